Source: an optimization exercise on an open RTL-to-GDS flow (aim: small area). Production flows keep margins and buffers that such runs may drop.
RTL that was checked went through simulation tests only; none was proved equivalent to the original.
Order is by start time. A run may have started before the one above it ended, and the first run may already hold edits.
Not every run is shown, and edits may drop behaviour that the tests do not exercise.
For run 3, only the layout was checked, not whether the RTL still works.
The clock cells of runs 10 to 12 come from the design's own scripts or RTL, not from TritonCTS.
The clock input has no modelled driver; a real chip could not lean on it and would need a root buffer or a full tree.
Power is estimated from default activity; no workload was simulated.

`constraint.sdc`:
```
create_clock -name core_clock -period 20.0 [get_ports {clk}]
set_input_delay 4.0000 -clock core_clock [delete_from_list [all_inputs] [get_ports {clk}]]
set_output_delay 4.0000 -clock core_clock [all_outputs]
set_load 0.01 [all_outputs]
```
`config.mk`:
```
export PLATFORM = sky130hd
export DESIGN_NAME = kof_top
export DESIGN_NICKNAME = kof_top
export VERILOG_FILES = /design/flow/design.v
export SDC_FILE = /design/flow/constraint.sdc
export NUM_CORES = 4
export LEC_CHECK = 0
export CAP_MARGIN = 20
export CORE_MARGIN = 2
export CORE_UTILIZATION = 40
export SLEW_MARGIN = 20
export SYNTH_MEMORY_MAX_BITS = 131072
```
`run.sh`:
```
#!/bin/bash
# synth_recipe.tcl (not shown) runs the flow's synth.tcl, then flattens the netlist and writes it again
# the make line also repeats each setting of config.mk as NAME=value (left out here)
make -C /OpenROAD-flow-scripts/flow DESIGN_CONFIG=/design/flow/config.mk WORK_HOME=/design/flow/orfs CLKGATE_MAP_FILE= SYNTH_SCRIPT=/design/flow/synth_recipe.tcl finish
```
`design.v`:
```
module INV(input I, output O);
	assign O = ~I;
endmodule
module AND2(input I0, I1, output O);
	assign O = I0 & I1;
endmodule
module AND3(input I0, I1, I2, output O);
	assign O = I0 & I1 & I2;
endmodule
module AND4(input I0, I1, I2, I3, output O);
	assign O = I0 & I1 & I2 & I3;
endmodule
module OR2(input I0, I1, output O);
	assign O = I0 | I1;
endmodule
module OR3(input I0, I1, I2, output O);
	assign O = I0 | I1 | I2;
endmodule
module OR4(input I0, I1, I2, I3, output O);
	assign O = I0 | I1 | I2 | I3;
endmodule
`timescale 1ns / 1ps
module Mux441(input wire[1:0] sel, 
input wire[3:0] num1, 
input wire[3:0] num2, 
input wire[3:0] num3, 
input wire[3:0] num4, 
output reg[3:0] num);
	always @(*) begin
		case(sel) 
			2'b00: num <= num1;
			2'b01: num <= num2;
			2'b10: num <= num3;
			2'b11: num <= num4;
		endcase
	end
endmodule
`timescale 1ns / 1ps
module clkdiv(input clk, input rst, output reg[31:0] clkdiv);
	always @(posedge clk) begin 
		if (rst) clkdiv <= 0;
		else clkdiv <= clkdiv + 1;
	end
endmodule
`timescale 1ns / 1ps
module MY_MC14495_MUSER_disp_num(D0, 
                                 D1, 
                                 D2, 
                                 D3, 
                                 LE, 
                                 point, 
                                 a, 
                                 b, 
                                 c, 
                                 d, 
                                 e, 
                                 f, 
                                 g, 
                                 p);
    input D0;
    input D1;
    input D2;
    input D3;
    input LE;
    input point;
   output a;
   output b;
   output c;
   output d;
   output e;
   output f;
   output g;
   output p;
   wire XLXN_129;
   wire XLXN_130;
   wire XLXN_131;
   wire XLXN_132;
   wire XLXN_133;
   wire XLXN_134;
   wire XLXN_135;
   wire XLXN_136;
   wire XLXN_137;
   wire XLXN_138;
   wire XLXN_139;
   wire XLXN_140;
   wire XLXN_141;
   wire XLXN_142;
   wire XLXN_143;
   wire XLXN_144;
   wire XLXN_145;
   wire XLXN_146;
   wire XLXN_148;
   wire XLXN_149;
   wire XLXN_152;
   wire XLXN_156;
   wire XLXN_158;
   wire XLXN_166;
   wire XLXN_171;
   wire XLXN_178;
   wire XLXN_179;
   wire XLXN_180;
   wire XLXN_184;
   wire XLXN_185;
   wire XLXN_186;
   wire XLXN_187;
   INV  XLXI_97 (.I(D0), 
                .O(XLXN_171));
   INV  XLXI_98 (.I(D1), 
                .O(XLXN_166));
   INV  XLXI_99 (.I(D2), 
                .O(XLXN_158));
   INV  XLXI_100 (.I(D3), 
                 .O(XLXN_156));
   AND4  XLXI_228 (.I0(XLXN_171), 
                  .I1(XLXN_166), 
                  .I2(D2), 
                  .I3(D3), 
                  .O(XLXN_129));
   AND4  XLXI_229 (.I0(D0), 
                  .I1(D1), 
                  .I2(D2), 
                  .I3(XLXN_156), 
                  .O(XLXN_130));
   AND3  XLXI_233 (.I0(XLXN_166), 
                  .I1(XLXN_158), 
                  .I2(XLXN_156), 
                  .O(XLXN_131));
   AND3  XLXI_234 (.I0(D0), 
                  .I1(D1), 
                  .I2(XLXN_156), 
                  .O(XLXN_132));
   AND3  XLXI_235 (.I0(D1), 
                  .I1(XLXN_158), 
                  .I2(XLXN_156), 
                  .O(XLXN_133));
   AND3  XLXI_236 (.I0(D0), 
                  .I1(XLXN_158), 
                  .I2(XLXN_156), 
                  .O(XLXN_134));
   AND3  XLXI_237 (.I0(D0), 
                  .I1(XLXN_166), 
                  .I2(XLXN_158), 
                  .O(XLXN_136));
   AND3  XLXI_238 (.I0(XLXN_166), 
                  .I1(D2), 
                  .I2(XLXN_156), 
                  .O(XLXN_137));
   AND2  XLXI_239 (.I0(D0), 
                  .I1(XLXN_156), 
                  .O(XLXN_138));
   AND4  XLXI_240 (.I0(XLXN_171), 
                  .I1(D1), 
                  .I2(XLXN_158), 
                  .I3(D3), 
                  .O(XLXN_139));
   AND3  XLXI_241 (.I0(D0), 
                  .I1(D1), 
                  .I2(D2), 
                  .O(XLXN_140));
   AND3  XLXI_242 (.I0(D1), 
                  .I1(D2), 
                  .I2(D3), 
                  .O(XLXN_143));
   AND4  XLXI_243 (.I0(XLXN_171), 
                  .I1(D1), 
                  .I2(XLXN_158), 
                  .I3(XLXN_156), 
                  .O(XLXN_144));
   AND3  XLXI_244 (.I0(D0), 
                  .I1(D1), 
                  .I2(D3), 
                  .O(XLXN_146));
   AND3  XLXI_245 (.I0(XLXN_171), 
                  .I1(D2), 
                  .I2(D3), 
                  .O(XLXN_145));
   AND3  XLXI_246 (.I0(XLXN_171), 
                  .I1(D1), 
                  .I2(D2), 
                  .O(XLXN_148));
   AND4  XLXI_247 (.I0(D0), 
                  .I1(XLXN_166), 
                  .I2(D2), 
                  .I3(XLXN_156), 
                  .O(XLXN_149));
   AND4  XLXI_248 (.I0(D0), 
                  .I1(D1), 
                  .I2(XLXN_158), 
                  .I3(D3), 
                  .O(XLXN_152));
   AND4  XLXI_249 (.I0(D0), 
                  .I1(XLXN_166), 
                  .I2(D2), 
                  .I3(D3), 
                  .O(XLXN_135));
   AND4  XLXI_250 (.I0(XLXN_171), 
                  .I1(XLXN_166), 
                  .I2(D2), 
                  .I3(XLXN_156), 
                  .O(XLXN_141));
   AND4  XLXI_271 (.I0(D0), 
                  .I1(XLXN_158), 
                  .I2(XLXN_166), 
                  .I3(XLXN_156), 
                  .O(XLXN_142));
   OR3  XLXI_272 (.I0(XLXN_129), 
                 .I1(XLXN_130), 
                 .I2(XLXN_131), 
                 .O(XLXN_187));
   OR4  XLXI_273 (.I0(XLXN_132), 
                 .I1(XLXN_133), 
                 .I2(XLXN_134), 
                 .I3(XLXN_135), 
                 .O(XLXN_186));
   OR3  XLXI_274 (.I0(XLXN_136), 
                 .I1(XLXN_137), 
                 .I2(XLXN_138), 
                 .O(XLXN_185));
   OR4  XLXI_275 (.I0(XLXN_139), 
                 .I1(XLXN_140), 
                 .I2(XLXN_141), 
                 .I3(XLXN_142), 
                 .O(XLXN_184));
   OR3  XLXI_276 (.I0(XLXN_143), 
                 .I1(XLXN_144), 
                 .I2(XLXN_145), 
                 .O(XLXN_180));
   OR4  XLXI_277 (.I0(XLXN_146), 
                 .I1(XLXN_145), 
                 .I2(XLXN_148), 
                 .I3(XLXN_149), 
                 .O(XLXN_179));
   OR4  XLXI_278 (.I0(XLXN_152), 
                 .I1(XLXN_135), 
                 .I2(XLXN_141), 
                 .I3(XLXN_142), 
                 .O(XLXN_178));
   OR2  XLXI_290 (.I0(LE), 
                 .I1(XLXN_187), 
                 .O(g));
   OR2  XLXI_291 (.I0(LE), 
                 .I1(XLXN_186), 
                 .O(f));
   OR2  XLXI_292 (.I0(LE), 
                 .I1(XLXN_185), 
                 .O(e));
   OR2  XLXI_293 (.I0(LE), 
                 .I1(XLXN_184), 
                 .O(d));
   OR2  XLXI_294 (.I0(LE), 
                 .I1(XLXN_180), 
                 .O(c));
   OR2  XLXI_295 (.I0(LE), 
                 .I1(XLXN_179), 
                 .O(b));
   OR2  XLXI_296 (.I0(LE), 
                 .I1(XLXN_178), 
                 .O(a));
   INV  XLXI_297 (.I(point), 
                 .O(p));
endmodule
`timescale 1ns / 1ps
module Mux4to1_MUSER_disp_num(I0, 
                              I1, 
                              I2, 
                              I3, 
                              s, 
                              o);
    input I0;
    input I1;
    input I2;
    input I3;
    input [1:0] s;
   output o;
   wire XLXN_17;
   wire XLXN_20;
   wire XLXN_26;
   wire XLXN_27;
   wire XLXN_28;
   wire XLXN_29;
   wire XLXN_30;
   wire XLXN_31;
   wire XLXN_32;
   wire XLXN_33;
   AND2  XLXI_1 (.I0(XLXN_20), 
                .I1(XLXN_17), 
                .O(XLXN_26));
   AND2  XLXI_2 (.I0(s[0]), 
                .I1(XLXN_17), 
                .O(XLXN_27));
   AND2  XLXI_3 (.I0(s[1]), 
                .I1(XLXN_20), 
                .O(XLXN_28));
   AND2  XLXI_4 (.I0(s[1]), 
                .I1(s[0]), 
                .O(XLXN_29));
   AND2  XLXI_5 (.I0(I0), 
                .I1(XLXN_26), 
                .O(XLXN_30));
   AND2  XLXI_6 (.I0(I1), 
                .I1(XLXN_27), 
                .O(XLXN_31));
   AND2  XLXI_7 (.I0(I2), 
                .I1(XLXN_28), 
                .O(XLXN_32));
   AND2  XLXI_8 (.I0(I3), 
                .I1(XLXN_29), 
                .O(XLXN_33));
   INV  XLXI_9 (.I(s[1]), 
               .O(XLXN_17));
   INV  XLXI_10 (.I(s[0]), 
                .O(XLXN_20));
   OR4  XLXI_11 (.I0(XLXN_33), 
                .I1(XLXN_32), 
                .I2(XLXN_31), 
                .I3(XLXN_30), 
                .O(o));
endmodule
`timescale 1ns / 1ps
module Dispsync_MUSER_disp_num(Hexs, 
                               LES, 
                               point, 
                               Scan, 
                               AN, 
                               Hex, 
                               LE, 
                               p);
    input [15:0] Hexs;
    input [3:0] LES;
    input [3:0] point;
    input [1:0] Scan;
   output [3:0] AN;
   output [3:0] Hex;
   output LE;
   output p;
   wire [3:0] XLXN_21;
   wire [3:0] XLXN_22;
   wire [3:0] XLXN_23;
   wire [3:0] XLXN_24;
   assign XLXN_21 = 4'hE;
   assign XLXN_22 = 4'hD;
   assign XLXN_23 = 4'hB;
   assign XLXN_24 = 4'h7;
   Mux441  XLXI_3 (.num1(Hexs[3:0]), 
                  .num2(Hexs[7:4]), 
                  .num3(Hexs[11:8]), 
                  .num4(Hexs[15:12]), 
                  .sel(Scan[1:0]), 
                  .num(Hex[3:0]));
   Mux441  XLXI_4 (.num1(XLXN_21[3:0]), 
                  .num2(XLXN_22[3:0]), 
                  .num3(XLXN_23[3:0]), 
                  .num4(XLXN_24[3:0]), 
                  .sel(Scan[1:0]), 
                  .num(AN[3:0]));
   Mux4to1_MUSER_disp_num  XLXI_5 (.I0(point[0]), 
                                  .I1(point[1]), 
                                  .I2(point[2]), 
                                  .I3(point[3]), 
                                  .s(Scan[1:0]), 
                                  .o(p));
   Mux4to1_MUSER_disp_num  XLXI_6 (.I0(LES[0]), 
                                  .I1(LES[1]), 
                                  .I2(LES[2]), 
                                  .I3(LES[3]), 
                                  .s(Scan[1:0]), 
                                  .o(LE));
endmodule
`timescale 1ns / 1ps
module disp_num(clk, 
                hex_num, 
                Les, 
                Points, 
                rst, 
                AN, 
                SEGMENT);
    input clk;
    input [15:0] hex_num;
    input [3:0] Les;
    input [3:0] Points;
    input rst;
   output [3:0] AN;
   output [7:0] SEGMENT;
   wire [31:0] clkd;
   wire [3:0] h;
   wire XLXN_13;
   wire XLXN_14;
   clkdiv  XLXI_1 (.clk(clk), 
                  .rst(rst), 
                  .clkdiv(clkd[31:0]));
   Dispsync_MUSER_disp_num  XLXI_2 (.Hexs(hex_num[15:0]), 
                                   .LES(Les[3:0]), 
                                   .point(Points[3:0]), 
                                   .Scan(clkd[18:17]), 
                                   .AN(AN[3:0]), 
                                   .Hex(h[3:0]), 
                                   .LE(XLXN_14), 
                                   .p(XLXN_13));
   MY_MC14495_MUSER_disp_num  XLXI_3 (.D0(h[0]), 
                                     .D1(h[1]), 
                                     .D2(h[2]), 
                                     .D3(h[3]), 
                                     .LE(XLXN_14), 
                                     .point(XLXN_13), 
                                     .a(SEGMENT[0]), 
                                     .b(SEGMENT[1]), 
                                     .c(SEGMENT[2]), 
                                     .d(SEGMENT[3]), 
                                     .e(SEGMENT[4]), 
                                     .f(SEGMENT[5]), 
                                     .g(SEGMENT[6]), 
                                     .p(SEGMENT[7]));
endmodule
`timescale 1ns / 1ps
module vga_sync(input wire clk, reset,output wire hsync ,vsync, video_on, p_tick,
	output wire [9:0] pixel_x, pixel_y);
	localparam HD = 640;  
	localparam HF = 48 ;  
	localparam HB = 16 ;  
	localparam HR = 96 ;  
	localparam VD = 480;  
	localparam VF = 10;  
	localparam VB = 33;  
	localparam VR = 2;  
	reg mod2_reg;
	wire mod2_next ;
	reg [9:0] h_count_reg, h_count_next;
	reg [9:0] v_count_reg , v_count_next;
	reg v_sync_reg, h_sync_reg;
	wire v_sync_next, h_sync_next;
	wire h_end,v_end,pixel_tick;
	always @(posedge clk)
		if (reset)
			begin
				mod2_reg <= 1'b0;
				v_count_reg <= 0;
				h_count_reg <= 0 ;
				v_sync_reg <= 1'b0;
				h_sync_reg <= 1'b0;
			end
		else
			begin
				mod2_reg <= mod2_next ;
				v_count_reg <= v_count_next;
				h_count_reg <= h_count_next;
				v_sync_reg <= v_sync_next ;
				h_sync_reg <= h_sync_next ;
			end
	assign mod2_next = ~mod2_reg;
	assign pixel_tick = mod2_reg;
	assign h_end = (h_count_reg==(HD+HF+HB+HR-1)) ;
	assign v_end = (v_count_reg==(VD+VF+VB+VR-1)) ;
	always @*
		if (pixel_tick)  
			if (h_end)
				h_count_next = 0 ;
			else
				h_count_next = h_count_reg + 1;
		else
			h_count_next = h_count_reg;
	always @*
		if (pixel_tick & h_end)
			if (v_end)
				v_count_next = 0;
			else
				v_count_next = v_count_reg + 1;
		else
			v_count_next = v_count_reg;
	assign h_sync_next = (h_count_reg>=(HD+HB) &&
								h_count_reg<=(HD+HB+HR-1));
	assign v_sync_next = (v_count_reg>=(VD+VB) &&
								v_count_reg<=(VD+VB+VR-1));
   assign video_on = (h_count_reg<HD) && (v_count_reg<VD);
	assign hsync = h_sync_reg;
	assign vsync = v_sync_reg;
	assign pixel_x = h_count_reg;
	assign pixel_y = v_count_reg;
	assign p_tick = pixel_tick;
endmodule
`timescale 1ns / 1ps
module PS2_Keyboard(
input clk,
input rst,
input ps2_clk,
input ps2_data,
output [9:0] data_out,
output ready
    );
    reg ps2_clk_sign0, ps2_clk_sign1, ps2_clk_sign2, ps2_clk_sign3;
    wire negedge_ps2_clk;
    always @(posedge clk) begin
        if(rst) begin
            ps2_clk_sign0 <= 1'b0;
            ps2_clk_sign1 <= 1'b0;
            ps2_clk_sign2 <= 1'b0; 
            ps2_clk_sign3 <= 1'b0;
        end
        else begin
            ps2_clk_sign0 <= ps2_clk;
            ps2_clk_sign1 <= ps2_clk_sign0;
            ps2_clk_sign2 <= ps2_clk_sign1; 
            ps2_clk_sign3 <= ps2_clk_sign2;  
        end
    end
    assign negedge_ps2_clk = !ps2_clk_sign0 & !ps2_clk_sign1 & ps2_clk_sign2 & ps2_clk_sign3;
    reg [3:0] cnt;
    always @(posedge clk) begin
        if(rst)
            cnt <= 4'd0;
        else if(cnt == 4'd11)
            cnt <= 4'd0;
        else if(negedge_ps2_clk)
            cnt <= cnt + 1'b1;
    end
    reg negedge_ps2_clk_shift;
    always @ (posedge clk) begin
        negedge_ps2_clk_shift <= negedge_ps2_clk;
    end
    reg [7:0] data_in;
    always @(posedge clk) begin
        if(rst)
            data_in <= 8'd0;
        else if(negedge_ps2_clk_shift) begin
            case(cnt)
                4'd2 : data_in[0] <= ps2_data;
                4'd3 : data_in[1] <= ps2_data;
                4'd4 : data_in[2] <= ps2_data;
                4'd5 : data_in[3] <= ps2_data;
                4'd6 : data_in[4] <= ps2_data;
                4'd7 : data_in[5] <= ps2_data;
                4'd8 : data_in[6] <= ps2_data;
                4'd9 : data_in[7] <= ps2_data;
                default : data_in <= data_in;
            endcase 
        end else
            data_in <= data_in;
    end
    reg key_break, key_done, key_expand;
    reg [9:0] data;
    always @(posedge clk) begin
        if(rst) begin
            key_break <= 1'b0;
            data <= 10'd0;
            key_done <= 1'b0;
            key_expand <= 1'b0;
        end else if(cnt == 4'd11) begin
            if(data_in == 8'hE0)
                key_expand <= 1'b1;
            else if(data_in == 8'hF0)
                key_break <= 1'b1;
            else begin
                data <= {key_expand, key_break, data_in};
                key_done <= 1'b1;
                key_expand <= 1'b0;
                key_break <= 1'b0;
            end  
        end else begin
            data <= data;
            key_done <= 1'b0;
            key_expand <= key_expand;
            key_break <= key_break;
        end
    end
    assign data_out = data;
    assign ready = key_done;
endmodule
`timescale 1ns / 1ps
module Scan_Code_ASCII(
    input clk,
    input rst,
    input [9:0] data,
    output [7:0] data_out
    );
    reg [7:0] data_ascii;
    parameter Scan_Space = 8'h29;
    parameter Scan_Enter = 8'h5A;
    parameter Scan_Back = 8'h66;
    parameter Scan_Esc = 8'h76;
    parameter Scan_0 = 8'h45;
    parameter Scan_1 = 8'h16;
    parameter Scan_2 = 8'h1E;
    parameter Scan_3 = 8'h26;
    parameter Scan_4 = 8'h25;
    parameter Scan_5 = 8'h2E;
    parameter Scan_6 = 8'h36;
    parameter Scan_7 = 8'h3D;
    parameter Scan_8 = 8'h3E;
    parameter Scan_9 = 8'h46;
    parameter Scan_A = 8'h1C;
    parameter Scan_B = 8'h32;
    parameter Scan_C = 8'h21;
    parameter Scan_D = 8'h23;
    parameter Scan_E = 8'h24;
    parameter Scan_F = 8'h2B;
    parameter Scan_G = 8'h34;
    parameter Scan_H = 8'h33;
    parameter Scan_I = 8'h43;
    parameter Scan_J = 8'h3B;
    parameter Scan_K = 8'h42;
    parameter Scan_L = 8'h4B;
    parameter Scan_M = 8'h3A;
    parameter Scan_N = 8'h31;
    parameter Scan_O = 8'h44;
    parameter Scan_P = 8'h4D;
    parameter Scan_Q = 8'h15;
    parameter Scan_R = 8'h2D;
    parameter Scan_S = 8'h1B;
    parameter Scan_T = 8'h2C;
    parameter Scan_U = 8'h3C;
    parameter Scan_V = 8'h2A;
    parameter Scan_W = 8'h1D;
    parameter Scan_X = 8'h22;
    parameter Scan_Y = 8'h35;
    parameter Scan_Z = 8'h1A;
    parameter Scan_Right = 8'h74;
    parameter Scan_Left = 8'h6B;
    parameter Scan_Up = 8'h75;
    parameter Scan_Down = 8'h72;
    always @ (posedge clk) begin
        if(rst) data_ascii <= 8'h00;
        else if(!data[9] & !data[8]) begin
            case (data[7:0])
                Scan_Space : data_ascii <= 8'h20;
                Scan_Enter : data_ascii <= 8'h0D;
                Scan_Back : data_ascii <= 8'h08;
                Scan_Esc : data_ascii <= 8'h1B;
                Scan_0 : data_ascii <= 8'h30;
                Scan_1 : data_ascii <= 8'h31;
                Scan_2 : data_ascii <= 8'h32;
                Scan_3 : data_ascii <= 8'h33;
                Scan_4 : data_ascii <= 8'h34;
                Scan_5 : data_ascii <= 8'h35;
                Scan_6 : data_ascii <= 8'h36;
                Scan_7 : data_ascii <= 8'h37;
                Scan_8 : data_ascii <= 8'h38;
                Scan_9 : data_ascii <= 8'h39;
                Scan_A : data_ascii <= 8'h61;
                Scan_B : data_ascii <= 8'h62;
                Scan_C : data_ascii <= 8'h63;
                Scan_D : data_ascii <= 8'h64;
                Scan_E : data_ascii <= 8'h65;
                Scan_F : data_ascii <= 8'h66;
                Scan_G : data_ascii <= 8'h67;
                Scan_H : data_ascii <= 8'h68;
                Scan_I : data_ascii <= 8'h69;
                Scan_J : data_ascii <= 8'h6A;
                Scan_K : data_ascii <= 8'h6B;
                Scan_L : data_ascii <= 8'h6C;
                Scan_M : data_ascii <= 8'h6D;
                Scan_N : data_ascii <= 8'h6E;
                Scan_O : data_ascii <= 8'h6F;
                Scan_P : data_ascii <= 8'h70;
                Scan_Q : data_ascii <= 8'h71;
                Scan_R : data_ascii <= 8'h72;
                Scan_S : data_ascii <= 8'h73;
                Scan_T : data_ascii <= 8'h74;
                Scan_U : data_ascii <= 8'h75;
                Scan_V : data_ascii <= 8'h76;
                Scan_W : data_ascii <= 8'h77;
                Scan_X : data_ascii <= 8'h78;
                Scan_Y : data_ascii <= 8'h79;
                Scan_Z : data_ascii <= 8'h7A;
                default : data_ascii <= 8'h00;
            endcase
        end else if(data[9] & !data[8]) begin
            case (data[7:0])
                Scan_Right : data_ascii <= 8'h1C;
                Scan_Left : data_ascii <= 8'h1D;
                Scan_Up : data_ascii <= 8'h1E;
                Scan_Down : data_ascii <= 8'h1F;
                default : data_ascii <= 8'h00;
            endcase
        end else data_ascii <= data_ascii;
    end
    assign data_out = data_ascii;
endmodule
`timescale 1ns / 1ps
module PS2_Read(
    input clk,
    input rst,
    input ps2_clk,
    input ps2_data,
    output reg [7:0] ascii,
    output key_break,
    output ready
    );
    wire ready_keyboard;
    wire [9:0] data;
    wire [7:0] data_ascii;
    assign key_break = data[8];
    PS2_Keyboard    PS2_1(.clk(clk), .rst(rst), .ps2_clk(ps2_clk), .ps2_data(ps2_data), .data_out(data), .ready(ready_keyboard));
    Scan_Code_ASCII PS2_2(.clk(clk), .rst(rst), .data(data), .data_out(data_ascii));
    reg [4:0] ready_shift;
    always @(posedge clk) begin
        if(rst) ready_shift <= 0;
        else ready_shift <= {ready_shift[3:0], ready_keyboard};
    end
    assign ready = ready_shift[4];
    always @(posedge clk) begin
        if(rst) begin
            ascii <= 8'h00;
        end else if (ready_shift[2] & ~ready_shift[3]) begin
            ascii <= data_ascii;
        end
    end
endmodule
`timescale 1ns / 1ps
module Blood_Counter(input wire clk, reset, keep, fresh, input wire[15:0] blood_dec,
	output wire[15:0] blood, output wire over);
	localparam blood_init=16'b00001111_00001111;
	reg [15:0] blood_reg,blood_next;
	reg over_reg,over_next;
	always @(posedge clk)
		if (reset)
			begin
				blood_reg<=blood_init;
				over_reg<=0;
			end
		else
			begin
				if (fresh) begin
					blood_reg<=blood_next;
					over_reg<=over_next;
				end
			end
	always @(*)
	begin
		over_next=over_reg;
		blood_next=blood_reg;
		if (~keep) begin 
		if (blood_next[15:8]<=blood_dec[15:8]) 
			begin
				over_next=1;
				blood_next[15:8]=0;
			end
		else 
			blood_next[15:8]=blood_reg[15:8]-blood_dec[15:8];
		if (blood_next[7:0]<=blood_dec[7:0]) 
			begin
				over_next=1;
				blood_next[7:0]=0;
			end
		else 
			blood_next[7:0]=blood_reg[7:0]-blood_dec[7:0];
		end
	end
	assign blood=blood_reg;
	assign over=over_reg;
endmodule
`timescale 1ns / 1ps
module Timer(input wire clk, reset, keep, output wire [6:0] remain_t,
	output wire timeout);
	localparam limit_time=7'd60;
	localparam freq=400000;
	reg[6:0] times;
	reg[31:0] clk_1s;
	reg timeout_reg;
	always @(posedge clk)
	begin
		if (reset)
			begin
				times<=limit_time;
				clk_1s<=0;
				timeout_reg<=0;
			end
		else 
			if (~keep) begin 
			if (times==0) 
				timeout_reg<=1;
			else 
				begin
					if (clk_1s==freq-1) 
						begin
							times<=times-1;
							clk_1s<=0;
						end
					else
						clk_1s<=clk_1s+1;
				end
			end
	end
	assign remain_t=times;
	assign timeout=timeout_reg;
endmodule
`timescale 1ns / 1ps
module BCD_cvt(input wire clk, input wire [15:0] data_in, output reg [15:0] bcd);
	reg [15:0] data;
	always @(posedge clk)
		data<=data_in;
	always@(*) 
	begin
		bcd=0;
		if (data[15:8]>=90) 
					begin
						bcd[15:12]=9;
						bcd[11:8]=data[15:8]-90;
					end
		else if (data[15:8]>=80) 
					begin
						bcd[15:12]=8;
						bcd[11:8]=data[15:8]-80;
					end
		else if (data[15:8]>=70) 
					begin
						bcd[15:12]=7;
						bcd[11:8]=data[15:8]-70;
					end
		else if (data[15:8]>=60) 
					begin
						bcd[15:12]=6;
						bcd[11:8]=data[15:8]-60;
					end
		else if (data[15:8]>=50) 
					begin
						bcd[15:12]=5;
						bcd[11:8]=data[15:8]-50;
					end
		else if (data[15:8]>=40) 
					begin
						bcd[15:12]=4;
						bcd[11:8]=data[15:8]-40;
					end
		else if (data[15:8]>=30) 
					begin
						bcd[15:12]=3;
						bcd[11:8]=data[15:8]-30;
					end
		else if (data[15:8]>=20) 
					begin
						bcd[15:12]=2;
						bcd[11:8]=data[15:8]-20;
					end
		else if (data[15:8]>=10) 
					begin
						bcd[15:12]=1;
						bcd[11:8]=data[15:8]-10;
					end
		else bcd[11:8]=data[11:8];
		if (data[7:0]>=90) 
					begin
						bcd[7:4]=9;
						bcd[3:0]=data[7:0]-90;
					end
		else if (data[7:0]>=80) 
					begin
						bcd[7:4]=8;
						bcd[3:0]=data[7:0]-80;
					end
		else if (data[7:0]>=70) 
					begin
						bcd[7:4]=7;
						bcd[3:0]=data[7:0]-70;
					end
		else if (data[7:0]>=60) 
					begin
						bcd[7:4]=6;
						bcd[3:0]=data[7:0]-60;
					end
		else if (data[7:0]>=50) 
					begin
						bcd[7:4]=5;
						bcd[3:0]=data[7:0]-50;
					end
		else if (data[7:0]>=40) 
					begin
						bcd[7:4]=4;
						bcd[3:0]=data[7:0]-40;
					end
		else if (data[7:0]>=30) 
					begin
						bcd[7:4]=3;
						bcd[3:0]=data[7:0]-30;
					end
		else if (data[7:0]>=20) 
					begin
						bcd[7:4]=2;
						bcd[3:0]=data[7:0]-20;
					end
		else if (data[7:0]>=10) 
					begin
						bcd[7:4]=1;
						bcd[3:0]=data[7:0]-10;
					end
		else bcd[3:0]=data[3:0];
	end
endmodule
`timescale 1ns / 1ps
module BCD_cvt_t(input wire clk, input wire [6:0] data_in, output reg [7:0] bcd);
	reg [6:0] data;
	always @(posedge clk)
		data<=data_in;
	always@(*) 
	begin
		bcd=0;
		if (data>=90)
			begin
				bcd[7:4]=9;
				bcd[3:0]=data-7'd90;
			end
		else if (data>=80)
			begin
				bcd[7:4]=8;
				bcd[3:0]=data-7'd80;
			end	
		else if (data>=70)
			begin
				bcd[7:4]=7;
				bcd[3:0]=data-7'd70;
			end	
		else if (data>=60)
			begin
				bcd[7:4]=6;
				bcd[3:0]=data-7'd60;
			end	
		else if (data>=50)
			begin
				bcd[7:4]=5;
				bcd[3:0]=data-7'd50;
			end	
		else if (data>=40)
			begin
				bcd[7:4]=4;
				bcd[3:0]=data-7'd40;
			end	
		else if (data>=30)
			begin
				bcd[7:4]=3;
				bcd[3:0]=data-7'd30;
			end	
		else if (data>=20)
			begin
				bcd[7:4]=2;
				bcd[3:0]=data-7'd20;
			end	
		else if (data>=10)
			begin
				bcd[7:4]=1;
				bcd[3:0]=data-7'd10;
			end	
		else 	bcd[3:0]=data[3:0];
	end
endmodule
`timescale 1ns / 1ps
module p1_rom_red(input wire clk, input wire[9:0] addr, output reg[15:0] bitmap);
	reg [9:0] addr_reg;
	always @(posedge clk)
		addr_reg<=addr;
	always @(*)
	begin
		case (addr_reg)
10'o0000:bitmap<=16'b1111110000111111;
10'o0100:bitmap<=16'b1111100000011111;
10'o0200:bitmap<=16'b1111110000111111;
10'o0300:bitmap<=16'b1111110000011111;
10'o0400:bitmap<=16'b1111101110011111;
10'o0500:bitmap<=16'b1111101111011111;
10'o0600:bitmap<=16'b1111110111011111;
10'o0700:bitmap<=16'b1111100001111111;
10'o1000:bitmap<=16'b1111111111111111;
10'o1100:bitmap<=16'b1111111111111111;
10'o1200:bitmap<=16'b1111111111111111;
10'o1300:bitmap<=16'b1111111111111111;
10'o1400:bitmap<=16'b1111111111111111;
10'o1500:bitmap<=16'b1111111111111111;
10'o1600:bitmap<=16'b1111111111111111;
10'o1700:bitmap<=16'b1111111111111111;
10'o0001:bitmap<=16'b1111110000111111;
10'o0101:bitmap<=16'b1111100000011111;
10'o0201:bitmap<=16'b1111110000111111;
10'o0301:bitmap<=16'b1111110000011111;
10'o0401:bitmap<=16'b1111101110011111;
10'o0501:bitmap<=16'b1111101111011111;
10'o0601:bitmap<=16'b1111110111011111;
10'o0701:bitmap<=16'b1111100001111111;
10'o1001:bitmap<=16'b1111111111111111;
10'o1101:bitmap<=16'b1111111111111111;
10'o1201:bitmap<=16'b1111111111111111;
10'o1301:bitmap<=16'b1111111111111111;
10'o1401:bitmap<=16'b1111111111111111;
10'o1501:bitmap<=16'b1111111111111111;
10'o1601:bitmap<=16'b1111111111111111;
10'o1701:bitmap<=16'b1111111111111111;
10'o0002:bitmap<=16'b1111110000111111;
10'o0102:bitmap<=16'b1111100000011111;
10'o0202:bitmap<=16'b1111110000111111;
10'o0302:bitmap<=16'b1111110000011111;
10'o0402:bitmap<=16'b1111101110011111;
10'o0502:bitmap<=16'b1111101111011111;
10'o0602:bitmap<=16'b1111110111011111;
10'o0702:bitmap<=16'b1111100001111111;
10'o1002:bitmap<=16'b1111111111111111;
10'o1102:bitmap<=16'b1111111111111111;
10'o1202:bitmap<=16'b1111111111111111;
10'o1302:bitmap<=16'b1111111111111111;
10'o1402:bitmap<=16'b1111111111111111;
10'o1502:bitmap<=16'b1111111111111111;
10'o1602:bitmap<=16'b1111111111111111;
10'o1702:bitmap<=16'b1111111111111111;
10'o0003:bitmap<=16'b1111110000111111;
10'o0103:bitmap<=16'b1111100000011111;
10'o0203:bitmap<=16'b1111110000111111;
10'o0303:bitmap<=16'b1111110000011111;
10'o0403:bitmap<=16'b1111101110011111;
10'o0503:bitmap<=16'b1111101111011111;
10'o0603:bitmap<=16'b1111110111011111;
10'o0703:bitmap<=16'b1111100001111111;
10'o1003:bitmap<=16'b1111111111111111;
10'o1103:bitmap<=16'b1111111111111111;
10'o1203:bitmap<=16'b1111111111111111;
10'o1303:bitmap<=16'b1111111111111111;
10'o1403:bitmap<=16'b1111111111111111;
10'o1503:bitmap<=16'b1111111111111111;
10'o1603:bitmap<=16'b1111111111111111;
10'o1703:bitmap<=16'b1111111111111111;
10'o0010:bitmap<=16'b1111110000111111;
10'o0110:bitmap<=16'b1111100000011111;
10'o0210:bitmap<=16'b1111110000111111;
10'o0310:bitmap<=16'b1111110000011111;
10'o0410:bitmap<=16'b1111101110011111;
10'o0510:bitmap<=16'b1111101111010111;
10'o0610:bitmap<=16'b1111111111111111;
10'o0710:bitmap<=16'b1111100111111111;
10'o1010:bitmap<=16'b1111111111111111;
10'o1110:bitmap<=16'b1111111111111111;
10'o1210:bitmap<=16'b1111111111111111;
10'o1310:bitmap<=16'b1111111111111111;
10'o1410:bitmap<=16'b1111111111111111;
10'o1510:bitmap<=16'b1111111111111111;
10'o1610:bitmap<=16'b1111111111111111;
10'o1710:bitmap<=16'b1111111111111111;
10'o0011:bitmap<=16'b1111110000111111;
10'o0111:bitmap<=16'b1111100000011111;
10'o0211:bitmap<=16'b1111110000111111;
10'o0311:bitmap<=16'b1111110000011111;
10'o0411:bitmap<=16'b1111100111011111;
10'o0511:bitmap<=16'b1111111100011111;
10'o0611:bitmap<=16'b1111110000011111;
10'o0711:bitmap<=16'b1111110000011111;
10'o1011:bitmap<=16'b1111111111111111;
10'o1111:bitmap<=16'b1111111111111111;
10'o1211:bitmap<=16'b1111111111111111;
10'o1311:bitmap<=16'b1111111111111111;
10'o1411:bitmap<=16'b1111111111111111;
10'o1511:bitmap<=16'b1111111111111111;
10'o1611:bitmap<=16'b1111111111111111;
10'o1711:bitmap<=16'b1111111111111111;
10'o0012:bitmap<=16'b1111110000111111;
10'o0112:bitmap<=16'b1111100000011111;
10'o0212:bitmap<=16'b1111110000111111;
10'o0312:bitmap<=16'b1111110000011111;
10'o0412:bitmap<=16'b1111100111011111;
10'o0512:bitmap<=16'b1111111100011111;
10'o0612:bitmap<=16'b1111110000011111;
10'o0712:bitmap<=16'b1111110000011111;
10'o1012:bitmap<=16'b1111111111111111;
10'o1112:bitmap<=16'b1111111111111111;
10'o1212:bitmap<=16'b1111111111111111;
10'o1312:bitmap<=16'b1111111111111111;
10'o1412:bitmap<=16'b1111111111111111;
10'o1512:bitmap<=16'b1111111111111111;
10'o1612:bitmap<=16'b1111111111111111;
10'o1712:bitmap<=16'b1111111111111111;
10'o0013:bitmap<=16'b1111110000111111;
10'o0113:bitmap<=16'b1111100000011111;
10'o0213:bitmap<=16'b1111110000111111;
10'o0313:bitmap<=16'b1111110000011111;
10'o0413:bitmap<=16'b1111101110011111;
10'o0513:bitmap<=16'b1111101111010111;
10'o0613:bitmap<=16'b1111111111111111;
10'o0713:bitmap<=16'b1111100111111111;
10'o1013:bitmap<=16'b1111111111111111;
10'o1113:bitmap<=16'b1111111111111111;
10'o1213:bitmap<=16'b1111111111111111;
10'o1313:bitmap<=16'b1111111111111111;
10'o1413:bitmap<=16'b1111111111111111;
10'o1513:bitmap<=16'b1111111111111111;
10'o1613:bitmap<=16'b1111111111111111;
10'o1713:bitmap<=16'b1111111111111111;
10'o0020:bitmap<=16'b1111110000111111;
10'o0120:bitmap<=16'b1111100000011111;
10'o0220:bitmap<=16'b1111110000111111;
10'o0320:bitmap<=16'b1111110000011111;
10'o0420:bitmap<=16'b1111101110011111;
10'o0520:bitmap<=16'b1111101111010111;
10'o0620:bitmap<=16'b1111111111111111;
10'o0720:bitmap<=16'b1111100111111111;
10'o1020:bitmap<=16'b1111111111111111;
10'o1120:bitmap<=16'b1111111111111111;
10'o1220:bitmap<=16'b1111111111111111;
10'o1320:bitmap<=16'b1111111111111111;
10'o1420:bitmap<=16'b1111111111111111;
10'o1520:bitmap<=16'b1111111111111111;
10'o1620:bitmap<=16'b1111111111111111;
10'o1720:bitmap<=16'b1111111111111111;
10'o0021:bitmap<=16'b1111110000111111;
10'o0121:bitmap<=16'b1111100000011111;
10'o0221:bitmap<=16'b1111110000111111;
10'o0321:bitmap<=16'b1111110000011111;
10'o0421:bitmap<=16'b1111100111011111;
10'o0521:bitmap<=16'b1111111100011111;
10'o0621:bitmap<=16'b1111110000011111;
10'o0721:bitmap<=16'b1111110000011111;
10'o1021:bitmap<=16'b1111111111111111;
10'o1121:bitmap<=16'b1111111111111111;
10'o1221:bitmap<=16'b1111111111111111;
10'o1321:bitmap<=16'b1111111111111111;
10'o1421:bitmap<=16'b1111111111111111;
10'o1521:bitmap<=16'b1111111111111111;
10'o1621:bitmap<=16'b1111111111111111;
10'o1721:bitmap<=16'b1111111111111111;
10'o0022:bitmap<=16'b1111110000111111;
10'o0122:bitmap<=16'b1111100000011111;
10'o0222:bitmap<=16'b1111110000111111;
10'o0322:bitmap<=16'b1111110000011111;
10'o0422:bitmap<=16'b1111100111011111;
10'o0522:bitmap<=16'b1111111100011111;
10'o0622:bitmap<=16'b1111110000011111;
10'o0722:bitmap<=16'b1111110000011111;
10'o1022:bitmap<=16'b1111111111111111;
10'o1122:bitmap<=16'b1111111111111111;
10'o1222:bitmap<=16'b1111111111111111;
10'o1322:bitmap<=16'b1111111111111111;
10'o1422:bitmap<=16'b1111111111111111;
10'o1522:bitmap<=16'b1111111111111111;
10'o1622:bitmap<=16'b1111111111111111;
10'o1722:bitmap<=16'b1111111111111111;
10'o0023:bitmap<=16'b1111110000111111;
10'o0123:bitmap<=16'b1111100000011111;
10'o0223:bitmap<=16'b1111110000111111;
10'o0323:bitmap<=16'b1111110000011111;
10'o0423:bitmap<=16'b1111101110011111;
10'o0523:bitmap<=16'b1111101111010111;
10'o0623:bitmap<=16'b1111111111111111;
10'o0723:bitmap<=16'b1111100111111111;
10'o1023:bitmap<=16'b1111111111111111;
10'o1123:bitmap<=16'b1111111111111111;
10'o1223:bitmap<=16'b1111111111111111;
10'o1323:bitmap<=16'b1111111111111111;
10'o1423:bitmap<=16'b1111111111111111;
10'o1523:bitmap<=16'b1111111111111111;
10'o1623:bitmap<=16'b1111111111111111;
10'o1723:bitmap<=16'b1111111111111111;
10'o0030:bitmap<=16'b1111000011111111;
10'o0130:bitmap<=16'b1110000001111111;
10'o0230:bitmap<=16'b1111000011111111;
10'o0330:bitmap<=16'b1111100000111111;
10'o0430:bitmap<=16'b1111101110011111;
10'o0530:bitmap<=16'b1111101111011111;
10'o0630:bitmap<=16'b1111111111111111;
10'o0730:bitmap<=16'b1111100111111111;
10'o1030:bitmap<=16'b1111111111111111;
10'o1130:bitmap<=16'b1111111111111111;
10'o1230:bitmap<=16'b1111111111111111;
10'o1330:bitmap<=16'b1111111111111111;
10'o1430:bitmap<=16'b1111111111111111;
10'o1530:bitmap<=16'b1111111111111111;
10'o1630:bitmap<=16'b1111111111111111;
10'o1730:bitmap<=16'b1111111111111111;
10'o0031:bitmap<=16'b1111000011111111;
10'o0131:bitmap<=16'b1110000001111111;
10'o0231:bitmap<=16'b1111000011111111;
10'o0331:bitmap<=16'b1111100000111111;
10'o0431:bitmap<=16'b1111101110011111;
10'o0531:bitmap<=16'b1111101111011111;
10'o0631:bitmap<=16'b1111111111111111;
10'o0731:bitmap<=16'b1111100111111111;
10'o1031:bitmap<=16'b1111111111111111;
10'o1131:bitmap<=16'b1111111111111111;
10'o1231:bitmap<=16'b1111111111111111;
10'o1331:bitmap<=16'b1111111111111111;
10'o1431:bitmap<=16'b1111111111111111;
10'o1531:bitmap<=16'b1111111111111111;
10'o1631:bitmap<=16'b1111111111111111;
10'o1731:bitmap<=16'b1111111111111111;
10'o0032:bitmap<=16'b1111111110000111;
10'o0132:bitmap<=16'b1111111100000011;
10'o0232:bitmap<=16'b1111111110000111;
10'o0332:bitmap<=16'b1111111000001111;
10'o0432:bitmap<=16'b1111101111111111;
10'o0532:bitmap<=16'b1111100000111111;
10'o0632:bitmap<=16'b1111110000111111;
10'o0732:bitmap<=16'b1111100000111111;
10'o1032:bitmap<=16'b1111111111111111;
10'o1132:bitmap<=16'b1111111111111111;
10'o1232:bitmap<=16'b1111111111111111;
10'o1332:bitmap<=16'b1111111111111111;
10'o1432:bitmap<=16'b1111111111111111;
10'o1532:bitmap<=16'b1111111111111111;
10'o1632:bitmap<=16'b1111111111111111;
10'o1732:bitmap<=16'b1111111111111111;
10'o0033:bitmap<=16'b1111111110000111;
10'o0133:bitmap<=16'b1111111100000011;
10'o0233:bitmap<=16'b1111111110000111;
10'o0333:bitmap<=16'b1111111000001111;
10'o0433:bitmap<=16'b1111101111111111;
10'o0533:bitmap<=16'b1111100000111111;
10'o0633:bitmap<=16'b1111110000111111;
10'o0733:bitmap<=16'b1111100000111111;
10'o1033:bitmap<=16'b1111111111111111;
10'o1133:bitmap<=16'b1111111111111111;
10'o1233:bitmap<=16'b1111111111111111;
10'o1333:bitmap<=16'b1111111111111111;
10'o1433:bitmap<=16'b1111111111111111;
10'o1533:bitmap<=16'b1111111111111111;
10'o1633:bitmap<=16'b1111111111111111;
10'o1733:bitmap<=16'b1111111111111111;
10'o0040:bitmap<=16'b1111110000111111;
10'o0140:bitmap<=16'b1111100000011111;
10'o0240:bitmap<=16'b1111110000111111;
10'o0340:bitmap<=16'b1111110000011111;
10'o0440:bitmap<=16'b1111101110011111;
10'o0540:bitmap<=16'b1111101111011111;
10'o0640:bitmap<=16'b1111110111011111;
10'o0740:bitmap<=16'b1111100001111111;
10'o1040:bitmap<=16'b1111111111111111;
10'o1140:bitmap<=16'b1111111111111111;
10'o1240:bitmap<=16'b1111111111111111;
10'o1340:bitmap<=16'b1111111111111111;
10'o1440:bitmap<=16'b1111111111111111;
10'o1540:bitmap<=16'b1111111111111111;
10'o1640:bitmap<=16'b1111111111111111;
10'o1740:bitmap<=16'b1111111111111111;
10'o0041:bitmap<=16'b1111110000111111;
10'o0141:bitmap<=16'b1111100000011111;
10'o0241:bitmap<=16'b1111110000111111;
10'o0341:bitmap<=16'b1111110000011111;
10'o0441:bitmap<=16'b1111100111011111;
10'o0541:bitmap<=16'b1111111100011111;
10'o0641:bitmap<=16'b1111110000011111;
10'o0741:bitmap<=16'b1111110000011111;
10'o1041:bitmap<=16'b1111111111111111;
10'o1141:bitmap<=16'b1111111111111111;
10'o1241:bitmap<=16'b1111111111111111;
10'o1341:bitmap<=16'b1111111111111111;
10'o1441:bitmap<=16'b1111111111111111;
10'o1541:bitmap<=16'b1111111111111111;
10'o1641:bitmap<=16'b1111111111111111;
10'o1741:bitmap<=16'b1111111111111111;
10'o0042:bitmap<=16'b1111110000111111;
10'o0142:bitmap<=16'b1111100000011111;
10'o0242:bitmap<=16'b1111110000111111;
10'o0342:bitmap<=16'b1111110000011111;
10'o0442:bitmap<=16'b1111100111011111;
10'o0542:bitmap<=16'b1111111100011111;
10'o0642:bitmap<=16'b1111110000011111;
10'o0742:bitmap<=16'b1111110000011111;
10'o1042:bitmap<=16'b1111111111111111;
10'o1142:bitmap<=16'b1111111111111111;
10'o1242:bitmap<=16'b1111111111111111;
10'o1342:bitmap<=16'b1111111111111111;
10'o1442:bitmap<=16'b1111111111111111;
10'o1542:bitmap<=16'b1111111111111111;
10'o1642:bitmap<=16'b1111111111111111;
10'o1742:bitmap<=16'b1111111111111111;
10'o0043:bitmap<=16'b1111000011111111;
10'o0143:bitmap<=16'b1110000001111111;
10'o0243:bitmap<=16'b1111000011111111;
10'o0343:bitmap<=16'b1111100000111111;
10'o0443:bitmap<=16'b1111100111011111;
10'o0543:bitmap<=16'b1111111100011111;
10'o0643:bitmap<=16'b1111110000011111;
10'o0743:bitmap<=16'b1111110000011111;
10'o1043:bitmap<=16'b1111111111111111;
10'o1143:bitmap<=16'b1111111111111111;
10'o1243:bitmap<=16'b1111111111111111;
10'o1343:bitmap<=16'b1111111111111111;
10'o1443:bitmap<=16'b1111111111111111;
10'o1543:bitmap<=16'b1111111111111111;
10'o1643:bitmap<=16'b1111111111111111;
10'o1743:bitmap<=16'b1111111111111111;
			default: bitmap<=16'b1111111111111111;
		endcase
	end
endmodule
`timescale 1ns / 1ps
module p1_rom_green(input wire clk, input wire[9:0] addr, output reg[15:0] bitmap);
reg [9:0] addr_reg;
	always @(posedge clk)
		addr_reg<=addr;
	always @(*)
	begin
		case (addr_reg)
10'o0000:bitmap<=16'b1111110000111111;
10'o0100:bitmap<=16'b1111100000011111;
10'o0200:bitmap<=16'b1111110000111111;
10'o0300:bitmap<=16'b1111000000011111;
10'o0400:bitmap<=16'b1100000000011100;
10'o0500:bitmap<=16'b0001100000010001;
10'o0600:bitmap<=16'b1000110000000111;
10'o0700:bitmap<=16'b1111100000011111;
10'o1000:bitmap<=16'b1111100000111111;
10'o1100:bitmap<=16'b1111000000011111;
10'o1200:bitmap<=16'b1111000000001111;
10'o1300:bitmap<=16'b1110000110000111;
10'o1400:bitmap<=16'b1110001111000011;
10'o1500:bitmap<=16'b1100011111100011;
10'o1600:bitmap<=16'b0000111111100001;
10'o1700:bitmap<=16'b0000111111110000;
10'o0001:bitmap<=16'b1111110000111111;
10'o0101:bitmap<=16'b1111100000011111;
10'o0201:bitmap<=16'b1111110000111111;
10'o0301:bitmap<=16'b1111000000011111;
10'o0401:bitmap<=16'b1100000000011100;
10'o0501:bitmap<=16'b0001100000010001;
10'o0601:bitmap<=16'b1000110000000111;
10'o0701:bitmap<=16'b1111100000011111;
10'o1001:bitmap<=16'b1111100000111111;
10'o1101:bitmap<=16'b1111000000011111;
10'o1201:bitmap<=16'b1111000000001111;
10'o1301:bitmap<=16'b1110000110000111;
10'o1401:bitmap<=16'b1110001111000011;
10'o1501:bitmap<=16'b1100011111100011;
10'o1601:bitmap<=16'b0000111111100001;
10'o1701:bitmap<=16'b0000111111110000;
10'o0002:bitmap<=16'b1111110000111111;
10'o0102:bitmap<=16'b1111100000011111;
10'o0202:bitmap<=16'b1111110000111111;
10'o0302:bitmap<=16'b1111000000011111;
10'o0402:bitmap<=16'b1100000000011100;
10'o0502:bitmap<=16'b0001100000010001;
10'o0602:bitmap<=16'b1000110000000111;
10'o0702:bitmap<=16'b1111100000011111;
10'o1002:bitmap<=16'b1111100000111111;
10'o1102:bitmap<=16'b1111000000011111;
10'o1202:bitmap<=16'b1111000000001111;
10'o1302:bitmap<=16'b1110000110000111;
10'o1402:bitmap<=16'b1110001111000011;
10'o1502:bitmap<=16'b1100011111100011;
10'o1602:bitmap<=16'b0000111111100001;
10'o1702:bitmap<=16'b0000111111110000;
10'o0003:bitmap<=16'b1111110000111111;
10'o0103:bitmap<=16'b1111100000011111;
10'o0203:bitmap<=16'b1111110000111111;
10'o0303:bitmap<=16'b1111000000011111;
10'o0403:bitmap<=16'b1100000000011100;
10'o0503:bitmap<=16'b0001100000010001;
10'o0603:bitmap<=16'b1000110000000111;
10'o0703:bitmap<=16'b1111100000011111;
10'o1003:bitmap<=16'b1111100000111111;
10'o1103:bitmap<=16'b1111000000011111;
10'o1203:bitmap<=16'b1111000000001111;
10'o1303:bitmap<=16'b1110000110000111;
10'o1403:bitmap<=16'b1110001111000011;
10'o1503:bitmap<=16'b1100011111100011;
10'o1603:bitmap<=16'b0000111111100001;
10'o1703:bitmap<=16'b0000111111110000;
10'o0010:bitmap<=16'b1111110000111111;
10'o0110:bitmap<=16'b1111100000011111;
10'o0210:bitmap<=16'b1111110000111111;
10'o0310:bitmap<=16'b1111110000011111;
10'o0410:bitmap<=16'b1111100000011111;
10'o0510:bitmap<=16'b1111100000011111;
10'o0610:bitmap<=16'b1111110000111111;
10'o0710:bitmap<=16'b1111100000000111;
10'o1010:bitmap<=16'b1111100000111111;
10'o1110:bitmap<=16'b1111100000001111;
10'o1210:bitmap<=16'b1111000010000111;
10'o1310:bitmap<=16'b1110000111000111;
10'o1410:bitmap<=16'b1110001111100011;
10'o1510:bitmap<=16'b1100011111000111;
10'o1610:bitmap<=16'b0000111110000111;
10'o1710:bitmap<=16'b0000111100001111;
10'o0011:bitmap<=16'b1111110000111111;
10'o0111:bitmap<=16'b1111100000011111;
10'o0211:bitmap<=16'b1111110000111111;
10'o0311:bitmap<=16'b1111110000011111;
10'o0411:bitmap<=16'b1111100000011100;
10'o0511:bitmap<=16'b1111000000011001;
10'o0611:bitmap<=16'b1100000000000111;
10'o0711:bitmap<=16'b1111000000011111;
10'o1011:bitmap<=16'b1111100000111111;
10'o1111:bitmap<=16'b1111100000111111;
10'o1211:bitmap<=16'b1111100000111111;
10'o1311:bitmap<=16'b1111100000111111;
10'o1411:bitmap<=16'b1111100000111111;
10'o1511:bitmap<=16'b1111100000111111;
10'o1611:bitmap<=16'b1111100000111111;
10'o1711:bitmap<=16'b1111100000111111;
10'o0012:bitmap<=16'b1111110000111111;
10'o0112:bitmap<=16'b1111100000011111;
10'o0212:bitmap<=16'b1111110000111111;
10'o0312:bitmap<=16'b1111110000011111;
10'o0412:bitmap<=16'b1111100000011100;
10'o0512:bitmap<=16'b1111000000011001;
10'o0612:bitmap<=16'b1100000000000111;
10'o0712:bitmap<=16'b1111000000011111;
10'o1012:bitmap<=16'b1111100000111111;
10'o1112:bitmap<=16'b1111100000111111;
10'o1212:bitmap<=16'b1111100000111111;
10'o1312:bitmap<=16'b1111100000111111;
10'o1412:bitmap<=16'b1111100000111111;
10'o1512:bitmap<=16'b1111100000111111;
10'o1612:bitmap<=16'b1111100000111111;
10'o1712:bitmap<=16'b1111100000111111;
10'o0013:bitmap<=16'b1111110000111111;
10'o0113:bitmap<=16'b1111100000011111;
10'o0213:bitmap<=16'b1111110000111111;
10'o0313:bitmap<=16'b1111110000011111;
10'o0413:bitmap<=16'b1111100000011111;
10'o0513:bitmap<=16'b1111100000011111;
10'o0613:bitmap<=16'b1111110000111111;
10'o0713:bitmap<=16'b1111100000000111;
10'o1013:bitmap<=16'b1111100000111111;
10'o1113:bitmap<=16'b1111100000001111;
10'o1213:bitmap<=16'b1111000010000111;
10'o1313:bitmap<=16'b1110000111000111;
10'o1413:bitmap<=16'b1110001111100011;
10'o1513:bitmap<=16'b1100011111000111;
10'o1613:bitmap<=16'b0000111110000111;
10'o1713:bitmap<=16'b0000111100001111;
10'o0020:bitmap<=16'b111111000011111;
10'o0120:bitmap<=16'b1111100000011111;
10'o0220:bitmap<=16'b1111110000111111;
10'o0320:bitmap<=16'b1111110000011111;
10'o0420:bitmap<=16'b1111100000011111;
10'o0520:bitmap<=16'b1111100000011111;
10'o0620:bitmap<=16'b1111110000111111;
10'o0720:bitmap<=16'b1111100000000111;
10'o1020:bitmap<=16'b1111100000111111;
10'o1120:bitmap<=16'b1111100000001111;
10'o1220:bitmap<=16'b1111000010000111;
10'o1320:bitmap<=16'b1110000111000111;
10'o1420:bitmap<=16'b1110001111100011;
10'o1520:bitmap<=16'b1100011111000111;
10'o1620:bitmap<=16'b0000111110000111;
10'o1720:bitmap<=16'b0000111100001111;
10'o0021:bitmap<=16'b1111110000111111;
10'o0121:bitmap<=16'b1111100000011111;
10'o0221:bitmap<=16'b1111110000111111;
10'o0321:bitmap<=16'b1111110000011111;
10'o0421:bitmap<=16'b1111100000011100;
10'o0521:bitmap<=16'b1111000000011001;
10'o0621:bitmap<=16'b1100000000000111;
10'o0721:bitmap<=16'b1111000000011111;
10'o1021:bitmap<=16'b1111100000111111;
10'o1121:bitmap<=16'b1111100000111111;
10'o1221:bitmap<=16'b1111100000111111;
10'o1321:bitmap<=16'b1111100000111111;
10'o1421:bitmap<=16'b1111100000111111;
10'o1521:bitmap<=16'b1111100000111111;
10'o1621:bitmap<=16'b1111100000111111;
10'o1721:bitmap<=16'b1111100000111111;
10'o0022:bitmap<=16'b1111110000111111;
10'o0122:bitmap<=16'b1111100000011111;
10'o0222:bitmap<=16'b1111110000111111;
10'o0322:bitmap<=16'b1111110000011111;
10'o0422:bitmap<=16'b1111100000011100;
10'o0522:bitmap<=16'b1111000000011001;
10'o0622:bitmap<=16'b1100000000000111;
10'o0722:bitmap<=16'b1111000000011111;
10'o1022:bitmap<=16'b1111100000111111;
10'o1122:bitmap<=16'b1111100000111111;
10'o1222:bitmap<=16'b1111100000111111;
10'o1322:bitmap<=16'b1111100000111111;
10'o1422:bitmap<=16'b1111100000111111;
10'o1522:bitmap<=16'b1111100000111111;
10'o1622:bitmap<=16'b1111100000111111;
10'o1722:bitmap<=16'b1111100000111111;
10'o0023:bitmap<=16'b1111110000111111;
10'o0123:bitmap<=16'b1111100000011111;
10'o0223:bitmap<=16'b1111110000111111;
10'o0323:bitmap<=16'b1111110000011111;
10'o0423:bitmap<=16'b1111100000011111;
10'o0523:bitmap<=16'b1111100000011111;
10'o0623:bitmap<=16'b1111110000111111;
10'o0723:bitmap<=16'b1111100000000111;
10'o1023:bitmap<=16'b1111100000111111;
10'o1123:bitmap<=16'b1111100000001111;
10'o1223:bitmap<=16'b1111000010000111;
10'o1323:bitmap<=16'b1110000111000111;
10'o1423:bitmap<=16'b1110001111100011;
10'o1523:bitmap<=16'b1100011111000111;
10'o1623:bitmap<=16'b0000111110000111;
10'o1723:bitmap<=16'b0000111100001111;
10'o0030:bitmap<=16'b1111000011111111;
10'o0130:bitmap<=16'b1110000001111111;
10'o0230:bitmap<=16'b1111000011111111;
10'o0330:bitmap<=16'b1111100000111111;
10'o0430:bitmap<=16'b1111100000011111;
10'o0530:bitmap<=16'b1111100000011111;
10'o0630:bitmap<=16'b1111110000111111;
10'o0730:bitmap<=16'b1111100000000111;
10'o1030:bitmap<=16'b1111100000111111;
10'o1130:bitmap<=16'b1111100000001111;
10'o1230:bitmap<=16'b1111000010000111;
10'o1330:bitmap<=16'b1110000111000111;
10'o1430:bitmap<=16'b1110001111100011;
10'o1530:bitmap<=16'b1100011111000111;
10'o1630:bitmap<=16'b0000111110000111;
10'o1730:bitmap<=16'b0000111100001111;
10'o0031:bitmap<=16'b1111000011111111;
10'o0131:bitmap<=16'b1110000001111111;
10'o0231:bitmap<=16'b1111000011111111;
10'o0331:bitmap<=16'b1111100000111111;
10'o0431:bitmap<=16'b1111100000011111;
10'o0531:bitmap<=16'b1111100000011111;
10'o0631:bitmap<=16'b1111110000111111;
10'o0731:bitmap<=16'b1111100000000111;
10'o1031:bitmap<=16'b1111100000111111;
10'o1131:bitmap<=16'b1111100000001111;
10'o1231:bitmap<=16'b1111000010000111;
10'o1331:bitmap<=16'b1110000111000111;
10'o1431:bitmap<=16'b1110001111100011;
10'o1531:bitmap<=16'b1100011111000111;
10'o1631:bitmap<=16'b0000111110000111;
10'o1731:bitmap<=16'b0000111100001111;
10'o0032:bitmap<=16'b1111111110000111;
10'o0132:bitmap<=16'b1111111100000011;
10'o0232:bitmap<=16'b1111111110000111;
10'o0332:bitmap<=16'b1111111000001111;
10'o0432:bitmap<=16'b1111100000000000;
10'o0532:bitmap<=16'b1111100000111111;
10'o0632:bitmap<=16'b1111110000111111;
10'o0732:bitmap<=16'b1111100000111111;
10'o1032:bitmap<=16'b1111100000111111;
10'o1132:bitmap<=16'b1111100000001111;
10'o1232:bitmap<=16'b1111000010000111;
10'o1332:bitmap<=16'b1110000111000111;
10'o1432:bitmap<=16'b1110001111100011;
10'o1532:bitmap<=16'b1100011111000111;
10'o1632:bitmap<=16'b0000111110000111;
10'o1732:bitmap<=16'b0000111100001111;
10'o0033:bitmap<=16'b1111111110000111;
10'o0133:bitmap<=16'b1111111100000011;
10'o0233:bitmap<=16'b1111111110000111;
10'o0333:bitmap<=16'b1111111000001111;
10'o0433:bitmap<=16'b1111100000000000;
10'o0533:bitmap<=16'b1111100000111111;
10'o0633:bitmap<=16'b1111110000111111;
10'o0733:bitmap<=16'b1111100000111111;
10'o1033:bitmap<=16'b1111100000111111;
10'o1133:bitmap<=16'b1111100000001111;
10'o1233:bitmap<=16'b1111000010000111;
10'o1333:bitmap<=16'b1110000111000111;
10'o1433:bitmap<=16'b1110001111100011;
10'o1533:bitmap<=16'b1100011111000111;
10'o1633:bitmap<=16'b0000111110000111;
10'o1733:bitmap<=16'b0000111100001111;
10'o0040:bitmap<=16'b1111110000111111;
10'o0140:bitmap<=16'b1111100000011111;
10'o0240:bitmap<=16'b1111110000111111;
10'o0340:bitmap<=16'b1111000000011111;
10'o0440:bitmap<=16'b1100000000011100;
10'o0540:bitmap<=16'b0001100000010001;
10'o0640:bitmap<=16'b1000110000000111;
10'o0740:bitmap<=16'b1111100000011111;
10'o1040:bitmap<=16'b1111100000111111;
10'o1140:bitmap<=16'b1111100000001111;
10'o1240:bitmap<=16'b1111000010000111;
10'o1340:bitmap<=16'b1110000111000111;
10'o1440:bitmap<=16'b1110001111100011;
10'o1540:bitmap<=16'b1100011111000111;
10'o1640:bitmap<=16'b0000111110000111;
10'o1740:bitmap<=16'b0000111100001111;
10'o0041:bitmap<=16'b1111110000111111;
10'o0141:bitmap<=16'b1111100000011111;
10'o0241:bitmap<=16'b1111110000111111;
10'o0341:bitmap<=16'b1111110000011111;
10'o0441:bitmap<=16'b1111100000011100;
10'o0541:bitmap<=16'b1111000000011001;
10'o0641:bitmap<=16'b1100000000000111;
10'o0741:bitmap<=16'b1111000000011111;
10'o1041:bitmap<=16'b1111100000111111;
10'o1141:bitmap<=16'b1111100000111111;
10'o1241:bitmap<=16'b1111100000111111;
10'o1341:bitmap<=16'b0000000000111111;
10'o1441:bitmap<=16'b1111100011111111;
10'o1541:bitmap<=16'b1111100011111111;
10'o1641:bitmap<=16'b1111100011111111;
10'o1741:bitmap<=16'b1111100011111111;
10'o0042:bitmap<=16'b1111000011111111;
10'o0142:bitmap<=16'b1110000001111111;
10'o0242:bitmap<=16'b1111000011111111;
10'o0342:bitmap<=16'b1111100000111111;
10'o0442:bitmap<=16'b1111100000011100;
10'o0542:bitmap<=16'b1111000000011001;
10'o0642:bitmap<=16'b1100000000000111;
10'o0742:bitmap<=16'b1111000000011111;
10'o1042:bitmap<=16'b1111100000111111;
10'o1142:bitmap<=16'b1111100010001111;
10'o1242:bitmap<=16'b1111100011000111;
10'o1342:bitmap<=16'b1111100011100011;
10'o1442:bitmap<=16'b1111100011110001;
10'o1542:bitmap<=16'b1111100011111000;
10'o1642:bitmap<=16'b1111100011111100;
10'o1742:bitmap<=16'b1111100011111110;
10'o0043:bitmap<=16'b1111110000111111;
10'o0143:bitmap<=16'b1111100000011111;
10'o0243:bitmap<=16'b1111110000111111;
10'o0343:bitmap<=16'b1111110000011111;
10'o0443:bitmap<=16'b1111100000011100;
10'o0543:bitmap<=16'b1111000000011001;
10'o0643:bitmap<=16'b1100000000000111;
10'o0743:bitmap<=16'b1111000000011111;
10'o1043:bitmap<=16'b1111100000111111;
10'o1143:bitmap<=16'b1111100000111111;
10'o1243:bitmap<=16'b1111100000111111;
10'o1343:bitmap<=16'b0000000000111111;
10'o1443:bitmap<=16'b1111100011111111;
10'o1543:bitmap<=16'b1111100011111111;
10'o1643:bitmap<=16'b1111100011111111;
10'o1743:bitmap<=16'b1111100011111111;
			default: bitmap<=16'b1111111111111111;
		endcase
	end
endmodule
`timescale 1ns / 1ps
module p1_rom_blue(input wire clk, input wire[9:0] addr, output reg[15:0] bitmap);
reg [9:0] addr_reg;
	always @(posedge clk)
		addr_reg<=addr;
	always @(*)
	begin
		case (addr_reg)
10'o0000:bitmap<=16'b1111110000111111;
10'o0100:bitmap<=16'b1111100000011111;
10'o0200:bitmap<=16'b1111110000111111;
10'o0300:bitmap<=16'b1111000000011111;
10'o0400:bitmap<=16'b1100000000011100;
10'o0500:bitmap<=16'b0001100000010001;
10'o0600:bitmap<=16'b1000110000000111;
10'o0700:bitmap<=16'b1111100000011111;
10'o1000:bitmap<=16'b1111100000111111;
10'o1100:bitmap<=16'b1111000000011111;
10'o1200:bitmap<=16'b1111000000001111;
10'o1300:bitmap<=16'b1110000110000111;
10'o1400:bitmap<=16'b1110001111000011;
10'o1500:bitmap<=16'b1100011111100011;
10'o1600:bitmap<=16'b0000111111100001;
10'o1700:bitmap<=16'b0000111111110000;
10'o0001:bitmap<=16'b1111110000111111;
10'o0101:bitmap<=16'b1111100000011111;
10'o0201:bitmap<=16'b1111110000111111;
10'o0301:bitmap<=16'b1111000000011111;
10'o0401:bitmap<=16'b1100000000011100;
10'o0501:bitmap<=16'b0001100000010001;
10'o0601:bitmap<=16'b1000110000000111;
10'o0701:bitmap<=16'b1111100000011111;
10'o1001:bitmap<=16'b1111100000111111;
10'o1101:bitmap<=16'b1111000000011111;
10'o1201:bitmap<=16'b1111000000001111;
10'o1301:bitmap<=16'b1110000110000111;
10'o1401:bitmap<=16'b1110001111000011;
10'o1501:bitmap<=16'b1100011111100011;
10'o1601:bitmap<=16'b0000111111100001;
10'o1701:bitmap<=16'b0000111111110000;
10'o0002:bitmap<=16'b1111110000111111;
10'o0102:bitmap<=16'b1111100000011111;
10'o0202:bitmap<=16'b1111110000111111;
10'o0302:bitmap<=16'b1111000000011111;
10'o0402:bitmap<=16'b1100000000011100;
10'o0502:bitmap<=16'b0001100000010001;
10'o0602:bitmap<=16'b1000110000000111;
10'o0702:bitmap<=16'b1111100000011111;
10'o1002:bitmap<=16'b1111100000111111;
10'o1102:bitmap<=16'b1111000000011111;
10'o1202:bitmap<=16'b1111000000001111;
10'o1302:bitmap<=16'b1110000110000111;
10'o1402:bitmap<=16'b1110001111000011;
10'o1502:bitmap<=16'b1100011111100011;
10'o1602:bitmap<=16'b0000111111100001;
10'o1702:bitmap<=16'b0000111111110000;
10'o0003:bitmap<=16'b1111110000111111;
10'o0103:bitmap<=16'b1111100000011111;
10'o0203:bitmap<=16'b1111110000111111;
10'o0303:bitmap<=16'b1111000000011111;
10'o0403:bitmap<=16'b1100000000011100;
10'o0503:bitmap<=16'b0001100000010001;
10'o0603:bitmap<=16'b1000110000000111;
10'o0703:bitmap<=16'b1111100000011111;
10'o1003:bitmap<=16'b1111100000111111;
10'o1103:bitmap<=16'b1111000000011111;
10'o1203:bitmap<=16'b1111000000001111;
10'o1303:bitmap<=16'b1110000110000111;
10'o1403:bitmap<=16'b1110001111000011;
10'o1503:bitmap<=16'b1100011111100011;
10'o1603:bitmap<=16'b0000111111100001;
10'o1703:bitmap<=16'b0000111111110000;
10'o0010:bitmap<=16'b1111110000111111;
10'o0110:bitmap<=16'b1111100000011111;
10'o0210:bitmap<=16'b1111110000111111;
10'o0310:bitmap<=16'b1111110000011111;
10'o0410:bitmap<=16'b1111100000011111;
10'o0510:bitmap<=16'b1111100000011111;
10'o0610:bitmap<=16'b1111110000111111;
10'o0710:bitmap<=16'b1111100000000111;
10'o1010:bitmap<=16'b1111100000111111;
10'o1110:bitmap<=16'b1111100000001111;
10'o1210:bitmap<=16'b1111000010000111;
10'o1310:bitmap<=16'b1110000111000111;
10'o1410:bitmap<=16'b1110001111100011;
10'o1510:bitmap<=16'b1100011111000111;
10'o1610:bitmap<=16'b0000111110000111;
10'o1710:bitmap<=16'b0000111100001111;
10'o0011:bitmap<=16'b1111110000111111;
10'o0111:bitmap<=16'b1111100000011111;
10'o0211:bitmap<=16'b1111110000111111;
10'o0311:bitmap<=16'b1111110000011111;
10'o0411:bitmap<=16'b1111100000011100;
10'o0511:bitmap<=16'b1111000000011001;
10'o0611:bitmap<=16'b1100000000000111;
10'o0711:bitmap<=16'b1111000000011111;
10'o1011:bitmap<=16'b1111100000111111;
10'o1111:bitmap<=16'b1111100000111111;
10'o1211:bitmap<=16'b1111100000111111;
10'o1311:bitmap<=16'b1111100000111111;
10'o1411:bitmap<=16'b1111100000111111;
10'o1511:bitmap<=16'b1111100000111111;
10'o1611:bitmap<=16'b1111100000111111;
10'o1711:bitmap<=16'b1111100000111111;
10'o0012:bitmap<=16'b1111110000111111;
10'o0112:bitmap<=16'b1111100000011111;
10'o0212:bitmap<=16'b1111110000111111;
10'o0312:bitmap<=16'b1111110000011111;
10'o0412:bitmap<=16'b1111100000011100;
10'o0512:bitmap<=16'b1111000000011001;
10'o0612:bitmap<=16'b1100000000000111;
10'o0712:bitmap<=16'b1111000000011111;
10'o1012:bitmap<=16'b1111100000111111;
10'o1112:bitmap<=16'b1111100000111111;
10'o1212:bitmap<=16'b1111100000111111;
10'o1312:bitmap<=16'b1111100000111111;
10'o1412:bitmap<=16'b1111100000111111;
10'o1512:bitmap<=16'b1111100000111111;
10'o1612:bitmap<=16'b1111100000111111;
10'o1712:bitmap<=16'b1111100000111111;
10'o0013:bitmap<=16'b1111110000111111;
10'o0113:bitmap<=16'b1111100000011111;
10'o0213:bitmap<=16'b1111110000111111;
10'o0313:bitmap<=16'b1111110000011111;
10'o0413:bitmap<=16'b1111100000011111;
10'o0513:bitmap<=16'b1111100000011111;
10'o0613:bitmap<=16'b1111110000111111;
10'o0713:bitmap<=16'b1111100000000111;
10'o1013:bitmap<=16'b1111100000111111;
10'o1113:bitmap<=16'b1111100000001111;
10'o1213:bitmap<=16'b1111000010000111;
10'o1313:bitmap<=16'b1110000111000111;
10'o1413:bitmap<=16'b1110001111100011;
10'o1513:bitmap<=16'b1100011111000111;
10'o1613:bitmap<=16'b0000111110000111;
10'o1713:bitmap<=16'b0000111100001111;
10'o0020:bitmap<=16'b111111000011111;
10'o0120:bitmap<=16'b1111100000011111;
10'o0220:bitmap<=16'b1111110000111111;
10'o0320:bitmap<=16'b1111110000011111;
10'o0420:bitmap<=16'b1111100000011111;
10'o0520:bitmap<=16'b1111100000011111;
10'o0620:bitmap<=16'b1111110000111111;
10'o0720:bitmap<=16'b1111100000000111;
10'o1020:bitmap<=16'b1111100000111111;
10'o1120:bitmap<=16'b1111100000001111;
10'o1220:bitmap<=16'b1111000010000111;
10'o1320:bitmap<=16'b1110000111000111;
10'o1420:bitmap<=16'b1110001111100011;
10'o1520:bitmap<=16'b1100011111000111;
10'o1620:bitmap<=16'b0000111110000111;
10'o1720:bitmap<=16'b0000111100001111;
10'o0021:bitmap<=16'b1111110000111111;
10'o0121:bitmap<=16'b1111100000011111;
10'o0221:bitmap<=16'b1111110000111111;
10'o0321:bitmap<=16'b1111110000011111;
10'o0421:bitmap<=16'b1111100000011100;
10'o0521:bitmap<=16'b1111000000011001;
10'o0621:bitmap<=16'b1100000000000111;
10'o0721:bitmap<=16'b1111000000011111;
10'o1021:bitmap<=16'b1111100000111111;
10'o1121:bitmap<=16'b1111100000111111;
10'o1221:bitmap<=16'b1111100000111111;
10'o1321:bitmap<=16'b1111100000111111;
10'o1421:bitmap<=16'b1111100000111111;
10'o1521:bitmap<=16'b1111100000111111;
10'o1621:bitmap<=16'b1111100000111111;
10'o1721:bitmap<=16'b1111100000111111;
10'o0022:bitmap<=16'b1111110000111111;
10'o0122:bitmap<=16'b1111100000011111;
10'o0222:bitmap<=16'b1111110000111111;
10'o0322:bitmap<=16'b1111110000011111;
10'o0422:bitmap<=16'b1111100000011100;
10'o0522:bitmap<=16'b1111000000011001;
10'o0622:bitmap<=16'b1100000000000111;
10'o0722:bitmap<=16'b1111000000011111;
10'o1022:bitmap<=16'b1111100000111111;
10'o1122:bitmap<=16'b1111100000111111;
10'o1222:bitmap<=16'b1111100000111111;
10'o1322:bitmap<=16'b1111100000111111;
10'o1422:bitmap<=16'b1111100000111111;
10'o1522:bitmap<=16'b1111100000111111;
10'o1622:bitmap<=16'b1111100000111111;
10'o1722:bitmap<=16'b1111100000111111;
10'o0023:bitmap<=16'b1111110000111111;
10'o0123:bitmap<=16'b1111100000011111;
10'o0223:bitmap<=16'b1111110000111111;
10'o0323:bitmap<=16'b1111110000011111;
10'o0423:bitmap<=16'b1111100000011111;
10'o0523:bitmap<=16'b1111100000011111;
10'o0623:bitmap<=16'b1111110000111111;
10'o0723:bitmap<=16'b1111100000000111;
10'o1023:bitmap<=16'b1111100000111111;
10'o1123:bitmap<=16'b1111100000001111;
10'o1223:bitmap<=16'b1111000010000111;
10'o1323:bitmap<=16'b1110000111000111;
10'o1423:bitmap<=16'b1110001111100011;
10'o1523:bitmap<=16'b1100011111000111;
10'o1623:bitmap<=16'b0000111110000111;
10'o1723:bitmap<=16'b0000111100001111;
10'o0030:bitmap<=16'b1111000011111111;
10'o0130:bitmap<=16'b1110000001111111;
10'o0230:bitmap<=16'b1111000011111111;
10'o0330:bitmap<=16'b1111100000111111;
10'o0430:bitmap<=16'b1111100000011111;
10'o0530:bitmap<=16'b1111100000011111;
10'o0630:bitmap<=16'b1111110000111111;
10'o0730:bitmap<=16'b1111100000000111;
10'o1030:bitmap<=16'b1111100000111111;
10'o1130:bitmap<=16'b1111100000001111;
10'o1230:bitmap<=16'b1111000010000111;
10'o1330:bitmap<=16'b1110000111000111;
10'o1430:bitmap<=16'b1110001111100011;
10'o1530:bitmap<=16'b1100011111000111;
10'o1630:bitmap<=16'b0000111110000111;
10'o1730:bitmap<=16'b0000111100001111;
10'o0031:bitmap<=16'b1111000011111111;
10'o0131:bitmap<=16'b1110000001111111;
10'o0231:bitmap<=16'b1111000011111111;
10'o0331:bitmap<=16'b1111100000111111;
10'o0431:bitmap<=16'b1111100000011111;
10'o0531:bitmap<=16'b1111100000011111;
10'o0631:bitmap<=16'b1111110000111111;
10'o0731:bitmap<=16'b1111100000000111;
10'o1031:bitmap<=16'b1111100000111111;
10'o1131:bitmap<=16'b1111100000001111;
10'o1231:bitmap<=16'b1111000010000111;
10'o1331:bitmap<=16'b1110000111000111;
10'o1431:bitmap<=16'b1110001111100011;
10'o1531:bitmap<=16'b1100011111000111;
10'o1631:bitmap<=16'b0000111110000111;
10'o1731:bitmap<=16'b0000111100001111;
10'o0032:bitmap<=16'b1111111110000111;
10'o0132:bitmap<=16'b1111111100000011;
10'o0232:bitmap<=16'b1111111110000111;
10'o0332:bitmap<=16'b1111111000001111;
10'o0432:bitmap<=16'b1111100000000000;
10'o0532:bitmap<=16'b1111100000111111;
10'o0632:bitmap<=16'b1111110000111111;
10'o0732:bitmap<=16'b1111100000111111;
10'o1032:bitmap<=16'b1111100000111111;
10'o1132:bitmap<=16'b1111100000001111;
10'o1232:bitmap<=16'b1111000010000111;
10'o1332:bitmap<=16'b1110000111000111;
10'o1432:bitmap<=16'b1110001111100011;
10'o1532:bitmap<=16'b1100011111000111;
10'o1632:bitmap<=16'b0000111110000111;
10'o1732:bitmap<=16'b0000111100001111;
10'o0033:bitmap<=16'b1111111110000111;
10'o0133:bitmap<=16'b1111111100000011;
10'o0233:bitmap<=16'b1111111110000111;
10'o0333:bitmap<=16'b1111111000001111;
10'o0433:bitmap<=16'b1111100000000000;
10'o0533:bitmap<=16'b1111100000111111;
10'o0633:bitmap<=16'b1111110000111111;
10'o0733:bitmap<=16'b1111100000111111;
10'o1033:bitmap<=16'b1111100000111111;
10'o1133:bitmap<=16'b1111100000001111;
10'o1233:bitmap<=16'b1111000010000111;
10'o1333:bitmap<=16'b1110000111000111;
10'o1433:bitmap<=16'b1110001111100011;
10'o1533:bitmap<=16'b1100011111000111;
10'o1633:bitmap<=16'b0000111110000111;
10'o1733:bitmap<=16'b0000111100001111;
10'o0040:bitmap<=16'b1111110000111111;
10'o0140:bitmap<=16'b1111100000011111;
10'o0240:bitmap<=16'b1111110000111111;
10'o0340:bitmap<=16'b1111000000011111;
10'o0440:bitmap<=16'b1100000000011100;
10'o0540:bitmap<=16'b0001100000010001;
10'o0640:bitmap<=16'b1000110000000111;
10'o0740:bitmap<=16'b1111100000011111;
10'o1040:bitmap<=16'b1111100000111111;
10'o1140:bitmap<=16'b1111100000001111;
10'o1240:bitmap<=16'b1111000010000111;
10'o1340:bitmap<=16'b1110000111000111;
10'o1440:bitmap<=16'b1110001111100011;
10'o1540:bitmap<=16'b1100011111000111;
10'o1640:bitmap<=16'b0000111110000111;
10'o1740:bitmap<=16'b0000111100001111;
10'o0041:bitmap<=16'b1111110000111111;
10'o0141:bitmap<=16'b1111100000011111;
10'o0241:bitmap<=16'b1111110000111111;
10'o0341:bitmap<=16'b1111110000011111;
10'o0441:bitmap<=16'b1111100000011100;
10'o0541:bitmap<=16'b1111000000011001;
10'o0641:bitmap<=16'b1100000000000111;
10'o0741:bitmap<=16'b1111000000011111;
10'o1041:bitmap<=16'b1111100000111111;
10'o1141:bitmap<=16'b1111100000111111;
10'o1241:bitmap<=16'b1111100000111111;
10'o1341:bitmap<=16'b0000000000111111;
10'o1441:bitmap<=16'b1111100011111111;
10'o1541:bitmap<=16'b1111100011111111;
10'o1641:bitmap<=16'b1111100011111111;
10'o1741:bitmap<=16'b1111100011111111;
10'o0042:bitmap<=16'b1111000011111111;
10'o0142:bitmap<=16'b1110000001111111;
10'o0242:bitmap<=16'b1111000011111111;
10'o0342:bitmap<=16'b1111100000111111;
10'o0442:bitmap<=16'b1111100000011100;
10'o0542:bitmap<=16'b1111000000011001;
10'o0642:bitmap<=16'b1100000000000111;
10'o0742:bitmap<=16'b1111000000011111;
10'o1042:bitmap<=16'b1111100000111111;
10'o1142:bitmap<=16'b1111100010001111;
10'o1242:bitmap<=16'b1111100011000111;
10'o1342:bitmap<=16'b1111100011100011;
10'o1442:bitmap<=16'b1111100011110001;
10'o1542:bitmap<=16'b1111100011111000;
10'o1642:bitmap<=16'b1111100011111100;
10'o1742:bitmap<=16'b1111100011111110;
10'o0043:bitmap<=16'b1111110000111111;
10'o0143:bitmap<=16'b1111100000011111;
10'o0243:bitmap<=16'b1111110000111111;
10'o0343:bitmap<=16'b1111110000011111;
10'o0443:bitmap<=16'b1111100000011100;
10'o0543:bitmap<=16'b1111000000011001;
10'o0643:bitmap<=16'b1100000000000111;
10'o0743:bitmap<=16'b1111000000011111;
10'o1043:bitmap<=16'b1111100000111111;
10'o1143:bitmap<=16'b1111100000111111;
10'o1243:bitmap<=16'b1111100000111111;
10'o1343:bitmap<=16'b0000000000111111;
10'o1443:bitmap<=16'b1111100011111111;
10'o1543:bitmap<=16'b1111100011111111;
10'o1643:bitmap<=16'b1111100011111111;
10'o1743:bitmap<=16'b1111100011111111;
			default: bitmap<=16'b1111111111111111;
		endcase
	end
endmodule
`timescale 1ns / 1ps
module p2_rom_red(input wire clk, input wire[9:0] addr, output reg[15:0] bitmap);
reg [9:0] addr_reg;
	always @(posedge clk)
		addr_reg<=addr;
	always @(*)
	begin
		case (addr_reg)
10'o0000:bitmap<=16'b1111110000111111;
10'o0100:bitmap<=16'b1111100000011111;
10'o0200:bitmap<=16'b1111110000111111;
10'o0300:bitmap<=16'b1111100000001111;
10'o0400:bitmap<=16'b0011100000000011;
10'o0500:bitmap<=16'b1000100000011000;
10'o0600:bitmap<=16'b1110000000110001;
10'o0700:bitmap<=16'b1111100000011111;
10'o1000:bitmap<=16'b1111110000011111;
10'o1100:bitmap<=16'b1111100000001111;
10'o1200:bitmap<=16'b1111000000001111;
10'o1300:bitmap<=16'b1110000110000111;
10'o1400:bitmap<=16'b1100001111000111;
10'o1500:bitmap<=16'b1100011111100011;
10'o1600:bitmap<=16'b1000011111110000;
10'o1700:bitmap<=16'b0000111111110000;
10'o0001:bitmap<=16'b1111110000111111;
10'o0101:bitmap<=16'b1111100000011111;
10'o0201:bitmap<=16'b1111110000111111;
10'o0301:bitmap<=16'b1111100000001111;
10'o0401:bitmap<=16'b0011100000000011;
10'o0501:bitmap<=16'b1000100000011000;
10'o0601:bitmap<=16'b1110000000110001;
10'o0701:bitmap<=16'b1111100000011111;
10'o1001:bitmap<=16'b1111110000011111;
10'o1101:bitmap<=16'b1111100000001111;
10'o1201:bitmap<=16'b1111000000001111;
10'o1301:bitmap<=16'b1110000110000111;
10'o1401:bitmap<=16'b1100001111000111;
10'o1501:bitmap<=16'b1100011111100011;
10'o1601:bitmap<=16'b1000011111110000;
10'o1701:bitmap<=16'b0000111111110000;
10'o0002:bitmap<=16'b1111110000111111;
10'o0102:bitmap<=16'b1111100000011111;
10'o0202:bitmap<=16'b1111110000111111;
10'o0302:bitmap<=16'b1111100000001111;
10'o0402:bitmap<=16'b0011100000000011;
10'o0502:bitmap<=16'b1000100000011000;
10'o0602:bitmap<=16'b1110000000110001;
10'o0702:bitmap<=16'b1111100000011111;
10'o1002:bitmap<=16'b1111110000011111;
10'o1102:bitmap<=16'b1111100000001111;
10'o1202:bitmap<=16'b1111000000001111;
10'o1302:bitmap<=16'b1110000110000111;
10'o1402:bitmap<=16'b1100001111000111;
10'o1502:bitmap<=16'b1100011111100011;
10'o1602:bitmap<=16'b1000011111110000;
10'o1702:bitmap<=16'b0000111111110000;
10'o0003:bitmap<=16'b1111110000111111;
10'o0103:bitmap<=16'b1111100000011111;
10'o0203:bitmap<=16'b1111110000111111;
10'o0303:bitmap<=16'b1111100000001111;
10'o0403:bitmap<=16'b0011100000000011;
10'o0503:bitmap<=16'b1000100000011000;
10'o0603:bitmap<=16'b1110000000110001;
10'o0703:bitmap<=16'b1111100000011111;
10'o1003:bitmap<=16'b1111110000011111;
10'o1103:bitmap<=16'b1111100000001111;
10'o1203:bitmap<=16'b1111000000001111;
10'o1303:bitmap<=16'b1110000110000111;
10'o1403:bitmap<=16'b1100001111000111;
10'o1503:bitmap<=16'b1100011111100011;
10'o1603:bitmap<=16'b1000011111110000;
10'o1703:bitmap<=16'b0000111111110000;
10'o0010:bitmap<=16'b111110000111111;
10'o0110:bitmap<=16'b1111100000011111;
10'o0210:bitmap<=16'b1111110000111111;
10'o0310:bitmap<=16'b1111100000111111;
10'o0410:bitmap<=16'b1111100000011111;
10'o0510:bitmap<=16'b1111100000011111;
10'o0610:bitmap<=16'b1111110000111111;
10'o0710:bitmap<=16'b1110000000011111;
10'o1010:bitmap<=16'b1111110000011111;
10'o1110:bitmap<=16'b1111000000011111;
10'o1210:bitmap<=16'b1110000100001111;
10'o1310:bitmap<=16'b1110001110000111;
10'o1410:bitmap<=16'b1100011111000111;
10'o1510:bitmap<=16'b1110001111100011;
10'o1610:bitmap<=16'b1110000111110000;
10'o1710:bitmap<=16'b1111000011110000;
10'o0011:bitmap<=16'b1111110000111111;
10'o0111:bitmap<=16'b1111100000011111;
10'o0211:bitmap<=16'b1111110000111111;
10'o0311:bitmap<=16'b1111100000111111;
10'o0411:bitmap<=16'b0011100000011111;
10'o0511:bitmap<=16'b1001100000001111;
10'o0611:bitmap<=16'b1110000000000011;
10'o0711:bitmap<=16'b1111100000001111;
10'o1011:bitmap<=16'b1111110000011111;
10'o1111:bitmap<=16'b1111110000011111;
10'o1211:bitmap<=16'b1111110000011111;
10'o1311:bitmap<=16'b1111110000011111;
10'o1411:bitmap<=16'b1111110000011111;
10'o1511:bitmap<=16'b1111110000011111;
10'o1611:bitmap<=16'b1111110000011111;
10'o1711:bitmap<=16'b1111110000011111;
10'o0012:bitmap<=16'b1111110000111111;
10'o0112:bitmap<=16'b1111100000011111;
10'o0212:bitmap<=16'b1111110000111111;
10'o0312:bitmap<=16'b1111100000111111;
10'o0412:bitmap<=16'b0011100000011111;
10'o0512:bitmap<=16'b1001100000001111;
10'o0612:bitmap<=16'b1110000000000011;
10'o0712:bitmap<=16'b1111100000001111;
10'o1012:bitmap<=16'b1111110000011111;
10'o1112:bitmap<=16'b1111110000011111;
10'o1212:bitmap<=16'b1111110000011111;
10'o1312:bitmap<=16'b1111110000011111;
10'o1412:bitmap<=16'b1111110000011111;
10'o1512:bitmap<=16'b1111110000011111;
10'o1612:bitmap<=16'b1111110000011111;
10'o1712:bitmap<=16'b1111110000011111;
10'o0013:bitmap<=16'b111110000111111;
10'o0113:bitmap<=16'b1111100000011111;
10'o0213:bitmap<=16'b1111110000111111;
10'o0313:bitmap<=16'b1111100000111111;
10'o0413:bitmap<=16'b1111100000011111;
10'o0513:bitmap<=16'b1111100000011111;
10'o0613:bitmap<=16'b1111110000111111;
10'o0713:bitmap<=16'b1110000000011111;
10'o1013:bitmap<=16'b1111110000011111;
10'o1113:bitmap<=16'b1111000000011111;
10'o1213:bitmap<=16'b1110000100001111;
10'o1313:bitmap<=16'b1110001110000111;
10'o1413:bitmap<=16'b1100011111000111;
10'o1513:bitmap<=16'b1110001111100011;
10'o1613:bitmap<=16'b1110000111110000;
10'o1713:bitmap<=16'b1111000011110000;
10'o0020:bitmap<=16'b111110000111111;
10'o0120:bitmap<=16'b1111100000011111;
10'o0220:bitmap<=16'b1111110000111111;
10'o0320:bitmap<=16'b1111100000111111;
10'o0420:bitmap<=16'b1111100000011111;
10'o0520:bitmap<=16'b1111100000011111;
10'o0620:bitmap<=16'b1111110000111111;
10'o0720:bitmap<=16'b1110000000011111;
10'o1020:bitmap<=16'b1111110000011111;
10'o1120:bitmap<=16'b1111000000011111;
10'o1220:bitmap<=16'b1110000100001111;
10'o1320:bitmap<=16'b1110001110000111;
10'o1420:bitmap<=16'b1100011111000111;
10'o1520:bitmap<=16'b1110001111100011;
10'o1620:bitmap<=16'b1110000111110000;
10'o1720:bitmap<=16'b1111000011110000;
10'o0021:bitmap<=16'b1111110000111111;
10'o0121:bitmap<=16'b1111100000011111;
10'o0221:bitmap<=16'b1111110000111111;
10'o0321:bitmap<=16'b1111100000111111;
10'o0421:bitmap<=16'b0011100000011111;
10'o0521:bitmap<=16'b1001100000001111;
10'o0621:bitmap<=16'b1110000000000011;
10'o0721:bitmap<=16'b1111100000001111;
10'o1021:bitmap<=16'b1111110000011111;
10'o1121:bitmap<=16'b1111110000011111;
10'o1221:bitmap<=16'b1111110000011111;
10'o1321:bitmap<=16'b1111110000011111;
10'o1421:bitmap<=16'b1111110000011111;
10'o1521:bitmap<=16'b1111110000011111;
10'o1621:bitmap<=16'b1111110000011111;
10'o1721:bitmap<=16'b1111110000011111;
10'o0022:bitmap<=16'b1111110000111111;
10'o0122:bitmap<=16'b1111100000011111;
10'o0222:bitmap<=16'b1111110000111111;
10'o0322:bitmap<=16'b1111100000111111;
10'o0422:bitmap<=16'b0011100000011111;
10'o0522:bitmap<=16'b1001100000001111;
10'o0622:bitmap<=16'b1110000000000011;
10'o0722:bitmap<=16'b1111100000001111;
10'o1022:bitmap<=16'b1111110000011111;
10'o1122:bitmap<=16'b1111110000011111;
10'o1222:bitmap<=16'b1111110000011111;
10'o1322:bitmap<=16'b1111110000011111;
10'o1422:bitmap<=16'b1111110000011111;
10'o1522:bitmap<=16'b1111110000011111;
10'o1622:bitmap<=16'b1111110000011111;
10'o1722:bitmap<=16'b1111110000011111;
10'o0023:bitmap<=16'b111110000111111;
10'o0123:bitmap<=16'b1111100000011111;
10'o0223:bitmap<=16'b1111110000111111;
10'o0323:bitmap<=16'b1111100000111111;
10'o0423:bitmap<=16'b1111100000011111;
10'o0523:bitmap<=16'b1111100000011111;
10'o0623:bitmap<=16'b1111110000111111;
10'o0723:bitmap<=16'b1110000000011111;
10'o1023:bitmap<=16'b1111110000011111;
10'o1123:bitmap<=16'b1111000000011111;
10'o1223:bitmap<=16'b1110000100001111;
10'o1323:bitmap<=16'b1110001110000111;
10'o1423:bitmap<=16'b1100011111000111;
10'o1523:bitmap<=16'b1110001111100011;
10'o1623:bitmap<=16'b1110000111110000;
10'o1723:bitmap<=16'b1111000011110000;
10'o0030:bitmap<=16'b1111111100001111;
10'o0130:bitmap<=16'b1111111000000111;
10'o0230:bitmap<=16'b1111111100001111;
10'o0330:bitmap<=16'b1111110000011111;
10'o0430:bitmap<=16'b1111100000011111;
10'o0530:bitmap<=16'b1111100000011111;
10'o0630:bitmap<=16'b111110000111111;
10'o0730:bitmap<=16'b110000000011111;
10'o1030:bitmap<=16'b1111110000011111;
10'o1130:bitmap<=16'b1111000000011111;
10'o1230:bitmap<=16'b1110000100001111;
10'o1330:bitmap<=16'b1110001110000111;
10'o1430:bitmap<=16'b1100011111000111;
10'o1530:bitmap<=16'b1110001111100011;
10'o1630:bitmap<=16'b1110000111110000;
10'o1730:bitmap<=16'b1111000011110000;
10'o0031:bitmap<=16'b1111111100001111;
10'o0131:bitmap<=16'b1111111000000111;
10'o0231:bitmap<=16'b1111111100001111;
10'o0331:bitmap<=16'b1111110000011111;
10'o0431:bitmap<=16'b1111100000011111;
10'o0531:bitmap<=16'b1111100000011111;
10'o0631:bitmap<=16'b111110000111111;
10'o0731:bitmap<=16'b110000000011111;
10'o1031:bitmap<=16'b1111110000011111;
10'o1131:bitmap<=16'b1111000000011111;
10'o1231:bitmap<=16'b1110000100001111;
10'o1331:bitmap<=16'b1110001110000111;
10'o1431:bitmap<=16'b1100011111000111;
10'o1531:bitmap<=16'b1110001111100011;
10'o1631:bitmap<=16'b1110000111110000;
10'o1731:bitmap<=16'b1111000011110000;
10'o0032:bitmap<=16'b1110000111111111;
10'o0132:bitmap<=16'b1100000011111111;
10'o0232:bitmap<=16'b1110000111111111;
10'o0332:bitmap<=16'b1111000001111111;
10'o0432:bitmap<=16'b0000000000011111;
10'o0532:bitmap<=16'b1111110000011111;
10'o0632:bitmap<=16'b1111110000111111;
10'o0732:bitmap<=16'b1111110000011111;
10'o1032:bitmap<=16'b1111110000011111;
10'o1132:bitmap<=16'b1111000000011111;
10'o1232:bitmap<=16'b1110000100001111;
10'o1332:bitmap<=16'b1110001110000111;
10'o1432:bitmap<=16'b1100011111000111;
10'o1532:bitmap<=16'b1110001111100011;
10'o1632:bitmap<=16'b1110000111110000;
10'o1732:bitmap<=16'b1111000011110000;
10'o0033:bitmap<=16'b1110000111111111;
10'o0133:bitmap<=16'b1100000011111111;
10'o0233:bitmap<=16'b1110000111111111;
10'o0333:bitmap<=16'b1111000001111111;
10'o0433:bitmap<=16'b0000000000011111;
10'o0533:bitmap<=16'b1111110000011111;
10'o0633:bitmap<=16'b1111110000111111;
10'o0733:bitmap<=16'b1111110000011111;
10'o1033:bitmap<=16'b1111110000011111;
10'o1133:bitmap<=16'b1111000000011111;
10'o1233:bitmap<=16'b1110000100001111;
10'o1333:bitmap<=16'b1110001110000111;
10'o1433:bitmap<=16'b1100011111000111;
10'o1533:bitmap<=16'b1110001111100011;
10'o1633:bitmap<=16'b1110000111110000;
10'o1733:bitmap<=16'b1111000011110000;
10'o0040:bitmap<=16'b1111111000011111;
10'o0140:bitmap<=16'b1111100000011111;
10'o0240:bitmap<=16'b1111110000111111;
10'o0340:bitmap<=16'b1111100000001111;
10'o0440:bitmap<=16'b0011100000000011;
10'o0540:bitmap<=16'b1000100000011000;
10'o0640:bitmap<=16'b1110000000110001;
10'o0740:bitmap<=16'b1111100000011111;
10'o1040:bitmap<=16'b1111110000011111;
10'o1140:bitmap<=16'b1111000000011111;
10'o1240:bitmap<=16'b1110000100001111;
10'o1340:bitmap<=16'b1110001110000111;
10'o1440:bitmap<=16'b1100011111000111;
10'o1540:bitmap<=16'b1110001111100011;
10'o1640:bitmap<=16'b1110000111110000;
10'o1740:bitmap<=16'b1111000011110000;
10'o0041:bitmap<=16'b1111110000111111;
10'o0141:bitmap<=16'b1111100000011111;
10'o0241:bitmap<=16'b1111110000111111;
10'o0341:bitmap<=16'b1111100000111111;
10'o0441:bitmap<=16'b0011100000011111;
10'o0541:bitmap<=16'b1001100000001111;
10'o0641:bitmap<=16'b1110000000000011;
10'o0741:bitmap<=16'b1111100000001111;
10'o1041:bitmap<=16'b1111110000011111;
10'o1141:bitmap<=16'b1111110000011111;
10'o1241:bitmap<=16'b1111110000011111;
10'o1341:bitmap<=16'b1111110000000000;
10'o1441:bitmap<=16'b1111111100011111;
10'o1541:bitmap<=16'b1111111100011111;
10'o1641:bitmap<=16'b1111111100011111;
10'o1741:bitmap<=16'b1111111100011111;
10'o0042:bitmap<=16'b1111111100001111;
10'o0142:bitmap<=16'b1111111000000111;
10'o0242:bitmap<=16'b1111111100001111;
10'o0342:bitmap<=16'b1111110000011111;
10'o0442:bitmap<=16'b0011100000011111;
10'o0542:bitmap<=16'b1001100000001111;
10'o0642:bitmap<=16'b1110000000000011;
10'o0742:bitmap<=16'b1111100000001111;
10'o1042:bitmap<=16'b1111110000011111;
10'o1142:bitmap<=16'b1111000100011111;
10'o1242:bitmap<=16'b1110001100011111;
10'o1342:bitmap<=16'b1100011100011111;
10'o1442:bitmap<=16'b1000111100011111;
10'o1542:bitmap<=16'b0001111100011111;
10'o1642:bitmap<=16'b0011111100011111;
10'o1742:bitmap<=16'b0111111100011111;
10'o0043:bitmap<=16'b1111110000111111;
10'o0143:bitmap<=16'b1111100000011111;
10'o0243:bitmap<=16'b1111110000111111;
10'o0343:bitmap<=16'b1111100000111111;
10'o0443:bitmap<=16'b0011100000011111;
10'o0543:bitmap<=16'b1001100000001111;
10'o0643:bitmap<=16'b1110000000000011;
10'o0743:bitmap<=16'b1111100000001111;
10'o1043:bitmap<=16'b1111110000011111;
10'o1143:bitmap<=16'b1111110000011111;
10'o1243:bitmap<=16'b1111110000011111;
10'o1343:bitmap<=16'b1111110000000000;
10'o1443:bitmap<=16'b1111111100011111;
10'o1543:bitmap<=16'b1111111100011111;
10'o1643:bitmap<=16'b1111111100011111;
10'o1743:bitmap<=16'b1111111100011111;
			default: bitmap<=16'b1111111111111111;
		endcase
	end
endmodule
`timescale 1ns / 1ps
module p2_rom_green(input wire clk, input wire[9:0] addr, output reg[15:0] bitmap);
reg [9:0] addr_reg;
	always @(posedge clk)
		addr_reg<=addr;
	always @(*)
	begin
		case (addr_reg)
10'o0000:bitmap<=16'b1111110000111111;
10'o0100:bitmap<=16'b1111100000011111;
10'o0200:bitmap<=16'b1111110000111111;
10'o0300:bitmap<=16'b1111100000001111;
10'o0400:bitmap<=16'b0011100000000011;
10'o0500:bitmap<=16'b1000100000011000;
10'o0600:bitmap<=16'b1110000000110001;
10'o0700:bitmap<=16'b1111100000011111;
10'o1000:bitmap<=16'b1111110000011111;
10'o1100:bitmap<=16'b1111100000001111;
10'o1200:bitmap<=16'b1111000000001111;
10'o1300:bitmap<=16'b1110000110000111;
10'o1400:bitmap<=16'b1100001111000111;
10'o1500:bitmap<=16'b1100011111100011;
10'o1600:bitmap<=16'b1000011111110000;
10'o1700:bitmap<=16'b0000111111110000;
10'o0001:bitmap<=16'b1111110000111111;
10'o0101:bitmap<=16'b1111100000011111;
10'o0201:bitmap<=16'b1111110000111111;
10'o0301:bitmap<=16'b1111100000001111;
10'o0401:bitmap<=16'b0011100000000011;
10'o0501:bitmap<=16'b1000100000011000;
10'o0601:bitmap<=16'b1110000000110001;
10'o0701:bitmap<=16'b1111100000011111;
10'o1001:bitmap<=16'b1111110000011111;
10'o1101:bitmap<=16'b1111100000001111;
10'o1201:bitmap<=16'b1111000000001111;
10'o1301:bitmap<=16'b1110000110000111;
10'o1401:bitmap<=16'b1100001111000111;
10'o1501:bitmap<=16'b1100011111100011;
10'o1601:bitmap<=16'b1000011111110000;
10'o1701:bitmap<=16'b0000111111110000;
10'o0002:bitmap<=16'b1111110000111111;
10'o0102:bitmap<=16'b1111100000011111;
10'o0202:bitmap<=16'b1111110000111111;
10'o0302:bitmap<=16'b1111100000001111;
10'o0402:bitmap<=16'b0011100000000011;
10'o0502:bitmap<=16'b1000100000011000;
10'o0602:bitmap<=16'b1110000000110001;
10'o0702:bitmap<=16'b1111100000011111;
10'o1002:bitmap<=16'b1111110000011111;
10'o1102:bitmap<=16'b1111100000001111;
10'o1202:bitmap<=16'b1111000000001111;
10'o1302:bitmap<=16'b1110000110000111;
10'o1402:bitmap<=16'b1100001111000111;
10'o1502:bitmap<=16'b1100011111100011;
10'o1602:bitmap<=16'b1000011111110000;
10'o1702:bitmap<=16'b0000111111110000;
10'o0003:bitmap<=16'b1111110000111111;
10'o0103:bitmap<=16'b1111100000011111;
10'o0203:bitmap<=16'b1111110000111111;
10'o0303:bitmap<=16'b1111100000001111;
10'o0403:bitmap<=16'b0011100000000011;
10'o0503:bitmap<=16'b1000100000011000;
10'o0603:bitmap<=16'b1110000000110001;
10'o0703:bitmap<=16'b1111100000011111;
10'o1003:bitmap<=16'b1111110000011111;
10'o1103:bitmap<=16'b1111100000001111;
10'o1203:bitmap<=16'b1111000000001111;
10'o1303:bitmap<=16'b1110000110000111;
10'o1403:bitmap<=16'b1100001111000111;
10'o1503:bitmap<=16'b1100011111100011;
10'o1603:bitmap<=16'b1000011111110000;
10'o1703:bitmap<=16'b0000111111110000;
10'o0010:bitmap<=16'b111110000111111;
10'o0110:bitmap<=16'b1111100000011111;
10'o0210:bitmap<=16'b1111110000111111;
10'o0310:bitmap<=16'b1111100000111111;
10'o0410:bitmap<=16'b1111100000011111;
10'o0510:bitmap<=16'b1111100000011111;
10'o0610:bitmap<=16'b1111110000111111;
10'o0710:bitmap<=16'b1110000000011111;
10'o1010:bitmap<=16'b1111110000011111;
10'o1110:bitmap<=16'b1111000000011111;
10'o1210:bitmap<=16'b1110000100001111;
10'o1310:bitmap<=16'b1110001110000111;
10'o1410:bitmap<=16'b1100011111000111;
10'o1510:bitmap<=16'b1110001111100011;
10'o1610:bitmap<=16'b1110000111110000;
10'o1710:bitmap<=16'b1111000011110000;
10'o0011:bitmap<=16'b1111110000111111;
10'o0111:bitmap<=16'b1111100000011111;
10'o0211:bitmap<=16'b1111110000111111;
10'o0311:bitmap<=16'b1111100000111111;
10'o0411:bitmap<=16'b0011100000011111;
10'o0511:bitmap<=16'b1001100000001111;
10'o0611:bitmap<=16'b1110000000000011;
10'o0711:bitmap<=16'b1111100000001111;
10'o1011:bitmap<=16'b1111110000011111;
10'o1111:bitmap<=16'b1111110000011111;
10'o1211:bitmap<=16'b1111110000011111;
10'o1311:bitmap<=16'b1111110000011111;
10'o1411:bitmap<=16'b1111110000011111;
10'o1511:bitmap<=16'b1111110000011111;
10'o1611:bitmap<=16'b1111110000011111;
10'o1711:bitmap<=16'b1111110000011111;
10'o0012:bitmap<=16'b1111110000111111;
10'o0112:bitmap<=16'b1111100000011111;
10'o0212:bitmap<=16'b1111110000111111;
10'o0312:bitmap<=16'b1111100000111111;
10'o0412:bitmap<=16'b0011100000011111;
10'o0512:bitmap<=16'b1001100000001111;
10'o0612:bitmap<=16'b1110000000000011;
10'o0712:bitmap<=16'b1111100000001111;
10'o1012:bitmap<=16'b1111110000011111;
10'o1112:bitmap<=16'b1111110000011111;
10'o1212:bitmap<=16'b1111110000011111;
10'o1312:bitmap<=16'b1111110000011111;
10'o1412:bitmap<=16'b1111110000011111;
10'o1512:bitmap<=16'b1111110000011111;
10'o1612:bitmap<=16'b1111110000011111;
10'o1712:bitmap<=16'b1111110000011111;
10'o0013:bitmap<=16'b111110000111111;
10'o0113:bitmap<=16'b1111100000011111;
10'o0213:bitmap<=16'b1111110000111111;
10'o0313:bitmap<=16'b1111100000111111;
10'o0413:bitmap<=16'b1111100000011111;
10'o0513:bitmap<=16'b1111100000011111;
10'o0613:bitmap<=16'b1111110000111111;
10'o0713:bitmap<=16'b1110000000011111;
10'o1013:bitmap<=16'b1111110000011111;
10'o1113:bitmap<=16'b1111000000011111;
10'o1213:bitmap<=16'b1110000100001111;
10'o1313:bitmap<=16'b1110001110000111;
10'o1413:bitmap<=16'b1100011111000111;
10'o1513:bitmap<=16'b1110001111100011;
10'o1613:bitmap<=16'b1110000111110000;
10'o1713:bitmap<=16'b1111000011110000;
10'o0020:bitmap<=16'b111110000111111;
10'o0120:bitmap<=16'b1111100000011111;
10'o0220:bitmap<=16'b1111110000111111;
10'o0320:bitmap<=16'b1111100000111111;
10'o0420:bitmap<=16'b1111100000011111;
10'o0520:bitmap<=16'b1111100000011111;
10'o0620:bitmap<=16'b1111110000111111;
10'o0720:bitmap<=16'b1110000000011111;
10'o1020:bitmap<=16'b1111110000011111;
10'o1120:bitmap<=16'b1111000000011111;
10'o1220:bitmap<=16'b1110000100001111;
10'o1320:bitmap<=16'b1110001110000111;
10'o1420:bitmap<=16'b1100011111000111;
10'o1520:bitmap<=16'b1110001111100011;
10'o1620:bitmap<=16'b1110000111110000;
10'o1720:bitmap<=16'b1111000011110000;
10'o0021:bitmap<=16'b1111110000111111;
10'o0121:bitmap<=16'b1111100000011111;
10'o0221:bitmap<=16'b1111110000111111;
10'o0321:bitmap<=16'b1111100000111111;
10'o0421:bitmap<=16'b0011100000011111;
10'o0521:bitmap<=16'b1001100000001111;
10'o0621:bitmap<=16'b1110000000000011;
10'o0721:bitmap<=16'b1111100000001111;
10'o1021:bitmap<=16'b1111110000011111;
10'o1121:bitmap<=16'b1111110000011111;
10'o1221:bitmap<=16'b1111110000011111;
10'o1321:bitmap<=16'b1111110000011111;
10'o1421:bitmap<=16'b1111110000011111;
10'o1521:bitmap<=16'b1111110000011111;
10'o1621:bitmap<=16'b1111110000011111;
10'o1721:bitmap<=16'b1111110000011111;
10'o0022:bitmap<=16'b1111110000111111;
10'o0122:bitmap<=16'b1111100000011111;
10'o0222:bitmap<=16'b1111110000111111;
10'o0322:bitmap<=16'b1111100000111111;
10'o0422:bitmap<=16'b0011100000011111;
10'o0522:bitmap<=16'b1001100000001111;
10'o0622:bitmap<=16'b1110000000000011;
10'o0722:bitmap<=16'b1111100000001111;
10'o1022:bitmap<=16'b1111110000011111;
10'o1122:bitmap<=16'b1111110000011111;
10'o1222:bitmap<=16'b1111110000011111;
10'o1322:bitmap<=16'b1111110000011111;
10'o1422:bitmap<=16'b1111110000011111;
10'o1522:bitmap<=16'b1111110000011111;
10'o1622:bitmap<=16'b1111110000011111;
10'o1722:bitmap<=16'b1111110000011111;
10'o0023:bitmap<=16'b111110000111111;
10'o0123:bitmap<=16'b1111100000011111;
10'o0223:bitmap<=16'b1111110000111111;
10'o0323:bitmap<=16'b1111100000111111;
10'o0423:bitmap<=16'b1111100000011111;
10'o0523:bitmap<=16'b1111100000011111;
10'o0623:bitmap<=16'b1111110000111111;
10'o0723:bitmap<=16'b1110000000011111;
10'o1023:bitmap<=16'b1111110000011111;
10'o1123:bitmap<=16'b1111000000011111;
10'o1223:bitmap<=16'b1110000100001111;
10'o1323:bitmap<=16'b1110001110000111;
10'o1423:bitmap<=16'b1100011111000111;
10'o1523:bitmap<=16'b1110001111100011;
10'o1623:bitmap<=16'b1110000111110000;
10'o1723:bitmap<=16'b1111000011110000;
10'o0030:bitmap<=16'b1111111100001111;
10'o0130:bitmap<=16'b1111111000000111;
10'o0230:bitmap<=16'b1111111100001111;
10'o0330:bitmap<=16'b1111110000011111;
10'o0430:bitmap<=16'b1111100000011111;
10'o0530:bitmap<=16'b1111100000011111;
10'o0630:bitmap<=16'b111110000111111;
10'o0730:bitmap<=16'b110000000011111;
10'o1030:bitmap<=16'b1111110000011111;
10'o1130:bitmap<=16'b1111000000011111;
10'o1230:bitmap<=16'b1110000100001111;
10'o1330:bitmap<=16'b1110001110000111;
10'o1430:bitmap<=16'b1100011111000111;
10'o1530:bitmap<=16'b1110001111100011;
10'o1630:bitmap<=16'b1110000111110000;
10'o1730:bitmap<=16'b1111000011110000;
10'o0031:bitmap<=16'b1111111100001111;
10'o0131:bitmap<=16'b1111111000000111;
10'o0231:bitmap<=16'b1111111100001111;
10'o0331:bitmap<=16'b1111110000011111;
10'o0431:bitmap<=16'b1111100000011111;
10'o0531:bitmap<=16'b1111100000011111;
10'o0631:bitmap<=16'b111110000111111;
10'o0731:bitmap<=16'b110000000011111;
10'o1031:bitmap<=16'b1111110000011111;
10'o1131:bitmap<=16'b1111000000011111;
10'o1231:bitmap<=16'b1110000100001111;
10'o1331:bitmap<=16'b1110001110000111;
10'o1431:bitmap<=16'b1100011111000111;
10'o1531:bitmap<=16'b1110001111100011;
10'o1631:bitmap<=16'b1110000111110000;
10'o1731:bitmap<=16'b1111000011110000;
10'o0032:bitmap<=16'b1110000111111111;
10'o0132:bitmap<=16'b1100000011111111;
10'o0232:bitmap<=16'b1110000111111111;
10'o0332:bitmap<=16'b1111000001111111;
10'o0432:bitmap<=16'b0000000000011111;
10'o0532:bitmap<=16'b1111110000011111;
10'o0632:bitmap<=16'b1111110000111111;
10'o0732:bitmap<=16'b1111110000011111;
10'o1032:bitmap<=16'b1111110000011111;
10'o1132:bitmap<=16'b1111000000011111;
10'o1232:bitmap<=16'b1110000100001111;
10'o1332:bitmap<=16'b1110001110000111;
10'o1432:bitmap<=16'b1100011111000111;
10'o1532:bitmap<=16'b1110001111100011;
10'o1632:bitmap<=16'b1110000111110000;
10'o1732:bitmap<=16'b1111000011110000;
10'o0033:bitmap<=16'b1110000111111111;
10'o0133:bitmap<=16'b1100000011111111;
10'o0233:bitmap<=16'b1110000111111111;
10'o0333:bitmap<=16'b1111000001111111;
10'o0433:bitmap<=16'b0000000000011111;
10'o0533:bitmap<=16'b1111110000011111;
10'o0633:bitmap<=16'b1111110000111111;
10'o0733:bitmap<=16'b1111110000011111;
10'o1033:bitmap<=16'b1111110000011111;
10'o1133:bitmap<=16'b1111000000011111;
10'o1233:bitmap<=16'b1110000100001111;
10'o1333:bitmap<=16'b1110001110000111;
10'o1433:bitmap<=16'b1100011111000111;
10'o1533:bitmap<=16'b1110001111100011;
10'o1633:bitmap<=16'b1110000111110000;
10'o1733:bitmap<=16'b1111000011110000;
10'o0040:bitmap<=16'b1111111000011111;
10'o0140:bitmap<=16'b1111100000011111;
10'o0240:bitmap<=16'b1111110000111111;
10'o0340:bitmap<=16'b1111100000001111;
10'o0440:bitmap<=16'b0011100000000011;
10'o0540:bitmap<=16'b1000100000011000;
10'o0640:bitmap<=16'b1110000000110001;
10'o0740:bitmap<=16'b1111100000011111;
10'o1040:bitmap<=16'b1111110000011111;
10'o1140:bitmap<=16'b1111000000011111;
10'o1240:bitmap<=16'b1110000100001111;
10'o1340:bitmap<=16'b1110001110000111;
10'o1440:bitmap<=16'b1100011111000111;
10'o1540:bitmap<=16'b1110001111100011;
10'o1640:bitmap<=16'b1110000111110000;
10'o1740:bitmap<=16'b1111000011110000;
10'o0041:bitmap<=16'b1111110000111111;
10'o0141:bitmap<=16'b1111100000011111;
10'o0241:bitmap<=16'b1111110000111111;
10'o0341:bitmap<=16'b1111100000111111;
10'o0441:bitmap<=16'b0011100000011111;
10'o0541:bitmap<=16'b1001100000001111;
10'o0641:bitmap<=16'b1110000000000011;
10'o0741:bitmap<=16'b1111100000001111;
10'o1041:bitmap<=16'b1111110000011111;
10'o1141:bitmap<=16'b1111110000011111;
10'o1241:bitmap<=16'b1111110000011111;
10'o1341:bitmap<=16'b1111110000000000;
10'o1441:bitmap<=16'b1111111100011111;
10'o1541:bitmap<=16'b1111111100011111;
10'o1641:bitmap<=16'b1111111100011111;
10'o1741:bitmap<=16'b1111111100011111;
10'o0042:bitmap<=16'b1111111100001111;
10'o0142:bitmap<=16'b1111111000000111;
10'o0242:bitmap<=16'b1111111100001111;
10'o0342:bitmap<=16'b1111110000011111;
10'o0442:bitmap<=16'b0011100000011111;
10'o0542:bitmap<=16'b1001100000001111;
10'o0642:bitmap<=16'b1110000000000011;
10'o0742:bitmap<=16'b1111100000001111;
10'o1042:bitmap<=16'b1111110000011111;
10'o1142:bitmap<=16'b1111000100011111;
10'o1242:bitmap<=16'b1110001100011111;
10'o1342:bitmap<=16'b1100011100011111;
10'o1442:bitmap<=16'b1000111100011111;
10'o1542:bitmap<=16'b0001111100011111;
10'o1642:bitmap<=16'b0011111100011111;
10'o1742:bitmap<=16'b0111111100011111;
10'o0043:bitmap<=16'b1111110000111111;
10'o0143:bitmap<=16'b1111100000011111;
10'o0243:bitmap<=16'b1111110000111111;
10'o0343:bitmap<=16'b1111100000111111;
10'o0443:bitmap<=16'b0011100000011111;
10'o0543:bitmap<=16'b1001100000001111;
10'o0643:bitmap<=16'b1110000000000011;
10'o0743:bitmap<=16'b1111100000001111;
10'o1043:bitmap<=16'b1111110000011111;
10'o1143:bitmap<=16'b1111110000011111;
10'o1243:bitmap<=16'b1111110000011111;
10'o1343:bitmap<=16'b1111110000000000;
10'o1443:bitmap<=16'b1111111100011111;
10'o1543:bitmap<=16'b1111111100011111;
10'o1643:bitmap<=16'b1111111100011111;
10'o1743:bitmap<=16'b1111111100011111;
			default: bitmap<=16'b1111111111111111;
		endcase
	end
endmodule
`timescale 1ns / 1ps
module p2_rom_blue(input wire clk, input wire[9:0] addr, output reg[15:0] bitmap);
reg [9:0] addr_reg;
	always @(posedge clk)
		addr_reg<=addr;
	always @(*)
	begin
		case (addr_reg)
10'o0000:bitmap<=16'b1111110000111111;
10'o0100:bitmap<=16'b1111100000011111;
10'o0200:bitmap<=16'b1111110000111111;
10'o0300:bitmap<=16'b1111100000111111;
10'o0400:bitmap<=16'b1111100111011111;
10'o0500:bitmap<=16'b1111101111011111;
10'o0600:bitmap<=16'b1111101110111111;
10'o0700:bitmap<=16'b1111111000011111;
10'o1000:bitmap<=16'b1111111111111111;
10'o1100:bitmap<=16'b1111111111111111;
10'o1200:bitmap<=16'b1111111111111111;
10'o1300:bitmap<=16'b1111111111111111;
10'o1400:bitmap<=16'b1111111111111111;
10'o1500:bitmap<=16'b1111111111111111;
10'o1600:bitmap<=16'b1111111111111111;
10'o1700:bitmap<=16'b1111111111111111;
10'o0001:bitmap<=16'b1111110000111111;
10'o0101:bitmap<=16'b1111100000011111;
10'o0201:bitmap<=16'b1111110000111111;
10'o0301:bitmap<=16'b1111100000111111;
10'o0401:bitmap<=16'b1111100111011111;
10'o0501:bitmap<=16'b1111101111011111;
10'o0601:bitmap<=16'b1111101110111111;
10'o0701:bitmap<=16'b1111111000011111;
10'o1001:bitmap<=16'b1111111111111111;
10'o1101:bitmap<=16'b1111111111111111;
10'o1201:bitmap<=16'b1111111111111111;
10'o1301:bitmap<=16'b1111111111111111;
10'o1401:bitmap<=16'b1111111111111111;
10'o1501:bitmap<=16'b1111111111111111;
10'o1601:bitmap<=16'b1111111111111111;
10'o1701:bitmap<=16'b1111111111111111;
10'o0002:bitmap<=16'b1111110000111111;
10'o0102:bitmap<=16'b1111100000011111;
10'o0202:bitmap<=16'b1111110000111111;
10'o0302:bitmap<=16'b1111100000111111;
10'o0402:bitmap<=16'b1111100111011111;
10'o0502:bitmap<=16'b1111101111011111;
10'o0602:bitmap<=16'b1111101110111111;
10'o0702:bitmap<=16'b1111111000011111;
10'o1002:bitmap<=16'b1111111111111111;
10'o1102:bitmap<=16'b1111111111111111;
10'o1202:bitmap<=16'b1111111111111111;
10'o1302:bitmap<=16'b1111111111111111;
10'o1402:bitmap<=16'b1111111111111111;
10'o1502:bitmap<=16'b1111111111111111;
10'o1602:bitmap<=16'b1111111111111111;
10'o1702:bitmap<=16'b1111111111111111;
10'o0003:bitmap<=16'b1111110000111111;
10'o0103:bitmap<=16'b1111100000011111;
10'o0203:bitmap<=16'b1111110000111111;
10'o0303:bitmap<=16'b1111100000111111;
10'o0403:bitmap<=16'b1111100111011111;
10'o0503:bitmap<=16'b1111101111011111;
10'o0603:bitmap<=16'b1111101110111111;
10'o0703:bitmap<=16'b1111111000011111;
10'o1003:bitmap<=16'b1111111111111111;
10'o1103:bitmap<=16'b1111111111111111;
10'o1203:bitmap<=16'b1111111111111111;
10'o1303:bitmap<=16'b1111111111111111;
10'o1403:bitmap<=16'b1111111111111111;
10'o1503:bitmap<=16'b1111111111111111;
10'o1603:bitmap<=16'b1111111111111111;
10'o1703:bitmap<=16'b1111111111111111;
10'o0010:bitmap<=16'b1111110000111111;
10'o0110:bitmap<=16'b1111100000011111;
10'o0210:bitmap<=16'b1111110000111111;
10'o0310:bitmap<=16'b1111100000111111;
10'o0410:bitmap<=16'b1111100111011111;
10'o0510:bitmap<=16'b1110101111011111;
10'o0610:bitmap<=16'b1111111111111111;
10'o0710:bitmap<=16'b1111111110011111;
10'o1010:bitmap<=16'b1111111111111111;
10'o1110:bitmap<=16'b1111111111111111;
10'o1210:bitmap<=16'b1111111111111111;
10'o1310:bitmap<=16'b1111111111111111;
10'o1410:bitmap<=16'b1111111111111111;
10'o1510:bitmap<=16'b1111111111111111;
10'o1610:bitmap<=16'b1111111111111111;
10'o1710:bitmap<=16'b1111111111111111;
10'o0011:bitmap<=16'b1111110000111111;
10'o0111:bitmap<=16'b1111100000011111;
10'o0211:bitmap<=16'b1111110000111111;
10'o0311:bitmap<=16'b1111100000111111;
10'o0411:bitmap<=16'b1111101110011111;
10'o0511:bitmap<=16'b1111100011111111;
10'o0611:bitmap<=16'b1111100000111111;
10'o0711:bitmap<=16'b1111100000111111;
10'o1011:bitmap<=16'b1111111111111111;
10'o1111:bitmap<=16'b1111111111111111;
10'o1211:bitmap<=16'b1111111111111111;
10'o1311:bitmap<=16'b1111111111111111;
10'o1411:bitmap<=16'b1111111111111111;
10'o1511:bitmap<=16'b1111111111111111;
10'o1611:bitmap<=16'b1111111111111111;
10'o1711:bitmap<=16'b1111111111111111;
10'o0012:bitmap<=16'b1111110000111111;
10'o0112:bitmap<=16'b1111100000011111;
10'o0212:bitmap<=16'b1111110000111111;
10'o0312:bitmap<=16'b1111100000111111;
10'o0412:bitmap<=16'b1111101110011111;
10'o0512:bitmap<=16'b1111100011111111;
10'o0612:bitmap<=16'b1111100000111111;
10'o0712:bitmap<=16'b1111100000111111;
10'o1012:bitmap<=16'b1111111111111111;
10'o1112:bitmap<=16'b1111111111111111;
10'o1212:bitmap<=16'b1111111111111111;
10'o1312:bitmap<=16'b1111111111111111;
10'o1412:bitmap<=16'b1111111111111111;
10'o1512:bitmap<=16'b1111111111111111;
10'o1612:bitmap<=16'b1111111111111111;
10'o1712:bitmap<=16'b1111111111111111;
10'o0013:bitmap<=16'b1111110000111111;
10'o0113:bitmap<=16'b1111100000011111;
10'o0213:bitmap<=16'b1111110000111111;
10'o0313:bitmap<=16'b1111100000111111;
10'o0413:bitmap<=16'b1111100111011111;
10'o0513:bitmap<=16'b1110101111011111;
10'o0613:bitmap<=16'b1111111111111111;
10'o0713:bitmap<=16'b1111111110011111;
10'o1013:bitmap<=16'b1111111111111111;
10'o1113:bitmap<=16'b1111111111111111;
10'o1213:bitmap<=16'b1111111111111111;
10'o1313:bitmap<=16'b1111111111111111;
10'o1413:bitmap<=16'b1111111111111111;
10'o1513:bitmap<=16'b1111111111111111;
10'o1613:bitmap<=16'b1111111111111111;
10'o1713:bitmap<=16'b1111111111111111;
10'o0020:bitmap<=16'b1111110000111111;
10'o0120:bitmap<=16'b1111100000011111;
10'o0220:bitmap<=16'b1111110000111111;
10'o0320:bitmap<=16'b1111100000111111;
10'o0420:bitmap<=16'b1111100111011111;
10'o0520:bitmap<=16'b1110101111011111;
10'o0620:bitmap<=16'b1111111111111111;
10'o0720:bitmap<=16'b1111111110011111;
10'o1020:bitmap<=16'b1111111111111111;
10'o1120:bitmap<=16'b1111111111111111;
10'o1220:bitmap<=16'b1111111111111111;
10'o1320:bitmap<=16'b1111111111111111;
10'o1420:bitmap<=16'b1111111111111111;
10'o1520:bitmap<=16'b1111111111111111;
10'o1620:bitmap<=16'b1111111111111111;
10'o1720:bitmap<=16'b1111111111111111;
10'o0021:bitmap<=16'b1111110000111111;
10'o0121:bitmap<=16'b1111100000011111;
10'o0221:bitmap<=16'b1111110000111111;
10'o0321:bitmap<=16'b1111100000111111;
10'o0421:bitmap<=16'b1111101110011111;
10'o0521:bitmap<=16'b1111100011111111;
10'o0621:bitmap<=16'b1111100000111111;
10'o0721:bitmap<=16'b1111100000111111;
10'o1021:bitmap<=16'b1111111111111111;
10'o1121:bitmap<=16'b1111111111111111;
10'o1221:bitmap<=16'b1111111111111111;
10'o1321:bitmap<=16'b1111111111111111;
10'o1421:bitmap<=16'b1111111111111111;
10'o1521:bitmap<=16'b1111111111111111;
10'o1621:bitmap<=16'b1111111111111111;
10'o1721:bitmap<=16'b1111111111111111;
10'o0022:bitmap<=16'b1111110000111111;
10'o0122:bitmap<=16'b1111100000011111;
10'o0222:bitmap<=16'b1111110000111111;
10'o0322:bitmap<=16'b1111100000111111;
10'o0422:bitmap<=16'b1111101110011111;
10'o0522:bitmap<=16'b1111100011111111;
10'o0622:bitmap<=16'b1111100000111111;
10'o0722:bitmap<=16'b1111100000111111;
10'o1022:bitmap<=16'b1111111111111111;
10'o1122:bitmap<=16'b1111111111111111;
10'o1222:bitmap<=16'b1111111111111111;
10'o1322:bitmap<=16'b1111111111111111;
10'o1422:bitmap<=16'b1111111111111111;
10'o1522:bitmap<=16'b1111111111111111;
10'o1622:bitmap<=16'b1111111111111111;
10'o1722:bitmap<=16'b1111111111111111;
10'o0023:bitmap<=16'b1111110000111111;
10'o0123:bitmap<=16'b1111100000011111;
10'o0223:bitmap<=16'b1111110000111111;
10'o0323:bitmap<=16'b1111100000111111;
10'o0423:bitmap<=16'b1111100111011111;
10'o0523:bitmap<=16'b1110101111011111;
10'o0623:bitmap<=16'b1111111111111111;
10'o0723:bitmap<=16'b1111111110011111;
10'o1023:bitmap<=16'b1111111111111111;
10'o1123:bitmap<=16'b1111111111111111;
10'o1223:bitmap<=16'b1111111111111111;
10'o1323:bitmap<=16'b1111111111111111;
10'o1423:bitmap<=16'b1111111111111111;
10'o1523:bitmap<=16'b1111111111111111;
10'o1623:bitmap<=16'b1111111111111111;
10'o1723:bitmap<=16'b1111111111111111;
10'o0030:bitmap<=16'b1111111100001111;
10'o0130:bitmap<=16'b1111111000000111;
10'o0230:bitmap<=16'b1111111100001111;
10'o0330:bitmap<=16'b1111110000011111;
10'o0430:bitmap<=16'b1111100111011111;
10'o0530:bitmap<=16'b1111101111011111;
10'o0630:bitmap<=16'b1111111111111111;
10'o0730:bitmap<=16'b1111111110011111;
10'o1030:bitmap<=16'b1111111111111111;
10'o1130:bitmap<=16'b1111111111111111;
10'o1230:bitmap<=16'b1111111111111111;
10'o1330:bitmap<=16'b1111111111111111;
10'o1430:bitmap<=16'b1111111111111111;
10'o1530:bitmap<=16'b1111111111111111;
10'o1630:bitmap<=16'b1111111111111111;
10'o1730:bitmap<=16'b1111111111111111;
10'o0031:bitmap<=16'b1111111100001111;
10'o0131:bitmap<=16'b1111111000000111;
10'o0231:bitmap<=16'b1111111100001111;
10'o0331:bitmap<=16'b1111110000011111;
10'o0431:bitmap<=16'b1111100111011111;
10'o0531:bitmap<=16'b1111101111011111;
10'o0631:bitmap<=16'b1111111111111111;
10'o0731:bitmap<=16'b1111111110011111;
10'o1031:bitmap<=16'b1111111111111111;
10'o1131:bitmap<=16'b1111111111111111;
10'o1231:bitmap<=16'b1111111111111111;
10'o1331:bitmap<=16'b1111111111111111;
10'o1431:bitmap<=16'b1111111111111111;
10'o1531:bitmap<=16'b1111111111111111;
10'o1631:bitmap<=16'b1111111111111111;
10'o1731:bitmap<=16'b1111111111111111;
10'o0032:bitmap<=16'b1110000111111111;
10'o0132:bitmap<=16'b1100000011111111;
10'o0232:bitmap<=16'b1110000111111111;
10'o0332:bitmap<=16'b1111000001111111;
10'o0432:bitmap<=16'b1111111111011111;
10'o0532:bitmap<=16'b1111110000011111;
10'o0632:bitmap<=16'b1111110000111111;
10'o0732:bitmap<=16'b1111110000011111;
10'o1032:bitmap<=16'b1111111111111111;
10'o1132:bitmap<=16'b1111111111111111;
10'o1232:bitmap<=16'b1111111111111111;
10'o1332:bitmap<=16'b1111111111111111;
10'o1432:bitmap<=16'b1111111111111111;
10'o1532:bitmap<=16'b1111111111111111;
10'o1632:bitmap<=16'b1111111111111111;
10'o1732:bitmap<=16'b1111111111111111;
10'o0033:bitmap<=16'b1110000111111111;
10'o0133:bitmap<=16'b1100000011111111;
10'o0233:bitmap<=16'b1110000111111111;
10'o0333:bitmap<=16'b1111000001111111;
10'o0433:bitmap<=16'b1111111111011111;
10'o0533:bitmap<=16'b1111110000011111;
10'o0633:bitmap<=16'b1111110000111111;
10'o0733:bitmap<=16'b1111110000011111;
10'o1033:bitmap<=16'b1111111111111111;
10'o1133:bitmap<=16'b1111111111111111;
10'o1233:bitmap<=16'b1111111111111111;
10'o1333:bitmap<=16'b1111111111111111;
10'o1433:bitmap<=16'b1111111111111111;
10'o1533:bitmap<=16'b1111111111111111;
10'o1633:bitmap<=16'b1111111111111111;
10'o1733:bitmap<=16'b1111111111111111;
10'o0040:bitmap<=16'b1111110000111111;
10'o0140:bitmap<=16'b1111100000011111;
10'o0240:bitmap<=16'b1111110000111111;
10'o0340:bitmap<=16'b1111100000111111;
10'o0440:bitmap<=16'b1111100111011111;
10'o0540:bitmap<=16'b1111101111011111;
10'o0640:bitmap<=16'b1111101110111111;
10'o0740:bitmap<=16'b1111111000011111;
10'o1040:bitmap<=16'b1111111111111111;
10'o1140:bitmap<=16'b1111111111111111;
10'o1240:bitmap<=16'b1111111111111111;
10'o1340:bitmap<=16'b1111111111111111;
10'o1440:bitmap<=16'b1111111111111111;
10'o1540:bitmap<=16'b1111111111111111;
10'o1640:bitmap<=16'b1111111111111111;
10'o1740:bitmap<=16'b1111111111111111;
10'o0041:bitmap<=16'b1111110000111111;
10'o0141:bitmap<=16'b1111100000011111;
10'o0241:bitmap<=16'b1111110000111111;
10'o0341:bitmap<=16'b1111100000111111;
10'o0441:bitmap<=16'b1111101110011111;
10'o0541:bitmap<=16'b1111100011111111;
10'o0641:bitmap<=16'b1111100000111111;
10'o0741:bitmap<=16'b1111100000111111;
10'o1041:bitmap<=16'b1111111111111111;
10'o1141:bitmap<=16'b1111111111111111;
10'o1241:bitmap<=16'b1111111111111111;
10'o1341:bitmap<=16'b1111111111111111;
10'o1441:bitmap<=16'b1111111111111111;
10'o1541:bitmap<=16'b1111111111111111;
10'o1641:bitmap<=16'b1111111111111111;
10'o1741:bitmap<=16'b1111111111111111;
10'o0042:bitmap<=16'b1111110000111111;
10'o0142:bitmap<=16'b1111100000011111;
10'o0242:bitmap<=16'b1111110000111111;
10'o0342:bitmap<=16'b1111100000111111;
10'o0442:bitmap<=16'b1111101110011111;
10'o0542:bitmap<=16'b1111100011111111;
10'o0642:bitmap<=16'b1111100000111111;
10'o0742:bitmap<=16'b1111100000111111;
10'o1042:bitmap<=16'b1111111111111111;
10'o1142:bitmap<=16'b1111111111111111;
10'o1242:bitmap<=16'b1111111111111111;
10'o1342:bitmap<=16'b1111111111111111;
10'o1442:bitmap<=16'b1111111111111111;
10'o1542:bitmap<=16'b1111111111111111;
10'o1642:bitmap<=16'b1111111111111111;
10'o1742:bitmap<=16'b1111111111111111;
10'o0043:bitmap<=16'b1111111100001111;
10'o0143:bitmap<=16'b1111111000000111;
10'o0243:bitmap<=16'b1111111100001111;
10'o0343:bitmap<=16'b1111110000011111;
10'o0443:bitmap<=16'b1111101110011111;
10'o0543:bitmap<=16'b1111100011111111;
10'o0643:bitmap<=16'b1111100000111111;
10'o0743:bitmap<=16'b1111100000111111;
10'o1043:bitmap<=16'b1111111111111111;
10'o1143:bitmap<=16'b1111111111111111;
10'o1243:bitmap<=16'b1111111111111111;
10'o1343:bitmap<=16'b1111111111111111;
10'o1443:bitmap<=16'b1111111111111111;
10'o1543:bitmap<=16'b1111111111111111;
10'o1643:bitmap<=16'b1111111111111111;
10'o1743:bitmap<=16'b1111111111111111;
			default: bitmap<=16'b1111111111111111;
		endcase
	end
endmodule
`timescale 1ns / 1ps
module graph(input wire clk, input wire rst, input wire p_tick, input wire keep, input wire[7:0] action, input wire[9:0] pixel_x, pixel_y, 
				input wire video_on, input wire graph_state,
				input wire[15:0] blood, output wire [3:0] hit, output wire fresh, 
				output reg [2:0] graph_rgb, output wire graph_on);
	localparam start_state=0;
	localparam run_state=1;
	localparam timeout_state=2;
	localparam gameover_state=3;
	localparam stay=3'b000;
	localparam forward=3'b001;
	localparam backward=3'b010;
	localparam punch=3'b011;
	localparam kick=3'b100;
	localparam action_frame=3'd3;
	localparam delay=2;
	localparam p1_bar_x=10'd10;
	localparam p1_bar_y=10'd10;
	localparam p2_bar_x=10'd330;
	localparam p2_bar_y=10'd10;
	localparam bar_lx=10'd200;
	localparam bar_ly=10'd50;
	localparam p1_init_x=10'd100;
	localparam p1_init_y=10'd380;
	localparam p2_init_x=10'd150;
	localparam p2_init_y=10'd380;
	localparam p1_lx=10'd64;
	localparam p1_ly=10'd64;
	localparam p2_lx=10'd64;
	localparam p2_ly=10'd64;
	localparam p1_speed=10'd4;
	localparam p2_speed=10'd4;
	localparam p_block=10'd32;
	localparam p_wall=10'd620;
	wire p1_bar_on,p2_bar_on;
	wire [2:0] p1_bar_rgb,p2_bar_rgb;
	reg[9:0] p1_x,p1_y,p2_x,p2_y;
	reg[9:0] p1_x_next,p1_y_next,p2_x_next,p2_y_next;
	wire[5:0] p1_bitrow,p2_bitrow;
	wire[5:0] p1_bitcol,p2_bitcol;
	wire[3:0] p1_bitcolh,p2_bitcolh;
	reg[5:0] p1_state,p2_state;  
	reg[5:0] p1_state_next,p2_state_next;
	wire[9:0] p1_addr,p2_addr;  
	wire[15:0] p1_bitmap_r,p1_bitmap_g,p1_bitmap_b;
	wire[15:0] p2_bitmap_r,p2_bitmap_g,p2_bitmap_b;
	wire p1_bit_r,p1_bit_g,p1_bit_b;
	wire p2_bit_r,p2_bit_g,p2_bit_b;
	wire[2:0] p1_rgb,p2_rgb;
	wire p1_on, p2_on;
	reg p1_anime,p2_anime;
	reg p1_anime_next,p2_anime_next;
	reg[4:0] hit_reg,hit_reg_next;
	reg[4:0] p1_delay,p2_delay;
	reg[4:0] p1_delay_next,p2_delay_next;
	wire frame;
	wire ground_on;
	assign ground_on=(pixel_y>=p1_init_y+p1_ly);
	assign p1_bar_on=(p1_bar_x<=pixel_x) && (p1_bar_x+bar_lx>=pixel_x) && (p1_bar_y<=pixel_y) && (p1_bar_y+bar_ly>=pixel_y);
	assign p1_bar_rgb=((p1_bar_x<=pixel_x) && ((p1_bar_x+blood[15:8]*2)>=pixel_x))?3'b100:3'b111;
	assign p2_bar_on=(p2_bar_x<=pixel_x) && (p2_bar_x+bar_lx>=pixel_x) && (p2_bar_y<=pixel_y) && (p2_bar_y+bar_ly>=pixel_y);
	assign p2_bar_rgb=((p2_bar_x+bar_lx-blood[7:0]*2<=pixel_x) && (p2_bar_x+bar_lx>=pixel_x))? 3'b100:3'b111;
	assign p1_on=(p1_x<=pixel_x) && (p1_x+p1_lx>=pixel_x) && (p1_y<=pixel_y) && (p1_y+p1_ly>=pixel_y);
	assign p1_bitcol=pixel_x-p1_x;
	assign p1_bitcolh=p1_bitcol[5:2];
	assign p1_bitrow=pixel_y-p1_y;
	assign p1_addr={p1_bitrow[5:2],p1_state};
	p1_rom_red p1_r(clk,p1_addr,p1_bitmap_r);
	p1_rom_green p1_g(clk,p1_addr,p1_bitmap_g);
	p1_rom_blue p1_b(clk,p1_addr,p1_bitmap_b);
	assign p1_bit_r=p1_bitmap_r[~p1_bitcolh];
	assign p1_bit_g=p1_bitmap_g[~p1_bitcolh];
	assign p1_bit_b=p1_bitmap_b[~p1_bitcolh];
	assign p1_rgb=p1_on?{p1_bit_r,p1_bit_g,p1_bit_b}:3'b000;
	assign p2_on=(p2_x<=pixel_x) && (p2_x+p2_lx>=pixel_x) && (p2_y<=pixel_y) && (p2_y+p2_ly>=pixel_y);
	assign p2_bitcol=pixel_x-p2_x;
	assign p2_bitcolh=p2_bitcol[5:2];
	assign p2_bitrow=pixel_y-p2_y;
	assign p2_addr={p2_bitrow[5:2],p2_state};
	p2_rom_red p2_r(clk,p2_addr,p2_bitmap_r);
	p2_rom_green p2_g(clk,p2_addr,p2_bitmap_g);
	p2_rom_blue p2_b(clk,p2_addr,p2_bitmap_b);
	assign p2_bit_r=p2_bitmap_r[~p2_bitcolh];
	assign p2_bit_g=p2_bitmap_g[~p2_bitcolh];
	assign p2_bit_b=p2_bitmap_b[~p2_bitcolh];
	assign p2_rgb=p2_on?{p2_bit_r,p2_bit_g,p2_bit_b}:3'b000;
	assign frame=(pixel_y==481) & (pixel_x==0) & ~p_tick;
	assign fresh=frame;
	always @(posedge clk)
		if (rst | (frame & (graph_state!=run_state)))
			begin
				p1_x<=p1_init_x;
				p1_y<=p1_init_y;
				p2_x<=p2_init_x;
				p2_y<=p2_init_y;
				p1_anime<=0;p2_anime<=0;
				p1_delay<=delay;p2_delay<=delay;
				p1_state<={stay,3'b000};p2_state<={stay,3'b000};
				hit_reg<=0;
			end
		else if (frame)
			begin
				p1_x<=p1_x_next;
				p1_y<=p1_init_y;
				p2_x<=p2_x_next;
				p2_y<=p2_init_y;
				p1_anime<=p1_anime_next;
				p2_anime<=p2_anime_next;
				p1_delay<=p1_delay_next;
				p2_delay<=p2_delay_next;
				p1_state<=p1_state_next;
				p2_state<=p2_state_next;
				hit_reg<=hit_reg_next;
			end
	always @(*)
		begin
			p1_x_next=p1_x;
			p2_x_next=p2_x;
			p1_anime_next=p1_anime;
			p1_state_next=p1_state;
			p1_delay_next=p1_delay;
			p2_anime_next=p2_anime;
			p2_state_next=p2_state;
			p2_delay_next=p2_delay;
			hit_reg_next=5'b0;
			if ((graph_state==run_state) & (~keep)) begin
			if ((p1_state_next[5:0]=={punch,3'b010}) && (p1_x_next+p1_lx>p2_x_next))
				hit_reg_next[1]=1;
			if ((p1_state_next[5:0]=={kick,3'b010}) && (p1_x_next+p1_lx>p2_x_next))
				hit_reg_next[0]=1;
			if ((p2_state_next[5:0]=={punch,3'b010}) && (p1_x_next+p1_lx>p2_x_next))
				hit_reg_next[3]=1;
			if ((p2_state_next[5:0]=={kick,3'b010}) && (p1_x_next+p1_lx>p2_x_next))
				hit_reg_next[2]=1;
			if (!p1_anime_next)
				begin
					if (action[7])
						begin
							p1_anime_next=1;
							p1_state_next={forward,3'b000};
						end
					else if (action[6])
						begin
							p1_anime_next=1;
							p1_state_next={backward,3'b000};
						end
					else if (action[5])
						begin
							p1_anime_next=1;
							p1_state_next={punch,3'b000};
						end
					else if (action[4])
						begin
							p1_anime_next=1;
							p1_state_next={kick,3'b000};
						end
				end
			else begin
				if (p1_state_next[2:0]<action_frame)
				begin
					p1_delay_next=p1_delay_next-1;
					if (p1_delay_next==0) 
					begin
						p1_state_next[2:0]=p1_state_next[2:0]+3'b1;
						p1_delay_next=delay;
					end
				end
				else 
					begin
						p1_anime_next=0;
						p1_delay_next=delay;
						p1_state_next={stay,3'b000};
					end	
			end	
			if (!p2_anime_next)
				begin
					if (action[3])
						begin
							p2_anime_next=1;
							p2_state_next={forward,3'b000};
						end
					else if (action[2])
						begin
							p2_anime_next=1;
							p2_state_next={backward,3'b000};
						end
					else if (action[1])
						begin
							p2_anime_next=1;
							p2_state_next={punch,3'b000};
						end
					else if (action[0])
						begin
							p2_anime_next=1;
							p2_state_next={kick,3'b000};
						end
				end
			else begin
				if (p2_state_next[2:0]<action_frame)
				begin
					p2_delay_next=p2_delay_next-1;
					if (p2_delay_next==0)
					begin
						p2_state_next[2:0]=p2_state_next[2:0]+3'b1;
						p2_delay_next=delay;
					end
				end
				else 
					begin
						p2_anime_next=0;
						p2_delay_next=delay;
						p2_state_next={stay,3'b000};
					end	
			end	
		if ((p1_state_next[5:3]==forward) && (p1_x_next+p1_speed+p_block<=p2_x_next))
			p1_x_next=p1_x_next+p1_speed;
		else if ((p1_state_next[5:3]==backward) && (p1_x_next>p_block))
			p1_x_next=p1_x_next-p1_speed;		
		if ((p2_state_next[5:3]==forward) && (p1_x_next+p1_speed+p_block<=p2_x_next))
			p2_x_next=p2_x_next-p2_speed;
		else if ((p2_state_next[5:3]==backward) && (p2_x_next+p2_lx<p_wall))
			p2_x_next=p2_x_next+p2_speed;	
		end
	end	
	assign hit=hit_reg;
	always @(*)
		if (!video_on)
			graph_rgb=3'b000;
		else
			if ((p1_on) && (p1_rgb!=3'b111))
				graph_rgb=p1_rgb;
			else if ((p2_on) && (p2_rgb!=3'b111))
				graph_rgb=p2_rgb;
			else if (p1_bar_on)
				graph_rgb=p1_bar_rgb;
			else if (p2_bar_on)
				graph_rgb=p2_bar_rgb;
			else if (ground_on)
				graph_rgb=3'b010;
			else graph_rgb=3'b111; 
	assign graph_on=p1_on|p2_on|p1_bar_on|p2_bar_on|ground_on;
endmodule
`timescale 1ns / 1ps
module Font_ROM(input wire clk, input wire[10:0] addr, output reg[7:0] data);
	reg [10:0] addr_reg;
	always @(posedge clk)
		addr_reg<=addr;
	always @(*)
		case (addr_reg)
			11'h000: data<=8'b0001_1000; 
			11'h001: data<=8'b0010_0100; 
			11'h002: data<=8'b0100_0010; 
			11'h003: data<=8'b0100_0010; 
			11'h004: data<=8'b0100_0010; 
			11'h005: data<=8'b0111_1110; 
			11'h006: data<=8'b0100_0010; 
			11'h007: data<=8'b0100_0010; 
			11'h010: data<=8'b0011_1100; 
			11'h011: data<=8'b0100_0010; 
			11'h012: data<=8'b0100_0010; 
			11'h013: data<=8'b0100_0010; 
			11'h014: data<=8'b0100_0010; 
			11'h015: data<=8'b0100_0010; 
			11'h016: data<=8'b0100_0010; 
			11'h017: data<=8'b0011_1100; 
			11'h020: data<=8'b0011_1100; 
			11'h021: data<=8'b0100_0010; 
			11'h022: data<=8'b0100_0010; 
			11'h023: data<=8'b0100_0000; 
			11'h024: data<=8'b0100_0110; 
			11'h025: data<=8'b0100_0010; 
			11'h026: data<=8'b0100_0010; 
			11'h027: data<=8'b0011_1100; 
			11'h030: data<=8'b0111_1110; 
			11'h031: data<=8'b0100_0000; 
			11'h032: data<=8'b0100_0000; 
			11'h033: data<=8'b0100_0000; 
			11'h034: data<=8'b0111_1110; 
			11'h035: data<=8'b0100_0000; 
			11'h036: data<=8'b0100_0000; 
			11'h037: data<=8'b0111_1110; 
			11'h040: data<=8'b0111_1100; 
			11'h041: data<=8'b0100_0010; 
			11'h042: data<=8'b0100_0010; 
			11'h043: data<=8'b0111_1100; 
			11'h044: data<=8'b0110_0000; 
			11'h045: data<=8'b0101_1000; 
			11'h046: data<=8'b0100_1100; 
			11'h047: data<=8'b0100_0010; 
			11'h050: data<=8'b1000_0001; 
			11'h051: data<=8'b1000_0001; 
			11'h052: data<=8'b1000_0001; 
			11'h053: data<=8'b1000_0001; 
			11'h054: data<=8'b1000_0001; 
			11'h055: data<=8'b0100_0010; 
			11'h056: data<=8'b0010_0100; 
			11'h057: data<=8'b0001_1000; 
			11'h060: data<=8'b1111_1111; 
			11'h061: data<=8'b0001_1000; 
			11'h062: data<=8'b0001_1000; 
			11'h063: data<=8'b0001_1000; 
			11'h064: data<=8'b0001_1000; 
			11'h065: data<=8'b0001_1000; 
			11'h066: data<=8'b0001_1000; 
			11'h067: data<=8'b0001_1000; 
			11'h070: data<=8'b0011_1100; 
			11'h071: data<=8'b0100_0010; 
			11'h072: data<=8'b0100_0010; 
			11'h073: data<=8'b0100_0000; 
			11'h074: data<=8'b0011_1100; 
			11'h075: data<=8'b0000_0010; 
			11'h076: data<=8'b0100_0010; 
			11'h077: data<=8'b0011_1100; 
			11'h080: data<=8'b1000_0010; 
			11'h081: data<=8'b1100_0110; 
			11'h082: data<=8'b1010_1010; 
			11'h083: data<=8'b1001_0010; 
			11'h084: data<=8'b1001_0010; 
			11'h085: data<=8'b1001_0010; 
			11'h086: data<=8'b1001_0010; 
			11'h087: data<=8'b1001_0010; 
			11'h090: data<=8'b0100_0010; 
			11'h091: data<=8'b0100_0010; 
			11'h092: data<=8'b0100_0010; 
			11'h093: data<=8'b0100_0010; 
			11'h094: data<=8'b0100_0010; 
			11'h095: data<=8'b0100_0010; 
			11'h096: data<=8'b0100_0010; 
			11'h097: data<=8'b0011_1100; 
			11'h0a0: data<=8'b1001_0010; 
			11'h0a1: data<=8'b1001_0010; 
			11'h0a2: data<=8'b1001_0010; 
			11'h0a3: data<=8'b1001_0010; 
			11'h0a4: data<=8'b1001_0010; 
			11'h0a5: data<=8'b1001_0010; 
			11'h0a6: data<=8'b0101_0100; 
			11'h0a7: data<=8'b0010_1000; 
			11'h0b0: data<=8'b0011_1100; 
			11'h0b1: data<=8'b0001_1000; 
			11'h0b2: data<=8'b0001_1000; 
			11'h0b3: data<=8'b0001_1000; 
			11'h0b4: data<=8'b0001_1000; 
			11'h0b5: data<=8'b0001_1000; 
			11'h0b6: data<=8'b0001_1000; 
			11'h0b7: data<=8'b0011_1100; 
			11'h0c0: data<=8'b0100_0010; 
			11'h0c1: data<=8'b0110_0010; 
			11'h0c2: data<=8'b0111_0010; 
			11'h0c3: data<=8'b0101_0010; 
			11'h0c4: data<=8'b0100_1010; 
			11'h0c5: data<=8'b0100_1110; 
			11'h0c6: data<=8'b0100_0110; 
			11'h0c7: data<=8'b0100_0010; 
			11'h0d0: data<=8'b0111_1100; 
			11'h0d1: data<=8'b0100_0010; 
			11'h0d2: data<=8'b0100_0010; 
			11'h0d3: data<=8'b0111_1100; 
			11'h0d4: data<=8'b0100_0000; 
			11'h0d5: data<=8'b0100_0000; 
			11'h0d6: data<=8'b0100_0000; 
			11'h0d7: data<=8'b0100_0000; 
			11'h0e0: data<=8'b0000_0000;
			11'h0e1: data<=8'b0000_0000;
			11'h0e2: data<=8'b0000_0000;
			11'h0e3: data<=8'b0000_0000;
			11'h0e4: data<=8'b0000_0000;
			11'h0e5: data<=8'b0000_0000;
			11'h0e6: data<=8'b0000_0000;
			11'h0e7: data<=8'b0000_0000;
			11'h100: data<=8'b0011_1100; 
			11'h101: data<=8'b0100_0010; 
			11'h102: data<=8'b0100_0010; 
			11'h103: data<=8'b0100_0010; 
			11'h104: data<=8'b0100_0010; 
			11'h105: data<=8'b0100_0010; 
			11'h106: data<=8'b0100_0010; 
			11'h107: data<=8'b0011_1100; 
			11'h110: data<=8'b0001_1000; 
			11'h111: data<=8'b0011_1000; 
			11'h112: data<=8'b0111_1000; 
			11'h113: data<=8'b0001_1000; 
			11'h114: data<=8'b0001_1000; 
			11'h115: data<=8'b0001_1000; 
			11'h116: data<=8'b0001_1000; 
			11'h117: data<=8'b0001_1000; 
			11'h120: data<=8'b0011_1100; 
			11'h121: data<=8'b0100_0010; 
			11'h122: data<=8'b0100_0010; 
			11'h123: data<=8'b0000_0010; 
			11'h124: data<=8'b0011_1100; 
			11'h125: data<=8'b0100_0000; 
			11'h126: data<=8'b0100_0000; 
			11'h127: data<=8'b0111_1110; 
			11'h130: data<=8'b0011_1100; 
			11'h131: data<=8'b0100_0010; 
			11'h132: data<=8'b0100_0010; 
			11'h133: data<=8'b0000_0010; 
			11'h134: data<=8'b0011_1100; 
			11'h135: data<=8'b0000_0010; 
			11'h136: data<=8'b0100_0010; 
			11'h137: data<=8'b0011_1100; 
			11'h140: data<=8'b0000_1100; 
			11'h141: data<=8'b0001_1100; 
			11'h142: data<=8'b0010_1100; 
			11'h143: data<=8'b0100_1100; 
			11'h144: data<=8'b0100_1100; 
			11'h145: data<=8'b0111_1111; 
			11'h146: data<=8'b0000_1100; 
			11'h147: data<=8'b0000_1100; 
			11'h150: data<=8'b0111_1110; 
			11'h151: data<=8'b0100_0000; 
			11'h152: data<=8'b0100_0000; 
			11'h153: data<=8'b0111_1100; 
			11'h154: data<=8'b0000_0010; 
			11'h155: data<=8'b0000_0010; 
			11'h156: data<=8'b0100_0010; 
			11'h157: data<=8'b0011_1100; 
			11'h160: data<=8'b0011_1100; 
			11'h161: data<=8'b0100_0000; 
			11'h162: data<=8'b0100_0000; 
			11'h163: data<=8'b0100_0000; 
			11'h164: data<=8'b0111_1100; 
			11'h165: data<=8'b0100_0010; 
			11'h166: data<=8'b0100_0010; 
			11'h167: data<=8'b0011_1100; 
			11'h170: data<=8'b0111_1111; 
			11'h171: data<=8'b0000_0011; 
			11'h172: data<=8'b0000_0110; 
			11'h173: data<=8'b0000_1000; 
			11'h174: data<=8'b0000_1000; 
			11'h175: data<=8'b0000_1000; 
			11'h176: data<=8'b0000_1000; 
			11'h177: data<=8'b0000_1000; 
			11'h180: data<=8'b0011_1100; 
			11'h181: data<=8'b0100_0010; 
			11'h182: data<=8'b0100_0010; 
			11'h183: data<=8'b0011_1100; 
			11'h184: data<=8'b0011_1100; 
			11'h185: data<=8'b0100_0010; 
			11'h186: data<=8'b0100_0010; 
			11'h187: data<=8'b0011_1100; 
			11'h190: data<=8'b0011_1100; 
			11'h191: data<=8'b0100_0010; 
			11'h192: data<=8'b0100_0010; 
			11'h193: data<=8'b0011_1110; 
			11'h194: data<=8'b0000_0010; 
			11'h195: data<=8'b0000_0010; 
			11'h196: data<=8'b0100_0010; 
			11'h197: data<=8'b0011_1100; 
			default: data<=8'b0000_0000;
		endcase
endmodule
`timescale 1ns / 1ps
module Font(input wire clk, input wire[9:0] pixel_x, pixel_y, input wire video_on, 
				input wire[7:0] time_BCD,  input wire[15:0] blood, input wire[1:0] graph_state, output reg [2:0] font_rgb, output wire [5:0] font_on);
	localparam start_state=0;
	localparam run_state=1;
	localparam timeout_state=2;
	localparam gameover_state=3;
	reg [3:0] font_row;
	reg [2:0] font_col;
	reg [7:0] font_addr;
	wire font_bit;
	wire [10:0] rom_addr;
	wire [7:0] rom_data;
	wire start_on;
	wire [3:0] start_row;
	wire [2:0] start_col;
	reg [6:0] start_addr;
	assign start_on=((pixel_y[9:5]==4) & (5<=pixel_x[9:5]) & (pixel_x[9:5]<=9));
	assign start_row={1'b0,pixel_y[4:2]};
	assign start_col=pixel_x[4:2];
	always @(*)
		case (pixel_x[9:5])
			5'd5:start_addr<=7'h07;
			5'd6:start_addr<=7'h06;
			5'd7:start_addr<=7'h00;
			5'd8:start_addr<=7'h04;
			default:start_addr<=7'h06;
		endcase
	wire gameover_on;
	wire [3:0] gameover_row;
	wire [2:0] gameover_col;
	reg [6:0] gameover_addr;
	assign gameover_on=((pixel_y[9:5]==4) & (4<=pixel_x[9:5]) & (pixel_x[9:5]<=12));
	assign gameover_row={1'b0,pixel_y[4:2]};
	assign gameover_col=pixel_x[4:2];
	always @(*)
		case (pixel_x[9:5])
			5'd4:gameover_addr<=7'h02;
			5'd5:gameover_addr<=7'h00;
			5'd6:gameover_addr<=7'h08;
			5'd7:gameover_addr<=7'h03;
			5'd8:gameover_addr<=7'h0e;
			5'd9:gameover_addr<=7'h01;
			5'd10:gameover_addr<=7'h05;
			5'd11:gameover_addr<=7'h03;
			default:gameover_addr<=7'h04;
		endcase
	wire p1win_on;
	wire [3:0] p1win_row;
	wire [2:0] p1win_col;
	reg [6:0] p1win_addr;
	assign p1win_on=((pixel_y[9:5]==6) & (5<=pixel_x[9:5]) & (pixel_x[9:5]<=10));
	assign p1win_row={1'b0,pixel_y[4:2]};
	assign p1win_col=pixel_x[4:2];
	always @(*)
		case (pixel_x[9:5])
			5'd5:p1win_addr<=7'h0d;
			5'd6:p1win_addr<=7'h11;
			5'd7:p1win_addr<=7'h0e;
			5'd8:p1win_addr<=7'h0a;
			5'd9:p1win_addr<=7'h0b;
			5'd10:p1win_addr<=7'h0c;
			default:p1win_addr<=7'h0c;
		endcase
	wire p2win_on;
	wire [3:0] p2win_row;
	wire [2:0] p2win_col;
	reg [6:0] p2win_addr;
	assign p2win_on=((pixel_y[9:5]==6) & (5<=pixel_x[9:5]) & (pixel_x[9:5]<=10));
	assign p2win_row={1'b0,pixel_y[4:2]};
	assign p2win_col=pixel_x[4:2];
	always @(*)
		case (pixel_x[9:5])
			5'd5:p2win_addr<=7'h0d;
			5'd6:p2win_addr<=7'h12;
			5'd7:p2win_addr<=7'h0e;
			5'd8:p2win_addr<=7'h0a;
			5'd9:p2win_addr<=7'h0b;
			5'd10:p2win_addr<=7'h0c;
			default:p2win_addr<=7'h0c;
		endcase
	wire timeout_on;
	wire [3:0] timeout_row;
	wire [2:0] timeout_col;
	reg [6:0] timeout_addr;
	assign timeout_on=((pixel_y[9:5]==4) & (4<=pixel_x[9:5]) & (pixel_x[9:5]<=10));
	assign timeout_row={1'b0,pixel_y[4:2]};
	assign timeout_col=pixel_x[4:2];
	always @(*)
		case (pixel_x[9:5])
			4'd4:timeout_addr<=7'h06;
			4'd5:timeout_addr<=7'h0b;
			4'd6:timeout_addr<=7'h08;
			4'd7:timeout_addr<=7'h03;
			4'd8:timeout_addr<=7'h01;
			4'd9:timeout_addr<=7'h09;
			default:timeout_addr<=7'h06;
		endcase
	wire time_on;
	wire [3:0] time_row;
	wire [2:0] time_col;
	reg [6:0] time_addr;
	assign time_on=((pixel_y[9:5]==1) & (7<=pixel_x[9:5]) & (pixel_x[9:5]<=8));
	assign time_row={1'b0,pixel_y[4:2]};
	assign time_col=pixel_x[4:2];
	always @(*)
		if (pixel_x[9:5]==7)
			time_addr={3'b001,time_BCD[7:4]};
		else
			time_addr={3'b001,time_BCD[3:0]};
	always @(*)
	begin
		font_rgb=3'b111;
		font_addr=8'd0;
		font_row=4'd0;
		font_col=3'd0;
		if ((start_on) & (graph_state==start_state))
			begin
				font_addr=start_addr;
				font_row=start_row;
				font_col=start_col;
				if (font_bit)
					font_rgb=3'b000;
			end
		else if ((gameover_on) & (graph_state==gameover_state))
			begin
				font_addr=gameover_addr;
				font_row=gameover_row;
				font_col=gameover_col;
				if (font_bit)
					font_rgb=3'b000;				
			end
		else if ((timeout_on) & (graph_state==timeout_state))
			begin
				font_addr=timeout_addr;
				font_row=timeout_row;
				font_col=timeout_col;
				if (font_bit)
					font_rgb=3'b000;
			end
		else if ((p1win_on) & ((graph_state==gameover_state) | (graph_state==timeout_state)))
			begin
				if (blood[7:0]==0) begin
				font_addr=p1win_addr;
				font_row=p1win_row;
				font_col=p1win_col;
				if (font_bit)
					font_rgb=3'b000;
				end	
			end
		else if ((p2win_on) & ((graph_state==gameover_state) | (graph_state==timeout_state)))
			begin
				if (blood[15:8]==0) begin
				font_addr=p2win_addr;
				font_row=p2win_row;
				font_col=p2win_col;
				if (font_bit)
					font_rgb=3'b000;
				end
			end
		else if (time_on)
			begin
				font_addr=time_addr;
				font_row=time_row;
				font_col=time_col;
				if (font_bit)
					font_rgb=3'b000;						
			end
	end
	assign rom_addr={font_addr,font_row};
	Font_ROM ftROM(clk,rom_addr,rom_data);
	assign font_bit=rom_data[~font_col];
	assign font_on={start_on,gameover_on,timeout_on,p1win_on,p2win_on,time_on};
endmodule
`timescale 1ns / 1ps
module kof_top(input wire clk, input wire rst, input wire [3:0] btn,input wire ps2d,ps2c,
			input wire [7:0]sw,output wire [3:0]an, output wire [7:0]segment,
			output wire hsync ,vsync, output wire [2:0] rgb);
	localparam start_state=2'b0;
	localparam run_state=2'd1;
	localparam timeout_state=2'd2;
	localparam gameover_state=2'd3;		
	wire video_on, p_tick;
	wire [9:0] pixel_x, pixel_y;
	wire [3:0] hit;
	wire reset,over,timeout;
	wire [6:0] remain_t;
	wire [7:0] time_BCD;
	wire [15:0] blood_dec;
	wire [15:0] blood;
	wire [15:0] blood_BCD;
	wire [1:0] graph_state;
	wire [2:0] graph_rgb;
	wire graph_on; 
	wire [2:0] font_rgb;
	wire [5:0] font_on;
	wire fresh;
	reg keep_reg,keep_next;
	wire reset_game;
	assign reset_game=sw[0];
	wire reset_scr;
	assign reset_scr=~sw[1];
	reg [7:0] action_reg,action_next;
	wire [7:0] ascii;
	wire keybreak,ready;
	PS2_Read ps2(clk, rst | ~reset_game, ps2c, ps2d, ascii, keybreak, ready); 
	always @(posedge clk)
		if (rst | ~reset_game)
			action_reg<=8'b0;
		else 
			action_reg<=action_next;
	always @(*)
	begin
		action_next=0;
		if ((~keybreak) && (ascii==8'h64))
			action_next[7]=1;
		if ((~keybreak) && (ascii==8'h61))
			action_next[6]=1;
		if ((~keybreak) && (ascii==8'h77))
			action_next[5]=1;
		if ((~keybreak) && (ascii==8'h73))
			action_next[4]=1;
		if ((~keybreak) && (ascii==8'h1d))
			action_next[3]=1;
		if ((~keybreak) && (ascii==8'h1c))
			action_next[2]=1;
		if ((~keybreak) && (ascii==8'h1e))
			action_next[1]=1;
		if ((~keybreak) && (ascii==8'h1f))
			action_next[0]=1;
	end
	vga_sync sync(clk, rst, hsync ,vsync, video_on, p_tick, pixel_x, pixel_y);
	Blood_Counter blood_c(clk, rst | reset, keep_reg, fresh, blood_dec, blood, over);
	Timer timer(clk, rst | reset, keep_reg, remain_t, timeout);
	BCD_cvt cvt(clk, blood, blood_BCD);
	BCD_cvt_t cvt_t(clk, remain_t, time_BCD);
	graph gph(clk, rst, p_tick, keep_reg, action_reg, pixel_x, pixel_y, video_on, graph_state, blood, hit, fresh, graph_rgb, graph_on);
	Font ft(clk, pixel_x, pixel_y, video_on, time_BCD, blood, graph_state, font_rgb, font_on);
	disp_num disp(clk, blood_BCD, 4'b0000,4'b0000, rst, an, segment);
	localparam hit_punch=8'd15;
	localparam hit_kick=8'd10;
	localparam hit_interval=8'd5;
	reg[15:0] blood_dec_reg,blood_dec_next;
	reg reset_reg,reset_next;
	reg[1:0] graph_state_reg,graph_state_next;
	reg [7:0] hit_valid_reg,hit_valid_next;
	always @(posedge clk)
		if (rst | ~reset_game)
			begin
				blood_dec_reg<=0;
				reset_reg<=1;
				keep_reg<=1;
				graph_state_reg<=start_state;
				hit_valid_reg<=0;
			end
		else 
			begin
				blood_dec_reg<=blood_dec_next;
				reset_reg<=reset_next;keep_reg<=keep_next;
				graph_state_reg<=graph_state_next;
				hit_valid_reg<=hit_valid_next;
			end
	always @(*)
	begin
		reset_next=reset_reg;
		graph_state_next=graph_state;
		keep_next=keep_reg;
		case (graph_state)
			start_state:
			if (reset_game)
				begin
					reset_next=0;
					keep_next=0;
					graph_state_next=run_state;
				end
			run_state:
			if (over)
				begin
					reset_next=0;
					keep_next=1;
					graph_state_next=gameover_state;
				end		
			else if (timeout)
				begin
					reset_next=0;
					keep_next=1;
					graph_state_next=timeout_state;
				end
			default:keep_next=1;
		endcase
	end
	always @(*)
		begin
		blood_dec_next=blood_dec_reg;
		hit_valid_next=hit_valid_reg;
		if (fresh & ~reset_reg)
		begin
			blood_dec_next=16'b0;
			if (hit_valid_next==hit_interval) begin
				if (hit[3]) blood_dec_next[15:8]=blood_dec_next[15:8]+hit_punch;
				if (hit[2]) blood_dec_next[15:8]=blood_dec_next[15:8]+hit_kick;
				if (hit[1]) blood_dec_next[7:0]=blood_dec_next[7:0]+hit_punch;
				if (hit[0]) blood_dec_next[7:0]=blood_dec_next[7:0]+hit_kick;
				hit_valid_next=0;
			end
			else hit_valid_next=hit_valid_next+1;
		end
		end
	assign blood_dec=blood_dec_reg;
	assign reset=reset_reg;	
	assign graph_state=graph_state_reg;
	reg [3:0] rgb_reg,rgb_next;
	always @(posedge clk)
		if (rst | ~reset_scr)
			rgb_reg<=0;
		else 
			if (p_tick)
				rgb_reg<=rgb_next;
	always @(*)
	begin
		if (~video_on)
			rgb_next=3'b000;
		else if ((font_on[5] & (graph_state==start_state)) | (font_on[4] & (graph_state==gameover_state))) 
			rgb_next=font_rgb;
		else if ((font_on[3] & (graph_state==timeout_state)) | font_on[0])
			rgb_next=font_rgb;
		else if (font_on[2] & ((graph_state==timeout_state) | (graph_state==gameover_state)))
			rgb_next=font_rgb;
		else if (font_on[1] & ((graph_state==timeout_state) | (graph_state==gameover_state)))
			rgb_next=font_rgb;
		else if (graph_on)
			rgb_next=graph_rgb;
		else rgb_next=3'b111;
	end
	assign rgb=rgb_reg;
endmodule
```
==> summary.txt, run 1 <==
Run status
  • Status: no timing/DRC/antenna violations

Critical path
  • Worst-path fanout max: 11
  • Crit path capture type: output pin
  • CP most frequent cell: o21ai_0
  • R2r setup slk: between 10 and 15 ns
  • Critical setup path kind: reg2out
  • Largest delay share family, worst path: compound AO/OA/AOI/OAI gates
  • Arrival time at the worst endpoint: between 4 and 5 ns
  • R2r endpoint: gph.p2_x[9]
  • CP Cell Sequence: inv_1, ha_1, a21oi_1, o21ai_0, a221oi_1, o21ai_0, xnor2_1, o211ai_1, nor2_1, a211o_1, clkdlybuf4s50_1
  • Critical path required time: about 16 ns
  • Buf/Inv on CP: 2
  • Critical register-to-register path startpoint: gph.p1_x[4]
  • Startpoint types: flop
  • Reg2reg path depth: 32
  • CP max stage delay: between 0.5 and 0.6 ns
  • Slowest cell on the critical path: o211ai_1

Die
  • Die X: 246 µm
  • Row Count: 88
  • Die extent in y: approximately 250 µm
  • Top Ports: 33
  • Initial Util: ~40%
  • Core Region: 57700 µm²
  • Die area: just over 60000 µm²

Route
  • WL final: around 68 mm
  • 1st-iter DRT viols: a little over 2000
  • Vias per inst: around 6.0
  • Routed Antenna Nets: 0
  • Avg WL per Cell: approximately 18 µm
  • Drt drc: 0
  • Drt first pass iters: 5
  • Via count: approximately 22000

Cells and area
  • Final std cells w/o fill: ~3700
  • Area grow syn2layout: 7.92%
  • Largest Register: timer.clk_1s
  • Max reg flops: 32
  • Fillers: approximately 5800
  • Regs by FF count: timer.clk_1s (32), disp.XLXI_1.clkdiv (19)
  • Share of layout cells above drive strength 1: roughly 5.5%
  • Design Area, Final: about 25000 µm²
  • Number of nets in the layout: between 3000 and 4000
  • Antenna cells: 0

Yosys
  • Post-Syn Area: 23400 µm²
  • Top FF cell, synth: dfxtp_1
  • Post-synth ARST share: 0%
  • EDFF count, synth: 0
  • Syn Nets: 3248
  • Top cells by count, synth: 350 x nor2_1, 320 x dfxtp_1, 291 x nand2_1
  • Yosys warns: 21
  • Most common cell in the netlist: nor2_1
  • Post-synthesis cell type count: between 90 and 100
  • Cells after Synth: 3047
  • Top post-synthesis cells by area: dfxtp_1 27%, ha_1 9.6%, nor2_1 5.6%
  • Synth area leader: dfxtp_1
  • Flops & latches, synth: 320
  • Post-Syn Area per Cell: about 7.7 µm²
  • Area share of the leading cell type in the synthesized netlist: 27.4%
  • Sequential fraction of the synthesis area: roughly 27%

CTS
  • Worst-skew pair later-pin latency: between 0.5 and 0.6 ns
  • Post-CTS Hold Buffers: 0
  • CTS Buf Count: 38
  • H-tree levels: 2
  • CTS sink count: 320
  • Max Root-Sink Buffers: 3
  • Clock root buffer: clkbuf_16
  • Post-cts resize count: 0
  • Post-CTS setup buffer count: 0
  • TritonCTS clock tree: built
  • Clock transition at path regs: 0.06 ns

Timing
  • Final hold violations: 0
  • Final period util: between 40% and 50%
  • Fmax: approximately 0.12 GHz
  • RSZ-0062 raised after global routing: no
  • Slew HR: between 20% and 30%
  • Final setup vio count: 0
  • Slew @ Worst Pin: roughly 1.1 ns
  • Setup Skew: about 0.021 ns
  • Period minus WS final: roughly 8.5 ns
  • Slew Viols, Final: 0
  • Setup TNS Final: 0 ns

Global routing
  • GRT overflow: 0
  • GRT Util Overall: between 20% and 30%
  • First-pass GRT wire length: about 110 mm
  • Vias in the first global route: 21000
  • Initial antenna violation count: 0
  • Largest net degree at the start of global routing: 69

Place
  • Inst Count DP: ~3700
  • Hpwl dp: 49.0 mm
  • Port buffer count: 21
  • GPL Wtd Cong: roughly 0.95
  • DP Area: approximately 24000 µm²

Hold path
  • HP Class: reg2reg
  • Hold EP: cvt_t.data[6]
  • Min-delay src: timer.times[6]
  • WHS Path Cells: 0

Job
  • Max-cap check violation count: 0
==> worst max path at each step <==
stage / slack, ns / startpoint / to / depth (start not counted)
2_1_floorplan: 13.04 / cvt.data[11] / segment[1] / 12
3_3_place_gp: 12.25 / cvt.data[10] / segment[1] / 11
3_5_place_dp: 12.20 / cvt.data[10] / segment[1] / 11
4_1_cts: 11.58 / cvt.data[10] / segment[1] / 11
5_1_grt: 11.28 / cvt.data[10] / segment[1] / 11
6_report: 11.51 / cvt.data[10] / segment[1] / 11
==> cell type report <==
cell class                      count  area, µm²  share of cell area, %
Inverter                          134        503                   1.99
Tap cell                          765        957                   3.80
Multi-Input combinational cell   2399      15700                   62.2
Clock inverter                     14        135                  0.536
Timing Repair Buffer               49        420                   1.67
Sequential cell                   320       6410                   25.4
Clock buffer                       54       1110                   4.41
==> stage by stage <==
| stage | hold slack (ns) | setup slack [ns] | utilization [%] |
|---|---|---|---|
| floorplan | 0.329 | 13.04 | - |
| CTS | 0.351 | 11.58 | 43.7 |
| global placement | 0.340 | 12.25 | 41.5 |
| global route | 0.359 | 11.28 | 43.7 |
| finish | 0.350 | 11.51 | 43.7 |
| detailed placement | 0.345 | 12.20 | 41.5 |
==> cells in the final DEF (no fill, tap or decap), types with 35 or more instances in the layout <==
cell type	n
nor2_1	349
dfxtp_1	318
nand2_1	291
a21oi_1	238
ha_1	179
o21ai_0	171
inv_1	129
nand3_1	112
nor3_1	88
xor2_1	81
xnor2_1	69
mux2i_1	60
a31oi_1	50
nand2b_1	40
nand4_1	39
clkbuf_16	38
o211ai_1	37
a22oi_1	35
==> cells by family after synthesis <==
| group | count (synthesis) | share of synthesized area (%) |
|---|---|---|
| simple gates | 1137 | 23.2 |
| compound gates | 837 | 23.2 |
| buf+inv | 328 | 5.62 |
| flops | 320 | 27.4 |
| fa+ha+maj | 185 | 10.1 |
| xor+xnor | 154 | 5.77 |
| mux | 85 | 4.64 |
| other cells | 1 | 0.0161 |
==> routing by layer <==
metal	track usage [%]	share of wire [%]	up-vias
met5	0	0	-
met4	6.47	2.1	0
met3	3.47	6.8	131
met2	35.9	46	826
met1	30.0	45	10700
li1	-	-	10800
Power of run 1 is not shown: the default activity estimate is doubtful for this run.
## Run 2: large edit since run 1, in outline
design.v: 3722 -> 5424 lines; modules unchanged: 0
  spr_p1: new, 2588 lines, shown in part
  spr_p2: new, 2332 lines, not shown
  font_rom: new, 199 lines
  kof_top: edited, 161 -> 304 lines
  removed: INV, AND2, AND3, AND4, OR2, OR3, OR4, Mux441, clkdiv, MY_MC14495_MUSER_disp_num, Mux4to1_MUSER_disp_num, Dispsync_MUSER_disp_num, disp_num, vga_sync, PS2_Keyboard, Scan_Code_ASCII, PS2_Read, Blood_Counter, Timer, BCD_cvt, BCD_cvt_t, p1_rom_red, p1_rom_green, p1_rom_blue, p2_rom_red, p2_rom_green, p2_rom_blue, graph, Font_ROM, Font
  code outside the modules changed too, not shown
==> module spr_p1 as of run 2, first 79 of 2588 lines <==
module spr_p1(input wire [2:0] a, input wire [1:0] f, input wire [3:0] row, input wire [3:0] col, output reg [1:0] q);
reg [3:0] id;
always @(*) begin
  case ({a,f})
    5'd0: id = 4'd0;
    5'd4: id = 4'd1;
    5'd5: id = 4'd2;
    5'd6: id = 4'd2;
    5'd7: id = 4'd1;
    5'd8: id = 4'd3;
    5'd9: id = 4'd2;
    5'd10: id = 4'd2;
    5'd11: id = 4'd1;
    5'd12: id = 4'd4;
    5'd13: id = 4'd4;
    5'd14: id = 4'd5;
    5'd15: id = 4'd5;
    5'd16: id = 4'd6;
    5'd17: id = 4'd7;
    5'd18: id = 4'd8;
    5'd19: id = 4'd9;
    default: id = 4'd0;
  endcase
  case ({id,row,col})
    12'd0: q = 2'd3;
    12'd1: q = 2'd3;
    12'd2: q = 2'd3;
    12'd3: q = 2'd3;
    12'd4: q = 2'd3;
    12'd5: q = 2'd3;
    12'd6: q = 2'd0;
    12'd7: q = 2'd0;
    12'd8: q = 2'd0;
    12'd9: q = 2'd0;
    12'd10: q = 2'd3;
    12'd11: q = 2'd3;
    12'd12: q = 2'd3;
    12'd13: q = 2'd3;
    12'd14: q = 2'd3;
    12'd15: q = 2'd3;
    12'd16: q = 2'd3;
    12'd17: q = 2'd3;
    12'd18: q = 2'd3;
    12'd19: q = 2'd3;
    12'd20: q = 2'd3;
    12'd21: q = 2'd0;
    12'd22: q = 2'd0;
    12'd23: q = 2'd0;
    12'd24: q = 2'd0;
    12'd25: q = 2'd0;
    12'd26: q = 2'd0;
    12'd27: q = 2'd3;
    12'd28: q = 2'd3;
    12'd29: q = 2'd3;
    12'd30: q = 2'd3;
    12'd31: q = 2'd3;
    12'd32: q = 2'd3;
    12'd33: q = 2'd3;
    12'd34: q = 2'd3;
    12'd35: q = 2'd3;
    12'd36: q = 2'd3;
    12'd37: q = 2'd3;
    12'd38: q = 2'd0;
    12'd39: q = 2'd0;
    12'd40: q = 2'd0;
    12'd41: q = 2'd0;
    12'd42: q = 2'd3;
    12'd43: q = 2'd3;
    12'd44: q = 2'd3;
    12'd45: q = 2'd3;
    12'd46: q = 2'd3;
    12'd47: q = 2'd3;
    12'd48: q = 2'd3;
    12'd49: q = 2'd3;
    12'd50: q = 2'd3;
    12'd51: q = 2'd3;
    12'd52: q = 2'd2;
    12'd53: q = 2'd2;
    12'd54: q = 2'd0;
==> module font_rom as of run 2 <==
module font_rom(input wire [4:0] ch, input wire [2:0] r, output reg [7:0] data);
always @(*) begin
  case ({ch,r})
    8'h00: data = 8'b00011000;
    8'h01: data = 8'b00100100;
    8'h02: data = 8'b01000010;
    8'h03: data = 8'b01000010;
    8'h04: data = 8'b01000010;
    8'h05: data = 8'b01111110;
    8'h06: data = 8'b01000010;
    8'h07: data = 8'b01000010;
    8'h08: data = 8'b00111100;
    8'h09: data = 8'b01000010;
    8'h0a: data = 8'b01000010;
    8'h0b: data = 8'b01000010;
    8'h0c: data = 8'b01000010;
    8'h0d: data = 8'b01000010;
    8'h0e: data = 8'b01000010;
    8'h0f: data = 8'b00111100;
    8'h10: data = 8'b00111100;
    8'h11: data = 8'b01000010;
    8'h12: data = 8'b01000010;
    8'h13: data = 8'b01000000;
    8'h14: data = 8'b01000110;
    8'h15: data = 8'b01000010;
    8'h16: data = 8'b01000010;
    8'h17: data = 8'b00111100;
    8'h18: data = 8'b01111110;
    8'h19: data = 8'b01000000;
    8'h1a: data = 8'b01000000;
    8'h1b: data = 8'b01000000;
    8'h1c: data = 8'b01111110;
    8'h1d: data = 8'b01000000;
    8'h1e: data = 8'b01000000;
    8'h1f: data = 8'b01111110;
    8'h20: data = 8'b01111100;
    8'h21: data = 8'b01000010;
    8'h22: data = 8'b01000010;
    8'h23: data = 8'b01111100;
    8'h24: data = 8'b01100000;
    8'h25: data = 8'b01011000;
    8'h26: data = 8'b01001100;
    8'h27: data = 8'b01000010;
    8'h28: data = 8'b10000001;
    8'h29: data = 8'b10000001;
    8'h2a: data = 8'b10000001;
    8'h2b: data = 8'b10000001;
    8'h2c: data = 8'b10000001;
    8'h2d: data = 8'b01000010;
    8'h2e: data = 8'b00100100;
    8'h2f: data = 8'b00011000;
    8'h30: data = 8'b11111111;
    8'h31: data = 8'b00011000;
    8'h32: data = 8'b00011000;
    8'h33: data = 8'b00011000;
    8'h34: data = 8'b00011000;
    8'h35: data = 8'b00011000;
    8'h36: data = 8'b00011000;
    8'h37: data = 8'b00011000;
    8'h38: data = 8'b00111100;
    8'h39: data = 8'b01000010;
    8'h3a: data = 8'b01000010;
    8'h3b: data = 8'b01000000;
    8'h3c: data = 8'b00111100;
    8'h3d: data = 8'b00000010;
    8'h3e: data = 8'b01000010;
    8'h3f: data = 8'b00111100;
    8'h40: data = 8'b10000010;
    8'h41: data = 8'b11000110;
    8'h42: data = 8'b10101010;
    8'h43: data = 8'b10010010;
    8'h44: data = 8'b10010010;
    8'h45: data = 8'b10010010;
    8'h46: data = 8'b10010010;
    8'h47: data = 8'b10010010;
    8'h48: data = 8'b01000010;
    8'h49: data = 8'b01000010;
    8'h4a: data = 8'b01000010;
    8'h4b: data = 8'b01000010;
    8'h4c: data = 8'b01000010;
    8'h4d: data = 8'b01000010;
    8'h4e: data = 8'b01000010;
    8'h4f: data = 8'b00111100;
    8'h50: data = 8'b10010010;
    8'h51: data = 8'b10010010;
    8'h52: data = 8'b10010010;
    8'h53: data = 8'b10010010;
    8'h54: data = 8'b10010010;
    8'h55: data = 8'b10010010;
    8'h56: data = 8'b01010100;
    8'h57: data = 8'b00101000;
    8'h58: data = 8'b00111100;
    8'h59: data = 8'b00011000;
    8'h5a: data = 8'b00011000;
    8'h5b: data = 8'b00011000;
    8'h5c: data = 8'b00011000;
    8'h5d: data = 8'b00011000;
    8'h5e: data = 8'b00011000;
    8'h5f: data = 8'b00111100;
    8'h60: data = 8'b01000010;
    8'h61: data = 8'b01100010;
    8'h62: data = 8'b01110010;
    8'h63: data = 8'b01010010;
    8'h64: data = 8'b01001010;
    8'h65: data = 8'b01001110;
    8'h66: data = 8'b01000110;
    8'h67: data = 8'b01000010;
    8'h68: data = 8'b01111100;
    8'h69: data = 8'b01000010;
    8'h6a: data = 8'b01000010;
    8'h6b: data = 8'b01111100;
    8'h6c: data = 8'b01000000;
    8'h6d: data = 8'b01000000;
    8'h6e: data = 8'b01000000;
    8'h6f: data = 8'b01000000;
    8'h80: data = 8'b00111100;
    8'h81: data = 8'b01000010;
    8'h82: data = 8'b01000010;
    8'h83: data = 8'b01000010;
    8'h84: data = 8'b01000010;
    8'h85: data = 8'b01000010;
    8'h86: data = 8'b01000010;
    8'h87: data = 8'b00111100;
    8'h88: data = 8'b00011000;
    8'h89: data = 8'b00111000;
    8'h8a: data = 8'b01111000;
    8'h8b: data = 8'b00011000;
    8'h8c: data = 8'b00011000;
    8'h8d: data = 8'b00011000;
    8'h8e: data = 8'b00011000;
    8'h8f: data = 8'b00011000;
    8'h90: data = 8'b00111100;
    8'h91: data = 8'b01000010;
    8'h92: data = 8'b01000010;
    8'h93: data = 8'b00000010;
    8'h94: data = 8'b00111100;
    8'h95: data = 8'b01000000;
    8'h96: data = 8'b01000000;
    8'h97: data = 8'b01111110;
    8'h98: data = 8'b00111100;
    8'h99: data = 8'b01000010;
    8'h9a: data = 8'b01000010;
    8'h9b: data = 8'b00000010;
    8'h9c: data = 8'b00111100;
    8'h9d: data = 8'b00000010;
    8'h9e: data = 8'b01000010;
    8'h9f: data = 8'b00111100;
    8'ha0: data = 8'b00001100;
    8'ha1: data = 8'b00011100;
    8'ha2: data = 8'b00101100;
    8'ha3: data = 8'b01001100;
    8'ha4: data = 8'b01001100;
    8'ha5: data = 8'b01111111;
    8'ha6: data = 8'b00001100;
    8'ha7: data = 8'b00001100;
    8'ha8: data = 8'b01111110;
    8'ha9: data = 8'b01000000;
    8'haa: data = 8'b01000000;
    8'hab: data = 8'b01111100;
    8'hac: data = 8'b00000010;
    8'had: data = 8'b00000010;
    8'hae: data = 8'b01000010;
    8'haf: data = 8'b00111100;
    8'hb0: data = 8'b00111100;
    8'hb1: data = 8'b01000000;
    8'hb2: data = 8'b01000000;
    8'hb3: data = 8'b01000000;
    8'hb4: data = 8'b01111100;
    8'hb5: data = 8'b01000010;
    8'hb6: data = 8'b01000010;
    8'hb7: data = 8'b00111100;
    8'hb8: data = 8'b01111111;
    8'hb9: data = 8'b00000011;
    8'hba: data = 8'b00000110;
    8'hbb: data = 8'b00001000;
    8'hbc: data = 8'b00001000;
    8'hbd: data = 8'b00001000;
    8'hbe: data = 8'b00001000;
    8'hbf: data = 8'b00001000;
    8'hc0: data = 8'b00111100;
    8'hc1: data = 8'b01000010;
    8'hc2: data = 8'b01000010;
    8'hc3: data = 8'b00111100;
    8'hc4: data = 8'b00111100;
    8'hc5: data = 8'b01000010;
    8'hc6: data = 8'b01000010;
    8'hc7: data = 8'b00111100;
    8'hc8: data = 8'b00111100;
    8'hc9: data = 8'b01000010;
    8'hca: data = 8'b01000010;
    8'hcb: data = 8'b00111110;
    8'hcc: data = 8'b00000010;
    8'hcd: data = 8'b00000010;
    8'hce: data = 8'b01000010;
    8'hcf: data = 8'b00111100;
    default: data = 8'b0;
  endcase
end
endmodule
==> module kof_top as of run 2 <==
module kof_top(input wire clk, input wire rst, input wire [3:0] btn, input wire ps2d, ps2c,
			input wire [7:0] sw, output wire [3:0] an, output wire [7:0] segment,
			output wire hsync, vsync, output wire [2:0] rgb);
	wire grst = rst | ~sw[0];           
	reg mod2;
	reg [9:0] hc, vc;
	reg hs, vs;
	wire h_end = (hc == 10'd799);
	wire v_end = (vc == 10'd524);
	always @(posedge clk)
		if (rst) begin
			mod2 <= 1'b0; hc <= 10'd0; vc <= 10'd0; hs <= 1'b0; vs <= 1'b0;
		end else begin
			mod2 <= ~mod2;
			if (mod2) hc <= h_end ? 10'd0 : hc + 10'd1;
			if (mod2 & h_end) vc <= v_end ? 10'd0 : vc + 10'd1;
			hs <= (hc >= 10'd656) && (hc <= 10'd751);
			vs <= (vc >= 10'd513) && (vc <= 10'd514);
		end
	assign hsync = hs;
	assign vsync = vs;
	wire video_on = (hc < 10'd640) && (vc < 10'd480);
	wire frame = (vc == 10'd481) && (hc == 10'd0) && ~mod2;
	reg [1:0] gs;
	reg over, timeout;
	wire gs_start = (gs == 2'd0);
	wire gs_run = (gs == 2'd1);
	always @(posedge clk)
		if (grst) gs <= 2'd0;
		else case (gs)
			2'd0: gs <= 2'd1;
			2'd1: if (over) gs <= 2'd3; else if (timeout) gs <= 2'd2;
			default: ;
		endcase
	wire greset = rst | gs_start;        
	reg [2:0] t1;
	reg [3:0] t0;
	reg [18:0] c1s;
	wire tzero = (t1 == 3'd0) && (t0 == 4'd0);
	always @(posedge clk)
		if (greset) begin
			t1 <= 3'd6; t0 <= 4'd0; c1s <= 19'd0; timeout <= 1'b0;
		end else if (gs_run) begin
			if (tzero) timeout <= 1'b1;
			else if (c1s == 19'd399999) begin
				c1s <= 19'd0;
				if (t0 == 4'd0) begin t0 <= 4'd9; t1 <= t1 - 3'd1; end
				else t0 <= t0 - 4'd1;
			end else c1s <= c1s + 19'd1;
		end
	reg [2:0] t1d;
	reg [3:0] t0d;
	always @(posedge clk) begin t1d <= t1; t0d <= t0; end
	reg [3:0] b1, b2;                   
	reg [3:0] bd;                       
	reg [2:0] hv;
	reg [3:0] hit;
	wire c1 = bd[3] | (bd[2] ? (b1 <= 4'd10) : (b1 == 4'd0));
	wire c2 = bd[1] | (bd[0] ? (b2 <= 4'd10) : (b2 == 4'd0));
	always @(posedge clk)
		if (greset) begin
			b1 <= 4'd15; b2 <= 4'd15; over <= 1'b0;
		end else if (frame & gs_run) begin
			if (c1) b1 <= 4'd0; else if (bd[2]) b1 <= b1 - 4'd10;
			if (c2) b2 <= 4'd0; else if (bd[0]) b2 <= b2 - 4'd10;
			if (c1 | c2) over <= 1'b1;
		end
	always @(posedge clk)
		if (grst) begin
			bd <= 4'd0; hv <= 3'd0;
		end else if (frame & ~gs_start) begin
			if (hv == 3'd5) begin bd <= hit; hv <= 3'd0; end
			else begin bd <= 4'd0; hv <= hv + 3'd1; end
		end
	reg [3:0] b1d, b2d;
	always @(posedge clk) begin b1d <= b1; b2d <= b2; end
	reg [18:0] cd;
	always @(posedge clk)
		if (rst) cd <= 19'd0;
		else cd <= cd + 19'd1;
	wire [1:0] sel = cd[18:17];
	assign an = ~(4'b0001 << sel);
	wire [3:0] dv = sel[1] ? b1d : b2d;
	wire tens = (dv >= 4'd10);
	wire [3:0] units = tens ? dv - 4'd10 : dv;
	wire [3:0] digit = sel[0] ? {3'b000, tens} : units;
	reg [6:0] seg;
	always @(*)
		case (digit)
			4'd0: seg = 7'b1000000;
			4'd1: seg = 7'b1111001;
			4'd2: seg = 7'b0100100;
			4'd3: seg = 7'b0110000;
			4'd4: seg = 7'b0011001;
			4'd5: seg = 7'b0010010;
			4'd6: seg = 7'b0000010;
			4'd7: seg = 7'b1111000;
			4'd8: seg = 7'b0000000;
			4'd9: seg = 7'b0010000;
			4'd10: seg = 7'b0001000;
			4'd11: seg = 7'b0000011;
			4'd12: seg = 7'b1000110;
			4'd13: seg = 7'b0100001;
			4'd14: seg = 7'b0000110;
			default: seg = 7'b0001110;
		endcase
	assign segment = {1'b1, seg};
	reg s0, s1, s2, s3;
	wire ne = ~s0 & ~s1 & s2 & s3;
	reg [3:0] cnt;
	reg nsh;
	reg [7:0] din;
	reg kbrk, kexp, kdone;
	reg kb;                              
	reg [3:0] kcode;                     
	reg [2:0] rs;
	reg [3:0] asc;
	reg [3:0] act;
	reg [3:0] cls;
	always @(*) begin
		cls = 4'd0;
		if (~kexp)
			case (din)
				8'h23: cls = 4'b1000;    
				8'h1C: cls = 4'b1001;    
				8'h1D: cls = 4'b1010;    
				8'h1B: cls = 4'b1011;    
				default: cls = 4'd0;
			endcase
		else
			case (din)
				8'h6B: cls = 4'b1100;    
				8'h74: cls = 4'b1101;    
				8'h75: cls = 4'b1110;    
				8'h72: cls = 4'b1111;    
				default: cls = 4'd0;
			endcase
	end
	always @(posedge clk) nsh <= ne;
	always @(posedge clk)
		if (grst) begin
			s0 <= 1'b0; s1 <= 1'b0; s2 <= 1'b0; s3 <= 1'b0;
			cnt <= 4'd0; din <= 8'd0;
			kbrk <= 1'b0; kexp <= 1'b0; kdone <= 1'b0;
			kb <= 1'b0; kcode <= 4'd0; rs <= 3'd0; asc <= 4'd0; act <= 4'd0;
		end else begin
			s0 <= ps2c; s1 <= s0; s2 <= s1; s3 <= s2;
			if (cnt == 4'd11) cnt <= 4'd0;
			else if (ne) cnt <= cnt + 4'd1;
			if (nsh)
				case (cnt)
					4'd2: din[0] <= ps2d;
					4'd3: din[1] <= ps2d;
					4'd4: din[2] <= ps2d;
					4'd5: din[3] <= ps2d;
					4'd6: din[4] <= ps2d;
					4'd7: din[5] <= ps2d;
					4'd8: din[6] <= ps2d;
					4'd9: din[7] <= ps2d;
					default: ;
				endcase
			kdone <= 1'b0;
			if (cnt == 4'd11) begin
				if (din == 8'hE0) kexp <= 1'b1;
				else if (din == 8'hF0) kbrk <= 1'b1;
				else begin
					kb <= kbrk;
					if (~kbrk) kcode <= cls;
					kdone <= 1'b1;
					kexp <= 1'b0;
					kbrk <= 1'b0;
				end
			end
			rs <= {rs[1:0], kdone};
			if (rs[2]) asc <= kcode;
			act <= (~kb & asc[3]) ? asc : 4'd0;
		end
	reg [7:0] x1, x2;
	reg [2:0] a1, a2;
	reg [1:0] f1, f2;
	reg dl1, dl2;
	reg [2:0] a1n, a2n;
	reg [1:0] f1n, f2n;
	reg dl1n, dl2n;
	reg [7:0] x1n, x2n;
	wire hitc = (x1 + 8'd16 > x2);
	wire [3:0] hitn = {(a2 == 3'd3) && (f2 == 2'd2) && hitc, (a2 == 3'd4) && (f2 == 2'd2) && hitc,
	                   (a1 == 3'd3) && (f1 == 2'd2) && hitc, (a1 == 3'd4) && (f1 == 2'd2) && hitc};
	always @(*) begin
		a1n = a1; f1n = f1; dl1n = dl1;
		a2n = a2; f2n = f2; dl2n = dl2;
		if (a1 == 3'd0) begin
			if (act[3] & ~act[2]) begin a1n = {1'b0, act[1:0]} + 3'd1; f1n = 2'd0; end
		end else if (f1 != 2'd3) begin
			if (dl1) begin f1n = f1 + 2'd1; dl1n = 1'b0; end
			else dl1n = 1'b1;
		end else begin
			a1n = 3'd0; f1n = 2'd0; dl1n = 1'b0;
		end
		if (a2 == 3'd0) begin
			if (act[3] & act[2]) begin a2n = {1'b0, act[1:0]} + 3'd1; f2n = 2'd0; end
		end else if (f2 != 2'd3) begin
			if (dl2) begin f2n = f2 + 2'd1; dl2n = 1'b0; end
			else dl2n = 1'b1;
		end else begin
			a2n = 3'd0; f2n = 2'd0; dl2n = 1'b0;
		end
		x1n = x1;
		if ((a1n == 3'd1) && (x1 + 8'd9 <= x2)) x1n = x1 + 8'd1;
		else if ((a1n == 3'd2) && (x1 > 8'd8)) x1n = x1 - 8'd1;
		x2n = x2;
		if ((a2n == 3'd1) && (x1n + 8'd9 <= x2)) x2n = x2 - 8'd1;
		else if ((a2n == 3'd2) && (x2 <= 8'd138)) x2n = x2 + 8'd1;
	end
	always @(posedge clk)
		if (rst | (frame & ~gs[0])) begin
			x1 <= 8'd25; x2 <= 8'd37;
			a1 <= 3'd0; f1 <= 2'd0; dl1 <= 1'b0;
			a2 <= 3'd0; f2 <= 2'd0; dl2 <= 1'b0;
			hit <= 4'd0;
		end else if (frame) begin
			if (gs_run) begin
				x1 <= x1n; x2 <= x2n;
				a1 <= a1n; f1 <= f1n; dl1 <= dl1n;
				a2 <= a2n; f2 <= f2n; dl2 <= dl2n;
				hit <= hitn;
			end else hit <= 4'd0;
		end
	wire [9:0] ry = vc - 10'd380;
	wire on_y = (vc >= 10'd380) && (vc <= 10'd444);
	wire [10:0] dx1 = {1'b0, hc} - {1'b0, x1, 2'b00};
	wire [10:0] dx2 = {1'b0, hc} - {1'b0, x2, 2'b10};
	wire p1_on = on_y && ~dx1[10] && ((dx1[9:6] == 4'd0) || (dx1[9:0] == 10'd64));
	wire p2_on = on_y && ~dx2[10] && ((dx2[9:6] == 4'd0) || (dx2[9:0] == 10'd64));
	wire [1:0] q1, q2;
	spr_p1 sp1(.a(a1), .f(f1), .row(ry[5:2]), .col(dx1[5:2]), .q(q1));
	spr_p2 sp2(.a(a2), .f(f2), .row(ry[5:2]), .col(dx2[5:2]), .q(q2));
	wire bar_y = (vc >= 10'd10) && (vc <= 10'd60);
	wire p1bar = bar_y && (hc >= 10'd10) && (hc <= 10'd210);
	wire p2bar = bar_y && (hc >= 10'd330) && (hc <= 10'd530);
	wire red1 = (hc <= 10'd10 + {5'd0, b1, 1'b0});
	wire red2 = (hc >= 10'd530 - {5'd0, b2, 1'b0});
	wire ground = (vc >= 10'd444);
	reg [2:0] grgb;
	always @(*)
		if (p1_on && (q1 != 2'b11)) grgb = {q1[1], q1[0], q1[0]};
		else if (p2_on && (q2 != 2'b11)) grgb = {q2[1], q2[1], q2[0]};
		else if (p1bar) grgb = red1 ? 3'b100 : 3'b111;
		else if (p2bar) grgb = red2 ? 3'b100 : 3'b111;
		else if (ground) grgb = 3'b010;
		else grgb = 3'b111;
	wire [4:0] X5 = hc[9:5];
	wire [4:0] Y5 = vc[9:5];
	wire br_start = gs_start && (Y5 == 5'd4) && (X5 >= 5'd5) && (X5 <= 5'd9);
	wire br_go = (gs == 2'd3) && (Y5 == 5'd4) && (X5 >= 5'd4) && (X5 <= 5'd12);
	wire br_to = (gs == 2'd2) && (Y5 == 5'd4) && (X5 >= 5'd4) && (X5 <= 5'd10);
	wire br_win = gs[1] && (Y5 == 5'd6) && (X5 >= 5'd5) && (X5 <= 5'd10);
	wire br_time = (Y5 == 5'd1) && (X5 >= 5'd7) && (X5 <= 5'd8);
	wire p1wins = (b2 == 4'd0);
	wire txt = br_start | br_go | br_to | br_win | br_time;
	wire txt_real = br_start | br_go | br_to | (br_win & p1wins) | br_time;
	reg [4:0] ch;
	always @(*) begin
		ch = 5'd0;
		if (br_start)
			case (X5)
				5'd5: ch = 5'h07; 5'd6: ch = 5'h06; 5'd7: ch = 5'h00; 5'd8: ch = 5'h04;
				default: ch = 5'h06;
			endcase
		else if (br_go)
			case (X5)
				5'd4: ch = 5'h02; 5'd5: ch = 5'h00; 5'd6: ch = 5'h08; 5'd7: ch = 5'h03;
				5'd8: ch = 5'h0e; 5'd9: ch = 5'h01; 5'd10: ch = 5'h05; 5'd11: ch = 5'h03;
				default: ch = 5'h04;
			endcase
		else if (br_to)
			case (X5)
				5'd4: ch = 5'h06; 5'd5: ch = 5'h0b; 5'd6: ch = 5'h08; 5'd7: ch = 5'h03;
				5'd8: ch = 5'h01; 5'd9: ch = 5'h09;
				default: ch = 5'h06;
			endcase
		else if (br_win) begin
			if (p1wins)
				case (X5)
					5'd5: ch = 5'h0d; 5'd6: ch = 5'h11; 5'd7: ch = 5'h0e; 5'd8: ch = 5'h0a;
					5'd9: ch = 5'h0b;
					default: ch = 5'h0c;
				endcase
		end else if (br_time)
			ch = (X5 == 5'd7) ? {2'b10, t1d} : {1'b1, t0d};
	end
	wire [2:0] frow = txt_real ? vc[4:2] : 3'd0;
	wire [7:0] fdata;
	font_rom from(.ch(ch), .r(frow), .data(fdata));
	reg fbit;
	always @(posedge clk) fbit <= fdata[~hc[4:2]];
	wire [2:0] frgb = (txt_real & fbit) ? 3'b000 : 3'b111;
	wire [2:0] rgb_next = ~video_on ? 3'b000 : txt ? frgb : grgb;
	reg [2:0] rgb_reg;
	always @(posedge clk)
		if (rst | sw[1]) rgb_reg <= 3'b000;
		else if (mod2) rgb_reg <= rgb_next;
	assign rgb = rgb_reg;
endmodule
==> summary.txt, run 2 <==
Yosys
  • Area share of the leading cell type in the synthesized netlist: 22.3% (was 27.4%)
  • Post-synthesis cell type count: 103 (was 95)
  • EDFF count, synth: 0 (unchanged)
  • Flops & latches, synth: 178 (was 320)
  • Post-synth ARST share: 0% (unchanged)
  • Top FF cell, synth: dfxtp_1 (unchanged)
  • Cells after Synth: 2152 (was 3047)
  • Synth area leader: dfxtp_1 (unchanged)
  • Top cells by count, synth: 252 x nor2_1, 198 x nand2_1, 178 x dfxtp_1 (was 350 x nor2_1, 320 x dfxtp_1, 291 x nand2_1)
  • Syn Nets: 2314 (was 3248)
  • Top post-synthesis cells by area: dfxtp_1 22%, ha_1 11%, nor2_1 5.9% (was dfxtp_1 27%, ha_1 9.6%, nor2_1 5.6%)
  • Post-Syn Area: 16000 µm² (was 23400 µm²)
  • Post-Syn Area per Cell: 7.42 µm² (was 7.67 µm²)
  • Most common cell in the netlist: nor2_1 (unchanged)
  • Yosys warns: 4 (was 21)
  • Sequential fraction of the synthesis area: 22.3% (was 27.4%)

CTS
  • Clock root buffer: clkbuf_16 (unchanged)
  • TritonCTS clock tree: built (unchanged)
  • Post-cts resize count: 0 (unchanged)
  • CTS sink count: 178 (was 320)
  • Max Root-Sink Buffers: 2 (was 3)
  • Post-CTS Hold Buffers: 0 (unchanged)
  • H-tree levels: 4 (was 2)
  • Post-CTS setup buffer count: 0 (unchanged)
  • Worst-skew pair later-pin latency: 0.45 ns (was 0.58 ns)
  • CTS Buf Count: 17 (was 38)
  • Clock transition at path regs: 0.07 ns (was 0.06 ns)

Critical path
  • Slowest cell on the critical path: nor4b_2 (was o211ai_1)
  • Startpoint types: flop (unchanged)
  • R2r setup slk: 12.22 ns (was 12.33 ns)
  • Crit path capture type: flop (was output pin)
  • Critical path required time: 20.31 ns (was 16.00 ns)
  • Arrival time at the worst endpoint: 8.09 ns (was 4.49 ns)
  • Worst-path fanout max: 8 (was 11)
  • Critical setup path kind: reg2reg (was reg2out)
  • Critical path origin: x1[0] (was cvt.data[10])
  • CP max stage delay: 0.73 ns (was 0.59 ns)
  • Critical register-to-register path startpoint: x1[0] (was gph.p1_x[4])
  • Reg2reg path depth: 35 (was 32)
  • CP most frequent cell: o21ai_0 (unchanged)
  • R2r endpoint: x2[7] (was gph.p2_x[9])
  • Crit path capture: x2[7] (was segment[1])

Pwr
  • Leak: approximately 6.3 nW
  • Int Pwr: roughly 550 µW
  • Clock share of power: between 40% and 50%
  • Max VDD drop: a little under 0.07 mV
  • Switching part of the total power: about 26%
  • Switching Power: ~190 µW
  • Gate power share: around 4%
  • Sequential group share of total power: 48.5%
  • Pwr Density: 43.2 nW/µm²

Place
  • Port buffer count: 21 (unchanged)
  • DP Area: 16500 µm² (was 24000 µm²)
  • Hpwl dp: 36.1 mm (was 49.0 mm)
  • GPL Wtd Cong: 0.961 (was 0.949)

Route
  • Drt first pass iters: 6 (was 5)
  • 1st-iter DRT viols: 1416 (was 2017)
  • Vias per inst: 6.15 (was 6.02)
  • Avg WL per Cell: 18.9 µm (was 18.2 µm)
  • WL final: 49.6 mm (was 68.1 mm)
  • Via count: 16100 (was 22500)
  • Routed Antenna Nets: 0 (unchanged)
  • Drt drc: 0 (unchanged)

Cells and area
  • Area grow syn2layout: 6.95% (was 7.92%)
  • Share of layout cells above drive strength 1: 5.30% (was 5.52%)
  • Regs by FF count: c1s (19), cd (19) (was timer.clk_1s (32), disp.XLXI_1.clkdiv (19))
  • Sequential cell area: 3560 µm² (was 6410 µm²)
  • Commonest non-fill, non-tap cell in the layout: nor2_1 (unchanged)
  • Most frequent cells in the layout: 252 x nor2_1, 198 x nand2_1, 177 x dfxtp_1 (was 349 x nor2_1, 318 x dfxtp_1, 291 x nand2_1)
  • Final Util: 43.2% (was 43.7%)
  • Antenna cells: 0 (unchanged)
  • Design Area, Final: 17100 µm² (was 25200 µm²)
  • Multi-input combinational cell area: 11500 µm² (was 15700 µm²)
  • Fillers: 4014 (was 5791)
  • Number of nets in the layout: 2243 (was 3143)

Timing
  • Final setup vio count: 0 (unchanged)
  • RSZ-0062 raised after global routing: no (unchanged)
  • Slew HR: 25.7% (was 26.8%)
  • Slew Viols, Final: 0 (unchanged)
  • Final hold violations: 0 (unchanged)
  • Final period util: 38.9% (was 42.4%)
  • Fmax: 0.129 GHz (was 0.118 GHz)
  • Setup Skew: 0.0172 ns (was 0.0209 ns)
  • Slew @ Worst Pin: 1.10 ns (about the same)
  • Period minus WS final: 7.78 ns (was 8.49 ns)
  • Setup TNS Final: 0 ns (unchanged)

Run status
  • Status: no timing/DRC/antenna violations (unchanged)

Die
  • Row Count: 73 (was 88)
  • Die area: 41600 µm² (was 60400 µm²)
  • Die X: 204 µm (was 246 µm)
  • Initial Util: 40.4% (was 40.5%)
  • Top Ports: 33 (unchanged)
  • Core Region: 39500 µm² (was 57700 µm²)
  • Die extent in y: 204 µm (was 246 µm)

Global routing
  • Initial antenna violation count: 1 (was 0)
  • Largest net degree at the start of global routing: 70 (was 69)
  • GRT overflow: 0 (unchanged)
  • Vias in the first global route: 15100 (was 21000)
  • GRT Util Overall: 23.7% (was 22.1%)
  • First-pass GRT wire length: 80.8 mm (was 110 mm)

Job
  • Max-cap check violation count: 0 (unchanged)

Hold path
  • HP Class: reg2reg (unchanged)
  • WHS Path Cells: 0 (unchanged)
-- run 2: cell types whose count changed after synthesis, moves of 52 or more --
| cell | before | now |
|---|---|---|
| a21oi_1 | 238 | 159 |
| o21ai_0 | 171 | 115 |
| clkbuf_1 | 147 | 95 |
| nand2_1 | 291 | 198 |
| dfxtp_1 | 320 | 178 |
| nor2_1 | 350 | 252 |
-- run 2: final cells by class --
class	count	share of cell area (%)
sequential	178	20.9
tap	525	3.84
inverter	87	1.91
multi-input combinational	1755	67.6
clock buffer	17	2.49
timing repair buffer	42	2.15
clock inverter	15	1.16
-- run 2: logic make-up (layout without fill, tap and decap cells) --
logic type | Yosys count | after routing | synth area share (%)
muxes | 45 | 45 | 2.87
AOI/OAI and AO/OA | 613 | 613 | 25.9
xor gates and xnor gates | 102 | 102 | 5.59
other | 1 | 1 | 0.0235
adders and majority gates | 146 | 146 | 11.6
buffers and inverters | 219 | 161 | 5.51
DFF | 178 | 178 | 22.3
and+or+nand+nor | 848 | 848 | 26.2
-- run 2: layer usage --
metal  track usage (%)  wire length [µm]  part of all wire (%)  up-vias
met3              3.75              3610                   7.3      109
met5                 0                 0                     0        -
met2              36.9             21700                    44      656
met4              7.95              1420                   2.9        0
li1                  -                 -                     -     7722
met1              33.2             22800                    46     7624
-- run 2: worst min path at each step --
stage | start | endpoint | slack [ns]
2_1_floorplan | t1[0] | t1d[0] | 0.33
3_3_place_gp | t1[0] | t1d[0] | 0.35
3_5_place_dp | t1[0] | t1d[0] | 0.35
4_1_cts | t1[0] | t1d[0] | 0.37
5_1_grt | t1[0] | t1d[0] | 0.37
6_report | t1[0] | t1d[0] | 0.36
-- run 2: critical path, delay by kind of cell (launching register included) --
| kind | cells | cell delay [ns] |
|---|---|---|
| AO/OA/AOI/OAI | 15 | 2.76 |
| XOR/XNOR | 4 | 0.63 |
| adder cells (fa/ha/maj) | 4 | 1.12 |
| buffers and inverters | 2 | 0.47 |
| flip-flops | 1 | 0.49 |
| multiplexers | 1 | 0.25 |
| AND/OR/NAND/NOR | 9 | 1.92 |
-- run 2: power by group through the flow --
| stage | sequential, mW | combinational, mW | clock [mW] |
|---|---|---|---|
| 6_report | 0.358 | 0.0288 | 0.351 |
| 5_1_grt | 0.358 | 0.0314 | 0.375 |
| 4_1_cts | 0.358 | 0.0283 | 0.360 |
| 3_5_place_dp | 0.366 | 0.0281 | 0 |
| 3_3_place_gp | 0.366 | 0.0279 | 0 |
| 2_1_floorplan | 0.365 | 0.0199 | 0 |
-- run 2: through the flow --
step                      worst slack [ns]  cells  hold slack [ns]  power, mW
after floorplan                      13.46   2152            0.331      0.385
after global placement               12.45   2587            0.354      0.394
after detailed placement             12.28   2587            0.346      0.394
after CTS                            12.26   2619            0.366      0.747
after global routing                 11.49   2619            0.372      0.765
final                                12.22   2619            0.362      0.738
==> inputs of run 3 (changes only) <==
--- a/design.v
+++ b/design.v
@@ -5131,3 +5131,3 @@
 		if (rst) begin
-			mod2 <= 1'b0; hc <= 10'd0; vc <= 10'd0; hs <= 1'b0; vs <= 1'b0;
+			mod2 <= 1'b0; hc <= 10'd0; vc <= 10'd0;
 		end else begin
@@ -5136,5 +5136,7 @@
 			if (mod2 & h_end) vc <= v_end ? 10'd0 : vc + 10'd1;
-			hs <= (hc >= 10'd656) && (hc <= 10'd751);
-			vs <= (vc >= 10'd513) && (vc <= 10'd514);
 		end
+	always @(posedge clk) begin
+		hs <= (hc >= 10'd656) && (hc <= 10'd751);
+		vs <= (vc >= 10'd513) && (vc <= 10'd514);
+	end
 	assign hsync = hs;
@@ -5162,9 +5164,11 @@
 			t1 <= 3'd6; t0 <= 4'd0; c1s <= 19'd0; timeout <= 1'b0;
-		end else if (gs_run) begin
-			if (tzero) timeout <= 1'b1;
-			else if (c1s == 19'd399999) begin
-				c1s <= 19'd0;
-				if (t0 == 4'd0) begin t0 <= 4'd9; t1 <= t1 - 3'd1; end
-				else t0 <= t0 - 4'd1;
-			end else c1s <= c1s + 19'd1;
+		end else begin
+			c1s <= (c1s == 19'd399999) ? 19'd0 : c1s + 19'd1;
+			if (gs_run) begin
+				if (tzero) timeout <= 1'b1;
+				else if (c1s == 19'd399999) begin
+					if (t0 == 4'd0) begin t0 <= 4'd9; t1 <= t1 - 3'd1; end
+					else t0 <= t0 - 4'd1;
+				end
+			end
 		end
@@ -5196,7 +5200,7 @@
 	always @(posedge clk) begin b1d <= b1; b2d <= b2; end
-	reg [18:0] cd;
+	reg [12:0] cd;
 	always @(posedge clk)
-		if (rst) cd <= 19'd0;
-		else cd <= cd + 19'd1;
-	wire [1:0] sel = cd[18:17];
+		if (rst) cd <= 13'd0;
+		else if (mod2 && (hc[4:0] == 5'd31)) cd <= cd + 13'd1;
+	wire [1:0] sel = cd[12:11];
 	assign an = ~(4'b0001 << sel);
@@ -5233,7 +5237,5 @@
 	reg kbrk, kexp, kdone;
-	reg kb;                              
-	reg [3:0] kcode;                     
-	reg [2:0] rs;
-	reg [3:0] asc;
-	reg [3:0] act;
+	reg [3:0] rs;
+	reg kb, ke;                          
+	reg [3:0] asc;                       
 	reg [3:0] cls;
@@ -5241,3 +5243,3 @@
 		cls = 4'd0;
-		if (~kexp)
+		if (~ke)
 			case (din)
@@ -5260,7 +5262,11 @@
 	always @(posedge clk)
+		if (nsh && (cnt >= 4'd2) && (cnt <= 4'd9)) din <= {ps2d, din[7:1]};
+	always @(posedge clk)
+		if (kdone) ke <= kexp;
+	always @(posedge clk)
 		if (grst) begin
 			s0 <= 1'b0; s1 <= 1'b0; s2 <= 1'b0; s3 <= 1'b0;
-			cnt <= 4'd0; din <= 8'd0;
+			cnt <= 4'd0;
 			kbrk <= 1'b0; kexp <= 1'b0; kdone <= 1'b0;
-			kb <= 1'b0; kcode <= 4'd0; rs <= 3'd0; asc <= 4'd0; act <= 4'd0;
+			kb <= 1'b0; rs <= 4'd0; asc <= 4'd0;
 		end else begin
@@ -5269,15 +5275,3 @@
 			else if (ne) cnt <= cnt + 4'd1;
-			if (nsh)
-				case (cnt)
-					4'd2: din[0] <= ps2d;
-					4'd3: din[1] <= ps2d;
-					4'd4: din[2] <= ps2d;
-					4'd5: din[3] <= ps2d;
-					4'd6: din[4] <= ps2d;
-					4'd7: din[5] <= ps2d;
-					4'd8: din[6] <= ps2d;
-					4'd9: din[7] <= ps2d;
-					default: ;
-				endcase
-			kdone <= 1'b0;
+			kdone <= (cnt == 4'd11) && (din != 8'hE0) && (din != 8'hF0);
 			if (cnt == 4'd11) begin
@@ -5285,14 +5279,12 @@
 				else if (din == 8'hF0) kbrk <= 1'b1;
-				else begin
-					kb <= kbrk;
-					if (~kbrk) kcode <= cls;
-					kdone <= 1'b1;
-					kexp <= 1'b0;
-					kbrk <= 1'b0;
-				end
 			end
-			rs <= {rs[1:0], kdone};
-			if (rs[2]) asc <= kcode;
-			act <= (~kb & asc[3]) ? asc : 4'd0;
+			if (kdone) begin
+				kb <= kbrk;
+				kbrk <= 1'b0;
+				kexp <= 1'b0;
+			end
+			rs <= {rs[2:0], kdone};
+			if (rs[3] & ~kb) asc <= cls;
 		end
+	wire [3:0] act = (~kb & asc[3]) ? asc : 4'd0;
 	reg [7:0] x1, x2;
==> flow/run.sh (new file) <==
#!/bin/bash
# Standard synthesis, then the combinational logic is re-mapped for area with a stronger ABC
# script (registers, their names and cell types are kept), then the standard layout flow.
set -euo pipefail
LIB=$FLOW_HOME/platforms/sky130hd/lib/sky130_fd_sc_hd__tt_025C_1v80.lib
RES=orfs/results/sky130hd/kof_top/base
bash standard.sh synth > synth.log 2>&1
cp $RES/1_2_yosys.v std_synth.v
python3 flow/mk_techmap.py $LIB > cells_comb.v
DU=$(sed -n '/DONT_USE_CELLS/,/^$/p' $FLOW_HOME/platforms/sky130hd/config.mk | grep -o "sky130_fd_sc_hd__[a-z0-9_]*" | sed 's/^/-dont_use /' | tr '\n' ' ')
cat > remap.ys <<EOS
read_liberty -lib $LIB
read_verilog std_synth.v
hierarchy -check -top kof_top
techmap -map cells_comb.v
techmap
opt -purge
abc -liberty $LIB $DU -script flow/deep.abc
splitnets
opt_clean -purge
hilomap -singleton -hicell sky130_fd_sc_hd__conb_1 HI -locell sky130_fd_sc_hd__conb_1 LO
insbuf -buf sky130_fd_sc_hd__buf_4 A X
opt_clean -purge
tee -o remap_stat.txt stat -liberty $LIB
write_verilog -noattr -nohex -nodec remap.v
EOS
yosys -s remap.ys > remap.log 2>&1
cp remap.v $RES/1_2_yosys.v
rm -f $RES/1_synth.odb $RES/1_synth.sdc
bash standard.sh finish > finish.log 2>&1
==> flow/deep.abc (new file) <==
strash
&get -n
&deepsyn -T 120
&put
dch -f
amap
==> flow/mk_techmap.py (new file) <==
# Generate a yosys techmap turning combinational sky130 cells into generic logic.
import re, sys
lib = open(sys.argv[1]).read()
out = []
# crude liberty parser: cell blocks
seen = set()
for m in re.finditer(r'\n\s*cell\s*\(\s*"?([\w]+)"?\s*\)\s*\{', lib):
    name = m.group(1)
    if name in seen:
        continue
    seen.add(name)
    # find block end by brace matching
    i = m.end(); depth = 1
    while depth:
        c = lib[i]
        if c == '{': depth += 1
        elif c == '}': depth -= 1
        i += 1
    body = lib[m.end():i]
    if re.search(r'\bff\s*\(|\blatch\s*\(|statetable', body):
        continue
    pins = []
    for pm in re.finditer(r'\n\s*pin\s*\(\s*"?(\w+)"?\s*\)\s*\{', body):
        j = pm.end(); d = 1
        while d:
            c = body[j]
            if c == '{': d += 1
            elif c == '}': d -= 1
            j += 1
        pb = body[pm.end():j]
        dirm = re.search(r'direction\s*:\s*"?(\w+)"?', pb)
        fm = re.search(r'function\s*:\s*"([^"]*)"', pb)
        pins.append((pm.group(1), dirm.group(1) if dirm else None, fm.group(1) if fm else None))
    outs = [p for p in pins if p[1] == 'output']
    ins = [p for p in pins if p[1] == 'input']
    if not outs or any(o[2] is None for o in outs):
        continue
    if re.search(r'three_state|tristate', body):
        continue
    ports = [p[0] for p in ins] + [o[0] for o in outs]
    s = f"module {name}(" + ", ".join(ports) + ");\n"
    for p in ins: s += f"  input {p[0]};\n"
    for o in outs:
        f = o[2].replace('!', '~')
        f = re.sub(r'\)\s*\(', ') & (', f)
        s += f"  output {o[0]};\n  assign {o[0]} = {f};\n"
    s += "endmodule\n"
    out.append(s)
print("\n".join(out))
==> standard.sh (new file) <==
#!/bin/bash
# synth_recipe.tcl (not shown) runs the flow's synth.tcl, then flattens the netlist and writes it again
# the make line also repeats each setting of config.mk as NAME=value (left out here)
make -C /OpenROAD-flow-scripts/flow DESIGN_CONFIG=/design/flow/config.mk WORK_HOME=/design/flow/orfs CLKGATE_MAP_FILE= SYNTH_SCRIPT=/design/flow/synth_recipe.tcl "${@:-finish}"
removed: run.sh
==> summary.txt, run 3 <==
Run status
  • Status: no timing/DRC/antenna violations (unchanged)

Timing
  • Hold Slack: 0.364 ns (was 0.362 ns)
  • Setup TNS Final: 0 ns (unchanged)
  • RSZ-0062 raised after global routing: no (unchanged)
  • Slew @ Worst Pin: 1.02 ns (was 1.10 ns)
  • Slew HR: 31.8% (was 25.7%)
  • Slew Viols, Final: 0 (unchanged)
  • Final period util: 35.4% (was 38.9%)
  • Final setup margin: 12.92 ns (was 12.22 ns)
  • Setup Skew: 0.00858 ns (was 0.0172 ns)
  • Final hold violations: 0 (unchanged)
  • Final setup vio count: 0 (unchanged)
  • Period minus WS final: 7.08 ns (was 7.78 ns)
  • Fmax: 0.141 GHz (was 0.129 GHz)

Cells and area
  • Most frequent cells in the layout: 361 x nor2_1, 201 x clkinv_1, 157 x dfxtp_1 (was 252 x nor2_1, 198 x nand2_1, 177 x dfxtp_1)
  • Area grow syn2layout: 12.3% (was 6.95%)
  • Commonest non-fill, non-tap cell in the layout: nor2_1 (unchanged)
  • Share of layout cells above drive strength 1: 2.68% (was 5.30%)
  • Number of nets in the layout: 1644 (was 2243)
  • Design Area, Final: 11800 µm² (was 17100 µm²)
  • Regs by FF count: c1s (19), cd (13) (was c1s (19), cd (19))
  • Final Util: 45.4% (was 43.2%)
  • Max reg flops: 19
  • Antenna cells: 0 (unchanged)
  • Largest Register: c1s
  • Final std cells w/o fill: 1975 (was 2619)

Critical path
  • Largest delay share family, worst path: buffers and inverters (was compound AO/OA/AOI/OAI gates)
  • Crit path capture type: output pin (was flop)
  • Startpoint types: flop (unchanged)
  • Worst-path fanout max: 7 (was 8)
  • CP Cell Sequence: clkinv_1, a32oi_1, clkinv_1, nor2_1, nand2_1, nand2_1, o31ai_1, and2_0, or2_0, clkdlybuf4s50_1
  • Buf/Inv on CP: 3 (was 2)
  • Arrival time at the worst endpoint: 3.08 ns (was 8.09 ns)
  • Critical setup path kind: reg2out (was reg2reg)
  • CP max stage delay: 0.49 ns (was 0.73 ns)
  • Slowest cell on the critical path: a32oi_1 (was nor4b_2)
  • Critical path required time: 16.00 ns (was 20.31 ns)

Die
  • Core Region: 25900 µm² (was 39500 µm²)
  • Row Count: 59 (was 73)
  • Die area: 27500 µm² (was 41600 µm²)
  • Die extent in y: 166 µm (was 204 µm)
  • Initial Util: 40.4% (about the same)
  • Die X: 166 µm (was 204 µm)
  • Top Ports: 33 (unchanged)

Route
  • Routed Antenna Nets: 0 (unchanged)
  • Drt first pass iters: 6 (unchanged)
  • Drt drc: 0 (unchanged)
  • Vias per inst: 6.05 (was 6.15)
  • WL final: 38.5 mm (was 49.6 mm)
  • Avg WL per Cell: 19.5 µm (was 18.9 µm)
  • Via count: 12000 (was 16100)
  • 1st-iter DRT viols: 1485 (was 1416)

Global routing
  • GRT overflow: 0 (unchanged)
  • Initial antenna violation count: 0 (was 1)
  • Largest net degree at the start of global routing: 29 (was 70)
  • GRT Util Overall: 27.2% (was 23.7%)
  • Vias in the first global route: 10800 (was 15100)
  • First-pass GRT wire length: 60.3 mm (was 80.8 mm)

Place
  • Inst Count DP: 1944 (was 2587)
  • Port buffer count: 21 (unchanged)
  • GPL Wtd Cong: 0.959 (was 0.961)
  • DP Area: 11200 µm² (was 16500 µm²)
  • Post-place setup slack: 12.97 ns (was 12.28 ns)
  • Hpwl dp: 29.7 mm (was 36.1 mm)

CTS
  • Post-cts resize count: 0 (unchanged)
  • Max Root-Sink Buffers: 2 (unchanged)
  • TritonCTS clock tree: built (unchanged)
  • Worst-skew pair later-pin latency: 0.43 ns (was 0.45 ns)
  • Post-CTS setup buffer count: 0 (unchanged)
  • Post-CTS Hold Buffers: 0 (unchanged)
  • Clock transition at path regs: 0.07 ns (about the same)
  • CTS sink count: 166 (was 178)
  • Clock root buffer: clkbuf_16 (unchanged)
  • H-tree levels: 4 (unchanged)
  • CTS Buf Count: 17 (unchanged)

Pwr
  • Sequential group share of total power: 50.1% (was 48.5%)
  • Clock share of power: 46.1% (was 47.6%)
  • Design Power: 675 µW (was 738 µW)
  • Switching part of the total power: 24.6% (was 25.8%)
  • Max VDD drop: 0.0510 mV (was 0.0689 mV)
  • Switching Power: 166 µW (was 190 µW)
  • Pwr Density: 57.4 nW/µm² (was 43.2 nW/µm²)
  • Gate power share: 3.8% (was 3.9%)
  • Int Pwr: 509 µW (was 548 µW)
  • Leak: 3.85 nW (was 6.33 nW)

Job
  • Max-cap check violation count: 0 (unchanged)

Yosys
  • Syn Nets: 1591 (was 2314)
  • Yosys warns: 4 (unchanged)
  • Post-Syn Area per Cell: 6.65 µm² (was 7.42 µm²)
  • Cells after Synth: 1575 (was 2152)
  • Post-Syn Area: 10500 µm² (was 16000 µm²)

Hold path
  • HP Class: reg2reg (unchanged)
-- run 3: final cells by class --
cell class	count	area, µm²
Clock buffer	19	443
Clock inverter	12	115
Fill cell	2708	14200
Inverter	201	754
Multi-Input combinational cell	1207	6300
Sequential cell	166	3410
Tap cell	335	419
Timing Repair Buffer	35	315
-- run 3: power by group through the flow --
stage / clock (mW) / combinational (mW) / sequential (mW)
after floorplan: 0 / 0.0155 / 0.344
after detailed placement: 0 / 0.0250 / 0.345
final: 0.311 / 0.0257 / 0.338
after global routing: 0.331 / 0.0283 / 0.338
after CTS: 0.317 / 0.0251 / 0.338
after global placement: 0 / 0.0250 / 0.345
-- run 3: metal layers --
layer	routed length, µm	vias up	GRT usage, %
li1	-	5804	-
met1	17200	5482	37.4
met2	16800	554	42.4
met3	2800	110	3.60
met4	1670	0	13.1
met5	0	-	0
-- run 3: path summary, 6_finish.rpt --
path / start / end / slack, ns / depth (start not counted)
max: cd[11] / segment[4] / 12.92 / 10
min: t1[2] / t1d[2] / 0.36 / 0
max reg2reg: x1[4] / x2[6] / 13.36 / 31
min reg2reg: t1[2] / t1d[2] / 0.36 / 0
==> inputs of run 4 (changes only) <==
--- a/design.v
+++ b/design.v
@@ -2588,2331 +2588,19 @@
 endmodule
-module spr_p2(input wire [2:0] a, input wire [1:0] f, input wire [3:0] row, input wire [3:0] col, output reg [1:0] q);
-reg [3:0] id;
+module spr_p2x(input wire [2:0] a, input wire [1:0] f, input wire [3:0] row, input wire [3:0] col, output reg [1:0] q);
 always @(*) begin
-  case ({a,f})
-    5'd0: id = 4'd0;
-    5'd4: id = 4'd1;
-    5'd5: id = 4'd2;
-    5'd6: id = 4'd2;
-    5'd7: id = 4'd1;
-    5'd8: id = 4'd1;
-    5'd9: id = 4'd2;
-    5'd10: id = 4'd2;
-    5'd11: id = 4'd1;
-    5'd12: id = 4'd3;
-    5'd13: id = 4'd3;
-    5'd14: id = 4'd4;
-    5'd15: id = 4'd4;
-    5'd16: id = 4'd5;
-    5'd17: id = 4'd6;
-    5'd18: id = 4'd7;
-    5'd19: id = 4'd8;
-    default: id = 4'd0;
-  endcase
-  case ({id,row,col})
-    12'd0: q = 2'd3;
-    12'd1: q = 2'd3;
-    12'd2: q = 2'd3;
-    12'd3: q = 2'd3;
-    12'd4: q = 2'd3;
-    12'd5: q = 2'd3;
-    12'd6: q = 2'd0;
-    12'd7: q = 2'd0;
-    12'd8: q = 2'd0;
-    12'd9: q = 2'd0;
-    12'd10: q = 2'd3;
-    12'd11: q = 2'd3;
-    12'd12: q = 2'd3;
-    12'd13: q = 2'd3;
-    12'd14: q = 2'd3;
-    12'd15: q = 2'd3;
-    12'd16: q = 2'd3;
-    12'd17: q = 2'd3;
-    12'd18: q = 2'd3;
-    12'd19: q = 2'd3;
-    12'd20: q = 2'd3;
-    12'd21: q = 2'd0;
-    12'd22: q = 2'd0;
-    12'd23: q = 2'd0;
-    12'd24: q = 2'd0;
-    12'd25: q = 2'd0;
-    12'd26: q = 2'd0;
-    12'd27: q = 2'd3;
-    12'd28: q = 2'd3;
-    12'd29: q = 2'd3;
-    12'd30: q = 2'd3;
-    12'd31: q = 2'd3;
-    12'd32: q = 2'd3;
-    12'd33: q = 2'd3;
-    12'd34: q = 2'd3;
-    12'd35: q = 2'd3;
-    12'd36: q = 2'd3;
-    12'd37: q = 2'd3;
-    12'd38: q = 2'd0;
-    12'd39: q = 2'd0;
-    12'd40: q = 2'd0;
-    12'd41: q = 2'd0;
-    12'd42: q = 2'd3;
-    12'd43: q = 2'd3;
-    12'd44: q = 2'd3;
-    12'd45: q = 2'd3;
-    12'd46: q = 2'd3;
-    12'd47: q = 2'd3;
-    12'd48: q = 2'd3;
-    12'd49: q = 2'd3;
-    12'd50: q = 2'd3;
-    12'd51: q = 2'd3;
-    12'd52: q = 2'd3;
-    12'd53: q = 2'd0;
-    12'd54: q = 2'd0;
-    12'd55: q = 2'd0;
-    12'd56: q = 2'd0;
-    12'd57: q = 2'd0;
-    12'd58: q = 2'd1;
-    12'd59: q = 2'd1;
-    12'd60: q = 2'd3;
-    12'd61: q = 2'd3;
-    12'd62: q = 2'd3;
-    12'd63: q = 2'd3;
-    12'd64: q = 2'd1;
-    12'd65: q = 2'd1;
-    12'd66: q = 2'd3;
-    12'd67: q = 2'd3;
-    12'd68: q = 2'd3;
-    12'd69: q = 2'd0;
-    12'd70: q = 2'd0;
-    12'd71: q = 2'd1;
-    12'd72: q = 2'd1;
-    12'd73: q = 2'd1;
-    12'd74: q = 2'd0;
-    12'd75: q = 2'd1;
-    12'd76: q = 2'd1;
-    12'd77: q = 2'd1;
-    12'd78: q = 2'd3;
-    12'd79: q = 2'd3;
-    12'd80: q = 2'd3;
-    12'd81: q = 2'd1;
-    12'd82: q = 2'd1;
-    12'd83: q = 2'd1;
-    12'd84: q = 2'd3;
-    12'd85: q = 2'd0;
-    12'd86: q = 2'd1;
-    12'd87: q = 2'd1;
-    12'd88: q = 2'd1;
-    12'd89: q = 2'd1;
-    12'd90: q = 2'd0;
-    12'd91: q = 2'd3;
-    12'd92: q = 2'd3;
-    12'd93: q = 2'd1;
-    12'd94: q = 2'd1;
-    12'd95: q = 2'd1;
-    12'd96: q = 2'd3;
-    12'd97: q = 2'd3;
-    12'd98: q = 2'd3;
-    12'd99: q = 2'd1;
-    12'd100: q = 2'd1;
-    12'd101: q = 2'd0;
-    12'd102: q = 2'd1;
-    12'd103: q = 2'd1;
-    12'd104: q = 2'd1;
-    12'd105: q = 2'd0;
-    12'd106: q = 2'd3;
-    12'd107: q = 2'd3;
-    12'd108: q = 2'd1;
-    12'd109: q = 2'd1;
-    12'd110: q = 2'd1;
-    12'd111: q = 2'd3;
-    12'd112: q = 2'd3;
-    12'd113: q = 2'd3;
-    12'd114: q = 2'd3;
-    12'd115: q = 2'd3;
-    12'd116: q = 2'd3;
-    12'd117: q = 2'd1;
-    12'd118: q = 2'd1;
-    12'd119: q = 2'd0;
-    12'd120: q = 2'd0;
-    12'd121: q = 2'd0;
-    12'd122: q = 2'd0;
-    12'd123: q = 2'd3;
-    12'd124: q = 2'd3;
-    12'd125: q = 2'd3;
-    12'd126: q = 2'd3;
-    12'd127: q = 2'd3;
-    12'd128: q = 2'd3;
-    12'd129: q = 2'd3;
-    12'd130: q = 2'd3;
-    12'd131: q = 2'd3;
-    12'd132: q = 2'd3;
-    12'd133: q = 2'd3;
-    12'd134: q = 2'd1;
-    12'd135: q = 2'd1;
-    12'd136: q = 2'd1;
-    12'd137: q = 2'd1;
-    12'd138: q = 2'd1;
-    12'd139: q = 2'd3;
-    12'd140: q = 2'd3;
-    12'd141: q = 2'd3;
-    12'd142: q = 2'd3;
-    12'd143: q = 2'd3;
-    12'd144: q = 2'd3;
-    12'd145: q = 2'd3;
-    12'd146: q = 2'd3;
-    12'd147: q = 2'd3;
-    12'd148: q = 2'd3;
-    12'd149: q = 2'd1;
-    12'd150: q = 2'd1;
-    12'd151: q = 2'd1;
-    12'd152: q = 2'd1;
-    12'd153: q = 2'd1;
-    12'd154: q = 2'd1;
-    12'd155: q = 2'd1;
-    12'd156: q = 2'd3;
-    12'd157: q = 2'd3;
-    12'd158: q = 2'd3;
-    12'd159: q = 2'd3;
-    12'd160: q = 2'd3;
-    12'd161: q = 2'd3;
-    12'd162: q = 2'd3;
-    12'd163: q = 2'd3;
-    12'd164: q = 2'd1;
-    12'd165: q = 2'd1;
-    12'd166: q = 2'd1;
-    12'd167: q = 2'd1;
-    12'd168: q = 2'd1;
-    12'd169: q = 2'd1;
-    12'd170: q = 2'd1;
-    12'd171: q = 2'd1;
-    12'd172: q = 2'd3;
-    12'd173: q = 2'd3;
-    12'd174: q = 2'd3;
-    12'd175: q = 2'd3;
-    12'd176: q = 2'd3;
-    12'd177: q = 2'd3;
-    12'd178: q = 2'd3;
-    12'd179: q = 2'd1;
-    12'd180: q = 2'd1;
-    12'd181: q = 2'd1;
-    12'd182: q = 2'd1;
-    12'd183: q = 2'd3;
-    12'd184: q = 2'd3;
-    12'd185: q = 2'd1;
-    12'd186: q = 2'd1;
-    12'd187: q = 2'd1;
-    12'd188: q = 2'd1;
-    12'd189: q = 2'd3;
-    12'd190: q = 2'd3;
-    12'd191: q = 2'd3;
-    12'd192: q = 2'd3;
-    12'd193: q = 2'd3;
-    12'd194: q = 2'd1;
-    12'd195: q = 2'd1;
-    12'd196: q = 2'd1;
-    12'd197: q = 2'd1;
-    12'd198: q = 2'd3;
-    12'd199: q = 2'd3;
-    12'd200: q = 2'd3;
-    12'd201: q = 2'd3;
-    12'd202: q = 2'd1;
-    12'd203: q = 2'd1;
-    12'd204: q = 2'd1;
-    12'd205: q = 2'd3;
-    12'd206: q = 2'd3;
-    12'd207: q = 2'd3;
-    12'd208: q = 2'd3;
-    12'd209: q = 2'd3;
-    12'd210: q = 2'd1;
-    12'd211: q = 2'd1;
-    12'd212: q = 2'd1;
-    12'd213: q = 2'd3;
-    12'd214: q = 2'd3;
-    12'd215: q = 2'd3;
-    12'd216: q = 2'd3;
-    12'd217: q = 2'd3;
-    12'd218: q = 2'd3;
-    12'd219: q = 2'd1;
-    12'd220: q = 2'd1;
-    12'd221: q = 2'd1;
-    12'd222: q = 2'd3;
-    12'd223: q = 2'd3;
-    12'd224: q = 2'd3;
-    12'd225: q = 2'd1;
-    12'd226: q = 2'd1;
-    12'd227: q = 2'd1;
-    12'd228: q = 2'd1;
-    12'd229: q = 2'd3;
-    12'd230: q = 2'd3;
-    12'd231: q = 2'd3;
-    12'd232: q = 2'd3;
-    12'd233: q = 2'd3;
-    12'd234: q = 2'd3;
-    12'd235: q = 2'd3;
-    12'd236: q = 2'd1;
-    12'd237: q = 2'd1;
-    12'd238: q = 2'd1;
-    12'd239: q = 2'd1;
-    12'd240: q = 2'd1;
-    12'd241: q = 2'd1;
-    12'd242: q = 2'd1;
-    12'd243: q = 2'd1;
-    12'd244: q = 2'd3;
-    12'd245: q = 2'd3;
-    12'd246: q = 2'd3;
-    12'd247: q = 2'd3;
-    12'd248: q = 2'd3;
-    12'd249: q = 2'd3;
-    12'd250: q = 2'd3;
-    12'd251: q = 2'd3;
-    12'd252: q = 2'd1;
-    12'd253: q = 2'd1;
-    12'd254: q = 2'd1;
-    12'd255: q = 2'd1;
-    12'd256: q = 2'd1;
-    12'd257: q = 2'd3;
-    12'd258: q = 2'd3;
-    12'd259: q = 2'd3;
-    12'd260: q = 2'd3;
-    12'd261: q = 2'd3;
-    12'd262: q = 2'd0;
-    12'd263: q = 2'd0;
-    12'd264: q = 2'd0;
-    12'd265: q = 2'd0;
-    12'd266: q = 2'd3;
-    12'd267: q = 2'd3;
-    12'd268: q = 2'd3;
-    12'd269: q = 2'd3;
-    12'd270: q = 2'd3;
-    12'd271: q = 2'd3;
-    12'd272: q = 2'd3;
-    12'd273: q = 2'd3;
-    12'd274: q = 2'd3;
-    12'd275: q = 2'd3;
-    12'd276: q = 2'd3;
-    12'd277: q = 2'd0;
-    12'd278: q = 2'd0;
-    12'd279: q = 2'd0;
-    12'd280: q = 2'd0;
-    12'd281: q = 2'd0;
-    12'd282: q = 2'd0;
-    12'd283: q = 2'd3;
-    12'd284: q = 2'd3;
-    12'd285: q = 2'd3;
-    12'd286: q = 2'd3;
-    12'd287: q = 2'd3;
-    12'd288: q = 2'd3;
-    12'd289: q = 2'd3;
-    12'd290: q = 2'd3;
-    12'd291: q = 2'd3;
-    12'd292: q = 2'd3;
-    12'd293: q = 2'd3;
-    12'd294: q = 2'd0;
-    12'd295: q = 2'd0;
-    12'd296: q = 2'd0;
-    12'd297: q = 2'd0;
-    12'd298: q = 2'd3;
-    12'd299: q = 2'd3;
-    12'd300: q = 2'd3;
-    12'd301: q = 2'd3;
-    12'd302: q = 2'd3;
-    12'd303: q = 2'd3;
-    12'd304: q = 2'd3;
-    12'd305: q = 2'd3;
-    12'd306: q = 2'd3;
-    12'd307: q = 2'd3;
-    12'd308: q = 2'd3;
-    12'd309: q = 2'd0;
-    12'd310: q = 2'd0;
-    12'd311: q = 2'd0;
-    12'd312: q = 2'd0;
-    12'd313: q = 2'd0;
-    12'd314: q = 2'd3;
-    12'd315: q = 2'd3;
-    12'd316: q = 2'd3;
-    12'd317: q = 2'd3;
-    12'd318: q = 2'd3;
-    12'd319: q = 2'd3;
-    12'd320: q = 2'd3;
-    12'd321: q = 2'd3;
-    12'd322: q = 2'd3;
-    12'd323: q = 2'd3;
-    12'd324: q = 2'd3;
-    12'd325: q = 2'd0;
-    12'd326: q = 2'd0;
-    12'd327: q = 2'd1;
-    12'd328: q = 2'd1;
-    12'd329: q = 2'd1;
-    12'd330: q = 2'd0;
-    12'd331: q = 2'd3;
-    12'd332: q = 2'd3;
-    12'd333: q = 2'd3;
-    12'd334: q = 2'd3;
-    12'd335: q = 2'd3;
-    12'd336: q = 2'd3;
-    12'd337: q = 2'd3;
-    12'd338: q = 2'd3;
-    12'd339: q = 2'd2;
-    12'd340: q = 2'd3;
-    12'd341: q = 2'd0;
-    12'd342: q = 2'd1;
-    12'd343: q = 2'd1;
-    12'd344: q = 2'd1;
-    12'd345: q = 2'd1;
-    12'd346: q = 2'd0;
-    12'd347: q = 2'd3;
-    12'd348: q = 2'd3;
-    12'd349: q = 2'd3;
-    12'd350: q = 2'd3;
-    12'd351: q = 2'd3;
-    12'd352: q = 2'd3;
-    12'd353: q = 2'd3;
-    12'd354: q = 2'd3;
-    12'd355: q = 2'd3;
-    12'd356: q = 2'd3;
-    12'd357: q = 2'd3;
-    12'd358: q = 2'd1;
-    12'd359: q = 2'd1;
-    12'd360: q = 2'd1;
-    12'd361: q = 2'd1;
-    12'd362: q = 2'd3;
-    12'd363: q = 2'd3;
-    12'd364: q = 2'd3;
-    12'd365: q = 2'd3;
-    12'd366: q = 2'd3;
-    12'd367: q = 2'd3;
-    12'd368: q = 2'd3;
-    12'd369: q = 2'd3;
-    12'd370: q = 2'd3;
-    12'd371: q = 2'd1;
-    12'd372: q = 2'd1;
-    12'd373: q = 2'd1;
-    12'd374: q = 2'd1;
-    12'd375: q = 2'd1;
-    12'd376: q = 2'd1;
-    12'd377: q = 2'd0;
-    12'd378: q = 2'd0;
-    12'd379: q = 2'd3;
-    12'd380: q = 2'd3;
-    12'd381: q = 2'd3;
-    12'd382: q = 2'd3;
-    12'd383: q = 2'd3;
-    12'd384: q = 2'd3;
-    12'd385: q = 2'd3;
-    12'd386: q = 2'd3;
-    12'd387: q = 2'd3;
-    12'd388: q = 2'd3;
-    12'd389: q = 2'd3;
-    12'd390: q = 2'd1;
-    12'd391: q = 2'd1;
-    12'd392: q = 2'd1;
-    12'd393: q = 2'd1;
-    12'd394: q = 2'd1;
-    12'd395: q = 2'd3;
-    12'd396: q = 2'd3;
-    12'd397: q = 2'd3;
-    12'd398: q = 2'd3;
-    12'd399: q = 2'd3;
-    12'd400: q = 2'd3;
-    12'd401: q = 2'd3;
-    12'd402: q = 2'd3;
-    12'd403: q = 2'd3;
-    12'd404: q = 2'd1;
-    12'd405: q = 2'd1;
-    12'd406: q = 2'd1;
-    12'd407: q = 2'd1;
-    12'd408: q = 2'd1;
-    12'd409: q = 2'd1;
-    12'd410: q = 2'd1;
-    12'd411: q = 2'd3;
-    12'd412: q = 2'd3;
-    12'd413: q = 2'd3;
-    12'd414: q = 2'd3;
-    12'd415: q = 2'd3;
-    12'd416: q = 2'd3;
-    12'd417: q = 2'd3;
-    12'd418: q = 2'd3;
-    12'd419: q = 2'd1;
-    12'd420: q = 2'd1;
-    12'd421: q = 2'd1;
-    12'd422: q = 2'd1;
-    12'd423: q = 2'd3;
-    12'd424: q = 2'd1;
-    12'd425: q = 2'd1;
-    12'd426: q = 2'd1;
-    12'd427: q = 2'd1;
-    12'd428: q = 2'd3;
-    12'd429: q = 2'd3;
-    12'd430: q = 2'd3;
-    12'd431: q = 2'd3;
-    12'd432: q = 2'd3;
-    12'd433: q = 2'd3;
-    12'd434: q = 2'd3;
-    12'd435: q = 2'd1;
-    12'd436: q = 2'd1;
-    12'd437: q = 2'd1;
-    12'd438: q = 2'd3;
-    12'd439: q = 2'd3;
-    12'd440: q = 2'd3;
-    12'd441: q = 2'd1;
-    12'd442: q = 2'd1;
-    12'd443: q = 2'd1;
-    12'd444: q = 2'd1;
-    12'd445: q = 2'd3;
-    12'd446: q = 2'd3;
-    12'd447: q = 2'd3;
-    12'd448: q = 2'd3;
-    12'd449: q = 2'd3;
-    12'd450: q = 2'd1;
-    12'd451: q = 2'd1;
-    12'd452: q = 2'd1;
-    12'd453: q = 2'd3;
-    12'd454: q = 2'd3;
-    12'd455: q = 2'd3;
-    12'd456: q = 2'd3;
-    12'd457: q = 2'd3;
-    12'd458: q = 2'd1;
-    12'd459: q = 2'd1;
-    12'd460: q = 2'd1;
-    12'd461: q = 2'd3;
-    12'd462: q = 2'd3;
-    12'd463: q = 2'd3;
-    12'd464: q = 2'd3;
-    12'd465: q = 2'd3;
-    12'd466: q = 2'd3;
-    12'd467: q = 2'd1;
-    12'd468: q = 2'd1;
-    12'd469: q = 2'd1;
-    12'd470: q = 2'd3;
-    12'd471: q = 2'd3;
-    12'd472: q = 2'd3;
-    12'd473: q = 2'd3;
-    12'd474: q = 2'd3;
-    12'd475: q = 2'd1;
-    12'd476: q = 2'd1;
-    12'd477: q = 2'd1;
-    12'd478: q = 2'd3;
-    12'd479: q = 2'd3;
-    12'd480: q = 2'd3;
-    12'd481: q = 2'd3;
-    12'd482: q = 2'd3;
-    12'd483: q = 2'd1;
-    12'd484: q = 2'd1;
-    12'd485: q = 2'd1;
-    12'd486: q = 2'd1;
-    12'd487: q = 2'd3;
-    12'd488: q = 2'd3;
-    12'd489: q = 2'd3;
-    12'd490: q = 2'd3;
-    12'd491: q = 2'd3;
-    12'd492: q = 2'd1;
-    12'd493: q = 2'd1;
-    12'd494: q = 2'd1;
-    12'd495: q = 2'd1;
-    12'd496: q = 2'd3;
-    12'd497: q = 2'd3;
-    12'd498: q = 2'd3;
-    12'd499: q = 2'd3;
-    12'd500: q = 2'd1;
-    12'd501: q = 2'd1;
-    12'd502: q = 2'd1;
-    12'd503: q = 2'd1;
-    12'd504: q = 2'd3;
-    12'd505: q = 2'd3;
-    12'd506: q = 2'd3;
-    12'd507: q = 2'd3;
-    12'd508: q = 2'd1;
-    12'd509: q = 2'd1;
-    12'd510: q = 2'd1;
-    12'd511: q = 2'd1;
-    12'd512: q = 2'd3;
-    12'd513: q = 2'd3;
-    12'd514: q = 2'd3;
-    12'd515: q = 2'd3;
-    12'd516: q = 2'd3;
-    12'd517: q = 2'd3;
-    12'd518: q = 2'd0;
-    12'd519: q = 2'd0;
-    12'd520: q = 2'd0;
-    12'd521: q = 2'd0;
-    12'd522: q = 2'd3;
-    12'd523: q = 2'd3;
-    12'd524: q = 2'd3;
-    12'd525: q = 2'd3;
-    12'd526: q = 2'd3;
-    12'd527: q = 2'd3;
-    12'd528: q = 2'd3;
-    12'd529: q = 2'd3;
-    12'd530: q = 2'd3;
-    12'd531: q = 2'd3;
-    12'd532: q = 2'd3;
-    12'd533: q = 2'd0;
-    12'd534: q = 2'd0;
-    12'd535: q = 2'd0;
-    12'd536: q = 2'd0;
-    12'd537: q = 2'd0;
-    12'd538: q = 2'd0;
-    12'd539: q = 2'd3;
-    12'd540: q = 2'd3;
-    12'd541: q = 2'd3;
-    12'd542: q = 2'd3;
-    12'd543: q = 2'd3;
-    12'd544: q = 2'd3;
-    12'd545: q = 2'd3;
-    12'd546: q = 2'd3;
-    12'd547: q = 2'd3;
-    12'd548: q = 2'd3;
-    12'd549: q = 2'd3;
-    12'd550: q = 2'd0;
-    12'd551: q = 2'd0;
-    12'd552: q = 2'd0;
-    12'd553: q = 2'd0;
-    12'd554: q = 2'd3;
-    12'd555: q = 2'd3;
-    12'd556: q = 2'd3;
-    12'd557: q = 2'd3;
-    12'd558: q = 2'd3;
-    12'd559: q = 2'd3;
-    12'd560: q = 2'd3;
-    12'd561: q = 2'd3;
-    12'd562: q = 2'd3;
-    12'd563: q = 2'd3;
-    12'd564: q = 2'd3;
-    12'd565: q = 2'd0;
-    12'd566: q = 2'd0;
-    12'd567: q = 2'd0;
-    12'd568: q = 2'd0;
-    12'd569: q = 2'd0;
-    12'd570: q = 2'd3;
-    12'd571: q = 2'd3;
-    12'd572: q = 2'd3;
-    12'd573: q = 2'd3;
-    12'd574: q = 2'd3;
-    12'd575: q = 2'd3;
-    12'd576: q = 2'd1;
-    12'd577: q = 2'd1;
-    12'd578: q = 2'd3;
-    12'd579: q = 2'd3;
-    12'd580: q = 2'd3;
-    12'd581: q = 2'd0;
-    12'd582: q = 2'd1;
-    12'd583: q = 2'd1;
-    12'd584: q = 2'd1;
-    12'd585: q = 2'd0;
-    12'd586: q = 2'd0;
-    12'd587: q = 2'd3;
-    12'd588: q = 2'd3;
-    12'd589: q = 2'd3;
-    12'd590: q = 2'd3;
-    12'd591: q = 2'd3;
-    12'd592: q = 2'd3;
-    12'd593: q = 2'd1;
-    12'd594: q = 2'd1;
-    12'd595: q = 2'd3;
-    12'd596: q = 2'd3;
-    12'd597: q = 2'd0;
-    12'd598: q = 2'd0;
-    12'd599: q = 2'd0;
-    12'd600: q = 2'd1;
-    12'd601: q = 2'd1;
-    12'd602: q = 2'd1;
-    12'd603: q = 2'd1;
-    12'd604: q = 2'd3;
-    12'd605: q = 2'd3;
-    12'd606: q = 2'd3;
-    12'd607: q = 2'd3;
-    12'd608: q = 2'd3;
-    12'd609: q = 2'd3;
-    12'd610: q = 2'd3;
-    12'd611: q = 2'd1;
-    12'd612: q = 2'd1;
-    12'd613: q = 2'd0;
-    12'd614: q = 2'd0;
-    12'd615: q = 2'd0;
-    12'd616: q = 2'd0;
-    12'd617: q = 2'd0;
-    12'd618: q = 2'd1;
-    12'd619: q = 2'd1;
-    12'd620: q = 2'd1;
-    12'd621: q = 2'd1;
-    12'd622: q = 2'd3;
-    12'd623: q = 2'd3;
-    12'd624: q = 2'd3;
-    12'd625: q = 2'd3;
-    12'd626: q = 2'd3;
-    12'd627: q = 2'd3;
-    12'd628: q = 2'd3;
-    12'd629: q = 2'd0;
-    12'd630: q = 2'd0;
-    12'd631: q = 2'd0;
-    12'd632: q = 2'd0;
-    12'd633: q = 2'd0;
-    12'd634: q = 2'd1;
-    12'd635: q = 2'd1;
-    12'd636: q = 2'd3;
-    12'd637: q = 2'd3;
-    12'd638: q = 2'd3;
-    12'd639: q = 2'd3;
-    12'd640: q = 2'd3;
-    12'd641: q = 2'd3;
-    12'd642: q = 2'd3;
-    12'd643: q = 2'd3;
-    12'd644: q = 2'd3;
-    12'd645: q = 2'd3;
-    12'd646: q = 2'd1;
-    12'd647: q = 2'd1;
-    12'd648: q = 2'd1;
-    12'd649: q = 2'd1;
-    12'd650: q = 2'd1;
-    12'd651: q = 2'd3;
-    12'd652: q = 2'd3;
-    12'd653: q = 2'd3;
-    12'd654: q = 2'd3;
-    12'd655: q = 2'd3;
-    12'd656: q = 2'd3;
-    12'd657: q = 2'd3;
-    12'd658: q = 2'd3;
-    12'd659: q = 2'd3;
-    12'd660: q = 2'd3;
-    12'd661: q = 2'd3;
-    12'd662: q = 2'd1;
-    12'd663: q = 2'd1;
-    12'd664: q = 2'd1;
-    12'd665: q = 2'd1;
-    12'd666: q = 2'd1;
-    12'd667: q = 2'd3;
-    12'd668: q = 2'd3;
-    12'd669: q = 2'd3;
-    12'd670: q = 2'd3;
-    12'd671: q = 2'd3;
-    12'd672: q = 2'd3;
-    12'd673: q = 2'd3;
-    12'd674: q = 2'd3;
-    12'd675: q = 2'd3;
-    12'd676: q = 2'd3;
-    12'd677: q = 2'd3;
-    12'd678: q = 2'd1;
-    12'd679: q = 2'd1;
-    12'd680: q = 2'd1;
-    12'd681: q = 2'd1;
-    12'd682: q = 2'd1;
-    12'd683: q = 2'd3;
-    12'd684: q = 2'd3;
-    12'd685: q = 2'd3;
-    12'd686: q = 2'd3;
-    12'd687: q = 2'd3;
-    12'd688: q = 2'd3;
-    12'd689: q = 2'd3;
-    12'd690: q = 2'd3;
-    12'd691: q = 2'd3;
-    12'd692: q = 2'd3;
-    12'd693: q = 2'd3;
-    12'd694: q = 2'd1;
-    12'd695: q = 2'd1;
-    12'd696: q = 2'd1;
-    12'd697: q = 2'd1;
-    12'd698: q = 2'd1;
-    12'd699: q = 2'd3;
-    12'd700: q = 2'd3;
-    12'd701: q = 2'd3;
-    12'd702: q = 2'd3;
-    12'd703: q = 2'd3;
-    12'd704: q = 2'd3;
-    12'd705: q = 2'd3;
-    12'd706: q = 2'd3;
-    12'd707: q = 2'd3;
-    12'd708: q = 2'd3;
-    12'd709: q = 2'd3;
-    12'd710: q = 2'd1;
-    12'd711: q = 2'd1;
-    12'd712: q = 2'd1;
-    12'd713: q = 2'd1;
-    12'd714: q = 2'd1;
-    12'd715: q = 2'd3;
-    12'd716: q = 2'd3;
-    12'd717: q = 2'd3;
-    12'd718: q = 2'd3;
-    12'd719: q = 2'd3;
-    12'd720: q = 2'd3;
-    12'd721: q = 2'd3;
-    12'd722: q = 2'd3;
-    12'd723: q = 2'd3;
-    12'd724: q = 2'd3;
-    12'd725: q = 2'd3;
-    12'd726: q = 2'd1;
-    12'd727: q = 2'd1;
-    12'd728: q = 2'd1;
-    12'd729: q = 2'd1;
-    12'd730: q = 2'd1;
-    12'd731: q = 2'd3;
-    12'd732: q = 2'd3;
-    12'd733: q = 2'd3;
-    12'd734: q = 2'd3;
-    12'd735: q = 2'd3;
-    12'd736: q = 2'd3;
-    12'd737: q = 2'd3;
-    12'd738: q = 2'd3;
-    12'd739: q = 2'd3;
-    12'd740: q = 2'd3;
-    12'd741: q = 2'd3;
-    12'd742: q = 2'd1;
-    12'd743: q = 2'd1;
-    12'd744: q = 2'd1;
-    12'd745: q = 2'd1;
-    12'd746: q = 2'd1;
-    12'd747: q = 2'd3;
-    12'd748: q = 2'd3;
-    12'd749: q = 2'd3;
-    12'd750: q = 2'd3;
-    12'd751: q = 2'd3;
-    12'd752: q = 2'd3;
-    12'd753: q = 2'd3;
-    12'd754: q = 2'd3;
-    12'd755: q = 2'd3;
-    12'd756: q = 2'd3;
-    12'd757: q = 2'd3;
-    12'd758: q = 2'd1;
-    12'd759: q = 2'd1;
-    12'd760: q = 2'd1;
-    12'd761: q = 2'd1;
-    12'd762: q = 2'd1;
-    12'd763: q = 2'd3;
-    12'd764: q = 2'd3;
-    12'd765: q = 2'd3;
-    12'd766: q = 2'd3;
-    12'd767: q = 2'd3;
-    12'd768: q = 2'd3;
-    12'd769: q = 2'd3;
-    12'd770: q = 2'd3;
-    12'd771: q = 2'd3;
-    12'd772: q = 2'd3;
-    12'd773: q = 2'd3;
-    12'd774: q = 2'd3;
-    12'd775: q = 2'd3;
-    12'd776: q = 2'd0;
-    12'd777: q = 2'd0;
-    12'd778: q = 2'd0;
-    12'd779: q = 2'd0;
-    12'd780: q = 2'd3;
-    12'd781: q = 2'd3;
-    12'd782: q = 2'd3;
-    12'd783: q = 2'd3;
-    12'd784: q = 2'd3;
-    12'd785: q = 2'd3;
-    12'd786: q = 2'd3;
-    12'd787: q = 2'd3;
-    12'd788: q = 2'd3;
-    12'd789: q = 2'd3;
-    12'd790: q = 2'd3;
-    12'd791: q = 2'd0;
-    12'd792: q = 2'd0;
-    12'd793: q = 2'd0;
-    12'd794: q = 2'd0;
-    12'd795: q = 2'd0;
-    12'd796: q = 2'd0;
-    12'd797: q = 2'd3;
-    12'd798: q = 2'd3;
-    12'd799: q = 2'd3;
-    12'd800: q = 2'd3;
-    12'd801: q = 2'd3;
-    12'd802: q = 2'd3;
-    12'd803: q = 2'd3;
-    12'd804: q = 2'd3;
-    12'd805: q = 2'd3;
-    12'd806: q = 2'd3;
-    12'd807: q = 2'd3;
-    12'd808: q = 2'd0;
-    12'd809: q = 2'd0;
-    12'd810: q = 2'd0;
-    12'd811: q = 2'd0;
-    12'd812: q = 2'd3;
-    12'd813: q = 2'd3;
-    12'd814: q = 2'd3;
-    12'd815: q = 2'd3;
-    12'd816: q = 2'd3;
-    12'd817: q = 2'd3;
-    12'd818: q = 2'd3;
-    12'd819: q = 2'd3;
-    12'd820: q = 2'd3;
-    12'd821: q = 2'd3;
-    12'd822: q = 2'd0;
-    12'd823: q = 2'd0;
-    12'd824: q = 2'd0;
-    12'd825: q = 2'd0;
-    12'd826: q = 2'd0;
-    12'd827: q = 2'd3;
-    12'd828: q = 2'd3;
-    12'd829: q = 2'd3;
-    12'd830: q = 2'd3;
-    12'd831: q = 2'd3;
-    12'd832: q = 2'd3;
-    12'd833: q = 2'd3;
-    12'd834: q = 2'd3;
-    12'd835: q = 2'd3;
-    12'd836: q = 2'd3;
-    12'd837: q = 2'd0;
-    12'd838: q = 2'd0;
-    12'd839: q = 2'd1;
-    12'd840: q = 2'd1;
-    12'd841: q = 2'd1;
-    12'd842: q = 2'd0;
-    12'd843: q = 2'd3;
-    12'd844: q = 2'd3;
-    12'd845: q = 2'd3;
-    12'd846: q = 2'd3;
-    12'd847: q = 2'd3;
-    12'd848: q = 2'd3;
-    12'd849: q = 2'd3;
-    12'd850: q = 2'd3;
-    12'd851: q = 2'd3;
-    12'd852: q = 2'd3;
-    12'd853: q = 2'd0;
-    12'd854: q = 2'd1;
-    12'd855: q = 2'd1;
-    12'd856: q = 2'd1;
-    12'd857: q = 2'd1;
-    12'd858: q = 2'd0;
-    12'd859: q = 2'd3;
-    12'd860: q = 2'd3;
-    12'd861: q = 2'd3;
-    12'd862: q = 2'd3;
-    12'd863: q = 2'd3;
-    12'd864: q = 2'd1;
-    12'd865: q = 2'd3;
-    12'd866: q = 2'd3;
-    12'd867: q = 2'd3;
-    12'd868: q = 2'd3;
-    12'd869: q = 2'd3;
-    12'd870: q = 2'd1;
-    12'd871: q = 2'd1;
-    12'd872: q = 2'd1;
-    12'd873: q = 2'd1;
-    12'd874: q = 2'd3;
-    12'd875: q = 2'd3;
-    12'd876: q = 2'd3;
-    12'd877: q = 2'd3;
-    12'd878: q = 2'd3;
-    12'd879: q = 2'd3;
-    12'd880: q = 2'd1;
-    12'd881: q = 2'd3;
-    12'd882: q = 2'd3;
-    12'd883: q = 2'd1;
-    12'd884: q = 2'd1;
-    12'd885: q = 2'd1;
-    12'd886: q = 2'd1;
-    12'd887: q = 2'd1;
-    12'd888: q = 2'd1;
-    12'd889: q = 2'd0;
-    12'd890: q = 2'd0;
-    12'd891: q = 2'd3;
-    12'd892: q = 2'd3;
-    12'd893: q = 2'd3;
-    12'd894: q = 2'd3;
-    12'd895: q = 2'd3;
-    12'd896: q = 2'd3;
-    12'd897: q = 2'd3;
-    12'd898: q = 2'd3;
-    12'd899: q = 2'd3;
-    12'd900: q = 2'd3;
-    12'd901: q = 2'd3;
-    12'd902: q = 2'd1;
-    12'd903: q = 2'd1;
-    12'd904: q = 2'd1;
-    12'd905: q = 2'd1;
-    12'd906: q = 2'd1;
-    12'd907: q = 2'd3;
-    12'd908: q = 2'd3;
-    12'd909: q = 2'd3;
-    12'd910: q = 2'd3;
-    12'd911: q = 2'd3;
-    12'd912: q = 2'd3;
-    12'd913: q = 2'd3;
-    12'd914: q = 2'd3;
-    12'd915: q = 2'd3;
-    12'd916: q = 2'd1;
-    12'd917: q = 2'd1;
-    12'd918: q = 2'd1;
-    12'd919: q = 2'd1;
-    12'd920: q = 2'd1;
-    12'd921: q = 2'd1;
-    12'd922: q = 2'd1;
-    12'd923: q = 2'd3;
-    12'd924: q = 2'd3;
-    12'd925: q = 2'd3;
-    12'd926: q = 2'd3;
-    12'd927: q = 2'd3;
-    12'd928: q = 2'd3;
-    12'd929: q = 2'd3;
-    12'd930: q = 2'd3;
-    12'd931: q = 2'd1;
-    12'd932: q = 2'd1;
-    12'd933: q = 2'd1;
-    12'd934: q = 2'd1;
-    12'd935: q = 2'd3;
-    12'd936: q = 2'd1;
-    12'd937: q = 2'd1;
-    12'd938: q = 2'd1;
-    12'd939: q = 2'd1;
-    12'd940: q = 2'd3;
-    12'd941: q = 2'd3;
-    12'd942: q = 2'd3;
-    12'd943: q = 2'd3;
-    12'd944: q = 2'd3;
-    12'd945: q = 2'd3;
-    12'd946: q = 2'd3;
-    12'd947: q = 2'd1;
-    12'd948: q = 2'd1;
-    12'd949: q = 2'd1;
-    12'd950: q = 2'd3;
-    12'd951: q = 2'd3;
-    12'd952: q = 2'd3;
-    12'd953: q = 2'd1;
-    12'd954: q = 2'd1;
-    12'd955: q = 2'd1;
-    12'd956: q = 2'd1;
-    12'd957: q = 2'd3;
-    12'd958: q = 2'd3;
-    12'd959: q = 2'd3;
-    12'd960: q = 2'd3;
-    12'd961: q = 2'd3;
-    12'd962: q = 2'd1;
-    12'd963: q = 2'd1;
-    12'd964: q = 2'd1;
-    12'd965: q = 2'd3;
-    12'd966: q = 2'd3;
-    12'd967: q = 2'd3;
-    12'd968: q = 2'd3;
-    12'd969: q = 2'd3;
-    12'd970: q = 2'd1;
-    12'd971: q = 2'd1;
-    12'd972: q = 2'd1;
-    12'd973: q = 2'd3;
-    12'd974: q = 2'd3;
-    12'd975: q = 2'd3;
-    12'd976: q = 2'd3;
-    12'd977: q = 2'd3;
-    12'd978: q = 2'd3;
-    12'd979: q = 2'd1;
-    12'd980: q = 2'd1;
-    12'd981: q = 2'd1;
-    12'd982: q = 2'd3;
-    12'd983: q = 2'd3;
-    12'd984: q = 2'd3;
-    12'd985: q = 2'd3;
-    12'd986: q = 2'd3;
-    12'd987: q = 2'd1;
-    12'd988: q = 2'd1;
-    12'd989: q = 2'd1;
-    12'd990: q = 2'd3;
-    12'd991: q = 2'd3;
-    12'd992: q = 2'd3;
-    12'd993: q = 2'd3;
-    12'd994: q = 2'd3;
-    12'd995: q = 2'd1;
-    12'd996: q = 2'd1;
-    12'd997: q = 2'd1;
-    12'd998: q = 2'd1;
-    12'd999: q = 2'd3;
-    12'd1000: q = 2'd3;
-    12'd1001: q = 2'd3;
-    12'd1002: q = 2'd3;
-    12'd1003: q = 2'd3;
-    12'd1004: q = 2'd1;
-    12'd1005: q = 2'd1;
-    12'd1006: q = 2'd1;
-    12'd1007: q = 2'd1;
-    12'd1008: q = 2'd3;
-    12'd1009: q = 2'd3;
-    12'd1010: q = 2'd3;
-    12'd1011: q = 2'd3;
-    12'd1012: q = 2'd1;
-    12'd1013: q = 2'd1;
-    12'd1014: q = 2'd1;
-    12'd1015: q = 2'd1;
-    12'd1016: q = 2'd3;
-    12'd1017: q = 2'd3;
-    12'd1018: q = 2'd3;
-    12'd1019: q = 2'd3;
-    12'd1020: q = 2'd1;
-    12'd1021: q = 2'd1;
-    12'd1022: q = 2'd1;
-    12'd1023: q = 2'd1;
-    12'd1024: q = 2'd3;
-    12'd1025: q = 2'd3;
-    12'd1026: q = 2'd3;
-    12'd1027: q = 2'd0;
-    12'd1028: q = 2'd0;
-    12'd1029: q = 2'd0;
-    12'd1030: q = 2'd0;
-    12'd1031: q = 2'd3;
-    12'd1032: q = 2'd3;
-    12'd1033: q = 2'd3;
-    12'd1034: q = 2'd3;
-    12'd1035: q = 2'd3;
-    12'd1036: q = 2'd3;
-    12'd1037: q = 2'd3;
-    12'd1038: q = 2'd3;
-    12'd1039: q = 2'd3;
-    12'd1040: q = 2'd3;
-    12'd1041: q = 2'd3;
-    12'd1042: q = 2'd0;
-    12'd1043: q = 2'd0;
-    12'd1044: q = 2'd0;
-    12'd1045: q = 2'd0;
-    12'd1046: q = 2'd0;
-    12'd1047: q = 2'd0;
-    12'd1048: q = 2'd3;
-    12'd1049: q = 2'd3;
-    12'd1050: q = 2'd3;
-    12'd1051: q = 2'd3;
-    12'd1052: q = 2'd3;
-    12'd1053: q = 2'd3;
-    12'd1054: q = 2'd3;
-    12'd1055: q = 2'd3;
-    12'd1056: q = 2'd3;
-    12'd1057: q = 2'd3;
-    12'd1058: q = 2'd3;
-    12'd1059: q = 2'd0;
-    12'd1060: q = 2'd0;
-    12'd1061: q = 2'd0;
-    12'd1062: q = 2'd0;
-    12'd1063: q = 2'd3;
-    12'd1064: q = 2'd3;
-    12'd1065: q = 2'd3;
-    12'd1066: q = 2'd3;
-    12'd1067: q = 2'd3;
-    12'd1068: q = 2'd3;
-    12'd1069: q = 2'd3;
-    12'd1070: q = 2'd3;
-    12'd1071: q = 2'd3;
-    12'd1072: q = 2'd3;
-    12'd1073: q = 2'd3;
-    12'd1074: q = 2'd3;
-    12'd1075: q = 2'd3;
-    12'd1076: q = 2'd0;
-    12'd1077: q = 2'd0;
-    12'd1078: q = 2'd0;
-    12'd1079: q = 2'd0;
-    12'd1080: q = 2'd0;
-    12'd1081: q = 2'd3;
-    12'd1082: q = 2'd3;
-    12'd1083: q = 2'd3;
-    12'd1084: q = 2'd3;
-    12'd1085: q = 2'd3;
-    12'd1086: q = 2'd3;
-    12'd1087: q = 2'd3;
-    12'd1088: q = 2'd1;
-    12'd1089: q = 2'd1;
-    12'd1090: q = 2'd1;
-    12'd1091: q = 2'd1;
-    12'd1092: q = 2'd1;
-    12'd1093: q = 2'd1;
-    12'd1094: q = 2'd1;
-    12'd1095: q = 2'd1;
-    12'd1096: q = 2'd1;
-    12'd1097: q = 2'd1;
-    12'd1098: q = 2'd0;
-    12'd1099: q = 2'd3;
-    12'd1100: q = 2'd3;
-    12'd1101: q = 2'd3;
-    12'd1102: q = 2'd3;
-    12'd1103: q = 2'd3;
-    12'd1104: q = 2'd3;
-    12'd1105: q = 2'd3;
-    12'd1106: q = 2'd3;
-    12'd1107: q = 2'd3;
-    12'd1108: q = 2'd3;
-    12'd1109: q = 2'd3;
-    12'd1110: q = 2'd0;
-    12'd1111: q = 2'd0;
-    12'd1112: q = 2'd0;
-    12'd1113: q = 2'd0;
-    12'd1114: q = 2'd0;
-    12'd1115: q = 2'd3;
-    12'd1116: q = 2'd3;
-    12'd1117: q = 2'd3;
-    12'd1118: q = 2'd3;
-    12'd1119: q = 2'd3;
-    12'd1120: q = 2'd3;
-    12'd1121: q = 2'd3;
-    12'd1122: q = 2'd3;
-    12'd1123: q = 2'd3;
-    12'd1124: q = 2'd3;
-    12'd1125: q = 2'd3;
-    12'd1126: q = 2'd0;
-    12'd1127: q = 2'd0;
-    12'd1128: q = 2'd0;
-    12'd1129: q = 2'd0;
-    12'd1130: q = 2'd3;
-    12'd1131: q = 2'd3;
-    12'd1132: q = 2'd3;
-    12'd1133: q = 2'd3;
-    12'd1134: q = 2'd3;
-    12'd1135: q = 2'd3;
-    12'd1136: q = 2'd3;
-    12'd1137: q = 2'd3;
-    12'd1138: q = 2'd3;
-    12'd1139: q = 2'd3;
-    12'd1140: q = 2'd3;
-    12'd1141: q = 2'd3;
-    12'd1142: q = 2'd0;
-    12'd1143: q = 2'd0;
-    12'd1144: q = 2'd0;
-    12'd1145: q = 2'd0;
-    12'd1146: q = 2'd0;
-    12'd1147: q = 2'd3;
-    12'd1148: q = 2'd3;
-    12'd1149: q = 2'd3;
-    12'd1150: q = 2'd3;
-    12'd1151: q = 2'd3;
-    12'd1152: q = 2'd3;
-    12'd1153: q = 2'd3;
-    12'd1154: q = 2'd3;
-    12'd1155: q = 2'd3;
-    12'd1156: q = 2'd3;
-    12'd1157: q = 2'd3;
-    12'd1158: q = 2'd1;
-    12'd1159: q = 2'd1;
-    12'd1160: q = 2'd1;
-    12'd1161: q = 2'd1;
-    12'd1162: q = 2'd1;
-    12'd1163: q = 2'd3;
-    12'd1164: q = 2'd3;
-    12'd1165: q = 2'd3;
-    12'd1166: q = 2'd3;
-    12'd1167: q = 2'd3;
-    12'd1168: q = 2'd3;
-    12'd1169: q = 2'd3;
-    12'd1170: q = 2'd3;
-    12'd1171: q = 2'd3;
-    12'd1172: q = 2'd1;
-    12'd1173: q = 2'd1;
-    12'd1174: q = 2'd1;
-    12'd1175: q = 2'd1;
-    12'd1176: q = 2'd1;
-    12'd1177: q = 2'd1;
-    12'd1178: q = 2'd1;
-    12'd1179: q = 2'd3;
-    12'd1180: q = 2'd3;
-    12'd1181: q = 2'd3;
-    12'd1182: q = 2'd3;
-    12'd1183: q = 2'd3;
-    12'd1184: q = 2'd3;
-    12'd1185: q = 2'd3;
-    12'd1186: q = 2'd3;
-    12'd1187: q = 2'd1;
-    12'd1188: q = 2'd1;
-    12'd1189: q = 2'd1;
-    12'd1190: q = 2'd1;
-    12'd1191: q = 2'd3;
-    12'd1192: q = 2'd1;
-    12'd1193: q = 2'd1;
-    12'd1194: q = 2'd1;
-    12'd1195: q = 2'd1;
-    12'd1196: q = 2'd3;
-    12'd1197: q = 2'd3;
-    12'd1198: q = 2'd3;
-    12'd1199: q = 2'd3;
-    12'd1200: q = 2'd3;
-    12'd1201: q = 2'd3;
-    12'd1202: q = 2'd3;
-    12'd1203: q = 2'd1;
-    12'd1204: q = 2'd1;
-    12'd1205: q = 2'd1;
-    12'd1206: q = 2'd3;
-    12'd1207: q = 2'd3;
-    12'd1208: q = 2'd3;
-    12'd1209: q = 2'd1;
-    12'd1210: q = 2'd1;
-    12'd1211: q = 2'd1;
-    12'd1212: q = 2'd1;
-    12'd1213: q = 2'd3;
-    12'd1214: q = 2'd3;
-    12'd1215: q = 2'd3;
-    12'd1216: q = 2'd3;
-    12'd1217: q = 2'd3;
-    12'd1218: q = 2'd1;
-    12'd1219: q = 2'd1;
-    12'd1220: q = 2'd1;
-    12'd1221: q = 2'd3;
-    12'd1222: q = 2'd3;
-    12'd1223: q = 2'd3;
-    12'd1224: q = 2'd3;
-    12'd1225: q = 2'd3;
-    12'd1226: q = 2'd1;
-    12'd1227: q = 2'd1;
-    12'd1228: q = 2'd1;
-    12'd1229: q = 2'd3;
-    12'd1230: q = 2'd3;
-    12'd1231: q = 2'd3;
-    12'd1232: q = 2'd3;
-    12'd1233: q = 2'd3;
-    12'd1234: q = 2'd3;
-    12'd1235: q = 2'd1;
-    12'd1236: q = 2'd1;
-    12'd1237: q = 2'd1;
-    12'd1238: q = 2'd3;
-    12'd1239: q = 2'd3;
-    12'd1240: q = 2'd3;
-    12'd1241: q = 2'd3;
-    12'd1242: q = 2'd3;
-    12'd1243: q = 2'd1;
-    12'd1244: q = 2'd1;
-    12'd1245: q = 2'd1;
-    12'd1246: q = 2'd3;
-    12'd1247: q = 2'd3;
-    12'd1248: q = 2'd3;
-    12'd1249: q = 2'd3;
-    12'd1250: q = 2'd3;
-    12'd1251: q = 2'd1;
-    12'd1252: q = 2'd1;
-    12'd1253: q = 2'd1;
-    12'd1254: q = 2'd1;
-    12'd1255: q = 2'd3;
-    12'd1256: q = 2'd3;
-    12'd1257: q = 2'd3;
-    12'd1258: q = 2'd3;
-    12'd1259: q = 2'd3;
-    12'd1260: q = 2'd1;
-    12'd1261: q = 2'd1;
-    12'd1262: q = 2'd1;
-    12'd1263: q = 2'd1;
-    12'd1264: q = 2'd3;
-    12'd1265: q = 2'd3;
-    12'd1266: q = 2'd3;
-    12'd1267: q = 2'd3;
-    12'd1268: q = 2'd1;
-    12'd1269: q = 2'd1;
-    12'd1270: q = 2'd1;
-    12'd1271: q = 2'd1;
-    12'd1272: q = 2'd3;
-    12'd1273: q = 2'd3;
-    12'd1274: q = 2'd3;
-    12'd1275: q = 2'd3;
-    12'd1276: q = 2'd1;
-    12'd1277: q = 2'd1;
-    12'd1278: q = 2'd1;
-    12'd1279: q = 2'd1;
-    12'd1280: q = 2'd3;
-    12'd1281: q = 2'd3;
-    12'd1282: q = 2'd3;
-    12'd1283: q = 2'd3;
-    12'd1284: q = 2'd3;
-    12'd1285: q = 2'd3;
-    12'd1286: q = 2'd2;
-    12'd1287: q = 2'd0;
-    12'd1288: q = 2'd0;
-    12'd1289: q = 2'd0;
-    12'd1290: q = 2'd1;
-    12'd1291: q = 2'd3;
-    12'd1292: q = 2'd3;
-    12'd1293: q = 2'd3;
-    12'd1294: q = 2'd3;
-    12'd1295: q = 2'd3;
-    12'd1296: q = 2'd3;
-    12'd1297: q = 2'd3;
-    12'd1298: q = 2'd3;
-    12'd1299: q = 2'd3;
-    12'd1300: q = 2'd3;
-    12'd1301: q = 2'd0;
-    12'd1302: q = 2'd0;
-    12'd1303: q = 2'd0;
-    12'd1304: q = 2'd0;
-    12'd1305: q = 2'd0;
-    12'd1306: q = 2'd0;
-    12'd1307: q = 2'd3;
-    12'd1308: q = 2'd3;
-    12'd1309: q = 2'd3;
-    12'd1310: q = 2'd3;
-    12'd1311: q = 2'd3;
-    12'd1312: q = 2'd3;
-    12'd1313: q = 2'd3;
-    12'd1314: q = 2'd3;
-    12'd1315: q = 2'd3;
-    12'd1316: q = 2'd3;
-    12'd1317: q = 2'd3;
-    12'd1318: q = 2'd0;
-    12'd1319: q = 2'd0;
-    12'd1320: q = 2'd0;
-    12'd1321: q = 2'd0;
-    12'd1322: q = 2'd3;
-    12'd1323: q = 2'd3;
-    12'd1324: q = 2'd3;
-    12'd1325: q = 2'd3;
-    12'd1326: q = 2'd3;
-    12'd1327: q = 2'd3;
-    12'd1328: q = 2'd3;
-    12'd1329: q = 2'd3;
-    12'd1330: q = 2'd3;
-    12'd1331: q = 2'd3;
-    12'd1332: q = 2'd3;
-    12'd1333: q = 2'd0;
-    12'd1334: q = 2'd0;
-    12'd1335: q = 2'd0;
-    12'd1336: q = 2'd0;
-    12'd1337: q = 2'd0;
-    12'd1338: q = 2'd1;
-    12'd1339: q = 2'd1;
-    12'd1340: q = 2'd3;
-    12'd1341: q = 2'd3;
-    12'd1342: q = 2'd3;
-    12'd1343: q = 2'd3;
-    12'd1344: q = 2'd1;
-    12'd1345: q = 2'd1;
-    12'd1346: q = 2'd3;
-    12'd1347: q = 2'd3;
-    12'd1348: q = 2'd3;
-    12'd1349: q = 2'd0;
-    12'd1350: q = 2'd0;
-    12'd1351: q = 2'd1;
-    12'd1352: q = 2'd1;
-    12'd1353: q = 2'd1;
-    12'd1354: q = 2'd0;
-    12'd1355: q = 2'd1;
-    12'd1356: q = 2'd1;
-    12'd1357: q = 2'd1;
-    12'd1358: q = 2'd3;
-    12'd1359: q = 2'd3;
-    12'd1360: q = 2'd3;
-    12'd1361: q = 2'd1;
-    12'd1362: q = 2'd1;
-    12'd1363: q = 2'd1;
-    12'd1364: q = 2'd3;
-    12'd1365: q = 2'd0;
-    12'd1366: q = 2'd1;
-    12'd1367: q = 2'd1;
-    12'd1368: q = 2'd1;
-    12'd1369: q = 2'd1;
-    12'd1370: q = 2'd0;
-    12'd1371: q = 2'd3;
-    12'd1372: q = 2'd3;
-    12'd1373: q = 2'd1;
-    12'd1374: q = 2'd1;
-    12'd1375: q = 2'd1;
-    12'd1376: q = 2'd3;
-    12'd1377: q = 2'd3;
-    12'd1378: q = 2'd3;
-    12'd1379: q = 2'd1;
-    12'd1380: q = 2'd1;
-    12'd1381: q = 2'd0;
-    12'd1382: q = 2'd1;
-    12'd1383: q = 2'd1;
-    12'd1384: q = 2'd1;
-    12'd1385: q = 2'd0;
-    12'd1386: q = 2'd3;
-    12'd1387: q = 2'd3;
-    12'd1388: q = 2'd1;
-    12'd1389: q = 2'd1;
-    12'd1390: q = 2'd1;
-    12'd1391: q = 2'd3;
-    12'd1392: q = 2'd3;
-    12'd1393: q = 2'd3;
-    12'd1394: q = 2'd3;
-    12'd1395: q = 2'd3;
-    12'd1396: q = 2'd3;
-    12'd1397: q = 2'd1;
-    12'd1398: q = 2'd1;
-    12'd1399: q = 2'd0;
-    12'd1400: q = 2'd0;
-    12'd1401: q = 2'd0;
-    12'd1402: q = 2'd0;
-    12'd1403: q = 2'd3;
-    12'd1404: q = 2'd3;
-    12'd1405: q = 2'd3;
-    12'd1406: q = 2'd3;
-    12'd1407: q = 2'd3;
-    12'd1408: q = 2'd3;
-    12'd1409: q = 2'd3;
-    12'd1410: q = 2'd3;
-    12'd1411: q = 2'd3;
-    12'd1412: q = 2'd3;
-    12'd1413: q = 2'd3;
-    12'd1414: q = 2'd1;
-    12'd1415: q = 2'd1;
-    12'd1416: q = 2'd1;
-    12'd1417: q = 2'd1;
-    12'd1418: q = 2'd1;
-    12'd1419: q = 2'd3;
-    12'd1420: q = 2'd3;
-    12'd1421: q = 2'd3;
-    12'd1422: q = 2'd3;
-    12'd1423: q = 2'd3;
-    12'd1424: q = 2'd3;
-    12'd1425: q = 2'd3;
-    12'd1426: q = 2'd3;
-    12'd1427: q = 2'd3;
-    12'd1428: q = 2'd1;
-    12'd1429: q = 2'd1;
-    12'd1430: q = 2'd1;
-    12'd1431: q = 2'd1;
-    12'd1432: q = 2'd1;
-    12'd1433: q = 2'd1;
-    12'd1434: q = 2'd1;
-    12'd1435: q = 2'd3;
-    12'd1436: q = 2'd3;
-    12'd1437: q = 2'd3;
-    12'd1438: q = 2'd3;
-    12'd1439: q = 2'd3;
-    12'd1440: q = 2'd3;
-    12'd1441: q = 2'd3;
-    12'd1442: q = 2'd3;
-    12'd1443: q = 2'd1;
-    12'd1444: q = 2'd1;
-    12'd1445: q = 2'd1;
-    12'd1446: q = 2'd1;
-    12'd1447: q = 2'd3;
-    12'd1448: q = 2'd1;
-    12'd1449: q = 2'd1;
-    12'd1450: q = 2'd1;
-    12'd1451: q = 2'd1;
-    12'd1452: q = 2'd3;
-    12'd1453: q = 2'd3;
-    12'd1454: q = 2'd3;
-    12'd1455: q = 2'd3;
-    12'd1456: q = 2'd3;
-    12'd1457: q = 2'd3;
-    12'd1458: q = 2'd3;
-    12'd1459: q = 2'd1;
-    12'd1460: q = 2'd1;
-    12'd1461: q = 2'd1;
-    12'd1462: q = 2'd3;
-    12'd1463: q = 2'd3;
-    12'd1464: q = 2'd3;
-    12'd1465: q = 2'd1;
-    12'd1466: q = 2'd1;
-    12'd1467: q = 2'd1;
-    12'd1468: q = 2'd1;
-    12'd1469: q = 2'd3;
-    12'd1470: q = 2'd3;
-    12'd1471: q = 2'd3;
-    12'd1472: q = 2'd3;
-    12'd1473: q = 2'd3;
-    12'd1474: q = 2'd1;
-    12'd1475: q = 2'd1;
-    12'd1476: q = 2'd1;
-    12'd1477: q = 2'd3;
-    12'd1478: q = 2'd3;
-    12'd1479: q = 2'd3;
-    12'd1480: q = 2'd3;
-    12'd1481: q = 2'd3;
-    12'd1482: q = 2'd1;
-    12'd1483: q = 2'd1;
-    12'd1484: q = 2'd1;
-    12'd1485: q = 2'd3;
-    12'd1486: q = 2'd3;
-    12'd1487: q = 2'd3;
-    12'd1488: q = 2'd3;
-    12'd1489: q = 2'd3;
-    12'd1490: q = 2'd3;
-    12'd1491: q = 2'd1;
-    12'd1492: q = 2'd1;
-    12'd1493: q = 2'd1;
-    12'd1494: q = 2'd3;
-    12'd1495: q = 2'd3;
-    12'd1496: q = 2'd3;
-    12'd1497: q = 2'd3;
-    12'd1498: q = 2'd3;
-    12'd1499: q = 2'd1;
-    12'd1500: q = 2'd1;
-    12'd1501: q = 2'd1;
-    12'd1502: q = 2'd3;
-    12'd1503: q = 2'd3;
-    12'd1504: q = 2'd3;
-    12'd1505: q = 2'd3;
-    12'd1506: q = 2'd3;
-    12'd1507: q = 2'd1;
-    12'd1508: q = 2'd1;
-    12'd1509: q = 2'd1;
-    12'd1510: q = 2'd1;
-    12'd1511: q = 2'd3;
-    12'd1512: q = 2'd3;
-    12'd1513: q = 2'd3;
-    12'd1514: q = 2'd3;
-    12'd1515: q = 2'd3;
-    12'd1516: q = 2'd1;
-    12'd1517: q = 2'd1;
-    12'd1518: q = 2'd1;
-    12'd1519: q = 2'd1;
-    12'd1520: q = 2'd3;
-    12'd1521: q = 2'd3;
-    12'd1522: q = 2'd3;
-    12'd1523: q = 2'd3;
-    12'd1524: q = 2'd1;
-    12'd1525: q = 2'd1;
-    12'd1526: q = 2'd1;
-    12'd1527: q = 2'd1;
-    12'd1528: q = 2'd3;
-    12'd1529: q = 2'd3;
-    12'd1530: q = 2'd3;
-    12'd1531: q = 2'd3;
-    12'd1532: q = 2'd1;
-    12'd1533: q = 2'd1;
-    12'd1534: q = 2'd1;
-    12'd1535: q = 2'd1;
-    12'd1536: q = 2'd3;
-    12'd1537: q = 2'd3;
-    12'd1538: q = 2'd3;
-    12'd1539: q = 2'd3;
-    12'd1540: q = 2'd3;
-    12'd1541: q = 2'd3;
-    12'd1542: q = 2'd0;
-    12'd1543: q = 2'd0;
-    12'd1544: q = 2'd0;
-    12'd1545: q = 2'd0;
-    12'd1546: q = 2'd3;
-    12'd1547: q = 2'd3;
-    12'd1548: q = 2'd3;
-    12'd1549: q = 2'd3;
-    12'd1550: q = 2'd3;
-    12'd1551: q = 2'd3;
-    12'd1552: q = 2'd3;
-    12'd1553: q = 2'd3;
-    12'd1554: q = 2'd3;
-    12'd1555: q = 2'd3;
-    12'd1556: q = 2'd3;
-    12'd1557: q = 2'd0;
-    12'd1558: q = 2'd0;
-    12'd1559: q = 2'd0;
-    12'd1560: q = 2'd0;
-    12'd1561: q = 2'd0;
-    12'd1562: q = 2'd0;
-    12'd1563: q = 2'd3;
-    12'd1564: q = 2'd3;
-    12'd1565: q = 2'd3;
-    12'd1566: q = 2'd3;
-    12'd1567: q = 2'd3;
-    12'd1568: q = 2'd3;
-    12'd1569: q = 2'd3;
-    12'd1570: q = 2'd3;
-    12'd1571: q = 2'd3;
-    12'd1572: q = 2'd3;
-    12'd1573: q = 2'd3;
-    12'd1574: q = 2'd0;
-    12'd1575: q = 2'd0;
-    12'd1576: q = 2'd0;
-    12'd1577: q = 2'd0;
-    12'd1578: q = 2'd3;
-    12'd1579: q = 2'd3;
-    12'd1580: q = 2'd3;
-    12'd1581: q = 2'd3;
-    12'd1582: q = 2'd3;
-    12'd1583: q = 2'd3;
-    12'd1584: q = 2'd3;
-    12'd1585: q = 2'd3;
-    12'd1586: q = 2'd3;
-    12'd1587: q = 2'd3;
-    12'd1588: q = 2'd3;
-    12'd1589: q = 2'd0;
-    12'd1590: q = 2'd0;
-    12'd1591: q = 2'd0;
-    12'd1592: q = 2'd0;
-    12'd1593: q = 2'd0;
-    12'd1594: q = 2'd3;
-    12'd1595: q = 2'd3;
-    12'd1596: q = 2'd3;
-    12'd1597: q = 2'd3;
-    12'd1598: q = 2'd3;
-    12'd1599: q = 2'd3;
-    12'd1600: q = 2'd1;
-    12'd1601: q = 2'd1;
-    12'd1602: q = 2'd3;
-    12'd1603: q = 2'd3;
-    12'd1604: q = 2'd3;
-    12'd1605: q = 2'd0;
-    12'd1606: q = 2'd1;
-    12'd1607: q = 2'd1;
-    12'd1608: q = 2'd1;
-    12'd1609: q = 2'd0;
-    12'd1610: q = 2'd0;
-    12'd1611: q = 2'd3;
-    12'd1612: q = 2'd3;
-    12'd1613: q = 2'd3;
-    12'd1614: q = 2'd3;
-    12'd1615: q = 2'd3;
-    12'd1616: q = 2'd3;
-    12'd1617: q = 2'd1;
-    12'd1618: q = 2'd1;
-    12'd1619: q = 2'd3;
-    12'd1620: q = 2'd3;
-    12'd1621: q = 2'd0;
-    12'd1622: q = 2'd0;
-    12'd1623: q = 2'd0;
-    12'd1624: q = 2'd1;
-    12'd1625: q = 2'd1;
-    12'd1626: q = 2'd1;
-    12'd1627: q = 2'd1;
-    12'd1628: q = 2'd3;
-    12'd1629: q = 2'd3;
-    12'd1630: q = 2'd3;
-    12'd1631: q = 2'd3;
-    12'd1632: q = 2'd3;
-    12'd1633: q = 2'd3;
-    12'd1634: q = 2'd3;
-    12'd1635: q = 2'd1;
-    12'd1636: q = 2'd1;
-    12'd1637: q = 2'd0;
-    12'd1638: q = 2'd0;
-    12'd1639: q = 2'd0;
-    12'd1640: q = 2'd0;
-    12'd1641: q = 2'd0;
-    12'd1642: q = 2'd1;
-    12'd1643: q = 2'd1;
-    12'd1644: q = 2'd1;
-    12'd1645: q = 2'd1;
-    12'd1646: q = 2'd3;
-    12'd1647: q = 2'd3;
-    12'd1648: q = 2'd3;
-    12'd1649: q = 2'd3;
-    12'd1650: q = 2'd3;
-    12'd1651: q = 2'd3;
-    12'd1652: q = 2'd3;
-    12'd1653: q = 2'd0;
-    12'd1654: q = 2'd0;
-    12'd1655: q = 2'd0;
-    12'd1656: q = 2'd0;
-    12'd1657: q = 2'd0;
-    12'd1658: q = 2'd1;
-    12'd1659: q = 2'd1;
-    12'd1660: q = 2'd3;
-    12'd1661: q = 2'd3;
-    12'd1662: q = 2'd3;
-    12'd1663: q = 2'd3;
-    12'd1664: q = 2'd3;
-    12'd1665: q = 2'd3;
-    12'd1666: q = 2'd3;
-    12'd1667: q = 2'd3;
-    12'd1668: q = 2'd3;
-    12'd1669: q = 2'd3;
-    12'd1670: q = 2'd1;
-    12'd1671: q = 2'd1;
-    12'd1672: q = 2'd1;
-    12'd1673: q = 2'd1;
-    12'd1674: q = 2'd1;
-    12'd1675: q = 2'd3;
-    12'd1676: q = 2'd3;
-    12'd1677: q = 2'd3;
-    12'd1678: q = 2'd3;
-    12'd1679: q = 2'd3;
-    12'd1680: q = 2'd3;
-    12'd1681: q = 2'd3;
-    12'd1682: q = 2'd3;
-    12'd1683: q = 2'd3;
-    12'd1684: q = 2'd3;
-    12'd1685: q = 2'd3;
-    12'd1686: q = 2'd1;
-    12'd1687: q = 2'd1;
-    12'd1688: q = 2'd1;
-    12'd1689: q = 2'd1;
-    12'd1690: q = 2'd1;
-    12'd1691: q = 2'd3;
-    12'd1692: q = 2'd3;
-    12'd1693: q = 2'd3;
-    12'd1694: q = 2'd3;
-    12'd1695: q = 2'd3;
-    12'd1696: q = 2'd3;
-    12'd1697: q = 2'd3;
-    12'd1698: q = 2'd3;
-    12'd1699: q = 2'd3;
-    12'd1700: q = 2'd3;
-    12'd1701: q = 2'd3;
-    12'd1702: q = 2'd1;
-    12'd1703: q = 2'd1;
-    12'd1704: q = 2'd1;
-    12'd1705: q = 2'd1;
-    12'd1706: q = 2'd1;
-    12'd1707: q = 2'd3;
-    12'd1708: q = 2'd3;
-    12'd1709: q = 2'd3;
-    12'd1710: q = 2'd3;
-    12'd1711: q = 2'd3;
-    12'd1712: q = 2'd3;
-    12'd1713: q = 2'd3;
-    12'd1714: q = 2'd3;
-    12'd1715: q = 2'd3;
-    12'd1716: q = 2'd3;
-    12'd1717: q = 2'd3;
-    12'd1718: q = 2'd1;
-    12'd1719: q = 2'd1;
-    12'd1720: q = 2'd1;
-    12'd1721: q = 2'd1;
-    12'd1722: q = 2'd1;
-    12'd1723: q = 2'd1;
-    12'd1724: q = 2'd1;
-    12'd1725: q = 2'd1;
-    12'd1726: q = 2'd1;
-    12'd1727: q = 2'd1;
-    12'd1728: q = 2'd3;
-    12'd1729: q = 2'd3;
-    12'd1730: q = 2'd3;
-    12'd1731: q = 2'd3;
-    12'd1732: q = 2'd3;
-    12'd1733: q = 2'd3;
-    12'd1734: q = 2'd3;
-    12'd1735: q = 2'd3;
-    12'd1736: q = 2'd1;
-    12'd1737: q = 2'd1;
-    12'd1738: q = 2'd1;
-    12'd1739: q = 2'd3;
-    12'd1740: q = 2'd3;
-    12'd1741: q = 2'd3;
-    12'd1742: q = 2'd3;
-    12'd1743: q = 2'd3;
-    12'd1744: q = 2'd3;
-    12'd1745: q = 2'd3;
-    12'd1746: q = 2'd3;
-    12'd1747: q = 2'd3;
-    12'd1748: q = 2'd3;
-    12'd1749: q = 2'd3;
-    12'd1750: q = 2'd3;
-    12'd1751: q = 2'd3;
-    12'd1752: q = 2'd1;
-    12'd1753: q = 2'd1;
-    12'd1754: q = 2'd1;
-    12'd1755: q = 2'd3;
-    12'd1756: q = 2'd3;
-    12'd1757: q = 2'd3;
-    12'd1758: q = 2'd3;
-    12'd1759: q = 2'd3;
-    12'd1760: q = 2'd3;
-    12'd1761: q = 2'd3;
-    12'd1762: q = 2'd3;
-    12'd1763: q = 2'd3;
-    12'd1764: q = 2'd3;
-    12'd1765: q = 2'd3;
-    12'd1766: q = 2'd3;
-    12'd1767: q = 2'd3;
-    12'd1768: q = 2'd1;
-    12'd1769: q = 2'd1;
-    12'd1770: q = 2'd1;
-    12'd1771: q = 2'd3;
-    12'd1772: q = 2'd3;
-    12'd1773: q = 2'd3;
-    12'd1774: q = 2'd3;
-    12'd1775: q = 2'd3;
-    12'd1776: q = 2'd3;
-    12'd1777: q = 2'd3;
-    12'd1778: q = 2'd3;
-    12'd1779: q = 2'd3;
-    12'd1780: q = 2'd3;
-    12'd1781: q = 2'd3;
-    12'd1782: q = 2'd3;
-    12'd1783: q = 2'd3;
-    12'd1784: q = 2'd1;
-    12'd1785: q = 2'd1;
-    12'd1786: q = 2'd1;
-    12'd1787: q = 2'd3;
-    12'd1788: q = 2'd3;
-    12'd1789: q = 2'd3;
-    12'd1790: q = 2'd3;
-    12'd1791: q = 2'd3;
-    12'd1792: q = 2'd3;
-    12'd1793: q = 2'd3;
-    12'd1794: q = 2'd3;
-    12'd1795: q = 2'd3;
-    12'd1796: q = 2'd3;
-    12'd1797: q = 2'd3;
-    12'd1798: q = 2'd2;
-    12'd1799: q = 2'd2;
-    12'd1800: q = 2'd0;
-    12'd1801: q = 2'd0;
-    12'd1802: q = 2'd1;
-    12'd1803: q = 2'd1;
-    12'd1804: q = 2'd3;
-    12'd1805: q = 2'd3;
-    12'd1806: q = 2'd3;
-    12'd1807: q = 2'd3;
-    12'd1808: q = 2'd3;
-    12'd1809: q = 2'd3;
-    12'd1810: q = 2'd3;
-    12'd1811: q = 2'd3;
-    12'd1812: q = 2'd3;
-    12'd1813: q = 2'd2;
-    12'd1814: q = 2'd2;
-    12'd1815: q = 2'd0;
-    12'd1816: q = 2'd0;
-    12'd1817: q = 2'd0;
-    12'd1818: q = 2'd0;
-    12'd1819: q = 2'd1;
-    12'd1820: q = 2'd1;
-    12'd1821: q = 2'd3;
-    12'd1822: q = 2'd3;
-    12'd1823: q = 2'd3;
-    12'd1824: q = 2'd3;
-    12'd1825: q = 2'd3;
-    12'd1826: q = 2'd3;
-    12'd1827: q = 2'd3;
-    12'd1828: q = 2'd3;
-    12'd1829: q = 2'd3;
-    12'd1830: q = 2'd2;
-    12'd1831: q = 2'd2;
-    12'd1832: q = 2'd0;
-    12'd1833: q = 2'd0;
-    12'd1834: q = 2'd1;
-    12'd1835: q = 2'd1;
-    12'd1836: q = 2'd3;
-    12'd1837: q = 2'd3;
-    12'd1838: q = 2'd3;
-    12'd1839: q = 2'd3;
-    12'd1840: q = 2'd3;
-    12'd1841: q = 2'd3;
-    12'd1842: q = 2'd3;
-    12'd1843: q = 2'd3;
-    12'd1844: q = 2'd3;
-    12'd1845: q = 2'd2;
-    12'd1846: q = 2'd0;
-    12'd1847: q = 2'd0;
-    12'd1848: q = 2'd0;
-    12'd1849: q = 2'd0;
-    12'd1850: q = 2'd1;
-    12'd1851: q = 2'd3;
-    12'd1852: q = 2'd3;
-    12'd1853: q = 2'd3;
-    12'd1854: q = 2'd3;
-    12'd1855: q = 2'd3;
-    12'd1856: q = 2'd1;
-    12'd1857: q = 2'd1;
-    12'd1858: q = 2'd3;
-    12'd1859: q = 2'd3;
-    12'd1860: q = 2'd3;
-    12'd1861: q = 2'd0;
-    12'd1862: q = 2'd1;
-    12'd1863: q = 2'd1;
-    12'd1864: q = 2'd1;
-    12'd1865: q = 2'd0;
-    12'd1866: q = 2'd0;
-    12'd1867: q = 2'd3;
-    12'd1868: q = 2'd3;
-    12'd1869: q = 2'd3;
-    12'd1870: q = 2'd3;
-    12'd1871: q = 2'd3;
-    12'd1872: q = 2'd3;
-    12'd1873: q = 2'd1;
-    12'd1874: q = 2'd1;
-    12'd1875: q = 2'd3;
-    12'd1876: q = 2'd3;
-    12'd1877: q = 2'd0;
-    12'd1878: q = 2'd0;
-    12'd1879: q = 2'd0;
-    12'd1880: q = 2'd1;
-    12'd1881: q = 2'd1;
-    12'd1882: q = 2'd1;
-    12'd1883: q = 2'd1;
-    12'd1884: q = 2'd3;
-    12'd1885: q = 2'd3;
-    12'd1886: q = 2'd3;
-    12'd1887: q = 2'd3;
-    12'd1888: q = 2'd3;
-    12'd1889: q = 2'd3;
-    12'd1890: q = 2'd3;
-    12'd1891: q = 2'd1;
-    12'd1892: q = 2'd1;
-    12'd1893: q = 2'd0;
-    12'd1894: q = 2'd0;
-    12'd1895: q = 2'd0;
-    12'd1896: q = 2'd0;
-    12'd1897: q = 2'd0;
-    12'd1898: q = 2'd1;
-    12'd1899: q = 2'd1;
-    12'd1900: q = 2'd1;
-    12'd1901: q = 2'd1;
-    12'd1902: q = 2'd3;
-    12'd1903: q = 2'd3;
-    12'd1904: q = 2'd3;
-    12'd1905: q = 2'd3;
-    12'd1906: q = 2'd3;
-    12'd1907: q = 2'd3;
-    12'd1908: q = 2'd3;
-    12'd1909: q = 2'd0;
-    12'd1910: q = 2'd0;
-    12'd1911: q = 2'd0;
-    12'd1912: q = 2'd0;
-    12'd1913: q = 2'd0;
-    12'd1914: q = 2'd1;
-    12'd1915: q = 2'd1;
-    12'd1916: q = 2'd3;
-    12'd1917: q = 2'd3;
-    12'd1918: q = 2'd3;
-    12'd1919: q = 2'd3;
-    12'd1920: q = 2'd3;
-    12'd1921: q = 2'd3;
-    12'd1922: q = 2'd3;
-    12'd1923: q = 2'd3;
-    12'd1924: q = 2'd3;
-    12'd1925: q = 2'd3;
-    12'd1926: q = 2'd1;
-    12'd1927: q = 2'd1;
-    12'd1928: q = 2'd1;
-    12'd1929: q = 2'd1;
-    12'd1930: q = 2'd1;
-    12'd1931: q = 2'd3;
-    12'd1932: q = 2'd3;
-    12'd1933: q = 2'd3;
-    12'd1934: q = 2'd3;
-    12'd1935: q = 2'd3;
-    12'd1936: q = 2'd3;
-    12'd1937: q = 2'd3;
-    12'd1938: q = 2'd3;
-    12'd1939: q = 2'd3;
-    12'd1940: q = 2'd1;
-    12'd1941: q = 2'd1;
-    12'd1942: q = 2'd1;
-    12'd1943: q = 2'd3;
-    12'd1944: q = 2'd1;
-    12'd1945: q = 2'd1;
-    12'd1946: q = 2'd1;
-    12'd1947: q = 2'd3;
-    12'd1948: q = 2'd3;
-    12'd1949: q = 2'd3;
-    12'd1950: q = 2'd3;
-    12'd1951: q = 2'd3;
-    12'd1952: q = 2'd3;
-    12'd1953: q = 2'd3;
-    12'd1954: q = 2'd3;
-    12'd1955: q = 2'd1;
-    12'd1956: q = 2'd1;
-    12'd1957: q = 2'd1;
-    12'd1958: q = 2'd3;
-    12'd1959: q = 2'd3;
-    12'd1960: q = 2'd1;
-    12'd1961: q = 2'd1;
-    12'd1962: q = 2'd1;
-    12'd1963: q = 2'd3;
-    12'd1964: q = 2'd3;
-    12'd1965: q = 2'd3;
-    12'd1966: q = 2'd3;
-    12'd1967: q = 2'd3;
-    12'd1968: q = 2'd3;
-    12'd1969: q = 2'd3;
-    12'd1970: q = 2'd1;
-    12'd1971: q = 2'd1;
-    12'd1972: q = 2'd1;
-    12'd1973: q = 2'd3;
-    12'd1974: q = 2'd3;
-    12'd1975: q = 2'd3;
-    12'd1976: q = 2'd1;
-    12'd1977: q = 2'd1;
-    12'd1978: q = 2'd1;
-    12'd1979: q = 2'd3;
-    12'd1980: q = 2'd3;
-    12'd1981: q = 2'd3;
-    12'd1982: q = 2'd3;
-    12'd1983: q = 2'd3;
-    12'd1984: q = 2'd3;
-    12'd1985: q = 2'd1;
-    12'd1986: q = 2'd1;
-    12'd1987: q = 2'd1;
-    12'd1988: q = 2'd3;
-    12'd1989: q = 2'd3;
-    12'd1990: q = 2'd3;
-    12'd1991: q = 2'd3;
-    12'd1992: q = 2'd1;
-    12'd1993: q = 2'd1;
-    12'd1994: q = 2'd1;
-    12'd1995: q = 2'd3;
-    12'd1996: q = 2'd3;
-    12'd1997: q = 2'd3;
-    12'd1998: q = 2'd3;
-    12'd1999: q = 2'd3;
-    12'd2000: q = 2'd1;
-    12'd2001: q = 2'd1;
-    12'd2002: q = 2'd1;
-    12'd2003: q = 2'd3;
-    12'd2004: q = 2'd3;
-    12'd2005: q = 2'd3;
-    12'd2006: q = 2'd3;
-    12'd2007: q = 2'd3;
-    12'd2008: q = 2'd1;
-    12'd2009: q = 2'd1;
-    12'd2010: q = 2'd1;
-    12'd2011: q = 2'd3;
-    12'd2012: q = 2'd3;
-    12'd2013: q = 2'd3;
-    12'd2014: q = 2'd3;
-    12'd2015: q = 2'd3;
-    12'd2016: q = 2'd1;
-    12'd2017: q = 2'd1;
-    12'd2018: q = 2'd3;
-    12'd2019: q = 2'd3;
-    12'd2020: q = 2'd3;
-    12'd2021: q = 2'd3;
-    12'd2022: q = 2'd3;
-    12'd2023: q = 2'd3;
-    12'd2024: q = 2'd1;
-    12'd2025: q = 2'd1;
-    12'd2026: q = 2'd1;
-    12'd2027: q = 2'd3;
-    12'd2028: q = 2'd3;
-    12'd2029: q = 2'd3;
-    12'd2030: q = 2'd3;
-    12'd2031: q = 2'd3;
-    12'd2032: q = 2'd1;
-    12'd2033: q = 2'd3;
-    12'd2034: q = 2'd3;
-    12'd2035: q = 2'd3;
-    12'd2036: q = 2'd3;
-    12'd2037: q = 2'd3;
-    12'd2038: q = 2'd3;
-    12'd2039: q = 2'd3;
-    12'd2040: q = 2'd1;
-    12'd2041: q = 2'd1;
-    12'd2042: q = 2'd1;
-    12'd2043: q = 2'd3;
-    12'd2044: q = 2'd3;
-    12'd2045: q = 2'd3;
-    12'd2046: q = 2'd3;
-    12'd2047: q = 2'd3;
-    12'd2048: q = 2'd3;
-    12'd2049: q = 2'd3;
-    12'd2050: q = 2'd3;
-    12'd2051: q = 2'd3;
-    12'd2052: q = 2'd3;
-    12'd2053: q = 2'd3;
-    12'd2054: q = 2'd1;
-    12'd2055: q = 2'd1;
-    12'd2056: q = 2'd0;
-    12'd2057: q = 2'd0;
-    12'd2058: q = 2'd2;
-    12'd2059: q = 2'd2;
-    12'd2060: q = 2'd3;
-    12'd2061: q = 2'd3;
-    12'd2062: q = 2'd3;
-    12'd2063: q = 2'd3;
-    12'd2064: q = 2'd3;
-    12'd2065: q = 2'd3;
-    12'd2066: q = 2'd3;
-    12'd2067: q = 2'd3;
-    12'd2068: q = 2'd3;
-    12'd2069: q = 2'd1;
-    12'd2070: q = 2'd1;
-    12'd2071: q = 2'd0;
-    12'd2072: q = 2'd0;
-    12'd2073: q = 2'd0;
-    12'd2074: q = 2'd0;
-    12'd2075: q = 2'd2;
-    12'd2076: q = 2'd2;
-    12'd2077: q = 2'd3;
-    12'd2078: q = 2'd3;
-    12'd2079: q = 2'd3;
-    12'd2080: q = 2'd3;
-    12'd2081: q = 2'd3;
-    12'd2082: q = 2'd3;
-    12'd2083: q = 2'd3;
-    12'd2084: q = 2'd3;
-    12'd2085: q = 2'd3;
-    12'd2086: q = 2'd1;
-    12'd2087: q = 2'd1;
-    12'd2088: q = 2'd0;
-    12'd2089: q = 2'd0;
-    12'd2090: q = 2'd2;
-    12'd2091: q = 2'd2;
-    12'd2092: q = 2'd3;
-    12'd2093: q = 2'd3;
-    12'd2094: q = 2'd3;
-    12'd2095: q = 2'd3;
-    12'd2096: q = 2'd3;
-    12'd2097: q = 2'd3;
-    12'd2098: q = 2'd3;
-    12'd2099: q = 2'd3;
-    12'd2100: q = 2'd3;
-    12'd2101: q = 2'd1;
-    12'd2102: q = 2'd0;
-    12'd2103: q = 2'd0;
-    12'd2104: q = 2'd0;
-    12'd2105: q = 2'd0;
-    12'd2106: q = 2'd2;
-    12'd2107: q = 2'd3;
-    12'd2108: q = 2'd3;
-    12'd2109: q = 2'd3;
-    12'd2110: q = 2'd3;
-    12'd2111: q = 2'd3;
-    12'd2112: q = 2'd1;
-    12'd2113: q = 2'd1;
-    12'd2114: q = 2'd3;
-    12'd2115: q = 2'd3;
-    12'd2116: q = 2'd3;
-    12'd2117: q = 2'd0;
-    12'd2118: q = 2'd1;
-    12'd2119: q = 2'd1;
-    12'd2120: q = 2'd1;
-    12'd2121: q = 2'd0;
-    12'd2122: q = 2'd0;
-    12'd2123: q = 2'd3;
-    12'd2124: q = 2'd3;
-    12'd2125: q = 2'd3;
-    12'd2126: q = 2'd3;
-    12'd2127: q = 2'd3;
-    12'd2128: q = 2'd3;
-    12'd2129: q = 2'd1;
-    12'd2130: q = 2'd1;
-    12'd2131: q = 2'd3;
-    12'd2132: q = 2'd3;
-    12'd2133: q = 2'd0;
-    12'd2134: q = 2'd0;
-    12'd2135: q = 2'd0;
-    12'd2136: q = 2'd1;
-    12'd2137: q = 2'd1;
-    12'd2138: q = 2'd1;
-    12'd2139: q = 2'd1;
-    12'd2140: q = 2'd3;
-    12'd2141: q = 2'd3;
-    12'd2142: q = 2'd3;
-    12'd2143: q = 2'd3;
-    12'd2144: q = 2'd3;
-    12'd2145: q = 2'd3;
-    12'd2146: q = 2'd3;
-    12'd2147: q = 2'd1;
-    12'd2148: q = 2'd1;
-    12'd2149: q = 2'd0;
-    12'd2150: q = 2'd0;
-    12'd2151: q = 2'd0;
-    12'd2152: q = 2'd0;
-    12'd2153: q = 2'd0;
-    12'd2154: q = 2'd1;
-    12'd2155: q = 2'd1;
-    12'd2156: q = 2'd1;
-    12'd2157: q = 2'd1;
-    12'd2158: q = 2'd3;
-    12'd2159: q = 2'd3;
-    12'd2160: q = 2'd3;
-    12'd2161: q = 2'd3;
-    12'd2162: q = 2'd3;
-    12'd2163: q = 2'd3;
-    12'd2164: q = 2'd3;
-    12'd2165: q = 2'd0;
-    12'd2166: q = 2'd0;
-    12'd2167: q = 2'd0;
-    12'd2168: q = 2'd0;
-    12'd2169: q = 2'd0;
-    12'd2170: q = 2'd1;
-    12'd2171: q = 2'd1;
-    12'd2172: q = 2'd3;
-    12'd2173: q = 2'd3;
-    12'd2174: q = 2'd3;
-    12'd2175: q = 2'd3;
-    12'd2176: q = 2'd3;
-    12'd2177: q = 2'd3;
-    12'd2178: q = 2'd3;
-    12'd2179: q = 2'd3;
-    12'd2180: q = 2'd3;
-    12'd2181: q = 2'd3;
-    12'd2182: q = 2'd1;
-    12'd2183: q = 2'd1;
-    12'd2184: q = 2'd1;
-    12'd2185: q = 2'd1;
-    12'd2186: q = 2'd1;
-    12'd2187: q = 2'd3;
-    12'd2188: q = 2'd3;
-    12'd2189: q = 2'd3;
-    12'd2190: q = 2'd3;
-    12'd2191: q = 2'd3;
-    12'd2192: q = 2'd3;
-    12'd2193: q = 2'd3;
-    12'd2194: q = 2'd3;
-    12'd2195: q = 2'd3;
-    12'd2196: q = 2'd3;
-    12'd2197: q = 2'd3;
-    12'd2198: q = 2'd1;
-    12'd2199: q = 2'd1;
-    12'd2200: q = 2'd1;
-    12'd2201: q = 2'd1;
-    12'd2202: q = 2'd1;
-    12'd2203: q = 2'd3;
-    12'd2204: q = 2'd3;
-    12'd2205: q = 2'd3;
-    12'd2206: q = 2'd3;
-    12'd2207: q = 2'd3;
-    12'd2208: q = 2'd3;
-    12'd2209: q = 2'd3;
-    12'd2210: q = 2'd3;
-    12'd2211: q = 2'd3;
-    12'd2212: q = 2'd3;
-    12'd2213: q = 2'd3;
-    12'd2214: q = 2'd1;
-    12'd2215: q = 2'd1;
-    12'd2216: q = 2'd1;
-    12'd2217: q = 2'd1;
-    12'd2218: q = 2'd1;
-    12'd2219: q = 2'd3;
-    12'd2220: q = 2'd3;
-    12'd2221: q = 2'd3;
-    12'd2222: q = 2'd3;
-    12'd2223: q = 2'd3;
-    12'd2224: q = 2'd3;
-    12'd2225: q = 2'd3;
-    12'd2226: q = 2'd3;
-    12'd2227: q = 2'd3;
-    12'd2228: q = 2'd3;
-    12'd2229: q = 2'd3;
-    12'd2230: q = 2'd1;
-    12'd2231: q = 2'd1;
-    12'd2232: q = 2'd1;
-    12'd2233: q = 2'd1;
-    12'd2234: q = 2'd1;
-    12'd2235: q = 2'd1;
-    12'd2236: q = 2'd1;
-    12'd2237: q = 2'd1;
-    12'd2238: q = 2'd1;
-    12'd2239: q = 2'd1;
-    12'd2240: q = 2'd3;
-    12'd2241: q = 2'd3;
-    12'd2242: q = 2'd3;
-    12'd2243: q = 2'd3;
-    12'd2244: q = 2'd3;
-    12'd2245: q = 2'd3;
-    12'd2246: q = 2'd3;
-    12'd2247: q = 2'd3;
-    12'd2248: q = 2'd1;
-    12'd2249: q = 2'd1;
-    12'd2250: q = 2'd1;
-    12'd2251: q = 2'd3;
-    12'd2252: q = 2'd3;
-    12'd2253: q = 2'd3;
-    12'd2254: q = 2'd3;
-    12'd2255: q = 2'd3;
-    12'd2256: q = 2'd3;
-    12'd2257: q = 2'd3;
-    12'd2258: q = 2'd3;
-    12'd2259: q = 2'd3;
-    12'd2260: q = 2'd3;
-    12'd2261: q = 2'd3;
-    12'd2262: q = 2'd3;
-    12'd2263: q = 2'd3;
-    12'd2264: q = 2'd1;
-    12'd2265: q = 2'd1;
-    12'd2266: q = 2'd1;
-    12'd2267: q = 2'd3;
-    12'd2268: q = 2'd3;
-    12'd2269: q = 2'd3;
-    12'd2270: q = 2'd3;
-    12'd2271: q = 2'd3;
-    12'd2272: q = 2'd3;
-    12'd2273: q = 2'd3;
-    12'd2274: q = 2'd3;
-    12'd2275: q = 2'd3;
-    12'd2276: q = 2'd3;
-    12'd2277: q = 2'd3;
-    12'd2278: q = 2'd3;
-    12'd2279: q = 2'd3;
-    12'd2280: q = 2'd1;
-    12'd2281: q = 2'd1;
-    12'd2282: q = 2'd1;
-    12'd2283: q = 2'd3;
-    12'd2284: q = 2'd3;
-    12'd2285: q = 2'd3;
-    12'd2286: q = 2'd3;
-    12'd2287: q = 2'd3;
-    12'd2288: q = 2'd3;
-    12'd2289: q = 2'd3;
-    12'd2290: q = 2'd3;
-    12'd2291: q = 2'd3;
-    12'd2292: q = 2'd3;
-    12'd2293: q = 2'd3;
-    12'd2294: q = 2'd3;
-    12'd2295: q = 2'd3;
-    12'd2296: q = 2'd1;
-    12'd2297: q = 2'd1;
-    12'd2298: q = 2'd1;
-    12'd2299: q = 2'd3;
-    12'd2300: q = 2'd3;
-    12'd2301: q = 2'd3;
-    12'd2302: q = 2'd3;
-    12'd2303: q = 2'd3;
-    default: q = 2'b11;
+  case ({a,f,row,col})
+    13'd1024: q = 2'd2;
+    13'd1792: q = 2'd2;
+    13'd2048: q = 2'd2;
+    13'd2053: q = 2'd2;
+    13'd2057: q = 2'd2;
+    13'd2063: q = 2'd2;
+    13'd2816: q = 2'd2;
+    13'd3168: q = 2'd2;
+    13'd3184: q = 2'd2;
+    13'd3424: q = 2'd2;
+    13'd3440: q = 2'd2;
+    13'd4102: q = 2'd2;
+    13'd4106: q = 2'd2;
+    default: q = 2'd0;
   endcase
@@ -5157,45 +2845,53 @@
 	wire greset = rst | gs_start;        
+	reg pr;                              
+	reg pdec;                            
+	reg pdm;                             
+	reg [2:0] t1L;
+	reg [3:0] t0L;
+	reg [3:0] b1L, b2L;
+	reg [2:0] hv;                        
+	reg [3:0] R;                         
 	reg [2:0] t1;
 	reg [3:0] t0;
-	reg [18:0] c1s;
+	always @(*) begin
+		t1 = t1L; t0 = t0L;
+		if (pr) begin t1 = 3'd6; t0 = 4'd0; end
+		else if (pdec) begin
+			if (t0L == 4'd0) begin t0 = 4'd9; t1 = t1L - 3'd1; end
+			else t0 = t0L - 4'd1;
+		end
+	end
 	wire tzero = (t1 == 3'd0) && (t0 == 4'd0);
+	reg [18:0] c1s;
+	wire sec = (c1s == 19'h0fbf1);
+	always @(posedge clk)
+		if (greset | sec) c1s <= 19'd0;
+		else c1s <= {c1s[17:0], ~(c1s[18] ^ c1s[17])};
+	wire c1p = R[3] | (R[2] ? (b1L <= 4'd10) : (b1L == 4'd0));
+	wire c2p = R[1] | (R[0] ? (b2L <= 4'd10) : (b2L == 4'd0));
+	wire [3:0] b1 = pr ? 4'd15 : ~pdm ? b1L : c1p ? 4'd0 : R[2] ? b1L - 4'd10 : b1L;
+	wire [3:0] b2 = pr ? 4'd15 : ~pdm ? b2L : c2p ? 4'd0 : R[0] ? b2L - 4'd10 : b2L;
+	wire dmg = (hv == 3'd0);
+	wire c1 = (dmg & R[3]) | ((dmg & R[2]) ? (b1 <= 4'd10) : (b1 == 4'd0));
+	wire c2 = (dmg & R[1]) | ((dmg & R[0]) ? (b2 <= 4'd10) : (b2 == 4'd0));
+	always @(posedge clk) begin
+		pr <= greset;
+		pdec <= ~greset & gs_run & ~tzero & sec;
+		pdm <= ~greset & frame & gs_run & dmg;
+		t1L <= t1; t0L <= t0;
+		b1L <= b1; b2L <= b2;
+	end
 	always @(posedge clk)
 		if (greset) begin
-			t1 <= 3'd6; t0 <= 4'd0; c1s <= 19'd0; timeout <= 1'b0;
+			timeout <= 1'b0; over <= 1'b0;
 		end else begin
-			c1s <= (c1s == 19'd399999) ? 19'd0 : c1s + 19'd1;
-			if (gs_run) begin
-				if (tzero) timeout <= 1'b1;
-				else if (c1s == 19'd399999) begin
-					if (t0 == 4'd0) begin t0 <= 4'd9; t1 <= t1 - 3'd1; end
-					else t0 <= t0 - 4'd1;
-				end
-			end
+			if (gs_run & tzero) timeout <= 1'b1;
+			if (frame & gs_run & (c1 | c2)) over <= 1'b1;
 		end
-	reg [2:0] t1d;
-	reg [3:0] t0d;
-	always @(posedge clk) begin t1d <= t1; t0d <= t0; end
-	reg [3:0] b1, b2;                   
-	reg [3:0] bd;                       
-	reg [2:0] hv;
-	reg [3:0] hit;
-	wire c1 = bd[3] | (bd[2] ? (b1 <= 4'd10) : (b1 == 4'd0));
-	wire c2 = bd[1] | (bd[0] ? (b2 <= 4'd10) : (b2 == 4'd0));
 	always @(posedge clk)
-		if (greset) begin
-			b1 <= 4'd15; b2 <= 4'd15; over <= 1'b0;
-		end else if (frame & gs_run) begin
-			if (c1) b1 <= 4'd0; else if (bd[2]) b1 <= b1 - 4'd10;
-			if (c2) b2 <= 4'd0; else if (bd[0]) b2 <= b2 - 4'd10;
-			if (c1 | c2) over <= 1'b1;
-		end
+		if (grst) hv <= 3'd7;
+		else if (frame & ~gs_start) hv <= (hv == 3'd5) ? 3'd0 : (hv == 3'd7) ? 3'd1 : hv + 3'd1;
+	wire [3:0] hitn;
 	always @(posedge clk)
-		if (grst) begin
-			bd <= 4'd0; hv <= 3'd0;
-		end else if (frame & ~gs_start) begin
-			if (hv == 3'd5) begin bd <= hit; hv <= 3'd0; end
-			else begin bd <= 4'd0; hv <= hv + 3'd1; end
-		end
-	reg [3:0] b1d, b2d;
-	always @(posedge clk) begin b1d <= b1; b2d <= b2; end
+		if (frame & ~gs_start & (hv == 3'd4)) R <= gs_run ? hitn : 4'd0;
 	reg [12:0] cd;
@@ -5206,3 +2902,3 @@
 	assign an = ~(4'b0001 << sel);
-	wire [3:0] dv = sel[1] ? b1d : b2d;
+	wire [3:0] dv = sel[1] ? b1L : b2L;
 	wire tens = (dv >= 4'd10);
@@ -5238,3 +2934,3 @@
 	reg [3:0] rs;
-	reg kb, ke;                          
+	reg kb;                              
 	reg [3:0] asc;                       
@@ -5243,3 +2939,3 @@
 		cls = 4'd0;
-		if (~ke)
+		if (~kexp)
 			case (din)
@@ -5264,4 +2960,2 @@
 	always @(posedge clk)
-		if (kdone) ke <= kexp;
-	always @(posedge clk)
 		if (grst) begin
@@ -5283,6 +2977,8 @@
 				kbrk <= 1'b0;
-				kexp <= 1'b0;
 			end
 			rs <= {rs[2:0], kdone};
-			if (rs[3] & ~kb) asc <= cls;
+			if (rs[3]) begin
+				kexp <= 1'b0;
+				if (~kb) asc <= cls;
+			end
 		end
@@ -5298,3 +2994,3 @@
 	wire hitc = (x1 + 8'd16 > x2);
-	wire [3:0] hitn = {(a2 == 3'd3) && (f2 == 2'd2) && hitc, (a2 == 3'd4) && (f2 == 2'd2) && hitc,
+	assign hitn = {(a2 == 3'd3) && (f2 == 2'd2) && hitc, (a2 == 3'd4) && (f2 == 2'd2) && hitc,
 	                   (a1 == 3'd3) && (f1 == 2'd2) && hitc, (a1 == 3'd4) && (f1 == 2'd2) && hitc};
@@ -5331,10 +3027,6 @@
 			a2 <= 3'd0; f2 <= 2'd0; dl2 <= 1'b0;
-			hit <= 4'd0;
-		end else if (frame) begin
-			if (gs_run) begin
-				x1 <= x1n; x2 <= x2n;
-				a1 <= a1n; f1 <= f1n; dl1 <= dl1n;
-				a2 <= a2n; f2 <= f2n; dl2 <= dl2n;
-				hit <= hitn;
-			end else hit <= 4'd0;
+		end else if (frame & gs_run) begin
+			x1 <= x1n; x2 <= x2n;
+			a1 <= a1n; f1 <= f1n; dl1 <= dl1n;
+			a2 <= a2n; f2 <= f2n; dl2 <= dl2n;
 		end
@@ -5346,5 +3038,9 @@
 	wire p2_on = on_y && ~dx2[10] && ((dx2[9:6] == 4'd0) || (dx2[9:0] == 10'd64));
-	wire [1:0] q1, q2;
-	spr_p1 sp1(.a(a1), .f(f1), .row(ry[5:2]), .col(dx1[5:2]), .q(q1));
-	spr_p2 sp2(.a(a2), .f(f2), .row(ry[5:2]), .col(dx2[5:2]), .q(q2));
+	wire [1:0] qb, qx;
+	spr_p1 sp(.a(mod2 ? a2 : a1), .f(mod2 ? f2 : f1), .row(ry[5:2]), .col(mod2 ? ~dx2[5:2] : dx1[5:2]), .q(qb));
+	spr_p2x sx(.a(a2), .f(f2), .row(ry[5:2]), .col(dx2[5:2]), .q(qx));
+	reg [1:0] q1r;
+	always @(posedge clk) q1r <= qb;
+	wire [1:0] q1 = q1r;
+	wire [1:0] q2 = {qb[0], qb[1]} ^ qx;
 	wire bar_y = (vc >= 10'd10) && (vc <= 10'd60);
@@ -5401,3 +3097,3 @@
 		end else if (br_time)
-			ch = (X5 == 5'd7) ? {2'b10, t1d} : {1'b1, t0d};
+			ch = (X5 == 5'd7) ? {2'b10, t1L} : {1'b1, t0L};
 	end
==> summary.txt, run 4 <==
Timing
  • Fmax: 0.142 GHz (was 0.141 GHz)
  • Final period util: 35.2% (was 35.4%)
  • Setup TNS Final: 0 ns (unchanged)
  • Hold Slack: 0.425 ns (was 0.364 ns)
  • Final hold violations: 0 (unchanged)
  • Slew Viols, Final: 0 (unchanged)
  • Setup Skew: 0.0155 ns (was 0.00858 ns)
  • Final setup vio count: 0 (unchanged)
  • Slew HR: 28.2% (was 31.8%)
  • Period minus WS final: 7.04 ns (was 7.08 ns)
  • RSZ-0062 raised after global routing: no (unchanged)
  • Slew @ Worst Pin: 1.07 ns (was 1.02 ns)

Route
  • WL final: 31.4 mm (was 38.5 mm)
  • Drt drc: 0 (unchanged)
  • Vias per inst: 5.92 (was 6.05)
  • Via count: 10600 (was 12000)
  • Routed Antenna Nets: 0 (unchanged)
  • Avg WL per Cell: 17.5 µm (was 19.5 µm)
  • 1st-iter DRT viols: 872 (was 1485)
  • Drt first pass iters: 8 (was 6)

Die
  • Die area: 24800 µm² (was 27500 µm²)
  • Core Region: 23300 µm² (was 25900 µm²)
  • Die extent in y: 158 µm (was 166 µm)
  • Row Count: 56 (was 59)
  • Initial Util: 40.4% (about the same)
  • Top Ports: 33 (unchanged)
  • Die X: 158 µm (was 166 µm)

Critical path
  • Crit path capture type: output pin (unchanged)
  • CP Cell Sequence: clkinv_1, o22ai_1, clkinv_1, or2_0, o21ai_0, nor2_1, nor2_1, o21ai_0, nor2b_1, clkdlybuf4s50_1 (was clkinv_1, a32oi_1, clkinv_1, nor2_1, nand2_1, nand2_1, o31ai_1, and2_0, or2_0, clkdlybuf4s50_1)
  • Buf/Inv on CP: 3 (unchanged)
  • Critical register-to-register path startpoint: x1[1] (was x1[4])
  • Critical path origin: cd[12] (was cd[11])
  • Largest delay share family, worst path: buffers and inverters (unchanged)
  • Worst-path fanout max: 9 (was 7)
  • Critical setup path kind: reg2out (unchanged)
  • Startpoint types: flop (unchanged)
  • Critical path required time: 16.00 ns (about the same)
  • Slowest cell on the critical path: clkdlybuf4s50_1 (was a32oi_1)
  • Arrival time at the worst endpoint: 3.04 ns (was 3.08 ns)
  • CP max stage delay: 0.48 ns (was 0.49 ns)

Yosys
  • Cells after Synth: 1405 (was 1575)
  • Post-Syn Area: 9440 µm² (was 10500 µm²)
  • Yosys warns: 4 (unchanged)
  • Syn Nets: 1421 (was 1591)
  • Post-Syn Area per Cell: 6.72 µm² (was 6.65 µm²)

Global routing
  • GR Util met3: 3.78% (was 3.60%)
  • GRT busiest layer: met2 (unchanged)
  • GRT overflow: 0 (unchanged)
  • Grt met1 use: 32.5% (was 37.4%)
  • Initial antenna violation count: 0 (unchanged)
  • M2 GR Usage: 41.8% (was 42.4%)
  • GRT Util Overall: 25.6% (was 27.2%)
  • First-pass GRT wire length: 50.0 mm (was 60.3 mm)
  • Largest net degree at the start of global routing: 24 (was 29)
  • Vias in the first global route: 9846 (was 10800)

CTS
  • Clock root buffer: clkbuf_16 (unchanged)
  • Post-cts resize count: 0 (unchanged)
  • Worst-skew pair later-pin latency: 0.44 ns (was 0.43 ns)
  • Post-CTS Hold Buffers: 0 (unchanged)
  • CTS sink count: 151 (was 166)
  • CTS Buf Count: 17 (unchanged)
  • H-tree levels: 4 (unchanged)
  • Clock transition at path regs: 0.07 ns (about the same)
  • Max Root-Sink Buffers: 2 (unchanged)
  • Post-CTS setup buffer count: 0 (unchanged)
  • TritonCTS clock tree: built (unchanged)

Run status
  • Status: no timing/DRC/antenna violations (unchanged)

Pwr
  • Max VDD drop: 0.0618 mV (was 0.0510 mV)
  • Leak: 3.57 nW (was 3.85 nW)
  • Pwr Density: 63.4 nW/µm² (was 57.4 nW/µm²)

Job
  • Max-cap check violation count: 0 (unchanged)

Cells and area
  • Antenna cells: 0 (unchanged)
  • Commonest non-fill, non-tap cell in the layout: nor2_1 (unchanged)
  • Largest Register: c1s (unchanged)
  • Share of layout cells above drive strength 1: 3.13% (was 2.68%)
  • Max reg flops: 19 (unchanged)
  • Number of nets in the layout: 1474 (was 1644)
  • Regs by FF count: c1s (19), cd (13) (unchanged)
  • Final std cells w/o fill: 1790 (was 1975)
  • Most frequent cells in the layout: 338 x nor2_1, 190 x clkinv_1, 139 x dfxtp_1 (was 361 x nor2_1, 201 x clkinv_1, 157 x dfxtp_1)
  • Area grow syn2layout: 14.0% (was 12.3%)

Place
  • Hpwl dp: 24.3 mm (was 29.7 mm)
  • Inst Count DP: 1758 (was 1944)
  • Port buffer count: 21 (unchanged)
  • GPL Wtd Cong: 0.937 (was 0.959)

Hold path
  • Min-delay src: s1 (was t1[2])
  • HP Class: reg2reg (unchanged)
run 4: tightest hold or removal path: cells and delay by family, from the launching register on:
family	cells	cell delay (ns)
buf+inv	1	0.05
flops	1	0.30
simple gates	1	0.04
run 4: layout make-up:
class                   count  area [µm²]
multi-input cells        1063        5570
repair buffers             35         315
flip-flops and latches    151        3140
clock buffers              17         425
clock inverters            15         191
inverters                 190         713
fillers                  2440       12600
well taps                 319         399
run 4: metrics by stage:
stage	power, mW	utilization (%)	setup WS (ns)	instance area (µm²)
final	0.682	46.1	12.96	10800
after global routing	0.706	46.1	12.63	10800
after CTS	0.687	46.1	12.94	10800
after detailed placement	0.361	43.5	13.06	10100
after global placement	0.362	43.5	13.05	10100
after floorplan	0.345	-	14.01	9440
run 4: path summary, 6_finish.rpt:
kind | end | slack (ns) | depth (start not counted)
setup / recovery | segment[2] | 12.96 | 10
hold / removal | s2 | 0.43 | 2
setup reg to reg | x2[4] | 13.47 | 30
hold reg to reg | s2 | 0.43 | 2
run 4: where the power goes:
group	leakage (nW)	internal, mW	switching [mW]	total (mW)
registers	1.22	0.307	0.00405	0.311
clock network	0.300	0.171	0.156	0.327
logic	2.05	0.0137	0.0309	0.0446
run 4: routing by layer:
metal / vias to the layer above / share of wire [%]
met1: 4829 / 43
met2: 473 / 46
met4: 0 / 4.6
met5: - / 0
li1: 5185 / -
met3: 111 / 6.8
==> inputs of run 5 (changes only) <==
==> flow/run.sh (replaced) <==
#!/bin/bash
# Standard synthesis; then the combinational logic is re-mapped for area with a stronger ABC
# script (registers, their names and cell types are kept), trying a few ABC seeds in parallel
# and keeping the smallest; then the standard layout flow, with small port buffers and a
# clock tree without dummy loads.
set -euo pipefail
LIB=$FLOW_HOME/platforms/sky130hd/lib/sky130_fd_sc_hd__tt_025C_1v80.lib
RES=orfs/results/sky130hd/kof_top/base
T=${DEEPSYN_T:-300}
bash standard.sh synth > synth.log 2>&1
cp $RES/1_2_yosys.v std_synth.v
python3 flow/mk_techmap.py $LIB > cells_comb.v
DU=$(sed -n '/DONT_USE_CELLS/,/^$/p' $FLOW_HOME/platforms/sky130hd/config.mk | grep -o "sky130_fd_sc_hd__[a-z0-9_]*" | sed 's/^/-dont_use /' | tr '\n' ' ')
for S in 0 1 2 3; do
  cat > deep_$S.abc <<EOS
strash
&get -n
&deepsyn -T $T -S $S
&put
dch -f
amap
EOS
  cat > remap_$S.ys <<EOS
read_liberty -lib $LIB
read_verilog std_synth.v
hierarchy -check -top kof_top
techmap -map cells_comb.v
techmap
opt -purge
abc -liberty $LIB $DU -script deep_$S.abc
splitnets
opt_clean -purge
hilomap -singleton -hicell sky130_fd_sc_hd__conb_1 HI -locell sky130_fd_sc_hd__conb_1 LO
insbuf -buf sky130_fd_sc_hd__buf_4 A X
opt_clean -purge
tee -o remap_stat_$S.txt stat -liberty $LIB
write_verilog -noattr -nohex -nodec remap_$S.v
EOS
  yosys -s remap_$S.ys > remap_$S.log 2>&1 &
done
wait
BEST=$(for S in 0 1 2 3; do echo "$(grep 'Chip area' remap_stat_$S.txt | awk '{print $NF}') $S"; done | sort -g | head -1 | awk '{print $2}')
echo "areas:"; grep 'Chip area' remap_stat_*.txt; echo "best seed $BEST"
cp remap_$BEST.v $RES/1_2_yosys.v
rm -f $RES/1_synth.odb $RES/1_synth.sdc
bash standard.sh BUFFER_PORTS_ARGS="-buffer_cell sky130_fd_sc_hd__buf_1" \
  CTS_ARGS="-sink_clustering_enable -repair_clock_nets -dont_use_dummy_load" finish > finish.log 2>&1
--- a/config.mk
+++ b/config.mk
@@ -9,3 +9,3 @@
 export CORE_MARGIN = 2
-export CORE_UTILIZATION = 40
+export CORE_UTILIZATION = 60
 export SLEW_MARGIN = 20
removed: flow/deep.abc
==> summary.txt, run 5 <==
Critical path
  • Worst-path fanout max: 10 (was 9)
  • R2r endpoint: x2[7] (was x2[4])
  • Critical register-to-register path startpoint: x1[4] (was x1[1])
  • Critical path required time: 16.00 ns (about the same)
  • Arrival time at the worst endpoint: 2.86 ns (was 3.04 ns)
  • R2r setup slk: 13.22 ns (was 13.47 ns)
  • Critical path origin: cd[12] (unchanged)
  • Critical setup path kind: reg2out (unchanged)
  • Crit path capture type: output pin (unchanged)
  • Reg2reg path depth: 30 (unchanged)
  • Startpoint types: flop (unchanged)

Timing
  • Period minus WS final: 6.86 ns (was 7.04 ns)
  • Final setup margin: 13.14 ns (was 12.96 ns)
  • Fmax: 0.146 GHz (was 0.142 GHz)
  • Setup TNS Final: 0 ns (unchanged)
  • Final hold violations: 0 (unchanged)
  • Final setup vio count: 0 (unchanged)
  • RSZ-0062 raised after global routing: no (unchanged)
  • Slew Viols, Final: 0 (unchanged)
  • Final period util: 34.3% (was 35.2%)
  • Setup Skew: 0.0276 ns (was 0.0155 ns)
  • Slew HR: 36.5% (was 28.2%)
  • Slew @ Worst Pin: 0.941 ns (was 1.07 ns)

Yosys
  • Syn Nets: 1363 (was 1421)
  • Post-Syn Area per Cell: 6.82 µm² (was 6.72 µm²)
  • Cells after Synth: 1347 (was 1405)
  • Yosys warns: 4 (unchanged)
  • Post-Syn Area: 9180 µm² (was 9440 µm²)

Run status
  • Status: no timing/DRC/antenna violations (unchanged)

Place
  • Hpwl dp: 22.1 mm (was 24.3 mm)
  • GPL Wtd Cong: 1.00 (was 0.937)
  • Port buffer count: 21 (unchanged)
  • Post-place setup slack: 13.09 ns (was 13.06 ns)

CTS
  • Worst-skew pair later-pin latency: 0.43 ns (was 0.44 ns)
  • Post-CTS Hold Buffers: 0 (unchanged)
  • TritonCTS clock tree: built (unchanged)
  • Max Root-Sink Buffers: 2 (unchanged)
  • Post-cts resize count: 0 (unchanged)
  • Post-CTS setup buffer count: 0 (unchanged)
  • CTS sink count: 151 (unchanged)
  • Clock transition at path regs: 0.07 ns (about the same)
  • Clock root buffer: clkbuf_16 (unchanged)
  • H-tree levels: 4 (unchanged)
  • CTS Buf Count: 17 (unchanged)

Hold path
  • Hold EP: c1s[4] (was s2)
  • WHS Path Cells: 2 (unchanged)
  • HP Class: reg2reg (unchanged)
  • Min-delay src: c1s[3] (was s1)

Pwr
  • Pwr Density: 58.0 nW/µm² (was 63.4 nW/µm²)
  • Leak: 3.24 nW (was 3.57 nW)
  • Max VDD drop: 0.0645 mV (was 0.0618 mV)

Cells and area
  • Largest Register: c1s (unchanged)
  • Commonest non-fill, non-tap cell in the layout: nor2_1 (unchanged)
  • Regs by FF count: c1s (19), cd (13) (unchanged)
  • Area grow syn2layout: 8.63% (was 14.0%)
  • Number of nets in the layout: 1410 (was 1474)
  • Max reg flops: 19 (unchanged)
  • Most frequent cells in the layout: 278 x nor2_1, 195 x clkinv_1, 139 x dfxtp_1 (was 338 x nor2_1, 190 x clkinv_1, 139 x dfxtp_1)
  • Antenna cells: 0 (unchanged)
  • Share of layout cells above drive strength 1: 1.80% (was 3.13%)

Global routing
  • GRT overflow: 0 (unchanged)
  • Vias in the first global route: 9338 (was 9846)
  • First-pass GRT wire length: 46.7 mm (was 50.0 mm)
  • Largest net degree at the start of global routing: 28 (was 24)
  • Initial antenna violation count: 0 (unchanged)
  • GRT Util Overall: 35.7% (was 25.6%)

Route
  • Drt first pass iters: 7 (was 8)
  • Avg WL per Cell: 18.4 µm (was 17.5 µm)
  • Vias per inst: 6.55 (was 5.92)
  • Drt drc: 0 (unchanged)
  • Via count: 10300 (was 10600)
  • WL final: 29.1 mm (was 31.4 mm)
  • 1st-iter DRT viols: 1280 (was 872)
  • Routed Antenna Nets: 0 (unchanged)

Job
  • Max-cap check violation count: 0 (unchanged)

Die
  • Row Count: 45 (was 56)
  • Die X: 128 µm (was 158 µm)
  • Initial Util: 60.8% (was 40.4%)
  • Top Ports: 33 (unchanged)
  • Die extent in y: 128 µm (was 158 µm)
  • Core Region: 15100 µm² (was 23300 µm²)
  • Die area: 16300 µm² (was 24800 µm²)
[run 5: per-stage QoR]
step	instances	util (%)	power, mW	hold WS (ns)	instance area (µm²)
final	1580	66.1	0.579	0.401	9970
after global routing	1580	66.1	0.596	0.433	9970
after CTS	1580	66.1	0.582	0.401	9970
after detailed placement	1563	63.3	0.332	0.414	9550
after global placement	1563	63.3	0.332	0.406	9550
after floorplan	1347	-	0.325	0.385	9180
[run 5: cell type report]
type / instances / area, µm²
inverter: 195 / 732
sequential: 151 / 3140
multi-input combinational: 1000 / 5300
fill: 1373 / 5120
clock buffer: 17 / 425
timing repair buffer: 29 / 139
tap: 188 / 235
[run 5: how the worst max path moves through the flow]
stage | end | slack, ns | depth (start not counted)
after detailed placement | asc[0] | 13.09 | 13
final | segment[2] | 13.14 | 12
after CTS | segment[2] | 13.17 | 12
after floorplan | segment[2] | 13.67 | 11
after global placement | asc[1] | 13.15 | 13
after global routing | x2[7] | 12.56 | 30
[run 5: power breakdown]
part	internal [mW]	leakage (nW)	switching, mW	total (mW)
clock	0.147	0.209	0.106	0.253
combinational	0.00487	1.81	0.0134	0.0183
sequential	0.306	1.22	0.00195	0.308
total	0.457	3.24	0.121	0.579
[run 5: critical path: stages, from the launching register on]
cell and delay [ns]:
dfxtp_1 0.51, clkinv_1 0.23, nor2_1 0.19, nor3_1 0.08, a221oi_1 0.36, nor2b_1 0.22, nor2b_1 0.06, o21ai_0 0.21
nand2_1 0.10, a21oi_1 0.20, a21o_1 0.13, nor2_1 0.05, buf_1 0.12
[run 5: metal layers]
| metal | track usage (%) | routed length, µm | vias up |
|---|---|---|---|
| met4 | 19.1 | 1500 | 0 |
| met2 | 55.0 | 12700 | 566 |
| met1 | 47.9 | 12400 | 4675 |
| met3 | 6.55 | 2610 | 120 |
| li1 | - | - | 4983 |
| met5 | 0 | 0 | - |
==> inputs of run 6 (changes only) <==
--- a/design.v
+++ b/design.v
@@ -2608,200 +2608,771 @@
 endmodule
-module font_rom(input wire [4:0] ch, input wire [2:0] r, output reg [7:0] data);
-always @(*) begin
-  case ({ch,r})
-    8'h00: data = 8'b00011000;
-    8'h01: data = 8'b00100100;
-    8'h02: data = 8'b01000010;
-    8'h03: data = 8'b01000010;
-    8'h04: data = 8'b01000010;
-    8'h05: data = 8'b01111110;
-    8'h06: data = 8'b01000010;
-    8'h07: data = 8'b01000010;
-    8'h08: data = 8'b00111100;
-    8'h09: data = 8'b01000010;
-    8'h0a: data = 8'b01000010;
-    8'h0b: data = 8'b01000010;
-    8'h0c: data = 8'b01000010;
-    8'h0d: data = 8'b01000010;
-    8'h0e: data = 8'b01000010;
-    8'h0f: data = 8'b00111100;
-    8'h10: data = 8'b00111100;
-    8'h11: data = 8'b01000010;
-    8'h12: data = 8'b01000010;
-    8'h13: data = 8'b01000000;
-    8'h14: data = 8'b01000110;
-    8'h15: data = 8'b01000010;
-    8'h16: data = 8'b01000010;
-    8'h17: data = 8'b00111100;
-    8'h18: data = 8'b01111110;
-    8'h19: data = 8'b01000000;
-    8'h1a: data = 8'b01000000;
-    8'h1b: data = 8'b01000000;
-    8'h1c: data = 8'b01111110;
-    8'h1d: data = 8'b01000000;
-    8'h1e: data = 8'b01000000;
-    8'h1f: data = 8'b01111110;
-    8'h20: data = 8'b01111100;
-    8'h21: data = 8'b01000010;
-    8'h22: data = 8'b01000010;
-    8'h23: data = 8'b01111100;
-    8'h24: data = 8'b01100000;
-    8'h25: data = 8'b01011000;
-    8'h26: data = 8'b01001100;
-    8'h27: data = 8'b01000010;
-    8'h28: data = 8'b10000001;
-    8'h29: data = 8'b10000001;
-    8'h2a: data = 8'b10000001;
-    8'h2b: data = 8'b10000001;
-    8'h2c: data = 8'b10000001;
-    8'h2d: data = 8'b01000010;
-    8'h2e: data = 8'b00100100;
-    8'h2f: data = 8'b00011000;
-    8'h30: data = 8'b11111111;
-    8'h31: data = 8'b00011000;
-    8'h32: data = 8'b00011000;
-    8'h33: data = 8'b00011000;
-    8'h34: data = 8'b00011000;
-    8'h35: data = 8'b00011000;
-    8'h36: data = 8'b00011000;
-    8'h37: data = 8'b00011000;
-    8'h38: data = 8'b00111100;
-    8'h39: data = 8'b01000010;
-    8'h3a: data = 8'b01000010;
-    8'h3b: data = 8'b01000000;
-    8'h3c: data = 8'b00111100;
-    8'h3d: data = 8'b00000010;
-    8'h3e: data = 8'b01000010;
-    8'h3f: data = 8'b00111100;
-    8'h40: data = 8'b10000010;
-    8'h41: data = 8'b11000110;
-    8'h42: data = 8'b10101010;
-    8'h43: data = 8'b10010010;
-    8'h44: data = 8'b10010010;
-    8'h45: data = 8'b10010010;
-    8'h46: data = 8'b10010010;
-    8'h47: data = 8'b10010010;
-    8'h48: data = 8'b01000010;
-    8'h49: data = 8'b01000010;
-    8'h4a: data = 8'b01000010;
-    8'h4b: data = 8'b01000010;
-    8'h4c: data = 8'b01000010;
-    8'h4d: data = 8'b01000010;
-    8'h4e: data = 8'b01000010;
-    8'h4f: data = 8'b00111100;
-    8'h50: data = 8'b10010010;
-    8'h51: data = 8'b10010010;
-    8'h52: data = 8'b10010010;
-    8'h53: data = 8'b10010010;
-    8'h54: data = 8'b10010010;
-    8'h55: data = 8'b10010010;
-    8'h56: data = 8'b01010100;
-    8'h57: data = 8'b00101000;
-    8'h58: data = 8'b00111100;
-    8'h59: data = 8'b00011000;
-    8'h5a: data = 8'b00011000;
-    8'h5b: data = 8'b00011000;
-    8'h5c: data = 8'b00011000;
-    8'h5d: data = 8'b00011000;
-    8'h5e: data = 8'b00011000;
-    8'h5f: data = 8'b00111100;
-    8'h60: data = 8'b01000010;
-    8'h61: data = 8'b01100010;
-    8'h62: data = 8'b01110010;
-    8'h63: data = 8'b01010010;
-    8'h64: data = 8'b01001010;
-    8'h65: data = 8'b01001110;
-    8'h66: data = 8'b01000110;
-    8'h67: data = 8'b01000010;
-    8'h68: data = 8'b01111100;
-    8'h69: data = 8'b01000010;
-    8'h6a: data = 8'b01000010;
-    8'h6b: data = 8'b01111100;
-    8'h6c: data = 8'b01000000;
-    8'h6d: data = 8'b01000000;
-    8'h6e: data = 8'b01000000;
-    8'h6f: data = 8'b01000000;
-    8'h80: data = 8'b00111100;
-    8'h81: data = 8'b01000010;
-    8'h82: data = 8'b01000010;
-    8'h83: data = 8'b01000010;
-    8'h84: data = 8'b01000010;
-    8'h85: data = 8'b01000010;
-    8'h86: data = 8'b01000010;
-    8'h87: data = 8'b00111100;
-    8'h88: data = 8'b00011000;
-    8'h89: data = 8'b00111000;
-    8'h8a: data = 8'b01111000;
-    8'h8b: data = 8'b00011000;
-    8'h8c: data = 8'b00011000;
-    8'h8d: data = 8'b00011000;
-    8'h8e: data = 8'b00011000;
-    8'h8f: data = 8'b00011000;
-    8'h90: data = 8'b00111100;
-    8'h91: data = 8'b01000010;
-    8'h92: data = 8'b01000010;
-    8'h93: data = 8'b00000010;
-    8'h94: data = 8'b00111100;
-    8'h95: data = 8'b01000000;
-    8'h96: data = 8'b01000000;
-    8'h97: data = 8'b01111110;
-    8'h98: data = 8'b00111100;
-    8'h99: data = 8'b01000010;
-    8'h9a: data = 8'b01000010;
-    8'h9b: data = 8'b00000010;
-    8'h9c: data = 8'b00111100;
-    8'h9d: data = 8'b00000010;
-    8'h9e: data = 8'b01000010;
-    8'h9f: data = 8'b00111100;
-    8'ha0: data = 8'b00001100;
-    8'ha1: data = 8'b00011100;
-    8'ha2: data = 8'b00101100;
-    8'ha3: data = 8'b01001100;
-    8'ha4: data = 8'b01001100;
-    8'ha5: data = 8'b01111111;
-    8'ha6: data = 8'b00001100;
-    8'ha7: data = 8'b00001100;
-    8'ha8: data = 8'b01111110;
-    8'ha9: data = 8'b01000000;
-    8'haa: data = 8'b01000000;
-    8'hab: data = 8'b01111100;
-    8'hac: data = 8'b00000010;
-    8'had: data = 8'b00000010;
-    8'hae: data = 8'b01000010;
-    8'haf: data = 8'b00111100;
-    8'hb0: data = 8'b00111100;
-    8'hb1: data = 8'b01000000;
-    8'hb2: data = 8'b01000000;
-    8'hb3: data = 8'b01000000;
-    8'hb4: data = 8'b01111100;
-    8'hb5: data = 8'b01000010;
-    8'hb6: data = 8'b01000010;
-    8'hb7: data = 8'b00111100;
-    8'hb8: data = 8'b01111111;
-    8'hb9: data = 8'b00000011;
-    8'hba: data = 8'b00000110;
-    8'hbb: data = 8'b00001000;
-    8'hbc: data = 8'b00001000;
-    8'hbd: data = 8'b00001000;
-    8'hbe: data = 8'b00001000;
-    8'hbf: data = 8'b00001000;
-    8'hc0: data = 8'b00111100;
-    8'hc1: data = 8'b01000010;
-    8'hc2: data = 8'b01000010;
-    8'hc3: data = 8'b00111100;
-    8'hc4: data = 8'b00111100;
-    8'hc5: data = 8'b01000010;
-    8'hc6: data = 8'b01000010;
-    8'hc7: data = 8'b00111100;
-    8'hc8: data = 8'b00111100;
-    8'hc9: data = 8'b01000010;
-    8'hca: data = 8'b01000010;
-    8'hcb: data = 8'b00111110;
-    8'hcc: data = 8'b00000010;
-    8'hcd: data = 8'b00000010;
-    8'hce: data = 8'b01000010;
-    8'hcf: data = 8'b00111100;
-    default: data = 8'b0;
+module txt_start(input wire [4:0] x, input wire [2:0] r, input wire [2:0] c, output reg q);
+always @(*)
+  case ({x,r,c})
+    11'd322: q = 1'b1;
+    11'd323: q = 1'b1;
+    11'd324: q = 1'b1;
+    11'd325: q = 1'b1;
+    11'd329: q = 1'b1;
+    11'd334: q = 1'b1;
+    11'd337: q = 1'b1;
+    11'd342: q = 1'b1;
+    11'd345: q = 1'b1;
+    11'd354: q = 1'b1;
+    11'd355: q = 1'b1;
+    11'd356: q = 1'b1;
+    11'd357: q = 1'b1;
+    11'd366: q = 1'b1;
+    11'd369: q = 1'b1;
+    11'd374: q = 1'b1;
+    11'd378: q = 1'b1;
+    11'd379: q = 1'b1;
+    11'd380: q = 1'b1;
+    11'd381: q = 1'b1;
+    11'd384: q = 1'b1;
+    11'd385: q = 1'b1;
+    11'd386: q = 1'b1;
+    11'd387: q = 1'b1;
+    11'd388: q = 1'b1;
+    11'd389: q = 1'b1;
+    11'd390: q = 1'b1;
+    11'd391: q = 1'b1;
+    11'd395: q = 1'b1;
+    11'd396: q = 1'b1;
+    11'd403: q = 1'b1;
+    11'd404: q = 1'b1;
+    11'd411: q = 1'b1;
+    11'd412: q = 1'b1;
+    11'd419: q = 1'b1;
+    11'd420: q = 1'b1;
+    11'd427: q = 1'b1;
+    11'd428: q = 1'b1;
+    11'd435: q = 1'b1;
+    11'd436: q = 1'b1;
+    11'd443: q = 1'b1;
+    11'd444: q = 1'b1;
+    11'd451: q = 1'b1;
+    11'd452: q = 1'b1;
+    11'd458: q = 1'b1;
+    11'd461: q = 1'b1;
+    11'd465: q = 1'b1;
+    11'd470: q = 1'b1;
+    11'd473: q = 1'b1;
+    11'd478: q = 1'b1;
+    11'd481: q = 1'b1;
+    11'd486: q = 1'b1;
+    11'd489: q = 1'b1;
+    11'd490: q = 1'b1;
+    11'd491: q = 1'b1;
+    11'd492: q = 1'b1;
+    11'd493: q = 1'b1;
+    11'd494: q = 1'b1;
+    11'd497: q = 1'b1;
+    11'd502: q = 1'b1;
+    11'd505: q = 1'b1;
+    11'd510: q = 1'b1;
+    11'd513: q = 1'b1;
+    11'd514: q = 1'b1;
+    11'd515: q = 1'b1;
+    11'd516: q = 1'b1;
+    11'd517: q = 1'b1;
+    11'd521: q = 1'b1;
+    11'd526: q = 1'b1;
+    11'd529: q = 1'b1;
+    11'd534: q = 1'b1;
+    11'd537: q = 1'b1;
+    11'd538: q = 1'b1;
+    11'd539: q = 1'b1;
+    11'd540: q = 1'b1;
+    11'd541: q = 1'b1;
+    11'd545: q = 1'b1;
+    11'd546: q = 1'b1;
+    11'd553: q = 1'b1;
+    11'd555: q = 1'b1;
+    11'd556: q = 1'b1;
+    11'd561: q = 1'b1;
+    11'd564: q = 1'b1;
+    11'd565: q = 1'b1;
+    11'd569: q = 1'b1;
+    11'd574: q = 1'b1;
+    11'd576: q = 1'b1;
+    11'd577: q = 1'b1;
+    11'd578: q = 1'b1;
+    11'd579: q = 1'b1;
+    11'd580: q = 1'b1;
+    11'd581: q = 1'b1;
+    11'd582: q = 1'b1;
+    11'd583: q = 1'b1;
+    11'd587: q = 1'b1;
+    11'd588: q = 1'b1;
+    11'd595: q = 1'b1;
+    11'd596: q = 1'b1;
+    11'd603: q = 1'b1;
+    11'd604: q = 1'b1;
+    11'd611: q = 1'b1;
+    11'd612: q = 1'b1;
+    11'd619: q = 1'b1;
+    11'd620: q = 1'b1;
+    11'd627: q = 1'b1;
+    11'd628: q = 1'b1;
+    11'd635: q = 1'b1;
+    11'd636: q = 1'b1;
+    default: q = 1'b0;
+  endcase
+endmodule
+module txt_go(input wire [4:0] x, input wire [2:0] r, input wire [2:0] c, output reg q);
+always @(*)
+  case ({x,r,c})
+    11'd258: q = 1'b1;
+    11'd259: q = 1'b1;
+    11'd260: q = 1'b1;
+    11'd261: q = 1'b1;
+    11'd265: q = 1'b1;
+    11'd270: q = 1'b1;
+    11'd273: q = 1'b1;
+    11'd278: q = 1'b1;
+    11'd281: q = 1'b1;
+    11'd289: q = 1'b1;
+    11'd293: q = 1'b1;
+    11'd294: q = 1'b1;
+    11'd297: q = 1'b1;
+    11'd302: q = 1'b1;
+    11'd305: q = 1'b1;
+    11'd310: q = 1'b1;
+    11'd314: q = 1'b1;
+    11'd315: q = 1'b1;
+    11'd316: q = 1'b1;
+    11'd317: q = 1'b1;
+    11'd323: q = 1'b1;
+    11'd324: q = 1'b1;
+    11'd330: q = 1'b1;
+    11'd333: q = 1'b1;
+    11'd337: q = 1'b1;
+    11'd342: q = 1'b1;
+    11'd345: q = 1'b1;
+    11'd350: q = 1'b1;
+    11'd353: q = 1'b1;
+    11'd358: q = 1'b1;
+    11'd361: q = 1'b1;
+    11'd362: q = 1'b1;
+    11'd363: q = 1'b1;
+    11'd364: q = 1'b1;
+    11'd365: q = 1'b1;
+    11'd366: q = 1'b1;
+    11'd369: q = 1'b1;
+    11'd374: q = 1'b1;
+    11'd377: q = 1'b1;
+    11'd382: q = 1'b1;
+    11'd384: q = 1'b1;
+    11'd390: q = 1'b1;
+    11'd392: q = 1'b1;
+    11'd393: q = 1'b1;
+    11'd397: q = 1'b1;
+    11'd398: q = 1'b1;
+    11'd400: q = 1'b1;
+    11'd402: q = 1'b1;
+    11'd404: q = 1'b1;
+    11'd406: q = 1'b1;
+    11'd408: q = 1'b1;
+    11'd411: q = 1'b1;
+    11'd414: q = 1'b1;
+    11'd416: q = 1'b1;
+    11'd419: q = 1'b1;
+    11'd422: q = 1'b1;
+    11'd424: q = 1'b1;
+    11'd427: q = 1'b1;
+    11'd430: q = 1'b1;
+    11'd432: q = 1'b1;
+    11'd435: q = 1'b1;
+    11'd438: q = 1'b1;
+    11'd440: q = 1'b1;
+    11'd443: q = 1'b1;
+    11'd446: q = 1'b1;
+    11'd449: q = 1'b1;
+    11'd450: q = 1'b1;
+    11'd451: q = 1'b1;
+    11'd452: q = 1'b1;
+    11'd453: q = 1'b1;
+    11'd454: q = 1'b1;
+    11'd457: q = 1'b1;
+    11'd465: q = 1'b1;
+    11'd473: q = 1'b1;
+    11'd481: q = 1'b1;
+    11'd482: q = 1'b1;
+    11'd483: q = 1'b1;
+    11'd484: q = 1'b1;
+    11'd485: q = 1'b1;
+    11'd486: q = 1'b1;
+    11'd489: q = 1'b1;
+    11'd497: q = 1'b1;
+    11'd505: q = 1'b1;
+    11'd506: q = 1'b1;
+    11'd507: q = 1'b1;
+    11'd508: q = 1'b1;
+    11'd509: q = 1'b1;
+    11'd510: q = 1'b1;
+    11'd578: q = 1'b1;
+    11'd579: q = 1'b1;
+    11'd580: q = 1'b1;
+    11'd581: q = 1'b1;
+    11'd585: q = 1'b1;
+    11'd590: q = 1'b1;
+    11'd593: q = 1'b1;
+    11'd598: q = 1'b1;
+    11'd601: q = 1'b1;
+    11'd606: q = 1'b1;
+    11'd609: q = 1'b1;
+    11'd614: q = 1'b1;
+    11'd617: q = 1'b1;
+    11'd622: q = 1'b1;
+    11'd625: q = 1'b1;
+    11'd630: q = 1'b1;
+    11'd634: q = 1'b1;
+    11'd635: q = 1'b1;
+    11'd636: q = 1'b1;
+    11'd637: q = 1'b1;
+    11'd640: q = 1'b1;
+    11'd647: q = 1'b1;
+    11'd648: q = 1'b1;
+    11'd655: q = 1'b1;
+    11'd656: q = 1'b1;
+    11'd663: q = 1'b1;
+    11'd664: q = 1'b1;
+    11'd671: q = 1'b1;
+    11'd672: q = 1'b1;
+    11'd679: q = 1'b1;
+    11'd681: q = 1'b1;
+    11'd686: q = 1'b1;
+    11'd690: q = 1'b1;
+    11'd693: q = 1'b1;
+    11'd699: q = 1'b1;
+    11'd700: q = 1'b1;
+    11'd705: q = 1'b1;
+    11'd706: q = 1'b1;
+    11'd707: q = 1'b1;
+    11'd708: q = 1'b1;
+    11'd709: q = 1'b1;
+    11'd710: q = 1'b1;
+    11'd713: q = 1'b1;
+    11'd721: q = 1'b1;
+    11'd729: q = 1'b1;
+    11'd737: q = 1'b1;
+    11'd738: q = 1'b1;
+    11'd739: q = 1'b1;
+    11'd740: q = 1'b1;
+    11'd741: q = 1'b1;
+    11'd742: q = 1'b1;
+    11'd745: q = 1'b1;
+    11'd753: q = 1'b1;
+    11'd761: q = 1'b1;
+    11'd762: q = 1'b1;
+    11'd763: q = 1'b1;
+    11'd764: q = 1'b1;
+    11'd765: q = 1'b1;
+    11'd766: q = 1'b1;
+    11'd769: q = 1'b1;
+    11'd770: q = 1'b1;
+    11'd771: q = 1'b1;
+    11'd772: q = 1'b1;
+    11'd773: q = 1'b1;
+    11'd777: q = 1'b1;
+    11'd782: q = 1'b1;
+    11'd785: q = 1'b1;
+    11'd790: q = 1'b1;
+    11'd793: q = 1'b1;
+    11'd794: q = 1'b1;
+    11'd795: q = 1'b1;
+    11'd796: q = 1'b1;
+    11'd797: q = 1'b1;
+    11'd801: q = 1'b1;
+    11'd802: q = 1'b1;
+    11'd809: q = 1'b1;
+    11'd811: q = 1'b1;
+    11'd812: q = 1'b1;
+    11'd817: q = 1'b1;
+    11'd820: q = 1'b1;
+    11'd821: q = 1'b1;
+    11'd825: q = 1'b1;
+    11'd830: q = 1'b1;
+    default: q = 1'b0;
+  endcase
+endmodule
+module txt_to(input wire [4:0] x, input wire [2:0] r, input wire [2:0] c, output reg q);
+always @(*)
+  case ({x,r,c})
+    11'd256: q = 1'b1;
+    11'd257: q = 1'b1;
+    11'd258: q = 1'b1;
+    11'd259: q = 1'b1;
+    11'd260: q = 1'b1;
+    11'd261: q = 1'b1;
+    11'd262: q = 1'b1;
+    11'd263: q = 1'b1;
+    11'd267: q = 1'b1;
+    11'd268: q = 1'b1;
+    11'd275: q = 1'b1;
+    11'd276: q = 1'b1;
+    11'd283: q = 1'b1;
+    11'd284: q = 1'b1;
+    11'd291: q = 1'b1;
+    11'd292: q = 1'b1;
+    11'd299: q = 1'b1;
+    11'd300: q = 1'b1;
+    11'd307: q = 1'b1;
+    11'd308: q = 1'b1;
+    11'd315: q = 1'b1;
+    11'd316: q = 1'b1;
+    11'd322: q = 1'b1;
+    11'd323: q = 1'b1;
+    11'd324: q = 1'b1;
+    11'd325: q = 1'b1;
+    11'd331: q = 1'b1;
+    11'd332: q = 1'b1;
+    11'd339: q = 1'b1;
+    11'd340: q = 1'b1;
+    11'd347: q = 1'b1;
+    11'd348: q = 1'b1;
+    11'd355: q = 1'b1;
+    11'd356: q = 1'b1;
+    11'd363: q = 1'b1;
+    11'd364: q = 1'b1;
+    11'd371: q = 1'b1;
+    11'd372: q = 1'b1;
+    11'd378: q = 1'b1;
+    11'd379: q = 1'b1;
+    11'd380: q = 1'b1;
+    11'd381: q = 1'b1;
+    11'd384: q = 1'b1;
+    11'd390: q = 1'b1;
+    11'd392: q = 1'b1;
+    11'd393: q = 1'b1;
+    11'd397: q = 1'b1;
+    11'd398: q = 1'b1;
+    11'd400: q = 1'b1;
+    11'd402: q = 1'b1;
+    11'd404: q = 1'b1;
+    11'd406: q = 1'b1;
+    11'd408: q = 1'b1;
+    11'd411: q = 1'b1;
+    11'd414: q = 1'b1;
+    11'd416: q = 1'b1;
+    11'd419: q = 1'b1;
+    11'd422: q = 1'b1;
+    11'd424: q = 1'b1;
+    11'd427: q = 1'b1;
+    11'd430: q = 1'b1;
+    11'd432: q = 1'b1;
+    11'd435: q = 1'b1;
+    11'd438: q = 1'b1;
+    11'd440: q = 1'b1;
+    11'd443: q = 1'b1;
+    11'd446: q = 1'b1;
+    11'd449: q = 1'b1;
+    11'd450: q = 1'b1;
+    11'd451: q = 1'b1;
+    11'd452: q = 1'b1;
+    11'd453: q = 1'b1;
+    11'd454: q = 1'b1;
+    11'd457: q = 1'b1;
+    11'd465: q = 1'b1;
+    11'd473: q = 1'b1;
+    11'd481: q = 1'b1;
+    11'd482: q = 1'b1;
+    11'd483: q = 1'b1;
+    11'd484: q = 1'b1;
+    11'd485: q = 1'b1;
+    11'd486: q = 1'b1;
+    11'd489: q = 1'b1;
+    11'd497: q = 1'b1;
+    11'd505: q = 1'b1;
+    11'd506: q = 1'b1;
+    11'd507: q = 1'b1;
+    11'd508: q = 1'b1;
+    11'd509: q = 1'b1;
+    11'd510: q = 1'b1;
+    11'd514: q = 1'b1;
+    11'd515: q = 1'b1;
+    11'd516: q = 1'b1;
+    11'd517: q = 1'b1;
+    11'd521: q = 1'b1;
+    11'd526: q = 1'b1;
+    11'd529: q = 1'b1;
+    11'd534: q = 1'b1;
+    11'd537: q = 1'b1;
+    11'd542: q = 1'b1;
+    11'd545: q = 1'b1;
+    11'd550: q = 1'b1;
+    11'd553: q = 1'b1;
+    11'd558: q = 1'b1;
+    11'd561: q = 1'b1;
+    11'd566: q = 1'b1;
+    11'd570: q = 1'b1;
+    11'd571: q = 1'b1;
+    11'd572: q = 1'b1;
+    11'd573: q = 1'b1;
+    11'd577: q = 1'b1;
+    11'd582: q = 1'b1;
+    11'd585: q = 1'b1;
+    11'd590: q = 1'b1;
+    11'd593: q = 1'b1;
+    11'd598: q = 1'b1;
+    11'd601: q = 1'b1;
+    11'd606: q = 1'b1;
+    11'd609: q = 1'b1;
+    11'd614: q = 1'b1;
+    11'd617: q = 1'b1;
+    11'd622: q = 1'b1;
+    11'd625: q = 1'b1;
+    11'd630: q = 1'b1;
+    11'd634: q = 1'b1;
+    11'd635: q = 1'b1;
+    11'd636: q = 1'b1;
+    11'd637: q = 1'b1;
+    11'd640: q = 1'b1;
+    11'd641: q = 1'b1;
+    11'd642: q = 1'b1;
+    11'd643: q = 1'b1;
+    11'd644: q = 1'b1;
+    11'd645: q = 1'b1;
+    11'd646: q = 1'b1;
+    11'd647: q = 1'b1;
+    11'd651: q = 1'b1;
+    11'd652: q = 1'b1;
+    11'd659: q = 1'b1;
+    11'd660: q = 1'b1;
+    11'd667: q = 1'b1;
+    11'd668: q = 1'b1;
+    11'd675: q = 1'b1;
+    11'd676: q = 1'b1;
+    11'd683: q = 1'b1;
+    11'd684: q = 1'b1;
+    11'd691: q = 1'b1;
+    11'd692: q = 1'b1;
+    11'd699: q = 1'b1;
+    11'd700: q = 1'b1;
+    default: q = 1'b0;
+  endcase
+endmodule
+module txt_win(input wire [4:0] x, input wire [2:0] r, input wire [2:0] c, output reg q);
+always @(*)
+  case ({x,r,c})
+    11'd321: q = 1'b1;
+    11'd322: q = 1'b1;
+    11'd323: q = 1'b1;
+    11'd324: q = 1'b1;
+    11'd325: q = 1'b1;
+    11'd329: q = 1'b1;
+    11'd334: q = 1'b1;
+    11'd337: q = 1'b1;
+    11'd342: q = 1'b1;
+    11'd345: q = 1'b1;
+    11'd346: q = 1'b1;
+    11'd347: q = 1'b1;
+    11'd348: q = 1'b1;
+    11'd349: q = 1'b1;
+    11'd353: q = 1'b1;
+    11'd361: q = 1'b1;
+    11'd369: q = 1'b1;
+    11'd377: q = 1'b1;
+    11'd387: q = 1'b1;
+    11'd388: q = 1'b1;
+    11'd394: q = 1'b1;
+    11'd395: q = 1'b1;
+    11'd396: q = 1'b1;
+    11'd401: q = 1'b1;
+    11'd402: q = 1'b1;
+    11'd403: q = 1'b1;
+    11'd404: q = 1'b1;
+    11'd411: q = 1'b1;
+    11'd412: q = 1'b1;
+    11'd419: q = 1'b1;
+    11'd420: q = 1'b1;
+    11'd427: q = 1'b1;
+    11'd428: q = 1'b1;
+    11'd435: q = 1'b1;
+    11'd436: q = 1'b1;
+    11'd443: q = 1'b1;
+    11'd444: q = 1'b1;
+    11'd512: q = 1'b1;
+    11'd515: q = 1'b1;
+    11'd518: q = 1'b1;
+    11'd520: q = 1'b1;
+    11'd523: q = 1'b1;
+    11'd526: q = 1'b1;
+    11'd528: q = 1'b1;
+    11'd531: q = 1'b1;
+    11'd534: q = 1'b1;
+    11'd536: q = 1'b1;
+    11'd539: q = 1'b1;
+    11'd542: q = 1'b1;
+    11'd544: q = 1'b1;
+    11'd547: q = 1'b1;
+    11'd550: q = 1'b1;
+    11'd552: q = 1'b1;
+    11'd555: q = 1'b1;
+    11'd558: q = 1'b1;
+    11'd561: q = 1'b1;
+    11'd563: q = 1'b1;
+    11'd565: q = 1'b1;
+    11'd570: q = 1'b1;
+    11'd572: q = 1'b1;
+    11'd578: q = 1'b1;
+    11'd579: q = 1'b1;
+    11'd580: q = 1'b1;
+    11'd581: q = 1'b1;
+    11'd587: q = 1'b1;
+    11'd588: q = 1'b1;
+    11'd595: q = 1'b1;
+    11'd596: q = 1'b1;
+    11'd603: q = 1'b1;
+    11'd604: q = 1'b1;
+    11'd611: q = 1'b1;
+    11'd612: q = 1'b1;
+    11'd619: q = 1'b1;
+    11'd620: q = 1'b1;
+    11'd627: q = 1'b1;
+    11'd628: q = 1'b1;
+    11'd634: q = 1'b1;
+    11'd635: q = 1'b1;
+    11'd636: q = 1'b1;
+    11'd637: q = 1'b1;
+    11'd641: q = 1'b1;
+    11'd646: q = 1'b1;
+    11'd649: q = 1'b1;
+    11'd650: q = 1'b1;
+    11'd654: q = 1'b1;
+    11'd657: q = 1'b1;
+    11'd658: q = 1'b1;
+    11'd659: q = 1'b1;
+    11'd662: q = 1'b1;
+    11'd665: q = 1'b1;
+    11'd667: q = 1'b1;
+    11'd670: q = 1'b1;
+    11'd673: q = 1'b1;
+    11'd676: q = 1'b1;
+    11'd678: q = 1'b1;
+    11'd681: q = 1'b1;
+    11'd684: q = 1'b1;
+    11'd685: q = 1'b1;
+    11'd686: q = 1'b1;
+    11'd689: q = 1'b1;
+    11'd693: q = 1'b1;
+    11'd694: q = 1'b1;
+    11'd697: q = 1'b1;
+    11'd702: q = 1'b1;
+    default: q = 1'b0;
+  endcase
+endmodule
+module txt_digit(input wire [3:0] d, input wire [2:0] r, input wire [2:0] c, output reg q);
+always @(*)
+  case ({d,r,c})
+    10'd2: q = 1'b1;
+    10'd3: q = 1'b1;
+    10'd4: q = 1'b1;
+    10'd5: q = 1'b1;
+    10'd9: q = 1'b1;
+    10'd14: q = 1'b1;
+    10'd17: q = 1'b1;
+    10'd22: q = 1'b1;
+    10'd25: q = 1'b1;
+    10'd30: q = 1'b1;
+    10'd33: q = 1'b1;
+    10'd38: q = 1'b1;
+    10'd41: q = 1'b1;
+    10'd46: q = 1'b1;
+    10'd49: q = 1'b1;
+    10'd54: q = 1'b1;
+    10'd58: q = 1'b1;
+    10'd59: q = 1'b1;
+    10'd60: q = 1'b1;
+    10'd61: q = 1'b1;
+    10'd67: q = 1'b1;
+    10'd68: q = 1'b1;
+    10'd74: q = 1'b1;
+    10'd75: q = 1'b1;
+    10'd76: q = 1'b1;
+    10'd81: q = 1'b1;
+    10'd82: q = 1'b1;
+    10'd83: q = 1'b1;
+    10'd84: q = 1'b1;
+    10'd91: q = 1'b1;
+    10'd92: q = 1'b1;
+    10'd99: q = 1'b1;
+    10'd100: q = 1'b1;
+    10'd107: q = 1'b1;
+    10'd108: q = 1'b1;
+    10'd115: q = 1'b1;
+    10'd116: q = 1'b1;
+    10'd123: q = 1'b1;
+    10'd124: q = 1'b1;
+    10'd130: q = 1'b1;
+    10'd131: q = 1'b1;
+    10'd132: q = 1'b1;
+    10'd133: q = 1'b1;
+    10'd137: q = 1'b1;
+    10'd142: q = 1'b1;
+    10'd145: q = 1'b1;
+    10'd150: q = 1'b1;
+    10'd158: q = 1'b1;
+    10'd162: q = 1'b1;
+    10'd163: q = 1'b1;
+    10'd164: q = 1'b1;
+    10'd165: q = 1'b1;
+    10'd169: q = 1'b1;
+    10'd177: q = 1'b1;
+    10'd185: q = 1'b1;
+    10'd186: q = 1'b1;
+    10'd187: q = 1'b1;
+    10'd188: q = 1'b1;
+    10'd189: q = 1'b1;
+    10'd190: q = 1'b1;
+    10'd194: q = 1'b1;
+    10'd195: q = 1'b1;
+    10'd196: q = 1'b1;
+    10'd197: q = 1'b1;
+    10'd201: q = 1'b1;
+    10'd206: q = 1'b1;
+    10'd209: q = 1'b1;
+    10'd214: q = 1'b1;
+    10'd222: q = 1'b1;
+    10'd226: q = 1'b1;
+    10'd227: q = 1'b1;
+    10'd228: q = 1'b1;
+    10'd229: q = 1'b1;
+    10'd238: q = 1'b1;
+    10'd241: q = 1'b1;
+    10'd246: q = 1'b1;
+    10'd250: q = 1'b1;
+    10'd251: q = 1'b1;
+    10'd252: q = 1'b1;
+    10'd253: q = 1'b1;
+    10'd260: q = 1'b1;
+    10'd261: q = 1'b1;
+    10'd267: q = 1'b1;
+    10'd268: q = 1'b1;
+    10'd269: q = 1'b1;
+    10'd274: q = 1'b1;
+    10'd276: q = 1'b1;
+    10'd277: q = 1'b1;
+    10'd281: q = 1'b1;
+    10'd284: q = 1'b1;
+    10'd285: q = 1'b1;
+    10'd289: q = 1'b1;
+    10'd292: q = 1'b1;
+    10'd293: q = 1'b1;
+    10'd297: q = 1'b1;
+    10'd298: q = 1'b1;
+    10'd299: q = 1'b1;
+    10'd300: q = 1'b1;
+    10'd301: q = 1'b1;
+    10'd302: q = 1'b1;
+    10'd303: q = 1'b1;
+    10'd308: q = 1'b1;
+    10'd309: q = 1'b1;
+    10'd316: q = 1'b1;
+    10'd317: q = 1'b1;
+    10'd321: q = 1'b1;
+    10'd322: q = 1'b1;
+    10'd323: q = 1'b1;
+    10'd324: q = 1'b1;
+    10'd325: q = 1'b1;
+    10'd326: q = 1'b1;
+    10'd329: q = 1'b1;
+    10'd337: q = 1'b1;
+    10'd345: q = 1'b1;
+    10'd346: q = 1'b1;
+    10'd347: q = 1'b1;
+    10'd348: q = 1'b1;
+    10'd349: q = 1'b1;
+    10'd358: q = 1'b1;
+    10'd366: q = 1'b1;
+    10'd369: q = 1'b1;
+    10'd374: q = 1'b1;
+    10'd378: q = 1'b1;
+    10'd379: q = 1'b1;
+    10'd380: q = 1'b1;
+    10'd381: q = 1'b1;
+    10'd386: q = 1'b1;
+    10'd387: q = 1'b1;
+    10'd388: q = 1'b1;
+    10'd389: q = 1'b1;
+    10'd393: q = 1'b1;
+    10'd401: q = 1'b1;
+    10'd409: q = 1'b1;
+    10'd417: q = 1'b1;
+    10'd418: q = 1'b1;
+    10'd419: q = 1'b1;
+    10'd420: q = 1'b1;
+    10'd421: q = 1'b1;
+    10'd425: q = 1'b1;
+    10'd430: q = 1'b1;
+    10'd433: q = 1'b1;
+    10'd438: q = 1'b1;
+    10'd442: q = 1'b1;
+    10'd443: q = 1'b1;
+    10'd444: q = 1'b1;
+    10'd445: q = 1'b1;
+    10'd449: q = 1'b1;
+    10'd450: q = 1'b1;
+    10'd451: q = 1'b1;
+    10'd452: q = 1'b1;
+    10'd453: q = 1'b1;
+    10'd454: q = 1'b1;
+    10'd455: q = 1'b1;
+    10'd462: q = 1'b1;
+    10'd463: q = 1'b1;
+    10'd469: q = 1'b1;
+    10'd470: q = 1'b1;
+    10'd476: q = 1'b1;
+    10'd484: q = 1'b1;
+    10'd492: q = 1'b1;
+    10'd500: q = 1'b1;
+    10'd508: q = 1'b1;
+    10'd514: q = 1'b1;
+    10'd515: q = 1'b1;
+    10'd516: q = 1'b1;
+    10'd517: q = 1'b1;
+    10'd521: q = 1'b1;
+    10'd526: q = 1'b1;
+    10'd529: q = 1'b1;
+    10'd534: q = 1'b1;
+    10'd538: q = 1'b1;
+    10'd539: q = 1'b1;
+    10'd540: q = 1'b1;
+    10'd541: q = 1'b1;
+    10'd546: q = 1'b1;
+    10'd547: q = 1'b1;
+    10'd548: q = 1'b1;
+    10'd549: q = 1'b1;
+    10'd553: q = 1'b1;
+    10'd558: q = 1'b1;
+    10'd561: q = 1'b1;
+    10'd566: q = 1'b1;
+    10'd570: q = 1'b1;
+    10'd571: q = 1'b1;
+    10'd572: q = 1'b1;
+    10'd573: q = 1'b1;
+    10'd578: q = 1'b1;
+    10'd579: q = 1'b1;
+    10'd580: q = 1'b1;
+    10'd581: q = 1'b1;
+    10'd585: q = 1'b1;
+    10'd590: q = 1'b1;
+    10'd593: q = 1'b1;
+    10'd598: q = 1'b1;
+    10'd602: q = 1'b1;
+    10'd603: q = 1'b1;
+    10'd604: q = 1'b1;
+    10'd605: q = 1'b1;
+    10'd606: q = 1'b1;
+    10'd614: q = 1'b1;
+    10'd622: q = 1'b1;
+    10'd625: q = 1'b1;
+    10'd630: q = 1'b1;
+    10'd634: q = 1'b1;
+    10'd635: q = 1'b1;
+    10'd636: q = 1'b1;
+    10'd637: q = 1'b1;
+    default: q = 1'b0;
   endcase
-end
 endmodule
@@ -2993,3 +3564,5 @@
 	reg [7:0] x1n, x2n;
-	wire hitc = (x1 + 8'd16 > x2);
+	reg p1f, p1b;
+	wire [7:0] dx = x2 - x1;
+	wire hitc = (dx < 8'd16);             
 	assign hitn = {(a2 == 3'd3) && (f2 == 2'd2) && hitc, (a2 == 3'd4) && (f2 == 2'd2) && hitc,
@@ -3016,6 +3589,8 @@
 		x1n = x1;
-		if ((a1n == 3'd1) && (x1 + 8'd9 <= x2)) x1n = x1 + 8'd1;
-		else if ((a1n == 3'd2) && (x1 > 8'd8)) x1n = x1 - 8'd1;
+		p1f = (a1n == 3'd1) && (dx >= 8'd9);
+		p1b = (a1n == 3'd2) && (x1 > 8'd8);
+		if (p1f) x1n = x1 + 8'd1;
+		else if (p1b) x1n = x1 - 8'd1;
 		x2n = x2;
-		if ((a2n == 3'd1) && (x1n + 8'd9 <= x2)) x2n = x2 - 8'd1;
+		if ((a2n == 3'd1) && (p1f ? (dx >= 8'd10) : p1b ? (dx >= 8'd8) : (dx >= 8'd9))) x2n = x2 - 8'd1;
 		else if ((a2n == 3'd2) && (x2 <= 8'd138)) x2n = x2 + 8'd1;
@@ -3034,13 +3609,13 @@
 	wire on_y = (vc >= 10'd380) && (vc <= 10'd444);
-	wire [10:0] dx1 = {1'b0, hc} - {1'b0, x1, 2'b00};
-	wire [10:0] dx2 = {1'b0, hc} - {1'b0, x2, 2'b10};
-	wire p1_on = on_y && ~dx1[10] && ((dx1[9:6] == 4'd0) || (dx1[9:0] == 10'd64));
-	wire p2_on = on_y && ~dx2[10] && ((dx2[9:6] == 4'd0) || (dx2[9:0] == 10'd64));
+	wire [10:0] dxs = {1'b0, hc} - {1'b0, (mod2 ? {x2, 2'b10} : {x1, 2'b00})};
+	wire s_on = on_y && ~dxs[10] && ((dxs[9:6] == 4'd0) || (dxs[9:0] == 10'd64));
 	wire [1:0] qb, qx;
-	spr_p1 sp(.a(mod2 ? a2 : a1), .f(mod2 ? f2 : f1), .row(ry[5:2]), .col(mod2 ? ~dx2[5:2] : dx1[5:2]), .q(qb));
-	spr_p2x sx(.a(a2), .f(f2), .row(ry[5:2]), .col(dx2[5:2]), .q(qx));
+	spr_p1 sp(.a(mod2 ? a2 : a1), .f(mod2 ? f2 : f1), .row(ry[5:2]), .col(mod2 ? ~dxs[5:2] : dxs[5:2]), .q(qb));
+	spr_p2x sx(.a(a2), .f(f2), .row(ry[5:2]), .col(dxs[5:2]), .q(qx));
 	reg [1:0] q1r;
-	always @(posedge clk) q1r <= qb;
+	always @(posedge clk) q1r <= s_on ? qb : 2'b11;
 	wire [1:0] q1 = q1r;
 	wire [1:0] q2 = {qb[0], qb[1]} ^ qx;
+	wire p1_vis = (q1 != 2'b11);
+	wire p2_vis = s_on && (q2 != 2'b11);
 	wire bar_y = (vc >= 10'd10) && (vc <= 10'd60);
@@ -3053,4 +3628,4 @@
 	always @(*)
-		if (p1_on && (q1 != 2'b11)) grgb = {q1[1], q1[0], q1[0]};
-		else if (p2_on && (q2 != 2'b11)) grgb = {q2[1], q2[1], q2[0]};
+		if (p1_vis) grgb = {q1[1], q1[0], q1[0]};
+		else if (p2_vis) grgb = {q2[1], q2[1], q2[0]};
 		else if (p1bar) grgb = red1 ? 3'b100 : 3'b111;
@@ -3069,37 +3644,13 @@
 	wire txt_real = br_start | br_go | br_to | (br_win & p1wins) | br_time;
-	reg [4:0] ch;
-	always @(*) begin
-		ch = 5'd0;
-		if (br_start)
-			case (X5)
-				5'd5: ch = 5'h07; 5'd6: ch = 5'h06; 5'd7: ch = 5'h00; 5'd8: ch = 5'h04;
-				default: ch = 5'h06;
-			endcase
-		else if (br_go)
-			case (X5)
-				5'd4: ch = 5'h02; 5'd5: ch = 5'h00; 5'd6: ch = 5'h08; 5'd7: ch = 5'h03;
-				5'd8: ch = 5'h0e; 5'd9: ch = 5'h01; 5'd10: ch = 5'h05; 5'd11: ch = 5'h03;
-				default: ch = 5'h04;
-			endcase
-		else if (br_to)
-			case (X5)
-				5'd4: ch = 5'h06; 5'd5: ch = 5'h0b; 5'd6: ch = 5'h08; 5'd7: ch = 5'h03;
-				5'd8: ch = 5'h01; 5'd9: ch = 5'h09;
-				default: ch = 5'h06;
-			endcase
-		else if (br_win) begin
-			if (p1wins)
-				case (X5)
-					5'd5: ch = 5'h0d; 5'd6: ch = 5'h11; 5'd7: ch = 5'h0e; 5'd8: ch = 5'h0a;
-					5'd9: ch = 5'h0b;
-					default: ch = 5'h0c;
-				endcase
-		end else if (br_time)
-			ch = (X5 == 5'd7) ? {2'b10, t1L} : {1'b1, t0L};
-	end
-	wire [2:0] frow = txt_real ? vc[4:2] : 3'd0;
-	wire [7:0] fdata;
-	font_rom from(.ch(ch), .r(frow), .data(fdata));
+	wire [7:0] c0row = 8'b00011000;
+	wire tb_start, tb_go, tb_to, tb_win, tb_dig;
+	txt_start u_ts(.x(X5), .r(vc[4:2]), .c(hc[4:2]), .q(tb_start));
+	txt_go u_tg(.x(X5), .r(vc[4:2]), .c(hc[4:2]), .q(tb_go));
+	txt_to u_tt(.x(X5), .r(vc[4:2]), .c(hc[4:2]), .q(tb_to));
+	txt_win u_tw(.x(X5), .r(vc[4:2]), .c(hc[4:2]), .q(tb_win));
+	txt_digit u_td(.d((X5 == 5'd7) ? {1'b0, t1L} : t0L), .r(vc[4:2]), .c(hc[4:2]), .q(tb_dig));
+	wire tbit = br_start ? tb_start : br_go ? tb_go : br_to ? tb_to : (br_win & p1wins) ? tb_win :
+	            br_time ? tb_dig : c0row[~hc[4:2]];
 	reg fbit;
-	always @(posedge clk) fbit <= fdata[~hc[4:2]];
+	always @(posedge clk) fbit <= tbit;
 	wire [2:0] frgb = (txt_real & fbit) ? 3'b000 : 3'b111;
==> summary.txt, run 6 <==
Route
  • Drt first pass iters: 7 (unchanged)
  • Drt drc: 0 (unchanged)
  • 1st-iter DRT viols: 1095 (was 1280)
  • Via count: 9345 (was 10300)
  • Routed Antenna Nets: 0 (unchanged)
  • Avg WL per Cell: 18.2 µm (was 18.4 µm)
  • WL final: 26.2 mm (was 29.1 mm)
  • Vias per inst: 6.50 (was 6.55)

Cells and area
  • Antenna cells: 0 (unchanged)
  • Share of layout cells above drive strength 1: 1.91% (was 1.80%)
  • Fillers: 1245 (was 1373)
  • Most frequent cells in the layout: 277 x nor2_1, 170 x clkinv_1, 135 x dfxtp_1 (was 278 x nor2_1, 195 x clkinv_1, 139 x dfxtp_1)
  • Regs by FF count: c1s (19), cd (13) (unchanged)
  • Largest Register: c1s (unchanged)
  • Area grow syn2layout: 9.11% (was 8.63%)
  • Commonest non-fill, non-tap cell in the layout: nor2_1 (unchanged)
  • Final std cells w/o fill: 1438 (was 1580)
  • Max reg flops: 19 (unchanged)
  • Number of nets in the layout: 1276 (was 1410)
  • Design Area, Final: 9270 µm² (was 9970 µm²)

Hold path
  • HP Class: reg2reg (unchanged)
  • Hold EP: c1s[13] (was c1s[4])
  • Min-delay src: c1s[12] (was c1s[3])
  • WHS Path Cells: 2 (unchanged)

Place
  • Inst Count DP: 1421 (was 1563)
  • GPL Wtd Cong: 1.09 (was 1.00)
  • Hpwl dp: 19.5 mm (was 22.1 mm)
  • Port buffer count: 21 (unchanged)
  • DP Area: 8850 µm² (was 9550 µm²)

Yosys
  • Cells after Synth: 1214 (was 1347)
  • Syn Nets: 1230 (was 1363)
  • Yosys warns: 8 (was 4)
  • Post-Syn Area: 8500 µm² (was 9180 µm²)
  • Post-Syn Area per Cell: 7.00 µm² (was 6.82 µm²)

Global routing
  • GRT Util Overall: 35.1% (was 35.7%)
  • GRT busiest layer: met2 (unchanged)
  • GRT overflow: 0 (unchanged)
  • Grt met1 use: 46.9% (was 47.9%)
  • Largest net degree at the start of global routing: 24 (was 28)
  • M2 GR Usage: 55.1% (was 55.0%)
  • First-pass GRT wire length: 41.7 mm (was 46.7 mm)
  • Initial antenna violation count: 0 (unchanged)
  • Vias in the first global route: 8404 (was 9338)
  • GR Util met3: 7.75% (was 6.55%)

Critical path
  • Critical register-to-register path startpoint: mod2 (was x1[4])
  • R2r endpoint: rgb_reg[2] (was x2[7])
  • CP max stage delay: 0.70 ns (was 0.51 ns)
  • Critical setup path kind: reg2reg (was reg2out)
  • Arrival time at the worst endpoint: 7.60 ns (was 2.86 ns)
  • CP most frequent cell: nor2_1
  • Startpoint types: flop (unchanged)
  • Worst-path fanout max: 20 (was 10)
  • Slowest cell on the critical path: o22ai_1 (was dfxtp_1)
  • Critical path required time: 20.29 ns (was 16.00 ns)
  • Reg2reg path depth: 27 (was 30)
  • R2r setup slk: 12.69 ns (was 13.22 ns)
  • Crit path capture type: flop (was output pin)

CTS
  • Max Root-Sink Buffers: 2 (unchanged)
  • Clock transition at path regs: 0.07 ns (about the same)
  • CTS sink count: 147 (was 151)
  • TritonCTS clock tree: built (unchanged)
  • Post-CTS setup buffer count: 0 (unchanged)
  • Post-CTS Hold Buffers: 0 (unchanged)
  • CTS Buf Count: 17 (unchanged)
  • Worst-skew pair later-pin latency: 0.43 ns (about the same)
  • H-tree levels: 4 (unchanged)
  • Clock root buffer: clkbuf_16 (unchanged)
  • Post-cts resize count: 0 (unchanged)

Die
  • Row Count: 43 (was 45)
  • Top Ports: 33 (unchanged)
  • Die X: 123 µm (was 128 µm)
  • Die extent in y: 123 µm (was 128 µm)
  • Die area: 15100 µm² (was 16300 µm²)
  • Core Region: 13900 µm² (was 15100 µm²)
  • Initial Util: 61.2% (was 60.8%)

Timing
  • Final period util: 36.6% (was 34.3%)
  • Final setup vio count: 0 (unchanged)
  • Setup TNS Final: 0 ns (unchanged)
  • Setup Skew: 0.0258 ns (was 0.0276 ns)
  • Slew @ Worst Pin: 0.895 ns (was 0.941 ns)
  • Final hold violations: 0 (unchanged)
  • RSZ-0062 raised after global routing: no (unchanged)
  • Slew Viols, Final: 0 (unchanged)
  • Slew HR: 40.3% (was 36.5%)
  • Fmax: 0.137 GHz (was 0.146 GHz)
  • Period minus WS final: 7.31 ns (was 6.86 ns)

Run status
  • Status: no timing/DRC/antenna violations (unchanged)

Pwr
  • Pwr Density: 63.3 nW/µm² (was 58.0 nW/µm²)
  • Max VDD drop: 0.0540 mV (was 0.0645 mV)
  • Leak: 2.93 nW (was 3.24 nW)

Job
  • Max-cap check violation count: 0 (unchanged)
run 6: worst max path at each step:
stage	to	slack, ns	start
after floorplan	segment[1]	13.91	cd[12]
after global placement	rgb_reg[2]	13.09	hc[2]
after detailed placement	rgb_reg[2]	13.28	mod2
after CTS	rgb_reg[2]	13.22	mod2
after global routing	rgb_reg[2]	12.24	hc[2]
final	rgb_reg[2]	12.69	mod2
run 6: routing by layer:
metal | wire, µm | share of wire [%] | vias up
met1 | 11100 | 42 | 4205
met2 | 11400 | 44 | 571
li1 | - | - | 4479
met5 | 0 | 0 | -
met3 | 2810 | 11 | 90
met4 | 880 | 3.4 | 0
run 6: final cells by class:
| class | count | area, µm² | area share [%] |
|---|---|---|---|
| Inverter | 170 | 638 | 6.88 |
| Clock buffer | 17 | 425 | 4.59 |
| Multi-Input combinational cell | 896 | 4790 | 51.6 |
| Tap cell | 180 | 225 | 2.43 |
| Timing Repair Buffer | 28 | 131 | 1.42 |
| Sequential cell | 147 | 3060 | 33.0 |
run 6: report_power, final:
part / internal [mW] / switching, mW / leakage [nW]
Combinational: 0.00971 / 0.0249 / 1.53
Clock: 0.147 / 0.107 / 0.209
Sequential: 0.298 / 0.00156 / 1.19
Total: 0.454 / 0.133 / 2.93
run 6: critical path: cells and delay by family, from the launching register on:
kind | cells | cell delay [ns]
compound gates | 15 | 4.01
flops | 1 | 0.33
simple gates | 7 | 1.41
buf+inv | 5 | 1.42
run 6: metrics by stage:
| step | power [mW] | hold WS (ns) | worst slack, ns | utilization [%] |
|---|---|---|---|---|
| CTS | 0.588 | 0.420 | 13.22 | 66.8 |
| detailed placement | 0.338 | 0.414 | 13.28 | 63.7 |
| global placement | 0.338 | 0.413 | 13.09 | 63.7 |
| finish | 0.587 | 0.415 | 12.69 | 66.8 |
| global route | 0.604 | 0.439 | 12.24 | 66.8 |
| floorplan | 0.327 | 0.385 | 13.91 | - |
==> inputs of run 7 (changes only) <==
--- a/flow/run.sh
+++ b/flow/run.sh
@@ -46,2 +46,2 @@
 bash standard.sh BUFFER_PORTS_ARGS="-buffer_cell sky130_fd_sc_hd__buf_1" \
-  CTS_ARGS="-sink_clustering_enable -repair_clock_nets -dont_use_dummy_load" finish > finish.log 2>&1
+  CTS_ARGS="-sink_clustering_enable -repair_clock_nets -dont_use_dummy_load -buf_list sky130_fd_sc_hd__clkbuf_8" finish > finish.log 2>&1
==> summary.txt, run 7 <==
Cells and area
  • Area grow syn2layout: 6.86% (was 9.11%)
  • Number of nets in the layout: 1276 (unchanged)
  • Regs by FF count: c1s (19), cd (13) (unchanged)
  • Commonest non-fill, non-tap cell in the layout: nor2_1 (unchanged)
  • Largest Register: c1s (unchanged)
  • Multi-input combinational cell area: 4790 µm² (unchanged)
  • Final std cells w/o fill: 1438 (unchanged)
  • Design Area, Final: 9080 µm² (was 9270 µm²)
  • Sequential cell area: 3060 µm² (unchanged)
  • Share of layout cells above drive strength 1: 1.91% (unchanged)
  • Antenna cells: 0 (unchanged)
  • Most frequent cells in the layout: 277 x nor2_1, 170 x clkinv_1, 135 x dfxtp_1 (unchanged)
  • Max reg flops: 19 (unchanged)
  • Fillers: 1286 (was 1245)

Place
  • GPL Wtd Cong: 1.09 (unchanged)
  • Port buffer count: 21 (unchanged)
  • Inst Count DP: 1421 (unchanged)
  • Hpwl dp: 19.5 mm (unchanged)
  • DP Area: 8850 µm² (unchanged)

Die
  • Die extent in y: 123 µm (unchanged)
  • Die X: 123 µm (unchanged)
  • Initial Util: 61.2% (unchanged)
  • Die area: 15100 µm² (unchanged)
  • Row Count: 43 (unchanged)
  • Core Region: 13900 µm² (unchanged)
  • Top Ports: 33 (unchanged)

CTS
  • Max Root-Sink Buffers: 2 (unchanged)
  • Clock root buffer: clkbuf_8 (was clkbuf_16)
  • Post-CTS setup buffer count: 0 (unchanged)
  • CTS sink count: 147 (unchanged)
  • Worst-skew pair later-pin latency: 0.46 ns (was 0.43 ns)
  • TritonCTS clock tree: built (unchanged)
  • Post-cts resize count: 0 (unchanged)
  • Post-CTS Hold Buffers: 0 (unchanged)
  • H-tree levels: 4 (unchanged)
  • Clock transition at path regs: 0.09 ns (was 0.07 ns)
  • CTS Buf Count: 17 (unchanged)

Timing
  • Setup TNS Final: 0 ns (unchanged)
  • Final period util: 36.2% (was 36.6%)
  • Fmax: 0.138 GHz (was 0.137 GHz)
  • Setup Skew: 0.0342 ns (was 0.0258 ns)
  • Slew HR: 41.5% (was 40.3%)
  • Final hold violations: 0 (unchanged)
  • RSZ-0062 raised after global routing: no (unchanged)
  • Slew Viols, Final: 0 (unchanged)
  • Period minus WS final: 7.24 ns (was 7.31 ns)
  • Final setup vio count: 0 (unchanged)
  • Slew @ Worst Pin: 0.869 ns (was 0.895 ns)

Critical path
  • Critical path origin: mod2 (unchanged)
  • Startpoint types: flop (unchanged)
  • Buf/Inv on CP: 5 (unchanged)
  • Slowest cell on the critical path: o22ai_1 (unchanged)
  • Reg2reg path depth: 27 (unchanged)
  • Critical setup path kind: reg2reg (unchanged)
  • Largest delay share family, worst path: compound AO/OA/AOI/OAI gates (unchanged)
  • Worst-path fanout max: 20 (unchanged)
  • Arrival time at the worst endpoint: 7.55 ns (was 7.60 ns)
  • Critical path required time: 20.31 ns (was 20.29 ns)
  • CP most frequent cell: nor2_1 (unchanged)
  • R2r setup slk: 12.76 ns (was 12.69 ns)
  • R2r endpoint: rgb_reg[2] (unchanged)
  • Critical register-to-register path startpoint: mod2 (unchanged)
  • CP max stage delay: 0.68 ns (was 0.70 ns)
  • Crit path capture type: flop (unchanged)

Hold path
  • WHS Path Cells: 2 (unchanged)
  • Min-delay src: c1s[12] (unchanged)
  • HP Class: reg2reg (unchanged)
  • Hold EP: c1s[13] (unchanged)

Pwr
  • Design Power: 503 µW (was 587 µW)
  • Pwr Density: 55.3 nW/µm² (was 63.3 nW/µm²)
  • Leak: 2.84 nW (was 2.93 nW)
  • Max VDD drop: 0.0493 mV (was 0.0540 mV)

Global routing
  • GRT busiest layer: met2 (unchanged)
  • Largest net degree at the start of global routing: 24 (unchanged)
  • GR Util met3: 8.16% (was 7.75%)
  • Initial antenna violation count: 0 (unchanged)
  • M2 GR Usage: 54.7% (was 55.1%)
  • Grt met1 use: 46.2% (was 46.9%)
  • GRT Util Overall: 34.6% (was 35.1%)
  • Vias in the first global route: 8360 (was 8404)
  • GRT overflow: 0 (unchanged)
  • First-pass GRT wire length: 41.4 mm (was 41.7 mm)

Route
  • WL final: 25.8 mm (was 26.2 mm)
  • Avg WL per Cell: 17.9 µm (was 18.2 µm)
  • 1st-iter DRT viols: 1035 (was 1095)
  • Drt first pass iters: 6 (was 7)
  • Drt drc: 0 (unchanged)
  • Via count: 9279 (was 9345)
  • Routed Antenna Nets: 0 (unchanged)
  • Vias per inst: 6.45 (was 6.50)

Yosys
  • Cells after Synth: 1214 (unchanged)
  • Yosys warns: 8 (unchanged)
  • Syn Nets: 1230 (unchanged)
  • Post-Syn Area: 8500 µm² (unchanged)
  • Post-Syn Area per Cell: 7.00 µm² (unchanged)

Job
  • Max-cap check violation count: 0 (unchanged)

Run status
  • Status: no timing/DRC/antenna violations (unchanged)
==> run 7: power by group <==
part | switching [mW] | internal, mW
registers | 0.00158 | 0.297
clock network | 0.0946 | 0.0748
logic | 0.0247 | 0.00971
total | 0.121 | 0.382
==> run 7: stage by stage <==
step	hold WS, ns	worst slack, ns	utilization (%)
finish	0.415	12.76	65.4
global route	0.434	12.25	65.4
CTS	0.418	13.22	65.4
detailed placement	0.414	13.28	63.7
global placement	0.413	13.09	63.7
floorplan	0.385	13.91	-
==> run 7: worst max path at each step <==
stage	endpoint	slack, ns	cells past startpoint
after global placement	rgb_reg[2]	13.09	27
after global routing	rgb_reg[2]	12.25	27
after floorplan	segment[1]	13.91	9
after detailed placement	rgb_reg[2]	13.28	27
final	rgb_reg[2]	12.76	27
after CTS	rgb_reg[2]	13.22	27
==> run 7: layer usage <==
| layer | wire length, µm | share of wire [%] |
|---|---|---|
| met1 | 11000 | 43 |
| met2 | 11300 | 44 |
| met3 | 2610 | 10 |
| met4 | 885 | 3.4 |
| met5 | 0 | 0 |
==> run 7: final cells by class <==
class / count / area share, %
multi-input combinational: 896 / 52.7
timing repair buffer: 28 / 1.45
tap: 180 / 2.48
clock buffer: 17 / 2.58
sequential: 147 / 33.7
inverter: 170 / 7.03
==> run 7: worst register-to-register path, cell delays in order (launching register included) <==
cell      delay (ns)
dfxtp_1         0.34
clkinv_1        0.53
o22ai_1         0.51
nor2_1          0.10
nor2_1          0.15
nor2_1          0.06
a21oi_1         0.37
clkinv_1        0.16
o22ai_1         0.68
clkinv_1        0.37
nor2_1          0.48
clkinv_1        0.18
nor2_1          0.26
clkinv_1        0.17
o21ai_0         0.28
a222oi_1        0.18
a211oi_1        0.47
a221oi_1        0.20
o32ai_1         0.32
a31oi_1         0.08
o2111a_1        0.32
nor2_1          0.12
a21oi_1         0.05
nor2_1          0.24
a21oi_1         0.07
o21a_1          0.19
o21ai_0         0.14
o21ai_0         0.09
==> inputs of run 8 (changes only) <==
==> flow/run.sh (replaced) <==
#!/bin/bash
# Standard synthesis; then the combinational logic is re-mapped for area with a stronger ABC
# script (registers, their names and cell types are kept): a few deepsyn seeds run in
# parallel, each result is mapped a few ways, and the smallest netlist is kept. Then the
# standard layout flow, with small port buffers and a clock tree without dummy loads.
set -euo pipefail
LIB=$FLOW_HOME/platforms/sky130hd/lib/sky130_fd_sc_hd__tt_025C_1v80.lib
RES=orfs/results/sky130hd/kof_top/base
T=${DEEPSYN_T:-300}
W=$PWD
bash standard.sh synth > synth.log 2>&1
cp $RES/1_2_yosys.v std_synth.v
python3 flow/mk_techmap.py $LIB > cells_comb.v
DU=$(sed -n '/DONT_USE_CELLS/,/^$/p' $FLOW_HOME/platforms/sky130hd/config.mk | grep -o "sky130_fd_sc_hd__[a-z0-9_]*" | sed 's/^/-dont_use /' | tr '\n' ' ')
remap() {  # remap NAME SCRIPT
  cat > remap_$1.ys <<EOS
read_liberty -lib $LIB
read_verilog std_synth.v
hierarchy -check -top kof_top
techmap -map cells_comb.v
techmap
opt -purge
abc -liberty $LIB $DU -script $2
splitnets
opt_clean -purge
hilomap -singleton -hicell sky130_fd_sc_hd__conb_1 HI -locell sky130_fd_sc_hd__conb_1 LO
insbuf -buf sky130_fd_sc_hd__buf_4 A X
opt_clean -purge
tee -o remap_stat_$1.txt stat -liberty $LIB
write_verilog -noattr -nohex -nodec remap_$1.v
EOS
  yosys -s remap_$1.ys > remap_$1.log 2>&1 || true
}
for S in 0 1 2 3; do
  printf 'strash\n&get -n\n&deepsyn -T %s -S %s\n&put\nwrite_blif %s/deep_%s.blif\ndch -f\namap\n' $T $S $W $S > s${S}_a.abc
  remap s${S}_a s${S}_a.abc &
done
wait
for S in 0 1 2 3; do
  printf 'read_blif %s/deep_%s.blif\nstrash\namap\n' $W $S > s${S}_b.abc
  printf 'read_blif %s/deep_%s.blif\nstrash\namap -F 5 -A 5\n' $W $S > s${S}_c.abc
  printf 'read_blif %s/deep_%s.blif\nstrash\ndch -f\namap -F 5 -A 5\n' $W $S > s${S}_d.abc
  for V in b c d; do remap s${S}_$V s${S}_$V.abc & done
done
wait
grep 'Chip area' remap_stat_*.txt > remap_areas.txt || true
BEST=$(for f in remap_stat_*.txt; do a=$(grep 'Chip area' $f | awk '{print $NF}'); n=${f#remap_stat_}; n=${n%.txt}; [ -n "$a" ] && [ -s remap_$n.v ] && echo "$a $n"; done | sort -g | head -1 | awk '{print $2}')
echo "best $BEST" >> remap_areas.txt
cp remap_$BEST.v $RES/1_2_yosys.v
rm -f $RES/1_synth.odb $RES/1_synth.sdc
bash standard.sh BUFFER_PORTS_ARGS="-buffer_cell sky130_fd_sc_hd__buf_1" \
  CTS_ARGS="-sink_clustering_enable -repair_clock_nets -dont_use_dummy_load -buf_list sky130_fd_sc_hd__clkbuf_8" finish > finish.log 2>&1
==> summary.txt, run 8 <==
Run status
  • Status: no timing/DRC/antenna violations (unchanged)

Critical path
  • Critical register-to-register path startpoint: hc[2] (was mod2)
  • Startpoint types: flop (unchanged)
  • Crit path capture type: output pin (was flop)
  • Critical setup path kind: reg2out (was reg2reg)
  • Worst-path fanout max: 8 (was 20)
  • Critical path required time: 16.00 ns (was 20.31 ns)
  • Arrival time at the worst endpoint: 2.85 ns (was 7.55 ns)
  • Critical path origin: cd[12] (was mod2)

Pwr
  • Gate power share: 7.6% (was 6.8%)
  • Switching part of the total power: 24.7% (was 24.1%)
  • Int Pwr: 384 µW (was 382 µW)
  • Max VDD drop: 0.0570 mV (was 0.0493 mV)
  • Pwr Density: 56.1 nW/µm² (was 55.3 nW/µm²)
  • Clock share of power: 33.7% (about the same)
  • Sequential group share of total power: 58.6% (was 59.5%)
  • Leak: 2.94 nW (was 2.84 nW)
  • Switching Power: 126 µW (was 121 µW)

Cells and area
  • Fillers: 1260 (was 1286)
  • Most frequent cells in the layout: 215 x nor2_1, 194 x clkinv_1, 135 x dfxtp_1 (was 277 x nor2_1, 170 x clkinv_1, 135 x dfxtp_1)
  • Final Util: 65.7% (was 65.4%)
  • Commonest non-fill, non-tap cell in the layout: nor2_1 (unchanged)
  • Antenna cells: 0 (unchanged)
  • Regs by FF count: c1s (19), cd (13) (unchanged)
  • Largest Register: c1s (unchanged)
  • Area grow syn2layout: 7.24% (was 6.86%)
  • Share of layout cells above drive strength 1: 2.26% (was 1.91%)
  • Final std cells w/o fill: 1418 (was 1438)
  • Max reg flops: 19 (unchanged)
  • Number of nets in the layout: 1256 (was 1276)

CTS
  • Post-CTS Hold Buffers: 0 (unchanged)
  • Clock root buffer: clkbuf_8 (unchanged)
  • H-tree levels: 4 (unchanged)
  • Worst-skew pair later-pin latency: 0.46 ns (about the same)
  • CTS Buf Count: 17 (unchanged)
  • CTS sink count: 147 (unchanged)
  • Clock transition at path regs: 0.09 ns (about the same)
  • TritonCTS clock tree: built (unchanged)
  • Post-CTS setup buffer count: 0 (unchanged)
  • Max Root-Sink Buffers: 2 (unchanged)
  • Post-cts resize count: 0 (unchanged)

Die
  • Die area: 15100 µm² (about the same)
  • Die X: 123 µm (about the same)
  • Die extent in y: 123 µm (about the same)
  • Initial Util: 61.3% (was 61.2%)
  • Top Ports: 33 (unchanged)
  • Row Count: 43 (unchanged)
  • Core Region: 13800 µm² (was 13900 µm²)

Route
  • 1st-iter DRT viols: 1313 (was 1035)
  • Drt drc: 0 (unchanged)
  • WL final: 26.2 mm (was 25.8 mm)
  • Vias per inst: 6.57 (was 6.45)
  • Via count: 9317 (was 9279)
  • Avg WL per Cell: 18.5 µm (was 17.9 µm)
  • Drt first pass iters: 6 (unchanged)
  • Routed Antenna Nets: 0 (unchanged)

Yosys
  • Post-Syn Area per Cell: 7.12 µm² (was 7.00 µm²)
  • Post-Syn Area: 8470 µm² (was 8500 µm²)
  • Cells after Synth: 1190 (was 1214)
  • Syn Nets: 1206 (was 1230)
  • Yosys warns: 8 (unchanged)

Job
  • Max-cap check violation count: 0 (unchanged)

Timing
  • Final hold violations: 0 (unchanged)
  • Setup TNS Final: 0 ns (unchanged)
  • RSZ-0062 raised after global routing: no (unchanged)
  • Final period util: 34.3% (was 36.2%)
  • Final setup vio count: 0 (unchanged)
  • Fmax: 0.146 GHz (was 0.138 GHz)
  • Final setup margin: 13.15 ns (was 12.76 ns)
  • Period minus WS final: 6.85 ns (was 7.24 ns)
  • Slew HR: 41.5% (about the same)
  • Slew Viols, Final: 0 (unchanged)
  • Setup Skew: 0.0280 ns (was 0.0342 ns)
  • Slew @ Worst Pin: 0.874 ns (was 0.869 ns)

Place
  • Hpwl dp: 19.6 mm (was 19.5 mm)
  • Inst Count DP: 1401 (was 1421)
  • GPL Wtd Cong: 1.03 (was 1.09)
  • Post-place setup slack: 13.45 ns (was 13.28 ns)
  • Port buffer count: 21 (unchanged)

Global routing
  • Largest net degree at the start of global routing: 29 (was 24)
  • First-pass GRT wire length: 41.1 mm (was 41.4 mm)
  • GRT Util Overall: 35.0% (was 34.6%)
  • Initial antenna violation count: 0 (unchanged)
  • GRT overflow: 0 (unchanged)
  • Vias in the first global route: 8226 (was 8360)

Hold path
  • HP Class: reg2reg (unchanged)
  • Min-delay src: c1s[10] (was c1s[12])
run 8: worst max-delay path, cell delays in order (launching register included):
cell      delay, ns
dfxtp_1        0.46
clkinv_1       0.23
nor2_1         0.21
a221oi_1       0.12
nor2b_1        0.17
o21ai_0        0.30
o221ai_1       0.19
a31oi_1        0.32
o22ai_1        0.15
nor2_1         0.11
buf_1          0.15
run 8: power groups by stage:
stage / Clock [mW] / Sequential [mW] / Combinational [mW]
after floorplan: 0 / 0.306 / 0.0239
after global placement: 0 / 0.305 / 0.0374
after detailed placement: 0 / 0.306 / 0.0368
after CTS: 0.173 / 0.299 / 0.0370
after global routing: 0.183 / 0.299 / 0.0419
final: 0.172 / 0.299 / 0.0388
run 8: metal layers:
layer  GRT usage [%]  share of wire (%)  up-vias  wire length, µm
met5               0                  0        -                0
met3            7.90                9.1      101             2390
met1            45.3                 42     4278            11000
li1                -                  -     4459                -
met4            17.5                4.5        0             1180
met2            54.8                 44      479            11600
run 8: cell type report:
cell class              count  area, µm²  share of cell area [%]
repair buffers             32        161                    1.78
flip-flops and latches    147       3060                    33.7
inverters                 194        728                    8.02
well taps                 180        225                    2.48
clock buffers              17        234                    2.58
multi-input cells         848       4670                    51.4
run 8: final timing paths:
kind / depth (start not counted) / slack, ns / end
worst max-delay path: 10 / 13.15 / segment[2]
worst min-delay path: 2 / 0.43 / c1s[11]
worst max register to register: 32 / 13.15 / rgb_reg[2]
worst min register to register: 2 / 0.43 / c1s[11]
run 8: metrics by stage:
step           instance area [µm²]  hold WS, ns  total power, mW
4_1_cts                       9080        0.430            0.509
6_report                      9080        0.428            0.510
5_1_grt                       9080        0.453            0.524
3_3_place_gp                  8850        0.408            0.343
3_5_place_dp                  8850        0.417            0.342
2_1_floorplan                 8470        0.401            0.330
==> inputs of run 9 (changes only) <==
--- a/design.v
+++ b/design.v
@@ -3444,5 +3444,7 @@
 	wire [3:0] b2 = pr ? 4'd15 : ~pdm ? b2L : c2p ? 4'd0 : R[0] ? b2L - 4'd10 : b2L;
+	wire [3:0] b1v = pr ? 4'd15 : b1L;
+	wire [3:0] b2v = pr ? 4'd15 : b2L;
 	wire dmg = (hv == 3'd0);
-	wire c1 = (dmg & R[3]) | ((dmg & R[2]) ? (b1 <= 4'd10) : (b1 == 4'd0));
-	wire c2 = (dmg & R[1]) | ((dmg & R[0]) ? (b2 <= 4'd10) : (b2 == 4'd0));
+	wire c1 = (dmg & R[3]) | ((dmg & R[2]) ? (b1v <= 4'd10) : (b1v == 4'd0));
+	wire c2 = (dmg & R[1]) | ((dmg & R[0]) ? (b2v <= 4'd10) : (b2v == 4'd0));
 	always @(posedge clk) begin
@@ -3623,4 +3625,4 @@
 	wire p2bar = bar_y && (hc >= 10'd330) && (hc <= 10'd530);
-	wire red1 = (hc <= 10'd10 + {5'd0, b1, 1'b0});
-	wire red2 = (hc >= 10'd530 - {5'd0, b2, 1'b0});
+	wire red1 = (hc <= 10'd10 + {5'd0, b1v, 1'b0});
+	wire red2 = (hc >= 10'd530 - {5'd0, b2v, 1'b0});
 	wire ground = (vc >= 10'd444);
@@ -3641,3 +3643,3 @@
 	wire br_time = (Y5 == 5'd1) && (X5 >= 5'd7) && (X5 <= 5'd8);
-	wire p1wins = (b2 == 4'd0);
+	wire p1wins = (b2v == 4'd0);
 	wire txt = br_start | br_go | br_to | br_win | br_time;
==> summary.txt, run 9 <==
Die
  • Die area: 15100 µm² (unchanged)
  • Core Region: 13800 µm² (unchanged)
  • Die extent in y: 123 µm (unchanged)
  • Initial Util: 61.3% (unchanged)
  • Row Count: 43 (unchanged)
  • Top Ports: 33 (unchanged)
  • Die X: 123 µm (unchanged)

Run status
  • Status: no timing/DRC/antenna violations (unchanged)

Global routing
  • GRT Util Overall: 34.6% (was 35.0%)
  • GR Util met3: 8.27% (was 7.90%)
  • GRT busiest layer: met2 (unchanged)
  • Largest net degree at the start of global routing: 25 (was 29)
  • M2 GR Usage: 54.2% (was 54.8%)
  • Grt met1 use: 45.1% (was 45.3%)
  • GRT overflow: 0 (unchanged)
  • Initial antenna violation count: 0 (unchanged)
  • First-pass GRT wire length: 41.0 mm (was 41.1 mm)
  • Vias in the first global route: 8301 (was 8226)

CTS
  • TritonCTS clock tree: built (unchanged)
  • Post-cts resize count: 0 (unchanged)
  • H-tree levels: 4 (unchanged)
  • CTS Buf Count: 17 (unchanged)
  • Clock root buffer: clkbuf_8 (unchanged)
  • Post-CTS Hold Buffers: 0 (unchanged)
  • Max Root-Sink Buffers: 2 (unchanged)
  • Post-CTS setup buffer count: 0 (unchanged)
  • Clock transition at path regs: 0.10 ns (was 0.09 ns)
  • Worst-skew pair later-pin latency: 0.47 ns (was 0.46 ns)
  • CTS sink count: 147 (unchanged)

Cells and area
  • Final Util: 65.5% (was 65.7%)
  • Most frequent cells in the layout: 229 x nor2_1, 178 x clkinv_1, 135 x dfxtp_1 (was 215 x nor2_1, 194 x clkinv_1, 135 x dfxtp_1)
  • Regs by FF count: c1s (19), cd (13) (unchanged)
  • Design Area, Final: 9050 µm² (was 9080 µm²)
  • Largest Register: c1s (unchanged)
  • Max reg flops: 19 (unchanged)
  • Commonest non-fill, non-tap cell in the layout: nor2_1 (unchanged)
  • Fillers: 1277 (was 1260)
  • Antenna cells: 0 (unchanged)
  • Share of layout cells above drive strength 1: 1.93% (was 2.26%)
  • Area grow syn2layout: 6.88% (was 7.24%)
  • Number of nets in the layout: 1262 (was 1256)

Timing
  • Final period util: 35.5% (was 34.3%)
  • Setup Skew: 0.0376 ns (was 0.0280 ns)
  • Final setup vio count: 0 (unchanged)
  • Slew Viols, Final: 0 (unchanged)
  • Slew HR: 35.8% (was 41.5%)
  • Fmax: 0.141 GHz (was 0.146 GHz)
  • Period minus WS final: 7.11 ns (was 6.85 ns)
  • Final hold violations: 0 (unchanged)
  • Setup TNS Final: 0 ns (unchanged)
  • RSZ-0062 raised after global routing: no (unchanged)
  • Final setup margin: 12.89 ns (was 13.15 ns)
  • Slew @ Worst Pin: 0.963 ns (was 0.874 ns)

Route
  • 1st-iter DRT viols: 1063 (was 1313)
  • Drt first pass iters: 7 (was 6)
  • Routed Antenna Nets: 0 (unchanged)
  • WL final: 25.8 mm (was 26.2 mm)
  • Vias per inst: 6.64 (was 6.57)
  • Via count: 9453 (was 9317)
  • Drt drc: 0 (unchanged)
  • Avg WL per Cell: 18.1 µm (was 18.5 µm)

Yosys
  • Yosys warns: 8 (unchanged)
  • Syn Nets: 1216 (was 1206)
  • Post-Syn Area: 8470 µm² (unchanged)
  • Post-Syn Area per Cell: 7.06 µm² (was 7.12 µm²)
  • Cells after Synth: 1200 (was 1190)

Place
  • GPL Wtd Cong: 1.05 (was 1.03)
  • DP Area: 8820 µm² (was 8850 µm²)
  • Hpwl dp: 19.1 mm (was 19.6 mm)
  • Port buffer count: 21 (unchanged)
  • Post-place setup slack: 13.21 ns (was 13.45 ns)

Critical path
  • Critical setup path kind: reg2out (unchanged)
  • CP max stage delay: 0.46 ns (about the same)
  • Buf/Inv on CP: 3 (was 2)
  • Slowest cell on the critical path: dfxtp_1 (unchanged)
  • Arrival time at the worst endpoint: 3.11 ns (was 2.85 ns)
  • Critical path origin: cd[12] (unchanged)
  • Worst-path fanout max: 8 (unchanged)
  • Critical path required time: 16.00 ns (about the same)
  • Startpoint types: flop (unchanged)
  • Largest delay share family, worst path: compound AO/OA/AOI/OAI gates (unchanged)
  • Critical register-to-register path startpoint: hc[2] (unchanged)
  • CP Cell Sequence: clkinv_1, o22ai_1, clkinv_1, nor2_1, nor2_1, o21ai_0, o221ai_1, a22oi_1, o21ai_0, nor2b_1, buf_1 (was clkinv_1, nor2_1, a221oi_1, nor2b_1, o21ai_0, o221ai_1, a31oi_1, o22ai_1, nor2_1, buf_1)
  • Crit path capture type: output pin (unchanged)

Job
  • Max-cap check violation count: 0 (unchanged)

Pwr
  • Max VDD drop: 0.0542 mV (was 0.0570 mV)
  • Pwr Density: 56.1 nW/µm² (about the same)
  • Leak: 2.90 nW (was 2.94 nW)

Hold path
  • Min-delay src: c1s[6] (was c1s[10])
  • HP Class: reg2reg (unchanged)
## run 9: worst paths after layout
check	end	slack, ns	depth (start not counted)
setup / recovery	segment[2]	12.89	11
hold / removal	c1s[7]	0.42	2
setup reg to reg	rgb_reg[2]	12.91	28
hold reg to reg	c1s[7]	0.42	2
## run 9: metrics by stage
step                      power, mW  std cells  hold WS [ns]
after floorplan               0.329       1200         0.398
after global placement        0.341       1407         0.406
after detailed placement      0.341       1407         0.413
after CTS                     0.509       1424         0.426
after global routing          0.523       1424         0.436
final                         0.508       1424         0.423
## run 9: per-layer routing
layer  vias up  wire length, µm
met5         -                0
met4         0             1180
met3       123             2880
met2       612            11300
li1       4474                -
met1      4244            10400
## run 9: cell type report
type / instances / area (µm²) / share of cell area [%]
inverters: 178 / 668 / 7.38
well taps: 180 / 225 / 2.49
clock buffers: 17 / 234 / 2.58
multi-input cells: 874 / 4730 / 52.3
flip-flops and latches: 147 / 3060 / 33.8
repair buffers: 28 / 131 / 1.45
## run 9: report_power, final
group	internal [mW]	total [mW]	switching (mW)
combinational	0.0109	0.0370	0.0261
sequential	0.297	0.298	0.00113
clock	0.0748	0.173	0.0978
total	0.383	0.508	0.125
## run 9: worst min-delay path: stages, from the launching register on
cell      delay [ns]
dfxtp_1         0.31
clkinv_1        0.05
nor2_1          0.05
==> inputs of run 10 (changes only) <==
--- a/flow/run.sh
+++ b/flow/run.sh
@@ -4,3 +4,3 @@
 # parallel, each result is mapped a few ways, and the smallest netlist is kept. Then the
-# standard layout flow, with small port buffers and a clock tree without dummy loads.
+# standard layout flow, with small port buffers and a smaller clock tree.
 set -euo pipefail
@@ -8,3 +8,3 @@
 RES=orfs/results/sky130hd/kof_top/base
-T=${DEEPSYN_T:-300}
+T=${DEEPSYN_T:-600}
 W=$PWD
@@ -50,3 +50,7 @@
 rm -f $RES/1_synth.odb $RES/1_synth.sdc
+# clock tree: after ORFS's CTS, flow/clock_tree.tcl rebuilds it as one clkbuf_8 root driving
+# CT_NB clkbuf_8 buffers, each driving one positional cluster of flip-flops
+export CT_NB=12 CT_LEAF=sky130_fd_sc_hd__clkbuf_8 CT_ROOT=sky130_fd_sc_hd__clkbuf_8
 bash standard.sh BUFFER_PORTS_ARGS="-buffer_cell sky130_fd_sc_hd__buf_1" \
-  CTS_ARGS="-sink_clustering_enable -repair_clock_nets -dont_use_dummy_load -buf_list sky130_fd_sc_hd__clkbuf_8" finish > finish.log 2>&1
+  CTS_ARGS="-sink_clustering_enable -repair_clock_nets -dont_use_dummy_load -buf_list sky130_fd_sc_hd__clkbuf_8" \
+  POST_CTS_TCL=$W/flow/clock_tree.tcl finish > finish.log 2>&1
==> flow/clock_tree.tcl (new file) <==
set NB [expr {[info exists ::env(CT_NB)] ? $::env(CT_NB) : 4}]
set LEAF [expr {[info exists ::env(CT_LEAF)] ? $::env(CT_LEAF) : "sky130_fd_sc_hd__clkbuf_16"}]
set ROOT [expr {[info exists ::env(CT_ROOT)] ? $::env(CT_ROOT) : ""}]
set block [ord::get_db_block]
set clknet [$block findNet clk]
set bufm [[ord::get_db] findMaster $LEAF]
# walk the tree from the clock port: buffers to remove, flip-flop clock pins to reconnect
set sinks {}
set oldbufs {}
set oldnets {}
set todo [list $clknet]
while {[llength $todo]} {
  set net [lindex $todo 0]
  set todo [lrange $todo 1 end]
  foreach it [$net getITerms] {
    if {![$it isInputSignal]} { continue }
    set inst [$it getInst]
    set mname [[$inst getMaster] getName]
    if {[string match "sky130_fd_sc_hd__clkbuf_*" $mname] || [string match "sky130_fd_sc_hd__clkinv_*" $mname] && [string match "clk*" [$inst getName]]} {
      if {[lsearch -exact $oldbufs $inst] < 0} {
        lappend oldbufs $inst
        foreach ot [$inst getITerms] {
          if {[$ot isOutputSignal] && [$ot getNet] ne "NULL"} {
            lappend oldnets [$ot getNet]
            lappend todo [$ot getNet]
          }
        }
      }
    } else {
      lappend sinks $it
    }
  }
}
puts "clock_tree.tcl: [llength $sinks] sinks, removing [llength $oldbufs] buffers"
foreach it $sinks { $it disconnect }
foreach inst $oldbufs { odb::dbInst_destroy $inst }
foreach net $oldnets { odb::dbNet_destroy $net }
# sink positions
set pts {}
foreach it $sinks {
  set b [[$it getInst] getBBox]
  lappend pts [list [expr {([$b xMin] + [$b xMax]) / 2}] [expr {([$b yMin] + [$b yMax]) / 2}]]
}
# k-means, started from sinks spread along x+y
set n [llength $pts]
set order [lsort -integer -indices [lmap p $pts {expr {[lindex $p 0] + [lindex $p 1]}}]]
set cent {}
for {set k 0} {$k < $NB} {incr k} {
  lappend cent [lindex $pts [lindex $order [expr {int(($k + 0.5) * $n / $NB)}]]]
}
for {set iter 0} {$iter < 30} {incr iter} {
  set asg {}
  foreach p $pts {
    set best 0; set bd 1e30
    for {set k 0} {$k < $NB} {incr k} {
      set c [lindex $cent $k]
      set d [expr {abs([lindex $p 0] - [lindex $c 0]) + abs([lindex $p 1] - [lindex $c 1])}]
      if {$d < $bd} { set bd $d; set best $k }
    }
    lappend asg $best
  }
  set nc {}
  for {set k 0} {$k < $NB} {incr k} {
    set sx 0; set sy 0; set cnt 0
    foreach p $pts a $asg { if {$a == $k} { incr sx [lindex $p 0]; incr sy [lindex $p 1]; incr cnt } }
    if {$cnt} { lappend nc [list [expr {$sx / $cnt}] [expr {$sy / $cnt}]] } else { lappend nc [lindex $cent $k] }
  }
  set cent $nc
}
set drv $clknet
if {$ROOT ne ""} {
  set rb [odb::dbInst_create $block [[ord::get_db] findMaster $ROOT] "clkbuf_root"]
  set drv [odb::dbNet_create $block "clk_root"]
  $drv setSigType CLOCK
  [$rb findITerm A] connect $clknet
  [$rb findITerm X] connect $drv
  set sx 0; set sy 0
  foreach c $cent { incr sx [lindex $c 0]; incr sy [lindex $c 1] }
  $rb setLocation [expr {$sx / $NB}] [expr {$sy / $NB}]
  $rb setPlacementStatus PLACED
}
for {set k 0} {$k < $NB} {incr k} {
  set buf [odb::dbInst_create $block $bufm "clkbuf_leaf_$k"]
  set net [odb::dbNet_create $block "clk_leaf_$k"]
  $net setSigType CLOCK
  [$buf findITerm A] connect $drv
  [$buf findITerm X] connect $net
  foreach it $sinks a $asg { if {$a == $k} { $it connect $net } }
  set c [lindex $cent $k]
  $buf setLocation [lindex $c 0] [lindex $c 1]
  $buf setPlacementStatus PLACED
}
detailed_placement
check_placement -verbose
estimate_parasitics -placement
report_clock_skew
==> summary.txt, run 10 <==
Pwr
  • Leak: 2.91 nW (was 2.90 nW)
  • Pwr Density: 55.6 nW/µm² (was 56.1 nW/µm²)
  • Max VDD drop: 0.0550 mV (was 0.0542 mV)

Die
  • Top Ports: 33 (unchanged)
  • Die area: 15100 µm² (about the same)
  • Row Count: 43 (unchanged)
  • Die X: 123 µm (about the same)
  • Die extent in y: 123 µm (about the same)
  • Initial Util: 61.1% (was 61.3%)
  • Core Region: 13800 µm² (unchanged)

Cells and area
  • Most frequent cells in the layout: 241 x nor2_1, 178 x clkinv_1, 135 x dfxtp_1 (was 229 x nor2_1, 178 x clkinv_1, 135 x dfxtp_1)
  • Final Util: 64.9% (was 65.5%)
  • Share of layout cells above drive strength 1: 1.53% (was 1.93%)
  • Final std cells w/o fill: 1421 (was 1424)
  • Regs by FF count: c1s (19), cd (13) (unchanged)
  • Number of nets in the layout: 1259 (was 1262)
  • Commonest non-fill, non-tap cell in the layout: nor2_1 (unchanged)
  • Antenna cells: 0 (unchanged)
  • Fillers: 1251 (was 1277)
  • Area grow syn2layout: 6.16% (was 6.88%)
  • Largest Register: c1s (unchanged)
  • Sequential cell area: 3060 µm² (unchanged)
  • Multi-input combinational cell area: 4710 µm² (was 4730 µm²)
  • Max reg flops: 19 (unchanged)

Timing
  • Setup Skew: 0.0520 ns (was 0.0376 ns)
  • Slew @ Worst Pin: 0.921 ns (was 0.963 ns)
  • Setup TNS Final: 0 ns (unchanged)
  • Final hold violations: 0 (unchanged)
  • Final setup vio count: 0 (unchanged)
  • Final period util: 34.9% (was 35.5%)
  • RSZ-0062 raised after global routing: no (unchanged)
  • Slew Viols, Final: 0 (unchanged)
  • Period minus WS final: 6.97 ns (was 7.11 ns)
  • Fmax: 0.143 GHz (was 0.141 GHz)
  • Slew HR: 37.9% (was 35.8%)

Critical path
  • Critical path required time: 20.40 ns (was 16.00 ns)
  • Critical path origin: mod2 (was cd[12])
  • Critical setup path kind: reg2reg (was reg2out)
  • Arrival time at the worst endpoint: 7.37 ns (was 3.11 ns)
  • Startpoint types: flop (unchanged)
  • Critical register-to-register path startpoint: mod2 (was hc[2])
  • R2r setup slk: 13.03 ns (was 12.91 ns)
  • Crit path capture type: flop (was output pin)
  • Worst-path fanout max: 22 (was 8)

Hold path
  • Min-delay src: c1s[1] (was c1s[6])
  • HP Class: reg2reg (unchanged)

Route
  • Routed Antenna Nets: 0 (unchanged)
  • 1st-iter DRT viols: 962 (was 1063)
  • Vias per inst: 6.46 (was 6.64)
  • WL final: 25.7 mm (was 25.8 mm)
  • Drt drc: 0 (unchanged)
  • Via count: 9179 (was 9453)
  • Drt first pass iters: 5 (was 7)
  • Avg WL per Cell: 18.1 µm (about the same)

CTS
  • Worst-skew pair later-pin latency: 0.49 ns (was 0.47 ns)
  • Clock transition at path regs: 0.10 ns (about the same)
  • CTS sink count: 147 (unchanged)

Place
  • Port buffer count: 21 (unchanged)
  • GPL Wtd Cong: 0.997 (was 1.05)
  • Inst Count DP: 1408 (was 1407)
  • Hpwl dp: 19.3 mm (was 19.1 mm)

Yosys
  • Yosys warns: 8 (unchanged)
  • Post-Syn Area per Cell: 7.03 µm² (was 7.06 µm²)
  • Post-Syn Area: 8450 µm² (was 8470 µm²)
  • Cells after Synth: 1202 (was 1200)
  • Syn Nets: 1218 (was 1216)

Global routing
  • GRT Util Overall: 34.0% (was 34.6%)
  • Largest net degree at the start of global routing: 31 (was 25)
  • First-pass GRT wire length: 41.2 mm (was 41.0 mm)
  • Vias in the first global route: 8330 (was 8301)
  • GRT overflow: 0 (unchanged)
  • Initial antenna violation count: 0 (unchanged)

Job
  • Max-cap check violation count: 0 (unchanged)

Run status
  • Status: no timing/DRC/antenna violations (unchanged)
## run 10: final cells by class
type | count | share of cell area (%)
Tap cell | 180 | 2.51
Sequential cell | 147 | 34.1
Buffer | 13 | 1.99
Inverter | 178 | 7.45
Timing Repair Buffer | 27 | 1.38
Multi-Input combinational cell | 876 | 52.5
## run 10: stage by stage
stage               worst slack, ns  power, mW  hold slack, ns  cell area (µm²)
detailed placement            13.24      0.354           0.417             8790
finish                        13.03      0.499           0.431             8970
floorplan                     13.98      0.339           0.393             8450
global route                  12.44      0.516           0.448             8970
global placement              13.23      0.354           0.404             8790
## run 10: worst max-delay path, cell delays in order (launching register included)
cell and delay, ns:
dfxtp_1 0.79, clkinv_1 0.79, o22ai_1 0.41, nor2_1 0.10
a21o_1 0.19, nor2_1 0.13, nor2_1 0.07, nand2_1 0.07
o21ai_0 0.16, o21ai_0 0.78, clkinv_1 0.63, o311ai_0 0.76
clkinv_1 0.20, a311oi_1 0.35, o21ai_0 0.15, o21ai_0 0.21
o32a_1 0.16, o21ai_0 0.07, nor2_1 0.09, nor2b_1 0.08
o221ai_1 0.32, o21a_1 0.18, nor2_1 0.04, o32ai_1 0.19
## run 10: where the power goes
part | leakage, nW | switching (mW) | internal [mW] | total (mW)
clock network | 0.0935 | 0.0920 | 0.0576 | 0.150
logic | 1.63 | 0.0350 | 0.0146 | 0.0497
registers | 1.19 | 0.00224 | 0.297 | 0.299
## run 10: routing by layer
layer | track usage (%) | share of wire [%]
met1 | 45.5 | 43
met4 | 15.6 | 4.5
met3 | 6.60 | 8.8
met2 | 52.8 | 43
met5 | 0 | 0
## run 10: worst paths after layout
| path | cells after the start | end |
|---|---|---|
| worst max register to register | 23 | rgb_reg[2] |
| worst max-delay path | 23 | rgb_reg[2] |
| worst min-delay path | 2 | c1s[2] |
| worst min register to register | 2 | c1s[2] |
==> inputs of run 11 (changes only) <==
--- a/flow/run.sh
+++ b/flow/run.sh
@@ -1,6 +1,2 @@
 #!/bin/bash
-# Standard synthesis; then the combinational logic is re-mapped for area with a stronger ABC
-# script (registers, their names and cell types are kept): a few deepsyn seeds run in
-# parallel, each result is mapped a few ways, and the smallest netlist is kept. Then the
-# standard layout flow, with small port buffers and a smaller clock tree.
 set -euo pipefail
@@ -8,3 +4,4 @@
 RES=orfs/results/sky130hd/kof_top/base
-T=${DEEPSYN_T:-600}
+T=${DEEPSYN_T:-300}
+T2=${DEEPSYN_T2:-300}
 W=$PWD
@@ -33,12 +30,24 @@
 }
+best_of() {  # print the name of the smallest remap_<name>.v among the given names
+  for n in "$@"; do a=$(grep 'Chip area' remap_stat_$n.txt 2>/dev/null | awk '{print $NF}'); [ -n "$a" ] && [ -s remap_$n.v ] && echo "$a $n"; done | sort -g | head -1 | awk '{print $2}'
+}
+# round 1: deepsyn from the standard netlist, 4 seeds
 for S in 0 1 2 3; do
-  printf 'strash\n&get -n\n&deepsyn -T %s -S %s\n&put\nwrite_blif %s/deep_%s.blif\ndch -f\namap\n' $T $S $W $S > s${S}_a.abc
-  remap s${S}_a s${S}_a.abc &
+  printf 'strash\n&get -n\n&deepsyn -T %s -S %s\n&put\nwrite_blif %s/deep_r1_%s.blif\namap\n' $T $S $W $S > r1_$S.abc
+  remap r1_$S r1_$S.abc &
 done
 wait
-for S in 0 1 2 3; do
-  printf 'read_blif %s/deep_%s.blif\nstrash\namap\n' $W $S > s${S}_b.abc
-  printf 'read_blif %s/deep_%s.blif\nstrash\namap -F 5 -A 5\n' $W $S > s${S}_c.abc
-  printf 'read_blif %s/deep_%s.blif\nstrash\ndch -f\namap -F 5 -A 5\n' $W $S > s${S}_d.abc
-  for V in b c d; do remap s${S}_$V s${S}_$V.abc & done
+B1=$(best_of r1_0 r1_1 r1_2 r1_3); B1=${B1#r1_}
+# round 2: deepsyn again from round 1's best, 4 other seeds
+for S in 4 5 6 7; do
+  printf 'read_blif %s/deep_r1_%s.blif\nstrash\n&get -n\n&deepsyn -T %s -S %s\n&put\nwrite_blif %s/deep_r2_%s.blif\namap\n' $W $B1 $T2 $S $W $S > r2_$S.abc
+  remap r2_$S r2_$S.abc &
+done
+wait
+# each round-2 result mapped a few more ways
+for S in 4 5 6 7; do
+  printf 'read_blif %s/deep_r2_%s.blif\nstrash\ndch -f\namap\n' $W $S > r2_${S}_b.abc
+  printf 'read_blif %s/deep_r2_%s.blif\nstrash\namap -F 5 -A 5\n' $W $S > r2_${S}_c.abc
+  printf 'read_blif %s/deep_r2_%s.blif\nstrash\ndch -f\namap -F 5 -A 5\n' $W $S > r2_${S}_d.abc
+  for V in b c d; do remap r2_${S}_$V r2_${S}_$V.abc & done
 done
==> summary.txt, run 11 <==
Run status
  • Status: no timing/DRC/antenna violations (unchanged)

Pwr
  • Leak: 2.80 nW (was 2.91 nW)
  • Max VDD drop: 0.0643 mV (was 0.0550 mV)
  • Design Power: 480 µW (was 499 µW)
  • Pwr Density: 53.9 nW/µm² (was 55.6 nW/µm²)

Critical path
  • Critical setup path kind: reg2reg (unchanged)
  • Crit path capture type: flop (unchanged)
  • Arrival time at the worst endpoint: 7.68 ns (was 7.37 ns)
  • Startpoint types: flop (unchanged)
  • Worst-path fanout max: 27 (was 22)
  • R2r setup slk: 12.70 ns (was 13.03 ns)
  • Critical path required time: 20.38 ns (was 20.40 ns)

Cells and area
  • Design Area, Final: 8900 µm² (was 8970 µm²)
  • Regs by FF count: c1s (19), cd (13) (unchanged)
  • Largest Register: c1s (unchanged)
  • Final std cells w/o fill: 1403 (was 1421)
  • Fillers: 1230 (was 1251)
  • Antenna cells: 0 (unchanged)
  • Share of layout cells above drive strength 1: 1.55% (was 1.53%)
  • Most frequent cells in the layout: 227 x nor2_1, 174 x clkinv_1, 135 x dfxtp_1 (was 241 x nor2_1, 178 x clkinv_1, 135 x dfxtp_1)
  • Number of nets in the layout: 1241 (was 1259)
  • Max reg flops: 19 (unchanged)
  • Commonest non-fill, non-tap cell in the layout: nor2_1 (unchanged)
  • Area grow syn2layout: 6.21% (was 6.16%)

Die
  • Die area: 14900 µm² (was 15100 µm²)
  • Die X: 122 µm (was 123 µm)
  • Row Count: 43 (unchanged)
  • Core Region: 13800 µm² (about the same)
  • Top Ports: 33 (unchanged)
  • Die extent in y: 122 µm (was 123 µm)
  • Initial Util: 60.9% (was 61.1%)

Timing
  • Slew HR: 33.9% (was 37.9%)
  • Setup TNS Final: 0 ns (unchanged)
  • Slew @ Worst Pin: 0.986 ns (was 0.921 ns)
  • Final hold violations: 0 (unchanged)
  • Slew Viols, Final: 0 (unchanged)
  • Hold Slack: 0.414 ns (was 0.431 ns)
  • Setup Skew: 0.0352 ns (was 0.0520 ns)
  • Period minus WS final: 7.30 ns (was 6.97 ns)
  • Final setup vio count: 0 (unchanged)
  • Fmax: 0.137 GHz (was 0.143 GHz)
  • RSZ-0062 raised after global routing: no (unchanged)
  • Final period util: 36.5% (was 34.9%)

Global routing
  • Largest net degree at the start of global routing: 28 (was 31)
  • Vias in the first global route: 7988 (was 8330)
  • GRT overflow: 0 (unchanged)
  • Initial antenna violation count: 0 (unchanged)
  • GRT Util Overall: 33.4% (was 34.0%)
  • First-pass GRT wire length: 40.1 mm (was 41.2 mm)

Yosys
  • Yosys warns: 8 (unchanged)
  • Post-Syn Area: 8380 µm² (was 8450 µm²)
  • Post-Syn Area per Cell: 7.08 µm² (was 7.03 µm²)
  • Syn Nets: 1200 (was 1218)
  • Cells after Synth: 1184 (was 1202)

Route
  • Via count: 9063 (was 9179)
  • Drt drc: 0 (unchanged)
  • Vias per inst: 6.46 (about the same)
  • Routed Antenna Nets: 0 (unchanged)
  • 1st-iter DRT viols: 1095 (was 962)
  • WL final: 25.3 mm (was 25.7 mm)
  • Avg WL per Cell: 18.0 µm (was 18.1 µm)
  • Drt first pass iters: 6 (was 5)

CTS
  • Worst-skew pair later-pin latency: 0.45 ns (was 0.49 ns)
  • CTS sink count: 147 (unchanged)
  • Clock transition at path regs: 0.10 ns (about the same)

Place
  • Hpwl dp: 19.1 mm (was 19.3 mm)
  • GPL Wtd Cong: 1.04 (was 0.997)
  • Port buffer count: 21 (unchanged)
  • DP Area: 8720 µm² (was 8790 µm²)
  • Inst Count DP: 1390 (was 1408)

Hold path
  • HP Class: reg2reg (unchanged)

Job
  • Max-cap check violation count: 0 (unchanged)
==> run 11: changes by cell type in the layout (fill, tap and decap cells not counted), sizes merged, moves of 6 or more <==
cell    before  now
o21ai       96  109
a21oi       55   67
nor3        53   60
a221oi       4   10
nand3       25   18
o211ai      19    9
nor2       241  227
and3        16    9
nand2      102   76
or3          8   15
==> run 11: per-stage QoR <==
step | utilization, % | setup WS [ns]
6_report | 64.6 | 12.70
5_1_grt | 64.6 | 11.97
3_5_place_dp | 63.3 | 13.01
2_1_floorplan | - | 14.11
3_3_place_gp | 63.3 | 12.97
==> run 11: final cells by class <==
cell class                      count  area, µm²  share of cell area, %
Buffer                             13        179                   2.01
Timing Repair Buffer               27        124                   1.39
Tap cell                          180        225                   2.53
Multi-Input combinational cell    862       4660                   52.3
Sequential cell                   147       3060                   34.4
Inverter                          174        653                   7.34
==> run 11: worst paths after layout <==
kind              startpoint    endpoint  cells past startpoint
setup / recovery        mod2  rgb_reg[2]                     25
hold / removal        c1s[2]      c1s[3]                      2
setup reg to reg        mod2  rgb_reg[2]                     25
hold reg to reg       c1s[2]      c1s[3]                      2
==> run 11: metal layers <==
layer | routed length [µm] | share of wire (%) | global-route usage, % | up-vias
li1 | - | - | - | 4405
met1 | 10800 | 43 | 45.3 | 4124
met2 | 11300 | 45 | 54.5 | 451
met3 | 2230 | 8.8 | 5.48 | 83
met4 | 931 | 3.7 | 10.6 | 0
met5 | 0 | 0 | 0 | -
==> run 11: power breakdown <==
group | leakage [nW] | switching, mW | internal [mW]
clock network | 0.0935 | 0.0903 | 0.0578
registers | 1.19 | 0.00118 | 0.297
logic | 1.52 | 0.0244 | 0.00892
total | 2.80 | 0.116 | 0.364
==> run 11: worst max-delay path: stages, from the launching register on <==
cell and delay, ns:
dfxtp_1 0.31, buf_4 0.30, clkinv_1 0.55, o22ai_1 0.47
nor2_1 0.09, o21ai_0 0.23, a21oi_1 0.07, a31oi_1 0.73
clkinv_1 0.51, nor2_1 0.53, clkinv_1 0.26, o21ai_0 0.17
o22ai_1 0.13, a2111oi_0 0.59, or3_1 0.23, a21oi_1 0.08
o21ai_0 0.28, clkinv_1 0.10, o311ai_0 0.40, nor4_1 0.09
o21ai_0 0.17, o21ai_0 0.17, o221ai_1 0.35, a21boi_0 0.22
o221ai_1 0.12, o21ai_0 0.12
==> inputs of run 12 (changes only) <==
--- a/design.v
+++ b/design.v
@@ -3505,4 +3505,5 @@
 	reg [7:0] din;
-	reg kbrk, kexp, kdone;
-	reg [3:0] rs;
+	reg kbrk, kexp;
+	reg [2:0] kc;                        
+	wire kdone = (kc == 3'd1);
 	reg kb;                              
@@ -3536,4 +3537,4 @@
 			cnt <= 4'd0;
-			kbrk <= 1'b0; kexp <= 1'b0; kdone <= 1'b0;
-			kb <= 1'b0; rs <= 4'd0; asc <= 4'd0;
+			kbrk <= 1'b0; kexp <= 1'b0; kc <= 3'd0;
+			kb <= 1'b0; asc <= 4'd0;
 		end else begin
@@ -3542,3 +3543,4 @@
 			else if (ne) cnt <= cnt + 4'd1;
-			kdone <= (cnt == 4'd11) && (din != 8'hE0) && (din != 8'hF0);
+			if ((cnt == 4'd11) && (din != 8'hE0) && (din != 8'hF0)) kc <= 3'd1;
+			else if (kc != 3'd0) kc <= (kc == 3'd5) ? 3'd0 : kc + 3'd1;
 			if (cnt == 4'd11) begin
@@ -3551,4 +3553,3 @@
 			end
-			rs <= {rs[2:0], kdone};
-			if (rs[3]) begin
+			if (kc == 3'd5) begin
 				kexp <= 1'b0;
--- a/flow/run.sh
+++ b/flow/run.sh
@@ -4,4 +4,5 @@
 RES=orfs/results/sky130hd/kof_top/base
-T=${DEEPSYN_T:-300}
-T2=${DEEPSYN_T2:-300}
+T=${DEEPSYN_T:-240}
+T2=${DEEPSYN_T2:-240}
+ROUNDS=${DEEPSYN_ROUNDS:-4}
 W=$PWD
@@ -39,15 +40,23 @@
 wait
-B1=$(best_of r1_0 r1_1 r1_2 r1_3); B1=${B1#r1_}
-# round 2: deepsyn again from round 1's best, 4 other seeds
-for S in 4 5 6 7; do
-  printf 'read_blif %s/deep_r1_%s.blif\nstrash\n&get -n\n&deepsyn -T %s -S %s\n&put\nwrite_blif %s/deep_r2_%s.blif\namap\n' $W $B1 $T2 $S $W $S > r2_$S.abc
-  remap r2_$S r2_$S.abc &
+# rounds 2..ROUNDS: deepsyn again from the previous round's best, 4 other seeds each
+PREV=$(best_of r1_0 r1_1 r1_2 r1_3)
+for R in $(seq 2 $ROUNDS); do
+  names=""
+  for k in 0 1 2 3; do
+    S=$((4 * (R - 1) + k))
+    printf 'read_blif %s/deep_%s.blif\nstrash\n&get -n\n&deepsyn -T %s -S %s\n&put\nwrite_blif %s/deep_r%s_%s.blif\namap\n' $W $PREV $T2 $S $W $R $S > r${R}_$S.abc
+    remap r${R}_$S r${R}_$S.abc &
+    names="$names r${R}_$S"
+  done
+  wait
+  NEW=$(best_of $PREV $names)
+  PREV=$NEW
 done
-wait
-# each round-2 result mapped a few more ways
-for S in 4 5 6 7; do
-  printf 'read_blif %s/deep_r2_%s.blif\nstrash\ndch -f\namap\n' $W $S > r2_${S}_b.abc
-  printf 'read_blif %s/deep_r2_%s.blif\nstrash\namap -F 5 -A 5\n' $W $S > r2_${S}_c.abc
-  printf 'read_blif %s/deep_r2_%s.blif\nstrash\ndch -f\namap -F 5 -A 5\n' $W $S > r2_${S}_d.abc
-  for V in b c d; do remap r2_${S}_$V r2_${S}_$V.abc & done
+# the last round's results mapped a few more ways
+for f in deep_r${ROUNDS}_*.blif; do
+  n=${f#deep_}; n=${n%.blif}
+  printf 'read_blif %s/%s\nstrash\ndch -f\namap\n' $W $f > ${n}_b.abc
+  printf 'read_blif %s/%s\nstrash\namap -F 5 -A 5\n' $W $f > ${n}_c.abc
+  printf 'read_blif %s/%s\nstrash\ndch -f\namap -F 5 -A 5\n' $W $f > ${n}_d.abc
+  for V in b c d; do remap ${n}_$V ${n}_$V.abc & done
 done
==> summary.txt, run 12 <==
Timing
  • Slew HR: 35.9% (was 33.9%)
  • Period minus WS final: 7.83 ns (was 7.30 ns)
  • Final hold violations: 0 (unchanged)
  • Final setup vio count: 0 (unchanged)
  • RSZ-0062 raised after global routing: no (unchanged)
  • Slew Viols, Final: 0 (unchanged)
  • Setup Skew: 0.0430 ns (was 0.0352 ns)
  • Slew @ Worst Pin: 0.960 ns (was 0.986 ns)
  • Final period util: 39.2% (was 36.5%)
  • Fmax: 0.128 GHz (was 0.137 GHz)
  • Setup TNS Final: 0 ns (unchanged)

Cells and area
  • Max reg flops: 19 (unchanged)
  • Design Area, Final: 8950 µm² (was 8900 µm²)
  • Largest Register: c1s (unchanged)
  • Number of nets in the layout: 1261 (was 1241)
  • Fillers: 1250 (was 1230)
  • Most frequent cells in the layout: 274 x nor2_1, 182 x clkinv_1, 133 x dfxtp_1 (was 227 x nor2_1, 174 x clkinv_1, 135 x dfxtp_1)
  • Share of layout cells above drive strength 1: 1.69% (was 1.55%)
  • Regs by FF count: c1s (19), cd (13) (unchanged)
  • Commonest non-fill, non-tap cell in the layout: nor2_1 (unchanged)
  • Antenna cells: 0 (unchanged)
  • Area grow syn2layout: 6.36% (was 6.21%)

Critical path
  • Critical path origin: mod2 (unchanged)
  • CP most frequent cell: nor2_1 (was o21ai_0)
  • Startpoint types: flop (unchanged)
  • Worst-path fanout max: 23 (was 27)
  • R2r setup slk: 12.17 ns (was 12.70 ns)
  • Critical path required time: 20.33 ns (was 20.38 ns)
  • Critical setup path kind: reg2reg (unchanged)
  • Slowest cell on the critical path: dfxtp_1 (was a31oi_1)
  • Crit path capture type: flop (unchanged)
  • Arrival time at the worst endpoint: 8.16 ns (was 7.68 ns)
  • Critical register-to-register path startpoint: mod2 (unchanged)
  • CP max stage delay: 0.96 ns (was 0.73 ns)
  • Reg2reg path depth: 31 (was 25)

CTS
  • CTS sink count: 145 (was 147)
  • Clock transition at path regs: 0.10 ns (about the same)
  • Worst-skew pair later-pin latency: 0.47 ns (was 0.45 ns)

Global routing
  • Largest net degree at the start of global routing: 33 (was 28)
  • First-pass GRT wire length: 42.4 mm (was 40.1 mm)
  • GRT overflow: 0 (unchanged)
  • Vias in the first global route: 8562 (was 7988)
  • Initial antenna violation count: 0 (unchanged)
  • GRT Util Overall: 35.0% (was 33.4%)

Pwr
  • Max VDD drop: 0.0545 mV (was 0.0643 mV)
  • Switching part of the total power: 26.7% (was 24.2%)
  • Pwr Density: 56.4 nW/µm² (was 53.9 nW/µm²)
  • Gate power share: 12.2% (was 7.0%)
  • Leak: 2.93 nW (was 2.80 nW)
  • Sequential group share of total power: 58.6% (was 62.2%)
  • Int Pwr: 370 µW (was 364 µW)
  • Switching Power: 135 µW (was 116 µW)
  • Clock share of power: 29.2% (was 30.9%)

Run status
  • Status: no timing/DRC/antenna violations (unchanged)

Place
  • DP Area: 8770 µm² (was 8720 µm²)
  • GPL Wtd Cong: 0.993 (was 1.04)
  • Port buffer count: 21 (unchanged)
  • Hpwl dp: 19.6 mm (was 19.1 mm)

Route
  • Via count: 9376 (was 9063)
  • Drt drc: 0 (unchanged)
  • Drt first pass iters: 10 (was 6)
  • Avg WL per Cell: 18.5 µm (was 18.0 µm)
  • WL final: 26.3 mm (was 25.3 mm)
  • Routed Antenna Nets: 0 (unchanged)
  • Vias per inst: 6.59 (was 6.46)
  • 1st-iter DRT viols: 937 (was 1095)

Die
  • Row Count: 43 (unchanged)
  • Core Region: 13800 µm² (unchanged)
  • Initial Util: 61.1% (was 60.9%)
  • Die area: 15000 µm² (was 14900 µm²)
  • Top Ports: 33 (unchanged)
  • Die extent in y: 122 µm (about the same)
  • Die X: 122 µm (about the same)

Yosys
  • Post-Syn Area: 8420 µm² (was 8380 µm²)
  • Post-Syn Area per Cell: 7.00 µm² (was 7.08 µm²)
  • Cells after Synth: 1202 (was 1184)
  • Yosys warns: 8 (unchanged)
  • Syn Nets: 1218 (was 1200)

Hold path
  • WHS Path Cells: 2 (unchanged)
  • HP Class: reg2reg (unchanged)
  • Min-delay src: c1s[1] (was c1s[2])

Job
  • Max-cap check violation count: 0 (unchanged)
## run 12: power groups by stage
| stage | logic, mW | clock network [mW] | registers [mW] |
|---|---|---|---|
| finish | 0.0615 | 0.147 | 0.296 |
| global route | 0.0667 | 0.159 | 0.296 |
| detailed placement | 0.0589 | 0 | 0.303 |
| global placement | 0.0610 | 0 | 0.302 |
| floorplan | 0.0404 | 0 | 0.302 |
## run 12: critical path, delay by kind of cell (launching register included)
| family | cells | cell delay, ns |
|---|---|---|
| buf+inv | 5 | 1.69 |
| compound gates | 15 | 3.30 |
| flops | 1 | 0.96 |
| simple gates | 11 | 1.71 |
## run 12: worst paths after layout
check,end
min reg2reg,c1s[2]
max,rgb_reg[0]
min,c1s[2]
max reg2reg,rgb_reg[0]
## run 12: area by class of cell
| class | count | area, µm² | area share, % |
|---|---|---|---|
| Multi-Input combinational cell | 874 | 4700 | 52.5 |
| Sequential cell | 145 | 3020 | 33.8 |
| Inverter | 182 | 683 | 7.63 |
| Tap cell | 180 | 225 | 2.52 |
| Buffer | 13 | 179 | 2.00 |
| Timing Repair Buffer | 29 | 139 | 1.55 |
## run 12: layer usage
layer,vias to the layer above,routed length [µm],GRT usage [%]
li1,4442,-,-
met1,4291,10900,46.6
met2,531,11800,57.4
met3,112,2630,5.34
met4,0,981,13.4
met5,-,0,0
## run 12: through the flow
| stage | utilization (%) | power (mW) | setup WS [ns] | hold WS [ns] | instances |
|---|---|---|---|---|---|
| after floorplan | - | 0.342 | 13.87 | 0.403 | 1202 |
| after global placement | 63.7 | 0.363 | 12.43 | 0.408 | 1410 |
| after detailed placement | 63.7 | 0.361 | 12.52 | 0.421 | 1410 |
| after global routing | 65.0 | 0.522 | 11.64 | 0.452 | 1423 |
| final | 65.0 | 0.505 | 12.17 | 0.433 | 1423 |
==> inputs of run 13 (changes only) <==
--- a/flow/run.sh
+++ b/flow/run.sh
@@ -4,5 +4,5 @@
 RES=orfs/results/sky130hd/kof_top/base
-T=${DEEPSYN_T:-240}
-T2=${DEEPSYN_T2:-240}
-ROUNDS=${DEEPSYN_ROUNDS:-4}
+T=${DEEPSYN_T:-150}
+T2=${DEEPSYN_T2:-150}
+ROUNDS=${DEEPSYN_ROUNDS:-2}
 W=$PWD
@@ -69,4 +69,5 @@
 # clock tree: after ORFS's CTS, flow/clock_tree.tcl rebuilds it as one clkbuf_8 root driving
-# CT_NB clkbuf_8 buffers, each driving one positional cluster of flip-flops
-export CT_NB=12 CT_LEAF=sky130_fd_sc_hd__clkbuf_8 CT_ROOT=sky130_fd_sc_hd__clkbuf_8
+# CT_NB or more clkbuf_8 buffers (more if the clock slew estimate is too high), each driving one
+# cluster of flip-flops
+export CT_NB=12 CT_LEAF=sky130_fd_sc_hd__clkbuf_8 CT_ROOT=sky130_fd_sc_hd__clkbuf_8 CT_MAX_SLEW=0.095
 bash standard.sh BUFFER_PORTS_ARGS="-buffer_cell sky130_fd_sc_hd__buf_1" \
==> flow/clock_tree.tcl (replaced) <==
# Run after ORFS's clock tree synthesis (POST_CTS_TCL): replace its tree by a CT_ROOT buffer
# driving CT_NB buffers (CT_LEAF), each driving one cluster of the flip-flops (clusters of equal
# size by recursive bisection of their positions). If the estimated slew at any flip-flop clock
# pin exceeds CT_MAX_SLEW, the tree is rebuilt with more buffers.
set NB [expr {[info exists ::env(CT_NB)] ? $::env(CT_NB) : 12}]
set LEAF [expr {[info exists ::env(CT_LEAF)] ? $::env(CT_LEAF) : "sky130_fd_sc_hd__clkbuf_8"}]
set ROOT [expr {[info exists ::env(CT_ROOT)] ? $::env(CT_ROOT) : "sky130_fd_sc_hd__clkbuf_8"}]
set MAXS [expr {[info exists ::env(CT_MAX_SLEW)] ? $::env(CT_MAX_SLEW) : 0.095}]
set db [ord::get_db]
set block [ord::get_db_block]
set clknet [$block findNet clk]
# walk the tree from the clock port: buffers to remove, flip-flop clock pins to reconnect
set sinks {}
set oldbufs {}
set oldnets {}
set todo [list $clknet]
while {[llength $todo]} {
  set net [lindex $todo 0]
  set todo [lrange $todo 1 end]
  foreach it [$net getITerms] {
    if {![$it isInputSignal]} { continue }
    set inst [$it getInst]
    set mname [[$inst getMaster] getName]
    if {[string match "sky130_fd_sc_hd__clkbuf_*" $mname] || [string match "sky130_fd_sc_hd__clkinv_*" $mname] && [string match "clk*" [$inst getName]]} {
      if {[lsearch -exact $oldbufs $inst] < 0} {
        lappend oldbufs $inst
        foreach ot [$inst getITerms] {
          if {[$ot isOutputSignal] && [$ot getNet] ne "NULL"} {
            lappend oldnets [$ot getNet]
            lappend todo [$ot getNet]
          }
        }
      }
    } else {
      lappend sinks $it
    }
  }
}
puts "clock_tree.tcl: [llength $sinks] sinks, removing [llength $oldbufs] buffers"
foreach it $sinks { $it disconnect }
foreach inst $oldbufs { odb::dbInst_destroy $inst }
foreach net $oldnets { odb::dbNet_destroy $net }
set pos {}
foreach it $sinks {
  set b [[$it getInst] getBBox]
  lappend pos [list [expr {([$b xMin] + [$b xMax]) / 2}] [expr {([$b yMin] + [$b yMax]) / 2}] $it]
}
# recursive bisection into n clusters of (nearly) equal size
proc bisect {items n} {
  if {$n <= 1 || [llength $items] <= 1} { return [list $items] }
  set xs [lmap p $items {lindex $p 0}]; set ys [lmap p $items {lindex $p 1}]
  set w [expr {[tcl::mathfunc::max {*}$xs] - [tcl::mathfunc::min {*}$xs]}]
  set h [expr {[tcl::mathfunc::max {*}$ys] - [tcl::mathfunc::min {*}$ys]}]
  set k [expr {$w >= $h ? 0 : 1}]
  set s [lsort -integer -index $k $items]
  set n1 [expr {$n / 2}]
  set cut [expr {int(round([llength $s] * double($n1) / $n))}]
  return [concat [bisect [lrange $s 0 [expr {$cut - 1}]] $n1] [bisect [lrange $s $cut end] [expr {$n - $n1}]]]
}
proc build {nb} {
  global block db clknet pos LEAF ROOT made
  set made {}
  set clusters [bisect $pos $nb]
  set rb [odb::dbInst_create $block [$db findMaster $ROOT] "clkbuf_root"]
  set drv [odb::dbNet_create $block "clk_root"]
  $drv setSigType CLOCK
  [$rb findITerm A] connect $clknet
  [$rb findITerm X] connect $drv
  lappend made $rb $drv
  set ax 0; set ay 0; set k 0
  foreach c $clusters {
    if {![llength $c]} { continue }
    set buf [odb::dbInst_create $block [$db findMaster $LEAF] "clkbuf_leaf_$k"]
    set net [odb::dbNet_create $block "clk_leaf_$k"]
    $net setSigType CLOCK
    [$buf findITerm A] connect $drv
    [$buf findITerm X] connect $net
    set sx 0; set sy 0
    foreach p $c { [lindex $p 2] connect $net; incr sx [lindex $p 0]; incr sy [lindex $p 1] }
    set cx [expr {$sx / [llength $c]}]; set cy [expr {$sy / [llength $c]}]
    $buf setLocation $cx $cy
    $buf setPlacementStatus PLACED
    incr ax $cx; incr ay $cy
    lappend made $buf $net
    incr k
  }
  $rb setLocation [expr {$ax / $k}] [expr {$ay / $k}]
  $rb setPlacementStatus PLACED
}
proc teardown {} {
  global made pos
  foreach p $pos { [lindex $p 2] disconnect }
  foreach {i n} $made { odb::dbInst_destroy $i; odb::dbNet_destroy $n }
}
proc max_clk_slew {} {
  estimate_parasitics -placement
  set mx 0
  foreach p [get_pins -hierarchical */CLK] {
    set s [get_property $p slew_max]
    if {$s > $mx} { set mx $s }
  }
  return $mx
}
set_propagated_clock [all_clocks]
foreach nb [list $NB [expr {$NB + 2}] [expr {$NB + 4}] [expr {$NB + 6}] 24] {
  build $nb
  detailed_placement
  set s [max_clk_slew]
  puts "clock_tree.tcl: $nb leaf buffers, estimated max flip-flop clock slew $s"
  if {$s <= $MAXS || $nb >= 24} { break }
  teardown
}
check_placement -verbose
report_clock_skew
==> summary.txt, run 13 <==
Run status
  • Stop stage: clock tree synthesis
  • Status: did not finish (was no timing/DRC/antenna violations)
  • Err: Error: cts.tcl, 90 can't read "pos": no such variable

Place
  • GPL Wtd Cong: 1.05 (was 0.993)
  • Port buffer count: 21 (unchanged)
  • DP Area: 8760 µm² (was 8770 µm²)
  • Hpwl dp: 18.9 mm (was 19.6 mm)

Die
  • Initial Util: 61.0% (was 61.1%)
  • Top Ports: 33 (unchanged)
  • Die X: 122 µm (about the same)
  • Die extent in y: 122 µm (about the same)
  • Row Count: 43 (unchanged)

Yosys
  • Cells after Synth: 1183 (was 1202)
  • Post-Syn Area: 8400 µm² (was 8420 µm²)
  • Post-Syn Area per Cell: 7.10 µm² (was 7.00 µm²)
  • Yosys warns: 8 (unchanged)
  • Syn Nets: 1199 (was 1218)
-- run 13: through the flow --
step           util, %  setup slack (ns)  instances  hold WS (ns)
3_5_place_dp      63.6             12.60       1391         0.410
3_3_place_gp      63.6             12.49       1391         0.407
2_1_floorplan        -             13.47       1183         0.398
-- run 13: power groups by stage --
stage	Sequential [mW]	Clock (mW)	Combinational, mW
detailed placement	0.301	0	0.0390
global placement	0.301	0	0.0398
floorplan	0.301	0	0.0258
-- run 13: worst max path at each step --
stage / startpoint / end / slack (ns) / cells after the start
after global placement: mod2 / rgb_reg[1] / 12.49 / 26
after detailed placement: mod2 / rgb_reg[1] / 12.60 / 26
after floorplan: mod2 / rgb_reg[1] / 13.47 / 22

-- what the ideal ports hide --
How much do the figures lean on ideal ports? The routed layouts below were timed once more, with nothing changed but the port constraints. Step 1 sets driving cells, clkbuf_16 on the clock port and buf_2 on the other inputs (assumed; they add their load-dependent delay and slew). Step 2 also shifts input and output timing later by t, the mid clock arrival at the registers, as if the neighbouring blocks saw the same clock. a / b / c = ideal / step 1 / step 2; a / b = the first two.
run | shift t [ns] | setup slack, ns | worst setup path after step 2
run 1 | 0.626 | 11.510 / 11.450 / 12.076 | register to output
run 2 | 0.487 | 12.224 / 12.224 / 12.224 | register to register
run 3 | 0.476 | 12.915 / 12.868 / 12.943 | input to register
run 4 | 0.479 | 12.959 / 12.912 / 13.165 | input to register
run 5 | 0.462 | 13.137 / 13.092 / 13.018 | input to register
run 6 | 0.463 | 12.687 / 12.687 / 12.687 | register to register
run 7 | 0.485 | 12.765 / 12.765 / 12.765 | register to register
run 8 | 0.488 | 13.145 / 13.105 / 13.153 | register to register
run 9 | 0.490 | 12.894 / 12.856 / 12.906 | register to register
run 10 | 0.504 | 13.028 / 13.028 / 13.028 | register to register
run 11 | 0.467 | 12.699 / 12.699 / 12.699 | register to register
run 12 | 0.490 | 12.168 / 12.168 / 12.168 | register to register
After both steps setup and hold are still met in every run listed. For run 5, which loses most, drivers alone change the setup slack by -0.045 ns; drivers and shift together by -0.119 ns.
